Source: an optimization exercise on an open RTL-to-GDS flow (aim: small area, a short achievable clock period and few clock cycles). Production flows keep margins and buffers that such runs may drop. At most, simulation tests tie the RTL to the original design; equivalence was not proved. Runs are listed by start time; runs that overlapped did not see each other's results, and the first one shown may already differ from the original design. Not every run is shown, and edits may drop behaviour that the tests do not exercise. Function not checked in runs 3, 4, 7 to 10, 13, 19, 30 and 31: the RTL went through the layout flow alone.

==> flow/design.v <==
module geofence (clk, reset, X, Y, valid, is_inside);
    input clk;
    input reset;
    input [9:0] X;
    input [9:0] Y;
    output valid;
    output is_inside;
    reg [9:0] targetX, targetY;
    integer i;
    reg [2:0] countGeofence;
    reg [9:0] geofenceX [5:0];
    reg [9:0] geofenceY [5:0];
    reg [1:0] readStatus;
    reg [2:0] calStatus;
    reg [2:0] countElement, countResult;
    reg signed [11:0] xA, yA, xB, yB;
    wire [9:0] sxA, syA, sxB, syB, subxA, subyA, subxB, subyB;
    wire [20:0] outPot;
    wire judge;
    wire [1:0] calResult;
    reg _valid, _inside, bitJudge;
    assign valid = _valid;
    assign is_inside = _inside;
    assign judge = outPot[20];
    assign sxA = (calStatus < 5) ? geofenceX[countElement + 1] : ((calStatus == 5) ? geofenceX[5] : geofenceX[countElement]);
    assign syA = (calStatus < 5) ? geofenceY[countElement + 1] : ((calStatus == 5) ? geofenceY[5] : geofenceY[countElement]);
    assign sxB = (calStatus < 5) ? geofenceX[countElement + 2] : ((calStatus == 5) ? geofenceX[0] : geofenceX[countElement + 1]);
    assign syB = (calStatus < 5) ? geofenceY[countElement + 2] : ((calStatus == 5) ? geofenceY[0] : geofenceY[countElement + 1]);
    assign subxA = (calStatus < 5) ? geofenceX[0] : targetX;
    assign subyA = (calStatus < 5) ? geofenceY[0] : targetY;
    assign subxB = (calStatus < 5) ? geofenceX[0] : ((calStatus == 5) ? geofenceX[5] : geofenceX[countElement]);
    assign subyB = (calStatus < 5) ? geofenceY[0] : ((calStatus == 5) ? geofenceY[5] : geofenceY[countElement]);
    assign outPot = (sxA - subxA) * (syB - subyB) - (sxB - subxB) * (syA - subyA);
    always @(posedge clk or posedge reset) begin
        if (reset) begin
            _valid <= 0;
            _inside <= 0;
            readStatus <= 0;
            calStatus <= 0;
            countGeofence <= 0;
        end else begin
            case(readStatus)
                2'd0: begin
                    _valid <= 0;
                    readStatus <= 1;
                    targetX <= X;
                    targetY <= Y;
                    calStatus <= 0;
                    countGeofence <= 0;
                end
                2'd1: begin
                    for (i = 0; i < 5; i = i + 1) begin
                        geofenceX[i] <= geofenceX[i + 1];
                        geofenceY[i] <= geofenceY[i + 1];
                    end
                    geofenceX[5] <= X;
                    geofenceY[5] <= Y;
                    countGeofence <= countGeofence + 1;
                    if (countGeofence == 5) readStatus <= 2;
                end
                2'd2: begin
                end
                default: begin
                    _valid <= 1'b0;
                    readStatus <= 2'd0;
                end
            endcase
            case(calStatus)
                3'd0: begin
                    if (readStatus == 2) begin
                        calStatus <= 1;
                        countElement <= 0;
                    end
                end
                3'd1: begin
                    if (judge) begin  
                        calStatus <= calStatus + 1;
                        countElement <= countElement + 1;
                    end else begin
                        calStatus <= 3'd7;
                    end
                end
                3'd2: begin
                    if (judge) begin  
                        calStatus <= calStatus + 1;
                        countElement <= countElement + 1;
                    end else begin
                        calStatus <= 3'd7;
                    end
                end
                3'd3: begin
                    if (judge) begin  
                        calStatus <= calStatus + 1;
                        countElement <= countElement + 1;
                    end else begin
                        calStatus <= 3'd7;
                    end
                end
                3'd4: begin
                    if (judge) begin  
                        calStatus <= calStatus + 1;
                    end else begin
                        calStatus <= 3'd7;
                    end
                end
                3'd5: begin
                    countElement <= 0;
                    calStatus <= 6;
                    countResult <= 0;
                    bitJudge <= outPot[20];
                end
                3'd6: begin
                    if (countElement == 5) begin
                        _valid <= 1;
                        _inside <= (countResult == 5) ? 1 : 0;
                        calStatus <= 0;
                        readStatus <= 3;
                    end else begin
                        countElement <= countElement + 1;
                        countResult <= (judge == bitJudge) ? countResult + 1 : countResult;
                    end
                end
                default: begin
                    geofenceX[countElement + 1] <= geofenceX[countElement + 2];
                    geofenceX[countElement + 2] <= geofenceX[countElement + 1];
                    geofenceY[countElement + 1] <= geofenceY[countElement + 2];
                    geofenceY[countElement + 2] <= geofenceY[countElement + 1];
                    calStatus <= 1;
                    countElement <= 3'd0;
                end
            endcase
        end
    end
endmodule
==> flow/run.sh <==
#!/bin/bash
# synth_recipe.tcl (not shown) runs the flow's synth.tcl, then flattens the netlist and writes it again
# the make line also repeats each setting of config.mk as NAME=value (left out here)
make -C /OpenROAD-flow-scripts/flow DESIGN_CONFIG=/design/flow/config.mk WORK_HOME=/design/flow/orfs CLKGATE_MAP_FILE= SYNTH_SCRIPT=/design/flow/synth_recipe.tcl finish
==> flow/config.mk <==
export PLATFORM = sky130hd
export DESIGN_NAME = geofence
export DESIGN_NICKNAME = geofence
export VERILOG_FILES = /design/flow/design.v
export SDC_FILE = /design/flow/constraint.sdc
export NUM_CORES = 4
export LEC_CHECK = 0
export CAP_MARGIN = 20
export CORE_MARGIN = 2
export CORE_UTILIZATION = 40
export SLEW_MARGIN = 20
==> flow/constraint.sdc <==
create_clock -name core_clock -period 12.0 [get_ports {clk}]
set_input_delay 2.4000 -clock core_clock [delete_from_list [all_inputs] [get_ports {clk}]]
set_output_delay 2.4000 -clock core_clock [all_outputs]
set_load 0.01 [all_outputs]
==> results of run 1 <==
==> cell usage in the layout (no fill, tap or decap), drive strengths merged, types with 8 or more instances in the layout <==
master         synthesis  layout
a221oi                63      63
xor2                  21      21
ha                   135     135
inv                  329     336
nand2b                28      28
mux2                  54      54
a21o                  28      28
a21oi                167     167
nand3                  9       9
xnor2                 44      44
a31oi                 25      25
a21boi                 8       8
mux2i                 83      83
nand2                373     373
edfxtp               147     147
nand4                  8       8
o21bai                16      16
and2                  54      54
nor2                 188     188
a211oi                15      15
o2111ai               28      28
buf                   20      98
o22ai                 57      57
o211ai                28      28
nor2b                 21      21
a22o                  23      23
or2                    9       9
a22oi                 91      91
fa                   257     257
nor3                  11      11
clkbuf               150      19
clkdlybuf4s50          0      23
dfrtp                 10      10
o21ai                185     185
==> per-stage QoR <==
stage	worst slack, ns	hold slack [ns]	area, µm²
after global placement	0.514	0.478	24800
after floorplan	1.36	0.513	23400
after detailed placement	0.303	0.486	24800
after global routing	0.0532	0.537	25500
final	0.541	0.498	25500
after CTS	0.291	0.513	25400
==> layer usage <==
layer | vias to the layer above | GRT usage (%)
li1 | 9354 | -
met1 | 10400 | 37.0
met2 | 1106 | 43.2
met3 | 219 | 4.35
met4 | 0 | 11.8
met5 | - | 0.163
==> worst min-delay path by stage <==
stage                         end  cells past startpoint     from  slack (ns)
after detailed placement   _valid                      2   _valid        0.49
after global routing       _valid                      2   _valid        0.54
final                     _inside                      2  _inside        0.50
after floorplan            _valid                      2   _valid        0.51
after CTS                 _inside                      2  _inside        0.51
after global placement     _valid                      2   _valid        0.48
==> synthesized netlist by cell type (all sizes together), types with 8 or more instances <==
master	instances
a211oi	15
a21boi	8
a21o	28
a21oi	167
a221oi	63
a22o	23
a22oi	91
a31oi	25
and2	54
buf	20
clkbuf	150
dfrtp	10
edfxtp	147
fa	257
ha	135
inv	329
mux2	54
mux2i	83
nand2	373
nand2b	28
nand3	9
nand4	8
nor2	188
nor2b	21
nor3	11
o2111ai	28
o211ai	28
o21ai	185
o21bai	16
o22ai	57
or2	9
xnor2	44
xor2	21
==> flip-flops by register name, summed over array words and instances, names as in the netlist <==
register and count:
countResult 3, calStatus 3, geofenceY 60, targetX 10, _inside 1, geofenceX 60, bitJudge 1, _valid 1
targetY 10, readStatus 2, countGeofence 3, countElement 3
==> cells by family after synthesis <==
family                   after synthesis  synth area share (%)
buffers and inverters                499                  8.03
flip-flops                           157                  19.9
adder cells (fa/ha/maj)              392                  29.1
XOR/XNOR                              66                  2.52
AO/OA/AOI/OAI                        756                  21.1
AND/OR/NAND/NOR                      718                  13.2
multiplexers                         137                  6.14
==> tightest hold or removal path, delay by kind of cell (launching register included) <==
family | cells | cell delay [ns]
flip-flops | 1 | 0.35
AO/OA/AOI/OAI | 1 | 0.07
AND/OR/NAND/NOR | 1 | 0.05
==> layout make-up <==
type,instances,area [µm²],area share (%)
inverter,329,1240,4.86
timing repair buffer,121,978,3.84
clock inverter,13,119,0.467
clock buffer,19,475,1.87
multi-input combinational,2069,17000,66.9
tap,765,957,3.76
sequential,157,4660,18.3
==> what timing repair did <==
action / 4_1_cts / 5_1_grt
resized for setup: 0 / 9
setup endpoints to repair: 0 / 6
buffers inserted: 0 / 0
==> results.sh, run 1 <==
export IMPL_finalSetupTns_ns=0
export IMPL_drtIter0Drc=2336
export IMPL_worst_path_buf_inv=7
export IMPL_final_setup_viol_count=0
export IMPL_die_h_um=246
export IMPL_fin_nets=3109
export IMPL_crit_path_frequent_cell="fa_1"
export IMPL_cpMaxStageDelayCell="fa_1"
export IMPL_yosysWarningCount=3
export IMPL_ys_seq_area_share_pct=19.9
export IMPL_maxUsedRoutingLayer="met4"
export IMPL_finClkSkew_ns=0.0242
export IMPL_ys_ff_latch=157
export IMPL_root_buffer="clkbuf_16"
export IMPL_cts_htree_levels=4
export IMPL_hold_class="reg -> reg"
export IMPL_layout_drive_gt1_share_pct=8.68
export IMPL_crit_end="countElement[0]"
export IMPL_cts_sinks=157
export IMPL_post_route_min_period_ns=11.46
export IMPL_drcViolationCount=0
export IMPL_critPathLaunch="countElement[0]"
export IMPL_die_w_um=246
export IMPL_syn_area_per_cell_um2=8.60
export IMPL_slew_violations=0
export IMPL_synthFlopType="edfxtp_1"
export IMPL_wl_met2_um=37600
export IMPL_cp_max_fo=21
export IMPL_pin_count=24
export IMPL_timing_final_crit_share_pct=95.5
export IMPL_diodes=0
export IMPL_reg2reg_depth=42
export IMPL_dieArea_um2=60600
export IMPL_utilization_pct=44.0
export IMPL_fillCellCount=5664
export IMPL_wl_met1_um=34800
export IMPL_grt_pass1_wl_um=127000
export IMPL_max_freq_ghz=0.0873
export IMPL_holdBufCountCts=0
export IMPL_endpoint_kind="flop"
export IMPL_async_flop_share_pct=6.37
export IMPL_crit_cells=42
export IMPL_antenna_left=0
export IMPL_synth_area_leaders="fa_1, edfxtp_1, ha_1, nand2_1, inv_1"
export IMPL_drtPass1Iterations=6
export IMPL_instances_no_fill=3473
export IMPL_placed_cells=3441
export IMPL_grt_pass1_vias=21200
export IMPL_start_util_pct=40.6
export IMPL_grt_usage_pct=27.3
export IMPL_cts_inserted_buffers=17
export IMPL_path_clk_slew_ns=0.08
export IMPL_rrSetupSlack_ns=0.54
export IMPL_grt_ovfl_total=0
export IMPL_maxSlewHeadroom_pct=31.8
export IMPL_antenna_found_initial=0
export IMPL_clock_latency_ns=0.47
export IMPL_cp_top_family="adder cells"
export IMPL_regToRegEndpoint="countElement[0]"
export IMPL_rsz0062_at_grt="false"
export IMPL_crit_arrival_ns=11.61
export IMPL_synth_top_area_share_pct=21.9
export IMPL_routed_via_count=21000
export IMPL_place_hpwl_um=61700
export IMPL_port_buffers=23
export IMPL_row_count=88
export IMPL_r2r_start="countElement[0]"
export IMPL_crit_type="reg -> reg"
export IMPL_yosysTopAreaCell="fa_1"
export IMPL_tightestPinTransition_ns=1.02
export IMPL_synth_edf_count=147
export IMPL_clk_path_buf_depth=2
export IMPL_synth_cell_types=71
export IMPL_cts_tree="yes"
export IMPL_netlist_instances=2725
export IMPL_wl_per_cell_um=23.9
export IMPL_vias_per_cell=6.06
export IMPL_wl_um=83000
export IMPL_grt_max_degree=81
export IMPL_critical_path_required_ns=12.15
export IMPL_fp_coreArea_um2=57800
export IMPL_met3_wirelength_um=6800
export IMPL_place_congestion=0.964
export IMPL_finalHoldViolCount=0
export IMPL_outcome="finished clean"
export IMPL_start_kind="flop"
export IMPL_syn_num_nets=3139
export IMPL_syn_area_um2=23400
export IMPL_max_stage_delay_ns=0.55
export IMPL_maxCapViolCount=0
export IMPL_area_growth_syn_to_layout_pct=8.58
Testbench counts, summed over its fixed seeds: cycles 43,816.
Power of run 1 is not shown: default switching activity piles up to over one toggle a cycle in this logic, so the estimate is an artifact.
==> run 2, diff against run 1 <==
==> flow/design.v (replaced) <==
module geofence (clk, reset, X, Y, valid, is_inside);
    input clk;
    input reset;
    input [9:0] X;
    input [9:0] Y;
    output valid;
    output is_inside;
    reg [3:0] phase;
    reg [9:0] tx, ty;
    reg       vsx, vsy, lsx, lsy, rsx, rsy;
    reg [9:0] vmx, vmy, lmx, lmy, rmx, rmy;
    reg       inside_acc;
    reg       _valid, _inside;
    assign valid = _valid;
    assign is_inside = _inside;
    wire       dsx = X < tx;
    wire       dsy = Y < ty;
    wire [9:0] dmx = dsx ? tx - X : X - tx;
    wire [9:0] dmy = dsy ? ty - Y : Y - ty;
    function cross_neg;
        input       asx, asy;
        input [9:0] amx, amy;
        input       bsx, bsy;
        input [9:0] bmx, bmy;
        reg         s1, s2;
        begin
            s1 = asx ^ bsy;
            s2 = bsx ^ asy;
            if (s1 == s2)
                cross_neg = s1 ^ ({10'd0, amx} * bmy < {10'd0, bmx} * amy);
            else
                cross_neg = s1;
        end
    endfunction
    wire nl = cross_neg(lsx, lsy, lmx, lmy, vsx, vsy, vmx, vmy);
    wire nr = cross_neg(rsx, rsy, rmx, rmy, vsx, vsy, vmx, vmy);
    wire wrap = nl & ~nr;
    always @(posedge clk or posedge reset) begin
        if (reset) begin
            phase <= 4'd0;
            _valid <= 1'b0;
            _inside <= 1'b0;
        end else begin
            phase <= (phase == 4'd8) ? 4'd0 : phase + 4'd1;
            _valid <= (phase == 4'd7);
            if (phase == 4'd7) _inside <= inside_acc | wrap;
        end
    end
    always @(posedge clk) begin
        if (phase == 4'd0) begin
            tx <= X;
            ty <= Y;
        end
        vsx <= dsx; vsy <= dsy; vmx <= dmx; vmy <= dmy;
        if (phase == 4'd1) begin
            lsx <= dsx; lsy <= dsy; lmx <= dmx; lmy <= dmy;
            rsx <= dsx; rsy <= dsy; rmx <= dmx; rmy <= dmy;
            inside_acc <= 1'b0;
        end else if (phase >= 4'd3 && phase <= 4'd7) begin
            if (nl & nr) begin
                lsx <= vsx; lsy <= vsy; lmx <= vmx; lmy <= vmy;
            end
            if (~nl & ~nr) begin
                rsx <= vsx; rsy <= vsy; rmx <= vmx; rmy <= vmy;
            end
            if (wrap) inside_acc <= 1'b1;
        end
    end
endmodule
==> results.sh, run 2 <==
export IMPL_synth_area_leaders="fa_1, ha_1, edfxtp_1, and2_1, inv_1"
export IMPL_rsz0062_at_grt="false"
export IMPL_max_freq_ghz=0.117
export IMPL_yosysTopAreaCell="fa_1"
export IMPL_netlist_instances=2047
export IMPL_syn_num_nets=2620
export IMPL_fp_coreArea_um2=46600
export IMPL_fin_nets=2588
export IMPL_endpoint_kind="flop"
export IMPL_wl_um=43800
export IMPL_diodes=0
export IMPL_row_count=79
export IMPL_clk_path_buf_depth=2
export IMPL_layout_commonest_cell="inv_1"
export IMPL_cp_max_fo=22
export IMPL_vias_per_cell=5.17
export IMPL_cts_htree_levels=3
export IMPL_grt_usage_pct=18.5
export IMPL_final_setup_viol_count=0
export IMPL_grt_pass1_wl_um=73700
export IMPL_pin_count=24
export IMPL_cts_sinks=93
export IMPL_cts_tree="yes"
export IMPL_post_cts_resized=0
export IMPL_path_clk_slew_ns=0.07
export IMPL_clock_latency_ns=0.36
export IMPL_finalSetupTns_ns=0
export IMPL_crit_arrival_ns=8.51
export IMPL_ys_seq_area_share_pct=13.4
export IMPL_outcome="finished clean"
export IMPL_routed_via_count=13600
export IMPL_area_growth_syn_to_layout_pct=5.78
export IMPL_slew_violations=0
export IMPL_maxSlewHeadroom_pct=23.5
export IMPL_yosys_top_cells_count="inv_1, ha_1, and2_1"
export IMPL_die_w_um=221
export IMPL_drtPass1Iterations=5
export IMPL_cpMaxStageDelayCell="dfxtp_1"
export IMPL_synth_edf_count=64
export IMPL_antenna_found_initial=1
export IMPL_start_kind="flop"
export IMPL_ys_ff_latch=93
export IMPL_maxCapViolCount=0
export IMPL_syn_area_um2=18900
export IMPL_wl_per_cell_um=16.7
export IMPL_synth_cell_types=78
export IMPL_tightestPinTransition_ns=1.15
export IMPL_syn_area_per_cell_um2=9.23
export IMPL_place_congestion=0.859
export IMPL_grt_pass1_vias=14200
export IMPL_timing_final_crit_share_pct=71.2
export IMPL_die_h_um=221
export IMPL_cts_setup_buffers=0
export IMPL_grt_ovfl_total=0
export IMPL_grt_max_degree=23
export IMPL_antenna_left=0
export IMPL_synthFlopType="edfxtp_1"
export IMPL_drcViolationCount=0
export IMPL_synth_top_area_share_pct=26.7
export IMPL_final_cell_mix="inv_1, ha_1, and2_1"
export IMPL_critical_path_required_ns=11.97
export IMPL_hold_class="reg -> reg"
export IMPL_start_util_pct=40.6
export IMPL_root_buffer="clkbuf_16"
export IMPL_yosysWarningCount=1
export IMPL_synth_most_common_cell="inv_1"
export IMPL_post_route_min_period_ns=8.54
export IMPL_port_buffers=23
export IMPL_place_hpwl_um=36200
export IMPL_crit_type="reg -> reg"
export IMPL_rrSetupSlack_ns=3.46
export IMPL_finalHoldViolCount=0
export IMPL_holdBufCountCts=0
export IMPL_layout_drive_gt1_share_pct=3.02
export IMPL_drtIter0Drc=604
export IMPL_cts_inserted_buffers=9
export IMPL_max_stage_delay_ns=0.92
export IMPL_async_flop_share_pct=6.45
export IMPL_finClkSkew_ns=0.0103
export IMPL_dieArea_um2=49000
## run 2: cell types whose count changed after synthesis, moves of 25 or more
cell,previous run,this run
and2_1,53,265
ha_1,135,299
nand2_1,372,214
nor2_1,187,61
o21ai_0,155,40
a22oi_1,91,3
clkbuf_1,150,66
edfxtp_1,147,64
a21oi_1,163,84
mux2i_1,83,11
a221oi_1,61,2
o22ai_1,57,0
mux2_2,54,11
o2111ai_1,28,3
## run 2: worst paths after layout
path	cells past startpoint	end	startpoint
worst max-delay path	27	rmy[9]	vmx[7]
worst min-delay path	2	inside_acc	inside_acc
worst max register to register	27	rmy[9]	vmx[7]
worst min register to register	2	inside_acc	inside_acc
max in group asynchronous	2	phase[3]	reset
min in group asynchronous	2	phase[2]	reset
## run 2: routing by layer
layer	track usage (%)	up-vias	wire, µm
met2	31.6	282	21100
met3	1.82	70	1500
li1	-	6552	-
met5	0	-	0
met1	24.4	6676	19700
met4	6.43	0	1530
## run 2: cells by family (layout without fill, tap and decap cells)
kind of cell,after synthesis,after routing,synth area share (%)
fa+ha+maj,551,551,46.5
compound gates,278,278,9.89
buf+inv,384,357,7.71
flops,93,93,13.4
xor+xnor,82,82,3.80
mux,24,24,1.38
simple gates,635,635,17.3
## run 2: layout make-up
cell class	instances	area, µm²
clock buffers	10	229
clock inverters	6	97.6
fillers	4459	26600
inverters	311	1170
multi-input cells	1570	14900
flip-flops and latches	93	2530
well taps	607	759
repair buffers	30	283
## run 2: critical path: cells and delay by family (launching register included)
| kind | cells | cell delay [ns] |
|---|---|---|
| and+or+nand+nor | 2 | 0.26 |
| AOI/OAI and AO/OA | 11 | 2.82 |
| xor gates and xnor gates | 1 | 0.18 |
| buffers and inverters | 5 | 0.26 |
| adders and majority gates | 7 | 3.17 |
| muxes | 1 | 0.56 |
| DFF | 1 | 0.92 |
## run 2: through the flow
stage / setup slack, ns / hold slack [ns] / std cells / cell area, µm² / util (%)
3_5_place_dp: 3.37 / 0.453 / 2611 / 19600 / 42.2
6_report: 3.46 / 0.470 / 2627 / 20000 / 42.9
3_3_place_gp: 3.44 / 0.453 / 2611 / 19600 / 42.2
5_1_grt: 2.97 / 0.488 / 2627 / 20000 / 42.9
2_1_floorplan: 4.04 / 0.420 / 2047 / 18900 / -
4_1_cts: 3.32 / 0.475 / 2627 / 20000 / 42.9
Testbench counts for the RTL of run 2, summed over its fixed seeds: cycles 10,800.
Power of run 2 is left out for the same reason.
==> run 3, diff against run 2 <==
--- a/flow/design.v
+++ b/flow/design.v
@@ -23,11 +23,18 @@
         input       bsx, bsy;
         input [9:0] bmx, bmy;
         reg         s1, s2;
+        reg  [20:0] acc;
+        integer     i;
         begin
             s1 = asx ^ bsy;
             s2 = bsx ^ asy;
+            acc = 21'd2047;
+            for (i = 0; i < 10; i = i + 1) begin
+                acc = acc + ({11'd0, amx & {10{bmy[i]}}} << i);
+                acc = acc + ({11'd0, ~(bmx & {10{amy[i]}})} << i);
+            end
             if (s1 == s2)
-                cross_neg = s1 ^ ({10'd0, amx} * bmy < {10'd0, bmx} * amy);
+                cross_neg = ~(s1 ^ acc[20]);
             else
                 cross_neg = s1;
         end
@@ -52,9 +59,9 @@
             ty <= Y;
         end
         vsx <= dsx; vsy <= dsy; vmx <= dmx; vmy <= dmy;
-        if (phase == 4'd1) begin
-            lsx <= dsx; lsy <= dsy; lmx <= dmx; lmy <= dmy;
-            rsx <= dsx; rsy <= dsy; rmx <= dmx; rmy <= dmy;
+        if (phase == 4'd2) begin
+            lsx <= vsx; lsy <= vsy; lmx <= vmx; lmy <= vmy;
+            rsx <= vsx; rsy <= vsy; rmx <= vmx; rmy <= vmy;
             inside_acc <= 1'b0;
         end else if (phase >= 4'd3 && phase <= 4'd7) begin
             if (nl & nr) begin
==> results.sh, run 3 <==
export IMPL_routed_via_count=10800
export IMPL_holdBufCountCts=0
export IMPL_yosysWarningCount=1
export IMPL_finalHoldViolCount=0
export IMPL_grt_pass1_wl_um=61100
export IMPL_vias_per_cell=4.92
export IMPL_cts_htree_levels=3
export IMPL_finClkSkew_ns=0.00717
export IMPL_rsz0062_at_grt="false"
export IMPL_fin_nets=2187
export IMPL_wl_per_cell_um=16.0
export IMPL_grt_ovfl_total=0
export IMPL_hold_class="reg -> reg"
export IMPL_tightestPinTransition_ns=1.03
export IMPL_wl_um=35100
export IMPL_diodes=0
export IMPL_hold_path_depth=1
export IMPL_final_setup_viol_count=0
export IMPL_max_freq_ghz=0.119
export IMPL_cpMaxStageDelayCell="dfxtp_1"
export IMPL_synth_top_area_share_pct=39.5
export IMPL_synth_most_common_cell="inv_1"
export IMPL_cts_sinks=93
export IMPL_synth_area_leaders="fa_1, ha_1, edfxtp_1, inv_1, and2_1"
export IMPL_layout_drive_gt1_share_pct=2.28
export IMPL_endpoint_kind="flop"
export IMPL_grt_pass1_vias=12200
export IMPL_outcome="finished clean"
export IMPL_synth_edf_count=64
export IMPL_drcViolationCount=0
export IMPL_instances_no_fill=2197
export IMPL_path_clk_slew_ns=0.07
export IMPL_timing_final_crit_share_pct=70.3
export IMPL_slew_violations=0
export IMPL_async_flop_share_pct=6.45
export IMPL_maxCapViolCount=0
export IMPL_worstHoldEndpoint="phase[0]"
export IMPL_drtPass1Iterations=5
export IMPL_ys_seq_area_share_pct=15.3
export IMPL_r2r_start="vmy[3]"
export IMPL_rrSetupSlack_ns=3.57
export IMPL_cts_setup_buffers=0
export IMPL_crit_path_frequent_cell="fa_1"
export IMPL_clk_path_buf_depth=2
export IMPL_area_growth_syn_to_layout_pct=6.10
export IMPL_row_count=74
export IMPL_cp_max_fo=22
export IMPL_start_kind="flop"
export IMPL_cts_tree="yes"
export IMPL_syn_area_um2=16500
export IMPL_cts_inserted_buffers=9
export IMPL_root_buffer="clkbuf_16"
export IMPL_grt_max_degree=23
export IMPL_drtIter0Drc=473
export IMPL_critical_path_required_ns=11.97
export IMPL_yosys_top_cells_count="inv_1, fa_1, nand2_1"
export IMPL_clock_latency_ns=0.34
export IMPL_port_buffers=23
export IMPL_crit_arrival_ns=8.41
export IMPL_synthFlopType="edfxtp_1"
export IMPL_fillCellCount=3933
export IMPL_ys_ff_latch=93
export IMPL_crit_type="reg -> reg"
export IMPL_antenna_left=0
export IMPL_placed_cells=2181
export IMPL_hp_start="phase[0]"
export IMPL_layout_commonest_cell="inv_1"
export IMPL_post_cts_resized=0
export IMPL_dieArea_um2=43000
export IMPL_antenna_found_initial=0
export IMPL_synth_cell_types=50
export IMPL_regToRegEndpoint="lmy[8]"
export IMPL_grt_usage_pct=17.6
export IMPL_maxSlewHeadroom_pct=31.2
export IMPL_netlist_instances=1693
export IMPL_pin_count=24
export IMPL_fp_coreArea_um2=40800
export IMPL_post_route_min_period_ns=8.43
export IMPL_die_h_um=207
export IMPL_finalSetupTns_ns=0
export IMPL_die_w_um=207
export IMPL_yosysTopAreaCell="fa_1"
export IMPL_place_hpwl_um=28100
export IMPL_final_cell_mix="inv_1, fa_1, nand2_1"
export IMPL_syn_area_per_cell_um2=9.76
export IMPL_syn_num_nets=2220
export IMPL_start_util_pct=40.5
export IMPL_max_stage_delay_ns=0.99
export IMPL_place_congestion=0.815
export IMPL_worstPathCellList="nand2_1 > fa_1 > inv_1 > fa_1 > fa_1 > fa_1 > fa_1 > fa_1 > inv_1 > fa_1 > inv_1 > ha_1 > o21ai_0 > nor2_1 > o31a_1 > o31ai_1 > a21oi_1 > xnor2_1 > mux2i_1 > or3b_1 > a21oi_4"
export IMPL_reg2reg_depth=21
## run 3: changes by cell type in the layout (fill, tap and decap cells not counted), moves of 31 or more
cell and delta:
xor2_1 -31, fa_1 +74, a21oi_1 -50, and2_1 -66
ha_1 -120, inv_1 +77, nor2_1 -39
## run 3: final cells by class
cell class,count,area [µm²],area share (%)
flip-flops and latches,93,2530,14.4
repair buffers,35,320,1.83
clock buffers,10,229,1.31
well taps,532,666,3.80
clock inverters,6,70.1,0.400
inverters,388,1460,8.31
multi-input cells,1133,12300,69.9
## run 3: critical path, delay by kind of cell (launching register included)
kind	cells	cell delay, ns
fa+ha+maj	8	3.74
compound gates	5	1.67
flops	1	0.99
simple gates	3	0.70
mux	1	0.48
xor+xnor	1	0.32
buf+inv	3	0.15
## run 3: worst max-delay path by stage
stage | startpoint | to | slack, ns | cells after the start
floorplan | vmx[3] | lmx[0] | 4.28 | 23
finish | vmy[3] | lmy[8] | 3.57 | 21
global placement | vmx[3] | lmx[3] | 3.51 | 22
CTS | vmy[3] | lmy[9] | 3.34 | 21
global route | vmx[3] | lmy[8] | 3.04 | 22
detailed placement | vmy[3] | lmx[1] | 3.38 | 21
## run 3: routing by layer
| layer | vias to the layer above | global-route usage, % | part of all wire [%] |
|---|---|---|---|
| met5 | - | 0 | 0 |
| met4 | 0 | 4.75 | 2.4 |
| met3 | 49 | 1.71 | 3.9 |
| met2 | 234 | 31.6 | 51 |
| met1 | 5552 | 22.6 | 43 |
| li1 | 4973 | - | - |
## run 3: per-stage QoR
stage	utilization, %	hold WS [ns]	cell area, µm²	setup WS, ns
2_1_floorplan	-	0.444	16500	4.28
3_3_place_gp	42.2	0.468	17200	3.51
3_5_place_dp	42.2	0.486	17200	3.38
4_1_cts	42.9	0.496	17500	3.34
5_1_grt	42.9	0.517	17500	3.04
6_report	42.9	0.504	17500	3.57
## run 3: logic make-up after synthesis
logic type / after synthesis / share of synthesized area [%]
mux: 19 / 1.16
flops: 93 / 15.3
xor+xnor: 25 / 1.32
fa+ha+maj: 505 / 53.0
simple gates: 480 / 14.5
compound gates: 104 / 4.02
buf+inv: 467 / 10.7
Power of run 3 is left out for the same reason.
==> run 4, diff against run 3 <==
--- a/flow/config.mk
+++ b/flow/config.mk
@@ -5,7 +5,9 @@
 export SDC_FILE = /design/flow/constraint.sdc
 export NUM_CORES = 4
 export LEC_CHECK = 0
+export ABC_CLOCK_PERIOD_IN_PS = 6000
 export CAP_MARGIN = 20
 export CORE_MARGIN = 2
 export CORE_UTILIZATION = 40
+export SETUP_SLACK_MARGIN = 5
 export SLEW_MARGIN = 20
==> results.sh, run 4 <==
export IMPL_worst_path_buf_inv=7
export IMPL_layout_commonest_cell="inv_1"
export IMPL_hold_class="reg -> reg"
export IMPL_cp_top_family="adder cells"
export IMPL_crit_arrival_ns=7.30
export IMPL_row_count=74
export IMPL_root_buffer="clkbuf_16"
export IMPL_die_w_um=207
export IMPL_antenna_left=0
export IMPL_finalSetupTns_ns=0
export IMPL_critical_path_required_ns=12.07
export IMPL_grt_pass1_vias=12700
export IMPL_yosysTopAreaCell="fa_1"
export IMPL_wl_um=39100
export IMPL_grt_usage_pct=19.1
export IMPL_yosysWarningCount=1
export IMPL_clock_latency_ns=0.35
export IMPL_synth_area_leaders="fa_1, ha_1, edfxtp_1, inv_1, and2_1"
export IMPL_fin_hold_ws_ns=0.484
export IMPL_instances_no_fill=2320
export IMPL_crit_path_frequent_cell="fa_1"
export IMPL_place_hpwl_um=28300
export IMPL_placed_cells=2178
export IMPL_start_kind="flop"
export IMPL_dieArea_um2=43000
export IMPL_synthFlopType="edfxtp_1"
export IMPL_syn_area_um2=16500
export IMPL_final_cell_mix="inv_1, fa_1, nand2_1"
export IMPL_timing_final_crit_share_pct=60.2
export IMPL_area_growth_syn_to_layout_pct=15.2
export IMPL_clk_path_buf_depth=2
export IMPL_async_flop_share_pct=6.45
export IMPL_outcome="finished clean"
export IMPL_cts_inserted_buffers=9
export IMPL_die_h_um=207
export IMPL_post_route_min_period_ns=7.23
export IMPL_cts_tree="yes"
export IMPL_crit_type="reg -> reg"
export IMPL_maxCapViolCount=0
export IMPL_fp_coreArea_um2=40800
export IMPL_antenna_found_initial=1
export IMPL_r2r_start="lmx[5]"
export IMPL_endpoint_kind="flop"
export IMPL_hp_start="phase[0]"
export IMPL_max_stage_delay_ns=0.57
export IMPL_drtIter0Drc=606
export IMPL_pin_count=24
export IMPL_synth_edf_count=64
export IMPL_critPathLaunch="lmx[5]"
export IMPL_synth_top_area_share_pct=39.5
export IMPL_cpMaxStageDelayCell="fa_1"
export IMPL_grt_max_degree=23
export IMPL_routed_via_count=11500
export IMPL_start_util_pct=40.5
export IMPL_yosys_top_cells_count="inv_1, fa_1, nand2_1"
export IMPL_cts_sinks=93
export IMPL_grt_ovfl_total=0
export IMPL_finClkSkew_ns=0.00969
export IMPL_netlist_instances=1693
export IMPL_ys_ff_latch=93
export IMPL_final_setup_viol_count=0
export IMPL_fin_nets=2309
export IMPL_synth_most_common_cell="inv_1"
export IMPL_cts_htree_levels=3
export IMPL_tightestPinTransition_ns=0.704
export IMPL_grt_pass1_wl_um=65200
export IMPL_syn_area_per_cell_um2=9.76
export IMPL_finalHoldViolCount=0
export IMPL_cp_max_fo=9
export IMPL_slew_violations=0
export IMPL_path_clk_slew_ns=0.07
export IMPL_maxSlewHeadroom_pct=53.1
export IMPL_drcViolationCount=0
export IMPL_syn_num_nets=2220
export IMPL_rsz0062_at_grt="true"
export IMPL_ys_seq_area_share_pct=15.3
export IMPL_max_freq_ghz=0.138
export IMPL_wl_per_cell_um=16.8
export IMPL_layout_drive_gt1_share_pct=13.7
export IMPL_vias_per_cell=4.95
export IMPL_place_congestion=0.846
export IMPL_drtPass1Iterations=7
export IMPL_port_buffers=23
export IMPL_synth_cell_types=50
-- run 4: cell counts after synthesis --
Identical to the previous run, type by type.
-- run 4: cells by family after synthesis --
| logic type | Yosys count | share of synthesized area (%) |
|---|---|---|
| compound gates | 104 | 4.02 |
| xor+xnor | 25 | 1.32 |
| fa+ha+maj | 505 | 53.0 |
| buf+inv | 467 | 10.7 |
| flops | 93 | 15.3 |
| mux | 19 | 1.16 |
| simple gates | 480 | 14.5 |
-- run 4: final timing paths --
check                            to  slack [ns]  depth (start not counted)
setup / recovery                lsx        4.77                         25
hold / removal             phase[0]        0.48                          1
setup reg to reg                lsx        4.77                         25
hold reg to reg            phase[0]        0.48                          1
max in group asynchronous  phase[1]        9.46                          2
min in group asynchronous    _valid        2.30                          2
-- run 4: routing by layer --
| metal | global-route usage [%] | wire length (µm) |
|---|---|---|
| met4 | 5.81 | 1100 |
| met3 | 1.71 | 2060 |
| met5 | 0 | 0 |
| met2 | 33.4 | 19600 |
| met1 | 25.1 | 16300 |
-- run 4: worst register-to-register path: stages (launching register included) --
cell and delay, ns:
edfxtp_1 0.44, buf_4 0.17, and2_1 0.14, fa_1 0.47, inv_1 0.06, fa_2 0.40
fa_1 0.57, inv_1 0.06, fa_1 0.45, fa_1 0.48, fa_1 0.51, inv_1 0.06
fa_1 0.52, inv_2 0.05, ha_4 0.21, o21ai_2 0.12, nor2_1 0.05, o31a_1 0.30
o31ai_4 0.27, a21oi_2 0.12, xnor2_2 0.32, mux2i_4 0.29, or3b_4 0.44, buf_12 0.14
a21oi_4 0.16, buf_12 0.16
-- run 4: cell type report --
| cell class | count | area [µm²] |
|---|---|---|
| clock inverter | 7 | 50.0 |
| tap | 532 | 666 |
| multi-input combinational | 1135 | 12500 |
| antenna | 1 | 2.50 |
| inverter | 388 | 1460 |
| timing repair buffer | 155 | 1520 |
| clock buffer | 9 | 225 |
| fill | 3753 | 21800 |
| sequential | 93 | 2590 |
-- run 4: metrics by stage --
| stage | util (%) | setup WS, ns | instance area, µm² |
|---|---|---|---|
| 2_1_floorplan | - | 5.00 | 16600 |
| 3_3_place_gp | 42.1 | 3.71 | 17200 |
| 3_5_place_dp | 42.1 | 3.62 | 17200 |
| 4_1_cts | 46.1 | 4.84 | 18800 |
| 5_1_grt | 46.6 | 4.64 | 19000 |
| 6_report | 46.6 | 4.77 | 19000 |
-- run 4: timing repair --
item	4_1_cts	5_1_grt
setup buffers	103	16
pin swaps	52	12
cloned	6	0
endpoints found under the setup margin	46	45
hold buffers	0	0
gates resized for setup	102	30
Power of run 4 is left out for the same reason.
==> run 5, diff against run 4 <==
==> flow/design.v (replaced) <==
module geofence (clk, reset, X, Y, valid, is_inside);
    input clk;
    input reset;
    input [9:0] X;
    input [9:0] Y;
    output valid;
    output is_inside;
    reg [3:0] phase;
    reg [9:0] tx, ty;
    reg       vsx, vsy, lsx, lsy, rsx, rsy;
    reg [9:0] vmx, vmy, lmx, lmy, rmx, rmy;
    reg       inside_acc;
    reg       _valid, _inside;
    assign valid = _valid;
    assign is_inside = _inside;
    wire       dsx = X < tx;
    wire       dsy = Y < ty;
    wire [9:0] dmx = dsx ? tx - X : X - tx;
    wire [9:0] dmy = dsy ? ty - Y : Y - ty;
    wire ge_l, ge_r;   
    geofence_cmp cmp_l (.a(lmx), .b(vmy), .c(vmx), .d(lmy), .msb(ge_l));
    geofence_cmp cmp_r (.a(rmx), .b(vmy), .c(vmx), .d(rmy), .msb(ge_r));
    wire s1l = lsx ^ vsy, s2l = vsx ^ lsy;
    wire s1r = rsx ^ vsy, s2r = vsx ^ rsy;
    wire nl = (s1l == s2l) ? ~(s1l ^ ge_l) : s1l;
    wire nr = (s1r == s2r) ? ~(s1r ^ ge_r) : s1r;
    wire wrap = nl & ~nr;
    always @(posedge clk or posedge reset) begin
        if (reset) begin
            phase <= 4'd0;
            _valid <= 1'b0;
            _inside <= 1'b0;
        end else begin
            phase <= (phase == 4'd8) ? 4'd0 : phase + 4'd1;
            _valid <= (phase == 4'd7);
            if (phase == 4'd7) _inside <= inside_acc | wrap;
        end
    end
    always @(posedge clk) begin
        if (phase == 4'd0) begin
            tx <= X;
            ty <= Y;
        end
        vsx <= dsx; vsy <= dsy; vmx <= dmx; vmy <= dmy;
        if (phase == 4'd2) begin
            lsx <= vsx; lsy <= vsy; lmx <= vmx; lmy <= vmy;
            rsx <= vsx; rsy <= vsy; rmx <= vmx; rmy <= vmy;
            inside_acc <= 1'b0;
        end else if (phase >= 4'd3 && phase <= 4'd7) begin
            if (nl & nr) begin
                lsx <= vsx; lsy <= vsy; lmx <= vmx; lmy <= vmy;
            end
            if (~nl & ~nr) begin
                rsx <= vsx; rsy <= vsy; rmx <= vmx; rmy <= vmy;
            end
            if (wrap) inside_acc <= 1'b1;
        end
    end
endmodule
module geofence_cmp(input [9:0] a,b,c,d, output msb);
  wire t1 = a[0] & b[0];
  wire t2 = ~(c[0] & d[0]);
  wire t3 = a[1] & b[0];
  wire t4 = ~(c[1] & d[0]);
  wire t5 = a[2] & b[0];
  wire t6 = ~(c[2] & d[0]);
  wire t7 = a[3] & b[0];
  wire t8 = ~(c[3] & d[0]);
  wire t9 = a[4] & b[0];
  wire t10 = ~(c[4] & d[0]);
  wire t11 = a[5] & b[0];
  wire t12 = ~(c[5] & d[0]);
  wire t13 = a[6] & b[0];
  wire t14 = ~(c[6] & d[0]);
  wire t15 = a[7] & b[0];
  wire t16 = ~(c[7] & d[0]);
  wire t17 = a[8] & b[0];
  wire t18 = ~(c[8] & d[0]);
  wire t19 = a[9] & b[0];
  wire t20 = ~(c[9] & d[0]);
  wire t21 = a[0] & b[1];
  wire t22 = ~(c[0] & d[1]);
  wire t23 = a[1] & b[1];
  wire t24 = ~(c[1] & d[1]);
  wire t25 = a[2] & b[1];
  wire t26 = ~(c[2] & d[1]);
  wire t27 = a[3] & b[1];
  wire t28 = ~(c[3] & d[1]);
  wire t29 = a[4] & b[1];
  wire t30 = ~(c[4] & d[1]);
  wire t31 = a[5] & b[1];
  wire t32 = ~(c[5] & d[1]);
  wire t33 = a[6] & b[1];
  wire t34 = ~(c[6] & d[1]);
  wire t35 = a[7] & b[1];
  wire t36 = ~(c[7] & d[1]);
  wire t37 = a[8] & b[1];
  wire t38 = ~(c[8] & d[1]);
  wire t39 = a[9] & b[1];
  wire t40 = ~(c[9] & d[1]);
  wire t41 = a[0] & b[2];
  wire t42 = ~(c[0] & d[2]);
  wire t43 = a[1] & b[2];
  wire t44 = ~(c[1] & d[2]);
  wire t45 = a[2] & b[2];
  wire t46 = ~(c[2] & d[2]);
  wire t47 = a[3] & b[2];
  wire t48 = ~(c[3] & d[2]);
  wire t49 = a[4] & b[2];
  wire t50 = ~(c[4] & d[2]);
  wire t51 = a[5] & b[2];
  wire t52 = ~(c[5] & d[2]);
  wire t53 = a[6] & b[2];
  wire t54 = ~(c[6] & d[2]);
  wire t55 = a[7] & b[2];
  wire t56 = ~(c[7] & d[2]);
  wire t57 = a[8] & b[2];
  wire t58 = ~(c[8] & d[2]);
  wire t59 = a[9] & b[2];
  wire t60 = ~(c[9] & d[2]);
  wire t61 = a[0] & b[3];
  wire t62 = ~(c[0] & d[3]);
  wire t63 = a[1] & b[3];
  wire t64 = ~(c[1] & d[3]);
  wire t65 = a[2] & b[3];
  wire t66 = ~(c[2] & d[3]);
  wire t67 = a[3] & b[3];
  wire t68 = ~(c[3] & d[3]);
  wire t69 = a[4] & b[3];
  wire t70 = ~(c[4] & d[3]);
  wire t71 = a[5] & b[3];
  wire t72 = ~(c[5] & d[3]);
  wire t73 = a[6] & b[3];
  wire t74 = ~(c[6] & d[3]);
  wire t75 = a[7] & b[3];
  wire t76 = ~(c[7] & d[3]);
  wire t77 = a[8] & b[3];
  wire t78 = ~(c[8] & d[3]);
  wire t79 = a[9] & b[3];
  wire t80 = ~(c[9] & d[3]);
  wire t81 = a[0] & b[4];
  wire t82 = ~(c[0] & d[4]);
  wire t83 = a[1] & b[4];
  wire t84 = ~(c[1] & d[4]);
  wire t85 = a[2] & b[4];
  wire t86 = ~(c[2] & d[4]);
  wire t87 = a[3] & b[4];
  wire t88 = ~(c[3] & d[4]);
  wire t89 = a[4] & b[4];
  wire t90 = ~(c[4] & d[4]);
  wire t91 = a[5] & b[4];
  wire t92 = ~(c[5] & d[4]);
  wire t93 = a[6] & b[4];
  wire t94 = ~(c[6] & d[4]);
  wire t95 = a[7] & b[4];
  wire t96 = ~(c[7] & d[4]);
  wire t97 = a[8] & b[4];
  wire t98 = ~(c[8] & d[4]);
  wire t99 = a[9] & b[4];
  wire t100 = ~(c[9] & d[4]);
  wire t101 = a[0] & b[5];
  wire t102 = ~(c[0] & d[5]);
  wire t103 = a[1] & b[5];
  wire t104 = ~(c[1] & d[5]);
  wire t105 = a[2] & b[5];
  wire t106 = ~(c[2] & d[5]);
  wire t107 = a[3] & b[5];
  wire t108 = ~(c[3] & d[5]);
  wire t109 = a[4] & b[5];
  wire t110 = ~(c[4] & d[5]);
  wire t111 = a[5] & b[5];
  wire t112 = ~(c[5] & d[5]);
  wire t113 = a[6] & b[5];
  wire t114 = ~(c[6] & d[5]);
  wire t115 = a[7] & b[5];
  wire t116 = ~(c[7] & d[5]);
  wire t117 = a[8] & b[5];
  wire t118 = ~(c[8] & d[5]);
  wire t119 = a[9] & b[5];
  wire t120 = ~(c[9] & d[5]);
  wire t121 = a[0] & b[6];
  wire t122 = ~(c[0] & d[6]);
  wire t123 = a[1] & b[6];
  wire t124 = ~(c[1] & d[6]);
  wire t125 = a[2] & b[6];
  wire t126 = ~(c[2] & d[6]);
  wire t127 = a[3] & b[6];
  wire t128 = ~(c[3] & d[6]);
  wire t129 = a[4] & b[6];
  wire t130 = ~(c[4] & d[6]);
  wire t131 = a[5] & b[6];
  wire t132 = ~(c[5] & d[6]);
  wire t133 = a[6] & b[6];
  wire t134 = ~(c[6] & d[6]);
  wire t135 = a[7] & b[6];
  wire t136 = ~(c[7] & d[6]);
  wire t137 = a[8] & b[6];
  wire t138 = ~(c[8] & d[6]);
  wire t139 = a[9] & b[6];
  wire t140 = ~(c[9] & d[6]);
  wire t141 = a[0] & b[7];
  wire t142 = ~(c[0] & d[7]);
  wire t143 = a[1] & b[7];
  wire t144 = ~(c[1] & d[7]);
  wire t145 = a[2] & b[7];
  wire t146 = ~(c[2] & d[7]);
  wire t147 = a[3] & b[7];
  wire t148 = ~(c[3] & d[7]);
  wire t149 = a[4] & b[7];
  wire t150 = ~(c[4] & d[7]);
  wire t151 = a[5] & b[7];
  wire t152 = ~(c[5] & d[7]);
  wire t153 = a[6] & b[7];
  wire t154 = ~(c[6] & d[7]);
  wire t155 = a[7] & b[7];
  wire t156 = ~(c[7] & d[7]);
  wire t157 = a[8] & b[7];
  wire t158 = ~(c[8] & d[7]);
  wire t159 = a[9] & b[7];
  wire t160 = ~(c[9] & d[7]);
  wire t161 = a[0] & b[8];
  wire t162 = ~(c[0] & d[8]);
  wire t163 = a[1] & b[8];
  wire t164 = ~(c[1] & d[8]);
  wire t165 = a[2] & b[8];
  wire t166 = ~(c[2] & d[8]);
  wire t167 = a[3] & b[8];
  wire t168 = ~(c[3] & d[8]);
  wire t169 = a[4] & b[8];
  wire t170 = ~(c[4] & d[8]);
  wire t171 = a[5] & b[8];
  wire t172 = ~(c[5] & d[8]);
  wire t173 = a[6] & b[8];
  wire t174 = ~(c[6] & d[8]);
  wire t175 = a[7] & b[8];
  wire t176 = ~(c[7] & d[8]);
  wire t177 = a[8] & b[8];
  wire t178 = ~(c[8] & d[8]);
  wire t179 = a[9] & b[8];
  wire t180 = ~(c[9] & d[8]);
  wire t181 = a[0] & b[9];
  wire t182 = ~(c[0] & d[9]);
  wire t183 = a[1] & b[9];
  wire t184 = ~(c[1] & d[9]);
  wire t185 = a[2] & b[9];
  wire t186 = ~(c[2] & d[9]);
  wire t187 = a[3] & b[9];
  wire t188 = ~(c[3] & d[9]);
  wire t189 = a[4] & b[9];
  wire t190 = ~(c[4] & d[9]);
  wire t191 = a[5] & b[9];
  wire t192 = ~(c[5] & d[9]);
  wire t193 = a[6] & b[9];
  wire t194 = ~(c[6] & d[9]);
  wire t195 = a[7] & b[9];
  wire t196 = ~(c[7] & d[9]);
  wire t197 = a[8] & b[9];
  wire t198 = ~(c[8] & d[9]);
  wire t199 = a[9] & b[9];
  wire t200 = ~(c[9] & d[9]);
  wire t201, t202;
  assign {t202, t201} = t19 + t20 + t37;
  wire t203 = t39 ^ t40;
  wire t204 = t39 & t40;
  wire t205, t206;
  assign {t206, t205} = t13 + t14 + t31;
  wire t207, t208;
  assign {t208, t207} = t15 + t16 + t33;
  wire t209, t210;
  assign {t210, t209} = t34 + t51 + t52;
  wire t211 = t69 ^ t70;
  wire t212 = t69 & t70;
  wire t213, t214;
  assign {t214, t213} = t17 + t18 + t35;
  wire t215, t216;
  assign {t216, t215} = t36 + t53 + t54;
  wire t217, t218;
  assign {t218, t217} = t71 + t72 + t89;
  wire t219, t220;
  assign {t220, t219} = t90 + t107 + t108;
  wire t221 = t125 ^ t126;
  wire t222 = t125 & t126;
  wire t223, t224;
  assign {t224, t223} = t38 + t55 + t56;
  wire t225, t226;
  assign {t226, t225} = t73 + t74 + t91;
  wire t227, t228;
  assign {t228, t227} = t92 + t109 + t110;
  wire t229, t230;
  assign {t230, t229} = t127 + t128 + t145;
  wire t231, t232;
  assign {t232, t231} = t146 + t163 + t164;
  wire t233 = t181 ^ t182;
  wire t234 = t181 & t182;
  wire t235, t236;
  assign {t236, t235} = t57 + t58 + t75;
  wire t237, t238;
  assign {t238, t237} = t76 + t93 + t94;
  wire t239, t240;
  assign {t240, t239} = t111 + t112 + t129;
  wire t241, t242;
  assign {t242, t241} = t130 + t147 + t148;
  wire t243, t244;
  assign {t244, t243} = t165 + t166 + t183;
  wire t245, t246;
  assign {t246, t245} = t184 + 1'b1 + t202;
  wire t247, t248;
  assign {t248, t247} = t59 + t60 + t77;
  wire t249, t250;
  assign {t250, t249} = t78 + t95 + t96;
  wire t251, t252;
  assign {t252, t251} = t113 + t114 + t131;
  wire t253, t254;
  assign {t254, t253} = t132 + t149 + t150;
  wire t255, t256;
  assign {t256, t255} = t167 + t168 + t185;
  wire t257, t258;
  assign {t258, t257} = t79 + t80 + t97;
  wire t259, t260;
  assign {t260, t259} = t98 + t115 + t116;
  wire t261, t262;
  assign {t262, t261} = t133 + t134 + t151;
  wire t263, t264;
  assign {t264, t263} = t99 + t100 + t117;
  wire t265, t266;
  assign {t266, t265} = t9 + t10 + t27;
  wire t267, t268;
  assign {t268, t267} = t11 + t12 + t29;
  wire t269, t270;
  assign {t270, t269} = t30 + t47 + t48;
  wire t271 = t65 ^ t66;
  wire t272 = t65 & t66;
  wire t273, t274;
  assign {t274, t273} = t32 + t49 + t50;
  wire t275, t276;
  assign {t276, t275} = t67 + t68 + t85;
  wire t277, t278;
  assign {t278, t277} = t86 + t103 + t104;
  wire t279 = t121 ^ t122;
  wire t280 = t121 & t122;
  wire t281, t282;
  assign {t282, t281} = t87 + t88 + t105;
  wire t283, t284;
  assign {t284, t283} = t106 + t123 + t124;
  wire t285, t286;
  assign {t286, t285} = t141 + t142 + 1'b1;
  wire t287, t288;
  assign {t288, t287} = t206 + t207 + t209;
  wire t289, t290;
  assign {t290, t289} = t143 + t144 + t161;
  wire t291, t292;
  assign {t292, t291} = t162 + 1'b1 + t208;
  wire t293, t294;
  assign {t294, t293} = t210 + t212 + t213;
  wire t295, t296;
  assign {t296, t295} = t215 + t217 + t219;
  wire t297, t298;
  assign {t298, t297} = 1'b1 + t201 + t214;
  wire t299, t300;
  assign {t300, t299} = t216 + t218 + t220;
  wire t301, t302;
  assign {t302, t301} = t222 + t223 + t225;
  wire t303, t304;
  assign {t304, t303} = t227 + t229 + t231;
  wire t305, t306;
  assign {t306, t305} = t203 + t224 + t226;
  wire t307, t308;
  assign {t308, t307} = t228 + t230 + t232;
  wire t309, t310;
  assign {t310, t309} = t234 + t235 + t237;
  wire t311, t312;
  assign {t312, t311} = t239 + t241 + t243;
  wire t313, t314;
  assign {t314, t313} = t186 + t204 + t236;
  wire t315, t316;
  assign {t316, t315} = t238 + t240 + t242;
  wire t317, t318;
  assign {t318, t317} = t244 + t246 + t247;
  wire t319, t320;
  assign {t320, t319} = t249 + t251 + t253;
  wire t321, t322;
  assign {t322, t321} = t152 + t169 + t170;
  wire t323, t324;
  assign {t324, t323} = t187 + t188 + t248;
  wire t325, t326;
  assign {t326, t325} = t250 + t252 + t254;
  wire t327, t328;
  assign {t328, t327} = t256 + t257 + t259;
  wire t329, t330;
  assign {t330, t329} = t118 + t135 + t136;
  wire t331, t332;
  assign {t332, t331} = t153 + t154 + t171;
  wire t333, t334;
  assign {t334, t333} = t172 + t189 + t190;
  wire t335, t336;
  assign {t336, t335} = t258 + t260 + t262;
  wire t337, t338;
  assign {t338, t337} = t119 + t120 + t137;
  wire t339, t340;
  assign {t340, t339} = t138 + t155 + t156;
  wire t341, t342;
  assign {t342, t341} = t173 + t174 + t191;
  wire t343, t344;
  assign {t344, t343} = t139 + t140 + t157;
  wire t345 = t5 ^ t6;
  wire t346 = t5 & t6;
  wire t347, t348;
  assign {t348, t347} = t7 + t8 + t25;
  wire t349, t350;
  assign {t350, t349} = t26 + t43 + t44;
  wire t351, t352;
  assign {t352, t351} = t28 + t45 + t46;
  wire t353, t354;
  assign {t354, t353} = t63 + t64 + t81;
  wire t355 = t82 ^ 1'b1;
  wire t356 = t82 & 1'b1;
  wire t357, t358;
  assign {t358, t357} = t83 + t84 + t101;
  wire t359, t360;
  assign {t360, t359} = t102 + 1'b1 + t266;
  wire t361, t362;
  assign {t362, t361} = t267 + t269 + t271;
  wire t363, t364;
  assign {t364, t363} = 1'b1 + t205 + t268;
  wire t365, t366;
  assign {t366, t365} = t270 + t272 + t273;
  wire t367, t368;
  assign {t368, t367} = t275 + t277 + t279;
  wire t369, t370;
  assign {t370, t369} = t211 + t274 + t276;
  wire t371, t372;
  assign {t372, t371} = t278 + t280 + t281;
  wire t373, t374;
  assign {t374, t373} = t283 + t285 + t287;
  wire t375, t376;
  assign {t376, t375} = t221 + t282 + t284;
  wire t377, t378;
  assign {t378, t377} = t286 + t288 + t289;
  wire t379, t380;
  assign {t380, t379} = t291 + t293 + t295;
  wire t381, t382;
  assign {t382, t381} = t233 + t290 + t292;
  wire t383, t384;
  assign {t384, t383} = t294 + t296 + t297;
  wire t385, t386;
  assign {t386, t385} = t299 + t301 + t303;
  wire t387, t388;
  assign {t388, t387} = t245 + t298 + t300;
  wire t389, t390;
  assign {t390, t389} = t302 + t304 + t305;
  wire t391, t392;
  assign {t392, t391} = t307 + t309 + t311;
  wire t393, t394;
  assign {t394, t393} = t255 + t306 + t308;
  wire t395, t396;
  assign {t396, t395} = t310 + t312 + t313;
  wire t397, t398;
  assign {t398, t397} = t315 + t317 + t319;
  wire t399, t400;
  assign {t400, t399} = t261 + t314 + t316;
  wire t401, t402;
  assign {t402, t401} = t318 + t320 + t321;
  wire t403, t404;
  assign {t404, t403} = t323 + t325 + t327;
  wire t405, t406;
  assign {t406, t405} = t263 + t322 + t324;
  wire t407, t408;
  assign {t408, t407} = t326 + t328 + t329;
  wire t409, t410;
  assign {t410, t409} = t331 + t333 + t335;
  wire t411, t412;
  assign {t412, t411} = t192 + t264 + t330;
  wire t413, t414;
  assign {t414, t413} = t332 + t334 + t336;
  wire t415, t416;
  assign {t416, t415} = t337 + t339 + t341;
  wire t417, t418;
  assign {t418, t417} = t158 + t175 + t176;
  wire t419, t420;
  assign {t420, t419} = t193 + t194 + t338;
  wire t421, t422;
  assign {t422, t421} = t340 + t342 + t343;
  wire t423, t424;
  assign {t424, t423} = t159 + t160 + t177;
  wire t425, t426;
  assign {t426, t425} = t178 + t195 + t196;
  wire t427 = t3 ^ t4;
  wire t428 = t3 & t4;
  wire t429, t430;
  assign {t430, t429} = t23 + t24 + t41;
  wire t431 = t42 ^ 1'b1;
  wire t432 = t42 & 1'b1;
  wire t433, t434;
  assign {t434, t433} = t61 + t62 + 1'b1;
  wire t435, t436;
  assign {t436, t435} = t346 + t347 + t349;
  wire t437, t438;
  assign {t438, t437} = t265 + t348 + t350;
  wire t439, t440;
  assign {t440, t439} = t351 + t353 + t355;
  wire t441, t442;
  assign {t442, t441} = t352 + t354 + t356;
  wire t443, t444;
  assign {t444, t443} = t357 + t359 + t361;
  wire t445, t446;
  assign {t446, t445} = t358 + t360 + t362;
  wire t447, t448;
  assign {t448, t447} = t363 + t365 + t367;
  wire t449, t450;
  assign {t450, t449} = t364 + t366 + t368;
  wire t451, t452;
  assign {t452, t451} = t369 + t371 + t373;
  wire t453, t454;
  assign {t454, t453} = t370 + t372 + t374;
  wire t455, t456;
  assign {t456, t455} = t375 + t377 + t379;
  wire t457, t458;
  assign {t458, t457} = t376 + t378 + t380;
  wire t459, t460;
  assign {t460, t459} = t381 + t383 + t385;
  wire t461, t462;
  assign {t462, t461} = t382 + t384 + t386;
  wire t463, t464;
  assign {t464, t463} = t387 + t389 + t391;
  wire t465, t466;
  assign {t466, t465} = t388 + t390 + t392;
  wire t467, t468;
  assign {t468, t467} = t393 + t395 + t397;
  wire t469, t470;
  assign {t470, t469} = t394 + t396 + t398;
  wire t471, t472;
  assign {t472, t471} = t399 + t401 + t403;
  wire t473, t474;
  assign {t474, t473} = t400 + t402 + t404;
  wire t475, t476;
  assign {t476, t475} = t405 + t407 + t409;
  wire t477, t478;
  assign {t478, t477} = t406 + t408 + t410;
  wire t479, t480;
  assign {t480, t479} = t411 + t413 + t415;
  wire t481, t482;
  assign {t482, t481} = t412 + t414 + t416;
  wire t483, t484;
  assign {t484, t483} = t417 + t419 + t421;
  wire t485, t486;
  assign {t486, t485} = t344 + t418 + t420;
  wire t487, t488;
  assign {t488, t487} = t422 + t423 + t425;
  wire t489, t490;
  assign {t490, t489} = t179 + t180 + t197;
  wire t491, t492;
  assign {t492, t491} = t198 + t424 + t426;
  wire t493 = t21 ^ t22;
  wire t494 = t21 & t22;
  wire t495, t496;
  assign {t496, t495} = t345 + t428 + t429;
  wire t497, t498;
  assign {t498, t497} = t430 + t432 + t433;
  wire t499, t500;
  assign {t500, t499} = t434 + t436 + t437;
  wire t501, t502;
  assign {t502, t501} = t438 + t440 + t441;
  wire t503, t504;
  assign {t504, t503} = t442 + t444 + t445;
  wire t505, t506;
  assign {t506, t505} = t446 + t448 + t449;
  wire t507, t508;
  assign {t508, t507} = t450 + t452 + t453;
  wire t509, t510;
  assign {t510, t509} = t454 + t456 + t457;
  wire t511, t512;
  assign {t512, t511} = t458 + t460 + t461;
  wire t513, t514;
  assign {t514, t513} = t462 + t464 + t465;
  wire t515, t516;
  assign {t516, t515} = t466 + t468 + t469;
  wire t517, t518;
  assign {t518, t517} = t470 + t472 + t473;
  wire t519, t520;
  assign {t520, t519} = t474 + t476 + t477;
  wire t521, t522;
  assign {t522, t521} = t478 + t480 + t481;
  wire t523, t524;
  assign {t524, t523} = t482 + t484 + t485;
  wire t525, t526;
  assign {t526, t525} = t486 + t488 + t489;
  wire t527, t528;
  assign {t528, t527} = t199 + t200 + t490;
  wire t529 = t1 ^ t2;
  wire t530 = t1 & t2;
  wire t531, t532;
  assign {t532, t531} = 1'b1 + t427 + t493;
  wire t533, t534;
  assign {t534, t533} = t431 + t494 + t495;
  wire t535, t536;
  assign {t536, t535} = t435 + t496 + t497;
  wire t537, t538;
  assign {t538, t537} = t439 + t498 + t499;
  wire t539, t540;
  assign {t540, t539} = t443 + t500 + t501;
  wire t541, t542;
  assign {t542, t541} = t447 + t502 + t503;
  wire t543, t544;
  assign {t544, t543} = t451 + t504 + t505;
  wire t545, t546;
  assign {t546, t545} = t455 + t506 + t507;
  wire t547, t548;
  assign {t548, t547} = t459 + t508 + t509;
  wire t549, t550;
  assign {t550, t549} = t463 + t510 + t511;
  wire t551, t552;
  assign {t552, t551} = t467 + t512 + t513;
  wire t553, t554;
  assign {t554, t553} = t471 + t514 + t515;
  wire t555, t556;
  assign {t556, t555} = t475 + t516 + t517;
  wire t557, t558;
  assign {t558, t557} = t479 + t518 + t519;
  wire t559, t560;
  assign {t560, t559} = t483 + t520 + t521;
  wire t561, t562;
  assign {t562, t561} = t487 + t522 + t523;
  wire t563, t564;
  assign {t564, t563} = t491 + t524 + t525;
  wire t565, t566;
  assign {t566, t565} = t492 + t526 + t527;
  wire [20:0] r0 = {1'b0, t528, t564, t562, t560, t558, t556, t554, t552, t550, t548, t546, t544, t542, t540, t538, t536, t534, t532, t530, 1'b1};
  wire [20:0] r1 = {1'b0, t566, t565, t563, t561, t559, t557, t555, t553, t551, t549, t547, t545, t543, t541, t539, t537, t535, t533, t531, t529};
  wire [20:0] s = r0 + r1;
  assign msb = s[20];
endmodule
==> results.sh, run 5 <==
export IMPL_max_freq_ghz=0.148
export IMPL_ys_ff_latch=93
export IMPL_drtPass1Iterations=5
export IMPL_drcViolationCount=0
export IMPL_post_route_min_period_ns=6.74
export IMPL_holdBufCountCts=0
export IMPL_antenna_left=0
export IMPL_critical_path_required_ns=12.01
export IMPL_cts_inserted_buffers=9
export IMPL_finalSetupTns_ns=0
export IMPL_cts_tree="yes"
export IMPL_maxSlewHeadroom_pct=56.2
export IMPL_rsz0062_at_grt="true"
export IMPL_wl_um=35000
export IMPL_path_clk_slew_ns=0.07
export IMPL_clock_latency_ns=0.35
export IMPL_endpoint_kind="flop"
export IMPL_yosysTopAreaCell="fa_1"
export IMPL_syn_num_nets=1999
export IMPL_fillCellCount=3689
export IMPL_die_w_um=200
export IMPL_utilization_pct=43.5
export IMPL_place_hpwl_um=26800
export IMPL_ys_seq_area_share_pct=16.5
export IMPL_synth_cell_types=49
export IMPL_area_growth_syn_to_layout_pct=7.06
export IMPL_netlist_instances=1532
export IMPL_syn_area_per_cell_um2=9.99
export IMPL_synthFlopType="edfxtp_1"
export IMPL_layout_commonest_cell="fa_1"
export IMPL_pin_count=24
export IMPL_diodes=0
export IMPL_die_h_um=200
export IMPL_fin_nets=1970
export IMPL_timing_final_crit_share_pct=56.1
export IMPL_finClkSkew_ns=0.0168
export IMPL_yosys_top_cells_count="fa_1, inv_1, nand2_1"
export IMPL_cts_htree_levels=3
export IMPL_root_buffer="clkbuf_16"
export IMPL_fp_coreArea_um2=37700
export IMPL_dpl_instance_area_um2=16000
export IMPL_vias_per_cell=4.97
export IMPL_start_kind="flop"
export IMPL_routed_via_count=10000
export IMPL_grt_usage_pct=19.2
export IMPL_final_cell_mix="fa_1, inv_1, nand2_1"
export IMPL_antenna_found_initial=0
export IMPL_clk_path_buf_depth=2
export IMPL_port_buffers=23
export IMPL_maxCapViolCount=0
export IMPL_layout_drive_gt1_share_pct=4.05
export IMPL_slew_violations=0
export IMPL_synth_area_leaders="fa_1, edfxtp_1, ha_1, inv_1, and2_1"
export IMPL_dieArea_um2=39800
export IMPL_rrSetupSlack_ns=5.26
export IMPL_row_count=71
export IMPL_cp_max_fo=22
export IMPL_start_util_pct=40.6
export IMPL_grt_pass1_vias=11300
export IMPL_drtIter0Drc=573
export IMPL_grt_pass1_wl_um=58800
export IMPL_syn_area_um2=15300
export IMPL_synth_most_common_cell="fa_1"
export IMPL_async_flop_share_pct=6.45
export IMPL_grt_max_degree=23
export IMPL_synth_edf_count=64
export IMPL_yosysWarningCount=1
export IMPL_tightestPinTransition_ns=0.653
export IMPL_outcome="finished clean"
export IMPL_grt_ovfl_total=0
export IMPL_hold_class="reg -> reg"
export IMPL_crit_type="reg -> reg"
export IMPL_finalHoldViolCount=0
export IMPL_crit_arrival_ns=6.74
export IMPL_stdcell_area_um2=16400
export IMPL_final_setup_viol_count=0
export IMPL_cts_sinks=93
export IMPL_wl_per_cell_um=17.3
export IMPL_place_congestion=0.839
export IMPL_synth_top_area_share_pct=43.2
[run 5: cell count changes in the layout (fill, tap and decap cells not counted), moves of 11 or more]
cell and change:
fa_2 -20, and2_4 -22, fa_1 +24, dfxtp_4 -13, inv_1 -79, buf_4 -75
and2_1 -18, ha_1 -60, xnor2_1 -11, buf_6 -20, nand2_1 +40
[run 5: logic make-up after synthesis]
logic type,share of synthesized area (%)
buf+inv,9.53
xor+xnor,1.20
compound gates,4.21
fa+ha+maj,52.6
mux,1.27
simple gates,14.7
flops,16.5
[run 5: what timing repair did]
action / 4_1_cts / 5_1_grt
setup buffers: 0 / 5
gates resized for setup: 7 / 4
endpoints found under the setup margin: 44 / 44
[run 5: per-layer routing]
metal | GRT usage [%] | routed length [µm]
met2 | 33.6 | 17600
met1 | 25.2 | 14700
met4 | 4.42 | 754
met3 | 2.80 | 1960
met5 | 0 | 0
[run 5: cell type report]
type / count / area [µm²] / area share, %
clock buffers: 10 / 229 / 1.40
clock inverters: 6 / 93.8 / 0.573
inverters: 301 / 1130 / 6.90
multi-input cells: 1053 / 11400 / 69.3
flip-flops and latches: 93 / 2550 / 15.5
well taps: 511 / 639 / 3.90
repair buffers: 45 / 395 / 2.41
[run 5: path summary, 6_finish.rpt]
kind,start,to,cells after the start
worst min register to register,inside_acc,inside_acc,2
worst min-delay path,inside_acc,inside_acc,2
worst max register to register,vmy[4],lmx[1],16
min in group asynchronous,reset,phase[1],2
worst max-delay path,vmy[4],lmx[1],16
max in group asynchronous,reset,_inside,2
[run 5: stage by stage]
| stage | instances | hold slack, ns | setup WS [ns] |
|---|---|---|---|
| floorplan | 1532 | 0.424 | 5.05 |
| global placement | 1998 | 0.444 | 4.87 |
| detailed placement | 1998 | 0.449 | 4.74 |
| CTS | 2014 | 0.462 | 5.06 |
| global route | 2019 | 0.497 | 5.00 |
| finish | 2019 | 0.461 | 5.26 |
[run 5: worst max-delay path, cell delays in order (launching register included)]
cell	delay [ns]
dfxtp_2	0.70
nand2_1	0.17
fa_1	0.59
fa_1	0.45
fa_1	0.47
fa_1	0.52
fa_1	0.54
inv_1	0.05
fa_1	0.47
ha_1	0.33
a21o_1	0.19
a221o_1	0.37
a221oi_2	0.29
o211ai_1	0.25
mux2i_2	0.28
o41ai_4	0.34
buf_4	0.35
Testbench counts for the RTL of run 5, summed over its fixed seeds: cycles 10,800.
Power of run 5 is left out for the same reason.
==> run 6, diff against run 5 <==
--- a/flow/config.mk
+++ b/flow/config.mk
@@ -8,6 +8,6 @@
 export ABC_CLOCK_PERIOD_IN_PS = 6000
 export CAP_MARGIN = 20
 export CORE_MARGIN = 2
-export CORE_UTILIZATION = 40
+export CORE_UTILIZATION = 60
 export SETUP_SLACK_MARGIN = 5
 export SLEW_MARGIN = 20
==> results.sh, run 6 <==
export IMPL_outcome="finished clean"
export IMPL_syn_area_per_cell_um2=9.99
export IMPL_fin_nets=1964
export IMPL_clock_latency_ns=0.34
export IMPL_diodes=0
export IMPL_post_route_min_period_ns=6.70
export IMPL_worstPathCellList="nand2_1 > fa_1 > inv_1 > fa_1 > fa_1 > fa_1 > fa_1 > inv_1 > fa_1 > ha_1 > a21o_1 > a221o_1 > a221oi_2 > o211ai_1 > mux2i_2 > o41ai_4 > buf_4"
export IMPL_port_buffers=23
export IMPL_yosysWarningCount=1
export IMPL_cp_top_family="adder cells"
export IMPL_drtIter0Drc=662
export IMPL_fillCellCount=2079
export IMPL_crit_path_frequent_cell="fa_1"
export IMPL_antenna_found_initial=1
export IMPL_netlist_instances=1532
export IMPL_layout_drive_gt1_share_pct=3.73
export IMPL_synthFlopType="edfxtp_1"
export IMPL_syn_area_um2=15300
export IMPL_timing_final_crit_share_pct=55.8
export IMPL_area_growth_syn_to_layout_pct=5.00
export IMPL_cts_sinks=93
export IMPL_routed_via_count=9977
export IMPL_syn_num_nets=1999
export IMPL_die_h_um=164
export IMPL_cts_htree_levels=3
export IMPL_slew_violations=0
export IMPL_cp_max_fo=22
export IMPL_final_setup_viol_count=0
export IMPL_grt_pass1_wl_um=56500
export IMPL_cts_inserted_buffers=9
export IMPL_synth_top_area_share_pct=43.2
export IMPL_utilization_pct=64.0
export IMPL_rsz0062_at_grt="false"
export IMPL_worst_path_buf_inv=3
export IMPL_max_stage_delay_ns=0.67
export IMPL_final_cell_mix="fa_1, inv_1, nand2_1"
export IMPL_finalSetupTns_ns=0
export IMPL_row_count=58
export IMPL_antenna_left=0
export IMPL_synth_cell_types=49
export IMPL_synth_edf_count=64
export IMPL_fin_ws_ns=5.30
export IMPL_hp_start="inside_acc"
export IMPL_clk_path_buf_depth=2
export IMPL_crit_type="reg -> reg"
export IMPL_grt_max_degree=23
export IMPL_finClkSkew_ns=0.0150
export IMPL_wl_per_cell_um=18.8
export IMPL_root_buffer="clkbuf_16"
export IMPL_grt_usage_pct=28.0
export IMPL_cpMaxStageDelayCell="edfxtp_1"
export IMPL_pin_count=24
export IMPL_wl_um=34400
export IMPL_synth_area_leaders="fa_1, edfxtp_1, ha_1, inv_1, and2_1"
export IMPL_critPathLaunch="rmy[5]"
export IMPL_ys_ff_latch=93
export IMPL_hold_class="reg -> reg"
export IMPL_grt_pass1_vias=10900
export IMPL_critical_path_required_ns=12.02
export IMPL_place_congestion=0.828
export IMPL_cts_tree="yes"
export IMPL_dpl_worst_slack_ns=4.63
export IMPL_tightestPinTransition_ns=0.610
export IMPL_layout_commonest_cell="fa_1"
export IMPL_dieArea_um2=26800
export IMPL_drcViolationCount=0
export IMPL_yosys_top_cells_count="fa_1, inv_1, nand2_1"
export IMPL_finalHoldViolCount=0
export IMPL_drtPass1Iterations=5
export IMPL_fp_coreArea_um2=25100
export IMPL_max_freq_ghz=0.149
export IMPL_ys_seq_area_share_pct=16.5
export IMPL_die_w_um=164
export IMPL_grt_ovfl_total=0
export IMPL_start_kind="flop"
export IMPL_yosysTopAreaCell="fa_1"
export IMPL_maxCapViolCount=0
export IMPL_r2r_start="rmy[5]"
export IMPL_place_hpwl_um=26200
export IMPL_async_flop_share_pct=6.45
export IMPL_vias_per_cell=5.45
export IMPL_path_clk_slew_ns=0.07
export IMPL_start_util_pct=60.9
export IMPL_crit_arrival_ns=6.72
export IMPL_maxSlewHeadroom_pct=59.1
export IMPL_synth_most_common_cell="fa_1"
export IMPL_endpoint_kind="flop"
[run 6: cells by family (layout without fill, tap and decap cells)]
kind of cell | count (synthesis) | in the layout | share of synthesized area (%)
buf+inv | 386 | 356 | 9.53
mux | 19 | 19 | 1.27
compound gates | 99 | 99 | 4.21
flops | 93 | 93 | 16.5
simple gates | 469 | 469 | 14.7
xor+xnor | 21 | 21 | 1.20
fa+ha+maj | 445 | 445 | 52.6
[run 6: worst reg2reg max path, cell delays in order, from the launching register on]
cell      delay, ns
edfxtp_1       0.67
nand2_1        0.17
fa_1           0.56
inv_1          0.06
fa_1           0.54
fa_1           0.44
fa_1           0.51
fa_1           0.54
inv_1          0.05
fa_1           0.47
ha_1           0.33
a21o_1         0.18
a221o_1        0.37
a221oi_2       0.28
o211ai_1       0.23
mux2i_2        0.27
o41ai_4        0.35
buf_4          0.35
[run 6: worst paths after layout]
check | cells after the start | endpoint | slack, ns
max in group asynchronous | 2 | phase[3] | 9.54
hold reg to reg | 2 | inside_acc | 0.47
hold / removal | 2 | inside_acc | 0.47
setup reg to reg | 17 | lmx[3] | 5.30
setup / recovery | 17 | lmx[3] | 5.30
min in group asynchronous | 2 | _inside | 2.27
[run 6: metrics by stage]
stage	hold WS (ns)	instance area (µm²)	cells
2_1_floorplan	0.424	15300	1532
3_3_place_gp	0.456	15800	1816
3_5_place_dp	0.451	15800	1816
4_1_cts	0.467	16100	1832
5_1_grt	0.493	16100	1832
6_report	0.467	16100	1832
[run 6: final cells by class]
cell class                 count  area [µm²]  share of cell area, %
multi-input combinational   1053       11300                   70.6
tap                          330         413                   2.57
sequential                    93        2540                   15.8
inverter                     301        1130                   7.03
timing repair buffer          39         350                   2.18
clock buffer                  11         254                   1.58
clock inverter                 5        30.0                  0.187
[run 6: timing repair]
action	CTS	global route
buffers inserted	0	0
cloned	0	0
gates resized for setup	9	1
setup endpoints to repair	44	44
hold buffers	0	0
[run 6: routing by layer]
metal / up-vias / wire (µm) / GRT usage (%) / share of wire [%]
met3: 84 / 1640 / 3.23 / 4.8
met1: 5068 / 13900 / 36.1 / 40
met4: 0 / 1330 / 11.1 / 3.9
met2: 308 / 17600 / 48.8 / 51
met5: - / 0 / 0 / 0
li1: 4517 / - / - / -
Power of run 6 is left out for the same reason.
==> run 7, diff against run 6 <==
--- a/flow/design.v
+++ b/flow/design.v
@@ -13,10 +13,12 @@
     reg       _valid, _inside;
     assign valid = _valid;
     assign is_inside = _inside;
-    wire       dsx = X < tx;
-    wire       dsy = Y < ty;
-    wire [9:0] dmx = dsx ? tx - X : X - tx;
-    wire [9:0] dmy = dsy ? ty - Y : Y - ty;
+    wire [10:0] ex = {1'b0, X} + {1'b0, ~tx};
+    wire [10:0] ey = {1'b0, Y} + {1'b0, ~ty};
+    wire        dsx = ~ex[10];
+    wire        dsy = ~ey[10];
+    wire [9:0]  dmx = dsx ? ~ex[9:0] : ex[9:0] + 10'd1;
+    wire [9:0]  dmy = dsy ? ~ey[9:0] : ey[9:0] + 10'd1;
     wire ge_l, ge_r;   
     geofence_cmp cmp_l (.a(lmx), .b(vmy), .c(vmx), .d(lmy), .msb(ge_l));
     geofence_cmp cmp_r (.a(rmx), .b(vmy), .c(vmx), .d(rmy), .msb(ge_r));
==> results.sh, run 7 <==
export IMPL_netlist_instances=1484
export IMPL_worstHoldEndpoint="inside_acc"
export IMPL_routed_via_count=9603
export IMPL_drcViolationCount=0
export IMPL_place_congestion=0.859
export IMPL_timing_final_crit_share_pct=56.6
export IMPL_syn_area_per_cell_um2=10.0
export IMPL_place_hpwl_um=25500
export IMPL_row_count=57
export IMPL_antenna_found_initial=0
export IMPL_maxCapViolCount=0
export IMPL_layout_drive_gt1_share_pct=3.78
export IMPL_layout_commonest_cell="fa_1"
export IMPL_wl_um=32700
export IMPL_root_buffer="clkbuf_16"
export IMPL_tightestPinTransition_ns=1.04
export IMPL_rrSetupSlack_ns=5.20
export IMPL_drtPass1Iterations=7
export IMPL_holdBufCountCts=0
export IMPL_clock_latency_ns=0.34
export IMPL_cts_sinks=93
export IMPL_grt_ovfl_total=0
export IMPL_clk_path_buf_depth=2
export IMPL_yosysTopAreaCell="fa_1"
export IMPL_area_growth_syn_to_layout_pct=5.19
export IMPL_r2r_start="vmx[5]"
export IMPL_endpoint_kind="flop"
export IMPL_antenna_left=0
export IMPL_syn_area_um2=14900
export IMPL_post_route_min_period_ns=6.80
export IMPL_die_w_um=162
export IMPL_final_setup_viol_count=0
export IMPL_diodes=0
export IMPL_grt_max_degree=23
export IMPL_hold_class="reg -> reg"
export IMPL_critical_path_required_ns=11.95
export IMPL_synth_top_area_share_pct=44.1
export IMPL_finalSetupTns_ns=0
export IMPL_rsz0062_at_grt="true"
export IMPL_synthFlopType="edfxtp_1"
export IMPL_fp_coreArea_um2=24300
export IMPL_syn_num_nets=1933
export IMPL_cp_max_fo=22
export IMPL_synth_most_common_cell="fa_1"
export IMPL_cts_htree_levels=3
export IMPL_final_cell_mix="fa_1, inv_1, nand2_1"
export IMPL_grt_usage_pct=27.6
export IMPL_hold_path_depth=2
export IMPL_drtIter0Drc=465
export IMPL_regToRegEndpoint="lmy[8]"
export IMPL_finalHoldViolCount=0
export IMPL_yosysWarningCount=1
export IMPL_cts_inserted_buffers=9
export IMPL_synth_area_leaders="fa_1, edfxtp_1, ha_1, inv_1, and2_1"
export IMPL_max_freq_ghz=0.147
export IMPL_grt_pass1_vias=10800
export IMPL_synth_cell_types=56
export IMPL_outcome="finished clean"
export IMPL_fin_nets=1899
export IMPL_wl_per_cell_um=18.4
export IMPL_pin_count=24
export IMPL_ys_seq_area_share_pct=17.0
export IMPL_grt_pass1_wl_um=55300
export IMPL_dieArea_um2=26100
export IMPL_start_util_pct=61.3
export IMPL_cts_tree="yes"
export IMPL_path_clk_slew_ns=0.06
export IMPL_finClkSkew_ns=0.00712
export IMPL_slew_violations=0
export IMPL_crit_type="reg -> reg"
export IMPL_async_flop_share_pct=6.45
export IMPL_start_kind="flop"
export IMPL_reg2reg_depth=17
export IMPL_crit_arrival_ns=6.75
export IMPL_ys_ff_latch=93
export IMPL_port_buffers=23
export IMPL_die_h_um=162
export IMPL_synth_edf_count=64
export IMPL_hp_start="inside_acc"
export IMPL_yosys_top_cells_count="fa_1, inv_1, nand2_1"
export IMPL_vias_per_cell=5.40
export IMPL_maxSlewHeadroom_pct=30.6
-- run 7: cell count changes after synthesis, sizes merged, moves of 4 or more --
cell,previous run,this run
buf,4,0
nor2,14,23
inv,301,284
mux2i,19,2
a31oi,1,9
ha,115,99
a21oi,35,25
a31o,5,1
nand4,3,8
o22ai,5,0
xnor2,6,20
-- run 7: layout make-up --
cell class / instances / area (µm²)
multi-input cells: 1028 / 11000
flip-flops and latches: 93 / 2560
clock inverters: 4 / 47.5
inverters: 284 / 1070
fillers: 2041 / 8650
clock buffers: 12 / 246
well taps: 324 / 405
repair buffers: 34 / 317
-- run 7: kinds of logic (layout without fill, tap and decap cells) --
family / after synthesis / after routing / share of synthesized area (%)
and+or+nand+nor: 482 / 482 / 15.4
adders and majority gates: 427 / 427 / 52.4
buffers and inverters: 363 / 334 / 9.15
DFF: 93 / 93 / 17.0
AOI/OAI and AO/OA: 83 / 83 / 3.87
xor gates and xnor gates: 33 / 33 / 1.94
muxes: 3 / 3 / 0.235
-- run 7: timing repair --
action	4_1_cts	5_1_grt
buffers inserted	0	2
pin swaps	0	1
gates resized for setup	13	6
setup endpoints to repair	44	44
-- run 7: how the worst max path moves through the flow --
stage | start | end | slack, ns | cells after the start
floorplan | vmx[7] | rmx[0] | 5.37 | 17
global placement | vmx[4] | lmy[7] | 4.95 | 15
detailed placement | vmx[4] | lmy[8] | 4.81 | 15
CTS | vmy[7] | lmy[8] | 4.98 | 16
global route | lmy[7] | lmy[8] | 4.81 | 17
finish | vmx[5] | lmy[8] | 5.20 | 17
-- run 7: worst max-delay path, cell delays in order, from the launching register on --
cell     delay (ns)
dfxtp_2        0.65
nand2_1        0.16
fa_1           0.56
inv_1          0.06
fa_1           0.55
fa_1           0.47
fa_1           0.52
fa_1           0.52
fa_1           0.54
inv_1          0.04
ha_1           0.28
nand4_1        0.12
nor4_1         0.22
o21ai_1        0.12
nand4_1        0.20
mux2i_1        0.42
nand2_1        0.14
o21ai_2        0.82
-- run 7: metrics by stage --
step / hold WS (ns) / util [%] / setup slack [ns] / instances / area [µm²]
2_1_floorplan: 0.425 / - / 5.37 / 1484 / 14900
3_5_place_dp: 0.450 / 63.0 / 4.81 / 1761 / 15300
4_1_cts: 0.460 / 64.3 / 4.98 / 1777 / 15600
6_report: 0.461 / 64.4 / 5.20 / 1779 / 15700
5_1_grt: 0.490 / 64.4 / 4.81 / 1779 / 15700
3_3_place_gp: 0.446 / 63.0 / 4.95 / 1761 / 15300
-- run 7: per-layer routing --
metal | track usage [%] | vias up | wire (µm) | share of wire (%)
li1 | - | 4372 | - | -
met1 | 36.3 | 4927 | 13500 | 41
met2 | 48.7 | 244 | 16700 | 51
met3 | 2.77 | 60 | 1480 | 4.5
met4 | 8.73 | 0 | 1040 | 3.2
met5 | 0 | - | 0 | 0
Power of run 7 is left out for the same reason.
==> run 8, diff against run 7 <==
==> flow/design.v (replaced) <==
module geofence (clk, reset, X, Y, valid, is_inside);
    input clk;
    input reset;
    input [9:0] X;
    input [9:0] Y;
    output valid;
    output is_inside;
    reg [3:0] phase;
    reg [9:0] tx, ty;
    reg       vsx, vsy, lsx, lsy, rsx, rsy;
    reg [9:0] vmx, vmy, lmx, lmy, rmx, rmy;
    reg [11:0] vmx3, vmy3;   
    reg       inside_acc;
    reg       _valid, _inside;
    assign valid = _valid;
    assign is_inside = _inside;
    wire [10:0] ex = {1'b0, X} + {1'b0, ~tx};
    wire [10:0] ey = {1'b0, Y} + {1'b0, ~ty};
    wire        dsx = ~ex[10];
    wire        dsy = ~ey[10];
    wire [9:0]  dmx = dsx ? ~ex[9:0] : ex[9:0] + 10'd1;
    wire [9:0]  dmy = dsy ? ~ey[9:0] : ey[9:0] + 10'd1;
    wire ge_l, ge_r;   
    geofence_cmp cmp_l (.lx(lmx), .ly(lmy), .vx(vmx), .vy(vmy), .vx3(vmx3), .vy3(vmy3), .msb(ge_l));
    geofence_cmp cmp_r (.lx(rmx), .ly(rmy), .vx(vmx), .vy(vmy), .vx3(vmx3), .vy3(vmy3), .msb(ge_r));
    wire s1l = lsx ^ vsy, s2l = vsx ^ lsy;
    wire s1r = rsx ^ vsy, s2r = vsx ^ rsy;
    wire nl = (s1l == s2l) ? ~(s1l ^ ge_l) : s1l;
    wire nr = (s1r == s2r) ? ~(s1r ^ ge_r) : s1r;
    wire wrap = nl & ~nr;
    always @(posedge clk or posedge reset) begin
        if (reset) begin
            phase <= 4'd0;
            _valid <= 1'b0;
            _inside <= 1'b0;
        end else begin
            phase <= (phase == 4'd8) ? 4'd0 : phase + 4'd1;
            _valid <= (phase == 4'd7);
            if (phase == 4'd7) _inside <= inside_acc | wrap;
        end
    end
    always @(posedge clk) begin
        if (phase == 4'd0) begin
            tx <= X;
            ty <= Y;
        end
        vsx <= dsx; vsy <= dsy; vmx <= dmx; vmy <= dmy;
        vmx3 <= {2'b00, dmx} + {1'b0, dmx, 1'b0};
        vmy3 <= {2'b00, dmy} + {1'b0, dmy, 1'b0};
        if (phase == 4'd2) begin
            lsx <= vsx; lsy <= vsy; lmx <= vmx; lmy <= vmy;
            rsx <= vsx; rsy <= vsy; rmx <= vmx; rmy <= vmy;
            inside_acc <= 1'b0;
        end else if (phase >= 4'd3 && phase <= 4'd7) begin
            if (nl & nr) begin
                lsx <= vsx; lsy <= vsy; lmx <= vmx; lmy <= vmy;
            end
            if (~nl & ~nr) begin
                rsx <= vsx; rsy <= vsy; rmx <= vmx; rmy <= vmy;
            end
            if (wrap) inside_acc <= 1'b1;
        end
    end
endmodule
module geofence_cmp(input [9:0] lx, ly, vx, vy, input [11:0] vx3, vy3, output msb);
  wire t1 = lx[0] & ~lx[1];
  wire t2 = ~lx[0] & lx[1];
  wire t3 = lx[0] & lx[1];
  wire t4 = (t1 & vy[0]) | (t3 & vy3[0]);
  wire t5 = (t1 & vy[1]) | (t2 & vy[0]) | (t3 & vy3[1]);
  wire t6 = (t1 & vy[2]) | (t2 & vy[1]) | (t3 & vy3[2]);
  wire t7 = (t1 & vy[3]) | (t2 & vy[2]) | (t3 & vy3[3]);
  wire t8 = (t1 & vy[4]) | (t2 & vy[3]) | (t3 & vy3[4]);
  wire t9 = (t1 & vy[5]) | (t2 & vy[4]) | (t3 & vy3[5]);
  wire t10 = (t1 & vy[6]) | (t2 & vy[5]) | (t3 & vy3[6]);
  wire t11 = (t1 & vy[7]) | (t2 & vy[6]) | (t3 & vy3[7]);
  wire t12 = (t1 & vy[8]) | (t2 & vy[7]) | (t3 & vy3[8]);
  wire t13 = (t1 & vy[9]) | (t2 & vy[8]) | (t3 & vy3[9]);
  wire t14 = (t2 & vy[9]) | (t3 & vy3[10]);
  wire t15 = (t3 & vy3[11]);
  wire t16 = lx[2] & ~lx[3];
  wire t17 = ~lx[2] & lx[3];
  wire t18 = lx[2] & lx[3];
  wire t19 = (t16 & vy[0]) | (t18 & vy3[0]);
  wire t20 = (t16 & vy[1]) | (t17 & vy[0]) | (t18 & vy3[1]);
  wire t21 = (t16 & vy[2]) | (t17 & vy[1]) | (t18 & vy3[2]);
  wire t22 = (t16 & vy[3]) | (t17 & vy[2]) | (t18 & vy3[3]);
  wire t23 = (t16 & vy[4]) | (t17 & vy[3]) | (t18 & vy3[4]);
  wire t24 = (t16 & vy[5]) | (t17 & vy[4]) | (t18 & vy3[5]);
  wire t25 = (t16 & vy[6]) | (t17 & vy[5]) | (t18 & vy3[6]);
  wire t26 = (t16 & vy[7]) | (t17 & vy[6]) | (t18 & vy3[7]);
  wire t27 = (t16 & vy[8]) | (t17 & vy[7]) | (t18 & vy3[8]);
  wire t28 = (t16 & vy[9]) | (t17 & vy[8]) | (t18 & vy3[9]);
  wire t29 = (t17 & vy[9]) | (t18 & vy3[10]);
  wire t30 = (t18 & vy3[11]);
  wire t31 = lx[4] & ~lx[5];
  wire t32 = ~lx[4] & lx[5];
  wire t33 = lx[4] & lx[5];
  wire t34 = (t31 & vy[0]) | (t33 & vy3[0]);
  wire t35 = (t31 & vy[1]) | (t32 & vy[0]) | (t33 & vy3[1]);
  wire t36 = (t31 & vy[2]) | (t32 & vy[1]) | (t33 & vy3[2]);
  wire t37 = (t31 & vy[3]) | (t32 & vy[2]) | (t33 & vy3[3]);
  wire t38 = (t31 & vy[4]) | (t32 & vy[3]) | (t33 & vy3[4]);
  wire t39 = (t31 & vy[5]) | (t32 & vy[4]) | (t33 & vy3[5]);
  wire t40 = (t31 & vy[6]) | (t32 & vy[5]) | (t33 & vy3[6]);
  wire t41 = (t31 & vy[7]) | (t32 & vy[6]) | (t33 & vy3[7]);
  wire t42 = (t31 & vy[8]) | (t32 & vy[7]) | (t33 & vy3[8]);
  wire t43 = (t31 & vy[9]) | (t32 & vy[8]) | (t33 & vy3[9]);
  wire t44 = (t32 & vy[9]) | (t33 & vy3[10]);
  wire t45 = (t33 & vy3[11]);
  wire t46 = lx[6] & ~lx[7];
  wire t47 = ~lx[6] & lx[7];
  wire t48 = lx[6] & lx[7];
  wire t49 = (t46 & vy[0]) | (t48 & vy3[0]);
  wire t50 = (t46 & vy[1]) | (t47 & vy[0]) | (t48 & vy3[1]);
  wire t51 = (t46 & vy[2]) | (t47 & vy[1]) | (t48 & vy3[2]);
  wire t52 = (t46 & vy[3]) | (t47 & vy[2]) | (t48 & vy3[3]);
  wire t53 = (t46 & vy[4]) | (t47 & vy[3]) | (t48 & vy3[4]);
  wire t54 = (t46 & vy[5]) | (t47 & vy[4]) | (t48 & vy3[5]);
  wire t55 = (t46 & vy[6]) | (t47 & vy[5]) | (t48 & vy3[6]);
  wire t56 = (t46 & vy[7]) | (t47 & vy[6]) | (t48 & vy3[7]);
  wire t57 = (t46 & vy[8]) | (t47 & vy[7]) | (t48 & vy3[8]);
  wire t58 = (t46 & vy[9]) | (t47 & vy[8]) | (t48 & vy3[9]);
  wire t59 = (t47 & vy[9]) | (t48 & vy3[10]);
  wire t60 = (t48 & vy3[11]);
  wire t61 = lx[8] & ~lx[9];
  wire t62 = ~lx[8] & lx[9];
  wire t63 = lx[8] & lx[9];
  wire t64 = (t61 & vy[0]) | (t63 & vy3[0]);
  wire t65 = (t61 & vy[1]) | (t62 & vy[0]) | (t63 & vy3[1]);
  wire t66 = (t61 & vy[2]) | (t62 & vy[1]) | (t63 & vy3[2]);
  wire t67 = (t61 & vy[3]) | (t62 & vy[2]) | (t63 & vy3[3]);
  wire t68 = (t61 & vy[4]) | (t62 & vy[3]) | (t63 & vy3[4]);
  wire t69 = (t61 & vy[5]) | (t62 & vy[4]) | (t63 & vy3[5]);
  wire t70 = (t61 & vy[6]) | (t62 & vy[5]) | (t63 & vy3[6]);
  wire t71 = (t61 & vy[7]) | (t62 & vy[6]) | (t63 & vy3[7]);
  wire t72 = (t61 & vy[8]) | (t62 & vy[7]) | (t63 & vy3[8]);
  wire t73 = (t61 & vy[9]) | (t62 & vy[8]) | (t63 & vy3[9]);
  wire t74 = (t62 & vy[9]) | (t63 & vy3[10]);
  wire t75 = (t63 & vy3[11]);
  wire t76 = ly[0] & ~ly[1];
  wire t77 = ~ly[0] & ly[1];
  wire t78 = ly[0] & ly[1];
  wire t79 = ~((t76 & vx[0]) | (t78 & vx3[0]));
  wire t80 = ~((t76 & vx[1]) | (t77 & vx[0]) | (t78 & vx3[1]));
  wire t81 = ~((t76 & vx[2]) | (t77 & vx[1]) | (t78 & vx3[2]));
  wire t82 = ~((t76 & vx[3]) | (t77 & vx[2]) | (t78 & vx3[3]));
  wire t83 = ~((t76 & vx[4]) | (t77 & vx[3]) | (t78 & vx3[4]));
  wire t84 = ~((t76 & vx[5]) | (t77 & vx[4]) | (t78 & vx3[5]));
  wire t85 = ~((t76 & vx[6]) | (t77 & vx[5]) | (t78 & vx3[6]));
  wire t86 = ~((t76 & vx[7]) | (t77 & vx[6]) | (t78 & vx3[7]));
  wire t87 = ~((t76 & vx[8]) | (t77 & vx[7]) | (t78 & vx3[8]));
  wire t88 = ~((t76 & vx[9]) | (t77 & vx[8]) | (t78 & vx3[9]));
  wire t89 = ~((t77 & vx[9]) | (t78 & vx3[10]));
  wire t90 = ~((t78 & vx3[11]));
  wire t91 = ly[2] & ~ly[3];
  wire t92 = ~ly[2] & ly[3];
  wire t93 = ly[2] & ly[3];
  wire t94 = ~((t91 & vx[0]) | (t93 & vx3[0]));
  wire t95 = ~((t91 & vx[1]) | (t92 & vx[0]) | (t93 & vx3[1]));
  wire t96 = ~((t91 & vx[2]) | (t92 & vx[1]) | (t93 & vx3[2]));
  wire t97 = ~((t91 & vx[3]) | (t92 & vx[2]) | (t93 & vx3[3]));
  wire t98 = ~((t91 & vx[4]) | (t92 & vx[3]) | (t93 & vx3[4]));
  wire t99 = ~((t91 & vx[5]) | (t92 & vx[4]) | (t93 & vx3[5]));
  wire t100 = ~((t91 & vx[6]) | (t92 & vx[5]) | (t93 & vx3[6]));
  wire t101 = ~((t91 & vx[7]) | (t92 & vx[6]) | (t93 & vx3[7]));
  wire t102 = ~((t91 & vx[8]) | (t92 & vx[7]) | (t93 & vx3[8]));
  wire t103 = ~((t91 & vx[9]) | (t92 & vx[8]) | (t93 & vx3[9]));
  wire t104 = ~((t92 & vx[9]) | (t93 & vx3[10]));
  wire t105 = ~((t93 & vx3[11]));
  wire t106 = ly[4] & ~ly[5];
  wire t107 = ~ly[4] & ly[5];
  wire t108 = ly[4] & ly[5];
  wire t109 = ~((t106 & vx[0]) | (t108 & vx3[0]));
  wire t110 = ~((t106 & vx[1]) | (t107 & vx[0]) | (t108 & vx3[1]));
  wire t111 = ~((t106 & vx[2]) | (t107 & vx[1]) | (t108 & vx3[2]));
  wire t112 = ~((t106 & vx[3]) | (t107 & vx[2]) | (t108 & vx3[3]));
  wire t113 = ~((t106 & vx[4]) | (t107 & vx[3]) | (t108 & vx3[4]));
  wire t114 = ~((t106 & vx[5]) | (t107 & vx[4]) | (t108 & vx3[5]));
  wire t115 = ~((t106 & vx[6]) | (t107 & vx[5]) | (t108 & vx3[6]));
  wire t116 = ~((t106 & vx[7]) | (t107 & vx[6]) | (t108 & vx3[7]));
  wire t117 = ~((t106 & vx[8]) | (t107 & vx[7]) | (t108 & vx3[8]));
  wire t118 = ~((t106 & vx[9]) | (t107 & vx[8]) | (t108 & vx3[9]));
  wire t119 = ~((t107 & vx[9]) | (t108 & vx3[10]));
  wire t120 = ~((t108 & vx3[11]));
  wire t121 = ly[6] & ~ly[7];
  wire t122 = ~ly[6] & ly[7];
  wire t123 = ly[6] & ly[7];
  wire t124 = ~((t121 & vx[0]) | (t123 & vx3[0]));
  wire t125 = ~((t121 & vx[1]) | (t122 & vx[0]) | (t123 & vx3[1]));
  wire t126 = ~((t121 & vx[2]) | (t122 & vx[1]) | (t123 & vx3[2]));
  wire t127 = ~((t121 & vx[3]) | (t122 & vx[2]) | (t123 & vx3[3]));
  wire t128 = ~((t121 & vx[4]) | (t122 & vx[3]) | (t123 & vx3[4]));
  wire t129 = ~((t121 & vx[5]) | (t122 & vx[4]) | (t123 & vx3[5]));
  wire t130 = ~((t121 & vx[6]) | (t122 & vx[5]) | (t123 & vx3[6]));
  wire t131 = ~((t121 & vx[7]) | (t122 & vx[6]) | (t123 & vx3[7]));
  wire t132 = ~((t121 & vx[8]) | (t122 & vx[7]) | (t123 & vx3[8]));
  wire t133 = ~((t121 & vx[9]) | (t122 & vx[8]) | (t123 & vx3[9]));
  wire t134 = ~((t122 & vx[9]) | (t123 & vx3[10]));
  wire t135 = ~((t123 & vx3[11]));
  wire t136 = ly[8] & ~ly[9];
  wire t137 = ~ly[8] & ly[9];
  wire t138 = ly[8] & ly[9];
  wire t139 = ~((t136 & vx[0]) | (t138 & vx3[0]));
  wire t140 = ~((t136 & vx[1]) | (t137 & vx[0]) | (t138 & vx3[1]));
  wire t141 = ~((t136 & vx[2]) | (t137 & vx[1]) | (t138 & vx3[2]));
  wire t142 = ~((t136 & vx[3]) | (t137 & vx[2]) | (t138 & vx3[3]));
  wire t143 = ~((t136 & vx[4]) | (t137 & vx[3]) | (t138 & vx3[4]));
  wire t144 = ~((t136 & vx[5]) | (t137 & vx[4]) | (t138 & vx3[5]));
  wire t145 = ~((t136 & vx[6]) | (t137 & vx[5]) | (t138 & vx3[6]));
  wire t146 = ~((t136 & vx[7]) | (t137 & vx[6]) | (t138 & vx3[7]));
  wire t147 = ~((t136 & vx[8]) | (t137 & vx[7]) | (t138 & vx3[8]));
  wire t148 = ~((t136 & vx[9]) | (t137 & vx[8]) | (t138 & vx3[9]));
  wire t149 = ~((t137 & vx[9]) | (t138 & vx3[10]));
  wire t150 = ~((t138 & vx3[11]));
  wire t151, t152;
  assign {t152, t151} = t12 + t25 + t38;
  wire t153, t154;
  assign {t154, t153} = t13 + t26 + t39;
  wire t155, t156;
  assign {t156, t155} = t14 + t27 + t40;
  wire t157, t158;
  assign {t158, t157} = t15 + t28 + t41;
  wire t159 = t29 ^ t42;
  wire t160 = t29 & t42;
  wire t161 = t30 ^ t43;
  wire t162 = t30 & t43;
  wire t163 = t8 ^ t21;
  wire t164 = t8 & t21;
  wire t165 = t9 ^ t22;
  wire t166 = t9 & t22;
  wire t167, t168;
  assign {t168, t167} = t10 + t23 + t36;
  wire t169, t170;
  assign {t170, t169} = t49 + t85 + t98;
  wire t171, t172;
  assign {t172, t171} = t11 + t24 + t37;
  wire t173, t174;
  assign {t174, t173} = t50 + t86 + t99;
  wire t175, t176;
  assign {t176, t175} = t51 + t64 + t87;
  wire t177, t178;
  assign {t178, t177} = t100 + t113 + t126;
  wire t179 = t139 ^ 1'b1;
  wire t180 = t139 & 1'b1;
  wire t181, t182;
  assign {t182, t181} = t52 + t65 + t88;
  wire t183, t184;
  assign {t184, t183} = t101 + t114 + t127;
  wire t185, t186;
  assign {t186, t185} = t140 + t152 + t153;
  wire t187, t188;
  assign {t188, t187} = t53 + t66 + t89;
  wire t189, t190;
  assign {t190, t189} = t102 + t115 + t128;
  wire t191, t192;
  assign {t192, t191} = t141 + t154 + t155;
  wire t193, t194;
  assign {t194, t193} = t54 + t67 + t90;
  wire t195, t196;
  assign {t196, t195} = t103 + t116 + t129;
  wire t197, t198;
  assign {t198, t197} = t142 + t156 + t157;
  wire t199, t200;
  assign {t200, t199} = t55 + t68 + t104;
  wire t201, t202;
  assign {t202, t201} = t117 + t130 + t143;
  wire t203, t204;
  assign {t204, t203} = 1'b1 + t158 + t159;
  wire t205, t206;
  assign {t206, t205} = t56 + t69 + t105;
  wire t207, t208;
  assign {t208, t207} = t118 + t131 + t144;
  wire t209, t210;
  assign {t210, t209} = 1'b1 + t160 + t161;
  wire t211, t212;
  assign {t212, t211} = t44 + t57 + t70;
  wire t213, t214;
  assign {t214, t213} = t119 + t132 + t145;
  wire t215, t216;
  assign {t216, t215} = t45 + t58 + t71;
  wire t217 = t120 ^ t133;
  wire t218 = t120 & t133;
  wire t219 = t6 ^ t19;
  wire t220 = t6 & t19;
  wire t221 = t7 ^ t20;
  wire t222 = t7 & t20;
  wire t223, t224;
  assign {t224, t223} = t34 + t83 + t96;
  wire t225 = t109 ^ 1'b1;
  wire t226 = t109 & 1'b1;
  wire t227, t228;
  assign {t228, t227} = t35 + t84 + t97;
  wire t229, t230;
  assign {t230, t229} = t110 + t164 + t165;
  wire t231, t232;
  assign {t232, t231} = t111 + t124 + 1'b1;
  wire t233, t234;
  assign {t234, t233} = t166 + t167 + t169;
  wire t235, t236;
  assign {t236, t235} = t112 + t125 + t168;
  wire t237, t238;
  assign {t238, t237} = t170 + t171 + t173;
  wire t239, t240;
  assign {t240, t239} = t151 + t172 + t174;
  wire t241, t242;
  assign {t242, t241} = t175 + t177 + t179;
  wire t243, t244;
  assign {t244, t243} = t176 + t178 + t180;
  wire t245, t246;
  assign {t246, t245} = t181 + t183 + t185;
  wire t247, t248;
  assign {t248, t247} = t182 + t184 + t186;
  wire t249, t250;
  assign {t250, t249} = t187 + t189 + t191;
  wire t251, t252;
  assign {t252, t251} = t188 + t190 + t192;
  wire t253, t254;
  assign {t254, t253} = t193 + t195 + t197;
  wire t255, t256;
  assign {t256, t255} = t194 + t196 + t198;
  wire t257, t258;
  assign {t258, t257} = t199 + t201 + t203;
  wire t259, t260;
  assign {t260, t259} = t200 + t202 + t204;
  wire t261, t262;
  assign {t262, t261} = t205 + t207 + t209;
  wire t263, t264;
  assign {t264, t263} = t162 + t206 + t208;
  wire t265, t266;
  assign {t266, t265} = t210 + t211 + t213;
  wire t267, t268;
  assign {t268, t267} = t146 + 1'b1 + t212;
  wire t269, t270;
  assign {t270, t269} = t214 + t215 + t217;
  wire t271, t272;
  assign {t272, t271} = t59 + t72 + t134;
  wire t273, t274;
  assign {t274, t273} = t147 + t216 + t218;
  wire t275, t276;
  assign {t276, t275} = t60 + t73 + t135;
  wire t277 = t148 ^ 1'b1;
  wire t278 = t148 & 1'b1;
  wire t279 = t81 ^ t94;
  wire t280 = t81 & t94;
  wire t281, t282;
  assign {t282, t281} = t82 + t95 + t220;
  wire t283, t284;
  assign {t284, t283} = t163 + t222 + t223;
  wire t285, t286;
  assign {t286, t285} = t224 + t226 + t227;
  wire t287, t288;
  assign {t288, t287} = t228 + t230 + t231;
  wire t289, t290;
  assign {t290, t289} = t232 + t234 + t235;
  wire t291, t292;
  assign {t292, t291} = t236 + t238 + t239;
  wire t293, t294;
  assign {t294, t293} = t240 + t242 + t243;
  wire t295, t296;
  assign {t296, t295} = t244 + t246 + t247;
  wire t297, t298;
  assign {t298, t297} = t248 + t250 + t251;
  wire t299, t300;
  assign {t300, t299} = t252 + t254 + t255;
  wire t301, t302;
  assign {t302, t301} = t256 + t258 + t259;
  wire t303, t304;
  assign {t304, t303} = t260 + t262 + t263;
  wire t305, t306;
  assign {t306, t305} = t264 + t266 + t267;
  wire t307, t308;
  assign {t308, t307} = t268 + t270 + t271;
  wire t309, t310;
  assign {t310, t309} = t272 + t274 + t275;
  wire t311, t312;
  assign {t312, t311} = t74 + t149 + t276;
  wire t313 = t75 ^ t150;
  wire t314 = t75 & t150;
  wire t315 = t4 ^ t79;
  wire t316 = t4 & t79;
  wire t317 = t5 ^ t80;
  wire t318 = t5 & t80;
  wire t319, t320;
  assign {t320, t319} = 1'b1 + t219 + t279;
  wire t321, t322;
  assign {t322, t321} = t221 + t280 + t281;
  wire t323, t324;
  assign {t324, t323} = t225 + t282 + t283;
  wire t325, t326;
  assign {t326, t325} = t229 + t284 + t285;
  wire t327, t328;
  assign {t328, t327} = t233 + t286 + t287;
  wire t329, t330;
  assign {t330, t329} = t237 + t288 + t289;
  wire t331, t332;
  assign {t332, t331} = t241 + t290 + t291;
  wire t333, t334;
  assign {t334, t333} = t245 + t292 + t293;
  wire t335, t336;
  assign {t336, t335} = t249 + t294 + t295;
  wire t337, t338;
  assign {t338, t337} = t253 + t296 + t297;
  wire t339, t340;
  assign {t340, t339} = t257 + t298 + t299;
  wire t341, t342;
  assign {t342, t341} = t261 + t300 + t301;
  wire t343, t344;
  assign {t344, t343} = t265 + t302 + t303;
  wire t345, t346;
  assign {t346, t345} = t269 + t304 + t305;
  wire t347, t348;
  assign {t348, t347} = t273 + t306 + t307;
  wire t349, t350;
  assign {t350, t349} = t277 + t308 + t309;
  wire t351, t352;
  assign {t352, t351} = t278 + t310 + t311;
  wire t353, t354;
  assign {t354, t353} = 1'b1 + t312 + t313;
  wire t355 = 1'b1 ^ t314;
  wire t356 = 1'b1 & t314;
  wire [20:0] r0 = {t354, t352, t350, t348, t346, t344, t342, t340, t338, t336, t334, t332, t330, t328, t326, t324, t322, t320, t318, t316, 1'b1};
  wire [20:0] r1 = {t355, t353, t351, t349, t347, t345, t343, t341, t339, t337, t335, t333, t331, t329, t327, t325, t323, t321, t319, t317, t315};
  wire [20:0] s = r0 + r1;
  assign msb = s[20];
endmodule
==> results.sh, run 8 <==
export IMPL_synth_fa_ha_area_share_pct=32.5
export IMPL_wl_per_cell_um=22.4
export IMPL_yosysWarningCount=1
export IMPL_ys_ff_latch=115
export IMPL_netlist_instances=1452
export IMPL_synthFlopType="edfxtp_1"
export IMPL_synth_top_area_share_pct=22.5
export IMPL_endpoint_kind="flop"
export IMPL_regToRegEndpoint="rsx"
export IMPL_drtPass1Iterations=6
export IMPL_grt_max_degree=23
export IMPL_yosys_top_cells_count="inv_1, mux2_2, fa_1"
export IMPL_crit_arrival_ns=6.76
export IMPL_place_hpwl_um=28500
export IMPL_finClkSkew_ns=0.0162
export IMPL_cpMaxStageDelayCell="edfxtp_1"
export IMPL_hp_start="phase[0]"
export IMPL_routed_via_count=11000
export IMPL_dpl_instance_area_um2=15400
export IMPL_cts_sinks=115
export IMPL_synth_xor_xnor_area_share_pct=3.08
export IMPL_cts_tree="yes"
export IMPL_instances_no_fill=1753
export IMPL_cp_top_family="adder cells"
export IMPL_post_route_min_period_ns=6.71
export IMPL_critical_path_required_ns=12.04
export IMPL_clk_path_buf_depth=2
export IMPL_start_kind="flop"
export IMPL_async_flop_share_pct=5.22
export IMPL_row_count=57
export IMPL_wl_met2_um=19200
export IMPL_worstHoldEndpoint="phase[0]"
export IMPL_cts_htree_levels=4
export IMPL_grt_usage_pct=30.8
export IMPL_antenna_left=0
export IMPL_utilization_pct=65.8
export IMPL_cp_max_fo=13
export IMPL_antenna_found_initial=0
export IMPL_final_setup_viol_count=0
export IMPL_synth_most_common_cell="inv_1"
export IMPL_syn_num_nets=1761
export IMPL_max_stage_delay_ns=0.73
export IMPL_vias_per_cell=6.28
export IMPL_timing_final_crit_share_pct=55.9
export IMPL_crit_path_frequent_cell="fa_1"
export IMPL_crit_type="reg -> reg"
export IMPL_ys_seq_area_share_pct=19.9
export IMPL_layout_drive_gt1_share_pct=19.0
export IMPL_fin_nets=1725
export IMPL_tightestPinTransition_ns=1.08
export IMPL_yosysTopAreaCell="fa_1"
export IMPL_fp_coreArea_um2=24400
export IMPL_reg2reg_depth=18
export IMPL_wl_um=39200
export IMPL_drtIter0Drc=831
export IMPL_die_w_um=162
export IMPL_grt_pass1_vias=11300
export IMPL_diodes=0
export IMPL_drcViolationCount=0
export IMPL_synth_cell_types=60
export IMPL_cts_inserted_buffers=17
export IMPL_hold_class="reg -> reg"
export IMPL_final_cell_mix="inv_1, mux2_2, fa_1"
export IMPL_rsz0062_at_grt="false"
export IMPL_hold_path_depth=1
export IMPL_start_util_pct=61.3
export IMPL_reg_largest_list="vmx3 (12), vmy3 (12)"
export IMPL_r2r_start="rmx[4]"
export IMPL_met3_wirelength_um=2910
export IMPL_worstPathCellList="mux2_2 > a22o_1 > fa_1 > inv_1 > fa_1 > fa_1 > fa_1 > inv_1 > fa_1 > ha_1 > nand2_1 > nor4_1 > a22oi_1 > o211ai_1 > xnor2_1 > mux2i_1 > nand2b_1 > o22ai_4"
export IMPL_maxCapViolCount=0
export IMPL_clock_latency_ns=0.41
export IMPL_syn_area_per_cell_um2=10.3
export IMPL_synthSimpleGateAreaFrac_pct=6.49
export IMPL_synth_edf_count=64
export IMPL_placed_cells=1717
export IMPL_grt_ovfl_total=0
export IMPL_place_congestion=0.869
export IMPL_slew_violations=0
export IMPL_synth_compound_area_share_pct=14.8
export IMPL_path_clk_slew_ns=0.05
export IMPL_maxSlewHeadroom_pct=27.9
export IMPL_stdcell_area_um2=16000
export IMPL_dieArea_um2=26200
export IMPL_synth_area_leaders="fa_1, mux2_2, edfxtp_1, ha_1, dfxtp_1"
export IMPL_pin_count=24
export IMPL_grt_pass1_wl_um=61900
export IMPL_layout_commonest_cell="inv_1"
export IMPL_outcome="finished clean"
export IMPL_wl_met1_um=15800
export IMPL_maxUsedRoutingLayer="met4"
export IMPL_synth_top_family_by_area="adder cells"
export IMPL_root_buffer="clkbuf_16"
export IMPL_finalHoldViolCount=0
export IMPL_area_growth_syn_to_layout_pct=7.36
export IMPL_port_buffers=23
export IMPL_rrSetupSlack_ns=5.29
export IMPL_syn_area_um2=14900
export IMPL_die_h_um=162
export IMPL_synth_mux_area_share_pct=15.3
export IMPL_finalSetupTns_ns=0
export IMPL_worst_path_buf_inv=2
export IMPL_max_freq_ghz=0.149
-- run 8: cell type report --
cell class	instances	area (µm²)
clock buffers	22	529
clock inverters	10	78.8
fillers	2046	8340
inverters	218	818
multi-input cells	1017	10800
flip-flops and latches	115	2970
well taps	324	405
repair buffers	47	410
-- run 8: metal layers --
layer  track usage (%)  vias to the layer above
met5                 0                        -
met4              10.7                        0
met3              5.80                       89
met2              53.0                      447
met1              39.1                     5497
li1                  -                     4970
-- run 8: kinds of logic after synthesis --
family | count (synthesis)
DFF | 115
adders and majority gates | 287
and+or+nand+nor | 183
muxes | 204
AOI/OAI and AO/OA | 292
buffers and inverters | 321
xor gates and xnor gates | 50
-- run 8: how the worst max path moves through the flow --
stage	to	slack [ns]	cells past startpoint	from
after floorplan	rmx[0]	5.29	19	rmx[4]
after global placement	rmx[2]	5.00	17	rmx[4]
after detailed placement	rmx[2]	4.93	17	rmx[4]
final	rsx	5.29	18	rmx[4]
after global routing	rmx[1]	4.98	18	rmx[4]
after CTS	lmx[8]	5.05	17	lmx[4]
-- run 8: timing repair --
item                                   CTS  global route
setup endpoints to repair               22            44
pin swaps                                0             1
hold buffers                             0             0
endpoints found under the hold margin    0             0
setup buffers                            0             3
gates cloned                             0             1
gates resized for setup                  1             7
-- run 8: through the flow --
| step | hold slack, ns | setup WS [ns] |
|---|---|---|
| finish | 0.488 | 5.29 |
| global route | 0.538 | 4.98 |
| CTS | 0.490 | 5.05 |
| detailed placement | 0.478 | 4.93 |
| global placement | 0.471 | 5.00 |
| floorplan | 0.442 | 5.29 |
Power of run 8 is left out for the same reason.
==> run 9, diff against run 8 <==
==> flow/design.v: back to that of run 7 <==
--- a/flow/config.mk
+++ b/flow/config.mk
@@ -8,6 +8,6 @@
 export ABC_CLOCK_PERIOD_IN_PS = 6000
 export CAP_MARGIN = 20
 export CORE_MARGIN = 2
-export CORE_UTILIZATION = 60
+export CORE_UTILIZATION = 70
 export SETUP_SLACK_MARGIN = 5
 export SLEW_MARGIN = 20
==> results.sh, run 9 <==
export IMPL_place_congestion=0.889
export IMPL_cp_max_fo=22
export IMPL_crit_type="reg -> reg"
export IMPL_fin_ws_ns=5.19
export IMPL_die_h_um=150
export IMPL_yosys_top_cells_count="fa_1, inv_1, nand2_1"
export IMPL_antenna_found_initial=0
export IMPL_finalSetupTns_ns=0
export IMPL_placed_cells=1713
export IMPL_holdBufCountCts=0
export IMPL_grt_pass1_wl_um=53100
export IMPL_cts_tree="yes"
export IMPL_port_buffers=23
export IMPL_worstPathCellList="nand2_1 > fa_1 > inv_1 > fa_1 > fa_1 > fa_1 > fa_1 > fa_1 > inv_1 > ha_1 > nand4_1 > or4_1 > o211ai_1 > mux2i_2 > inv_2 > o41ai_4 > buf_6"
export IMPL_async_flop_share_pct=6.45
export IMPL_cts_sinks=93
export IMPL_drtPass1Iterations=7
export IMPL_synth_cell_types=56
export IMPL_final_setup_viol_count=0
export IMPL_outcome="finished clean"
export IMPL_synth_edf_count=64
export IMPL_wl_um=32100
export IMPL_wl_per_cell_um=18.5
export IMPL_critical_path_required_ns=12.02
export IMPL_netlist_instances=1484
export IMPL_root_buffer="clkbuf_16"
export IMPL_fin_nets=1900
export IMPL_diodes=0
export IMPL_routed_via_count=9912
export IMPL_antenna_left=0
export IMPL_timing_final_crit_share_pct=56.8
export IMPL_tightestPinTransition_ns=0.955
export IMPL_maxCapViolCount=0
export IMPL_instances_no_fill=1731
export IMPL_slew_violations=0
export IMPL_cts_inserted_buffers=9
export IMPL_ys_seq_area_share_pct=17.0
export IMPL_syn_area_per_cell_um2=10.0
export IMPL_start_kind="flop"
export IMPL_start_util_pct=71.1
export IMPL_layout_drive_gt1_share_pct=3.98
export IMPL_path_clk_slew_ns=0.06
export IMPL_layout_commonest_cell="fa_1"
export IMPL_synth_top_area_share_pct=44.1
export IMPL_row_count=53
export IMPL_ys_ff_latch=93
export IMPL_synth_most_common_cell="fa_1"
export IMPL_yosysWarningCount=1
export IMPL_grt_ovfl_total=0
export IMPL_crit_arrival_ns=6.84
export IMPL_drcViolationCount=0
export IMPL_yosysTopAreaCell="fa_1"
export IMPL_syn_num_nets=1933
export IMPL_vias_per_cell=5.73
export IMPL_die_w_um=150
export IMPL_crit_path_frequent_cell="fa_1"
export IMPL_synthFlopType="edfxtp_1"
export IMPL_cp_top_family="adder cells"
export IMPL_drtIter0Drc=598
export IMPL_rrSetupSlack_ns=5.19
export IMPL_hold_class="reg -> reg"
export IMPL_pin_count=24
export IMPL_cpMaxStageDelayCell="dfxtp_2"
export IMPL_syn_area_um2=14900
export IMPL_max_stage_delay_ns=0.63
export IMPL_grt_pass1_vias=10800
export IMPL_dieArea_um2=22500
export IMPL_max_freq_ghz=0.147
export IMPL_finalHoldViolCount=0
export IMPL_clk_path_buf_depth=2
export IMPL_grt_usage_pct=31.3
export IMPL_dpl_worst_slack_ns=4.88
export IMPL_rsz0062_at_grt="true"
export IMPL_area_growth_syn_to_layout_pct=4.91
export IMPL_endpoint_kind="flop"
export IMPL_grt_max_degree=23
export IMPL_worst_path_buf_inv=4
export IMPL_synth_area_leaders="fa_1, edfxtp_1, ha_1, inv_1, and2_1"
export IMPL_maxSlewHeadroom_pct=36.3
export IMPL_fp_coreArea_um2=21000
export IMPL_cts_htree_levels=3
export IMPL_post_route_min_period_ns=6.81
export IMPL_place_hpwl_um=25000
export IMPL_final_cell_mix="fa_1, inv_1, nand2_1"
export IMPL_clock_latency_ns=0.33
export IMPL_finClkSkew_ns=0.00808
export IMPL_fin_hold_ws_ns=0.490
==> run 9: cell count changes after synthesis, moves of 31 or more <==
cell / previous run / this run
buf_1: 31 / 0
inv_1: 218 / 282
nor2b_1: 36 / 1
fa_1: 168 / 328
a22oi_1: 102 / 0
and2_1: 16 / 159
mux2_2: 190 / 0
nand2_1: 42 / 262
a22o_1: 80 / 0
==> run 9: worst min-delay path, stage by stage (launching register included) <==
cell and delay [ns]:
dfxtp_1 0.33, nand2_1 0.06, o21ai_1 0.06
==> run 9: metrics by stage <==
step / util (%) / instance area, µm²
global placement: 72.9 / 15300
detailed placement: 72.9 / 15300
CTS: 74.4 / 15600
finish: 74.6 / 15600
global route: 74.6 / 15600
floorplan: - / 14900
==> run 9: final cells by class <==
cell class                      count  area, µm²
Tap cell                          275        344
Clock buffer                       10        229
Clock inverter                      6       71.3
Sequential cell                    93       2550
Timing Repair Buffer               35        324
Multi-Input combinational cell   1028      11000
Fill cell                        1531       5330
Inverter                          284       1070
==> run 9: worst paths after layout <==
| check | from | cells past startpoint | to |
|---|---|---|---|
| setup / recovery | vmx[7] | 17 | rmx[6] |
| hold reg to reg | inside_acc | 2 | inside_acc |
| setup reg to reg | vmx[7] | 17 | rmx[6] |
| max in group asynchronous | reset | 2 | phase[1] |
| min in group asynchronous | reset | 2 | phase[3] |
| hold / removal | inside_acc | 2 | inside_acc |
==> run 9: routing by layer <==
layer	wire, µm	vias up	GRT usage, %
met4	1370	0	12.0
met1	12100	5059	40.0
met2	16400	382	55.0
met5	0	-	0
met3	2110	104	4.12
li1	-	4367	-
==> run 9: kinds of logic after synthesis <==
| logic type | share of synthesized area (%) |
|---|---|
| fa+ha+maj | 52.4 |
| compound gates | 3.87 |
| xor+xnor | 1.94 |
| buf+inv | 9.15 |
| simple gates | 15.4 |
| flops | 17.0 |
| mux | 0.235 |
==> run 9: repair_timing <==
action / 4_1_cts / 5_1_grt
gates resized for setup: 12 / 7
pin swaps: 0 / 1
buffers inserted: 0 / 2
endpoints found under the setup margin: 44 / 44
Power of run 9 is left out for the same reason.
==> run 10, diff against run 9 <==
==> flow/flow/run.sh (new file) <==
#!/bin/bash
# The standard layout (standard.sh), with gate resizing allowed in
# ORFS's timing repair: sky130hd's config sets MATCH_CELL_FOOTPRINT=1, which
# keeps repair_timing from changing a cell's drive strength.
# make's output goes to make.log; ORFS keeps each step's log in orfs/logs.
set -euo pipefail
bash standard.sh MATCH_CELL_FOOTPRINT=0 finish > make.log 2>&1
==> flow/standard.sh (new file) <==
#!/bin/bash
# synth_recipe.tcl (not shown) runs the flow's synth.tcl, then flattens the netlist and writes it again
# the make line also repeats each setting of config.mk as NAME=value (left out here)
make -C /OpenROAD-flow-scripts/flow DESIGN_CONFIG=/design/flow/config.mk WORK_HOME=/design/flow/orfs CLKGATE_MAP_FILE= SYNTH_SCRIPT=/design/flow/synth_recipe.tcl "${@:-finish}"
--- a/flow/config.mk
+++ b/flow/config.mk
@@ -8,6 +8,6 @@
 export ABC_CLOCK_PERIOD_IN_PS = 6000
 export CAP_MARGIN = 20
 export CORE_MARGIN = 2
-export CORE_UTILIZATION = 70
+export CORE_UTILIZATION = 60
 export SETUP_SLACK_MARGIN = 5
 export SLEW_MARGIN = 20
removed: flow/run.sh
==> results.sh, run 10 <==
export IMPL_dpl_worst_slack_ns=4.81
export IMPL_cts_inserted_buffers=9
export IMPL_grt_pass1_vias=10800
export IMPL_yosysTopAreaCell="fa_1"
export IMPL_syn_area_per_cell_um2=10.0
export IMPL_rrSetupSlack_ns=5.20
export IMPL_grt_ovfl_total=0
export IMPL_finalSetupTns_ns=0
export IMPL_cts_tree="yes"
export IMPL_fin_ws_ns=5.20
export IMPL_vias_per_cell=5.40
export IMPL_tightestPinTransition_ns=1.04
export IMPL_die_h_um=162
export IMPL_fp_coreArea_um2=24300
export IMPL_final_cell_mix="fa_1, inv_1, nand2_1"
export IMPL_worstHoldEndpoint="inside_acc"
export IMPL_critical_path_required_ns=11.95
export IMPL_wl_met2_um=16700
export IMPL_syn_area_um2=14900
export IMPL_yosysWarningCount=1
export IMPL_wl_met1_um=13500
export IMPL_place_hpwl_um=25500
export IMPL_start_kind="flop"
export IMPL_instances_no_fill=1779
export IMPL_endpoint_kind="flop"
export IMPL_wl_per_cell_um=18.4
export IMPL_row_count=57
export IMPL_die_w_um=162
export IMPL_clock_latency_ns=0.34
export IMPL_final_setup_viol_count=0
export IMPL_fin_nets=1899
export IMPL_reg2reg_depth=17
export IMPL_timing_final_crit_share_pct=56.6
export IMPL_fillCellCount=2041
export IMPL_crit_arrival_ns=6.75
export IMPL_area_growth_syn_to_layout_pct=5.19
export IMPL_layout_commonest_cell="fa_1"
export IMPL_clk_path_buf_depth=2
export IMPL_ys_seq_area_share_pct=17.0
export IMPL_hp_start="inside_acc"
export IMPL_routed_via_count=9603
export IMPL_diodes=0
export IMPL_grt_max_degree=23
export IMPL_multi_input_area_um2=11000
export IMPL_antenna_found_initial=0
export IMPL_finalHoldViolCount=0
export IMPL_r2r_start="vmx[5]"
export IMPL_grt_usage_pct=27.6
export IMPL_seq_area_um2=2560
export IMPL_synth_edf_count=64
export IMPL_synth_cell_types=56
export IMPL_slew_violations=0
export IMPL_maxCapViolCount=0
export IMPL_synth_top_area_share_pct=44.1
export IMPL_yosys_top_cells_count="fa_1, inv_1, nand2_1"
export IMPL_start_util_pct=61.3
export IMPL_layout_drive_gt1_share_pct=3.78
export IMPL_ys_ff_latch=93
export IMPL_finClkSkew_ns=0.00712
export IMPL_hold_path_depth=2
export IMPL_syn_num_nets=1933
export IMPL_netlist_instances=1484
export IMPL_wl_um=32700
export IMPL_root_buffer="clkbuf_16"
export IMPL_cp_max_fo=22
export IMPL_synthFlopType="edfxtp_1"
export IMPL_path_clk_slew_ns=0.06
export IMPL_antenna_left=0
export IMPL_max_freq_ghz=0.147
export IMPL_maxSlewHeadroom_pct=30.6
export IMPL_maxUsedRoutingLayer="met4"
export IMPL_hold_class="reg -> reg"
export IMPL_grt_pass1_wl_um=55300
export IMPL_crit_type="reg -> reg"
export IMPL_dieArea_um2=26100
export IMPL_synth_area_leaders="fa_1, edfxtp_1, ha_1, inv_1, and2_1"
export IMPL_place_congestion=0.859
export IMPL_post_route_min_period_ns=6.80
export IMPL_pin_count=24
export IMPL_drtPass1Iterations=7
export IMPL_fin_hold_ws_ns=0.461
export IMPL_outcome="finished clean"
export IMPL_drtIter0Drc=465
export IMPL_regToRegEndpoint="lmy[8]"
export IMPL_drcViolationCount=0
export IMPL_port_buffers=23
export IMPL_cts_sinks=93
export IMPL_rsz0062_at_grt="true"
export IMPL_cts_htree_levels=3
export IMPL_async_flop_share_pct=6.45
export IMPL_synth_most_common_cell="fa_1"
export IMPL_placed_cells=1761
export IMPL_met3_wirelength_um=1480
[run 10: per-layer routing]
layer	global-route usage, %	vias to the layer above
met5	0	-
met3	2.77	60
met4	8.73	0
met2	48.7	244
met1	36.3	4927
li1	-	4372
[run 10: cell families after synthesis]
| kind of cell | count (synthesis) | synth area share (%) |
|---|---|---|
| and+or+nand+nor | 482 | 15.4 |
| adders and majority gates | 427 | 52.4 |
| buffers and inverters | 363 | 9.15 |
| DFF | 93 | 17.0 |
| AOI/OAI and AO/OA | 83 | 3.87 |
| xor gates and xnor gates | 33 | 1.94 |
| muxes | 3 | 0.235 |
[run 10: what timing repair did]
item,CTS,global route
buffers inserted,0,2
gates cloned,0,0
gates resized for setup,13,6
endpoints found under the setup margin,44,44
hold buffers,0,0
pin swaps,0,1
[run 10: area by class of cell]
type	instances	area share, %
Multi-Input combinational cell	1028	70.4
Clock buffer	12	1.57
Timing Repair Buffer	34	2.02
Sequential cell	93	16.3
Clock inverter	4	0.303
Inverter	284	6.80
Tap cell	324	2.59
[run 10: how the worst max path moves through the flow]
| stage | start | endpoint | slack (ns) |
|---|---|---|---|
| floorplan | vmx[7] | rmx[0] | 5.37 |
| global placement | vmx[4] | lmy[7] | 4.95 |
| detailed placement | vmx[4] | lmy[8] | 4.81 |
| CTS | vmy[7] | lmy[8] | 4.98 |
| global route | lmy[7] | lmy[8] | 4.81 |
| finish | vmx[5] | lmy[8] | 5.20 |
[run 10: metrics by stage]
| step | util, % | area [µm²] |
|---|---|---|
| 3_5_place_dp | 63.0 | 15300 |
| 4_1_cts | 64.3 | 15600 |
| 5_1_grt | 64.4 | 15700 |
| 3_3_place_gp | 63.0 | 15300 |
| 6_report | 64.4 | 15700 |
| 2_1_floorplan | - | 14900 |
[run 10: worst max-delay path, cell delays in order, from the launching register on]
cell     delay (ns)
dfxtp_2        0.65
nand2_1        0.16
fa_1           0.56
inv_1          0.06
fa_1           0.55
fa_1           0.47
fa_1           0.52
fa_1           0.52
fa_1           0.54
inv_1          0.04
ha_1           0.28
nand4_1        0.12
nor4_1         0.22
o21ai_1        0.12
nand4_1        0.20
mux2i_1        0.42
nand2_1        0.14
o21ai_2        0.82
Power of run 10 is left out for the same reason.
==> run 11, diff against run 10 <==
--- a/flow/design.v
+++ b/flow/design.v
@@ -24,8 +24,15 @@
     geofence_cmp cmp_r (.a(rmx), .b(vmy), .c(vmx), .d(rmy), .msb(ge_r));
     wire s1l = lsx ^ vsy, s2l = vsx ^ lsy;
     wire s1r = rsx ^ vsy, s2r = vsx ^ rsy;
-    wire nl = (s1l == s2l) ? ~(s1l ^ ge_l) : s1l;
-    wire nr = (s1r == s2r) ? ~(s1r ^ ge_r) : s1r;
+    wire nl1 = s1l, nl0 = s1l ^ (s1l == s2l);
+    wire nr1 = s1r, nr0 = s1r ^ (s1r == s2r);
+    wire nl = ge_l ? nl1 : nl0;
+    wire nr = ge_r ? nr1 : nr0;
+    wire active = (phase >= 4'd3) && (phase <= 4'd7);
+    wire [3:0] upd_l_t = {nl1 & nr1, nl1 & nr0, nl0 & nr1, nl0 & nr0};
+    wire [3:0] upd_r_t = {~nl1 & ~nr1, ~nl1 & ~nr0, ~nl0 & ~nr1, ~nl0 & ~nr0};
+    wire upd_l = active & upd_l_t[{ge_l, ge_r}];
+    wire upd_r = active & upd_r_t[{ge_l, ge_r}];
     wire wrap = nl & ~nr;
     always @(posedge clk or posedge reset) begin
         if (reset) begin
@@ -48,14 +55,14 @@
             lsx <= vsx; lsy <= vsy; lmx <= vmx; lmy <= vmy;
             rsx <= vsx; rsy <= vsy; rmx <= vmx; rmy <= vmy;
             inside_acc <= 1'b0;
-        end else if (phase >= 4'd3 && phase <= 4'd7) begin
-            if (nl & nr) begin
+        end else begin
+            if (upd_l) begin
                 lsx <= vsx; lsy <= vsy; lmx <= vmx; lmy <= vmy;
             end
-            if (~nl & ~nr) begin
+            if (upd_r) begin
                 rsx <= vsx; rsy <= vsy; rmx <= vmx; rmy <= vmy;
             end
-            if (wrap) inside_acc <= 1'b1;
+            if (active & wrap) inside_acc <= 1'b1;
         end
     end
 endmodule
==> flow/run.sh (new file) <==
#!/bin/bash
# synth_recipe.tcl (not shown) runs the flow's synth.tcl, then flattens the netlist and writes it again
# the make line also repeats each setting of config.mk as NAME=value (left out here)
make -C /OpenROAD-flow-scripts/flow DESIGN_CONFIG=/design/flow/config.mk WORK_HOME=/design/flow/orfs CLKGATE_MAP_FILE= SYNTH_SCRIPT=/design/flow/synth_recipe.tcl finish
removed: flow/flow/run.sh
removed: flow/standard.sh
==> results.sh, run 11 <==
export IMPL_outcome="finished clean"
export IMPL_cts_sinks=93
export IMPL_worstPathCellList="nand2_1 > fa_1 > inv_1 > fa_1 > fa_1 > fa_1 > fa_1 > fa_1 > inv_1 > ha_1 > a21oi_1 > o21ai_0 > a221oi_2 > nand3_1 > mux2i_2 > nand2_1 > o21ai_4"
export IMPL_synth_edf_count=64
export IMPL_synthFlopType="edfxtp_1"
export IMPL_worst_path_buf_inv=2
export IMPL_grt_pass1_vias=10800
export IMPL_holdBufCountCts=0
export IMPL_finalHoldViolCount=0
export IMPL_cts_inserted_buffers=9
export IMPL_drtPass1Iterations=5
export IMPL_crit_arrival_ns=6.66
export IMPL_clock_latency_ns=0.34
export IMPL_syn_area_per_cell_um2=10.1
export IMPL_maxCapViolCount=0
export IMPL_grt_usage_pct=27.8
export IMPL_ys_seq_area_share_pct=16.8
export IMPL_yosysWarningCount=1
export IMPL_cp_top_family="adder cells"
export IMPL_maxSlewHeadroom_pct=43.0
export IMPL_syn_num_nets=1943
export IMPL_yosysTopAreaCell="fa_1"
export IMPL_netlist_instances=1494
export IMPL_start_kind="flop"
export IMPL_area_growth_syn_to_layout_pct=5.17
export IMPL_place_hpwl_um=25900
export IMPL_pin_count=24
export IMPL_antenna_found_initial=0
export IMPL_synth_cell_types=47
export IMPL_timing_final_crit_share_pct=55.6
export IMPL_synth_area_leaders="fa_1, edfxtp_1, ha_1, inv_1, and2_1"
export IMPL_slew_violations=0
export IMPL_layout_commonest_cell="fa_1"
export IMPL_max_freq_ghz=0.150
export IMPL_max_stage_delay_ns=0.72
export IMPL_wl_per_cell_um=18.8
export IMPL_async_flop_share_pct=6.45
export IMPL_grt_ovfl_total=0
export IMPL_routed_via_count=9798
export IMPL_syn_area_um2=15100
export IMPL_crit_type="reg -> reg"
export IMPL_critical_path_required_ns=11.99
export IMPL_die_h_um=162
export IMPL_drcViolationCount=0
export IMPL_fp_coreArea_um2=24500
export IMPL_cts_tree="yes"
export IMPL_cts_htree_levels=3
export IMPL_cp_max_fo=22
export IMPL_fin_nets=1909
export IMPL_place_congestion=0.865
export IMPL_finClkSkew_ns=0.00711
export IMPL_synth_most_common_cell="fa_1"
export IMPL_grt_max_degree=23
export IMPL_final_cell_mix="fa_1, inv_1, nand2_1"
export IMPL_diodes=0
export IMPL_final_setup_viol_count=0
export IMPL_dieArea_um2=26400
export IMPL_root_buffer="clkbuf_16"
export IMPL_clk_path_buf_depth=2
export IMPL_synth_top_area_share_pct=43.6
export IMPL_drtIter0Drc=563
export IMPL_tightestPinTransition_ns=0.841
export IMPL_yosys_top_cells_count="fa_1, inv_1, nand2_1"
export IMPL_die_w_um=162
export IMPL_rsz0062_at_grt="false"
export IMPL_ys_ff_latch=93
export IMPL_finalSetupTns_ns=0
export IMPL_hold_class="reg -> reg"
export IMPL_cpMaxStageDelayCell="dfxtp_2"
export IMPL_port_buffers=23
export IMPL_antenna_left=0
export IMPL_dpl_worst_slack_ns=4.43
export IMPL_wl_um=33700
export IMPL_crit_path_frequent_cell="fa_1"
export IMPL_start_util_pct=61.5
export IMPL_fin_ws_ns=5.33
export IMPL_grt_pass1_wl_um=55700
export IMPL_endpoint_kind="flop"
export IMPL_vias_per_cell=5.48
export IMPL_path_clk_slew_ns=0.06
export IMPL_row_count=57
export IMPL_layout_drive_gt1_share_pct=5.32
export IMPL_post_route_min_period_ns=6.67
## run 11: cell types whose count changed after synthesis, moves of 3 or more
cell and delta:
a211oi_2 +3, a21o_1 -3, a21oi_2 +6, a31oi_1 -6, and3_1 +4, nand2_1 +5
o21ai_1 -5, o22ai_1 +3, xnor2_2 +7, xor2_1 -4
## run 11: kinds of logic after synthesis
| kind of cell | synth area share, % |
|---|---|
| AND/OR/NAND/NOR | 15.7 |
| XOR/XNOR | 2.39 |
| flip-flops | 16.8 |
| adder cells (fa/ha/maj) | 51.8 |
| AO/OA/AOI/OAI | 4.08 |
| multiplexers | 0.133 |
| buffers and inverters | 9.03 |
## run 11: worst register-to-register path, stage by stage (launching register included)
cell and delay, ns:
dfxtp_2 0.72, nand2_1 0.17, fa_1 0.53, inv_1 0.07
fa_1 0.50, fa_1 0.48, fa_1 0.53, fa_1 0.52
fa_1 0.54, inv_1 0.04, ha_1 0.16, a21oi_1 0.18
o21ai_0 0.17, a221oi_2 0.44, nand3_1 0.28, mux2i_2 0.39
nand2_1 0.21, o21ai_4 0.40
## run 11: stage by stage
stage / cells / hold slack (ns) / util (%) / cell area (µm²)
floorplan: 1494 / 0.444 / - / 15100
global placement: 1769 / 0.492 / 63.2 / 15500
detailed placement: 1769 / 0.478 / 63.2 / 15500
CTS: 1786 / 0.485 / 64.6 / 15800
global route: 1789 / 0.504 / 64.7 / 15800
finish: 1789 / 0.481 / 64.7 / 15800
## run 11: final timing paths
path | startpoint | to | slack (ns) | cells past startpoint
max in group asynchronous | reset | phase[1] | 9.55 | 2
min reg2reg | phase[0] | phase[0] | 0.48 | 1
min in group asynchronous | reset | phase[3] | 2.26 | 2
max | vmx[5] | rmy[3] | 5.33 | 17
min | phase[0] | phase[0] | 0.48 | 1
max reg2reg | vmx[5] | rmy[3] | 5.33 | 17
## run 11: area by class of cell
cell class | instances | area [µm²]
clock inverter | 6 | 62.6
clock buffer | 10 | 229
fill | 2000 | 8630
sequential | 93 | 2560
tap | 324 | 405
inverter | 283 | 1070
timing repair buffer | 32 | 298
multi-input combinational | 1041 | 11200
## run 11: per-layer routing
| layer | global-route usage (%) | routed length [µm] |
|---|---|---|
| met5 | 0 | 0 |
| met2 | 49.8 | 17500 |
| met4 | 8.25 | 1080 |
| met3 | 2.98 | 1870 |
| met1 | 36.0 | 13200 |
## run 11: repair_timing
item                       CTS  global route
gates resized for setup     17             6
setup endpoints to repair   44            44
setup buffers                0             3
gates cloned                 1             0
Testbench counts for the RTL of run 11, summed over its fixed seeds: cycles 10,800.
Power of run 11 is left out for the same reason.
==> run 12, diff against run 11 <==
==> flow/flow/run.sh (new file) <==
#!/bin/bash
# The standard layout, with one step added after synthesis: flow/fapol.py
# picks the polarity of each full-adder cell (a full adder is self-dual) so
# that fewer inverters are left between the adders of the carry-save trees.
# It changes only combinational cells; the registers keep their names and cells.
# Each tool's output goes to a log here: synth.log, fapol.log, finish.log
# (ORFS also keeps each step's log under orfs/logs).
set -euo pipefail
R=orfs/results/$FLOW_PLATFORM/geofence/base
bash standard.sh synth > synth.log 2>&1
cp $R/1_2_yosys.v $R/1_2_yosys.std.v
python3 flow/fapol.py $R/1_2_yosys.std.v $R/1_2_yosys.v > fapol.log 2>&1
rm -f $R/1_synth.odb $R/1_synth.sdc
bash standard.sh finish > finish.log 2>&1
==> flow/flow/fapol.py (new file) <==
#!/usr/bin/env python3
"""Chooses the polarity of each full adder in a Yosys netlist to remove inverters.

A full adder is self-dual: FA(~a, ~b, ~c) = (~sum, ~cout). Each sky130 fa cell
may be flipped (its inputs and outputs taken complemented); inverters are then
put back only where a load needs the other polarity of a net (at most one per
net). The flips are chosen by simulated annealing on the inverter count.
Inverters that drive a port or an assign are left alone.
usage: fapol2.py in.v out.v [seed]
"""
import re, sys, random, math
from collections import defaultdict

src = open(sys.argv[1]).read()
seed = int(sys.argv[3]) if len(sys.argv) > 3 else 1
mstart = src.index('module ')
head_end = src.index(');', mstart) + 2
body = src[head_end:src.rindex('endmodule')]
stmts = re.findall(r'\s*(.*?;)', body, re.S)
decls = []; insts = []; others = []
inst_re = re.compile(r'(\S+)\s+(\S+)\s*\((.*)\)\s*;', re.S)
for s in stmts:
    t = s.strip()
    if t.startswith(('wire', 'input', 'output', 'reg')):
        decls.append(t)
    elif t.startswith('assign'):
        others.append(t)
    else:
        m = inst_re.match(t)
        assert m, t
        typ, name, pins = m.groups()
        pm = [(p, n.strip()) for p, n in re.findall(r'\.(\w+)\(([^()]*)\)', pins)]
        insts.append([typ, name, pm])

OUTP = {'X', 'Y', 'Q', 'Q_N', 'SUM', 'COUT', 'HI', 'LO'}
def is_inv(t): return re.fullmatch(r'sky130_fd_sc_hd__inv_\d+', t) is not None
def is_fa(t): return re.fullmatch(r'sky130_fd_sc_hd__fa_\d+', t) is not None

protected = set()
for o in others:
    for w in re.findall(r'\\?[A-Za-z_][\w$]*(?:\s*\[\d+\])?', o):
        protected.add(w.replace(' ', ''))
for d in decls:
    if d.startswith(('input', 'output')):
        for nm in re.sub(r'^(input|output)\s+(\[[^\]]*\]\s*)?', '', d).rstrip(';').split(','):
            protected.add(nm.strip())
# bus ports: any net whose base name is a port is protected
pbase = set(p.split('[')[0].strip() for p in protected)
def is_prot(n): return n in protected or n.split('[')[0].strip() in pbase

drv = {}
for k, (t, n, pm) in enumerate(insts):
    for p, net in pm:
        if p in OUTP: drv[net] = k

# removable inverters: input driven by a cell output, output not protected
removable = set()
for k, (t, n, pm) in enumerate(insts):
    if is_inv(t):
        d = dict(pm)
        if not is_prot(d['Y']) and d['A'] in drv:
            removable.add(k)

def root(net):
    """follow removable inverters back: (root net, parity)"""
    par = 0
    while net in drv and drv[net] in removable:
        net = dict(insts[drv[net]][2])['A']; par ^= 1
    return net, par

# loads of each root net: (inst, pin index, parity)
loads = defaultdict(list)
for k, (t, n, pm) in enumerate(insts):
    if k in removable: continue
    for i, (p, net) in enumerate(pm):
        if p in OUTP: continue
        r, par = root(net)
        if r != net or par:
            loads[r].append((k, i, par))
        else:
            loads[r].append((k, i, 0))
fa_ids = [k for k, (t, n, pm) in enumerate(insts) if is_fa(t)
          and not any(is_prot(net) for p, net in pm if p in OUTP)]
flip = defaultdict(int)
fa_set = set(fa_ids)
def drv_flip(r):
    k = drv.get(r)
    return flip[k] if k in fa_set else 0
def net_cost(r):
    fd = drv_flip(r)
    for (k, i, par) in loads[r]:
        if par ^ fd ^ (flip[k] if k in fa_set else 0): return 1
    return 0
# nets touched by each FA
touch = {}
for k in fa_ids:
    s = set()
    for p, net in insts[k][2]:
        s.add(root(net)[0] if p not in OUTP else net)
    touch[k] = s
allnets = list(loads.keys())
cost = sum(net_cost(r) for r in allnets)
start = cost
rng = random.Random(seed)
T = 1.0
best = cost; bestflip = dict(flip)
steps = 200000
for step in range(steps):
    T = 2.0 * (1 - step / steps) + 0.01
    k = rng.choice(fa_ids)
    before = sum(net_cost(r) for r in touch[k])
    flip[k] ^= 1
    after = sum(net_cost(r) for r in touch[k])
    d = after - before
    if d <= 0 or rng.random() < math.exp(-d / T):
        cost += d
        if cost < best:
            best = cost; bestflip = dict(flip)
    else:
        flip[k] ^= 1
flip = defaultdict(int, bestflip)
sys.stderr.write(f'removable inverters {len(removable)}; nets needing an inverter {start} -> {best}; flipped {sum(flip.values())}\n')

# rebuild
new_insts = []
new_wires = []
invnet = {}
def get_inv(r):
    if r not in invnet:
        n = f'_pol{len(invnet)}_'
        invnet[r] = n
        new_wires.append(n)
        new_insts.append(['sky130_fd_sc_hd__inv_1', f'_polinv{len(invnet)}_', [('A', r), ('Y', n)]])
    return invnet[r]
rewired = {}
for r, ls in loads.items():
    fd = drv_flip(r)
    for (k, i, par) in ls:
        q = par ^ fd ^ (flip[k] if k in fa_set else 0)
        rewired[(k, i)] = get_inv(r) if q else r
out_insts = []
for k, (t, n, pm) in enumerate(insts):
    if k in removable: continue
    pm2 = [(p, rewired.get((k, i), net)) for i, (p, net) in enumerate(pm)]
    out_insts.append([t, n, pm2])
out_insts += new_insts
out = [src[:head_end]]
for d in decls: out.append('  ' + d)
for w in new_wires: out.append(f'  wire {w};')
for t, n, pm in out_insts:
    pins = ',\n'.join(f'    .{p}({v}' + (' )' if v.startswith('\\') else ')') for p, v in pm)
    out.append(f'  {t} {n} (\n{pins}\n  );')
for o in others: out.append('  ' + o)
out.append('endmodule')
open(sys.argv[2], 'w').write('\n'.join(out) + '\n')
ninv = sum(1 for t, n, pm in out_insts if is_inv(t))
sys.stderr.write(f'inverters in netlist {sum(1 for t,n,pm in insts if is_inv(t))} -> {ninv}\n')
==> flow/standard.sh (new file) <==
#!/bin/bash
# synth_recipe.tcl (not shown) runs the flow's synth.tcl, then flattens the netlist and writes it again
# the make line also repeats each setting of config.mk as NAME=value (left out here)
make -C /OpenROAD-flow-scripts/flow DESIGN_CONFIG=/design/flow/config.mk WORK_HOME=/design/flow/orfs CLKGATE_MAP_FILE= SYNTH_SCRIPT=/design/flow/synth_recipe.tcl "${@:-finish}"
removed: flow/run.sh
==> results.sh, run 12 <==
export IMPL_final_setup_viol_count=0
export IMPL_fp_coreArea_um2=24200
export IMPL_cts_tree="yes"
export IMPL_worstPathCellList="nand2_1 > fa_1 > inv_1 > fa_1 > fa_1 > fa_1 > fa_1 > fa_1 > ha_1 > a21oi_1 > o21ai_0 > a221oi_2 > nand3_1 > mux2i_2 > nand2_1 > o21ai_4"
export IMPL_clk_path_buf_depth=2
export IMPL_multi_input_area_um2=11200
export IMPL_rsz0062_at_grt="false"
export IMPL_root_buffer="clkbuf_16"
export IMPL_drtIter0Drc=584
export IMPL_drcViolationCount=0
export IMPL_layout_commonest_cell="fa_1"
export IMPL_crit_path_frequent_cell="fa_1"
export IMPL_cts_sinks=93
export IMPL_syn_area_um2=14700
export IMPL_start_util_pct=60.9
export IMPL_final_cell_mix="fa_1, nand2_1, inv_1"
export IMPL_maxSlewHeadroom_pct=42.2
export IMPL_area_growth_syn_to_layout_pct=5.08
export IMPL_slew_violations=0
export IMPL_grt_pass1_wl_um=55700
export IMPL_syn_num_nets=1856
export IMPL_vias_per_cell=5.62
export IMPL_max_freq_ghz=0.149
export IMPL_cts_setup_buffers=0
export IMPL_clock_latency_ns=0.35
export IMPL_timing_final_crit_share_pct=55.8
export IMPL_cpMaxStageDelayCell="dfxtp_2"
export IMPL_antenna_left=0
export IMPL_endpoint_kind="flop"
export IMPL_die_h_um=161
export IMPL_place_hpwl_um=25800
export IMPL_cts_inserted_buffers=9
export IMPL_hold_class="reg -> reg"
export IMPL_netlist_instances=1407
export IMPL_crit_type="reg -> reg"
export IMPL_finClkSkew_ns=0.00927
export IMPL_critical_path_required_ns=12.01
export IMPL_cp_max_fo=22
export IMPL_holdBufCountCts=0
export IMPL_row_count=57
export IMPL_syn_area_per_cell_um2=10.5
export IMPL_path_clk_slew_ns=0.07
export IMPL_diodes=0
export IMPL_grt_pass1_vias=10700
export IMPL_antenna_found_initial=0
export IMPL_port_buffers=23
export IMPL_tightestPinTransition_ns=0.867
export IMPL_finalSetupTns_ns=0
export IMPL_dieArea_um2=25800
export IMPL_grt_ovfl_total=0
export IMPL_grt_usage_pct=28.4
export IMPL_wl_per_cell_um=19.6
export IMPL_drtPass1Iterations=5
export IMPL_outcome="finished clean"
export IMPL_max_stage_delay_ns=0.72
export IMPL_post_route_min_period_ns=6.69
export IMPL_grt_max_degree=23
export IMPL_worst_path_buf_inv=1
export IMPL_wl_um=33400
export IMPL_seq_area_um2=2550
export IMPL_fillCellCount=1999
export IMPL_cp_top_family="adder cells"
export IMPL_maxCapViolCount=0
export IMPL_rrSetupSlack_ns=5.31
export IMPL_pin_count=24
export IMPL_cts_htree_levels=3
export IMPL_crit_arrival_ns=6.70
export IMPL_routed_via_count=9549
export IMPL_start_kind="flop"
export IMPL_fin_nets=1820
export IMPL_place_congestion=0.843
export IMPL_die_w_um=161
export IMPL_yosysWarningCount=1
export IMPL_finalHoldViolCount=0
export IMPL_layout_drive_gt1_share_pct=5.38
[run 12: cell count changes in the layout (fill, tap and decap cells not counted), sizes merged]
cell / previous run / this run
clkbuf: 10 / 12
clkinv: 2 / 1
clkinvlp: 2 / 1
bufinv: 1 / 0
inv: 284 / 198
buf: 9 / 7
[run 12: final timing paths]
| kind | startpoint | endpoint | cells past startpoint |
|---|---|---|---|
| min in group asynchronous | reset | phase[0] | 2 |
| min | phase[0] | phase[0] | 1 |
| min reg2reg | phase[0] | phase[0] | 1 |
| max | vmy[4] | rmx[2] | 16 |
| max reg2reg | vmy[4] | rmx[2] | 16 |
| max in group asynchronous | reset | phase[1] | 2 |
[run 12: layout make-up]
cell class | count | share of cell area [%]
clock buffers | 12 | 1.66
flip-flops and latches | 93 | 16.5
clock inverters | 4 | 0.202
multi-input cells | 1041 | 72.5
well taps | 324 | 2.62
repair buffers | 30 | 1.83
inverters | 196 | 4.75
[run 12: layer usage]
metal,share of wire (%),GRT usage [%]
met1,39,36.6
met2,51,48.5
met3,5.9,4.24
met4,4.3,12.3
met5,0,0
[run 12: timing repair]
action,CTS,global route
endpoints found under the setup margin,44,44
cloned,1,0
gates resized for setup,16,2
[run 12: stage by stage]
step	hold WS [ns]	std cells	utilization (%)	setup WS, ns	instance area, µm²
after floorplan	0.444	1407	-	5.04	14700
after CTS	0.484	1700	64.0	5.05	15500
after global routing	0.507	1700	64.0	5.09	15500
after global placement	0.479	1683	62.6	4.51	15100
after detailed placement	0.476	1683	62.6	4.40	15100
final	0.479	1700	64.0	5.31	15500
[run 12: worst register-to-register path: stages, from the launching register on]
cell and delay [ns]:
dfxtp_2 0.72, nand2_1 0.18, fa_1 0.56, inv_1 0.05, fa_1 0.48, fa_1 0.46
fa_1 0.52, fa_1 0.52, fa_1 0.49, ha_1 0.30, a21oi_1 0.16, o21ai_0 0.13
a221oi_2 0.44, nand3_1 0.34, mux2i_2 0.41, nand2_1 0.20, o21ai_4 0.39
Power of run 12 is left out for the same reason.
==> run 13, diff against run 12 <==
--- a/flow/design.v
+++ b/flow/design.v
@@ -9,6 +9,7 @@
     reg [9:0] tx, ty;
     reg       vsx, vsy, lsx, lsy, rsx, rsy;
     reg [9:0] vmx, vmy, lmx, lmy, rmx, rmy;
+    reg [9:0] vmx_n, vmy_n;   
     reg       inside_acc;
     reg       _valid, _inside;
     assign valid = _valid;
@@ -21,7 +22,7 @@
     wire [9:0]  dmy = dsy ? ~ey[9:0] : ey[9:0] + 10'd1;
     wire ge_l, ge_r;   
     geofence_cmp cmp_l (.a(lmx), .b(vmy), .c(vmx), .d(lmy), .msb(ge_l));
-    geofence_cmp cmp_r (.a(rmx), .b(vmy), .c(vmx), .d(rmy), .msb(ge_r));
+    geofence_cmp cmp_r (.a(rmx), .b(~vmy_n), .c(~vmx_n), .d(rmy), .msb(ge_r));
     wire s1l = lsx ^ vsy, s2l = vsx ^ lsy;
     wire s1r = rsx ^ vsy, s2r = vsx ^ rsy;
     wire nl1 = s1l, nl0 = s1l ^ (s1l == s2l);
@@ -51,6 +52,7 @@
             ty <= Y;
         end
         vsx <= dsx; vsy <= dsy; vmx <= dmx; vmy <= dmy;
+        vmx_n <= ~dmx; vmy_n <= ~dmy;
         if (phase == 4'd2) begin
             lsx <= vsx; lsy <= vsy; lmx <= vmx; lmy <= vmy;
             rsx <= vsx; rsy <= vsy; rmx <= vmx; rmy <= vmy;
==> results.sh, run 13 <==
export IMPL_row_count=58
export IMPL_post_route_min_period_ns=6.64
export IMPL_fin_nets=1854
export IMPL_crit_path_frequent_cell="fa_1"
export IMPL_dieArea_um2=26800
export IMPL_clk_path_buf_depth=2
export IMPL_endpoint_kind="flop"
export IMPL_antenna_found_initial=0
export IMPL_fp_coreArea_um2=25100
export IMPL_wl_per_cell_um=20.1
export IMPL_clock_latency_ns=0.41
export IMPL_root_buffer="clkbuf_16"
export IMPL_netlist_instances=1398
export IMPL_crit_arrival_ns=6.72
export IMPL_yosysWarningCount=1
export IMPL_area_growth_syn_to_layout_pct=7.72
export IMPL_syn_area_per_cell_um2=10.9
export IMPL_holdBufCountCts=0
export IMPL_cts_tree="yes"
export IMPL_place_congestion=0.906
export IMPL_routed_via_count=9663
export IMPL_worstPathCellList="nor2b_1 > fa_1 > inv_1 > fa_1 > fa_1 > fa_1 > fa_1 > fa_1 > ha_1 > o21ai_0 > o21bai_2 > a41oi_1 > o31ai_2 > mux2i_2 > nor3b_2 > a21bo_2"
export IMPL_die_w_um=164
export IMPL_max_stage_delay_ns=0.60
export IMPL_slew_violations=0
export IMPL_grt_max_degree=23
export IMPL_maxCapViolCount=0
export IMPL_hold_class="reg -> reg"
export IMPL_outcome="finished clean"
export IMPL_cts_inserted_buffers=17
export IMPL_cts_sinks=113
export IMPL_cp_top_family="adder cells"
export IMPL_rrSetupSlack_ns=5.36
export IMPL_start_kind="flop"
export IMPL_syn_num_nets=1847
export IMPL_cpMaxStageDelayCell="edfxtp_1"
export IMPL_final_setup_viol_count=0
export IMPL_path_clk_slew_ns=0.06
export IMPL_wl_um=35200
export IMPL_drtIter0Drc=589
export IMPL_vias_per_cell=5.53
export IMPL_grt_pass1_wl_um=57900
export IMPL_grt_ovfl_total=0
export IMPL_die_h_um=164
export IMPL_max_freq_ghz=0.151
export IMPL_port_buffers=23
export IMPL_grt_usage_pct=29.0
export IMPL_antenna_left=0
export IMPL_worst_path_buf_inv=1
export IMPL_layout_drive_gt1_share_pct=3.60
export IMPL_finClkSkew_ns=0.0114
export IMPL_tightestPinTransition_ns=0.760
export IMPL_maxSlewHeadroom_pct=49.2
export IMPL_place_hpwl_um=28400
export IMPL_pin_count=24
export IMPL_start_util_pct=60.8
export IMPL_critical_path_required_ns=12.08
export IMPL_final_cell_mix="fa_1, inv_1, nand2_1"
export IMPL_cp_max_fo=11
export IMPL_timing_final_crit_share_pct=55.4
export IMPL_finalSetupTns_ns=0
export IMPL_layout_commonest_cell="fa_1"
export IMPL_grt_pass1_vias=11000
export IMPL_drtPass1Iterations=5
export IMPL_cts_htree_levels=4
export IMPL_drcViolationCount=0
export IMPL_finalHoldViolCount=0
export IMPL_diodes=0
export IMPL_rsz0062_at_grt="false"
export IMPL_crit_type="reg -> reg"
export IMPL_syn_area_um2=15300
==> run 13: path summary, 6_finish.rpt <==
path / from / end / cells past startpoint
setup / recovery: rmy[4] / rmx[2] / 16
hold / removal: phase[0] / phase[0] / 1
hold reg to reg: phase[0] / phase[0] / 1
setup reg to reg: rmy[4] / rmx[2] / 16
max in group asynchronous: reset / phase[2] / 2
min in group asynchronous: reset / _valid / 2
==> run 13: worst reg2reg max path: stages, from the launching register on <==
cell	delay (ns)
edfxtp_1	0.60
nor2b_1	0.25
fa_1	0.56
inv_1	0.06
fa_1	0.55
fa_1	0.46
fa_1	0.45
fa_1	0.47
fa_1	0.51
ha_1	0.31
o21ai_0	0.11
o21bai_2	0.26
a41oi_1	0.16
o31ai_2	0.49
mux2i_2	0.41
nor3b_2	0.32
a21bo_2	0.36
==> run 13: final cells by class <==
cell class                      count  area, µm²
Clock inverter                     15        176
Clock buffer                       17        425
Inverter                          202        758
Fill cell                        2046       8650
Sequential cell                   113       2930
Multi-Input combinational cell   1046      11500
Timing Repair Buffer               25        245
Tap cell                          330        413
==> run 13: per-layer routing <==
layer | up-vias | global-route usage [%] | part of all wire (%)
met5 | - | 0 | 0
met4 | 0 | 8.21 | 2.2
met3 | 58 | 4.01 | 5.5
met2 | 308 | 48.4 | 49
met1 | 4968 | 40.2 | 44
li1 | 4329 | - | -
==> run 13: per-stage QoR <==
step | utilization (%) | worst slack (ns) | hold slack, ns | cell area [µm²] | cells
floorplan | - | 5.46 | 0.424 | 15300 | 1398
global placement | 63.0 | 4.78 | 0.477 | 15800 | 1715
detailed placement | 63.0 | 4.78 | 0.479 | 15800 | 1715
CTS | 65.4 | 5.02 | 0.494 | 16400 | 1747
global route | 65.5 | 5.07 | 0.512 | 16500 | 1748
finish | 65.5 | 5.36 | 0.492 | 16500 | 1748
==> run 13: what timing repair did <==
| item | 4_1_cts | 5_1_grt |
|---|---|---|
| buffers inserted | 0 | 0 |
| endpoints found under the setup margin | 22 | 22 |
| cloned | 0 | 1 |
| pin swaps | 0 | 2 |
| resized for setup | 2 | 4 |
Power of run 13 is left out for the same reason.
==> run 14, diff against run 13 <==
--- a/flow/design.v
+++ b/flow/design.v
@@ -9,7 +9,6 @@
     reg [9:0] tx, ty;
     reg       vsx, vsy, lsx, lsy, rsx, rsy;
     reg [9:0] vmx, vmy, lmx, lmy, rmx, rmy;
-    reg [9:0] vmx_n, vmy_n;   
     reg       inside_acc;
     reg       _valid, _inside;
     assign valid = _valid;
@@ -22,7 +21,7 @@
     wire [9:0]  dmy = dsy ? ~ey[9:0] : ey[9:0] + 10'd1;
     wire ge_l, ge_r;   
     geofence_cmp cmp_l (.a(lmx), .b(vmy), .c(vmx), .d(lmy), .msb(ge_l));
-    geofence_cmp cmp_r (.a(rmx), .b(~vmy_n), .c(~vmx_n), .d(rmy), .msb(ge_r));
+    geofence_cmp cmp_r (.a(rmx), .b(vmy), .c(vmx), .d(rmy), .msb(ge_r));
     wire s1l = lsx ^ vsy, s2l = vsx ^ lsy;
     wire s1r = rsx ^ vsy, s2r = vsx ^ rsy;
     wire nl1 = s1l, nl0 = s1l ^ (s1l == s2l);
@@ -52,7 +51,6 @@
             ty <= Y;
         end
         vsx <= dsx; vsy <= dsy; vmx <= dmx; vmy <= dmy;
-        vmx_n <= ~dmx; vmy_n <= ~dmy;
         if (phase == 4'd2) begin
             lsx <= vsx; lsy <= vsy; lmx <= vmx; lmy <= vmy;
             rsx <= vsx; rsy <= vsy; rmx <= vmx; rmy <= vmy;
--- a/flow/flow/run.sh
+++ b/flow/flow/run.sh
@@ -1,7 +1,8 @@
 #!/bin/bash
 # The standard layout, with one step added after synthesis: flow/fapol.py
 # picks the polarity of each full-adder cell (a full adder is self-dual) so
-# that fewer inverters are left between the adders of the carry-save trees.
+# that fewer inverters are left between the adders of the carry-save trees,
+# and puts each adder's latest-arriving input on its fastest pin (CIN).
 # It changes only combinational cells; the registers keep their names and cells.
 # Each tool's output goes to a log here: synth.log, fapol.log, finish.log
 # (ORFS also keeps each step's log under orfs/logs).
--- a/flow/flow/fapol.py
+++ b/flow/flow/fapol.py
@@ -1,11 +1,13 @@
 #!/usr/bin/env python3
-"""Chooses the polarity of each full adder in a Yosys netlist to remove inverters.
+"""Chooses the polarity and the input order of each full adder in a Yosys netlist.
 
 A full adder is self-dual: FA(~a, ~b, ~c) = (~sum, ~cout). Each sky130 fa cell
 may be flipped (its inputs and outputs taken complemented); inverters are then
 put back only where a load needs the other polarity of a net (at most one per
 net). The flips are chosen by simulated annealing on the inverter count.
 Inverters that drive a port or an assign are left alone.
+Then each adder's inputs are reordered by estimated arrival time: the latest
+net goes to CIN, the fastest input, and the earliest to A.
 usage: fapol2.py in.v out.v [seed]
 """
 import re, sys, random, math
@@ -144,6 +146,49 @@
     pm2 = [(p, rewired.get((k, i), net)) for i, (p, net) in enumerate(pm)]
     out_insts.append([t, n, pm2])
 out_insts += new_insts
+# Pin order: the inputs of a full adder are interchangeable, and CIN is its
+# fastest input, A its slowest; give the latest-arriving net CIN, the earliest A.
+FA_D = {'A': (0.57, 0.45), 'B': (0.54, 0.42), 'CIN': (0.52, 0.40)}
+odrv = {}
+for idx, (t, n, pm) in enumerate(out_insts):
+    for p, net in pm:
+        if p in OUTP: odrv[net] = (idx, p)
+arr = {}
+SEQ = ('dfxtp', 'dfrtp', 'edfxtp', 'dfstp', 'dfbbp', 'dfxbp', 'dfrbp', 'sdf', 'dlx', 'conb')
+def arrival(net, depth=0):
+    if net in arr: return arr[net]
+    d = odrv.get(net)
+    if d is None or depth > 500:
+        arr[net] = 0.0; return 0.0
+    t, n, pm = out_insts[d[0]]
+    base = t[16:]
+    if base.startswith(SEQ):
+        arr[net] = 0.4; return 0.4
+    ins = [(p, v) for p, v in pm if p not in OUTP]
+    if is_fa(t):
+        k = 0 if d[1] == 'SUM' else 1
+        a = max(arrival(v, depth + 1) + FA_D[p][k] for p, v in ins)
+    else:
+        dl = 0.06 if is_inv(t) else 0.3 if 'ha_' in t else 0.2
+        a = max([arrival(v, depth + 1) for p, v in ins] or [0.0]) + dl
+    arr[net] = a
+    return a
+import sys as _s
+_s.setrecursionlimit(100000)
+# adders in order of their inputs' arrival, so that each sees final arrivals
+swapped = 0
+for _ in range(3):
+    arr.clear()
+    for idx, (t, n, pm) in enumerate(out_insts):
+        if not is_fa(t): continue
+        d = dict(pm)
+        nets = sorted([d['A'], d['B'], d['CIN']], key=lambda v: arrival(v))
+        new = {'A': nets[0], 'B': nets[1], 'CIN': nets[2]}
+        if new != {'A': d['A'], 'B': d['B'], 'CIN': d['CIN']}:
+            swapped += 1
+            out_insts[idx][2] = [(p, new.get(p, v)) for p, v in pm]
+sys.stderr.write(f'adders with inputs reordered: {swapped}\n')
+
 out = [src[:head_end]]
 for d in decls: out.append('  ' + d)
 for w in new_wires: out.append(f'  wire {w};')
==> results.sh, run 14 <==
export IMPL_outcome="finished clean"
export IMPL_layout_commonest_cell="fa_1"
export IMPL_grtUsageMet2_pct=50.5
export IMPL_max_stage_delay_ns=0.68
export IMPL_cts_inserted_buffers=9
export IMPL_drcViolationCount=0
export IMPL_diodes=0
export IMPL_start_kind="flop"
export IMPL_syn_area_um2=14700
export IMPL_syn_area_per_cell_um2=10.5
export IMPL_grt_usage_pct=28.7
export IMPL_fp_coreArea_um2=24200
export IMPL_timing_final_crit_share_pct=55.1
export IMPL_pin_count=24
export IMPL_grt_pass1_vias=11000
export IMPL_wl_per_cell_um=19.6
export IMPL_grt_pass1_wl_um=56700
export IMPL_post_route_min_period_ns=6.62
export IMPL_cpMaxStageDelayCell="dfxtp_1"
export IMPL_final_cell_mix="fa_1, nand2_1, inv_1"
export IMPL_crit_arrival_ns=6.61
export IMPL_grt_ovfl_total=0
export IMPL_worstPathCellList="buf_4 > nand2_1 > fa_1 > inv_1 > fa_1 > fa_1 > fa_1 > fa_1 > fa_1 > ha_1 > nand4_1 > nor4_1 > a22oi_1 > nand3_1 > mux2i_1 > nand2_1 > o21ai_4"
export IMPL_final_setup_viol_count=0
export IMPL_cts_setup_buffers=0
export IMPL_place_hpwl_um=25600
export IMPL_crit_type="reg -> reg"
export IMPL_fin_nets=1823
export IMPL_port_buffers=23
export IMPL_max_freq_ghz=0.151
export IMPL_drtPass1Iterations=5
export IMPL_dieArea_um2=25800
export IMPL_drtIter0Drc=568
export IMPL_tightestPinTransition_ns=0.881
export IMPL_maxCapViolCount=0
export IMPL_multi_input_area_um2=11200
export IMPL_vias_per_cell=5.59
export IMPL_cp_max_fo=12
export IMPL_cts_sinks=93
export IMPL_grt_use_met1_pct=37.1
export IMPL_finalHoldViolCount=0
export IMPL_hold_class="reg -> reg"
export IMPL_routed_via_count=9521
export IMPL_seq_area_um2=2540
export IMPL_start_util_pct=60.9
export IMPL_endpoint_kind="flop"
export IMPL_finClkSkew_ns=0.0105
export IMPL_antenna_left=0
export IMPL_grt_max_degree=23
export IMPL_die_w_um=161
export IMPL_slew_violations=0
export IMPL_finalSetupTns_ns=0
export IMPL_area_growth_syn_to_layout_pct=5.06
export IMPL_place_congestion=0.828
export IMPL_critical_path_required_ns=11.99
export IMPL_antenna_found_initial=0
export IMPL_crit_path_frequent_cell="fa_1"
export IMPL_die_h_um=161
export IMPL_holdBufCountCts=0
export IMPL_cts_tree="yes"
export IMPL_maxSlewHeadroom_pct=41.3
export IMPL_root_buffer="clkbuf_16"
export IMPL_path_clk_slew_ns=0.07
export IMPL_rsz0062_at_grt="false"
export IMPL_busiest_layer="met2"
export IMPL_wl_um=33300
export IMPL_fillCellCount=1965
export IMPL_cts_htree_levels=3
export IMPL_netlist_instances=1407
export IMPL_clock_latency_ns=0.33
export IMPL_syn_num_nets=1856
export IMPL_clk_path_buf_depth=2
export IMPL_yosysWarningCount=1
export IMPL_layout_drive_gt1_share_pct=5.29
export IMPL_row_count=57
export IMPL_met3_usage_pct=3.28
## run 14: per-stage QoR
step / hold slack [ns] / instances / instance area [µm²] / util [%] / worst slack [ns]
2_1_floorplan: 0.444 / 1407 / 14700 / - / 5.21
3_3_place_gp: 0.474 / 1686 / 15100 / 62.7 / 5.00
3_5_place_dp: 0.492 / 1686 / 15100 / 62.7 / 4.86
4_1_cts: 0.509 / 1702 / 15400 / 63.8 / 5.03
5_1_grt: 0.528 / 1703 / 15500 / 64.0 / 5.03
6_report: 0.507 / 1703 / 15500 / 64.0 / 5.38
## run 14: final timing paths
kind,startpoint,depth (start not counted),slack [ns],to
worst max-delay path,vmy[6],17,5.38,rmx[1]
worst min-delay path,phase[0],1,0.51,phase[0]
worst max register to register,vmy[6],17,5.38,rmx[1]
worst min register to register,phase[0],1,0.51,phase[0]
max in group asynchronous,reset,2,9.53,phase[3]
min in group asynchronous,reset,2,2.28,phase[0]
## run 14: critical path, delay by kind of cell (launching register included)
kind	cells	cell delay (ns)
AND/OR/NAND/NOR	5	1.06
flip-flops	1	0.68
buffers and inverters	2	0.37
multiplexers	1	0.46
adder cells (fa/ha/maj)	7	3.16
AO/OA/AOI/OAI	2	0.56
## run 14: cell type report
type	instances	area share (%)
Clock inverter	7	0.332
Multi-Input combinational cell	1041	72.4
Tap cell	324	2.62
Timing Repair Buffer	33	1.97
Clock buffer	9	1.46
Sequential cell	93	16.5
Inverter	196	4.76
## run 14: what timing repair did
item | CTS | global route
endpoints found under the setup margin | 44 | 44
gates cloned | 0 | 1
resized for setup | 2 | 11
## run 14: routing by layer
metal	up-vias	routed length [µm]
li1	4225	-
met1	4932	13300
met2	295	17200
met3	69	1720
met4	0	1130
met5	-	0
Testbench counts for the RTL of run 14, summed over its fixed seeds: cycles 10,800.
Power of run 14 is left out for the same reason.
==> run 15, diff against run 14 <==
==> flow/flow/run.sh (replaced) <==
#!/bin/bash
# The standard layout, with one step added after synthesis: flow/fapol.py
# picks the polarity of each full-adder cell (a full adder is self-dual), of
# each half adder (rebuilt from an xor and an and-type gate) and of 2-input
# and/or gates, so that few inverters are left in the carry-save trees, and
# puts each full adder's latest-arriving input on its fastest pin (CIN).
# It changes only combinational cells; the registers keep their names and cells.
# Each tool's output goes to a log here: synth.log, fapol.log, finish.log
# (ORFS also keeps each step's log under orfs/logs).
set -euo pipefail
R=orfs/results/$FLOW_PLATFORM/geofence/base
bash standard.sh synth > synth.log 2>&1
cp $R/1_2_yosys.v $R/1_2_yosys.std.v
python3 flow/fapol.py $R/1_2_yosys.std.v $R/1_2_yosys.v > fapol.log 2>&1
rm -f $R/1_synth.odb $R/1_synth.sdc
bash standard.sh finish > finish.log 2>&1
==> flow/flow/fapol.py (replaced) <==
#!/usr/bin/env python3
"""Picks signal polarities around the full and half adders of a Yosys netlist.

A full adder is self-dual: FA(~a, ~b, ~c) = (~sum, ~cout), so each sky130 fa
cell may be flipped (inputs and outputs taken complemented). A half adder is
rebuilt from an xor2/xnor2 and a 2-input and-type gate, which take inputs in
either polarity and give outputs in either polarity. 2-input and/nand/or/nor
gates may give their output complemented (and2 <-> nand2, or2 <-> nor2).
Inverters are put back only where a load needs the other polarity of a net
(at most one per net). Flips are chosen by simulated annealing on inverter
count and gate area. Then each full adder gets its latest-arriving input on
CIN, its fastest pin, and its earliest on A. Registers are not touched;
inverters that drive a port or an assign are left alone.
usage: fapol.py in.v out.v [seed]
"""
import re, sys, random, math
from collections import defaultdict
sys.setrecursionlimit(100000)

src = re.sub(r'\(\*.*?\*\)', '', open(sys.argv[1]).read())
seed = int(sys.argv[3]) if len(sys.argv) > 3 else 1
mstart = src.index('module ')
head_end = src.index(');', mstart) + 2
body = src[head_end:src.rindex('endmodule')]
stmts = re.findall(r'\s*(.*?;)', body, re.S)
decls = []; insts = []; others = []
inst_re = re.compile(r'(\S+)\s+(\S+)\s*\((.*)\)\s*;', re.S)
for s in stmts:
    t = s.strip()
    if t.startswith(('wire', 'input', 'output', 'reg')):
        decls.append(t)
    elif t.startswith('assign'):
        others.append(t)
    else:
        m = inst_re.match(t)
        assert m, t
        typ, name, pins = m.groups()
        pm = [(p, n.strip()) for p, n in re.findall(r'\.(\w+)\(([^()]*)\)', pins)]
        insts.append([typ, name, pm])

OUTP = {'X', 'Y', 'Q', 'Q_N', 'SUM', 'COUT', 'HI', 'LO'}
PFX = 'sky130_fd_sc_hd__'
def kind(t):
    b = t[len(PFX):] if t.startswith(PFX) else t
    m = re.fullmatch(r'(\w+?)_(\d+)', b)
    return (m.group(1), m.group(2)) if m else (b, '')
def is_inv(t): return kind(t)[0] == 'inv'
def is_fa(t): return kind(t)[0] == 'fa'
def is_ha(t): return kind(t)[0] == 'ha' and kind(t)[1] == '1'
FLEX = {'and2': 'nand2', 'nand2': 'and2', 'or2': 'nor2', 'nor2': 'or2'}
CHEAP = {'nand2', 'nor2'}
def is_flex(t):
    k, d = kind(t)
    return k in FLEX and d in ('0', '1', '2', '4') and (FLEX[k] + '_' + d) in LIBCELLS
LIBCELLS = set(re.findall(r'cell \("' + PFX + r'(\w+)"\)', open('/OpenROAD-flow-scripts/flow/platforms/sky130hd/lib/sky130_fd_sc_hd__tt_025C_1v80.lib').read()))

protected = set()
for o in others:
    for w in re.findall(r'\\?[A-Za-z_][\w$]*(?:\s*\[\d+\])?', o):
        protected.add(w.replace(' ', ''))
for d in decls:
    if d.startswith(('input', 'output')):
        for nm in re.sub(r'^(input|output)\s+(\[[^\]]*\]\s*)?', '', d).rstrip(';').split(','):
            protected.add(nm.strip())
pbase = set(p.split('[')[0].strip() for p in protected)
def is_prot(n): return n in protected or n.split('[')[0].strip() in pbase

drv = {}
for k, (t, n, pm) in enumerate(insts):
    for p, net in pm:
        if p in OUTP: drv[net] = k
removable = set()
for k, (t, n, pm) in enumerate(insts):
    if is_inv(t):
        d = dict(pm)
        if not is_prot(d['Y']) and d['A'] in drv:
            removable.add(k)
def root(net):
    par = 0
    while net in drv and drv[net] in removable:
        net = dict(insts[drv[net]][2])['A']; par ^= 1
    return net, par

fa_set = set(k for k, (t, n, pm) in enumerate(insts) if is_fa(t)
             and not any(is_prot(net) for p, net in pm if p in OUTP))
ha_set = set(k for k, (t, n, pm) in enumerate(insts) if is_ha(t)
             and not any(is_prot(net) for p, net in pm if p in OUTP))
flex_set = set(k for k, (t, n, pm) in enumerate(insts) if k not in removable and is_flex(t)
               and not any(is_prot(net) for p, net in pm if p in OUTP))
fa_ids = sorted(fa_set)

loads = defaultdict(list)   # root net -> [(inst, pin index, parity)]
for k, (t, n, pm) in enumerate(insts):
    if k in removable: continue
    for i, (p, net) in enumerate(pm):
        if p in OUTP: continue
        r, par = root(net)
        loads[r].append((k, i, par))
flip = defaultdict(int)
def drv_kind(r):
    k = drv.get(r)
    if k in fa_set: return 'fa'
    if k in ha_set or k in flex_set: return 'free'
    return 'fixed'
def wants(r):
    w = set()
    for (k, i, par) in loads[r]:
        if k in ha_set: continue          # a half adder takes either polarity
        w.add(par ^ (flip[k] if k in fa_set else 0))
    return w
def choose(r):
    """(driver polarity, cost) for root net r"""
    w = wants(r)
    dk = drv_kind(r)
    if dk == 'fa':
        d = flip[drv[r]]
    elif dk == 'free':
        if len(w) == 1: d = next(iter(w))
        else:
            d = 1 if kind(insts[drv[r]][0])[0] in FLEX and FLEX.get(kind(insts[drv[r]][0])[0]) in CHEAP and len(w) == 2 else 0
            if kind(insts[drv[r]][0])[0] in CHEAP: d = 0
    else:
        d = 0
    cost = 1.0 if any(x != d for x in w) else 0.0
    k = drv.get(r)
    if k in flex_set:
        base = kind(insts[k][0])[0]
        now = base if d == 0 else FLEX[base]
        if now not in CHEAP: cost += 0.67
    return d, cost
touch = {}
for k in fa_ids:
    s = set()
    for p, net in insts[k][2]:
        s.add(root(net)[0] if p not in OUTP else net)
    touch[k] = s
allnets = list(set(loads.keys()) | set(n for n in drv if drv[n] not in removable))
cost = sum(choose(r)[1] for r in allnets)
start = cost
rng = random.Random(seed)
best = cost; bestflip = dict(flip)
steps = 300000
for step in range(steps):
    T = 2.0 * (1 - step / steps) + 0.01
    k = rng.choice(fa_ids)
    before = sum(choose(r)[1] for r in touch[k])
    flip[k] ^= 1
    after = sum(choose(r)[1] for r in touch[k])
    d = after - before
    if d <= 0 or rng.random() < math.exp(-d / T):
        cost += d
        if cost < best - 1e-9:
            best = cost; bestflip = dict(flip)
    else:
        flip[k] ^= 1
flip = defaultdict(int, bestflip)
sys.stderr.write(f'cost {start:.1f} -> {best:.1f}; flipped {sum(flip.values())} of {len(fa_ids)} adders\n')

# rebuild
pol = {}
for r in allnets: pol[r] = choose(r)[0]
new_insts = []; new_wires = []; invnet = {}
cnt = [0]
def fresh(prefix):
    cnt[0] += 1
    return f'_{prefix}{cnt[0]}_'
def get_inv(r):
    if r not in invnet:
        n = fresh('pol'); invnet[r] = n; new_wires.append(n)
        new_insts.append([PFX + 'inv_1', fresh('polinv'), [('A', r), ('Y', n)]])
    return invnet[r]
rewired = {}; inpol = {}
for r, ls in loads.items():
    d = pol.get(r, 0)
    for (k, i, par) in ls:
        if k in ha_set:
            rewired[(k, i)] = r
            inpol[(k, i)] = par ^ d        # physical = wanted ^ inpol
            continue
        w = par ^ (flip[k] if k in fa_set else 0)
        rewired[(k, i)] = get_inv(r) if w != d else r
out_insts = []
for k, (t, n, pm) in enumerate(insts):
    if k in removable: continue
    pm2 = [(p, rewired.get((k, i), net)) for i, (p, net) in enumerate(pm)]
    if k in flex_set:
        outn = [v for p, v in pm2 if p in OUTP][0]
        if pol.get(outn, 0):
            b, dstr = kind(t)
            t = PFX + FLEX[b] + '_' + dstr
            op = 'Y' if FLEX[b] in CHEAP else 'X'
            pm2 = [((op if p in ('X', 'Y') else p), v) for p, v in pm2]
    if k in ha_set:
        d = dict(pm2)
        pa = inpol[(k, [p for p, v in pm].index('A'))]
        pb = inpol[(k, [p for p, v in pm].index('B'))]
        ps = pol.get(d['SUM'], 0); pc = pol.get(d['COUT'], 0)
        A, B = d['A'], d['B']
        xt = 'xor2_1' if (pa ^ pb ^ ps) == 0 else 'xnor2_1'
        out_insts.append([PFX + xt, n + 's', [('A', A), ('B', B), ('X' if xt == 'xor2_1' else 'Y', d['SUM'])]])
        # carry: a & b, inputs physical A = a ^ pa, B = b ^ pb, output c ^ pc
        if pa == 0 and pb == 0:
            ct, pins = ('and2_1', 'X') if pc == 0 else ('nand2_1', 'Y'), [('A', A), ('B', B)]
        elif pa == 1 and pb == 1:
            ct, pins = ('nor2_1', 'Y') if pc == 0 else ('or2_1', 'X'), [('A', A), ('B', B)]
        else:
            An, Bp = (A, B) if pa == 1 else (B, A)   # An carries ~x, Bp carries y
            ct, pins = ('and2b_1', 'X') if pc == 0 else ('nand2b_1', 'Y'), [('A_N', An), ('B', Bp)]
        out_insts.append([PFX + ct[0], n + 'c', pins + [(ct[1], d['COUT'])]])
        continue
    out_insts.append([t, n, pm2])
out_insts += new_insts

# pin order of full adders by estimated arrival
FA_D = {'A': (0.57, 0.45), 'B': (0.54, 0.42), 'CIN': (0.52, 0.40)}
odrv = {}
for idx, (t, n, pm) in enumerate(out_insts):
    for p, net in pm:
        if p in OUTP: odrv[net] = (idx, p)
SEQ = ('dfxtp', 'dfrtp', 'edfxtp', 'dfstp', 'dfbbp', 'dfxbp', 'dfrbp', 'sdf', 'dlx', 'conb')
arr = {}
def arrival(net):
    if net in arr: return arr[net]
    d = odrv.get(net)
    if d is None:
        arr[net] = 0.0; return 0.0
    t, n, pm = out_insts[d[0]]
    b = kind(t)[0]
    if b.startswith(SEQ):
        arr[net] = 0.4; return 0.4
    arr[net] = 0.0
    ins = [(p, v) for p, v in pm if p not in OUTP]
    if is_fa(t):
        k = 0 if d[1] == 'SUM' else 1
        a = max(arrival(v) + FA_D[p][k] for p, v in ins)
    else:
        dl = 0.06 if b == 'inv' else 0.25 if b.startswith('x') else 0.2
        a = max([arrival(v) for p, v in ins] or [0.0]) + dl
    arr[net] = a
    return a
swapped = 0
for _ in range(3):
    arr.clear()
    for idx, (t, n, pm) in enumerate(out_insts):
        if not is_fa(t): continue
        d = dict(pm)
        nets = sorted([d['A'], d['B'], d['CIN']], key=arrival)
        new = {'A': nets[0], 'B': nets[1], 'CIN': nets[2]}
        if new != {'A': d['A'], 'B': d['B'], 'CIN': d['CIN']}:
            swapped += 1
            out_insts[idx][2] = [(p, new.get(p, v)) for p, v in pm]
sys.stderr.write(f'adders with inputs reordered: {swapped}\n')

out = [src[:head_end]]
for d in decls: out.append('  ' + d)
for w in new_wires: out.append(f'  wire {w};')
for t, n, pm in out_insts:
    pins = ',\n'.join(f'    .{p}({v}' + (' )' if v.startswith('\\') else ')') for p, v in pm)
    name = n if not n.startswith('\\') else n
    out.append(f'  {t} {name} (\n{pins}\n  );')
for o in others: out.append('  ' + o)
out.append('endmodule')
open(sys.argv[2], 'w').write('\n'.join(out) + '\n')
cnt_inv = sum(1 for t, n, pm in out_insts if is_inv(t))
sys.stderr.write(f'inverters {sum(1 for t,n,pm in insts if is_inv(t))} -> {cnt_inv}\n')
==> results.sh, run 15 <==
export IMPL_wl_per_cell_um=20.5
export IMPL_maxSlewHeadroom_pct=41.8
export IMPL_diodes=0
export IMPL_rsz0062_at_grt="false"
export IMPL_syn_area_per_cell_um2=10.9
export IMPL_holdBufCountCts=0
export IMPL_antenna_left=0
export IMPL_crit_arrival_ns=6.65
export IMPL_worstPathCellList="nand2_1 > fa_1 > fa_1 > fa_1 > fa_1 > fa_1 > fa_1 > and2_1 > a21oi_1 > o21ai_0 > a221oi_1 > nand3_1 > mux2i_1 > nand2_1 > o21ai_2"
export IMPL_start_kind="flop"
export IMPL_netlist_instances=1328
export IMPL_fillCellCount=1947
export IMPL_die_h_um=159
export IMPL_final_setup_viol_count=0
export IMPL_tightestPinTransition_ns=0.873
export IMPL_max_stage_delay_ns=0.71
export IMPL_critical_path_required_ns=11.98
export IMPL_drtPass1Iterations=5
export IMPL_outcome="finished clean"
export IMPL_hold_class="reg -> reg"
export IMPL_antenna_found_initial=0
export IMPL_path_clk_slew_ns=0.07
export IMPL_slew_violations=0
export IMPL_pin_count=24
export IMPL_yosysWarningCount=1
export IMPL_cts_sinks=93
export IMPL_cts_tree="yes"
export IMPL_layout_commonest_cell="fa_1"
export IMPL_finalHoldViolCount=0
export IMPL_fp_coreArea_um2=23500
export IMPL_endpoint_kind="flop"
export IMPL_grt_pass1_vias=10600
export IMPL_wl_um=33200
export IMPL_place_hpwl_um=25300
export IMPL_crit_type="reg -> reg"
export IMPL_post_route_min_period_ns=6.67
export IMPL_multi_input_area_um2=11500
export IMPL_layout_drive_gt1_share_pct=5.63
export IMPL_seq_area_um2=2550
export IMPL_timing_final_crit_share_pct=55.6
export IMPL_grt_pass1_wl_um=55500
export IMPL_fin_nets=1642
export IMPL_cp_max_fo=22
export IMPL_finalSetupTns_ns=0
export IMPL_clk_path_buf_depth=2
export IMPL_grt_ovfl_total=0
export IMPL_row_count=56
export IMPL_place_congestion=0.834
export IMPL_routed_via_count=9314
export IMPL_cts_inserted_buffers=9
export IMPL_cpMaxStageDelayCell="dfxtp_2"
export IMPL_clock_latency_ns=0.34
export IMPL_fin_hold_ws_ns=0.524
export IMPL_port_buffers=23
export IMPL_start_util_pct=61.2
export IMPL_drcViolationCount=0
export IMPL_final_cell_mix="fa_1, and2_1, nand2_1"
export IMPL_grt_usage_pct=28.5
export IMPL_area_growth_syn_to_layout_pct=4.98
export IMPL_cts_htree_levels=3
export IMPL_grt_max_degree=23
export IMPL_syn_num_nets=1678
export IMPL_syn_area_um2=14400
export IMPL_root_buffer="clkbuf_16"
export IMPL_cp_top_family="adder cells"
export IMPL_crit_path_frequent_cell="fa_1"
export IMPL_finClkSkew_ns=0.00912
export IMPL_vias_per_cell=5.76
export IMPL_maxCapViolCount=0
export IMPL_dieArea_um2=25300
export IMPL_worst_path_buf_inv=0
export IMPL_max_freq_ghz=0.150
export IMPL_die_w_um=159
export IMPL_drtIter0Drc=675
run 15: repair_timing:
item	CTS	global route
setup buffers	0	0
gates resized for setup	1	13
endpoints found under the hold margin	0	0
pin swaps	0	0
gates cloned	0	1
endpoints found under the setup margin	42	44
run 15: final cells by class:
type,count,share of cell area [%]
clock buffers,9,1.49
inverters,20,0.496
flip-flops and latches,93,16.8
clock inverters,7,0.372
multi-input cells,1138,76.3
repair buffers,30,1.87
well taps,319,2.64
run 15: final timing paths:
| check | from | depth (start not counted) | slack, ns | to |
|---|---|---|---|---|
| min reg2reg | inside_acc | 2 | 0.52 | inside_acc |
| min | inside_acc | 2 | 0.52 | inside_acc |
| max reg2reg | vmx[4] | 15 | 5.33 | rmx[8] |
| min in group asynchronous | reset | 2 | 2.26 | _inside |
| max in group asynchronous | reset | 2 | 9.55 | phase[3] |
| max | vmx[4] | 15 | 5.33 | rmx[8] |
run 15: metrics by stage:
step                util (%)  instance area [µm²]  cells  setup slack, ns
CTS                     64.1                15100   1615             4.99
global placement        62.9                14800   1599             4.99
detailed placement      62.9                14800   1599             4.77
floorplan                  -                14400   1328             5.28
finish                  64.3                15100   1616             5.33
global route            64.3                15100   1616             5.01
run 15: worst min-delay path, stage by stage, from the launching register on:
cell and delay (ns):
dfxtp_1 0.34, a31oi_1 0.05, a21oi_1 0.10
run 15: routing by layer:
metal	share of wire, %	wire length [µm]	global-route usage (%)	vias to the layer above
li1	-	-	-	4061
met1	39	12800	35.4	4831
met2	53	17400	51.2	340
met3	5.4	1810	4.27	82
met4	3.4	1110	9.88	0
met5	0	0	0	-
Power of run 15 is left out for the same reason.
==> run 16, diff against run 15 <==
--- a/flow/design.v
+++ b/flow/design.v
@@ -8,7 +8,7 @@
     reg [3:0] phase;
     reg [9:0] tx, ty;
     reg       vsx, vsy, lsx, lsy, rsx, rsy;
-    reg [9:0] vmx, vmy, lmx, lmy, rmx, rmy;
+    reg [9:0] vmx, vmy_n, lmx_n, lmy, rmx_n, rmy;
     reg       inside_acc;
     reg       _valid, _inside;
     assign valid = _valid;
@@ -20,8 +20,8 @@
     wire [9:0]  dmx = dsx ? ~ex[9:0] : ex[9:0] + 10'd1;
     wire [9:0]  dmy = dsy ? ~ey[9:0] : ey[9:0] + 10'd1;
     wire ge_l, ge_r;   
-    geofence_cmp cmp_l (.a(lmx), .b(vmy), .c(vmx), .d(lmy), .msb(ge_l));
-    geofence_cmp cmp_r (.a(rmx), .b(vmy), .c(vmx), .d(rmy), .msb(ge_r));
+    geofence_cmp cmp_l (.an(lmx_n), .bn(vmy_n), .c(vmx), .d(lmy), .msb(ge_l));
+    geofence_cmp cmp_r (.an(rmx_n), .bn(vmy_n), .c(vmx), .d(rmy), .msb(ge_r));
     wire s1l = lsx ^ vsy, s2l = vsx ^ lsy;
     wire s1r = rsx ^ vsy, s2r = vsx ^ rsy;
     wire nl1 = s1l, nl0 = s1l ^ (s1l == s2l);
@@ -50,222 +50,222 @@
             tx <= X;
             ty <= Y;
         end
-        vsx <= dsx; vsy <= dsy; vmx <= dmx; vmy <= dmy;
+        vsx <= dsx; vsy <= dsy; vmx <= dmx; vmy_n <= ~dmy;
         if (phase == 4'd2) begin
-            lsx <= vsx; lsy <= vsy; lmx <= vmx; lmy <= vmy;
-            rsx <= vsx; rsy <= vsy; rmx <= vmx; rmy <= vmy;
+            lsx <= vsx; lsy <= vsy; lmx_n <= ~vmx; lmy <= ~vmy_n;
+            rsx <= vsx; rsy <= vsy; rmx_n <= ~vmx; rmy <= ~vmy_n;
             inside_acc <= 1'b0;
         end else begin
             if (upd_l) begin
-                lsx <= vsx; lsy <= vsy; lmx <= vmx; lmy <= vmy;
+                lsx <= vsx; lsy <= vsy; lmx_n <= ~vmx; lmy <= ~vmy_n;
             end
             if (upd_r) begin
-                rsx <= vsx; rsy <= vsy; rmx <= vmx; rmy <= vmy;
+                rsx <= vsx; rsy <= vsy; rmx_n <= ~vmx; rmy <= ~vmy_n;
             end
             if (active & wrap) inside_acc <= 1'b1;
         end
     end
 endmodule
-module geofence_cmp(input [9:0] a,b,c,d, output msb);
-  wire t1 = a[0] & b[0];
+module geofence_cmp(input [9:0] an,bn,c,d, output msb);
+  wire t1 = ~(an[0] | bn[0]);
   wire t2 = ~(c[0] & d[0]);
-  wire t3 = a[1] & b[0];
+  wire t3 = ~(an[1] | bn[0]);
   wire t4 = ~(c[1] & d[0]);
-  wire t5 = a[2] & b[0];
+  wire t5 = ~(an[2] | bn[0]);
   wire t6 = ~(c[2] & d[0]);
-  wire t7 = a[3] & b[0];
+  wire t7 = ~(an[3] | bn[0]);
   wire t8 = ~(c[3] & d[0]);
-  wire t9 = a[4] & b[0];
+  wire t9 = ~(an[4] | bn[0]);
   wire t10 = ~(c[4] & d[0]);
-  wire t11 = a[5] & b[0];
+  wire t11 = ~(an[5] | bn[0]);
   wire t12 = ~(c[5] & d[0]);
-  wire t13 = a[6] & b[0];
+  wire t13 = ~(an[6] | bn[0]);
   wire t14 = ~(c[6] & d[0]);
-  wire t15 = a[7] & b[0];
+  wire t15 = ~(an[7] | bn[0]);
   wire t16 = ~(c[7] & d[0]);
-  wire t17 = a[8] & b[0];
+  wire t17 = ~(an[8] | bn[0]);
   wire t18 = ~(c[8] & d[0]);
-  wire t19 = a[9] & b[0];
+  wire t19 = ~(an[9] | bn[0]);
   wire t20 = ~(c[9] & d[0]);
-  wire t21 = a[0] & b[1];
+  wire t21 = ~(an[0] | bn[1]);
   wire t22 = ~(c[0] & d[1]);
-  wire t23 = a[1] & b[1];
+  wire t23 = ~(an[1] | bn[1]);
   wire t24 = ~(c[1] & d[1]);
-  wire t25 = a[2] & b[1];
+  wire t25 = ~(an[2] | bn[1]);
   wire t26 = ~(c[2] & d[1]);
-  wire t27 = a[3] & b[1];
+  wire t27 = ~(an[3] | bn[1]);
   wire t28 = ~(c[3] & d[1]);
-  wire t29 = a[4] & b[1];
+  wire t29 = ~(an[4] | bn[1]);
   wire t30 = ~(c[4] & d[1]);
-  wire t31 = a[5] & b[1];
+  wire t31 = ~(an[5] | bn[1]);
   wire t32 = ~(c[5] & d[1]);
-  wire t33 = a[6] & b[1];
+  wire t33 = ~(an[6] | bn[1]);
   wire t34 = ~(c[6] & d[1]);
-  wire t35 = a[7] & b[1];
+  wire t35 = ~(an[7] | bn[1]);
   wire t36 = ~(c[7] & d[1]);
-  wire t37 = a[8] & b[1];
+  wire t37 = ~(an[8] | bn[1]);
   wire t38 = ~(c[8] & d[1]);
-  wire t39 = a[9] & b[1];
+  wire t39 = ~(an[9] | bn[1]);
   wire t40 = ~(c[9] & d[1]);
-  wire t41 = a[0] & b[2];
+  wire t41 = ~(an[0] | bn[2]);
   wire t42 = ~(c[0] & d[2]);
-  wire t43 = a[1] & b[2];
+  wire t43 = ~(an[1] | bn[2]);
   wire t44 = ~(c[1] & d[2]);
-  wire t45 = a[2] & b[2];
+  wire t45 = ~(an[2] | bn[2]);
   wire t46 = ~(c[2] & d[2]);
-  wire t47 = a[3] & b[2];
+  wire t47 = ~(an[3] | bn[2]);
   wire t48 = ~(c[3] & d[2]);
-  wire t49 = a[4] & b[2];
+  wire t49 = ~(an[4] | bn[2]);
   wire t50 = ~(c[4] & d[2]);
-  wire t51 = a[5] & b[2];
+  wire t51 = ~(an[5] | bn[2]);
   wire t52 = ~(c[5] & d[2]);
-  wire t53 = a[6] & b[2];
+  wire t53 = ~(an[6] | bn[2]);
   wire t54 = ~(c[6] & d[2]);
-  wire t55 = a[7] & b[2];
+  wire t55 = ~(an[7] | bn[2]);
   wire t56 = ~(c[7] & d[2]);
-  wire t57 = a[8] & b[2];
+  wire t57 = ~(an[8] | bn[2]);
   wire t58 = ~(c[8] & d[2]);
-  wire t59 = a[9] & b[2];
+  wire t59 = ~(an[9] | bn[2]);
   wire t60 = ~(c[9] & d[2]);
-  wire t61 = a[0] & b[3];
+  wire t61 = ~(an[0] | bn[3]);
   wire t62 = ~(c[0] & d[3]);
-  wire t63 = a[1] & b[3];
+  wire t63 = ~(an[1] | bn[3]);
   wire t64 = ~(c[1] & d[3]);
-  wire t65 = a[2] & b[3];
+  wire t65 = ~(an[2] | bn[3]);
   wire t66 = ~(c[2] & d[3]);
-  wire t67 = a[3] & b[3];
+  wire t67 = ~(an[3] | bn[3]);
   wire t68 = ~(c[3] & d[3]);
-  wire t69 = a[4] & b[3];
+  wire t69 = ~(an[4] | bn[3]);
   wire t70 = ~(c[4] & d[3]);
-  wire t71 = a[5] & b[3];
+  wire t71 = ~(an[5] | bn[3]);
   wire t72 = ~(c[5] & d[3]);
-  wire t73 = a[6] & b[3];
+  wire t73 = ~(an[6] | bn[3]);
   wire t74 = ~(c[6] & d[3]);
-  wire t75 = a[7] & b[3];
+  wire t75 = ~(an[7] | bn[3]);
   wire t76 = ~(c[7] & d[3]);
-  wire t77 = a[8] & b[3];
+  wire t77 = ~(an[8] | bn[3]);
   wire t78 = ~(c[8] & d[3]);
-  wire t79 = a[9] & b[3];
+  wire t79 = ~(an[9] | bn[3]);
   wire t80 = ~(c[9] & d[3]);
-  wire t81 = a[0] & b[4];
+  wire t81 = ~(an[0] | bn[4]);
   wire t82 = ~(c[0] & d[4]);
-  wire t83 = a[1] & b[4];
+  wire t83 = ~(an[1] | bn[4]);
   wire t84 = ~(c[1] & d[4]);
-  wire t85 = a[2] & b[4];
+  wire t85 = ~(an[2] | bn[4]);
   wire t86 = ~(c[2] & d[4]);
-  wire t87 = a[3] & b[4];
+  wire t87 = ~(an[3] | bn[4]);
   wire t88 = ~(c[3] & d[4]);
-  wire t89 = a[4] & b[4];
+  wire t89 = ~(an[4] | bn[4]);
   wire t90 = ~(c[4] & d[4]);
-  wire t91 = a[5] & b[4];
+  wire t91 = ~(an[5] | bn[4]);
   wire t92 = ~(c[5] & d[4]);
-  wire t93 = a[6] & b[4];
+  wire t93 = ~(an[6] | bn[4]);
   wire t94 = ~(c[6] & d[4]);
-  wire t95 = a[7] & b[4];
+  wire t95 = ~(an[7] | bn[4]);
   wire t96 = ~(c[7] & d[4]);
-  wire t97 = a[8] & b[4];
+  wire t97 = ~(an[8] | bn[4]);
   wire t98 = ~(c[8] & d[4]);
-  wire t99 = a[9] & b[4];
+  wire t99 = ~(an[9] | bn[4]);
   wire t100 = ~(c[9] & d[4]);
-  wire t101 = a[0] & b[5];
+  wire t101 = ~(an[0] | bn[5]);
   wire t102 = ~(c[0] & d[5]);
-  wire t103 = a[1] & b[5];
+  wire t103 = ~(an[1] | bn[5]);
   wire t104 = ~(c[1] & d[5]);
-  wire t105 = a[2] & b[5];
+  wire t105 = ~(an[2] | bn[5]);
   wire t106 = ~(c[2] & d[5]);
-  wire t107 = a[3] & b[5];
+  wire t107 = ~(an[3] | bn[5]);
   wire t108 = ~(c[3] & d[5]);
-  wire t109 = a[4] & b[5];
+  wire t109 = ~(an[4] | bn[5]);
   wire t110 = ~(c[4] & d[5]);
-  wire t111 = a[5] & b[5];
+  wire t111 = ~(an[5] | bn[5]);
   wire t112 = ~(c[5] & d[5]);
-  wire t113 = a[6] & b[5];
+  wire t113 = ~(an[6] | bn[5]);
   wire t114 = ~(c[6] & d[5]);
-  wire t115 = a[7] & b[5];
+  wire t115 = ~(an[7] | bn[5]);
   wire t116 = ~(c[7] & d[5]);
-  wire t117 = a[8] & b[5];
+  wire t117 = ~(an[8] | bn[5]);
   wire t118 = ~(c[8] & d[5]);
-  wire t119 = a[9] & b[5];
+  wire t119 = ~(an[9] | bn[5]);
   wire t120 = ~(c[9] & d[5]);
-  wire t121 = a[0] & b[6];
+  wire t121 = ~(an[0] | bn[6]);
   wire t122 = ~(c[0] & d[6]);
-  wire t123 = a[1] & b[6];
+  wire t123 = ~(an[1] | bn[6]);
   wire t124 = ~(c[1] & d[6]);
-  wire t125 = a[2] & b[6];
+  wire t125 = ~(an[2] | bn[6]);
   wire t126 = ~(c[2] & d[6]);
-  wire t127 = a[3] & b[6];
+  wire t127 = ~(an[3] | bn[6]);
   wire t128 = ~(c[3] & d[6]);
-  wire t129 = a[4] & b[6];
+  wire t129 = ~(an[4] | bn[6]);
   wire t130 = ~(c[4] & d[6]);
-  wire t131 = a[5] & b[6];
+  wire t131 = ~(an[5] | bn[6]);
   wire t132 = ~(c[5] & d[6]);
-  wire t133 = a[6] & b[6];
+  wire t133 = ~(an[6] | bn[6]);
   wire t134 = ~(c[6] & d[6]);
-  wire t135 = a[7] & b[6];
+  wire t135 = ~(an[7] | bn[6]);
   wire t136 = ~(c[7] & d[6]);
-  wire t137 = a[8] & b[6];
+  wire t137 = ~(an[8] | bn[6]);
   wire t138 = ~(c[8] & d[6]);
-  wire t139 = a[9] & b[6];
+  wire t139 = ~(an[9] | bn[6]);
   wire t140 = ~(c[9] & d[6]);
-  wire t141 = a[0] & b[7];
+  wire t141 = ~(an[0] | bn[7]);
   wire t142 = ~(c[0] & d[7]);
-  wire t143 = a[1] & b[7];
+  wire t143 = ~(an[1] | bn[7]);
   wire t144 = ~(c[1] & d[7]);
-  wire t145 = a[2] & b[7];
+  wire t145 = ~(an[2] | bn[7]);
   wire t146 = ~(c[2] & d[7]);
-  wire t147 = a[3] & b[7];
+  wire t147 = ~(an[3] | bn[7]);
   wire t148 = ~(c[3] & d[7]);
-  wire t149 = a[4] & b[7];
+  wire t149 = ~(an[4] | bn[7]);
   wire t150 = ~(c[4] & d[7]);
-  wire t151 = a[5] & b[7];
+  wire t151 = ~(an[5] | bn[7]);
   wire t152 = ~(c[5] & d[7]);
-  wire t153 = a[6] & b[7];
+  wire t153 = ~(an[6] | bn[7]);
   wire t154 = ~(c[6] & d[7]);
-  wire t155 = a[7] & b[7];
+  wire t155 = ~(an[7] | bn[7]);
   wire t156 = ~(c[7] & d[7]);
-  wire t157 = a[8] & b[7];
+  wire t157 = ~(an[8] | bn[7]);
   wire t158 = ~(c[8] & d[7]);
-  wire t159 = a[9] & b[7];
+  wire t159 = ~(an[9] | bn[7]);
   wire t160 = ~(c[9] & d[7]);
-  wire t161 = a[0] & b[8];
+  wire t161 = ~(an[0] | bn[8]);
   wire t162 = ~(c[0] & d[8]);
-  wire t163 = a[1] & b[8];
+  wire t163 = ~(an[1] | bn[8]);
   wire t164 = ~(c[1] & d[8]);
-  wire t165 = a[2] & b[8];
+  wire t165 = ~(an[2] | bn[8]);
   wire t166 = ~(c[2] & d[8]);
-  wire t167 = a[3] & b[8];
+  wire t167 = ~(an[3] | bn[8]);
   wire t168 = ~(c[3] & d[8]);
-  wire t169 = a[4] & b[8];
+  wire t169 = ~(an[4] | bn[8]);
   wire t170 = ~(c[4] & d[8]);
-  wire t171 = a[5] & b[8];
+  wire t171 = ~(an[5] | bn[8]);
   wire t172 = ~(c[5] & d[8]);
-  wire t173 = a[6] & b[8];
+  wire t173 = ~(an[6] | bn[8]);
   wire t174 = ~(c[6] & d[8]);
-  wire t175 = a[7] & b[8];
+  wire t175 = ~(an[7] | bn[8]);
   wire t176 = ~(c[7] & d[8]);
-  wire t177 = a[8] & b[8];
+  wire t177 = ~(an[8] | bn[8]);
   wire t178 = ~(c[8] & d[8]);
-  wire t179 = a[9] & b[8];
+  wire t179 = ~(an[9] | bn[8]);
   wire t180 = ~(c[9] & d[8]);
-  wire t181 = a[0] & b[9];
+  wire t181 = ~(an[0] | bn[9]);
   wire t182 = ~(c[0] & d[9]);
-  wire t183 = a[1] & b[9];
+  wire t183 = ~(an[1] | bn[9]);
   wire t184 = ~(c[1] & d[9]);
-  wire t185 = a[2] & b[9];
+  wire t185 = ~(an[2] | bn[9]);
   wire t186 = ~(c[2] & d[9]);
-  wire t187 = a[3] & b[9];
+  wire t187 = ~(an[3] | bn[9]);
   wire t188 = ~(c[3] & d[9]);
-  wire t189 = a[4] & b[9];
+  wire t189 = ~(an[4] | bn[9]);
   wire t190 = ~(c[4] & d[9]);
-  wire t191 = a[5] & b[9];
+  wire t191 = ~(an[5] | bn[9]);
   wire t192 = ~(c[5] & d[9]);
-  wire t193 = a[6] & b[9];
+  wire t193 = ~(an[6] | bn[9]);
   wire t194 = ~(c[6] & d[9]);
-  wire t195 = a[7] & b[9];
+  wire t195 = ~(an[7] | bn[9]);
   wire t196 = ~(c[7] & d[9]);
-  wire t197 = a[8] & b[9];
+  wire t197 = ~(an[8] | bn[9]);
   wire t198 = ~(c[8] & d[9]);
-  wire t199 = a[9] & b[9];
+  wire t199 = ~(an[9] | bn[9]);
   wire t200 = ~(c[9] & d[9]);
   wire t201, t202;
   assign {t202, t201} = t19 + t20 + t37;
==> results.sh, run 16 <==
export IMPL_crit_cells=16
export IMPL_finalHoldViolCount=0
export IMPL_pin_count=24
export IMPL_critical_path_required_ns=12.02
export IMPL_multi_input_area_um2=11300
export IMPL_cts_inserted_buffers=9
export IMPL_drtPass1Iterations=5
export IMPL_crit_path_frequent_cell="fa_1"
export IMPL_place_hpwl_um=25500
export IMPL_grt_pass1_wl_um=55300
export IMPL_slew_violations=0
export IMPL_yosysWarningCount=1
export IMPL_grt_ovfl_total=0
export IMPL_reg2reg_depth=16
export IMPL_grt_pass1_vias=10600
export IMPL_tightestPinTransition_ns=0.867
export IMPL_cts_sinks=93
export IMPL_drcViolationCount=0
export IMPL_drtIter0Drc=653
export IMPL_timing_final_crit_share_pct=56.0
export IMPL_cp_max_fo=16
export IMPL_utilization_pct=64.5
export IMPL_antenna_left=0
export IMPL_syn_area_um2=14200
export IMPL_final_setup_viol_count=0
export IMPL_layout_commonest_cell="fa_1"
export IMPL_hold_class="reg -> reg"
export IMPL_critPathLaunch="rmx_n[4]"
export IMPL_syn_area_per_cell_um2=10.6
export IMPL_rsz0062_at_grt="false"
export IMPL_start_util_pct=60.8
export IMPL_maxSlewHeadroom_pct=42.2
export IMPL_diodes=0
export IMPL_path_clk_slew_ns=0.07
export IMPL_finalSetupTns_ns=0
export IMPL_hold_path_depth=1
export IMPL_cpMaxStageDelayCell="edfxtp_1"
export IMPL_clk_path_buf_depth=2
export IMPL_row_count=56
export IMPL_seq_area_um2=2540
export IMPL_fillCellCount=1913
export IMPL_port_buffers=23
export IMPL_grt_max_degree=23
export IMPL_crit_type="reg -> reg"
export IMPL_start_kind="flop"
export IMPL_grt_usage_pct=29.6
export IMPL_max_freq_ghz=0.149
export IMPL_fin_hold_ws_ns=0.545
export IMPL_worst_path_buf_inv=2
export IMPL_vias_per_cell=5.86
export IMPL_wl_um=33800
export IMPL_root_buffer="clkbuf_16"
export IMPL_worstPathCellList="nor2_2 > fa_1 > fa_1 > fa_1 > fa_1 > fa_1 > fa_1 > xor2_1 > a21o_1 > a221o_1 > a221oi_2 > o211ai_1 > mux2i_1 > inv_1 > o41ai_4 > buf_4"
export IMPL_fin_nets=1681
export IMPL_fp_coreArea_um2=23400
export IMPL_post_route_min_period_ns=6.71
export IMPL_netlist_instances=1346
export IMPL_layout_drive_gt1_share_pct=12.9
export IMPL_hp_start="phase[1]"
export IMPL_dieArea_um2=25000
export IMPL_rrSetupSlack_ns=5.29
export IMPL_crit_arrival_ns=6.74
export IMPL_place_congestion=0.854
export IMPL_die_w_um=158
export IMPL_cts_htree_levels=3
export IMPL_antenna_found_initial=0
export IMPL_syn_num_nets=1696
export IMPL_area_growth_syn_to_layout_pct=5.95
export IMPL_holdBufCountCts=0
export IMPL_maxCapViolCount=0
export IMPL_cp_top_family="adder cells"
export IMPL_final_cell_mix="fa_1, nand2_1, nor2_2"
export IMPL_r2r_start="rmx_n[4]"
export IMPL_finClkSkew_ns=0.00679
export IMPL_cts_tree="yes"
export IMPL_endpoint_kind="flop"
export IMPL_max_stage_delay_ns=0.79
export IMPL_clock_latency_ns=0.33
export IMPL_wl_per_cell_um=20.4
export IMPL_die_h_um=158
export IMPL_outcome="finished clean"
export IMPL_routed_via_count=9693
[run 16: final timing paths]
check	end
min in group asynchronous	phase[0]
worst max register to register	rmx_n[8]
worst min register to register	phase[1]
max in group asynchronous	_inside
worst max-delay path	rmx_n[8]
worst min-delay path	phase[1]
[run 16: layer usage]
metal,up-vias,part of all wire [%],track usage (%)
met1,4941,37,37.8
met2,439,51,51.8
met3,117,8.1,4.43
met4,0,3.9,10.1
li1,4196,-,-
met5,-,0,0
[run 16: stage by stage]
stage	std cells	cell area, µm²	worst slack, ns
after floorplan	1346	14200	5.18
after global placement	1639	14800	5.16
after detailed placement	1639	14800	5.03
after CTS	1655	15100	5.01
after global routing	1655	15100	5.08
final	1655	15100	5.29
[run 16: cell type report]
cell class | instances | area share (%)
Clock inverter | 4 | 0.199
Sequential cell | 93 | 16.8
Multi-Input combinational cell | 1139 | 75.0
Timing Repair Buffer | 43 | 2.52
Tap cell | 319 | 2.65
Clock buffer | 12 | 1.71
Inverter | 45 | 1.12
[run 16: repair_timing]
action | 4_1_cts | 5_1_grt
resized for setup | 0 | 5
setup buffers | 0 | 0
endpoints found under the setup margin | 0 | 38
Testbench counts for the RTL of run 16, summed over its fixed seeds: cycles 10,800.
Power of run 16 is left out for the same reason.
==> run 17, diff against run 16 <==
--- a/flow/config.mk
+++ b/flow/config.mk
@@ -8,6 +8,7 @@
 export ABC_CLOCK_PERIOD_IN_PS = 6000
 export CAP_MARGIN = 20
 export CORE_MARGIN = 2
-export CORE_UTILIZATION = 60
+export CORE_UTILIZATION = 70
+export PLACE_DENSITY = 0.75
 export SETUP_SLACK_MARGIN = 5
 export SLEW_MARGIN = 20
==> results.sh, run 17 <==
export IMPL_clk_path_buf_depth=2
export IMPL_tightestPinTransition_ns=0.850
export IMPL_finalSetupTns_ns=0
export IMPL_routed_via_count=9840
export IMPL_post_route_min_period_ns=6.69
export IMPL_cp_max_fo=16
export IMPL_syn_area_per_cell_um2=10.6
export IMPL_syn_area_um2=14200
export IMPL_worst_path_buf_inv=2
export IMPL_cts_tree="yes"
export IMPL_multi_input_area_um2=11300
export IMPL_die_h_um=147
export IMPL_cp_top_family="adder cells"
export IMPL_diodes=0
export IMPL_critical_path_required_ns=12.03
export IMPL_area_growth_syn_to_layout_pct=5.78
export IMPL_pin_count=24
export IMPL_syn_num_nets=1696
export IMPL_rsz0062_at_grt="false"
export IMPL_max_stage_delay_ns=0.75
export IMPL_finClkSkew_ns=0.00839
export IMPL_slew_violations=0
export IMPL_cts_htree_levels=3
export IMPL_final_setup_viol_count=0
export IMPL_grt_ovfl_total=0
export IMPL_drcViolationCount=0
export IMPL_antenna_left=0
export IMPL_endpoint_kind="flop"
export IMPL_start_util_pct=70.8
export IMPL_antenna_found_initial=0
export IMPL_crit_type="reg -> reg"
export IMPL_port_buffers=23
export IMPL_maxSlewHeadroom_pct=43.4
export IMPL_grt_max_degree=23
export IMPL_cpMaxStageDelayCell="edfxtp_1"
export IMPL_crit_arrival_ns=6.72
export IMPL_fin_nets=1685
export IMPL_hold_class="reg -> reg"
export IMPL_layout_drive_gt1_share_pct=13.1
export IMPL_finalHoldViolCount=0
export IMPL_wl_per_cell_um=20.8
export IMPL_grt_pass1_wl_um=55600
export IMPL_drtIter0Drc=775
export IMPL_outcome="finished clean"
export IMPL_fp_coreArea_um2=20100
export IMPL_max_freq_ghz=0.150
export IMPL_vias_per_cell=6.11
export IMPL_netlist_instances=1346
export IMPL_wl_um=33400
export IMPL_fillCellCount=1393
export IMPL_drtPass1Iterations=5
export IMPL_layout_commonest_cell="fa_1"
export IMPL_seq_area_um2=2540
export IMPL_grt_pass1_vias=11100
export IMPL_start_kind="flop"
export IMPL_crit_path_frequent_cell="fa_1"
export IMPL_cts_inserted_buffers=9
export IMPL_yosysWarningCount=1
export IMPL_maxCapViolCount=0
export IMPL_cts_sinks=93
export IMPL_root_buffer="clkbuf_16"
export IMPL_place_congestion=0.877
export IMPL_die_w_um=147
export IMPL_clock_latency_ns=0.33
export IMPL_grt_usage_pct=34.0
export IMPL_path_clk_slew_ns=0.06
export IMPL_row_count=52
export IMPL_dieArea_um2=21500
export IMPL_final_cell_mix="fa_1, nand2_1, nor2_2"
export IMPL_timing_final_crit_share_pct=55.7
export IMPL_place_hpwl_um=25600
export IMPL_worstPathCellList="nor2_2 > fa_1 > nand2b_1 > fa_1 > fa_1 > fa_1 > fa_1 > fa_1 > xor2_1 > nand4_1 > nor2_1 > nand4_1 > o211ai_1 > mux2i_1 > inv_1 > o41ai_4 > buf_4"
-- run 17: worst register-to-register path: cells and delay by family (launching register included) --
kind | cells | cell delay [ns]
muxes | 1 | 0.45
buffers and inverters | 2 | 0.46
adders and majority gates | 6 | 2.79
xor gates and xnor gates | 1 | 0.27
AOI/OAI and AO/OA | 2 | 0.90
DFF | 1 | 0.75
and+or+nand+nor | 5 | 0.74
-- run 17: timing repair --
action                     4_1_cts  5_1_grt
setup endpoints to repair       16       38
hold buffers                     0        0
gates resized for setup          1        5
setup buffers                    0        4
-- run 17: stage by stage --
stage                     utilization (%)  setup slack, ns  area, µm²  hold WS, ns  cells
after floorplan                         -             5.18      14200        0.484   1346
after global placement               73.3             5.16      14700        0.515   1590
after detailed placement             73.3             4.98      14700        0.515   1590
after global routing                 74.9             5.01      15100        0.560   1610
final                                74.9             5.31      15100        0.522   1610
after CTS                            74.7             5.11      15000        0.524   1606
-- run 17: area by class of cell --
| class | count | area share, % |
|---|---|---|
| inverters | 45 | 1.12 |
| repair buffers | 47 | 2.81 |
| flip-flops and latches | 93 | 16.9 |
| clock inverters | 3 | 0.125 |
| clock buffers | 13 | 1.74 |
| well taps | 270 | 2.24 |
| multi-input cells | 1139 | 75.1 |
-- run 17: worst paths after layout --
check / startpoint / to / slack (ns) / cells past startpoint
setup / recovery: rmx_n[9] / rmy[7] / 5.31 / 17
hold / removal: phase[0] / phase[0] / 0.52 / 1
setup reg to reg: rmx_n[9] / rmy[7] / 5.31 / 17
hold reg to reg: phase[0] / phase[0] / 0.52 / 1
max in group asynchronous: reset / phase[3] / 9.53 / 2
min in group asynchronous: reset / phase[1] / 2.28 / 2
-- run 17: metal layers --
layer / track usage (%) / part of all wire (%)
met1: 42.0 / 35
met2: 58.1 / 51
met3: 6.06 / 7.9
met4: 17.2 / 5.8
met5: 1.36 / 0.12
Power of run 17 is left out for the same reason.
==> run 18, diff against run 17 <==
--- a/flow/flow/run.sh
+++ b/flow/flow/run.sh
@@ -13,4 +13,4 @@
 cp $R/1_2_yosys.v $R/1_2_yosys.std.v
 python3 flow/fapol.py $R/1_2_yosys.std.v $R/1_2_yosys.v > fapol.log 2>&1
 rm -f $R/1_synth.odb $R/1_synth.sdc
-bash standard.sh finish > finish.log 2>&1
+bash standard.sh SETUP_SLACK_MARGIN=6.5 MATCH_CELL_FOOTPRINT=0 finish > finish.log 2>&1
--- a/flow/config.mk
+++ b/flow/config.mk
@@ -8,7 +8,6 @@
 export ABC_CLOCK_PERIOD_IN_PS = 6000
 export CAP_MARGIN = 20
 export CORE_MARGIN = 2
-export CORE_UTILIZATION = 70
-export PLACE_DENSITY = 0.75
+export CORE_UTILIZATION = 60
 export SETUP_SLACK_MARGIN = 5
 export SLEW_MARGIN = 20
==> results.sh, run 18 <==
export IMPL_outcome="finished clean"
export IMPL_antenna_found_initial=1
export IMPL_crit_type="reg -> reg"
export IMPL_place_hpwl_um=26000
export IMPL_start_util_pct=60.8
export IMPL_final_setup_viol_count=0
export IMPL_grt_usage_pct=32.7
export IMPL_die_w_um=158
export IMPL_pin_count=24
export IMPL_grt_max_degree=22
export IMPL_seq_area_um2=2570
export IMPL_dieArea_um2=25000
export IMPL_finalHoldViolCount=0
export IMPL_clk_path_buf_depth=2
export IMPL_drcViolationCount=0
export IMPL_routed_via_count=10300
export IMPL_vias_per_cell=5.80
export IMPL_fillCellCount=1758
export IMPL_post_route_min_period_ns=6.16
export IMPL_hold_class="reg -> reg"
export IMPL_cts_htree_levels=3
export IMPL_holdBufCountCts=0
export IMPL_clock_latency_ns=0.34
export IMPL_critPathLaunch="rmx_n[7]"
export IMPL_finClkSkew_ns=0.00942
export IMPL_slew_violations=0
export IMPL_regToRegEndpoint="rmx_n[2]"
export IMPL_finalSetupTns_ns=0
export IMPL_rrSetupSlack_ns=5.84
export IMPL_path_clk_slew_ns=0.07
export IMPL_grt_pass1_vias=11500
export IMPL_yosysWarningCount=1
export IMPL_start_kind="flop"
export IMPL_cts_sinks=93
export IMPL_drtPass1Iterations=5
export IMPL_r2r_start="rmx_n[7]"
export IMPL_timing_final_crit_share_pct=51.4
export IMPL_syn_area_per_cell_um2=10.6
export IMPL_layout_drive_gt1_share_pct=22.5
export IMPL_drtIter0Drc=780
export IMPL_maxSlewHeadroom_pct=40.8
export IMPL_antenna_left=0
export IMPL_die_h_um=158
export IMPL_syn_num_nets=1696
export IMPL_crit_end="rmx_n[2]"
export IMPL_fp_coreArea_um2=23400
export IMPL_place_congestion=0.866
export IMPL_root_buffer="clkbuf_16"
export IMPL_wl_per_cell_um=21.2
export IMPL_max_freq_ghz=0.162
export IMPL_final_cell_mix="fa_1, nand2_1, nor2_2"
export IMPL_tightestPinTransition_ns=0.888
export IMPL_reg2reg_depth=18
export IMPL_grt_pass1_wl_um=60200
export IMPL_netlist_instances=1346
export IMPL_critical_path_required_ns=12.06
export IMPL_endpoint_kind="flop"
export IMPL_rsz0062_at_grt="true"
export IMPL_row_count=56
export IMPL_wl_um=37500
export IMPL_cts_tree="yes"
export IMPL_grt_ovfl_total=0
export IMPL_area_growth_syn_to_layout_pct=17.2
export IMPL_hp_start="phase[1]"
export IMPL_layout_commonest_cell="fa_1"
export IMPL_maxCapViolCount=0
export IMPL_cts_inserted_buffers=9
export IMPL_multi_input_area_um2=11400
export IMPL_crit_arrival_ns=6.22
export IMPL_diodes=0
export IMPL_syn_area_um2=14200
export IMPL_port_buffers=23
export IMPL_fin_nets=1796
export IMPL_cp_max_fo=5
-- run 18: how the worst min path moves through the flow --
stage / to / slack [ns] / cells after the start
2_1_floorplan: phase[0] / 0.48 / 1
3_3_place_gp: phase[1] / 0.52 / 1
3_5_place_dp: phase[1] / 0.52 / 1
4_1_cts: phase[1] / 0.53 / 1
5_1_grt: lsx / 0.55 / 0
6_report: phase[1] / 0.53 / 1
-- run 18: metrics by stage --
stage / hold WS [ns] / utilization, % / setup WS (ns) / area [µm²] / instances
4_1_cts: 0.529 / 70.8 / 5.94 / 16600 / 1764
6_report: 0.532 / 71.3 / 5.84 / 16700 / 1770
3_3_place_gp: 0.520 / 63.4 / 5.40 / 14800 / 1641
2_1_floorplan: 0.484 / - / 5.94 / 14400 / 1346
5_1_grt: 0.555 / 71.3 / 5.67 / 16700 / 1770
3_5_place_dp: 0.517 / 63.4 / 5.38 / 14800 / 1641
-- run 18: what timing repair did --
action / in CTS / in global routing
endpoints found under the setup margin: 46 / 46
gates resized for setup: 108 / 12
buffers inserted: 92 / 6
pin swaps: 18 / 6
gates cloned: 15 / 0
-- run 18: final cells by class --
class | count | area share, %
multi-input cells | 1139 | 68.6
flip-flops and latches | 93 | 15.4
repair buffers | 158 | 10.8
well taps | 319 | 2.39
clock buffers | 9 | 1.35
inverters | 45 | 1.01
clock inverters | 7 | 0.390
-- run 18: routing by layer --
metal | vias up | part of all wire (%) | track usage (%)
met1 | 5256 | 36 | 38.8
met3 | 144 | 7.5 | 6.10
li1 | 4432 | - | -
met4 | 0 | 5.3 | 15.1
met2 | 437 | 52 | 57.8
met5 | - | 0 | 0
-- run 18: worst max-delay path, cell delays in order, from the launching register on --
cell and delay (ns):
edfxtp_1 0.42, buf_6 0.17, nor2_4 0.11, fa_1 0.45, fa_2 0.61, fa_2 0.45, fa_2 0.35, fa_1 0.51
fa_1 0.46, xor2_2 0.17, a21o_1 0.19, a221o_1 0.34, a221oi_2 0.28, o211ai_1 0.30, mux2i_2 0.32, inv_1 0.11
o41ai_4 0.30, buf_6 0.18, clkbuf_16 0.15
Power of run 18 is left out for the same reason.
==> run 19, diff against run 18 <==
--- a/flow/design.v
+++ b/flow/design.v
@@ -7,8 +7,9 @@
     output is_inside;
     reg [3:0] phase;
     reg [9:0] tx, ty;
-    reg       vsx, vsy, lsx, lsy, rsx, rsy;
-    reg [9:0] vmx, vmy_n, lmx_n, lmy, rmx_n, rmy;
+    reg       vsx, vsy, psx, psy, lsx, lsy, rsx, rsy;
+    reg [9:0] vmx, vmy_n, pmx_n, pmy, lmx_n, lmy, rmx_n, rmy;
+    reg       take_l, take_r;
     reg       inside_acc;
     reg       _valid, _inside;
     assign valid = _valid;
@@ -19,11 +20,15 @@
     wire        dsy = ~ey[10];
     wire [9:0]  dmx = dsx ? ~ex[9:0] : ex[9:0] + 10'd1;
     wire [9:0]  dmy = dsy ? ~ey[9:0] : ey[9:0] + 10'd1;
+    wire       elsx = take_l ? psx : lsx, elsy = take_l ? psy : lsy;
+    wire       ersx = take_r ? psx : rsx, ersy = take_r ? psy : rsy;
+    wire [9:0] elmx_n = take_l ? pmx_n : lmx_n, elmy = take_l ? pmy : lmy;
+    wire [9:0] ermx_n = take_r ? pmx_n : rmx_n, ermy = take_r ? pmy : rmy;
     wire ge_l, ge_r;   
-    geofence_cmp cmp_l (.an(lmx_n), .bn(vmy_n), .c(vmx), .d(lmy), .msb(ge_l));
-    geofence_cmp cmp_r (.an(rmx_n), .bn(vmy_n), .c(vmx), .d(rmy), .msb(ge_r));
-    wire s1l = lsx ^ vsy, s2l = vsx ^ lsy;
-    wire s1r = rsx ^ vsy, s2r = vsx ^ rsy;
+    geofence_cmp cmp_l (.an(elmx_n), .bn(vmy_n), .c(vmx), .d(elmy), .msb(ge_l));
+    geofence_cmp cmp_r (.an(ermx_n), .bn(vmy_n), .c(vmx), .d(ermy), .msb(ge_r));
+    wire s1l = elsx ^ vsy, s2l = vsx ^ elsy;
+    wire s1r = ersx ^ vsy, s2r = vsx ^ ersy;
     wire nl1 = s1l, nl0 = s1l ^ (s1l == s2l);
     wire nr1 = s1r, nr0 = s1r ^ (s1r == s2r);
     wire nl = ge_l ? nl1 : nl0;
@@ -51,19 +56,15 @@
             ty <= Y;
         end
         vsx <= dsx; vsy <= dsy; vmx <= dmx; vmy_n <= ~dmy;
-        if (phase == 4'd2) begin
-            lsx <= vsx; lsy <= vsy; lmx_n <= ~vmx; lmy <= ~vmy_n;
-            rsx <= vsx; rsy <= vsy; rmx_n <= ~vmx; rmy <= ~vmy_n;
+        psx <= vsx; psy <= vsy; pmx_n <= ~vmx; pmy <= ~vmy_n;
+        lsx <= elsx; lsy <= elsy; lmx_n <= elmx_n; lmy <= elmy;
+        rsx <= ersx; rsy <= ersy; rmx_n <= ermx_n; rmy <= ermy;
+        take_l <= (phase == 4'd2) | upd_l;
+        take_r <= (phase == 4'd2) | upd_r;
+        if (phase == 4'd2)
             inside_acc <= 1'b0;
-        end else begin
-            if (upd_l) begin
-                lsx <= vsx; lsy <= vsy; lmx_n <= ~vmx; lmy <= ~vmy_n;
-            end
-            if (upd_r) begin
-                rsx <= vsx; rsy <= vsy; rmx_n <= ~vmx; rmy <= ~vmy_n;
-            end
-            if (active & wrap) inside_acc <= 1'b1;
-        end
+        else if (active & wrap)
+            inside_acc <= 1'b1;
     end
 endmodule
 module geofence_cmp(input [9:0] an,bn,c,d, output msb);
@@ -268,51 +269,51 @@
   wire t199 = ~(an[9] | bn[9]);
   wire t200 = ~(c[9] & d[9]);
   wire t201, t202;
-  assign {t202, t201} = t19 + t20 + t37;
-  wire t203 = t39 ^ t40;
-  wire t204 = t39 & t40;
+  assign {t202, t201} = 1'b1 + t19 + t20;
+  wire t203 = 1'b1 ^ t39;
+  wire t204 = 1'b1 & t39;
   wire t205, t206;
-  assign {t206, t205} = t13 + t14 + t31;
+  assign {t206, t205} = 1'b1 + t13 + t14;
   wire t207, t208;
-  assign {t208, t207} = t15 + t16 + t33;
+  assign {t208, t207} = 1'b1 + t15 + t16;
   wire t209, t210;
-  assign {t210, t209} = t34 + t51 + t52;
-  wire t211 = t69 ^ t70;
-  wire t212 = t69 & t70;
+  assign {t210, t209} = t33 + t34 + t51;
+  wire t211 = t52 ^ t69;
+  wire t212 = t52 & t69;
   wire t213, t214;
-  assign {t214, t213} = t17 + t18 + t35;
+  assign {t214, t213} = 1'b1 + t17 + t18;
   wire t215, t216;
-  assign {t216, t215} = t36 + t53 + t54;
+  assign {t216, t215} = t35 + t36 + t53;
   wire t217, t218;
-  assign {t218, t217} = t71 + t72 + t89;
+  assign {t218, t217} = t54 + t71 + t72;
   wire t219, t220;
-  assign {t220, t219} = t90 + t107 + t108;
-  wire t221 = t125 ^ t126;
-  wire t222 = t125 & t126;
+  assign {t220, t219} = t89 + t90 + t107;
+  wire t221 = t108 ^ t125;
+  wire t222 = t108 & t125;
   wire t223, t224;
-  assign {t224, t223} = t38 + t55 + t56;
+  assign {t224, t223} = t37 + t38 + t55;
   wire t225, t226;
-  assign {t226, t225} = t73 + t74 + t91;
+  assign {t226, t225} = t56 + t73 + t74;
   wire t227, t228;
-  assign {t228, t227} = t92 + t109 + t110;
+  assign {t228, t227} = t91 + t92 + t109;
   wire t229, t230;
-  assign {t230, t229} = t127 + t128 + t145;
+  assign {t230, t229} = t110 + t127 + t128;
   wire t231, t232;
-  assign {t232, t231} = t146 + t163 + t164;
-  wire t233 = t181 ^ t182;
-  wire t234 = t181 & t182;
+  assign {t232, t231} = t145 + t146 + t163;
+  wire t233 = t164 ^ t181;
+  wire t234 = t164 & t181;
   wire t235, t236;
-  assign {t236, t235} = t57 + t58 + t75;
+  assign {t236, t235} = t40 + t57 + t58;
   wire t237, t238;
-  assign {t238, t237} = t76 + t93 + t94;
+  assign {t238, t237} = t75 + t76 + t93;
   wire t239, t240;
-  assign {t240, t239} = t111 + t112 + t129;
+  assign {t240, t239} = t94 + t111 + t112;
   wire t241, t242;
-  assign {t242, t241} = t130 + t147 + t148;
+  assign {t242, t241} = t129 + t130 + t147;
   wire t243, t244;
-  assign {t244, t243} = t165 + t166 + t183;
+  assign {t244, t243} = t148 + t165 + t166;
   wire t245, t246;
-  assign {t246, t245} = t184 + 1'b1 + t202;
+  assign {t246, t245} = t183 + t184 + t234;
   wire t247, t248;
   assign {t248, t247} = t59 + t60 + t77;
   wire t249, t250;
@@ -332,51 +333,51 @@
   wire t263, t264;
   assign {t264, t263} = t99 + t100 + t117;
   wire t265, t266;
-  assign {t266, t265} = t9 + t10 + t27;
+  assign {t266, t265} = 1'b1 + t9 + t10;
   wire t267, t268;
-  assign {t268, t267} = t11 + t12 + t29;
+  assign {t268, t267} = 1'b1 + t11 + t12;
   wire t269, t270;
-  assign {t270, t269} = t30 + t47 + t48;
-  wire t271 = t65 ^ t66;
-  wire t272 = t65 & t66;
+  assign {t270, t269} = t29 + t30 + t47;
+  wire t271 = t48 ^ t65;
+  wire t272 = t48 & t65;
   wire t273, t274;
-  assign {t274, t273} = t32 + t49 + t50;
+  assign {t274, t273} = t31 + t32 + t49;
   wire t275, t276;
-  assign {t276, t275} = t67 + t68 + t85;
+  assign {t276, t275} = t50 + t67 + t68;
   wire t277, t278;
-  assign {t278, t277} = t86 + t103 + t104;
-  wire t279 = t121 ^ t122;
-  wire t280 = t121 & t122;
+  assign {t278, t277} = t85 + t86 + t103;
+  wire t279 = t104 ^ t121;
+  wire t280 = t104 & t121;
   wire t281, t282;
-  assign {t282, t281} = t87 + t88 + t105;
+  assign {t282, t281} = t70 + t87 + t88;
   wire t283, t284;
-  assign {t284, t283} = t106 + t123 + t124;
+  assign {t284, t283} = t105 + t106 + t123;
   wire t285, t286;
-  assign {t286, t285} = t141 + t142 + 1'b1;
+  assign {t286, t285} = t124 + t141 + t142;
   wire t287, t288;
-  assign {t288, t287} = t206 + t207 + t209;
+  assign {t288, t287} = t280 + t206 + t207;
   wire t289, t290;
-  assign {t290, t289} = t143 + t144 + t161;
+  assign {t290, t289} = t126 + t143 + t144;
   wire t291, t292;
-  assign {t292, t291} = t162 + 1'b1 + t208;
+  assign {t292, t291} = t161 + t162 + t212;
   wire t293, t294;
-  assign {t294, t293} = t210 + t212 + t213;
+  assign {t294, t293} = t208 + t213 + t221;
   wire t295, t296;
-  assign {t296, t295} = t215 + t217 + t219;
+  assign {t296, t295} = t210 + t282 + t284;
   wire t297, t298;
-  assign {t298, t297} = 1'b1 + t201 + t214;
+  assign {t298, t297} = t182 + t222 + t201;
   wire t299, t300;
-  assign {t300, t299} = t216 + t218 + t220;
+  assign {t300, t299} = t214 + t233 + t216;
   wire t301, t302;
-  assign {t302, t301} = t222 + t223 + t225;
+  assign {t302, t301} = t218 + t220 + t290;
   wire t303, t304;
-  assign {t304, t303} = t227 + t229 + t231;
+  assign {t304, t303} = t223 + t225 + t227;
   wire t305, t306;
-  assign {t306, t305} = t203 + t224 + t226;
+  assign {t306, t305} = t202 + t203 + t224;
   wire t307, t308;
-  assign {t308, t307} = t228 + t230 + t232;
+  assign {t308, t307} = t226 + t228 + t230;
   wire t309, t310;
-  assign {t310, t309} = t234 + t235 + t237;
+  assign {t310, t309} = t232 + t235 + t237;
   wire t311, t312;
   assign {t312, t311} = t239 + t241 + t243;
   wire t313, t314;
@@ -384,9 +385,9 @@
   wire t315, t316;
   assign {t316, t315} = t238 + t240 + t242;
   wire t317, t318;
-  assign {t318, t317} = t244 + t246 + t247;
+  assign {t318, t317} = t244 + t247 + t249;
   wire t319, t320;
-  assign {t320, t319} = t249 + t251 + t253;
+  assign {t320, t319} = t251 + t253 + t255;
   wire t321, t322;
   assign {t322, t321} = t152 + t169 + t170;
   wire t323, t324;
@@ -411,78 +412,78 @@
   assign {t342, t341} = t173 + t174 + t191;
   wire t343, t344;
   assign {t344, t343} = t139 + t140 + t157;
-  wire t345 = t5 ^ t6;
-  wire t346 = t5 & t6;
+  wire t345 = 1'b1 ^ t5;
+  wire t346 = 1'b1 & t5;
   wire t347, t348;
-  assign {t348, t347} = t7 + t8 + t25;
+  assign {t348, t347} = 1'b1 + t7 + t8;
   wire t349, t350;
-  assign {t350, t349} = t26 + t43 + t44;
+  assign {t350, t349} = t25 + t26 + t43;
   wire t351, t352;
-  assign {t352, t351} = t28 + t45 + t46;
+  assign {t352, t351} = t27 + t28 + t45;
   wire t353, t354;
-  assign {t354, t353} = t63 + t64 + t81;
-  wire t355 = t82 ^ 1'b1;
-  wire t356 = t82 & 1'b1;
+  assign {t354, t353} = t46 + t63 + t64;
+  wire t355 = t81 ^ t82;
+  wire t356 = t81 & t82;
   wire t357, t358;
-  assign {t358, t357} = t83 + t84 + t101;
+  assign {t358, t357} = t66 + t83 + t84;
   wire t359, t360;
-  assign {t360, t359} = t102 + 1'b1 + t266;
+  assign {t360, t359} = t101 + t102 + t356;
   wire t361, t362;
-  assign {t362, t361} = t267 + t269 + t271;
+  assign {t362, t361} = t266 + t267 + t271;
   wire t363, t364;
-  assign {t364, t363} = 1'b1 + t205 + t268;
+  assign {t364, t363} = t122 + t272 + t205;
   wire t365, t366;
-  assign {t366, t365} = t270 + t272 + t273;
+  assign {t366, t365} = t268 + t279 + t270;
   wire t367, t368;
-  assign {t368, t367} = t275 + t277 + t279;
+  assign {t368, t367} = t358 + t273 + t275;
   wire t369, t370;
   assign {t370, t369} = t211 + t274 + t276;
   wire t371, t372;
-  assign {t372, t371} = t278 + t280 + t281;
+  assign {t372, t371} = t278 + t209 + t281;
   wire t373, t374;
-  assign {t374, t373} = t283 + t285 + t287;
+  assign {t374, t373} = t283 + t285 + t364;
   wire t375, t376;
-  assign {t376, t375} = t221 + t282 + t284;
+  assign {t376, t375} = t286 + t215 + t217;
   wire t377, t378;
-  assign {t378, t377} = t286 + t288 + t289;
+  assign {t378, t377} = t219 + t289 + t288;
   wire t379, t380;
-  assign {t380, t379} = t291 + t293 + t295;
+  assign {t380, t379} = t291 + t293 + t370;
   wire t381, t382;
-  assign {t382, t381} = t233 + t290 + t292;
+  assign {t382, t381} = t229 + t231 + t292;
   wire t383, t384;
-  assign {t384, t383} = t294 + t296 + t297;
+  assign {t384, t383} = t294 + t297 + t296;
   wire t385, t386;
-  assign {t386, t385} = t299 + t301 + t303;
+  assign {t386, t385} = t299 + t376 + t301;
   wire t387, t388;
-  assign {t388, t387} = t245 + t298 + t300;
+  assign {t388, t387} = t298 + t245 + t300;
   wire t389, t390;
-  assign {t390, t389} = t302 + t304 + t305;
+  assign {t390, t389} = t302 + t305 + t304;
   wire t391, t392;
-  assign {t392, t391} = t307 + t309 + t311;
+  assign {t392, t391} = t307 + t382 + t309;
   wire t393, t394;
-  assign {t394, t393} = t255 + t306 + t308;
+  assign {t394, t393} = t246 + t306 + t308;
   wire t395, t396;
-  assign {t396, t395} = t310 + t312 + t313;
+  assign {t396, t395} = t313 + t310 + t312;
   wire t397, t398;
   assign {t398, t397} = t315 + t317 + t319;
   wire t399, t400;
-  assign {t400, t399} = t261 + t314 + t316;
+  assign {t400, t399} = t261 + t321 + t314;
   wire t401, t402;
-  assign {t402, t401} = t318 + t320 + t321;
+  assign {t402, t401} = t316 + t323 + t318;
   wire t403, t404;
-  assign {t404, t403} = t323 + t325 + t327;
+  assign {t404, t403} = t320 + t325 + t327;
   wire t405, t406;
-  assign {t406, t405} = t263 + t322 + t324;
+  assign {t406, t405} = t322 + t263 + t329;
   wire t407, t408;
-  assign {t408, t407} = t326 + t328 + t329;
+  assign {t408, t407} = t331 + t333 + t324;
   wire t409, t410;
-  assign {t410, t409} = t331 + t333 + t335;
+  assign {t410, t409} = t326 + t328 + t335;
   wire t411, t412;
   assign {t412, t411} = t192 + t264 + t330;
   wire t413, t414;
-  assign {t414, t413} = t332 + t334 + t336;
+  assign {t414, t413} = t332 + t334 + t337;
   wire t415, t416;
-  assign {t416, t415} = t337 + t339 + t341;
+  assign {t416, t415} = t339 + t341 + t336;
   wire t417, t418;
   assign {t418, t417} = t158 + t175 + t176;
   wire t419, t420;
@@ -493,124 +494,124 @@
   assign {t424, t423} = t159 + t160 + t177;
   wire t425, t426;
   assign {t426, t425} = t178 + t195 + t196;
-  wire t427 = t3 ^ t4;
-  wire t428 = t3 & t4;
+  wire t427 = 1'b1 ^ t3;
+  wire t428 = 1'b1 & t3;
   wire t429, t430;
-  assign {t430, t429} = t23 + t24 + t41;
-  wire t431 = t42 ^ 1'b1;
-  wire t432 = t42 & 1'b1;
+  assign {t430, t429} = t6 + t23 + t24;
+  wire t431 = t41 ^ t42;
+  wire t432 = t41 & t42;
   wire t433, t434;
-  assign {t434, t433} = t61 + t62 + 1'b1;
+  assign {t434, t433} = t44 + t61 + t62;
   wire t435, t436;
-  assign {t436, t435} = t346 + t347 + t349;
+  assign {t436, t435} = t346 + t432 + t347;
   wire t437, t438;
-  assign {t438, t437} = t265 + t348 + t350;
+  assign {t438, t437} = t265 + t348 + t355;
   wire t439, t440;
-  assign {t440, t439} = t351 + t353 + t355;
+  assign {t440, t439} = t350 + t434 + t351;
   wire t441, t442;
-  assign {t442, t441} = t352 + t354 + t356;
+  assign {t442, t441} = t352 + t354 + t269;
   wire t443, t444;
-  assign {t444, t443} = t357 + t359 + t361;
+  assign {t444, t443} = t357 + t438 + t359;
   wire t445, t446;
-  assign {t446, t445} = t358 + t360 + t362;
+  assign {t446, t445} = t277 + t360 + t362;
   wire t447, t448;
-  assign {t448, t447} = t363 + t365 + t367;
+  assign {t448, t447} = t363 + t365 + t442;
   wire t449, t450;
-  assign {t450, t449} = t364 + t366 + t368;
+  assign {t450, t449} = t287 + t366 + t368;
   wire t451, t452;
-  assign {t452, t451} = t369 + t371 + t373;
+  assign {t452, t451} = t369 + t446 + t371;
   wire t453, t454;
-  assign {t454, t453} = t370 + t372 + t374;
+  assign {t454, t453} = t372 + t295 + t374;
   wire t455, t456;
   assign {t456, t455} = t375 + t377 + t379;
   wire t457, t458;
-  assign {t458, t457} = t376 + t378 + t380;
+  assign {t458, t457} = t378 + t303 + t381;
   wire t459, t460;
-  assign {t460, t459} = t381 + t383 + t385;
+  assign {t460, t459} = t380 + t383 + t454;
   wire t461, t462;
-  assign {t462, t461} = t382 + t384 + t386;
+  assign {t462, t461} = t311 + t384 + t387;
   wire t463, t464;
-  assign {t464, t463} = t387 + t389 + t391;
+  assign {t464, t463} = t386 + t389 + t458;
   wire t465, t466;
-  assign {t466, t465} = t388 + t390 + t392;
+  assign {t466, t465} = t388 + t390 + t393;
   wire t467, t468;
-  assign {t468, t467} = t393 + t395 + t397;
+  assign {t468, t467} = t392 + t395 + t397;
   wire t469, t470;
-  assign {t470, t469} = t394 + t396 + t398;
+  assign {t470, t469} = t394 + t399 + t396;
   wire t471, t472;
-  assign {t472, t471} = t399 + t401 + t403;
+  assign {t472, t471} = t401 + t398 + t403;
   wire t473, t474;
-  assign {t474, t473} = t400 + t402 + t404;
+  assign {t474, t473} = t405 + t400 + t407;
   wire t475, t476;
-  assign {t476, t475} = t405 + t407 + t409;
+  assign {t476, t475} = t402 + t404 + t409;
   wire t477, t478;
-  assign {t478, t477} = t406 + t408 + t410;
+  assign {t478, t477} = t406 + t411 + t413;
   wire t479, t480;
-  assign {t480, t479} = t411 + t413 + t415;
+  assign {t480, t479} = t408 + t410 + t415;
   wire t481, t482;
-  assign {t482, t481} = t412 + t414 + t416;
+  assign {t482, t481} = t417 + t412 + t414;
   wire t483, t484;
-  assign {t484, t483} = t417 + t419 + t421;
+  assign {t484, t483} = t419 + t421 + t416;
   wire t485, t486;
-  assign {t486, t485} = t344 + t418 + t420;
+  assign {t486, t485} = t344 + t418 + t423;
   wire t487, t488;
-  assign {t488, t487} = t422 + t423 + t425;
+  assign {t488, t487} = t425 + t420 + t422;
   wire t489, t490;
   assign {t490, t489} = t179 + t180 + t197;
   wire t491, t492;
   assign {t492, t491} = t198 + t424 + t426;
-  wire t493 = t21 ^ t22;
-  wire t494 = t21 & t22;
+  wire t493 = t4 ^ t21;
+  wire t494 = t4 & t21;
   wire t495, t496;
-  assign {t496, t495} = t345 + t428 + t429;
+  assign {t496, t495} = t428 + t494 + t345;
   wire t497, t498;
-  assign {t498, t497} = t430 + t432 + t433;
+  assign {t498, t497} = t430 + t349 + t433;
   wire t499, t500;
-  assign {t500, t499} = t434 + t436 + t437;
+  assign {t500, t499} = t353 + t436 + t437;
   wire t501, t502;
-  assign {t502, t501} = t438 + t440 + t441;
+  assign {t502, t501} = t361 + t440 + t441;
   wire t503, t504;
-  assign {t504, t503} = t442 + t444 + t445;
+  assign {t504, t503} = t367 + t444 + t445;
   wire t505, t506;
-  assign {t506, t505} = t446 + t448 + t449;
+  assign {t506, t505} = t373 + t448 + t449;
   wire t507, t508;
   assign {t508, t507} = t450 + t452 + t453;
   wire t509, t510;
-  assign {t510, t509} = t454 + t456 + t457;
+  assign {t510, t509} = t385 + t457 + t456;
   wire t511, t512;
-  assign {t512, t511} = t458 + t460 + t461;
+  assign {t512, t511} = t391 + t460 + t461;
   wire t513, t514;
   assign {t514, t513} = t462 + t464 + t465;
   wire t515, t516;
-  assign {t516, t515} = t466 + t468 + t469;
+  assign {t516, t515} = t466 + t469 + t468;
   wire t517, t518;
-  assign {t518, t517} = t470 + t472 + t473;
+  assign {t518, t517} = t470 + t473 + t472;
   wire t519, t520;
-  assign {t520, t519} = t474 + t476 + t477;
+  assign {t520, t519} = t477 + t474 + t476;
   wire t521, t522;
-  assign {t522, t521} = t478 + t480 + t481;
+  assign {t522, t521} = t478 + t481 + t483;
   wire t523, t524;
-  assign {t524, t523} = t482 + t484 + t485;
+  assign {t524, t523} = t485 + t482 + t487;
   wire t525, t526;
-  assign {t526, t525} = t486 + t488 + t489;
+  assign {t526, t525} = t489 + t486 + t491;
   wire t527, t528;
   assign {t528, t527} = t199 + t200 + t490;
-  wire t529 = t1 ^ t2;
-  wire t530 = t1 & t2;
+  wire t529 = 1'b1 ^ t1;
+  wire t530 = 1'b1 & t1;
   wire t531, t532;
-  assign {t532, t531} = 1'b1 + t427 + t493;
+  assign {t532, t531} = t22 + t530 + t427;
   wire t533, t534;
-  assign {t534, t533} = t431 + t494 + t495;
+  assign {t534, t533} = t431 + t429 + t532;
   wire t535, t536;
-  assign {t536, t535} = t435 + t496 + t497;
+  assign {t536, t535} = t496 + t435 + t534;
   wire t537, t538;
-  assign {t538, t537} = t439 + t498 + t499;
+  assign {t538, t537} = t498 + t439 + t499;
   wire t539, t540;
-  assign {t540, t539} = t443 + t500 + t501;
+  assign {t540, t539} = t500 + t443 + t501;
   wire t541, t542;
-  assign {t542, t541} = t447 + t502 + t503;
+  assign {t542, t541} = t502 + t447 + t503;
   wire t543, t544;
-  assign {t544, t543} = t451 + t504 + t505;
+  assign {t544, t543} = t504 + t451 + t505;
   wire t545, t546;
   assign {t546, t545} = t455 + t506 + t507;
   wire t547, t548;
@@ -626,14 +627,14 @@
   wire t557, t558;
   assign {t558, t557} = t479 + t518 + t519;
   wire t559, t560;
-  assign {t560, t559} = t483 + t520 + t521;
+  assign {t560, t559} = t480 + t520 + t521;
   wire t561, t562;
-  assign {t562, t561} = t487 + t522 + t523;
+  assign {t562, t561} = t484 + t523 + t522;
   wire t563, t564;
-  assign {t564, t563} = t491 + t524 + t525;
+  assign {t564, t563} = t488 + t525 + t524;
   wire t565, t566;
-  assign {t566, t565} = t492 + t526 + t527;
-  wire [20:0] r0 = {1'b0, t528, t564, t562, t560, t558, t556, t554, t552, t550, t548, t546, t544, t542, t540, t538, t536, t534, t532, t530, 1'b1};
+  assign {t566, t565} = t492 + t527 + t526;
+  wire [20:0] r0 = {1'b0, t528, t564, t562, t560, t558, t556, t554, t552, t550, t548, t546, t544, t542, t540, t538, t536, t497, t495, t493, t2};
   wire [20:0] r1 = {1'b0, t566, t565, t563, t561, t559, t557, t555, t553, t551, t549, t547, t545, t543, t541, t539, t537, t535, t533, t531, t529};
   wire [20:0] s = r0 + r1;
   assign msb = s[20];
--- a/flow/flow/run.sh
+++ b/flow/flow/run.sh
@@ -13,4 +13,4 @@
 cp $R/1_2_yosys.v $R/1_2_yosys.std.v
 python3 flow/fapol.py $R/1_2_yosys.std.v $R/1_2_yosys.v > fapol.log 2>&1
 rm -f $R/1_synth.odb $R/1_synth.sdc
-bash standard.sh SETUP_SLACK_MARGIN=6.5 MATCH_CELL_FOOTPRINT=0 finish > finish.log 2>&1
+bash standard.sh finish > finish.log 2>&1
==> results.sh, run 19 <==
export IMPL_area_growth_syn_to_layout_pct=8.24
export IMPL_fin_hold_ws_ns=0.378
export IMPL_vias_per_cell=5.68
export IMPL_placed_cells=1764
export IMPL_cts_inserted_buffers=17
export IMPL_maxSlewHeadroom_pct=35.7
export IMPL_slew_violations=0
export IMPL_syn_num_nets=1802
export IMPL_path_clk_slew_ns=0.07
export IMPL_clk_path_buf_depth=2
export IMPL_layout_drive_gt1_share_pct=5.77
export IMPL_fin_nets=1811
export IMPL_netlist_instances=1450
export IMPL_diodes=0
export IMPL_root_buffer="clkbuf_16"
export IMPL_finClkSkew_ns=0.0196
export IMPL_die_h_um=161
export IMPL_finalHoldViolCount=0
export IMPL_grt_pass1_vias=11500
export IMPL_syn_area_um2=14700
export IMPL_cp_max_fo=22
export IMPL_crit_arrival_ns=7.02
export IMPL_layout_commonest_cell="fa_1"
export IMPL_cts_sinks=117
export IMPL_place_congestion=0.954
export IMPL_post_route_min_period_ns=6.72
export IMPL_fp_coreArea_um2=24200
export IMPL_antenna_left=0
export IMPL_wl_um=39100
export IMPL_pin_count=24
export IMPL_timing_final_crit_share_pct=56.0
export IMPL_syn_area_per_cell_um2=10.2
export IMPL_start_util_pct=60.9
export IMPL_antenna_found_initial=0
export IMPL_drtPass1Iterations=5
export IMPL_grt_ovfl_total=0
export IMPL_clock_latency_ns=0.43
export IMPL_grt_max_degree=23
export IMPL_start_kind="flop"
export IMPL_rsz0062_at_grt="true"
export IMPL_grt_pass1_wl_um=62200
export IMPL_wl_per_cell_um=21.8
export IMPL_outcome="finished clean"
export IMPL_drtIter0Drc=789
export IMPL_reg2reg_depth=18
export IMPL_row_count=57
export IMPL_finalSetupTns_ns=0
export IMPL_place_hpwl_um=30100
export IMPL_crit_type="reg -> reg"
export IMPL_final_setup_viol_count=0
export IMPL_yosysWarningCount=1
export IMPL_drcViolationCount=0
export IMPL_hold_class="reg -> reg"
export IMPL_hold_path_depth=0
export IMPL_dieArea_um2=25800
export IMPL_port_buffers=23
export IMPL_grt_usage_pct=32.6
export IMPL_instances_no_fill=1796
export IMPL_tightestPinTransition_ns=0.937
export IMPL_endpoint_kind="flop"
export IMPL_routed_via_count=10200
export IMPL_final_cell_mix="fa_1, nand2_1, nor2_1"
export IMPL_cts_tree="yes"
export IMPL_maxCapViolCount=0
export IMPL_die_w_um=161
export IMPL_critical_path_required_ns=12.30
export IMPL_max_freq_ghz=0.149
export IMPL_cts_htree_levels=4
[run 19: cell types whose count changed in the layout (fill, tap and decap cells not counted), moves of 44 or more]
cell	delta
nor2_2	-128
inv_1	+83
dfxtp_1	+79
buf_4	-72
nor2_1	+61
edfxtp_1	-44
[run 19: area by class of cell]
cell class	instances	area, µm²
clock inverters	14	165
multi-input cells	1155	11500
fillers	1970	8240
inverters	133	499
repair buffers	35	320
clock buffers	18	429
well taps	324	405
flip-flops and latches	117	2570
[run 19: per-stage QoR]
| step | instance area, µm² | utilization, % | setup slack, ns |
|---|---|---|---|
| 4_1_cts | 15900 | 65.6 | 5.09 |
| 2_1_floorplan | 14700 | - | 6.05 |
| 6_report | 15900 | 65.9 | 5.28 |
| 3_3_place_gp | 15300 | 63.2 | 5.00 |
| 3_5_place_dp | 15300 | 63.2 | 5.11 |
| 5_1_grt | 15900 | 65.9 | 4.95 |
[run 19: path summary, 6_finish.rpt]
check                      endpoint    from  slack [ns]
setup / recovery            _inside  take_r        5.28
hold / removal                  psx     vsx        0.38
setup reg to reg            _inside  take_r        5.28
hold reg to reg                 psx     vsx        0.38
max in group asynchronous    _valid   reset        9.63
min in group asynchronous  phase[1]   reset        2.18
[run 19: critical path, cell delays in order, from the launching register on]
cell,delay (ns)
dfxtp_1,0.31
buf_4,0.41
mux2i_1,0.67
inv_1,0.34
nand2_1,0.17
fa_1,0.46
fa_1,0.41
fa_1,0.44
fa_1,0.54
fa_1,0.43
fa_1,0.53
xor2_1,0.16
nand4_1,0.25
nor4_2,0.45
and3_1,0.23
a221oi_2,0.12
a21bo_1,0.24
a41oi_1,0.27
mux2i_1,0.12
[run 19: per-layer routing]
metal | GRT usage [%] | part of all wire [%] | wire length [µm] | vias up
met5 | 0 | 0 | 0 | -
met3 | 6.35 | 8.8 | 3440 | 135
li1 | - | - | - | 4488
met1 | 39.4 | 36 | 13900 | 5116
met4 | 16.5 | 5.6 | 2180 | 0
met2 | 56.1 | 50 | 19500 | 471
[run 19: what timing repair did]
item                                    4_1_cts  5_1_grt
buffers inserted                              0        0
resized for setup                             0       14
endpoints found under the setup margin        0        4
hold buffers                                  0        0
Power of run 19 is left out for the same reason.
==> run 20, diff against run 19 <==
--- a/flow/design.v
+++ b/flow/design.v
@@ -7,9 +7,8 @@
     output is_inside;
     reg [3:0] phase;
     reg [9:0] tx, ty;
-    reg       vsx, vsy, psx, psy, lsx, lsy, rsx, rsy;
-    reg [9:0] vmx, vmy_n, pmx_n, pmy, lmx_n, lmy, rmx_n, rmy;
-    reg       take_l, take_r;
+    reg       vsx, vsy, lsx, lsy, rsx, rsy;
+    reg [9:0] vmx, vmy_n, lmx_n, lmy, rmx_n, rmy;
     reg       inside_acc;
     reg       _valid, _inside;
     assign valid = _valid;
@@ -20,15 +19,11 @@
     wire        dsy = ~ey[10];
     wire [9:0]  dmx = dsx ? ~ex[9:0] : ex[9:0] + 10'd1;
     wire [9:0]  dmy = dsy ? ~ey[9:0] : ey[9:0] + 10'd1;
-    wire       elsx = take_l ? psx : lsx, elsy = take_l ? psy : lsy;
-    wire       ersx = take_r ? psx : rsx, ersy = take_r ? psy : rsy;
-    wire [9:0] elmx_n = take_l ? pmx_n : lmx_n, elmy = take_l ? pmy : lmy;
-    wire [9:0] ermx_n = take_r ? pmx_n : rmx_n, ermy = take_r ? pmy : rmy;
     wire ge_l, ge_r;   
-    geofence_cmp cmp_l (.an(elmx_n), .bn(vmy_n), .c(vmx), .d(elmy), .msb(ge_l));
-    geofence_cmp cmp_r (.an(ermx_n), .bn(vmy_n), .c(vmx), .d(ermy), .msb(ge_r));
-    wire s1l = elsx ^ vsy, s2l = vsx ^ elsy;
-    wire s1r = ersx ^ vsy, s2r = vsx ^ ersy;
+    geofence_cmp cmp_l (.an(lmx_n), .bn(vmy_n), .c(vmx), .d(lmy), .msb(ge_l));
+    geofence_cmp cmp_r (.an(rmx_n), .bn(vmy_n), .c(vmx), .d(rmy), .msb(ge_r));
+    wire s1l = lsx ^ vsy, s2l = vsx ^ lsy;
+    wire s1r = rsx ^ vsy, s2r = vsx ^ rsy;
     wire nl1 = s1l, nl0 = s1l ^ (s1l == s2l);
     wire nr1 = s1r, nr0 = s1r ^ (s1r == s2r);
     wire nl = ge_l ? nl1 : nl0;
@@ -56,15 +51,19 @@
             ty <= Y;
         end
         vsx <= dsx; vsy <= dsy; vmx <= dmx; vmy_n <= ~dmy;
-        psx <= vsx; psy <= vsy; pmx_n <= ~vmx; pmy <= ~vmy_n;
-        lsx <= elsx; lsy <= elsy; lmx_n <= elmx_n; lmy <= elmy;
-        rsx <= ersx; rsy <= ersy; rmx_n <= ermx_n; rmy <= ermy;
-        take_l <= (phase == 4'd2) | upd_l;
-        take_r <= (phase == 4'd2) | upd_r;
-        if (phase == 4'd2)
+        if (phase == 4'd2) begin
+            lsx <= vsx; lsy <= vsy; lmx_n <= ~vmx; lmy <= ~vmy_n;
+            rsx <= vsx; rsy <= vsy; rmx_n <= ~vmx; rmy <= ~vmy_n;
             inside_acc <= 1'b0;
-        else if (active & wrap)
-            inside_acc <= 1'b1;
+        end else begin
+            if (upd_l) begin
+                lsx <= vsx; lsy <= vsy; lmx_n <= ~vmx; lmy <= ~vmy_n;
+            end
+            if (upd_r) begin
+                rsx <= vsx; rsy <= vsy; rmx_n <= ~vmx; rmy <= ~vmy_n;
+            end
+            if (active & wrap) inside_acc <= 1'b1;
+        end
     end
 endmodule
 module geofence_cmp(input [9:0] an,bn,c,d, output msb);
==> results.sh, run 20 <==
export IMPL_drtPass1Iterations=5
export IMPL_cp_top_family="adder cells"
export IMPL_netlist_instances=1308
export IMPL_root_buffer="clkbuf_16"
export IMPL_final_cell_mix="fa_1, nand2_1, nor2_2"
export IMPL_rsz0062_at_grt="false"
export IMPL_start_kind="flop"
export IMPL_outcome="finished clean"
export IMPL_rrSetupSlack_ns=5.28
export IMPL_cts_tree="yes"
export IMPL_grt_max_degree=23
export IMPL_worst_path_buf_inv=1
export IMPL_drcViolationCount=0
export IMPL_path_clk_slew_ns=0.07
export IMPL_timing_final_crit_share_pct=56.0
export IMPL_dieArea_um2=24700
export IMPL_grt_pass1_vias=10400
export IMPL_wl_um=33900
export IMPL_stdcell_area_um2=15000
export IMPL_multi_input_area_um2=11200
export IMPL_grt_pass1_wl_um=55300
export IMPL_post_route_min_period_ns=6.72
export IMPL_holdBufCountCts=0
export IMPL_cp_max_fo=13
export IMPL_regToRegEndpoint="lsx"
export IMPL_place_hpwl_um=25800
export IMPL_grt_usage_pct=30.2
export IMPL_antenna_found_initial=0
export IMPL_tightestPinTransition_ns=0.904
export IMPL_clk_path_buf_depth=2
export IMPL_finClkSkew_ns=0.0118
export IMPL_hold_class="reg -> reg"
export IMPL_dpl_instance_area_um2=14600
export IMPL_hold_path_depth=2
export IMPL_grt_ovfl_total=0
export IMPL_die_w_um=157
export IMPL_pin_count=24
export IMPL_maxCapViolCount=0
export IMPL_cts_inserted_buffers=9
export IMPL_area_growth_syn_to_layout_pct=6.18
export IMPL_seq_area_um2=2540
export IMPL_r2r_start="vmy_n[1]"
export IMPL_critical_path_required_ns=11.99
export IMPL_crit_path_frequent_cell="fa_1"
export IMPL_layout_drive_gt1_share_pct=14.6
export IMPL_fp_coreArea_um2=23300
export IMPL_reg2reg_depth=15
export IMPL_yosysWarningCount=1
export IMPL_fillCellCount=1925
export IMPL_port_buffers=23
export IMPL_maxSlewHeadroom_pct=39.7
export IMPL_place_congestion=0.860
export IMPL_row_count=56
export IMPL_layout_commonest_cell="fa_1"
export IMPL_cpMaxStageDelayCell="dfxtp_1"
export IMPL_routed_via_count=9354
export IMPL_syn_area_per_cell_um2=10.8
export IMPL_worstHoldEndpoint="inside_acc"
export IMPL_finalHoldViolCount=0
export IMPL_die_h_um=157
export IMPL_start_util_pct=60.5
export IMPL_slew_violations=0
export IMPL_syn_num_nets=1660
export IMPL_wl_per_cell_um=20.9
export IMPL_finalSetupTns_ns=0
export IMPL_diodes=0
export IMPL_crit_type="reg -> reg"
export IMPL_hp_start="inside_acc"
export IMPL_cts_sinks=93
export IMPL_clock_latency_ns=0.35
export IMPL_endpoint_kind="flop"
export IMPL_fin_nets=1649
export IMPL_max_stage_delay_ns=0.78
export IMPL_vias_per_cell=5.77
export IMPL_cts_htree_levels=3
export IMPL_syn_area_um2=14100
export IMPL_crit_arrival_ns=6.72
export IMPL_max_freq_ghz=0.149
export IMPL_worstPathCellList="buf_4 > nor2_1 > fa_1 > fa_1 > fa_1 > fa_1 > fa_1 > fa_1 > xor2_1 > nand2_1 > or4_1 > o211ai_1 > mux2i_2 > nand2_1 > o21ai_4"
export IMPL_final_setup_viol_count=0
export IMPL_antenna_left=0
export IMPL_drtIter0Drc=626
[run 20: area by class of cell]
cell class	count	share of cell area (%)
multi-input combinational	1116	75.0
sequential	93	17.0
timing repair buffer	41	2.49
inverter	36	0.904
tap	319	2.67
clock buffer	9	1.51
clock inverter	7	0.452
[run 20: worst reg2reg max path, stage by stage, from the launching register on]
cell	delay, ns
dfxtp_1	0.78
buf_4	0.33
nor2_1	0.09
fa_1	0.44
fa_1	0.41
fa_1	0.50
fa_1	0.55
fa_1	0.44
fa_1	0.54
xor2_1	0.20
nand2_1	0.13
or4_1	0.48
o211ai_1	0.36
mux2i_2	0.44
nand2_1	0.24
o21ai_4	0.44
[run 20: worst max-delay path by stage]
stage / from / to / slack (ns) / depth (start not counted)
2_1_floorplan: vmy_n[4] / rmx_n[0] / 5.01 / 14
3_3_place_gp: vmy_n[6] / lmx_n[0] / 4.67 / 15
3_5_place_dp: vmy_n[6] / lmx_n[0] / 4.58 / 15
4_1_cts: vmy_n[1] / lmx_n[0] / 5.02 / 15
5_1_grt: vmy_n[9] / lmx_n[2] / 5.01 / 15
6_report: vmy_n[1] / lsx / 5.28 / 15
[run 20: stage by stage]
step / cells / setup WS [ns] / utilization, % / hold WS, ns
2_1_floorplan: 1308 / 5.01 / - / 0.465
3_3_place_gp: 1603 / 4.67 / 62.8 / 0.484
3_5_place_dp: 1603 / 4.58 / 62.8 / 0.497
4_1_cts: 1619 / 5.02 / 64.1 / 0.513
5_1_grt: 1621 / 5.01 / 64.3 / 0.543
6_report: 1621 / 5.28 / 64.3 / 0.508
[run 20: repair_timing]
action                                 CTS  global route
resized for setup                        6             2
setup endpoints to repair               44            22
gates cloned                             0             1
endpoints found under the hold margin    0             0
pin swaps                                0             1
buffers inserted                         0             0
[run 20: layer usage]
layer | global-route usage [%] | part of all wire [%]
met5 | 0 | 0
met4 | 10.3 | 3.1
met3 | 4.24 | 6.1
met1 | 38.6 | 40
met2 | 53.0 | 51
Testbench counts for the RTL of run 20, summed over its fixed seeds: cycles 10,800.
Power of run 20 is left out for the same reason.
==> run 21, diff against run 20 <==
--- a/flow/flow/run.sh
+++ b/flow/flow/run.sh
@@ -3,7 +3,8 @@
 # picks the polarity of each full-adder cell (a full adder is self-dual), of
 # each half adder (rebuilt from an xor and an and-type gate) and of 2-input
 # and/or gates, so that few inverters are left in the carry-save trees, and
-# puts each full adder's latest-arriving input on its fastest pin (CIN).
+# puts each full adder's latest-arriving input on its fastest pin (CIN);
+# cells that drive many pins get a larger drive strength.
 # It changes only combinational cells; the registers keep their names and cells.
 # Each tool's output goes to a log here: synth.log, fapol.log, finish.log
 # (ORFS also keeps each step's log under orfs/logs).
--- a/flow/flow/fapol.py
+++ b/flow/flow/fapol.py
@@ -11,6 +11,7 @@
 count and gate area. Then each full adder gets its latest-arriving input on
 CIN, its fastest pin, and its earliest on A. Registers are not touched;
 inverters that drive a port or an assign are left alone.
+Last, a cell driving many pins gets a larger drive strength.
 usage: fapol.py in.v out.v [seed]
 """
 import re, sys, random, math
@@ -47,8 +48,9 @@
 def is_inv(t): return kind(t)[0] == 'inv'
 def is_fa(t): return kind(t)[0] == 'fa'
 def is_ha(t): return kind(t)[0] == 'ha' and kind(t)[1] == '1'
-FLEX = {'and2': 'nand2', 'nand2': 'and2', 'or2': 'nor2', 'nor2': 'or2'}
-CHEAP = {'nand2', 'nor2'}
+FLEX = {'and2': 'nand2', 'nand2': 'and2', 'or2': 'nor2', 'nor2': 'or2', 'mux2': 'mux2i', 'mux2i': 'mux2'}
+CHEAP = {'nand2', 'nor2', 'mux2i'}
+OUTPIN = {'and2': 'X', 'or2': 'X', 'mux2': 'X', 'nand2': 'Y', 'nor2': 'Y', 'mux2i': 'Y'}
 def is_flex(t):
     k, d = kind(t)
     return k in FLEX and d in ('0', '1', '2', '4') and (FLEX[k] + '_' + d) in LIBCELLS
@@ -188,7 +190,7 @@
         if pol.get(outn, 0):
             b, dstr = kind(t)
             t = PFX + FLEX[b] + '_' + dstr
-            op = 'Y' if FLEX[b] in CHEAP else 'X'
+            op = OUTPIN[FLEX[b]]
             pm2 = [((op if p in ('X', 'Y') else p), v) for p, v in pm2]
     if k in ha_set:
         d = dict(pm2)
@@ -251,6 +253,29 @@
             out_insts[idx][2] = [(p, new.get(p, v)) for p, v in pm]
 sys.stderr.write(f'adders with inputs reordered: {swapped}\n')
 
+# drive strength by fanout: a cell (not a full or half adder, inverter or
+# buffer) that drives 4 or more pins gets the _2 size, 8 or more the _4 size,
+# where the library has it; nothing is made smaller
+fo = defaultdict(int)
+for t, n, pm in out_insts:
+    for p, v in pm:
+        if p not in OUTP: fo[v] += 1
+upsized = 0
+for idx, (t, n, pm) in enumerate(out_insts):
+    b, dstr = kind(t)
+    if not dstr or b in ('fa', 'ha', 'inv', 'buf', 'clkbuf', 'conb'): continue
+    outs = [v for p, v in pm if p in OUTP]
+    if not outs: continue
+    f = max(fo[v] for v in outs)
+    want = 4 if f >= 8 else 2 if f >= 4 else 0
+    if not want: continue
+    for size in (want, 2):
+        if size and int(dstr) < size and f'{b}_{size}' in LIBCELLS:
+            out_insts[idx][0] = PFX + f'{b}_{size}'
+            upsized += 1
+            break
+sys.stderr.write(f'cells upsized: {upsized}\n')
+
 out = [src[:head_end]]
 for d in decls: out.append('  ' + d)
 for w in new_wires: out.append(f'  wire {w};')
==> results.sh, run 21 <==
export IMPL_outcome="finished clean"
export IMPL_maxSlewHeadroom_pct=36.1
export IMPL_antenna_found_initial=1
export IMPL_max_freq_ghz=0.154
export IMPL_instances_no_fill=1620
export IMPL_crit_arrival_ns=6.49
export IMPL_wl_um=34300
export IMPL_diodes=0
export IMPL_syn_num_nets=1660
export IMPL_busiest_layer="met2"
export IMPL_grt_ovfl_total=0
export IMPL_final_cell_mix="fa_1, nand2_1, nor2_2"
export IMPL_post_route_min_period_ns=6.49
export IMPL_finalSetupTns_ns=0
export IMPL_clock_latency_ns=0.36
export IMPL_maxCapViolCount=0
export IMPL_cp_max_fo=11
export IMPL_grt_pass1_vias=10500
export IMPL_finClkSkew_ns=0.0149
export IMPL_rsz0062_at_grt="false"
export IMPL_die_h_um=158
export IMPL_yosysWarningCount=1
export IMPL_slew_violations=0
export IMPL_finalHoldViolCount=0
export IMPL_grt_usage_pct=30.2
export IMPL_fin_nets=1648
export IMPL_crit_path_frequent_cell="fa_1"
export IMPL_clk_path_buf_depth=2
export IMPL_root_buffer="clkbuf_16"
export IMPL_max_stage_delay_ns=0.59
export IMPL_start_util_pct=60.9
export IMPL_layout_drive_gt1_share_pct=17.1
export IMPL_path_clk_slew_ns=0.08
export IMPL_endpoint_kind="flop"
export IMPL_cts_htree_levels=3
export IMPL_grt_max_degree=23
export IMPL_antenna_left=0
export IMPL_drtIter0Drc=614
export IMPL_drcViolationCount=0
export IMPL_syn_area_um2=14200
export IMPL_drtPass1Iterations=5
export IMPL_grtUsageMet2_pct=51.7
export IMPL_worst_path_buf_inv=1
export IMPL_placed_cells=1602
export IMPL_worstPathCellList="buf_4 > nor2_2 > fa_1 > fa_1 > fa_1 > fa_1 > fa_1 > fa_1 > xor2_1 > nand2_1 > nor3_1 > nand4_1 > o211ai_1 > mux2i_2 > nand2_1 > o21ai_4"
export IMPL_netlist_instances=1308
export IMPL_place_hpwl_um=25500
export IMPL_final_setup_viol_count=0
export IMPL_dieArea_um2=25000
export IMPL_place_congestion=0.851
export IMPL_cp_top_family="adder cells"
export IMPL_port_buffers=23
export IMPL_cpMaxStageDelayCell="dfxtp_2"
export IMPL_cts_sinks=93
export IMPL_critical_path_required_ns=12.00
export IMPL_syn_area_per_cell_um2=10.9
export IMPL_holdBufCountCts=0
export IMPL_hold_class="reg -> reg"
export IMPL_met3_usage_pct=5.50
export IMPL_layout_commonest_cell="fa_1"
export IMPL_wl_per_cell_um=21.1
export IMPL_die_w_um=158
export IMPL_tightestPinTransition_ns=0.957
export IMPL_grt_use_met1_pct=39.2
export IMPL_timing_final_crit_share_pct=54.1
export IMPL_row_count=56
export IMPL_grt_pass1_wl_um=55900
export IMPL_pin_count=24
export IMPL_cts_inserted_buffers=9
export IMPL_area_growth_syn_to_layout_pct=5.67
export IMPL_cts_tree="yes"
export IMPL_start_kind="flop"
export IMPL_vias_per_cell=5.87
export IMPL_crit_type="reg -> reg"
export IMPL_fp_coreArea_um2=23400
export IMPL_routed_via_count=9508
-- run 21: metal layers --
metal | part of all wire (%) | vias up
met4 | 3.3 | 2
li1 | - | 4052
met2 | 51 | 427
met5 | 0.038 | -
met3 | 7.5 | 103
met1 | 38 | 4924
-- run 21: metrics by stage --
step	setup WS (ns)	util (%)	cell area (µm²)	hold slack, ns
after floorplan	5.99	-	14200	0.447
after global placement	5.14	63.0	14700	0.461
after detailed placement	5.12	63.0	14700	0.475
after CTS	5.04	64.2	15000	0.493
after global routing	5.18	64.3	15100	0.509
final	5.51	64.3	15100	0.508
-- run 21: final cells by class --
type	count	area, µm²
clock buffer	11	233
clock inverter	5	36.3
fill	1937	8350
inverter	36	135
multi-input combinational	1116	11300
sequential	93	2550
tap	319	399
timing repair buffer	40	362
-- run 21: final timing paths --
check	from	cells after the start	slack, ns	to
setup / recovery	vmy_n[6]	16	5.51	lmx_n[5]
hold / removal	vsy	0	0.51	lsy
setup reg to reg	vmy_n[6]	16	5.51	lmx_n[5]
hold reg to reg	vsy	0	0.51	lsy
max in group asynchronous	reset	2	9.55	phase[0]
min in group asynchronous	reset	2	2.25	_valid
-- run 21: repair_timing --
action,in CTS,in global routing
resized for setup,0,8
buffers inserted,0,0
setup endpoints to repair,0,35
-- run 21: worst register-to-register path, delay by kind of cell (launching register included) --
family,cells,cell delay [ns]
multiplexers,1,0.42
buffers and inverters,1,0.34
AO/OA/AOI/OAI,2,0.88
XOR/XNOR,1,0.18
AND/OR/NAND/NOR,5,0.84
flip-flops,1,0.59
adder cells (fa/ha/maj),6,2.88
Power of run 21 is left out for the same reason.
==> run 22, diff against run 21 <==
--- a/flow/flow/run.sh
+++ b/flow/flow/run.sh
@@ -5,7 +5,8 @@
 # and/or gates, so that few inverters are left in the carry-save trees, and
 # puts each full adder's latest-arriving input on its fastest pin (CIN);
 # cells that drive many pins get a larger drive strength.
-# It changes only combinational cells; the registers keep their names and cells.
+# The registers keep their names and cell types (some get a larger drive
+# strength); the other changes are to combinational cells.
 # Each tool's output goes to a log here: synth.log, fapol.log, finish.log
 # (ORFS also keeps each step's log under orfs/logs).
 set -euo pipefail
==> results.sh, run 22 <==
export IMPL_outcome="finished clean"
export IMPL_root_buffer="clkbuf_16"
export IMPL_antenna_left=0
export IMPL_area_growth_syn_to_layout_pct=5.67
export IMPL_fillCellCount=1937
export IMPL_pin_count=24
export IMPL_grt_usage_pct=30.2
export IMPL_critical_path_required_ns=12.00
export IMPL_seq_area_um2=2550
export IMPL_post_route_min_period_ns=6.49
export IMPL_cts_tree="yes"
export IMPL_finClkSkew_ns=0.0149
export IMPL_finalSetupTns_ns=0
export IMPL_layout_commonest_cell="fa_1"
export IMPL_max_freq_ghz=0.154
export IMPL_fin_nets=1648
export IMPL_vias_per_cell=5.87
export IMPL_grt_max_degree=23
export IMPL_netlist_instances=1308
export IMPL_cts_sinks=93
export IMPL_syn_num_nets=1660
export IMPL_cts_htree_levels=3
export IMPL_layout_drive_gt1_share_pct=17.1
export IMPL_slew_violations=0
export IMPL_syn_area_um2=14200
export IMPL_cts_setup_buffers=0
export IMPL_rrSetupSlack_ns=5.51
export IMPL_start_util_pct=60.9
export IMPL_hold_class="reg -> reg"
export IMPL_finalHoldViolCount=0
export IMPL_diodes=0
export IMPL_place_congestion=0.851
export IMPL_fp_coreArea_um2=23400
export IMPL_place_hpwl_um=25500
export IMPL_timing_final_crit_share_pct=54.1
export IMPL_grt_ovfl_total=0
export IMPL_syn_area_per_cell_um2=10.9
export IMPL_crit_arrival_ns=6.49
export IMPL_port_buffers=23
export IMPL_drtPass1Iterations=5
export IMPL_cts_inserted_buffers=9
export IMPL_dieArea_um2=25000
export IMPL_wl_um=34300
export IMPL_routed_via_count=9508
export IMPL_multi_input_area_um2=11300
export IMPL_wl_per_cell_um=21.1
export IMPL_drtIter0Drc=614
export IMPL_rsz0062_at_grt="false"
export IMPL_die_h_um=158
export IMPL_grt_pass1_vias=10500
export IMPL_final_setup_viol_count=0
export IMPL_final_cell_mix="fa_1, nand2_1, nor2_2"
export IMPL_drcViolationCount=0
export IMPL_maxSlewHeadroom_pct=36.1
export IMPL_clock_latency_ns=0.36
export IMPL_path_clk_slew_ns=0.08
export IMPL_clk_path_buf_depth=2
export IMPL_endpoint_kind="flop"
export IMPL_start_kind="flop"
export IMPL_grt_pass1_wl_um=55900
export IMPL_yosysWarningCount=1
export IMPL_maxCapViolCount=0
export IMPL_antenna_found_initial=1
export IMPL_die_w_um=158
export IMPL_tightestPinTransition_ns=0.957
export IMPL_crit_type="reg -> reg"
export IMPL_cp_max_fo=11
export IMPL_row_count=56
==> run 22: layout make-up <==
class	instances	share of cell area, %
sequential	93	16.9
inverter	36	0.898
multi-input combinational	1116	75.3
tap	319	2.65
clock buffer	11	1.55
timing repair buffer	40	2.40
clock inverter	5	0.241
==> run 22: worst paths after layout <==
check	from	cells past startpoint	end
worst max-delay path	vmy_n[6]	16	lmx_n[5]
worst min-delay path	vsy	0	lsy
worst max register to register	vmy_n[6]	16	lmx_n[5]
worst min register to register	vsy	0	lsy
max in group asynchronous	reset	2	phase[0]
min in group asynchronous	reset	2	_valid
==> run 22: critical path, stage by stage, from the launching register on <==
cell	delay, ns
dfxtp_2	0.59
buf_4	0.34
nor2_2	0.08
fa_1	0.43
fa_1	0.47
fa_1	0.52
fa_1	0.48
fa_1	0.46
fa_1	0.52
xor2_1	0.18
nand2_1	0.08
nor3_1	0.30
nand4_1	0.17
o211ai_1	0.45
mux2i_2	0.42
nand2_1	0.21
o21ai_4	0.42
==> run 22: timing repair <==
action / 4_1_cts / 5_1_grt
hold buffers: 0 / 0
endpoints found under the hold margin: 0 / 0
gates resized for setup: 0 / 8
setup endpoints to repair: 0 / 35
==> run 22: layer usage <==
layer  part of all wire [%]  routed length, µm  GRT usage [%]  up-vias
met2                     51              17600           51.7      427
li1                       -                  -              -     4052
met3                    7.5               2560           5.50      103
met5                  0.038                 13              0        -
met1                     38              13000           39.2     4924
met4                    3.3               1120           10.5        2
==> run 22: through the flow <==
| stage | hold WS, ns | utilization (%) | worst slack [ns] | instance area (µm²) | instances |
|---|---|---|---|---|---|
| after global routing | 0.509 | 64.3 | 5.18 | 15100 | 1620 |
| after CTS | 0.493 | 64.2 | 5.04 | 15000 | 1618 |
| final | 0.508 | 64.3 | 5.51 | 15100 | 1620 |
| after floorplan | 0.447 | - | 5.99 | 14200 | 1308 |
| after detailed placement | 0.475 | 63.0 | 5.12 | 14700 | 1602 |
| after global placement | 0.461 | 63.0 | 5.14 | 14700 | 1602 |
Power of run 22 is left out for the same reason.
==> run 23, diff against run 22 <==
--- a/flow/design.v
+++ b/flow/design.v
@@ -31,8 +31,10 @@
     wire active = (phase >= 4'd3) && (phase <= 4'd7);
     wire [3:0] upd_l_t = {nl1 & nr1, nl1 & nr0, nl0 & nr1, nl0 & nr0};
     wire [3:0] upd_r_t = {~nl1 & ~nr1, ~nl1 & ~nr0, ~nl0 & ~nr1, ~nl0 & ~nr0};
-    wire upd_l = active & upd_l_t[{ge_l, ge_r}];
-    wire upd_r = active & upd_r_t[{ge_l, ge_r}];
+    wire [3:0] load_l_t = {4{active}} & upd_l_t;
+    wire [3:0] load_r_t = {4{active}} & upd_r_t;
+    wire load_l = (phase == 4'd2) | load_l_t[{ge_l, ge_r}];
+    wire load_r = (phase == 4'd2) | load_r_t[{ge_l, ge_r}];
     wire wrap = nl & ~nr;
     always @(posedge clk or posedge reset) begin
         if (reset) begin
@@ -51,19 +53,16 @@
             ty <= Y;
         end
         vsx <= dsx; vsy <= dsy; vmx <= dmx; vmy_n <= ~dmy;
-        if (phase == 4'd2) begin
+        if (load_l) begin
             lsx <= vsx; lsy <= vsy; lmx_n <= ~vmx; lmy <= ~vmy_n;
+        end
+        if (load_r) begin
             rsx <= vsx; rsy <= vsy; rmx_n <= ~vmx; rmy <= ~vmy_n;
-            inside_acc <= 1'b0;
-        end else begin
-            if (upd_l) begin
-                lsx <= vsx; lsy <= vsy; lmx_n <= ~vmx; lmy <= ~vmy_n;
-            end
-            if (upd_r) begin
-                rsx <= vsx; rsy <= vsy; rmx_n <= ~vmx; rmy <= ~vmy_n;
-            end
-            if (active & wrap) inside_acc <= 1'b1;
         end
+        if (phase == 4'd2)
+            inside_acc <= 1'b0;
+        else if (active & wrap)
+            inside_acc <= 1'b1;
     end
 endmodule
 module geofence_cmp(input [9:0] an,bn,c,d, output msb);
==> results.sh, run 23 <==
export IMPL_start_util_pct=60.8
export IMPL_instances_no_fill=1620
export IMPL_wl_per_cell_um=21.4
export IMPL_crit_type="reg -> reg"
export IMPL_cp_max_fo=22
export IMPL_rsz0062_at_grt="false"
export IMPL_final_setup_viol_count=0
export IMPL_dieArea_um2=24900
export IMPL_clock_latency_ns=0.36
export IMPL_dpl_instance_area_um2=14700
export IMPL_finClkSkew_ns=0.0138
export IMPL_finalHoldViolCount=0
export IMPL_syn_area_um2=14200
export IMPL_fin_nets=1648
export IMPL_placed_cells=1604
export IMPL_multi_input_area_um2=11300
export IMPL_grt_pass1_vias=10500
export IMPL_pin_count=24
export IMPL_syn_area_per_cell_um2=10.9
export IMPL_antenna_found_initial=0
export IMPL_cts_sinks=93
export IMPL_slew_violations=0
export IMPL_hold_class="reg -> reg"
export IMPL_place_congestion=0.871
export IMPL_grt_usage_pct=30.6
export IMPL_wl_um=34700
export IMPL_cts_inserted_buffers=9
export IMPL_layout_drive_gt1_share_pct=16.1
export IMPL_fin_hold_ws_ns=0.476
export IMPL_layout_commonest_cell="fa_1"
export IMPL_root_buffer="clkbuf_16"
export IMPL_place_hpwl_um=26400
export IMPL_tightestPinTransition_ns=0.691
export IMPL_post_route_min_period_ns=6.47
export IMPL_outcome="finished clean"
export IMPL_maxCapViolCount=0
export IMPL_fp_coreArea_um2=23300
export IMPL_endpoint_kind="flop"
export IMPL_drtIter0Drc=612
export IMPL_cts_tree="yes"
export IMPL_path_clk_slew_ns=0.08
export IMPL_fillCellCount=1915
export IMPL_drtPass1Iterations=5
export IMPL_grt_max_degree=23
export IMPL_holdBufCountCts=0
export IMPL_critical_path_required_ns=12.03
export IMPL_seq_area_um2=2540
export IMPL_cts_htree_levels=3
export IMPL_grt_pass1_wl_um=56300
export IMPL_die_h_um=158
export IMPL_crit_arrival_ns=6.50
export IMPL_grt_ovfl_total=0
export IMPL_rrSetupSlack_ns=5.53
export IMPL_row_count=56
export IMPL_syn_num_nets=1656
export IMPL_vias_per_cell=5.84
export IMPL_max_freq_ghz=0.155
export IMPL_post_cts_resized=0
export IMPL_maxSlewHeadroom_pct=53.9
export IMPL_drcViolationCount=0
export IMPL_routed_via_count=9454
export IMPL_area_growth_syn_to_layout_pct=6.12
export IMPL_diodes=0
export IMPL_antenna_left=0
export IMPL_final_cell_mix="fa_1, nand2_1, nor2_2"
export IMPL_timing_final_crit_share_pct=53.9
export IMPL_die_w_um=158
export IMPL_cts_setup_buffers=0
export IMPL_finalSetupTns_ns=0
export IMPL_netlist_instances=1304
export IMPL_clk_path_buf_depth=2
export IMPL_port_buffers=23
export IMPL_stdcell_area_um2=15000
export IMPL_yosysWarningCount=1
export IMPL_start_kind="flop"
run 23: cell type report:
type | count | share of cell area, %
Sequential cell | 93 | 16.9
Clock buffer | 9 | 1.50
Clock inverter | 7 | 0.607
Multi-Input combinational cell | 1109 | 74.8
Timing Repair Buffer | 45 | 2.63
Tap cell | 319 | 2.65
Inverter | 38 | 0.948
run 23: final timing paths:
kind | startpoint | to | cells past startpoint
setup / recovery | vmy_n[3] | lmy[4] | 17
hold / removal | inside_acc | inside_acc | 2
setup reg to reg | vmy_n[3] | lmy[4] | 17
hold reg to reg | inside_acc | inside_acc | 2
max in group asynchronous | reset | phase[0] | 2
min in group asynchronous | reset | _valid | 2
run 23: metal layers:
metal,GRT usage (%),wire [µm],vias up
met1,39.0,13300,4919
met5,0,0,-
met4,8.92,1010,0
met3,6.19,2650,88
met2,53.4,17700,397
li1,-,-,4050
run 23: metrics by stage:
step | utilization (%) | worst slack, ns
2_1_floorplan | - | 5.76
3_3_place_gp | 63.1 | 5.57
3_5_place_dp | 63.1 | 5.57
4_1_cts | 64.5 | 5.55
5_1_grt | 64.5 | 5.20
6_report | 64.5 | 5.53
run 23: worst max-delay path, stage by stage, from the launching register on:
cell and delay [ns]:
dfxtp_1 0.63, buf_4 0.33, nor2_1 0.09, fa_1 0.41, fa_1 0.43, fa_1 0.48, fa_1 0.51, fa_1 0.53
fa_1 0.43, xor2_1 0.18, a21oi_1 0.13, o21ai_0 0.15, a221oi_1 0.30, o21ai_0 0.23, or3_1 0.44, and2_1 0.22
o41ai_4 0.28, buf_4 0.34
Testbench counts for the RTL of run 23, summed over its fixed seeds: cycles 10,800.
Power of run 23 is left out for the same reason.
==> run 24, diff against run 23 <==
--- a/flow/flow/fapol.py
+++ b/flow/flow/fapol.py
@@ -254,12 +254,26 @@
 sys.stderr.write(f'adders with inputs reordered: {swapped}\n')
 
 # drive strength by fanout: a cell (not a full or half adder, inverter or
-# buffer) that drives 4 or more pins gets the _2 size, 8 or more the _4 size,
+# buffer) that drives 4 or more pins (counted through buffers) gets the _2 size, 8 or more the _4 size,
 # where the library has it; nothing is made smaller
 fo = defaultdict(int)
 for t, n, pm in out_insts:
     for p, v in pm:
         if p not in OUTP: fo[v] += 1
+# buffers left by synthesis (removed by the floorplan step) count through
+ldr = defaultdict(list)
+for t, n, pm in out_insts:
+    for p, v in pm:
+        if p not in OUTP: ldr[v].append((t, pm))
+def eff_fo(v, depth=0):
+    tot = 0
+    for t, pm in ldr[v]:
+        if kind(t)[0] in ('buf', 'clkbuf') and depth < 20:
+            tot += sum(eff_fo(w, depth + 1) for p, w in pm if p in OUTP)
+        else:
+            tot += 1
+    return tot
+for v in list(fo): fo[v] = eff_fo(v)
 upsized = 0
 for idx, (t, n, pm) in enumerate(out_insts):
     b, dstr = kind(t)
==> results.sh, run 24 <==
export IMPL_outcome="finished clean"
export IMPL_worstHoldEndpoint="inside_acc"
export IMPL_yosysWarningCount=1
export IMPL_layout_drive_gt1_share_pct=16.3
export IMPL_wl_per_cell_um=21.1
export IMPL_grt_usage_pct=30.1
export IMPL_syn_area_um2=14300
export IMPL_cp_max_fo=22
export IMPL_hold_path_depth=2
export IMPL_drcViolationCount=0
export IMPL_multi_input_area_um2=11300
export IMPL_die_w_um=158
export IMPL_grt_max_degree=23
export IMPL_fp_coreArea_um2=23400
export IMPL_cts_inserted_buffers=9
export IMPL_critical_path_required_ns=12.04
export IMPL_cts_htree_levels=3
export IMPL_area_growth_syn_to_layout_pct=5.01
export IMPL_hp_start="inside_acc"
export IMPL_hold_class="reg -> reg"
export IMPL_post_route_min_period_ns=6.50
export IMPL_tightestPinTransition_ns=1.05
export IMPL_place_congestion=0.869
export IMPL_path_clk_slew_ns=0.07
export IMPL_cts_setup_buffers=0
export IMPL_syn_num_nets=1656
export IMPL_rsz0062_at_grt="false"
export IMPL_layout_commonest_cell="fa_1"
export IMPL_crit_type="reg -> reg"
export IMPL_die_h_um=158
export IMPL_reg2reg_depth=13
export IMPL_netlist_instances=1304
export IMPL_finClkSkew_ns=0.00983
export IMPL_syn_area_per_cell_um2=10.9
export IMPL_diodes=0
export IMPL_fin_nets=1627
export IMPL_max_freq_ghz=0.154
export IMPL_seq_area_um2=2620
export IMPL_drtIter0Drc=505
export IMPL_antenna_left=0
export IMPL_clk_path_buf_depth=2
export IMPL_cts_tree="yes"
export IMPL_root_buffer="clkbuf_16"
export IMPL_maxCapViolCount=0
export IMPL_clock_latency_ns=0.36
export IMPL_dieArea_um2=25000
export IMPL_routed_via_count=9270
export IMPL_cts_sinks=93
export IMPL_crit_arrival_ns=6.54
export IMPL_finalHoldViolCount=0
export IMPL_start_kind="flop"
export IMPL_timing_final_crit_share_pct=54.2
export IMPL_drtPass1Iterations=5
export IMPL_place_hpwl_um=25500
export IMPL_wl_um=33700
export IMPL_instances_no_fill=1599
export IMPL_rrSetupSlack_ns=5.50
export IMPL_post_cts_resized=0
export IMPL_placed_cells=1583
export IMPL_holdBufCountCts=0
export IMPL_grt_pass1_vias=10200
export IMPL_antenna_found_initial=1
export IMPL_vias_per_cell=5.80
export IMPL_r2r_start="lmy[5]"
export IMPL_endpoint_kind="flop"
export IMPL_final_setup_viol_count=0
export IMPL_fillCellCount=1920
export IMPL_regToRegEndpoint="rmy[0]"
export IMPL_start_util_pct=60.9
export IMPL_row_count=56
export IMPL_maxSlewHeadroom_pct=30.1
export IMPL_pin_count=24
export IMPL_finalSetupTns_ns=0
export IMPL_final_cell_mix="fa_1, nand2_1, nor2_2"
export IMPL_port_buffers=23
export IMPL_grt_ovfl_total=0
export IMPL_slew_violations=0
export IMPL_grt_pass1_wl_um=55700
run 24: metrics by stage:
step                util, %  hold WS, ns  setup WS, ns  area, µm²
global route           64.0        0.498          5.19      15000
detailed placement     62.6        0.461          5.57      14700
CTS                    64.0        0.479          5.55      15000
global placement       62.6        0.444          5.23      14700
floorplan                 -        0.425          5.77      14300
finish                 64.0        0.471          5.50      15000
run 24: critical path, stage by stage (launching register included):
cell,delay [ns]
edfxtp_1,0.73
nand2_1,0.16
fa_1,0.53
fa_1,0.55
fa_1,0.43
fa_1,0.42
fa_1,0.46
fa_1,0.52
xor2_1,0.20
nand4_1,0.24
a2111oi_1,0.95
o21ai_0,0.26
o31ai_2,0.20
a32o_4,0.50
run 24: layer usage:
| layer | vias up | part of all wire [%] | track usage, % |
|---|---|---|---|
| met2 | 372 | 50 | 50.9 |
| met3 | 67 | 7.2 | 5.12 |
| met4 | 2 | 2.5 | 7.98 |
| met5 | - | 0.039 | 0 |
| met1 | 4818 | 40 | 41.0 |
| li1 | 4011 | - | - |
run 24: worst max-delay path by stage:
stage	start	endpoint	slack, ns	cells after the start
4_1_cts	lmy[5]	rmx_n[3]	5.55	13
3_5_place_dp	lmy[5]	rmy[0]	5.57	13
5_1_grt	lmy[5]	rmy[2]	5.19	13
6_report	lmy[5]	rmy[0]	5.50	13
2_1_floorplan	vmy_n[4]	lmx_n[0]	5.77	16
3_3_place_gp	lmy[5]	rmx_n[0]	5.23	13
run 24: final cells by class:
class / instances / area share, %
clock inverters: 7 / 0.627
flip-flops and latches: 93 / 17.5
multi-input cells: 1109 / 75.2
clock buffers: 9 / 1.50
well taps: 319 / 2.67
repair buffers: 24 / 1.59
inverters: 38 / 0.953
Power of run 24 is left out for the same reason.
==> run 25, diff against run 24 <==
--- a/flow/flow/run.sh
+++ b/flow/flow/run.sh
@@ -4,7 +4,8 @@
 # each half adder (rebuilt from an xor and an and-type gate) and of 2-input
 # and/or gates, so that few inverters are left in the carry-save trees, and
 # puts each full adder's latest-arriving input on its fastest pin (CIN);
-# cells that drive many pins get a larger drive strength.
+# cells that drive many pins get a larger drive strength, and cells with a
+# stronger size of the same area in the library get that size.
 # The registers keep their names and cell types (some get a larger drive
 # strength); the other changes are to combinational cells.
 # Each tool's output goes to a log here: synth.log, fapol.log, finish.log
--- a/flow/flow/fapol.py
+++ b/flow/flow/fapol.py
@@ -11,7 +11,8 @@
 count and gate area. Then each full adder gets its latest-arriving input on
 CIN, its fastest pin, and its earliest on A. Registers are not touched;
 inverters that drive a port or an assign are left alone.
-Last, a cell driving many pins gets a larger drive strength.
+Last, a cell driving many pins gets a larger drive strength, and a cell
+whose library has a stronger size of the same area gets that size.
 usage: fapol.py in.v out.v [seed]
 """
 import re, sys, random, math
@@ -288,6 +289,16 @@
             out_insts[idx][0] = PFX + f'{b}_{size}'
             upsized += 1
             break
+# sizes the library gives at the same area: take the stronger one
+SAME = {('a21bo', '1'): '2', ('a21boi', '0'): '1', ('a31o', '1'): '2', ('and2', '0'): '1',
+        ('and4bb', '1'): '2', ('inv', '1'): '2', ('mux2', '1'): '2', ('o211a', '1'): '2',
+        ('o21ai', '0'): '1', ('o21ba', '1'): '2', ('o221a', '1'): '2', ('o311ai', '0'): '1',
+        ('or2', '0'): '2', ('or2', '1'): '2', ('or3b', '1'): '2', ('or4b', '1'): '2'}
+for idx, (t, n, pm) in enumerate(out_insts):
+    k = kind(t)
+    if k in SAME and t.startswith(PFX):
+        out_insts[idx][0] = PFX + k[0] + '_' + SAME[k]
+        upsized += 1
 sys.stderr.write(f'cells upsized: {upsized}\n')
 
 out = [src[:head_end]]
==> results.sh, run 25 <==
export IMPL_cts_sinks=93
export IMPL_syn_area_um2=14300
export IMPL_final_cell_mix="fa_1, nand2_1, nor2_2"
export IMPL_drcViolationCount=0
export IMPL_netlist_instances=1304
export IMPL_start_kind="flop"
export IMPL_die_h_um=158
export IMPL_start_util_pct=60.9
export IMPL_grt_usage_pct=30.0
export IMPL_rsz0062_at_grt="false"
export IMPL_dpl_worst_slack_ns=5.66
export IMPL_worstPathCellList="or2_2 > xnor2_1 > fa_1 > fa_1 > fa_1 > fa_1 > fa_1 > fa_1 > xor2_1 > a21oi_1 > o21ai_1 > a221oi_1 > o21ai_1 > or3_1 > and2_1 > o41ai_4 > buf_4"
export IMPL_port_buffers=23
export IMPL_wl_um=33900
export IMPL_syn_area_per_cell_um2=10.9
export IMPL_routed_via_count=9248
export IMPL_max_freq_ghz=0.156
export IMPL_antenna_found_initial=0
export IMPL_grt_pass1_vias=10400
export IMPL_finClkSkew_ns=0.00786
export IMPL_maxCapViolCount=0
export IMPL_area_growth_syn_to_layout_pct=5.05
export IMPL_fillCellCount=1958
export IMPL_cts_setup_buffers=0
export IMPL_hold_class="reg -> reg"
export IMPL_cts_htree_levels=3
export IMPL_drtPass1Iterations=5
export IMPL_seq_area_um2=2620
export IMPL_max_stage_delay_ns=0.65
export IMPL_endpoint_kind="flop"
export IMPL_finalSetupTns_ns=0
export IMPL_final_setup_viol_count=0
export IMPL_vias_per_cell=5.78
export IMPL_crit_arrival_ns=6.45
export IMPL_outcome="finished clean"
export IMPL_dpl_instance_area_um2=14700
export IMPL_cts_inserted_buffers=9
export IMPL_clock_latency_ns=0.35
export IMPL_layout_drive_gt1_share_pct=19.6
export IMPL_crit_type="reg -> reg"
export IMPL_pin_count=24
export IMPL_crit_path_frequent_cell="fa_1"
export IMPL_fin_nets=1628
export IMPL_multi_input_area_um2=11300
export IMPL_layout_commonest_cell="fa_1"
export IMPL_post_cts_resized=0
export IMPL_grt_pass1_wl_um=55200
export IMPL_holdBufCountCts=0
export IMPL_root_buffer="clkbuf_16"
export IMPL_grt_max_degree=23
export IMPL_antenna_left=0
export IMPL_place_hpwl_um=25500
export IMPL_path_clk_slew_ns=0.07
export IMPL_row_count=56
export IMPL_tightestPinTransition_ns=0.664
export IMPL_dieArea_um2=25000
export IMPL_drtIter0Drc=584
export IMPL_fin_ws_ns=5.58
export IMPL_cpMaxStageDelayCell="edfxtp_1"
export IMPL_critical_path_required_ns=12.03
export IMPL_die_w_um=158
export IMPL_finalHoldViolCount=0
export IMPL_diodes=0
export IMPL_cts_tree="yes"
export IMPL_stdcell_area_um2=15000
export IMPL_timing_final_crit_share_pct=53.5
export IMPL_grt_ovfl_total=0
export IMPL_wl_per_cell_um=21.2
export IMPL_syn_num_nets=1656
export IMPL_slew_violations=0
export IMPL_cp_max_fo=22
export IMPL_yosysWarningCount=1
export IMPL_maxSlewHeadroom_pct=55.7
export IMPL_post_route_min_period_ns=6.42
export IMPL_fp_coreArea_um2=23400
export IMPL_place_congestion=0.865
export IMPL_clk_path_buf_depth=2
## run 25: cell types whose count changed in the layout (fill, tap and decap cells not counted), moves of 2 or more
cell and change:
clkinv_1 -2, o21ai_0 -16, inv_1 -38, inv_2 +38
clkbuf_1 +2, o21ai_1 +16
## run 25: final timing paths
check                            from         end  slack [ns]  depth (start not counted)
max in group asynchronous       reset    phase[3]        9.61                          2
setup / recovery             rmx_n[7]    lmx_n[4]        5.58                         17
setup reg to reg             rmx_n[7]    lmx_n[4]        5.58                         17
hold / removal             inside_acc  inside_acc        0.45                          2
min in group asynchronous       reset    phase[1]        2.24                          2
hold reg to reg            inside_acc  inside_acc        0.45                          2
## run 25: area by class of cell
cell class	count	share of cell area, %
multi-input cells	1109	75.1
flip-flops and latches	93	17.5
well taps	319	2.66
repair buffers	25	1.65
clock buffers	11	1.55
inverters	38	0.952
clock inverters	5	0.551
## run 25: worst max-delay path: cells and delay by family (launching register included)
family | cells | cell delay [ns]
AOI/OAI and AO/OA | 5 | 1.08
xor gates and xnor gates | 2 | 0.34
adders and majority gates | 6 | 2.63
buffers and inverters | 1 | 0.34
DFF | 1 | 0.65
and+or+nand+nor | 3 | 1.04
## run 25: per-stage QoR
stage / std cells / hold slack (ns) / util [%]
after floorplan: 1304 / 0.425 / -
after global placement: 1583 / 0.453 / 62.6
after detailed placement: 1584 / 0.447 / 62.7
after CTS: 1600 / 0.456 / 64.0
after global routing: 1600 / 0.473 / 64.0
final: 1600 / 0.455 / 64.0
## run 25: routing by layer
layer	vias up	part of all wire, %	track usage, %
li1	4013	-	-
met1	4757	38	37.9
met2	378	51	51.9
met3	100	6.5	4.27
met4	0	4.1	13.0
met5	-	0	0
Power of run 25 is left out for the same reason.
==> run 26, diff against run 25 <==
--- a/flow/config.mk
+++ b/flow/config.mk
@@ -8,6 +8,6 @@
 export ABC_CLOCK_PERIOD_IN_PS = 6000
 export CAP_MARGIN = 20
 export CORE_MARGIN = 2
-export CORE_UTILIZATION = 60
+export CORE_UTILIZATION = 50
 export SETUP_SLACK_MARGIN = 5
 export SLEW_MARGIN = 20
==> results.sh, run 26 <==
export IMPL_hold_class="reg -> reg"
export IMPL_syn_num_nets=1656
export IMPL_path_clk_slew_ns=0.07
export IMPL_wl_um=34300
export IMPL_place_congestion=0.832
export IMPL_cts_setup_buffers=0
export IMPL_maxCapViolCount=0
export IMPL_grt_usage_pct=24.3
export IMPL_drcViolationCount=0
export IMPL_r2r_start="lmx_n[4]"
export IMPL_start_util_pct=51.0
export IMPL_holdBufCountCts=0
export IMPL_post_route_min_period_ns=6.77
export IMPL_syn_area_per_cell_um2=10.9
export IMPL_hold_path_depth=2
export IMPL_final_cell_mix="fa_1, nand2_1, nor2_2"
export IMPL_pin_count=24
export IMPL_timing_final_crit_share_pct=56.4
export IMPL_finalSetupTns_ns=0
export IMPL_diodes=0
export IMPL_cp_max_fo=22
export IMPL_vias_per_cell=5.55
export IMPL_fin_nets=1628
export IMPL_start_kind="flop"
export IMPL_grt_max_degree=23
export IMPL_maxSlewHeadroom_pct=24.0
export IMPL_fp_coreArea_um2=27900
export IMPL_clock_latency_ns=0.34
export IMPL_finClkSkew_ns=0.00728
export IMPL_drtPass1Iterations=5
export IMPL_slew_violations=0
export IMPL_cts_inserted_buffers=9
export IMPL_reg2reg_depth=14
export IMPL_cts_htree_levels=3
export IMPL_hp_start="inside_acc"
export IMPL_max_freq_ghz=0.148
export IMPL_syn_area_um2=14300
export IMPL_outcome="finished clean"
export IMPL_drtIter0Drc=521
export IMPL_row_count=61
export IMPL_fin_hold_ws_ns=0.459
export IMPL_stdcell_area_um2=15000
export IMPL_place_hpwl_um=25800
export IMPL_tightestPinTransition_ns=1.11
export IMPL_netlist_instances=1304
export IMPL_critical_path_required_ns=12.02
export IMPL_layout_commonest_cell="fa_1"
export IMPL_crit_arrival_ns=6.79
export IMPL_fillCellCount=2504
export IMPL_rsz0062_at_grt="false"
export IMPL_antenna_found_initial=0
export IMPL_rrSetupSlack_ns=5.23
export IMPL_dieArea_um2=29900
export IMPL_root_buffer="clkbuf_16"
export IMPL_endpoint_kind="flop"
export IMPL_port_buffers=23
export IMPL_cts_sinks=93
export IMPL_grt_pass1_wl_um=55900
export IMPL_finalHoldViolCount=0
export IMPL_grt_ovfl_total=0
export IMPL_routed_via_count=9203
export IMPL_grt_pass1_vias=10500
export IMPL_dpl_instance_area_um2=14700
export IMPL_clk_path_buf_depth=2
export IMPL_post_cts_resized=0
export IMPL_die_w_um=173
export IMPL_cts_tree="yes"
export IMPL_crit_type="reg -> reg"
export IMPL_yosysWarningCount=1
export IMPL_wl_per_cell_um=20.7
export IMPL_final_setup_viol_count=0
export IMPL_worstHoldEndpoint="inside_acc"
export IMPL_antenna_left=0
export IMPL_layout_drive_gt1_share_pct=19.8
export IMPL_die_h_um=173
export IMPL_area_growth_syn_to_layout_pct=5.45
export IMPL_regToRegEndpoint="lmx_n[1]"
-- run 26: critical path, cell delays in order (launching register included) --
cell and delay (ns):
edfxtp_1 0.79, nor2_2 0.10, fa_1 0.53, fa_1 0.62, fa_1 0.45, fa_1 0.39, fa_1 0.45, fa_1 0.53
xor2_1 0.16, nand4_1 0.24, a2111oi_0 1.00, buf_4 0.28, o31ai_2 0.14, o41ai_4 0.40, buf_4 0.35
-- run 26: worst max path at each step --
stage	start	end	cells after the start
floorplan	vmy_n[7]	lmx_n[0]	16
CTS	lmx_n[4]	lmy[4]	14
global route	lmx_n[4]	lmy[1]	14
finish	lmx_n[4]	lmx_n[1]	14
detailed placement	lmx_n[4]	lmx_n[1]	14
global placement	lmx_n[4]	lmx_n[1]	14
-- run 26: cell type report --
| class | instances | area (µm²) | area share (%) |
|---|---|---|---|
| repair buffers | 25 | 245 | 1.63 |
| multi-input cells | 1109 | 11300 | 74.8 |
| well taps | 378 | 473 | 3.15 |
| flip-flops and latches | 93 | 2620 | 17.4 |
| clock buffers | 10 | 250 | 1.66 |
| clock inverters | 6 | 51.3 | 0.341 |
| inverters | 38 | 143 | 0.949 |
-- run 26: stage by stage --
stage / utilization [%] / cells / setup slack [ns]
6_report: 53.8 / 1659 / 5.23
3_3_place_gp: 52.8 / 1643 / 5.32
2_1_floorplan: - / 1304 / 5.78
4_1_cts: 53.8 / 1659 / 5.33
5_1_grt: 53.8 / 1659 / 5.16
3_5_place_dp: 52.8 / 1643 / 5.40
-- run 26: routing by layer --
metal	up-vias	wire, µm	track usage (%)
met4	0	1100	8.51
met5	-	0	0
met1	4771	13100	30.6
met2	347	17800	43.5
met3	77	2260	2.88
li1	4008	-	-
Power of run 26 is left out for the same reason.
==> run 27, diff against run 26 <==
--- a/flow/config.mk
+++ b/flow/config.mk
@@ -5,9 +5,10 @@
 export SDC_FILE = /design/flow/constraint.sdc
 export NUM_CORES = 4
 export LEC_CHECK = 0
+export ABC_AREA = 1
 export ABC_CLOCK_PERIOD_IN_PS = 6000
 export CAP_MARGIN = 20
 export CORE_MARGIN = 2
-export CORE_UTILIZATION = 50
+export CORE_UTILIZATION = 60
 export SETUP_SLACK_MARGIN = 5
 export SLEW_MARGIN = 20
==> results.sh, run 27 <==
export IMPL_outcome="finished clean"
export IMPL_start_kind="flop"
export IMPL_worstHoldEndpoint="inside_acc"
export IMPL_cp_max_fo=22
export IMPL_clock_latency_ns=0.35
export IMPL_holdBufCountCts=0
export IMPL_drcViolationCount=0
export IMPL_wl_per_cell_um=20.1
export IMPL_finClkSkew_ns=0.0118
export IMPL_finalSetupTns_ns=0
export IMPL_regToRegEndpoint="rmx_n[1]"
export IMPL_dieArea_um2=25600
export IMPL_worst_path_buf_inv=1
export IMPL_drtPass1Iterations=5
export IMPL_tightestPinTransition_ns=0.865
export IMPL_grt_max_degree=23
export IMPL_rsz0062_at_grt="false"
export IMPL_finalHoldViolCount=0
export IMPL_cts_sinks=93
export IMPL_syn_area_per_cell_um2=9.99
export IMPL_cpMaxStageDelayCell="o21ai_4"
export IMPL_place_hpwl_um=28200
export IMPL_port_buffers=23
export IMPL_worstPathCellList="inv_2 > and2_1 > fa_1 > fa_1 > fa_1 > fa_1 > fa_1 > fa_1 > xor2_1 > nand2_1 > nor2_1 > nand4_1 > nor2_1 > nand2_1 > nand4_1 > nand2_2 > o21ai_4"
export IMPL_cp_top_family="adder cells"
export IMPL_layout_drive_gt1_share_pct=12.3
export IMPL_cts_tree="yes"
export IMPL_cts_htree_levels=3
export IMPL_reg2reg_depth=17
export IMPL_clk_path_buf_depth=2
export IMPL_netlist_instances=1464
export IMPL_maxSlewHeadroom_pct=42.1
export IMPL_antenna_found_initial=0
export IMPL_diodes=0
export IMPL_maxCapViolCount=0
export IMPL_path_clk_slew_ns=0.07
export IMPL_crit_type="reg -> reg"
export IMPL_yosysWarningCount=1
export IMPL_area_growth_syn_to_layout_pct=5.15
export IMPL_row_count=57
export IMPL_crit_path_frequent_cell="fa_1"
export IMPL_cts_setup_buffers=0
export IMPL_max_stage_delay_ns=0.61
export IMPL_wl_um=35600
export IMPL_seq_area_um2=2600
export IMPL_cts_inserted_buffers=9
export IMPL_final_setup_viol_count=0
export IMPL_final_cell_mix="nand2_1, fa_1, and2_1"
export IMPL_pin_count=24
export IMPL_syn_area_um2=14600
export IMPL_max_freq_ghz=0.164
export IMPL_die_w_um=160
export IMPL_post_route_min_period_ns=6.11
export IMPL_grt_ovfl_total=0
export IMPL_timing_final_crit_share_pct=50.9
export IMPL_die_h_um=160
export IMPL_drtIter0Drc=803
export IMPL_post_cts_resized=0
export IMPL_hp_start="inside_acc"
export IMPL_start_util_pct=60.7
export IMPL_place_congestion=0.949
export IMPL_slew_violations=0
export IMPL_grt_usage_pct=30.4
export IMPL_fp_coreArea_um2=24100
export IMPL_multi_input_area_um2=11400
export IMPL_root_buffer="clkbuf_16"
export IMPL_hold_class="reg -> reg"
export IMPL_syn_num_nets=1816
export IMPL_critical_path_required_ns=11.98
export IMPL_crit_arrival_ns=6.09
export IMPL_vias_per_cell=5.68
export IMPL_endpoint_kind="flop"
export IMPL_routed_via_count=10100
export IMPL_grt_pass1_vias=11400
export IMPL_hold_path_depth=2
export IMPL_antenna_left=0
export IMPL_grt_pass1_wl_um=58900
export IMPL_layout_commonest_cell="nand2_1"
export IMPL_rrSetupSlack_ns=5.89
export IMPL_fillCellCount=2065
export IMPL_r2r_start="vmy_n[4]"
export IMPL_fin_nets=1793
-- run 27: layout make-up --
cell class / instances / share of cell area [%]
clock buffer: 11 / 1.72
clock inverter: 5 / 0.545
inverter: 103 / 2.58
multi-input combinational: 1211 / 74.1
sequential: 93 / 16.9
tap: 324 / 2.64
timing repair buffer: 23 / 1.50
-- run 27: worst max path at each step --
stage / start / endpoint / slack, ns / cells after the start
after global routing: vmy_n[0] / rmy[1] / 5.63 / 20
after detailed placement: vmy_n[4] / rmy[6] / 5.97 / 17
after CTS: vmy_n[4] / rmy[3] / 5.95 / 17
after floorplan: vmy_n[2] / rmx_n[0] / 6.67 / 21
final: vmy_n[4] / rmx_n[1] / 5.89 / 17
after global placement: vmy_n[4] / rmy[7] / 6.06 / 17
-- run 27: worst min-delay path: cells and delay by family (launching register included) --
family	cells	cell delay, ns
flip-flops	1	0.32
buffers and inverters	1	0.04
AO/OA/AOI/OAI	1	0.05
-- run 27: through the flow --
| step | instances | util (%) | instance area [µm²] | worst slack [ns] | hold WS [ns] |
|---|---|---|---|---|---|
| 3_3_place_gp | 1754 | 62.4 | 15000 | 6.06 | 0.443 |
| 2_1_floorplan | 1464 | - | 14600 | 6.67 | 0.428 |
| 4_1_cts | 1770 | 63.8 | 15400 | 5.95 | 0.460 |
| 5_1_grt | 1770 | 63.8 | 15400 | 5.63 | 0.485 |
| 3_5_place_dp | 1754 | 62.4 | 15000 | 5.97 | 0.449 |
| 6_report | 1770 | 63.8 | 15400 | 5.89 | 0.458 |
-- run 27: layer usage --
metal  global-route usage (%)  share of wire [%]
met4                     14.0                4.7
met3                     4.60                7.8
met2                     53.2                 51
met1                     37.6                 37
met5                        0                  0
Power of run 27 is left out for the same reason.
==> run 28, diff against run 27 <==
--- a/flow/design.v
+++ b/flow/design.v
@@ -8,7 +8,7 @@
     reg [3:0] phase;
     reg [9:0] tx, ty;
     reg       vsx, vsy, lsx, lsy, rsx, rsy;
-    reg [9:0] vmx, vmy_n, lmx_n, lmy, rmx_n, rmy;
+    reg [9:0] vmx, vmy, lmx, lmy, rmx, rmy;
     reg       inside_acc;
     reg       _valid, _inside;
     assign valid = _valid;
@@ -20,8 +20,8 @@
     wire [9:0]  dmx = dsx ? ~ex[9:0] : ex[9:0] + 10'd1;
     wire [9:0]  dmy = dsy ? ~ey[9:0] : ey[9:0] + 10'd1;
     wire ge_l, ge_r;   
-    geofence_cmp cmp_l (.an(lmx_n), .bn(vmy_n), .c(vmx), .d(lmy), .msb(ge_l));
-    geofence_cmp cmp_r (.an(rmx_n), .bn(vmy_n), .c(vmx), .d(rmy), .msb(ge_r));
+    geofence_cmp cmp_l (.a(lmx), .b(vmy), .c(vmx), .d(lmy), .msb(ge_l));
+    geofence_cmp cmp_r (.a(rmx), .b(vmy), .c(vmx), .d(rmy), .msb(ge_r));
     wire s1l = lsx ^ vsy, s2l = vsx ^ lsy;
     wire s1r = rsx ^ vsy, s2r = vsx ^ rsy;
     wire nl1 = s1l, nl0 = s1l ^ (s1l == s2l);
@@ -52,12 +52,12 @@
             tx <= X;
             ty <= Y;
         end
-        vsx <= dsx; vsy <= dsy; vmx <= dmx; vmy_n <= ~dmy;
+        vsx <= dsx; vsy <= dsy; vmx <= dmx; vmy <= dmy;
         if (load_l) begin
-            lsx <= vsx; lsy <= vsy; lmx_n <= ~vmx; lmy <= ~vmy_n;
+            lsx <= vsx; lsy <= vsy; lmx <= vmx; lmy <= vmy;
         end
         if (load_r) begin
-            rsx <= vsx; rsy <= vsy; rmx_n <= ~vmx; rmy <= ~vmy_n;
+            rsx <= vsx; rsy <= vsy; rmx <= vmx; rmy <= vmy;
         end
         if (phase == 4'd2)
             inside_acc <= 1'b0;
@@ -65,206 +65,206 @@
             inside_acc <= 1'b1;
     end
 endmodule
-module geofence_cmp(input [9:0] an,bn,c,d, output msb);
-  wire t1 = ~(an[0] | bn[0]);
+module geofence_cmp(input [9:0] a,b,c,d, output msb);
+  wire t1 = a[0] & b[0];
   wire t2 = ~(c[0] & d[0]);
-  wire t3 = ~(an[1] | bn[0]);
+  wire t3 = a[1] & b[0];
   wire t4 = ~(c[1] & d[0]);
-  wire t5 = ~(an[2] | bn[0]);
+  wire t5 = a[2] & b[0];
   wire t6 = ~(c[2] & d[0]);
-  wire t7 = ~(an[3] | bn[0]);
+  wire t7 = a[3] & b[0];
   wire t8 = ~(c[3] & d[0]);
-  wire t9 = ~(an[4] | bn[0]);
+  wire t9 = a[4] & b[0];
   wire t10 = ~(c[4] & d[0]);
-  wire t11 = ~(an[5] | bn[0]);
+  wire t11 = a[5] & b[0];
   wire t12 = ~(c[5] & d[0]);
-  wire t13 = ~(an[6] | bn[0]);
+  wire t13 = a[6] & b[0];
   wire t14 = ~(c[6] & d[0]);
-  wire t15 = ~(an[7] | bn[0]);
+  wire t15 = a[7] & b[0];
   wire t16 = ~(c[7] & d[0]);
-  wire t17 = ~(an[8] | bn[0]);
+  wire t17 = a[8] & b[0];
   wire t18 = ~(c[8] & d[0]);
-  wire t19 = ~(an[9] | bn[0]);
+  wire t19 = a[9] & b[0];
   wire t20 = ~(c[9] & d[0]);
-  wire t21 = ~(an[0] | bn[1]);
+  wire t21 = a[0] & b[1];
   wire t22 = ~(c[0] & d[1]);
-  wire t23 = ~(an[1] | bn[1]);
+  wire t23 = a[1] & b[1];
   wire t24 = ~(c[1] & d[1]);
-  wire t25 = ~(an[2] | bn[1]);
+  wire t25 = a[2] & b[1];
   wire t26 = ~(c[2] & d[1]);
-  wire t27 = ~(an[3] | bn[1]);
+  wire t27 = a[3] & b[1];
   wire t28 = ~(c[3] & d[1]);
-  wire t29 = ~(an[4] | bn[1]);
+  wire t29 = a[4] & b[1];
   wire t30 = ~(c[4] & d[1]);
-  wire t31 = ~(an[5] | bn[1]);
+  wire t31 = a[5] & b[1];
   wire t32 = ~(c[5] & d[1]);
-  wire t33 = ~(an[6] | bn[1]);
+  wire t33 = a[6] & b[1];
   wire t34 = ~(c[6] & d[1]);
-  wire t35 = ~(an[7] | bn[1]);
+  wire t35 = a[7] & b[1];
   wire t36 = ~(c[7] & d[1]);
-  wire t37 = ~(an[8] | bn[1]);
+  wire t37 = a[8] & b[1];
   wire t38 = ~(c[8] & d[1]);
-  wire t39 = ~(an[9] | bn[1]);
+  wire t39 = a[9] & b[1];
   wire t40 = ~(c[9] & d[1]);
-  wire t41 = ~(an[0] | bn[2]);
+  wire t41 = a[0] & b[2];
   wire t42 = ~(c[0] & d[2]);
-  wire t43 = ~(an[1] | bn[2]);
+  wire t43 = a[1] & b[2];
   wire t44 = ~(c[1] & d[2]);
-  wire t45 = ~(an[2] | bn[2]);
+  wire t45 = a[2] & b[2];
   wire t46 = ~(c[2] & d[2]);
-  wire t47 = ~(an[3] | bn[2]);
+  wire t47 = a[3] & b[2];
   wire t48 = ~(c[3] & d[2]);
-  wire t49 = ~(an[4] | bn[2]);
+  wire t49 = a[4] & b[2];
   wire t50 = ~(c[4] & d[2]);
-  wire t51 = ~(an[5] | bn[2]);
+  wire t51 = a[5] & b[2];
   wire t52 = ~(c[5] & d[2]);
-  wire t53 = ~(an[6] | bn[2]);
+  wire t53 = a[6] & b[2];
   wire t54 = ~(c[6] & d[2]);
-  wire t55 = ~(an[7] | bn[2]);
+  wire t55 = a[7] & b[2];
   wire t56 = ~(c[7] & d[2]);
-  wire t57 = ~(an[8] | bn[2]);
+  wire t57 = a[8] & b[2];
   wire t58 = ~(c[8] & d[2]);
-  wire t59 = ~(an[9] | bn[2]);
+  wire t59 = a[9] & b[2];
   wire t60 = ~(c[9] & d[2]);
-  wire t61 = ~(an[0] | bn[3]);
+  wire t61 = a[0] & b[3];
   wire t62 = ~(c[0] & d[3]);
-  wire t63 = ~(an[1] | bn[3]);
+  wire t63 = a[1] & b[3];
   wire t64 = ~(c[1] & d[3]);
-  wire t65 = ~(an[2] | bn[3]);
+  wire t65 = a[2] & b[3];
   wire t66 = ~(c[2] & d[3]);
-  wire t67 = ~(an[3] | bn[3]);
+  wire t67 = a[3] & b[3];
   wire t68 = ~(c[3] & d[3]);
-  wire t69 = ~(an[4] | bn[3]);
+  wire t69 = a[4] & b[3];
   wire t70 = ~(c[4] & d[3]);
-  wire t71 = ~(an[5] | bn[3]);
+  wire t71 = a[5] & b[3];
   wire t72 = ~(c[5] & d[3]);
-  wire t73 = ~(an[6] | bn[3]);
+  wire t73 = a[6] & b[3];
   wire t74 = ~(c[6] & d[3]);
-  wire t75 = ~(an[7] | bn[3]);
+  wire t75 = a[7] & b[3];
   wire t76 = ~(c[7] & d[3]);
-  wire t77 = ~(an[8] | bn[3]);
+  wire t77 = a[8] & b[3];
   wire t78 = ~(c[8] & d[3]);
-  wire t79 = ~(an[9] | bn[3]);
+  wire t79 = a[9] & b[3];
   wire t80 = ~(c[9] & d[3]);
-  wire t81 = ~(an[0] | bn[4]);
+  wire t81 = a[0] & b[4];
   wire t82 = ~(c[0] & d[4]);
-  wire t83 = ~(an[1] | bn[4]);
+  wire t83 = a[1] & b[4];
   wire t84 = ~(c[1] & d[4]);
-  wire t85 = ~(an[2] | bn[4]);
+  wire t85 = a[2] & b[4];
   wire t86 = ~(c[2] & d[4]);
-  wire t87 = ~(an[3] | bn[4]);
+  wire t87 = a[3] & b[4];
   wire t88 = ~(c[3] & d[4]);
-  wire t89 = ~(an[4] | bn[4]);
+  wire t89 = a[4] & b[4];
   wire t90 = ~(c[4] & d[4]);
-  wire t91 = ~(an[5] | bn[4]);
+  wire t91 = a[5] & b[4];
   wire t92 = ~(c[5] & d[4]);
-  wire t93 = ~(an[6] | bn[4]);
+  wire t93 = a[6] & b[4];
   wire t94 = ~(c[6] & d[4]);
-  wire t95 = ~(an[7] | bn[4]);
+  wire t95 = a[7] & b[4];
   wire t96 = ~(c[7] & d[4]);
-  wire t97 = ~(an[8] | bn[4]);
+  wire t97 = a[8] & b[4];
   wire t98 = ~(c[8] & d[4]);
-  wire t99 = ~(an[9] | bn[4]);
+  wire t99 = a[9] & b[4];
   wire t100 = ~(c[9] & d[4]);
-  wire t101 = ~(an[0] | bn[5]);
+  wire t101 = a[0] & b[5];
   wire t102 = ~(c[0] & d[5]);
-  wire t103 = ~(an[1] | bn[5]);
+  wire t103 = a[1] & b[5];
   wire t104 = ~(c[1] & d[5]);
-  wire t105 = ~(an[2] | bn[5]);
+  wire t105 = a[2] & b[5];
   wire t106 = ~(c[2] & d[5]);
-  wire t107 = ~(an[3] | bn[5]);
+  wire t107 = a[3] & b[5];
   wire t108 = ~(c[3] & d[5]);
-  wire t109 = ~(an[4] | bn[5]);
+  wire t109 = a[4] & b[5];
   wire t110 = ~(c[4] & d[5]);
-  wire t111 = ~(an[5] | bn[5]);
+  wire t111 = a[5] & b[5];
   wire t112 = ~(c[5] & d[5]);
-  wire t113 = ~(an[6] | bn[5]);
+  wire t113 = a[6] & b[5];
   wire t114 = ~(c[6] & d[5]);
-  wire t115 = ~(an[7] | bn[5]);
+  wire t115 = a[7] & b[5];
   wire t116 = ~(c[7] & d[5]);
-  wire t117 = ~(an[8] | bn[5]);
+  wire t117 = a[8] & b[5];
   wire t118 = ~(c[8] & d[5]);
-  wire t119 = ~(an[9] | bn[5]);
+  wire t119 = a[9] & b[5];
   wire t120 = ~(c[9] & d[5]);
-  wire t121 = ~(an[0] | bn[6]);
+  wire t121 = a[0] & b[6];
   wire t122 = ~(c[0] & d[6]);
-  wire t123 = ~(an[1] | bn[6]);
+  wire t123 = a[1] & b[6];
   wire t124 = ~(c[1] & d[6]);
-  wire t125 = ~(an[2] | bn[6]);
+  wire t125 = a[2] & b[6];
   wire t126 = ~(c[2] & d[6]);
-  wire t127 = ~(an[3] | bn[6]);
+  wire t127 = a[3] & b[6];
   wire t128 = ~(c[3] & d[6]);
-  wire t129 = ~(an[4] | bn[6]);
+  wire t129 = a[4] & b[6];
   wire t130 = ~(c[4] & d[6]);
-  wire t131 = ~(an[5] | bn[6]);
+  wire t131 = a[5] & b[6];
   wire t132 = ~(c[5] & d[6]);
-  wire t133 = ~(an[6] | bn[6]);
+  wire t133 = a[6] & b[6];
   wire t134 = ~(c[6] & d[6]);
-  wire t135 = ~(an[7] | bn[6]);
+  wire t135 = a[7] & b[6];
   wire t136 = ~(c[7] & d[6]);
-  wire t137 = ~(an[8] | bn[6]);
+  wire t137 = a[8] & b[6];
   wire t138 = ~(c[8] & d[6]);
-  wire t139 = ~(an[9] | bn[6]);
+  wire t139 = a[9] & b[6];
   wire t140 = ~(c[9] & d[6]);
-  wire t141 = ~(an[0] | bn[7]);
+  wire t141 = a[0] & b[7];
   wire t142 = ~(c[0] & d[7]);
-  wire t143 = ~(an[1] | bn[7]);
+  wire t143 = a[1] & b[7];
   wire t144 = ~(c[1] & d[7]);
-  wire t145 = ~(an[2] | bn[7]);
+  wire t145 = a[2] & b[7];
   wire t146 = ~(c[2] & d[7]);
-  wire t147 = ~(an[3] | bn[7]);
+  wire t147 = a[3] & b[7];
   wire t148 = ~(c[3] & d[7]);
-  wire t149 = ~(an[4] | bn[7]);
+  wire t149 = a[4] & b[7];
   wire t150 = ~(c[4] & d[7]);
-  wire t151 = ~(an[5] | bn[7]);
+  wire t151 = a[5] & b[7];
   wire t152 = ~(c[5] & d[7]);
-  wire t153 = ~(an[6] | bn[7]);
+  wire t153 = a[6] & b[7];
   wire t154 = ~(c[6] & d[7]);
-  wire t155 = ~(an[7] | bn[7]);
+  wire t155 = a[7] & b[7];
   wire t156 = ~(c[7] & d[7]);
-  wire t157 = ~(an[8] | bn[7]);
+  wire t157 = a[8] & b[7];
   wire t158 = ~(c[8] & d[7]);
-  wire t159 = ~(an[9] | bn[7]);
+  wire t159 = a[9] & b[7];
   wire t160 = ~(c[9] & d[7]);
-  wire t161 = ~(an[0] | bn[8]);
+  wire t161 = a[0] & b[8];
   wire t162 = ~(c[0] & d[8]);
-  wire t163 = ~(an[1] | bn[8]);
+  wire t163 = a[1] & b[8];
   wire t164 = ~(c[1] & d[8]);
-  wire t165 = ~(an[2] | bn[8]);
+  wire t165 = a[2] & b[8];
   wire t166 = ~(c[2] & d[8]);
-  wire t167 = ~(an[3] | bn[8]);
+  wire t167 = a[3] & b[8];
   wire t168 = ~(c[3] & d[8]);
-  wire t169 = ~(an[4] | bn[8]);
+  wire t169 = a[4] & b[8];
   wire t170 = ~(c[4] & d[8]);
-  wire t171 = ~(an[5] | bn[8]);
+  wire t171 = a[5] & b[8];
   wire t172 = ~(c[5] & d[8]);
-  wire t173 = ~(an[6] | bn[8]);
+  wire t173 = a[6] & b[8];
   wire t174 = ~(c[6] & d[8]);
-  wire t175 = ~(an[7] | bn[8]);
+  wire t175 = a[7] & b[8];
   wire t176 = ~(c[7] & d[8]);
-  wire t177 = ~(an[8] | bn[8]);
+  wire t177 = a[8] & b[8];
   wire t178 = ~(c[8] & d[8]);
-  wire t179 = ~(an[9] | bn[8]);
+  wire t179 = a[9] & b[8];
   wire t180 = ~(c[9] & d[8]);
-  wire t181 = ~(an[0] | bn[9]);
+  wire t181 = a[0] & b[9];
   wire t182 = ~(c[0] & d[9]);
-  wire t183 = ~(an[1] | bn[9]);
+  wire t183 = a[1] & b[9];
   wire t184 = ~(c[1] & d[9]);
-  wire t185 = ~(an[2] | bn[9]);
+  wire t185 = a[2] & b[9];
   wire t186 = ~(c[2] & d[9]);
-  wire t187 = ~(an[3] | bn[9]);
+  wire t187 = a[3] & b[9];
   wire t188 = ~(c[3] & d[9]);
-  wire t189 = ~(an[4] | bn[9]);
+  wire t189 = a[4] & b[9];
   wire t190 = ~(c[4] & d[9]);
-  wire t191 = ~(an[5] | bn[9]);
+  wire t191 = a[5] & b[9];
   wire t192 = ~(c[5] & d[9]);
-  wire t193 = ~(an[6] | bn[9]);
+  wire t193 = a[6] & b[9];
   wire t194 = ~(c[6] & d[9]);
-  wire t195 = ~(an[7] | bn[9]);
+  wire t195 = a[7] & b[9];
   wire t196 = ~(c[7] & d[9]);
-  wire t197 = ~(an[8] | bn[9]);
+  wire t197 = a[8] & b[9];
   wire t198 = ~(c[8] & d[9]);
-  wire t199 = ~(an[9] | bn[9]);
+  wire t199 = a[9] & b[9];
   wire t200 = ~(c[9] & d[9]);
   wire t201, t202;
   assign {t202, t201} = 1'b1 + t19 + t20;
==> results.sh, run 28 <==
export IMPL_cts_htree_levels=3
export IMPL_syn_num_nets=1807
export IMPL_start_util_pct=60.7
export IMPL_dieArea_um2=25700
export IMPL_grt_ovfl_total=0
export IMPL_crit_type="reg -> reg"
export IMPL_cts_setup_buffers=0
export IMPL_antenna_left=0
export IMPL_drcViolationCount=0
export IMPL_area_growth_syn_to_layout_pct=4.28
export IMPL_routed_via_count=9645
export IMPL_instances_no_fill=1736
export IMPL_drtIter0Drc=574
export IMPL_yosysWarningCount=1
export IMPL_finalHoldViolCount=0
export IMPL_wl_um=34100
export IMPL_crit_arrival_ns=5.85
export IMPL_die_h_um=160
export IMPL_finClkSkew_ns=0.0119
export IMPL_cp_max_fo=22
export IMPL_antenna_found_initial=0
export IMPL_holdBufCountCts=0
export IMPL_start_kind="flop"
export IMPL_final_setup_viol_count=0
export IMPL_hold_path_depth=2
export IMPL_reg2reg_depth=16
export IMPL_grt_pass1_vias=10600
export IMPL_worstHoldEndpoint="inside_acc"
export IMPL_hold_class="reg -> reg"
export IMPL_cts_tree="yes"
export IMPL_rrSetupSlack_ns=6.12
export IMPL_post_route_min_period_ns=5.88
export IMPL_timing_final_crit_share_pct=49.0
export IMPL_hp_start="inside_acc"
export IMPL_drtPass1Iterations=5
export IMPL_netlist_instances=1455
export IMPL_clk_path_buf_depth=2
export IMPL_cts_inserted_buffers=9
export IMPL_grt_usage_pct=28.8
export IMPL_port_buffers=23
export IMPL_place_hpwl_um=26100
export IMPL_syn_area_um2=14700
export IMPL_pin_count=24
export IMPL_fp_coreArea_um2=24200
export IMPL_layout_drive_gt1_share_pct=9.92
export IMPL_critical_path_required_ns=11.97
export IMPL_final_cell_mix="nand2_1, fa_1, and2_1"
export IMPL_grt_pass1_wl_um=56400
export IMPL_maxSlewHeadroom_pct=55.0
export IMPL_endpoint_kind="flop"
export IMPL_placed_cells=1720
export IMPL_wl_per_cell_um=19.7
export IMPL_post_cts_resized=0
export IMPL_rsz0062_at_grt="false"
export IMPL_outcome="finished clean"
export IMPL_path_clk_slew_ns=0.06
export IMPL_slew_violations=0
export IMPL_cts_sinks=93
export IMPL_fin_nets=1759
export IMPL_grt_max_degree=23
export IMPL_regToRegEndpoint="lmx[1]"
export IMPL_maxCapViolCount=0
export IMPL_layout_commonest_cell="nand2_1"
export IMPL_vias_per_cell=5.56
export IMPL_row_count=57
export IMPL_tightestPinTransition_ns=0.672
export IMPL_r2r_start="lmy[6]"
export IMPL_root_buffer="clkbuf_16"
export IMPL_clock_latency_ns=0.35
export IMPL_finalSetupTns_ns=0
export IMPL_die_w_um=160
export IMPL_syn_area_per_cell_um2=10.1
export IMPL_max_freq_ghz=0.170
export IMPL_diodes=0
export IMPL_place_congestion=0.864
## run 28: worst max-delay path by stage
stage                     startpoint  endpoint  depth (start not counted)  slack (ns)
after global routing          lmy[6]    lmy[3]                         16        5.85
after global placement        lmy[6]    lmx[3]                         16        6.23
final                         lmy[6]    lmx[1]                         16        6.12
after detailed placement      lmy[6]    lmx[5]                         16        6.12
after floorplan               vmy[0]    lmx[0]                         19        6.86
after CTS                     lmy[6]    lmx[0]                         16        6.12
## run 28: cell type report
type | count | area (µm²)
Sequential cell | 93 | 2620
Clock inverter | 6 | 80.1
Multi-Input combinational cell | 1219 | 11500
Timing Repair Buffer | 23 | 230
Tap cell | 324 | 405
Inverter | 61 | 229
Fill cell | 1966 | 8860
Clock buffer | 10 | 239
## run 28: per-stage QoR
step	setup slack, ns	cell area [µm²]	utilization (%)	hold slack, ns
final	6.12	15300	63.3	0.485
after global routing	5.85	15300	63.3	0.505
after CTS	6.12	15300	63.3	0.480
after detailed placement	6.12	15000	62.0	0.470
after global placement	6.23	15000	62.0	0.451
after floorplan	6.86	14700	-	0.433
## run 28: worst max-delay path, stage by stage (launching register included)
cell      delay (ns)
edfxtp_1        0.62
and2_1          0.28
fa_1            0.45
fa_1            0.47
fa_1            0.47
fa_1            0.54
fa_1            0.43
fa_1            0.56
xor2_1          0.21
nand2_1         0.11
nor2_1          0.14
nand2_1         0.19
nor2_1          0.14
nand2_1         0.08
nand4_1         0.09
nand2_1         0.13
o21ai_4         0.59
## run 28: per-layer routing
metal,wire (µm),up-vias,GRT usage [%]
li1,-,4326,-
met1,13800,4880,39.2
met2,16900,360,48.6
met3,2220,79,3.10
met4,1170,0,10.2
met5,0,-,0
Testbench counts for the RTL of run 28, summed over its fixed seeds: cycles 10,800.
Power of run 28 is left out for the same reason.
==> run 29, diff against run 28 <==
--- a/flow/flow/run.sh
+++ b/flow/flow/run.sh
@@ -5,7 +5,8 @@
 # and/or gates, so that few inverters are left in the carry-save trees, and
 # puts each full adder's latest-arriving input on its fastest pin (CIN);
 # cells that drive many pins get a larger drive strength, and cells with a
-# stronger size of the same area in the library get that size.
+# stronger size of the same area in the library get that size; a gate that
+# drives 12 or more pins is split in two.
 # The registers keep their names and cell types (some get a larger drive
 # strength); the other changes are to combinational cells.
 # Each tool's output goes to a log here: synth.log, fapol.log, finish.log
--- a/flow/flow/fapol.py
+++ b/flow/flow/fapol.py
@@ -12,7 +12,8 @@
 CIN, its fastest pin, and its earliest on A. Registers are not touched;
 inverters that drive a port or an assign are left alone.
 Last, a cell driving many pins gets a larger drive strength, and a cell
-whose library has a stronger size of the same area gets that size.
+whose library has a stronger size of the same area gets that size; a gate
+driving 12 or more pins is split in two.
 usage: fapol.py in.v out.v [seed]
 """
 import re, sys, random, math
@@ -301,6 +302,30 @@
         upsized += 1
 sys.stderr.write(f'cells upsized: {upsized}\n')
 
+# a gate driving 12 or more pins directly is cloned, each copy driving half
+ldpins = defaultdict(list)
+for idx, (t, n, pm) in enumerate(out_insts):
+    for i, (p, v) in enumerate(pm):
+        if p not in OUTP: ldpins[v].append((idx, i))
+cloned = 0
+for idx in range(len(out_insts)):
+    t, n, pm = out_insts[idx]
+    b, dstr = kind(t)
+    if not dstr or b in ('fa', 'ha', 'buf', 'clkbuf', 'conb') or b.startswith(SEQ): continue
+    outs = [(p, v) for p, v in pm if p in OUTP]
+    if len(outs) != 1: continue
+    op, ov = outs[0]
+    lds = ldpins[ov]
+    if len(lds) < 12 or is_prot(ov): continue
+    nn = f'_polcl{cloned}_'
+    new_wires.append(nn)
+    out_insts.append([t, n.rstrip() + f'_cl{cloned}', [(p, (nn if p == op else v)) for p, v in pm]])
+    for (li, pi) in lds[len(lds) // 2:]:
+        lt, ln, lpm = out_insts[li]
+        lpm[pi] = (lpm[pi][0], nn)
+    cloned += 1
+sys.stderr.write(f'gates cloned: {cloned}\n')
+
 out = [src[:head_end]]
 for d in decls: out.append('  ' + d)
 for w in new_wires: out.append(f'  wire {w};')
==> results.sh, run 29 <==
export IMPL_slew_violations=0
export IMPL_die_w_um=161
export IMPL_clock_latency_ns=0.34
export IMPL_tightestPinTransition_ns=0.560
export IMPL_antenna_left=0
export IMPL_syn_area_um2=14700
export IMPL_holdBufCountCts=0
export IMPL_grt_usage_pct=29.5
export IMPL_endpoint_kind="flop"
export IMPL_maxCapViolCount=0
export IMPL_vias_per_cell=5.59
export IMPL_row_count=57
export IMPL_root_buffer="clkbuf_16"
export IMPL_path_clk_slew_ns=0.06
export IMPL_cts_tree="yes"
export IMPL_max_freq_ghz=0.169
export IMPL_yosysWarningCount=1
export IMPL_antenna_found_initial=0
export IMPL_grt_ovfl_total=0
export IMPL_rsz0062_at_grt="false"
export IMPL_placed_cells=1723
export IMPL_grt_max_degree=23
export IMPL_finClkSkew_ns=0.00720
export IMPL_wl_per_cell_um=19.9
export IMPL_fillCellCount=1975
export IMPL_netlist_instances=1458
export IMPL_wl_met1_um=13500
export IMPL_layout_drive_gt1_share_pct=10.0
export IMPL_place_congestion=0.878
export IMPL_seq_area_um2=2620
export IMPL_die_h_um=161
export IMPL_outcome="finished clean"
export IMPL_cts_sinks=93
export IMPL_maxUsedRoutingLayer="met4"
export IMPL_syn_area_per_cell_um2=10.1
export IMPL_drcViolationCount=0
export IMPL_grt_pass1_wl_um=58000
export IMPL_dieArea_um2=25800
export IMPL_fin_nets=1762
export IMPL_stdcell_area_um2=15300
export IMPL_start_util_pct=60.9
export IMPL_final_cell_mix="nand2_1, fa_1, and2_1"
export IMPL_hold_class="reg -> reg"
export IMPL_dpl_instance_area_um2=15000
export IMPL_met3_wirelength_um=2450
export IMPL_pin_count=24
export IMPL_maxSlewHeadroom_pct=62.6
export IMPL_post_cts_resized=0
export IMPL_cp_max_fo=11
export IMPL_start_kind="flop"
export IMPL_wl_met2_um=17600
export IMPL_finalHoldViolCount=0
export IMPL_wl_um=34600
export IMPL_place_hpwl_um=26100
export IMPL_critical_path_required_ns=12.03
export IMPL_utilization_pct=63.5
export IMPL_post_route_min_period_ns=5.90
export IMPL_finalSetupTns_ns=0
export IMPL_instances_no_fill=1739
export IMPL_crit_arrival_ns=5.93
export IMPL_syn_num_nets=1810
export IMPL_drtIter0Drc=711
export IMPL_crit_type="reg -> reg"
export IMPL_rrSetupSlack_ns=6.10
export IMPL_layout_commonest_cell="nand2_1"
export IMPL_cts_inserted_buffers=9
export IMPL_area_growth_syn_to_layout_pct=4.24
export IMPL_final_setup_viol_count=0
export IMPL_routed_via_count=9729
export IMPL_cts_setup_buffers=0
export IMPL_cts_htree_levels=3
export IMPL_diodes=0
export IMPL_grt_pass1_vias=11000
export IMPL_multi_input_area_um2=11600
export IMPL_port_buffers=23
export IMPL_fp_coreArea_um2=24200
export IMPL_drtPass1Iterations=5
export IMPL_clk_path_buf_depth=2
export IMPL_timing_final_crit_share_pct=49.2
run 29: cell count changes in the layout (fill, tap and decap cells not counted):
cell	delta
clkbuf_16	+2
bufinv_16	-1
clkbuf_1	+1
clkinv_8	-1
inv_8	-1
nand2_4	+1
nor2_4	+1
o21ai_4	+1
run 29: final timing paths:
| path | from | end | cells past startpoint |
|---|---|---|---|
| worst min register to register | inside_acc | inside_acc | 2 |
| max in group asynchronous | reset | phase[0] | 2 |
| worst min-delay path | inside_acc | inside_acc | 2 |
| worst max-delay path | lmy[6] | rmy[6] | 18 |
| min in group asynchronous | reset | _inside | 2 |
| worst max register to register | lmy[6] | rmy[6] | 18 |
run 29: area by class of cell:
type | instances | area share, %
flip-flops and latches | 93 | 17.0
repair buffers | 23 | 1.50
clock inverters | 3 | 0.147
multi-input cells | 1222 | 75.3
inverters | 61 | 1.49
well taps | 324 | 2.64
clock buffers | 13 | 1.91
run 29: per-layer routing:
layer  track usage, %  up-vias
met5                0        -
met4             9.38        0
met3             3.43       75
met2             51.4      396
met1             39.2     4915
li1                 -     4343
run 29: through the flow:
stage / hold WS (ns) / worst slack, ns
5_1_grt: 0.498 / 5.84
2_1_floorplan: 0.433 / 6.91
3_5_place_dp: 0.462 / 6.12
4_1_cts: 0.471 / 6.10
6_report: 0.469 / 6.10
3_3_place_gp: 0.454 / 6.16
run 29: worst max-delay path: stages (launching register included):
cell	delay, ns
edfxtp_1	0.63
and2_1	0.29
fa_1	0.45
fa_1	0.47
fa_1	0.47
fa_1	0.54
fa_1	0.43
fa_1	0.55
xor2_1	0.20
nand2_1	0.11
nor2_1	0.21
nand2_1	0.11
nor2_1	0.12
nand2_1	0.15
nand3_1	0.12
nand2_1	0.05
nand2_1	0.21
nand3_1	0.24
nand2_4	0.23
Power of run 29 is left out for the same reason.
==> run 30, diff against run 29 <==
--- a/flow/design.v
+++ b/flow/design.v
@@ -8,7 +8,7 @@
     reg [3:0] phase;
     reg [9:0] tx, ty;
     reg       vsx, vsy, lsx, lsy, rsx, rsy;
-    reg [9:0] vmx, vmy, lmx, lmy, rmx, rmy;
+    reg [9:0] vmx_n, vmy, lmx, lmy_n, rmx, rmy_n;
     reg       inside_acc;
     reg       _valid, _inside;
     assign valid = _valid;
@@ -20,8 +20,8 @@
     wire [9:0]  dmx = dsx ? ~ex[9:0] : ex[9:0] + 10'd1;
     wire [9:0]  dmy = dsy ? ~ey[9:0] : ey[9:0] + 10'd1;
     wire ge_l, ge_r;   
-    geofence_cmp cmp_l (.a(lmx), .b(vmy), .c(vmx), .d(lmy), .msb(ge_l));
-    geofence_cmp cmp_r (.a(rmx), .b(vmy), .c(vmx), .d(rmy), .msb(ge_r));
+    geofence_cmp cmp_l (.a(lmx), .b(vmy), .cn(vmx_n), .dn(lmy_n), .msb(ge_l));
+    geofence_cmp cmp_r (.a(rmx), .b(vmy), .cn(vmx_n), .dn(rmy_n), .msb(ge_r));
     wire s1l = lsx ^ vsy, s2l = vsx ^ lsy;
     wire s1r = rsx ^ vsy, s2r = vsx ^ rsy;
     wire nl1 = s1l, nl0 = s1l ^ (s1l == s2l);
@@ -52,12 +52,12 @@
             tx <= X;
             ty <= Y;
         end
-        vsx <= dsx; vsy <= dsy; vmx <= dmx; vmy <= dmy;
+        vsx <= dsx; vsy <= dsy; vmx_n <= ~dmx; vmy <= dmy;
         if (load_l) begin
-            lsx <= vsx; lsy <= vsy; lmx <= vmx; lmy <= vmy;
+            lsx <= vsx; lsy <= vsy; lmx <= ~vmx_n; lmy_n <= ~vmy;
         end
         if (load_r) begin
-            rsx <= vsx; rsy <= vsy; rmx <= vmx; rmy <= vmy;
+            rsx <= vsx; rsy <= vsy; rmx <= ~vmx_n; rmy_n <= ~vmy;
         end
         if (phase == 4'd2)
             inside_acc <= 1'b0;
@@ -65,207 +65,207 @@
             inside_acc <= 1'b1;
     end
 endmodule
-module geofence_cmp(input [9:0] a,b,c,d, output msb);
+module geofence_cmp(input [9:0] a,b,cn,dn, output msb);
   wire t1 = a[0] & b[0];
-  wire t2 = ~(c[0] & d[0]);
+  wire t2 = cn[0] | dn[0];
   wire t3 = a[1] & b[0];
-  wire t4 = ~(c[1] & d[0]);
+  wire t4 = cn[1] | dn[0];
   wire t5 = a[2] & b[0];
-  wire t6 = ~(c[2] & d[0]);
+  wire t6 = cn[2] | dn[0];
   wire t7 = a[3] & b[0];
-  wire t8 = ~(c[3] & d[0]);
+  wire t8 = cn[3] | dn[0];
   wire t9 = a[4] & b[0];
-  wire t10 = ~(c[4] & d[0]);
+  wire t10 = cn[4] | dn[0];
   wire t11 = a[5] & b[0];
-  wire t12 = ~(c[5] & d[0]);
+  wire t12 = cn[5] | dn[0];
   wire t13 = a[6] & b[0];
-  wire t14 = ~(c[6] & d[0]);
+  wire t14 = cn[6] | dn[0];
   wire t15 = a[7] & b[0];
-  wire t16 = ~(c[7] & d[0]);
+  wire t16 = cn[7] | dn[0];
   wire t17 = a[8] & b[0];
-  wire t18 = ~(c[8] & d[0]);
+  wire t18 = cn[8] | dn[0];
   wire t19 = a[9] & b[0];
-  wire t20 = ~(c[9] & d[0]);
+  wire t20 = cn[9] | dn[0];
   wire t21 = a[0] & b[1];
-  wire t22 = ~(c[0] & d[1]);
+  wire t22 = cn[0] | dn[1];
   wire t23 = a[1] & b[1];
-  wire t24 = ~(c[1] & d[1]);
+  wire t24 = cn[1] | dn[1];
   wire t25 = a[2] & b[1];
-  wire t26 = ~(c[2] & d[1]);
+  wire t26 = cn[2] | dn[1];
   wire t27 = a[3] & b[1];
-  wire t28 = ~(c[3] & d[1]);
+  wire t28 = cn[3] | dn[1];
   wire t29 = a[4] & b[1];
-  wire t30 = ~(c[4] & d[1]);
+  wire t30 = cn[4] | dn[1];
   wire t31 = a[5] & b[1];
-  wire t32 = ~(c[5] & d[1]);
+  wire t32 = cn[5] | dn[1];
   wire t33 = a[6] & b[1];
-  wire t34 = ~(c[6] & d[1]);
+  wire t34 = cn[6] | dn[1];
   wire t35 = a[7] & b[1];
-  wire t36 = ~(c[7] & d[1]);
+  wire t36 = cn[7] | dn[1];
   wire t37 = a[8] & b[1];
-  wire t38 = ~(c[8] & d[1]);
+  wire t38 = cn[8] | dn[1];
   wire t39 = a[9] & b[1];
-  wire t40 = ~(c[9] & d[1]);
+  wire t40 = cn[9] | dn[1];
   wire t41 = a[0] & b[2];
-  wire t42 = ~(c[0] & d[2]);
+  wire t42 = cn[0] | dn[2];
   wire t43 = a[1] & b[2];
-  wire t44 = ~(c[1] & d[2]);
+  wire t44 = cn[1] | dn[2];
   wire t45 = a[2] & b[2];
-  wire t46 = ~(c[2] & d[2]);
+  wire t46 = cn[2] | dn[2];
   wire t47 = a[3] & b[2];
-  wire t48 = ~(c[3] & d[2]);
+  wire t48 = cn[3] | dn[2];
   wire t49 = a[4] & b[2];
-  wire t50 = ~(c[4] & d[2]);
+  wire t50 = cn[4] | dn[2];
   wire t51 = a[5] & b[2];
-  wire t52 = ~(c[5] & d[2]);
+  wire t52 = cn[5] | dn[2];
   wire t53 = a[6] & b[2];
-  wire t54 = ~(c[6] & d[2]);
+  wire t54 = cn[6] | dn[2];
   wire t55 = a[7] & b[2];
-  wire t56 = ~(c[7] & d[2]);
+  wire t56 = cn[7] | dn[2];
   wire t57 = a[8] & b[2];
-  wire t58 = ~(c[8] & d[2]);
+  wire t58 = cn[8] | dn[2];
   wire t59 = a[9] & b[2];
-  wire t60 = ~(c[9] & d[2]);
+  wire t60 = cn[9] | dn[2];
   wire t61 = a[0] & b[3];
-  wire t62 = ~(c[0] & d[3]);
+  wire t62 = cn[0] | dn[3];
   wire t63 = a[1] & b[3];
-  wire t64 = ~(c[1] & d[3]);
+  wire t64 = cn[1] | dn[3];
   wire t65 = a[2] & b[3];
-  wire t66 = ~(c[2] & d[3]);
+  wire t66 = cn[2] | dn[3];
   wire t67 = a[3] & b[3];
-  wire t68 = ~(c[3] & d[3]);
+  wire t68 = cn[3] | dn[3];
   wire t69 = a[4] & b[3];
-  wire t70 = ~(c[4] & d[3]);
+  wire t70 = cn[4] | dn[3];
   wire t71 = a[5] & b[3];
-  wire t72 = ~(c[5] & d[3]);
+  wire t72 = cn[5] | dn[3];
   wire t73 = a[6] & b[3];
-  wire t74 = ~(c[6] & d[3]);
+  wire t74 = cn[6] | dn[3];
   wire t75 = a[7] & b[3];
-  wire t76 = ~(c[7] & d[3]);
+  wire t76 = cn[7] | dn[3];
   wire t77 = a[8] & b[3];
-  wire t78 = ~(c[8] & d[3]);
+  wire t78 = cn[8] | dn[3];
   wire t79 = a[9] & b[3];
-  wire t80 = ~(c[9] & d[3]);
+  wire t80 = cn[9] | dn[3];
   wire t81 = a[0] & b[4];
-  wire t82 = ~(c[0] & d[4]);
+  wire t82 = cn[0] | dn[4];
   wire t83 = a[1] & b[4];
-  wire t84 = ~(c[1] & d[4]);
+  wire t84 = cn[1] | dn[4];
   wire t85 = a[2] & b[4];
-  wire t86 = ~(c[2] & d[4]);
+  wire t86 = cn[2] | dn[4];
   wire t87 = a[3] & b[4];
-  wire t88 = ~(c[3] & d[4]);
+  wire t88 = cn[3] | dn[4];
   wire t89 = a[4] & b[4];
-  wire t90 = ~(c[4] & d[4]);
+  wire t90 = cn[4] | dn[4];
   wire t91 = a[5] & b[4];
-  wire t92 = ~(c[5] & d[4]);
+  wire t92 = cn[5] | dn[4];
   wire t93 = a[6] & b[4];
-  wire t94 = ~(c[6] & d[4]);
+  wire t94 = cn[6] | dn[4];
   wire t95 = a[7] & b[4];
-  wire t96 = ~(c[7] & d[4]);
+  wire t96 = cn[7] | dn[4];
   wire t97 = a[8] & b[4];
-  wire t98 = ~(c[8] & d[4]);
+  wire t98 = cn[8] | dn[4];
   wire t99 = a[9] & b[4];
-  wire t100 = ~(c[9] & d[4]);
+  wire t100 = cn[9] | dn[4];
   wire t101 = a[0] & b[5];
-  wire t102 = ~(c[0] & d[5]);
+  wire t102 = cn[0] | dn[5];
   wire t103 = a[1] & b[5];
-  wire t104 = ~(c[1] & d[5]);
+  wire t104 = cn[1] | dn[5];
   wire t105 = a[2] & b[5];
-  wire t106 = ~(c[2] & d[5]);
+  wire t106 = cn[2] | dn[5];
   wire t107 = a[3] & b[5];
-  wire t108 = ~(c[3] & d[5]);
+  wire t108 = cn[3] | dn[5];
   wire t109 = a[4] & b[5];
-  wire t110 = ~(c[4] & d[5]);
+  wire t110 = cn[4] | dn[5];
   wire t111 = a[5] & b[5];
-  wire t112 = ~(c[5] & d[5]);
+  wire t112 = cn[5] | dn[5];
   wire t113 = a[6] & b[5];
-  wire t114 = ~(c[6] & d[5]);
+  wire t114 = cn[6] | dn[5];
   wire t115 = a[7] & b[5];
-  wire t116 = ~(c[7] & d[5]);
+  wire t116 = cn[7] | dn[5];
   wire t117 = a[8] & b[5];
-  wire t118 = ~(c[8] & d[5]);
+  wire t118 = cn[8] | dn[5];
   wire t119 = a[9] & b[5];
-  wire t120 = ~(c[9] & d[5]);
+  wire t120 = cn[9] | dn[5];
   wire t121 = a[0] & b[6];
-  wire t122 = ~(c[0] & d[6]);
+  wire t122 = cn[0] | dn[6];
   wire t123 = a[1] & b[6];
-  wire t124 = ~(c[1] & d[6]);
+  wire t124 = cn[1] | dn[6];
   wire t125 = a[2] & b[6];
-  wire t126 = ~(c[2] & d[6]);
+  wire t126 = cn[2] | dn[6];
   wire t127 = a[3] & b[6];
-  wire t128 = ~(c[3] & d[6]);
+  wire t128 = cn[3] | dn[6];
   wire t129 = a[4] & b[6];
-  wire t130 = ~(c[4] & d[6]);
+  wire t130 = cn[4] | dn[6];
   wire t131 = a[5] & b[6];
-  wire t132 = ~(c[5] & d[6]);
+  wire t132 = cn[5] | dn[6];
   wire t133 = a[6] & b[6];
-  wire t134 = ~(c[6] & d[6]);
+  wire t134 = cn[6] | dn[6];
   wire t135 = a[7] & b[6];
-  wire t136 = ~(c[7] & d[6]);
+  wire t136 = cn[7] | dn[6];
   wire t137 = a[8] & b[6];
-  wire t138 = ~(c[8] & d[6]);
+  wire t138 = cn[8] | dn[6];
   wire t139 = a[9] & b[6];
-  wire t140 = ~(c[9] & d[6]);
+  wire t140 = cn[9] | dn[6];
   wire t141 = a[0] & b[7];
-  wire t142 = ~(c[0] & d[7]);
+  wire t142 = cn[0] | dn[7];
   wire t143 = a[1] & b[7];
-  wire t144 = ~(c[1] & d[7]);
+  wire t144 = cn[1] | dn[7];
   wire t145 = a[2] & b[7];
-  wire t146 = ~(c[2] & d[7]);
+  wire t146 = cn[2] | dn[7];
   wire t147 = a[3] & b[7];
-  wire t148 = ~(c[3] & d[7]);
+  wire t148 = cn[3] | dn[7];
   wire t149 = a[4] & b[7];
-  wire t150 = ~(c[4] & d[7]);
+  wire t150 = cn[4] | dn[7];
   wire t151 = a[5] & b[7];
-  wire t152 = ~(c[5] & d[7]);
+  wire t152 = cn[5] | dn[7];
   wire t153 = a[6] & b[7];
-  wire t154 = ~(c[6] & d[7]);
+  wire t154 = cn[6] | dn[7];
   wire t155 = a[7] & b[7];
-  wire t156 = ~(c[7] & d[7]);
+  wire t156 = cn[7] | dn[7];
   wire t157 = a[8] & b[7];
-  wire t158 = ~(c[8] & d[7]);
+  wire t158 = cn[8] | dn[7];
   wire t159 = a[9] & b[7];
-  wire t160 = ~(c[9] & d[7]);
+  wire t160 = cn[9] | dn[7];
   wire t161 = a[0] & b[8];
-  wire t162 = ~(c[0] & d[8]);
+  wire t162 = cn[0] | dn[8];
   wire t163 = a[1] & b[8];
-  wire t164 = ~(c[1] & d[8]);
+  wire t164 = cn[1] | dn[8];
   wire t165 = a[2] & b[8];
-  wire t166 = ~(c[2] & d[8]);
+  wire t166 = cn[2] | dn[8];
   wire t167 = a[3] & b[8];
-  wire t168 = ~(c[3] & d[8]);
+  wire t168 = cn[3] | dn[8];
   wire t169 = a[4] & b[8];
-  wire t170 = ~(c[4] & d[8]);
+  wire t170 = cn[4] | dn[8];
   wire t171 = a[5] & b[8];
-  wire t172 = ~(c[5] & d[8]);
+  wire t172 = cn[5] | dn[8];
   wire t173 = a[6] & b[8];
-  wire t174 = ~(c[6] & d[8]);
+  wire t174 = cn[6] | dn[8];
   wire t175 = a[7] & b[8];
-  wire t176 = ~(c[7] & d[8]);
+  wire t176 = cn[7] | dn[8];
   wire t177 = a[8] & b[8];
-  wire t178 = ~(c[8] & d[8]);
+  wire t178 = cn[8] | dn[8];
   wire t179 = a[9] & b[8];
-  wire t180 = ~(c[9] & d[8]);
+  wire t180 = cn[9] | dn[8];
   wire t181 = a[0] & b[9];
-  wire t182 = ~(c[0] & d[9]);
+  wire t182 = cn[0] | dn[9];
   wire t183 = a[1] & b[9];
-  wire t184 = ~(c[1] & d[9]);
+  wire t184 = cn[1] | dn[9];
   wire t185 = a[2] & b[9];
-  wire t186 = ~(c[2] & d[9]);
+  wire t186 = cn[2] | dn[9];
   wire t187 = a[3] & b[9];
-  wire t188 = ~(c[3] & d[9]);
+  wire t188 = cn[3] | dn[9];
   wire t189 = a[4] & b[9];
-  wire t190 = ~(c[4] & d[9]);
+  wire t190 = cn[4] | dn[9];
   wire t191 = a[5] & b[9];
-  wire t192 = ~(c[5] & d[9]);
+  wire t192 = cn[5] | dn[9];
   wire t193 = a[6] & b[9];
-  wire t194 = ~(c[6] & d[9]);
+  wire t194 = cn[6] | dn[9];
   wire t195 = a[7] & b[9];
-  wire t196 = ~(c[7] & d[9]);
+  wire t196 = cn[7] | dn[9];
   wire t197 = a[8] & b[9];
-  wire t198 = ~(c[8] & d[9]);
+  wire t198 = cn[8] | dn[9];
   wire t199 = a[9] & b[9];
-  wire t200 = ~(c[9] & d[9]);
+  wire t200 = cn[9] | dn[9];
   wire t201, t202;
   assign {t202, t201} = 1'b1 + t19 + t20;
   wire t203 = 1'b1 ^ t39;
--- a/flow/flow/run.sh
+++ b/flow/flow/run.sh
@@ -5,8 +5,7 @@
 # and/or gates, so that few inverters are left in the carry-save trees, and
 # puts each full adder's latest-arriving input on its fastest pin (CIN);
 # cells that drive many pins get a larger drive strength, and cells with a
-# stronger size of the same area in the library get that size; a gate that
-# drives 12 or more pins is split in two.
+# stronger size of the same area in the library get that size.
 # The registers keep their names and cell types (some get a larger drive
 # strength); the other changes are to combinational cells.
 # Each tool's output goes to a log here: synth.log, fapol.log, finish.log
--- a/flow/flow/fapol.py
+++ b/flow/flow/fapol.py
@@ -12,8 +12,7 @@
 CIN, its fastest pin, and its earliest on A. Registers are not touched;
 inverters that drive a port or an assign are left alone.
 Last, a cell driving many pins gets a larger drive strength, and a cell
-whose library has a stronger size of the same area gets that size; a gate
-driving 12 or more pins is split in two.
+whose library has a stronger size of the same area gets that size.
 usage: fapol.py in.v out.v [seed]
 """
 import re, sys, random, math
@@ -302,30 +301,6 @@
         upsized += 1
 sys.stderr.write(f'cells upsized: {upsized}\n')
 
-# a gate driving 12 or more pins directly is cloned, each copy driving half
-ldpins = defaultdict(list)
-for idx, (t, n, pm) in enumerate(out_insts):
-    for i, (p, v) in enumerate(pm):
-        if p not in OUTP: ldpins[v].append((idx, i))
-cloned = 0
-for idx in range(len(out_insts)):
-    t, n, pm = out_insts[idx]
-    b, dstr = kind(t)
-    if not dstr or b in ('fa', 'ha', 'buf', 'clkbuf', 'conb') or b.startswith(SEQ): continue
-    outs = [(p, v) for p, v in pm if p in OUTP]
-    if len(outs) != 1: continue
-    op, ov = outs[0]
-    lds = ldpins[ov]
-    if len(lds) < 12 or is_prot(ov): continue
-    nn = f'_polcl{cloned}_'
-    new_wires.append(nn)
-    out_insts.append([t, n.rstrip() + f'_cl{cloned}', [(p, (nn if p == op else v)) for p, v in pm]])
-    for (li, pi) in lds[len(lds) // 2:]:
-        lt, ln, lpm = out_insts[li]
-        lpm[pi] = (lpm[pi][0], nn)
-    cloned += 1
-sys.stderr.write(f'gates cloned: {cloned}\n')
-
 out = [src[:head_end]]
 for d in decls: out.append('  ' + d)
 for w in new_wires: out.append(f'  wire {w};')
==> results.sh, run 30 <==
export IMPL_cts_inserted_buffers=9
export IMPL_maxCapViolCount=0
export IMPL_routed_via_count=9919
export IMPL_fin_nets=1764
export IMPL_critPathLaunch="lmy_n[3]"
export IMPL_r2r_start="lmy_n[3]"
export IMPL_syn_area_um2=14500
export IMPL_grt_pass1_vias=11000
export IMPL_place_congestion=0.933
export IMPL_crit_arrival_ns=6.10
export IMPL_port_buffers=23
export IMPL_row_count=56
export IMPL_hp_start="inside_acc"
export IMPL_holdBufCountCts=0
export IMPL_cp_max_fo=22
export IMPL_grt_max_degree=23
export IMPL_diodes=0
export IMPL_critical_path_required_ns=11.98
export IMPL_hold_class="reg -> reg"
export IMPL_rsz0062_at_grt="false"
export IMPL_max_stage_delay_ns=0.65
export IMPL_die_w_um=159
export IMPL_grt_pass1_wl_um=59100
export IMPL_die_h_um=159
export IMPL_cpMaxStageDelayCell="o21ai_4"
export IMPL_outcome="finished clean"
export IMPL_cts_sinks=93
export IMPL_drtPass1Iterations=7
export IMPL_wl_um=36400
export IMPL_finalSetupTns_ns=0
export IMPL_slew_violations=0
export IMPL_place_hpwl_um=28300
export IMPL_fin_ws_ns=5.88
export IMPL_worstHoldEndpoint="inside_acc"
export IMPL_hold_path_depth=2
export IMPL_regToRegEndpoint="lmx[8]"
export IMPL_clock_latency_ns=0.35
export IMPL_cts_setup_buffers=0
export IMPL_cts_htree_levels=3
export IMPL_syn_num_nets=1789
export IMPL_crit_type="reg -> reg"
export IMPL_max_freq_ghz=0.163
export IMPL_fin_hold_ws_ns=0.483
export IMPL_root_buffer="clkbuf_16"
export IMPL_dpl_worst_slack_ns=5.93
export IMPL_finalHoldViolCount=0
export IMPL_crit_path_frequent_cell="fa_1"
export IMPL_yosysWarningCount=1
export IMPL_start_kind="flop"
export IMPL_final_setup_viol_count=0
export IMPL_rrSetupSlack_ns=5.88
export IMPL_reg2reg_depth=17
export IMPL_netlist_instances=1437
export IMPL_fp_coreArea_um2=23500
export IMPL_drcViolationCount=0
export IMPL_stdcell_area_um2=15200
export IMPL_post_cts_resized=0
export IMPL_antenna_left=0
export IMPL_endpoint_kind="flop"
export IMPL_dieArea_um2=25400
export IMPL_post_route_min_period_ns=6.12
export IMPL_maxSlewHeadroom_pct=51.3
export IMPL_area_growth_syn_to_layout_pct=4.86
export IMPL_syn_area_per_cell_um2=10.1
export IMPL_layout_drive_gt1_share_pct=12.1
export IMPL_cp_top_family="adder cells"
export IMPL_worst_path_buf_inv=1
export IMPL_antenna_found_initial=0
export IMPL_grt_usage_pct=30.9
export IMPL_clk_path_buf_depth=2
export IMPL_wl_per_cell_um=21.0
export IMPL_timing_final_crit_share_pct=51.0
export IMPL_final_cell_mix="nand2_1, fa_1, nor2_1"
export IMPL_finClkSkew_ns=0.00946
export IMPL_cts_tree="yes"
export IMPL_vias_per_cell=5.71
export IMPL_drtIter0Drc=815
export IMPL_start_util_pct=61.4
export IMPL_path_clk_slew_ns=0.07
export IMPL_dpl_instance_area_um2=14900
export IMPL_worstPathCellList="inv_2 > and2_1 > fa_1 > fa_1 > fa_1 > fa_1 > fa_1 > fa_1 > xor2_1 > nand2_1 > nor2_1 > nand4_1 > nor2_1 > nand2_1 > nand4_1 > nand2_1 > o21ai_4"
export IMPL_tightestPinTransition_ns=0.728
export IMPL_pin_count=24
export IMPL_grt_ovfl_total=0
## run 30: layout make-up
cell class / count / area (µm²)
Clock buffer: 9 / 225
Clock inverter: 7 / 86.3
Fill cell: 1936 / 8380
Inverter: 93 / 374
Multi-Input combinational cell: 1192 / 11200
Sequential cell: 93 / 2610
Tap cell: 319 / 399
Timing Repair Buffer: 23 / 230
## run 30: worst reg2reg max path, delay by kind of cell, from the launching register on
| kind | cells | cell delay (ns) |
|---|---|---|
| xor+xnor | 1 | 0.19 |
| flops | 1 | 0.56 |
| simple gates | 8 | 1.22 |
| buf+inv | 1 | 0.14 |
| fa+ha+maj | 6 | 2.98 |
| compound gates | 1 | 0.66 |
## run 30: stage by stage
stage | util, % | instances
after floorplan | - | 1437
after global placement | 63.1 | 1720
after CTS | 64.4 | 1736
after detailed placement | 63.1 | 1720
after global routing | 64.4 | 1736
final | 64.4 | 1736
## run 30: worst max-delay path by stage
| stage | endpoint | slack [ns] | cells after the start |
|---|---|---|---|
| 3_3_place_gp | lmy_n[1] | 5.91 | 17 |
| 2_1_floorplan | lmx[0] | 6.62 | 19 |
| 6_report | lmx[8] | 5.88 | 17 |
| 4_1_cts | lmy_n[1] | 5.91 | 17 |
| 5_1_grt | lmx[8] | 5.53 | 17 |
| 3_5_place_dp | lmy_n[1] | 5.93 | 17 |
## run 30: per-layer routing
layer  vias up  global-route usage (%)  wire length [µm]
li1       4324                       -                 -
met1      4986                    39.4             13400
met2       492                    52.5             18100
met3       117                    5.94              3260
met4         0                    12.9              1580
met5         -                   0.189                 0
Power of run 30 is left out for the same reason.
==> run 31, diff against run 30 <==
==> flow/design.v (replaced) <==
module geofence (clk, reset, X, Y, valid, is_inside);
    input clk;
    input reset;
    input [9:0] X;
    input [9:0] Y;
    output valid;
    output is_inside;
    reg [3:0] phase;
    reg [9:0] tx, ty;
    reg       vsx, vsy, lsx, lsy, rsx, rsy;
    reg [9:0] vmx, vmy, lmx, lmy, rmx, rmy;
    reg       inside_acc;
    reg       _valid, _inside;
    assign valid = _valid;
    assign is_inside = _inside;
    wire [10:0] ex = {1'b0, X} + {1'b0, ~tx};
    wire [10:0] ey = {1'b0, Y} + {1'b0, ~ty};
    wire        dsx = ~ex[10];
    wire        dsy = ~ey[10];
    wire [9:0]  dmx = dsx ? ~ex[9:0] : ex[9:0] + 10'd1;
    wire [9:0]  dmy = dsy ? ~ey[9:0] : ey[9:0] + 10'd1;
    wire ge_l, ge_r;   
    geofence_cmp cmp_l (.a(lmx), .b(vmy), .c(vmx), .d(lmy), .msb(ge_l));
    geofence_cmp cmp_r (.a(rmx), .b(vmy), .c(vmx), .d(rmy), .msb(ge_r));
    wire s1l = lsx ^ vsy, s2l = vsx ^ lsy;
    wire s1r = rsx ^ vsy, s2r = vsx ^ rsy;
    wire nl1 = s1l, nl0 = s1l ^ (s1l == s2l);
    wire nr1 = s1r, nr0 = s1r ^ (s1r == s2r);
    wire nl = ge_l ? nl1 : nl0;
    wire nr = ge_r ? nr1 : nr0;
    wire active = (phase >= 4'd3) && (phase <= 4'd7);
    wire [3:0] upd_l_t = {nl1 & nr1, nl1 & nr0, nl0 & nr1, nl0 & nr0};
    wire [3:0] upd_r_t = {~nl1 & ~nr1, ~nl1 & ~nr0, ~nl0 & ~nr1, ~nl0 & ~nr0};
    wire [3:0] load_l_t = {4{active}} & upd_l_t;
    wire [3:0] load_r_t = {4{active}} & upd_r_t;
    wire load_l = (phase == 4'd2) | load_l_t[{ge_l, ge_r}];
    wire load_r = (phase == 4'd2) | load_r_t[{ge_l, ge_r}];
    wire wrap = nl & ~nr;
    always @(posedge clk or posedge reset) begin
        if (reset) begin
            phase <= 4'd0;
            _valid <= 1'b0;
            _inside <= 1'b0;
        end else begin
            phase <= (phase == 4'd8) ? 4'd0 : phase + 4'd1;
            _valid <= (phase == 4'd7);
            if (phase == 4'd7) _inside <= inside_acc | wrap;
        end
    end
    always @(posedge clk) begin
        if (phase == 4'd0) begin
            tx <= X;
            ty <= Y;
        end
        vsx <= dsx; vsy <= dsy; vmx <= dmx; vmy <= dmy;
        if (load_l) begin
            lsx <= vsx; lsy <= vsy; lmx <= vmx; lmy <= vmy;
        end
        if (load_r) begin
            rsx <= vsx; rsy <= vsy; rmx <= vmx; rmy <= vmy;
        end
        if (phase == 4'd2)
            inside_acc <= 1'b0;
        else if (active & wrap)
            inside_acc <= 1'b1;
    end
endmodule
module geofence_cmp(input [9:0] a,b,c,d, output msb);
  wire t1 = a[0] & b[0];
  wire t2 = a[1] & b[0];
  wire t3 = a[2] & b[0];
  wire t4 = a[3] & b[0];
  wire t5 = a[4] & b[0];
  wire t6 = a[5] & b[0];
  wire t7 = a[6] & b[0];
  wire t8 = a[7] & b[0];
  wire t9 = a[8] & b[0];
  wire t10 = a[9] & b[0];
  wire t11 = a[0] & b[1];
  wire t12 = a[1] & b[1];
  wire t13 = a[2] & b[1];
  wire t14 = a[3] & b[1];
  wire t15 = a[4] & b[1];
  wire t16 = a[5] & b[1];
  wire t17 = a[6] & b[1];
  wire t18 = a[7] & b[1];
  wire t19 = a[8] & b[1];
  wire t20 = a[9] & b[1];
  wire t21 = a[0] & b[2];
  wire t22 = a[1] & b[2];
  wire t23 = a[2] & b[2];
  wire t24 = a[3] & b[2];
  wire t25 = a[4] & b[2];
  wire t26 = a[5] & b[2];
  wire t27 = a[6] & b[2];
  wire t28 = a[7] & b[2];
  wire t29 = a[8] & b[2];
  wire t30 = a[9] & b[2];
  wire t31 = a[0] & b[3];
  wire t32 = a[1] & b[3];
  wire t33 = a[2] & b[3];
  wire t34 = a[3] & b[3];
  wire t35 = a[4] & b[3];
  wire t36 = a[5] & b[3];
  wire t37 = a[6] & b[3];
  wire t38 = a[7] & b[3];
  wire t39 = a[8] & b[3];
  wire t40 = a[9] & b[3];
  wire t41 = a[0] & b[4];
  wire t42 = a[1] & b[4];
  wire t43 = a[2] & b[4];
  wire t44 = a[3] & b[4];
  wire t45 = a[4] & b[4];
  wire t46 = a[5] & b[4];
  wire t47 = a[6] & b[4];
  wire t48 = a[7] & b[4];
  wire t49 = a[8] & b[4];
  wire t50 = a[9] & b[4];
  wire t51 = a[0] & b[5];
  wire t52 = a[1] & b[5];
  wire t53 = a[2] & b[5];
  wire t54 = a[3] & b[5];
  wire t55 = a[4] & b[5];
  wire t56 = a[5] & b[5];
  wire t57 = a[6] & b[5];
  wire t58 = a[7] & b[5];
  wire t59 = a[8] & b[5];
  wire t60 = a[9] & b[5];
  wire t61 = a[0] & b[6];
  wire t62 = a[1] & b[6];
  wire t63 = a[2] & b[6];
  wire t64 = a[3] & b[6];
  wire t65 = a[4] & b[6];
  wire t66 = a[5] & b[6];
  wire t67 = a[6] & b[6];
  wire t68 = a[7] & b[6];
  wire t69 = a[8] & b[6];
  wire t70 = a[9] & b[6];
  wire t71 = a[0] & b[7];
  wire t72 = a[1] & b[7];
  wire t73 = a[2] & b[7];
  wire t74 = a[3] & b[7];
  wire t75 = a[4] & b[7];
  wire t76 = a[5] & b[7];
  wire t77 = a[6] & b[7];
  wire t78 = a[7] & b[7];
  wire t79 = a[8] & b[7];
  wire t80 = a[9] & b[7];
  wire t81 = a[0] & b[8];
  wire t82 = a[1] & b[8];
  wire t83 = a[2] & b[8];
  wire t84 = a[3] & b[8];
  wire t85 = a[4] & b[8];
  wire t86 = a[5] & b[8];
  wire t87 = a[6] & b[8];
  wire t88 = a[7] & b[8];
  wire t89 = a[8] & b[8];
  wire t90 = a[9] & b[8];
  wire t91 = a[0] & b[9];
  wire t92 = a[1] & b[9];
  wire t93 = a[2] & b[9];
  wire t94 = a[3] & b[9];
  wire t95 = a[4] & b[9];
  wire t96 = a[5] & b[9];
  wire t97 = a[6] & b[9];
  wire t98 = a[7] & b[9];
  wire t99 = a[8] & b[9];
  wire t100 = a[9] & b[9];
  wire t101 = ~(c[0] & d[0]);
  wire t102 = ~(c[1] & d[0]);
  wire t103 = ~(c[2] & d[0]);
  wire t104 = ~(c[3] & d[0]);
  wire t105 = ~(c[4] & d[0]);
  wire t106 = ~(c[5] & d[0]);
  wire t107 = ~(c[6] & d[0]);
  wire t108 = ~(c[7] & d[0]);
  wire t109 = ~(c[8] & d[0]);
  wire t110 = ~(c[9] & d[0]);
  wire t111 = ~(c[0] & d[1]);
  wire t112 = ~(c[1] & d[1]);
  wire t113 = ~(c[2] & d[1]);
  wire t114 = ~(c[3] & d[1]);
  wire t115 = ~(c[4] & d[1]);
  wire t116 = ~(c[5] & d[1]);
  wire t117 = ~(c[6] & d[1]);
  wire t118 = ~(c[7] & d[1]);
  wire t119 = ~(c[8] & d[1]);
  wire t120 = ~(c[9] & d[1]);
  wire t121 = ~(c[0] & d[2]);
  wire t122 = ~(c[1] & d[2]);
  wire t123 = ~(c[2] & d[2]);
  wire t124 = ~(c[3] & d[2]);
  wire t125 = ~(c[4] & d[2]);
  wire t126 = ~(c[5] & d[2]);
  wire t127 = ~(c[6] & d[2]);
  wire t128 = ~(c[7] & d[2]);
  wire t129 = ~(c[8] & d[2]);
  wire t130 = ~(c[9] & d[2]);
  wire t131 = ~(c[0] & d[3]);
  wire t132 = ~(c[1] & d[3]);
  wire t133 = ~(c[2] & d[3]);
  wire t134 = ~(c[3] & d[3]);
  wire t135 = ~(c[4] & d[3]);
  wire t136 = ~(c[5] & d[3]);
  wire t137 = ~(c[6] & d[3]);
  wire t138 = ~(c[7] & d[3]);
  wire t139 = ~(c[8] & d[3]);
  wire t140 = ~(c[9] & d[3]);
  wire t141 = ~(c[0] & d[4]);
  wire t142 = ~(c[1] & d[4]);
  wire t143 = ~(c[2] & d[4]);
  wire t144 = ~(c[3] & d[4]);
  wire t145 = ~(c[4] & d[4]);
  wire t146 = ~(c[5] & d[4]);
  wire t147 = ~(c[6] & d[4]);
  wire t148 = ~(c[7] & d[4]);
  wire t149 = ~(c[8] & d[4]);
  wire t150 = ~(c[9] & d[4]);
  wire t151 = ~(c[0] & d[5]);
  wire t152 = ~(c[1] & d[5]);
  wire t153 = ~(c[2] & d[5]);
  wire t154 = ~(c[3] & d[5]);
  wire t155 = ~(c[4] & d[5]);
  wire t156 = ~(c[5] & d[5]);
  wire t157 = ~(c[6] & d[5]);
  wire t158 = ~(c[7] & d[5]);
  wire t159 = ~(c[8] & d[5]);
  wire t160 = ~(c[9] & d[5]);
  wire t161 = ~(c[0] & d[6]);
  wire t162 = ~(c[1] & d[6]);
  wire t163 = ~(c[2] & d[6]);
  wire t164 = ~(c[3] & d[6]);
  wire t165 = ~(c[4] & d[6]);
  wire t166 = ~(c[5] & d[6]);
  wire t167 = ~(c[6] & d[6]);
  wire t168 = ~(c[7] & d[6]);
  wire t169 = ~(c[8] & d[6]);
  wire t170 = ~(c[9] & d[6]);
  wire t171 = ~(c[0] & d[7]);
  wire t172 = ~(c[1] & d[7]);
  wire t173 = ~(c[2] & d[7]);
  wire t174 = ~(c[3] & d[7]);
  wire t175 = ~(c[4] & d[7]);
  wire t176 = ~(c[5] & d[7]);
  wire t177 = ~(c[6] & d[7]);
  wire t178 = ~(c[7] & d[7]);
  wire t179 = ~(c[8] & d[7]);
  wire t180 = ~(c[9] & d[7]);
  wire t181 = ~(c[0] & d[8]);
  wire t182 = ~(c[1] & d[8]);
  wire t183 = ~(c[2] & d[8]);
  wire t184 = ~(c[3] & d[8]);
  wire t185 = ~(c[4] & d[8]);
  wire t186 = ~(c[5] & d[8]);
  wire t187 = ~(c[6] & d[8]);
  wire t188 = ~(c[7] & d[8]);
  wire t189 = ~(c[8] & d[8]);
  wire t190 = ~(c[9] & d[8]);
  wire t191 = ~(c[0] & d[9]);
  wire t192 = ~(c[1] & d[9]);
  wire t193 = ~(c[2] & d[9]);
  wire t194 = ~(c[3] & d[9]);
  wire t195 = ~(c[4] & d[9]);
  wire t196 = ~(c[5] & d[9]);
  wire t197 = ~(c[6] & d[9]);
  wire t198 = ~(c[7] & d[9]);
  wire t199 = ~(c[8] & d[9]);
  wire t200 = ~(c[9] & d[9]);
  wire t201, t202;
  assign {t202, t201} = 1'b1 + t10 + t19;
  wire t203 = 1'b1 ^ t20;
  wire t204 = 1'b1 & t20;
  wire t205, t206;
  assign {t206, t205} = 1'b1 + t7 + t16;
  wire t207, t208;
  assign {t208, t207} = 1'b1 + t8 + t17;
  wire t209, t210;
  assign {t210, t209} = t26 + t35 + t44;
  wire t211 = t53 ^ t62;
  wire t212 = t53 & t62;
  wire t213, t214;
  assign {t214, t213} = 1'b1 + t9 + t18;
  wire t215, t216;
  assign {t216, t215} = t27 + t36 + t45;
  wire t217, t218;
  assign {t218, t217} = t54 + t63 + t72;
  wire t219, t220;
  assign {t220, t219} = t81 + t109 + t118;
  wire t221 = t127 ^ t136;
  wire t222 = t127 & t136;
  wire t223, t224;
  assign {t224, t223} = t28 + t37 + t46;
  wire t225, t226;
  assign {t226, t225} = t55 + t64 + t73;
  wire t227, t228;
  assign {t228, t227} = t82 + t91 + t110;
  wire t229, t230;
  assign {t230, t229} = t119 + t128 + t137;
  wire t231, t232;
  assign {t232, t231} = t146 + t155 + t164;
  wire t233 = t173 ^ t182;
  wire t234 = t173 & t182;
  wire t235, t236;
  assign {t236, t235} = t29 + t38 + t47;
  wire t237, t238;
  assign {t238, t237} = t56 + t65 + t74;
  wire t239, t240;
  assign {t240, t239} = t83 + t92 + t120;
  wire t241, t242;
  assign {t242, t241} = t129 + t138 + t147;
  wire t243, t244;
  assign {t244, t243} = t156 + t165 + t174;
  wire t245, t246;
  assign {t246, t245} = t183 + t192 + t234;
  wire t247, t248;
  assign {t248, t247} = t30 + t39 + t48;
  wire t249, t250;
  assign {t250, t249} = t57 + t66 + t75;
  wire t251, t252;
  assign {t252, t251} = t84 + t93 + t130;
  wire t253, t254;
  assign {t254, t253} = t139 + t148 + t157;
  wire t255, t256;
  assign {t256, t255} = t166 + t175 + t184;
  wire t257, t258;
  assign {t258, t257} = t40 + t49 + t58;
  wire t259, t260;
  assign {t260, t259} = t67 + t76 + t85;
  wire t261, t262;
  assign {t262, t261} = t94 + t140 + t149;
  wire t263, t264;
  assign {t264, t263} = t50 + t59 + t68;
  wire t265, t266;
  assign {t266, t265} = 1'b1 + t5 + t14;
  wire t267, t268;
  assign {t268, t267} = 1'b1 + t6 + t15;
  wire t269, t270;
  assign {t270, t269} = t24 + t33 + t42;
  wire t271 = t51 ^ t106;
  wire t272 = t51 & t106;
  wire t273, t274;
  assign {t274, t273} = t25 + t34 + t43;
  wire t275, t276;
  assign {t276, t275} = t52 + t61 + t107;
  wire t277, t278;
  assign {t278, t277} = t116 + t125 + t134;
  wire t279 = t143 ^ t152;
  wire t280 = t143 & t152;
  wire t281, t282;
  assign {t282, t281} = t71 + t108 + t117;
  wire t283, t284;
  assign {t284, t283} = t126 + t135 + t144;
  wire t285, t286;
  assign {t286, t285} = t153 + t162 + t171;
  wire t287, t288;
  assign {t288, t287} = t280 + t206 + t207;
  wire t289, t290;
  assign {t290, t289} = t145 + t154 + t163;
  wire t291, t292;
  assign {t292, t291} = t172 + t181 + t212;
  wire t293, t294;
  assign {t294, t293} = t208 + t213 + t221;
  wire t295, t296;
  assign {t296, t295} = t210 + t282 + t284;
  wire t297, t298;
  assign {t298, t297} = t191 + t222 + t201;
  wire t299, t300;
  assign {t300, t299} = t214 + t233 + t216;
  wire t301, t302;
  assign {t302, t301} = t218 + t220 + t290;
  wire t303, t304;
  assign {t304, t303} = t223 + t225 + t227;
  wire t305, t306;
  assign {t306, t305} = t202 + t203 + t224;
  wire t307, t308;
  assign {t308, t307} = t226 + t228 + t230;
  wire t309, t310;
  assign {t310, t309} = t232 + t235 + t237;
  wire t311, t312;
  assign {t312, t311} = t239 + t241 + t243;
  wire t313, t314;
  assign {t314, t313} = t193 + t204 + t236;
  wire t315, t316;
  assign {t316, t315} = t238 + t240 + t242;
  wire t317, t318;
  assign {t318, t317} = t244 + t247 + t249;
  wire t319, t320;
  assign {t320, t319} = t251 + t253 + t255;
  wire t321, t322;
  assign {t322, t321} = t158 + t167 + t176;
  wire t323, t324;
  assign {t324, t323} = t185 + t194 + t248;
  wire t325, t326;
  assign {t326, t325} = t250 + t252 + t254;
  wire t327, t328;
  assign {t328, t327} = t256 + t257 + t259;
  wire t329, t330;
  assign {t330, t329} = t77 + t86 + t95;
  wire t331, t332;
  assign {t332, t331} = t150 + t159 + t168;
  wire t333, t334;
  assign {t334, t333} = t177 + t186 + t195;
  wire t335, t336;
  assign {t336, t335} = t258 + t260 + t262;
  wire t337, t338;
  assign {t338, t337} = t60 + t69 + t78;
  wire t339, t340;
  assign {t340, t339} = t87 + t96 + t160;
  wire t341, t342;
  assign {t342, t341} = t169 + t178 + t187;
  wire t343, t344;
  assign {t344, t343} = t70 + t79 + t88;
  wire t345 = 1'b1 ^ t3;
  wire t346 = 1'b1 & t3;
  wire t347, t348;
  assign {t348, t347} = 1'b1 + t4 + t13;
  wire t349, t350;
  assign {t350, t349} = t22 + t31 + t104;
  wire t351, t352;
  assign {t352, t351} = t23 + t32 + t41;
  wire t353, t354;
  assign {t354, t353} = t105 + t114 + t123;
  wire t355 = t132 ^ t141;
  wire t356 = t132 & t141;
  wire t357, t358;
  assign {t358, t357} = t115 + t124 + t133;
  wire t359, t360;
  assign {t360, t359} = t142 + t151 + t356;
  wire t361, t362;
  assign {t362, t361} = t266 + t267 + t271;
  wire t363, t364;
  assign {t364, t363} = t161 + t272 + t205;
  wire t365, t366;
  assign {t366, t365} = t268 + t279 + t270;
  wire t367, t368;
  assign {t368, t367} = t358 + t273 + t275;
  wire t369, t370;
  assign {t370, t369} = t211 + t274 + t276;
  wire t371, t372;
  assign {t372, t371} = t278 + t209 + t281;
  wire t373, t374;
  assign {t374, t373} = t283 + t285 + t364;
  wire t375, t376;
  assign {t376, t375} = t286 + t215 + t217;
  wire t377, t378;
  assign {t378, t377} = t219 + t289 + t288;
  wire t379, t380;
  assign {t380, t379} = t291 + t293 + t370;
  wire t381, t382;
  assign {t382, t381} = t229 + t231 + t292;
  wire t383, t384;
  assign {t384, t383} = t294 + t297 + t296;
  wire t385, t386;
  assign {t386, t385} = t299 + t376 + t301;
  wire t387, t388;
  assign {t388, t387} = t298 + t245 + t300;
  wire t389, t390;
  assign {t390, t389} = t302 + t305 + t304;
  wire t391, t392;
  assign {t392, t391} = t307 + t382 + t309;
  wire t393, t394;
  assign {t394, t393} = t246 + t306 + t308;
  wire t395, t396;
  assign {t396, t395} = t313 + t310 + t312;
  wire t397, t398;
  assign {t398, t397} = t315 + t317 + t319;
  wire t399, t400;
  assign {t400, t399} = t261 + t321 + t314;
  wire t401, t402;
  assign {t402, t401} = t316 + t323 + t318;
  wire t403, t404;
  assign {t404, t403} = t320 + t325 + t327;
  wire t405, t406;
  assign {t406, t405} = t322 + t263 + t329;
  wire t407, t408;
  assign {t408, t407} = t331 + t333 + t324;
  wire t409, t410;
  assign {t410, t409} = t326 + t328 + t335;
  wire t411, t412;
  assign {t412, t411} = t196 + t264 + t330;
  wire t413, t414;
  assign {t414, t413} = t332 + t334 + t337;
  wire t415, t416;
  assign {t416, t415} = t339 + t341 + t336;
  wire t417, t418;
  assign {t418, t417} = t97 + t170 + t179;
  wire t419, t420;
  assign {t420, t419} = t188 + t197 + t338;
  wire t421, t422;
  assign {t422, t421} = t340 + t342 + t343;
  wire t423, t424;
  assign {t424, t423} = t80 + t89 + t98;
  wire t425, t426;
  assign {t426, t425} = t180 + t189 + t198;
  wire t427 = 1'b1 ^ t2;
  wire t428 = 1'b1 & t2;
  wire t429, t430;
  assign {t430, t429} = t12 + t21 + t103;
  wire t431 = t112 ^ t121;
  wire t432 = t112 & t121;
  wire t433, t434;
  assign {t434, t433} = t113 + t122 + t131;
  wire t435, t436;
  assign {t436, t435} = t346 + t432 + t347;
  wire t437, t438;
  assign {t438, t437} = t265 + t348 + t355;
  wire t439, t440;
  assign {t440, t439} = t350 + t434 + t351;
  wire t441, t442;
  assign {t442, t441} = t352 + t354 + t269;
  wire t443, t444;
  assign {t444, t443} = t357 + t438 + t359;
  wire t445, t446;
  assign {t446, t445} = t277 + t360 + t362;
  wire t447, t448;
  assign {t448, t447} = t363 + t365 + t442;
  wire t449, t450;
  assign {t450, t449} = t287 + t366 + t368;
  wire t451, t452;
  assign {t452, t451} = t369 + t446 + t371;
  wire t453, t454;
  assign {t454, t453} = t372 + t295 + t374;
  wire t455, t456;
  assign {t456, t455} = t375 + t377 + t379;
  wire t457, t458;
  assign {t458, t457} = t378 + t303 + t381;
  wire t459, t460;
  assign {t460, t459} = t380 + t383 + t454;
  wire t461, t462;
  assign {t462, t461} = t311 + t384 + t387;
  wire t463, t464;
  assign {t464, t463} = t386 + t389 + t458;
  wire t465, t466;
  assign {t466, t465} = t388 + t390 + t393;
  wire t467, t468;
  assign {t468, t467} = t392 + t395 + t397;
  wire t469, t470;
  assign {t470, t469} = t394 + t399 + t396;
  wire t471, t472;
  assign {t472, t471} = t401 + t398 + t403;
  wire t473, t474;
  assign {t474, t473} = t405 + t400 + t407;
  wire t475, t476;
  assign {t476, t475} = t402 + t404 + t409;
  wire t477, t478;
  assign {t478, t477} = t406 + t411 + t413;
  wire t479, t480;
  assign {t480, t479} = t408 + t410 + t415;
  wire t481, t482;
  assign {t482, t481} = t417 + t412 + t414;
  wire t483, t484;
  assign {t484, t483} = t419 + t421 + t416;
  wire t485, t486;
  assign {t486, t485} = t344 + t418 + t423;
  wire t487, t488;
  assign {t488, t487} = t425 + t420 + t422;
  wire t489, t490;
  assign {t490, t489} = t90 + t99 + t190;
  wire t491, t492;
  assign {t492, t491} = t199 + t424 + t426;
  wire t493 = t11 ^ t102;
  wire t494 = t11 & t102;
  wire t495, t496;
  assign {t496, t495} = t428 + t494 + t345;
  wire t497, t498;
  assign {t498, t497} = t430 + t349 + t433;
  wire t499, t500;
  assign {t500, t499} = t353 + t436 + t437;
  wire t501, t502;
  assign {t502, t501} = t361 + t440 + t441;
  wire t503, t504;
  assign {t504, t503} = t367 + t444 + t445;
  wire t505, t506;
  assign {t506, t505} = t373 + t448 + t449;
  wire t507, t508;
  assign {t508, t507} = t450 + t452 + t453;
  wire t509, t510;
  assign {t510, t509} = t385 + t457 + t456;
  wire t511, t512;
  assign {t512, t511} = t391 + t460 + t461;
  wire t513, t514;
  assign {t514, t513} = t462 + t464 + t465;
  wire t515, t516;
  assign {t516, t515} = t466 + t469 + t468;
  wire t517, t518;
  assign {t518, t517} = t470 + t473 + t472;
  wire t519, t520;
  assign {t520, t519} = t477 + t474 + t476;
  wire t521, t522;
  assign {t522, t521} = t478 + t481 + t483;
  wire t523, t524;
  assign {t524, t523} = t485 + t482 + t487;
  wire t525, t526;
  assign {t526, t525} = t489 + t486 + t491;
  wire t527, t528;
  assign {t528, t527} = t100 + t200 + t490;
  wire t529 = 1'b1 ^ t1;
  wire t530 = 1'b1 & t1;
  wire t531, t532;
  assign {t532, t531} = t111 + t530 + t427;
  wire t533, t534;
  assign {t534, t533} = t431 + t429 + t532;
  wire t535, t536;
  assign {t536, t535} = t496 + t435 + t534;
  wire t537, t538;
  assign {t538, t537} = t498 + t439 + t499;
  wire t539, t540;
  assign {t540, t539} = t500 + t443 + t501;
  wire t541, t542;
  assign {t542, t541} = t502 + t447 + t503;
  wire t543, t544;
  assign {t544, t543} = t504 + t451 + t505;
  wire t545, t546;
  assign {t546, t545} = t455 + t506 + t507;
  wire t547, t548;
  assign {t548, t547} = t459 + t508 + t509;
  wire t549, t550;
  assign {t550, t549} = t463 + t510 + t511;
  wire t551, t552;
  assign {t552, t551} = t467 + t512 + t513;
  wire t553, t554;
  assign {t554, t553} = t471 + t514 + t515;
  wire t555, t556;
  assign {t556, t555} = t475 + t516 + t517;
  wire t557, t558;
  assign {t558, t557} = t479 + t518 + t519;
  wire t559, t560;
  assign {t560, t559} = t480 + t520 + t521;
  wire t561, t562;
  assign {t562, t561} = t484 + t523 + t522;
  wire t563, t564;
  assign {t564, t563} = t488 + t525 + t524;
  wire t565, t566;
  assign {t566, t565} = t492 + t527 + t526;
  wire [20:0] r0 = {1'b0, t528, t564, t562, t560, t558, t556, t554, t552, t550, t548, t546, t544, t542, t540, t538, t536, t497, t495, t493, t101};
  wire [20:0] r1 = {1'b0, t566, t565, t563, t561, t559, t557, t555, t553, t551, t549, t547, t545, t543, t541, t539, t537, t535, t533, t531, t529};
  wire [20:0] s = r0 + r1;
  assign msb = s[20];
endmodule
==> results.sh, run 31 <==
export IMPL_antenna_found_initial=0
export IMPL_reg2reg_depth=16
export IMPL_crit_end="lmy[1]"
export IMPL_cts_htree_levels=3
export IMPL_hold_class="reg -> reg"
export IMPL_cp_max_fo=22
export IMPL_worstPathCellList="nand2_1 > fa_1 > fa_1 > fa_1 > fa_1 > fa_1 > fa_1 > xor2_1 > nand2_1 > nor2_1 > nand4_1 > nor2_1 > nand2_1 > nand4_1 > nand3_1 > o21ai_4"
export IMPL_regToRegEndpoint="lmy[1]"
export IMPL_instances_no_fill=1805
export IMPL_start_kind="flop"
export IMPL_max_freq_ghz=0.165
export IMPL_crit_cells=16
export IMPL_dieArea_um2=25700
export IMPL_cp_top_family="adder cells"
export IMPL_vias_per_cell=5.53
export IMPL_rrSetupSlack_ns=5.94
export IMPL_crit_arrival_ns=6.02
export IMPL_wl_um=33600
export IMPL_slew_violations=0
export IMPL_cts_sinks=93
export IMPL_cts_inserted_buffers=9
export IMPL_routed_via_count=9986
export IMPL_critPathLaunch="rmy[3]"
export IMPL_die_h_um=160
export IMPL_fillCellCount=2078
export IMPL_fin_nets=1828
export IMPL_cts_tree="yes"
export IMPL_wl_per_cell_um=18.6
export IMPL_layout_commonest_cell="nand2_1"
export IMPL_drcViolationCount=0
export IMPL_r2r_start="rmy[3]"
export IMPL_utilization_pct=63.2
export IMPL_critical_path_required_ns=11.97
export IMPL_endpoint_kind="flop"
export IMPL_crit_path_frequent_cell="fa_1"
export IMPL_grt_pass1_wl_um=56800
export IMPL_maxCapViolCount=0
export IMPL_grt_pass1_vias=10900
export IMPL_row_count=57
export IMPL_crit_type="reg -> reg"
export IMPL_holdBufCountCts=0
export IMPL_tightestPinTransition_ns=0.715
export IMPL_post_cts_resized=0
export IMPL_timing_final_crit_share_pct=50.5
export IMPL_finClkSkew_ns=0.00993
export IMPL_path_clk_slew_ns=0.06
export IMPL_dpl_worst_slack_ns=6.01
export IMPL_pin_count=24
export IMPL_finalHoldViolCount=0
export IMPL_outcome="finished clean"
export IMPL_fin_ws_ns=5.94
export IMPL_diodes=0
export IMPL_port_buffers=23
export IMPL_rsz0062_at_grt="false"
export IMPL_finalSetupTns_ns=0
export IMPL_clk_path_buf_depth=2
export IMPL_grt_usage_pct=28.6
export IMPL_clock_latency_ns=0.34
export IMPL_grt_ovfl_total=0
export IMPL_yosysWarningCount=1
export IMPL_syn_area_um2=14700
export IMPL_start_util_pct=60.7
export IMPL_maxSlewHeadroom_pct=52.1
export IMPL_netlist_instances=1524
export IMPL_fp_coreArea_um2=24200
export IMPL_place_hpwl_um=25700
export IMPL_place_congestion=0.871
export IMPL_drtPass1Iterations=5
export IMPL_grt_max_degree=23
export IMPL_placed_cells=1789
export IMPL_root_buffer="clkbuf_16"
export IMPL_drtIter0Drc=592
export IMPL_syn_num_nets=1876
export IMPL_syn_area_per_cell_um2=9.63
export IMPL_post_route_min_period_ns=6.06
export IMPL_max_stage_delay_ns=0.68
export IMPL_cpMaxStageDelayCell="edfxtp_1"
export IMPL_die_w_um=160
export IMPL_worst_path_buf_inv=0
export IMPL_area_growth_syn_to_layout_pct=4.04
export IMPL_antenna_left=0
export IMPL_final_setup_viol_count=0
export IMPL_layout_drive_gt1_share_pct=14.0
export IMPL_final_cell_mix="nand2_1, fa_1, inv_2"
export IMPL_cts_setup_buffers=0
==> run 31: cell types whose count changed in the layout (fill, tap and decap cells not counted), sizes merged, moves of 4 or more <==
cell	before	now
nand3	27	33
or2	5	1
nand2b	19	6
clkinv	9	2
xor2	80	67
inv	89	134
xnor2	37	45
nor2	157	37
and2	108	112
a21oi	31	26
nand2	335	499
==> run 31: per-layer routing <==
metal  share of wire [%]  vias up  track usage, %
met4                 2.6        0            7.62
met3                 6.7       54            5.01
met5                   0        -               0
li1                    -     4462               -
met2                  51      340            49.6
met1                  39     5130            37.5
==> run 31: area by class of cell <==
class                      count  area [µm²]  area share (%)
multi-input combinational   1216       11200            73.6
sequential                    93        2620            17.1
inverter                     133         499            3.27
tap                          324         405            2.65
clock buffer                  11         254            1.66
timing repair buffer          23         230            1.51
clock inverter                 5        33.8           0.221
==> run 31: worst min-delay path by stage <==
stage	startpoint	end	slack, ns	cells past startpoint
after floorplan	vmx[0]	lmx[0]	0.43	0
final	inside_acc	inside_acc	0.48	2
after CTS	inside_acc	inside_acc	0.48	2
after global placement	inside_acc	inside_acc	0.45	2
after global routing	inside_acc	inside_acc	0.50	2
after detailed placement	inside_acc	inside_acc	0.47	2
==> run 31: through the flow <==
step	instance area [µm²]	hold WS, ns
after detailed placement	15000	0.469
after global routing	15300	0.502
after global placement	15000	0.451
after CTS	15300	0.480
final	15300	0.478
after floorplan	14700	0.433
==> run 31: worst min-delay path, cell delays in order, from the launching register on <==
cell and delay [ns]:
dfxtp_1 0.32, inv_2 0.05, a21oi_1 0.06
Power of run 31 is left out for the same reason.

[static timing again, ports no longer ideal]
The results above use ideal ports. As a check the final layouts listed here were re-extracted and re-timed, cells and wires unchanged. Step 1, drivers: a clkbuf_16 drives clk and a buf_2 each remaining input, both assumed. Step 2 also shifts input and output timing later by t, the mid clock arrival at the registers, as if the neighbouring blocks saw the same clock. a / b / c = ideal ports / drivers / drivers and shift; a / b = the first two.
run	shift t [ns]	slack for setup (ns)	worst setup path at the end	slew at the worst register clock pin (ns)
run 1	0.510	0.541 / 0.541 / 0.541	register to register	0.09 / 0.09
run 2	0.392	3.462 / 3.462 / 3.462	register to register	0.07 / 0.07
run 3	0.385	3.565 / 3.565 / 3.565	register to register	0.07 / 0.07
run 4	0.384	4.771 / 4.771 / 4.771	register to register	0.07 / 0.07
run 5	0.388	5.264 / 5.264 / 5.264	register to register	0.08 / 0.08
run 6	0.380	5.301 / 5.301 / 5.301	register to register	0.07 / 0.07
run 7	0.374	5.204 / 5.204 / 5.204	register to register	0.07 / 0.07
run 8	0.453	5.288 / 5.288 / 5.159	input to register	0.06 / 0.06
run 9	0.371	5.185 / 5.185 / 5.185	register to register	0.07 / 0.07
run 10	0.374	5.204 / 5.204 / 5.204	register to register	0.07 / 0.07
run 11	0.377	5.330 / 5.330 / 5.330	register to register	0.07 / 0.07
run 12	0.386	5.306 / 5.306 / 5.306	register to register	0.07 / 0.07
run 13	0.447	5.356 / 5.356 / 5.356	register to register	0.06 / 0.06
run 14	0.368	5.384 / 5.384 / 5.384	register to register	0.07 / 0.07
run 15	0.385	5.332 / 5.332 / 5.332	register to register	0.07 / 0.07
run 16	0.369	5.285 / 5.285 / 5.285	register to register	0.07 / 0.07
run 17	0.376	5.312 / 5.312 / 5.312	register to register	0.06 / 0.06
run 18	0.378	5.837 / 5.837 / 5.837	register to register	0.07 / 0.07
run 19	0.474	5.284 / 5.284 / 5.284	register to register	0.07 / 0.07
run 20	0.401	5.279 / 5.279 / 5.279	register to register	0.08 / 0.08
run 21	0.399	5.513 / 5.513 / 5.513	register to register	0.08 / 0.08
run 22	0.399	5.513 / 5.513 / 5.513	register to register	0.08 / 0.08
run 23	0.405	5.533 / 5.533 / 5.533	register to register	0.09 / 0.09
run 24	0.405	5.496 / 5.496 / 5.496	register to register	0.07 / 0.07
run 25	0.394	5.580 / 5.580 / 5.580	register to register	0.07 / 0.07
run 26	0.384	5.229 / 5.229 / 5.229	register to register	0.07 / 0.07
run 27	0.389	5.889 / 5.889 / 5.889	register to register	0.07 / 0.07
run 28	0.381	6.121 / 6.121 / 6.121	register to register	0.07 / 0.07
run 29	0.389	6.100 / 6.100 / 6.100	register to register	0.06 / 0.06
run 30	0.394	5.883 / 5.883 / 5.883	register to register	0.07 / 0.07
run 31	0.376	5.945 / 5.945 / 5.945	register to register	0.07 / 0.07
After both steps every run listed still meets setup and hold. The setup slack of run 8, which loses most, moves by 0.000 ns with the drivers and by -0.129 ns with both steps.
